Background: an optimization exercise with open tools, aiming at small area, a short achievable clock period and few clock cycles per item. Do not read the settings as production practice.
Where RTL was checked, it was by simulation tests only, not by an equivalence proof against the original.
The runs stand in the order in which they began. Some may have run side by side, so a run need not build on the results above it, and the first need not be the original design.
Some runs may be left out. An edit can pass the tests and still lose a function that they never use.
Only the layout flow was run in runs 2 to 11, 13 to 18, 23 to 25, 29 and 31 to 36; the RTL was not checked for function there.
Power figures rest on the tool's default switching activity, not on a simulated workload.

<file path="design.v">
module sign_multOut(
input wire[31:0] op1,
input wire[31:0] op2,
output wire sign
);
assign sign = op1[31]^op2[31];
endmodule
module mult_expAdd(
input wire[31:0] op1,
input wire[31:0] op2,
output wire [9:0] expOut);
wire [9:0] sum;
wire [9:0] exp1;
wire [9:0] exp2;
assign exp1={2'b00,op1[30:23]}-'d127;
assign exp2={2'b00,op2[30:23]}-'d127;
assign sum = exp1 + exp2;
assign expOut[9:0] = (sum + 'd127);
endmodule
module mant_mult(
input wire[31:0] op1,
input wire[31:0] op2,
output wire [47:0] mantOut);
wire [23:0] op1ExtMnt;
wire [23:0] op2ExtMnt;
assign op1ExtMnt = (op1[30:23]) ? {1'b1,op1[22:0]} : {1'b0,op1[22:0]};
assign op2ExtMnt = (op2[30:23]) ? {1'b1,op2[22:0]} : {1'b0,op2[22:0]};
assign mantOut = op1ExtMnt * op2ExtMnt;
endmodule
module LZC(
input [24:0] num,
output reg [5:0] count);
always @(*)  
casex (num)  
	25'b0000000000000000000000000: count=6'd25;
	25'b0000000000000000000000001: count=6'd24;
	25'b000000000000000000000001x: count=6'd23;
	25'b00000000000000000000001xx: count=6'd22;
	25'b0000000000000000000001xxx: count=6'd21;
	25'b000000000000000000001xxxx: count=6'd20;
	25'b00000000000000000001xxxxx: count=6'd19;
	25'b0000000000000000001xxxxxx: count=6'd18;
	25'b000000000000000001xxxxxxx: count=6'd17;
	25'b00000000000000001xxxxxxxx: count=6'd16;
	25'b0000000000000001xxxxxxxxx: count=6'd15;
	25'b000000000000001xxxxxxxxxx: count=6'd14;
	25'b00000000000001xxxxxxxxxxx: count=6'd13;
	25'b0000000000001xxxxxxxxxxxx: count=6'd12;
	25'b000000000001xxxxxxxxxxxxx: count=6'd11;
	25'b00000000001xxxxxxxxxxxxxx: count=6'd10;
	25'b0000000001xxxxxxxxxxxxxxx: count=6'd9;
	25'b000000001xxxxxxxxxxxxxxxx: count=6'd8;
	25'b00000001xxxxxxxxxxxxxxxxx: count=6'd7;
	25'b0000001xxxxxxxxxxxxxxxxxx: count=6'd6;
	25'b000001xxxxxxxxxxxxxxxxxxx: count=6'd5;
	25'b00001xxxxxxxxxxxxxxxxxxxx: count=6'd4;
	25'b0001xxxxxxxxxxxxxxxxxxxxx: count=6'd3;
	25'b001xxxxxxxxxxxxxxxxxxxxxx: count=6'd2;
	25'b01xxxxxxxxxxxxxxxxxxxxxxx: count=6'd1;
default: count=6'b000000;  
endcase  
endmodule
module mantBitSelect_mult(
input [47:0] mantProduct,
input [9:0] shift,
output reg [22:0] mantResult);
always @(*)
case (shift)
	10'b0000000001: mantResult = mantProduct[46:24];
	10'b0000000000: mantResult = mantProduct[45:23];
	10'b1111111111: mantResult = mantProduct[44:22];
	10'b1111111110: mantResult = mantProduct[43:21];
	10'b1111111101: mantResult = mantProduct[42:20];
	10'b1111111100: mantResult = mantProduct[41:19];
	10'b1111111011: mantResult = mantProduct[40:18];
	10'b1111111010: mantResult = mantProduct[39:17];
	10'b1111111001: mantResult = mantProduct[38:16];
	10'b1111111000: mantResult = mantProduct[37:15];
	10'b1111110111: mantResult = mantProduct[36:14];
	10'b1111110110: mantResult = mantProduct[35:13];
	10'b1111110101: mantResult = mantProduct[34:12];
	10'b1111110100: mantResult = mantProduct[33:11];
	10'b1111110011: mantResult = mantProduct[32:10];
	10'b1111110010: mantResult = mantProduct[31:9];
	10'b1111110001: mantResult = mantProduct[30:8];
	10'b1111110000: mantResult = mantProduct[29:7];
	10'b1111101111: mantResult = mantProduct[28:6];
	10'b1111101110: mantResult = mantProduct[27:5];
	10'b1111101101: mantResult = mantProduct[26:4];
	10'b1111101100: mantResult = mantProduct[25:3];
	10'b1111101011: mantResult = mantProduct[24:2];
	10'b1111101010: mantResult = mantProduct[23:1];
	10'b1111101001: mantResult = mantProduct[22:0];
default: mantResult = 23'b0;
endcase 
endmodule
module multiplier (
input wire[31:0] op1,
input wire[31:0] op2,
output [31:0] multOut);
wire sign_out;
wire [9:0] exp_out;
wire [47:0] mant_out;
wire [5:0] count;
wire [5:0] shift;
wire [9:0] expResult;
wire [7:0] expResult_chk;
wire OF, UF;
wire [22:0] mantResult;
wire [22:0] mantResult_chk;
wire [9:0] exp_temp;
reg [9:0] expShift;
sign_multOut sign(op1,op2,sign_out);
mult_expAdd exp(op1,op2,exp_out);
mant_mult mantissa(op1,op2,mant_out);
LZC shiftAmt(mant_out[47:23],count);
assign shift = 1 - count;
assign exp_temp = exp_out + {{4{shift[5]}},shift};
assign OF = ($signed(exp_temp)>254) ? 1'b1 : 1'b0;
assign UF = ($signed(exp_temp)<0) ? 1'b1 : 1'b0;
always @(*)
case ({OF,UF})
	2'b00: expShift = {{4{shift[5]}},shift};
	2'b01: expShift = (0 - exp_out);
	default: expShift = 1;
endcase
assign expResult = (op1[30:0]&&op2[30:0])? (exp_out + expShift) : 0;
mantBitSelect_mult mantselect(mant_out,expShift,mantResult);
assign expResult_chk = (OF ? (8'b11111111):(expResult[7:0]));
assign mantResult_chk = ((OF) ? 23'b0 :((op1[30:0]&op2[30:0])? mantResult : 0));
assign multOut = {sign_out, expResult_chk , mantResult_chk};
endmodule
module mantShiftRight(
input [23:0] mantissa,
input [8:0] shift,
output reg [23:0] mantShifted);
wire [47:0] extendedMant;
assign extendedMant = {{24{1'b0}},mantissa};
always @(*)
case (shift)
	9'd0: mantShifted = extendedMant[23:0];
	9'd1: mantShifted = extendedMant[24:1];
	9'd2: mantShifted = extendedMant[25:2];
	9'd3: mantShifted = extendedMant[26:3];
	9'd4: mantShifted = extendedMant[27:4];
	9'd5: mantShifted = extendedMant[28:5];
	9'd6: mantShifted = extendedMant[29:6];
	9'd7: mantShifted = extendedMant[30:7];
	9'd8: mantShifted = extendedMant[31:8];
	9'd9: mantShifted = extendedMant[32:9];
	9'd10: mantShifted = extendedMant[33:10];
	9'd11: mantShifted = extendedMant[34:11];
	9'd12: mantShifted = extendedMant[35:12];
	9'd13: mantShifted = extendedMant[36:13];
	9'd14: mantShifted = extendedMant[37:14];
	9'd15: mantShifted = extendedMant[38:15];
	9'd16: mantShifted = extendedMant[39:16];
	9'd17: mantShifted = extendedMant[40:17];
	9'd18: mantShifted = extendedMant[41:18];
	9'd19: mantShifted = extendedMant[42:19];
	9'd20: mantShifted = extendedMant[43:20];
	9'd21: mantShifted = extendedMant[44:21];
	9'd22: mantShifted = extendedMant[45:22];
	9'd23: mantShifted = extendedMant[46:23];
default: mantShifted = 24'b0;
endcase 
endmodule
module mntAdder(
input opControl,
input [23:0] mant1,
input [23:0] mant2,
output reg [24:0] mantSum);
always @(*)
case (opControl)
	1'b0: mantSum = {1'b0,mant1} + {1'b0,mant2};
	1'b1: mantSum = ({1'b0,mant1}>{1'b0,mant2}) ? ({1'b0,mant1} - {1'b0,mant2}) : ({1'b0,mant2} - {1'b0,mant1});
endcase
endmodule
module LZCAdd(
input [24:0] num,
output reg [5:0] count);
always @(*)  
casex (num)  
	25'b0000000000000000000000001: count=6'd24;
	25'b000000000000000000000001x: count=6'd23;
	25'b00000000000000000000001xx: count=6'd22;
	25'b0000000000000000000001xxx: count=6'd21;
	25'b000000000000000000001xxxx: count=6'd20;
	25'b00000000000000000001xxxxx: count=6'd19;
	25'b0000000000000000001xxxxxx: count=6'd18;
	25'b000000000000000001xxxxxxx: count=6'd17;
	25'b00000000000000001xxxxxxxx: count=6'd16;
	25'b0000000000000001xxxxxxxxx: count=6'd15;
	25'b000000000000001xxxxxxxxxx: count=6'd14;
	25'b00000000000001xxxxxxxxxxx: count=6'd13;
	25'b0000000000001xxxxxxxxxxxx: count=6'd12;
	25'b000000000001xxxxxxxxxxxxx: count=6'd11;
	25'b00000000001xxxxxxxxxxxxxx: count=6'd10;
	25'b0000000001xxxxxxxxxxxxxxx: count=6'd9;
	25'b000000001xxxxxxxxxxxxxxxx: count=6'd8;
	25'b00000001xxxxxxxxxxxxxxxxx: count=6'd7;
	25'b0000001xxxxxxxxxxxxxxxxxx: count=6'd6;
	25'b000001xxxxxxxxxxxxxxxxxxx: count=6'd5;
	25'b00001xxxxxxxxxxxxxxxxxxxx: count=6'd4;
	25'b0001xxxxxxxxxxxxxxxxxxxxx: count=6'd3;
	25'b001xxxxxxxxxxxxxxxxxxxxxx: count=6'd2;
	25'b01xxxxxxxxxxxxxxxxxxxxxxx: count=6'd1;
default: count=6'b000000;  
endcase  
endmodule
module mantNorm(
input [24:0] mantissa,
input [8:0] shift,
output reg [23:0] mantAdjusted);
wire [46:0] extendedMant;
assign extendedMant = {mantissa,{22{1'b0}}};
always @(*)
case (shift)
	9'b000000001: mantAdjusted = extendedMant[45:23];  
	9'b000000000: mantAdjusted = extendedMant[44:22];  
	9'b111111111: mantAdjusted = extendedMant[43:21];  
	9'b111111110: mantAdjusted = extendedMant[42:20];  
	9'b111111101: mantAdjusted = extendedMant[41:19];  
	9'b111111100: mantAdjusted = extendedMant[40:18];  
	9'b111111011: mantAdjusted = extendedMant[39:17];  
	9'b111111010: mantAdjusted = extendedMant[38:16];  
	9'b111111001: mantAdjusted = extendedMant[37:15];  
	9'b111111000: mantAdjusted = extendedMant[36:14];  
	9'b111110111: mantAdjusted = extendedMant[35:13];  
	9'b111110110: mantAdjusted = extendedMant[34:12];  
	9'b111110101: mantAdjusted = extendedMant[33:11];  
	9'b111110100: mantAdjusted = extendedMant[32:10];  
	9'b111110011: mantAdjusted = extendedMant[31:9];  
	9'b111110010: mantAdjusted = extendedMant[30:8];  
	9'b111110001: mantAdjusted = extendedMant[29:7];  
	9'b111110000: mantAdjusted = extendedMant[28:6];  
	9'b111101111: mantAdjusted = extendedMant[27:5];  
	9'b111101110: mantAdjusted = extendedMant[26:4];  
	9'b111101101: mantAdjusted = extendedMant[25:3];  
	9'b111101100: mantAdjusted = extendedMant[24:2];  
	9'b111101011: mantAdjusted = extendedMant[23:1];  
	9'b111101010: mantAdjusted = extendedMant[22:0];  
default: mantAdjusted = 23'b0;
endcase 
endmodule
module adder(
input [31:0] op1,
input [31:0] op2,
output [31:0] addOut
);
wire opSign1, opSign2;
wire [7:0] opExp1;
wire [7:0] opExp2;
wire [22:0] opMnt1;
wire [22:0] opMnt2;
wire [8:0] expSmall;
wire [8:0] expLarge;
wire [8:0] expDiff;
wire [31:0] opLarge;
wire [31:0] opSmall;
wire [23:0] Mant_expSmall;
wire [23:0] Mant_expLarge;
wire [23:0] Mant_expSmall_shifted;
wire [24:0] Mantout;
wire [5:0] count;
wire [5:0] shift;
wire OF,UF;
wire [8:0] exp_temp;
reg [8:0] expShift;
wire signResult;
wire [8:0] expResult;
wire [7:0] expResult_chk;
wire [22:0] mantResult;
wire [22:0] mantResult_chk;
assign opSign1 = op1[31];
assign opExp1 = op1[30:23];
assign opMnt1 = op1[22:0];
assign opSign2 = op2[31];
assign opExp2 = op2[30:23];
assign opMnt2 = op2[22:0];
assign expLarge = (opExp1>opExp2) ? {1'b0,opExp1}:{1'b0,opExp2};
assign expSmall = (opExp1<=opExp2)?{1'b0,opExp1}:{1'b0,opExp2};
assign expDiff = expLarge - expSmall;
assign opSmall = (opExp1>opExp2) ? op2:op1;
assign opLarge = (opExp1<=opExp2) ? op2:op1;
assign Mant_expLarge = expLarge ? {1'b1,opLarge[22:0]} : {1'b0,opLarge[22:0]};
assign Mant_expSmall = expSmall ? {1'b1,opSmall[22:0]} : {1'b0,opSmall[22:0]};
mantShiftRight mntSR(Mant_expSmall, expDiff, Mant_expSmall_shifted);
assign signResult = (Mant_expLarge > Mant_expSmall_shifted) ? opLarge[31]:opSmall[31];
mntAdder mntSum(opLarge[31]^opSmall[31], Mant_expLarge, Mant_expSmall_shifted, Mantout);
LZCAdd shiftAmt(Mantout,count);
assign shift = (op1[30:0]|op2[30:0]) ? (1 - count) : 0;
assign exp_temp = expLarge + {{3{shift[5]}},shift};
assign OF = ($signed(exp_temp)>254) ? 1'b1 : 1'b0;
assign UF = ($signed(exp_temp)<0) ? 1'b1 : 1'b0;
always @(*)
case ({OF,UF})
	2'b00: expShift = {{3{shift[5]}},shift};
	2'b01: expShift = (0 - expLarge);
	default: expShift = 1;
endcase
assign expResult = ((op1[30:0]==op2[30:0]) & (opSign1^opSign2)) ? 0 : (expLarge + expShift);
mantNorm mantselect(Mantout,expShift,mantResult);
assign expResult_chk = (OF ? 8'b11111111:expResult[7:0]);
assign mantResult_chk = ((OF) ? 23'b0 : mantResult);
assign addOut = {signResult,expResult_chk,mantResult_chk};
endmodule
module exception(
input [31:0]op1,
input [31:0]op2, 
output reg [31:0]addOutException,
output reg [31:0]multoutexception,
output reg exceptionFlagADD,
output reg exceptionFlagMUL
);
always @(*)
begin
if((op1[22:0] && op1[30:23]=={8{1'b1}}) || (op2[22:0] && op2[30:23]=={8{1'b1}}))
	begin
	exceptionFlagADD=1;
	exceptionFlagMUL=1;
	addOutException={32{1'b1}};	 
	multoutexception={32{1'b1}};  
	end
else if((op1[30:23]=={8{1'b1}} && op1[22:0]=={23{1'b0}}) && (op2[30:23]=={8{1'b1}} && op2[22:0]=={23{1'b0}}) && (op1[31]^op2[31]))
	begin
	exceptionFlagADD=1;
	exceptionFlagMUL=0;
	addOutException={32{1'b1}};	 
	multoutexception={32{1'b0}};
	end
else if(((op1[30:0]==31'b0)&&(op2[30:23]=={8{1'b1}} && op2[22:0]=={23{1'b0}}))||((op2[30:0]==31'b0)&&(op1[30:23]=={8{1'b1}} && op2[22:0]=={23{1'b0}})))
	begin
	exceptionFlagADD=0;	
	exceptionFlagMUL=1;
	addOutException={32{1'b0}};
	multoutexception={32{1'b1}};	 
	end
else begin
	exceptionFlagADD=0;
	exceptionFlagMUL=0;
	addOutException={32{1'b0}};
	multoutexception={32{1'b0}};
	end
end
endmodule
module muxExcept(
input [31:0] ValidOp,
input [31:0] ExceptOp,
input exceptionFlag,
output reg[31:0] opOut
);
always @(*)
case (exceptionFlag)
	1'b0: opOut = ValidOp;
	1'b1: opOut = ExceptOp;
endcase
endmodule
module muxOP(
input [31:0] addOut,
input [31:0] multOut,
input opControl,
output reg [31:0] opOut);
always @(*)
case (opControl)
	1'b0:opOut = addOut;
	1'b1:opOut = multOut;
endcase
endmodule
module FPU(
input [31:0] Data1,
input [31:0] Data2,
input Clock,
input Reset,
input In_Data_Valid,
input Op,
output reg [31:0] Data_Out,
output reg Out_Data_Valid
);
reg [31:0] op1;
reg [31:0] op2;
reg OpReg;
reg opValid;
wire [31:0] adderOut;
wire [31:0] addOutException;
wire [31:0] multiplierOut;
wire [31:0] multOutException;
wire EFAdd,EFMult;
wire [31:0] addOut_final;
wire [31:0] multOut_final;
wire [31:0] Data_Out_Reg;
adder ADD(op1,op2,adderOut);
multiplier MULTIPLY(op1,op2,multiplierOut);
exception exceptBlock(op1,op2,addOutException,multOutException,EFAdd,EFMult);
muxExcept muxAdd(adderOut,addOutException,EFAdd,addOut_final);
muxExcept muxMult(multiplierOut,multOutException,EFMult,multOut_final);
muxOP operation(addOut_final,multOut_final,OpReg,Data_Out_Reg);
always @(posedge Clock)
begin
if(In_Data_Valid)
	OpReg <= Op;
else
	OpReg <= OpReg;
end
always @(posedge Clock)
begin
if(In_Data_Valid)
begin
	{op1,op2} <= {Data1,Data2};
end
else
	{op1,op2} <= {op1,op2};
end
always @(posedge Clock)
begin
if(Reset)
begin
	opValid <= 1'b0;
	Out_Data_Valid <= 1'b0;
end
else
begin
	opValid <= In_Data_Valid;
	Out_Data_Valid <= opValid;
end
end
always @(posedge Clock)
if(opValid)
	Data_Out <= Data_Out_Reg;
endmodule
</file>
<file path="run.sh">
#!/bin/bash
# synth_recipe.tcl (not shown) runs the flow's synth.tcl, then flattens the netlist and writes it again
# the make line also repeats each setting of config.mk as NAME=value (left out here)
make -C /OpenROAD-flow-scripts/flow DESIGN_CONFIG=/design/flow/config.mk WORK_HOME=/design/flow/orfs CLKGATE_MAP_FILE= SYNTH_SCRIPT=/design/flow/synth_recipe.tcl finish
</file>
<file path="config.mk">
export PLATFORM = sky130hd
export DESIGN_NAME = FPU
export DESIGN_NICKNAME = FPU
export VERILOG_FILES = /design/flow/design.v
export SDC_FILE = /design/flow/constraint.sdc
export NUM_CORES = 8
export LEC_CHECK = 0
export CAP_MARGIN = 20
export CORE_MARGIN = 2
export CORE_UTILIZATION = 40
export PLACE_DENSITY = 0.6
export SLEW_MARGIN = 20
</file>
<file path="constraint.sdc">
create_clock -name core_clock -period 15.0 [get_ports {Clock}]
set_input_delay 3.0000 -clock core_clock [delete_from_list [all_inputs] [get_ports {Clock}]]
set_output_delay 3.0000 -clock core_clock [all_outputs]
set_load 0.01 [all_outputs]
</file>
==> results of run 1 <==
-- path summary, 6_finish.rpt --
path	startpoint	slack, ps	to	depth (start not counted)
setup / recovery	op1[8]	480	Data_Out[4]	49
hold / removal	opValid	710	Data_Out[23]	0
setup reg to reg	op1[8]	480	Data_Out[4]	49
hold reg to reg	opValid	710	Data_Out[23]	0
-- area by class of cell --
class / instances / share of cell area [%]
antenna: 2 / 0.0110
clock buffer: 10 / 0.504
clock inverter: 6 / 0.0991
inverter: 730 / 6.03
multi-input combinational: 4145 / 74.5
sequential: 99 / 6.50
tap: 1368 / 3.77
timing repair buffer: 481 / 8.63
-- worst register-to-register path, delay by kind of cell (launching register included) --
kind                     cells  cell delay, ps
AO/OA/AOI/OAI               12            3260
AND/OR/NAND/NOR             10            2260
buffers and inverters       13            1980
adder cells (fa/ha/maj)     10            4650
multiplexers                 1             460
XOR/XNOR                     3             660
flip-flops                   1             980
-- kinds of logic (layout without fill, tap and decap cells) --
logic type      count (synthesis)  after routing
fa+ha+maj                     861            861
simple gates                 1782           1782
mux                            29             29
flops                          99             99
xor+xnor                      129            129
compound gates               1343           1344
other cells                     0              2
buf+inv                      1118           1227
-- flip-flops by register name, summed over array words and instances (netlist names) --
name,count
op1,32
Data_Out,32
opValid,1
Out_Data_Valid,1
OpReg,1
op2,32
-- stage by stage --
stage / hold WS, ps / std cells / area, um2 / utilization (%) / TNS (ps)
after floorplan: 650 / 5361 / 40700 / - / 0
after global placement: 694 / 6795 / 44600 / 44.1 / -3420
after CTS: 719 / 6811 / 44900 / 44.4 / 0
after global routing: 760 / 6839 / 45400 / 44.9 / -184
after detailed placement: 694 / 6795 / 44600 / 44.1 / -516
final: 708 / 6841 / 45500 / 44.9 / 0
-- cell usage after synthesis, types with 81 or more instances --
cell,number
o22ai_1,318
clkbuf_1,306
nor3_1,103
edfxtp_1,97
fa_1,489
nand2_1,481
a21oi_1,242
nand3_1,127
inv_1,712
ha_1,371
o21ai_0,144
nor2_1,612
a21o_1,81
xnor2_1,84
-- what timing repair did --
action | in CTS | in global routing
pin swaps | 0 | 3
setup buffers | 0 | 27
hold buffers | 0 | 0
gates resized for setup | 4 | 62
endpoints found under the setup margin | 14 | 30
gates cloned | 0 | 1
-- layer usage --
metal  share of wire [%]  vias up
met4                 6.1        4
met1                  41    21100
met2                  41     3087
met5               0.014        -
li1                    -    18800
met3                  12      696
==> run notes, run 1 <==
* CTS buffer count at 9
* DP Worst Slack at -202 ps
* Fillers at ~10000
* Initial antenna violation count at 5
* Commonest non-fill, non-tap cell in the layout: inv_1
* Synth Instances at 5361
* Min cycle time layout at ~15000 ps
* Largest family of logic cells by synthesized area: adder cells
* FF+latch area at between 2000 and 3000 um2
* Distinct cell type count after synthesis at roughly 120
* Final period utilization at a little over nine tenths
* Met2 Usage GRT at between 50% and 60%
* Met3 Use GR at 10.4%
* Min setup slack post-route at between 400 and 500 ps
* GR peak layer: met2
* Max Cap Violations at 0
* Clock sinks at 99
* Die Footprint at approximately 100000 um2
* Root Driver: clkbuf_16
* Critical path data required time at roughly 15000 ps
* Total number of yosys warnings at 13
* GR Layer Usage met1 at approximately half
* Fin. max-slew vios at 0
* Top delay family on crit path: adder cells
* Adder-cell share of the synthesized area at 35.5%
* Post-Synth Simple-Gate Area at 20.6%
* DP Wirelength at approximately 150 mm
* DR pass1 iterations at 10
* CTS tree: yes
* Via density at about 6.4
* Slew HR at about a quarter
* Max stage delay on crit path at approximately 1000 ps
* CTS Buffer Depth at 2
* Core Footprint at about 100000 um2
* # nets final at 6394
* Drt wl/cell at ~27 um
* Fmax at slightly below 0.07 GHz
* Area Overhead vs Synth at 11.7%
* Most frequent cells in the layout: inv_1, nor2_1, fa_1, nand2_1, buf_4
* FF+latch count, synth at just under 100
* First-pass GRT wire length at approximately 280 mm
* Crit path top cell by count: inv_1
* Num rows at roughly 120
* Largest net degree at the start of global routing at between 90 and 100
* HP Class: reg2reg
* DR DRC count at 0
* Final setup fails at 0
* Register area share after synthesis at around 7.3%
* Buf+Inv Stages, Crit Path at 13
* EDFF count, synth at between 90 and 100
* Post-DRT Antenna Nets at 0
* Die Width at 323 um
* Outcome: complete, no violations
* Proportion of synthesized area in mux cells at less than 1%
* Top cells by area in the synthesized netlist: fa_1, ha_1, edfxtp_1, inv_1, nor2_1
* Final wirelength at 188 mm
* Vias at about 44000
* Xor/xnor share of the synthesized area at 2.78%
* Worst setup SP type: register
* Starting DRT DRC Count at 6279
* Synthesized cell area at around 41000 um2
* H-tree levels at 3
* Global route overflow at 0
* RSZ-0062 raised after global routing: yes
* Slew @ Worst Pin at approximately 1100 ps
* Layout cells sized above 1 at 10.5%
* CP max-delay cell: edfxtp_1
* Clock Skews at ~32 ps
* Final GP Congestion at between 1 and 1.5
* Io pins at between 100 and 150
* Critical path data arrival time at about 15000 ps
* Vias in the first global route at 42500
* Die Ht at 323 um
* Area of the multi-input gates at between 30000 and 40000 um2
* Hold Violations, Final at 0
* Worst-path fanout max at 23
* Worst Setup End Kind: register
* Top FF cell, synth: edfxtp_1
* Starting density of the core at between 40% and 50%
* Top-area cell type share of the netlist area at about a quarter
* Asr flop ratio synth at 0%
* Setup Crit Path Kind: reg2reg
* CTS clk-pin slew, worst paths at around 80 ps
* Complex-gate fraction of the synthesized area at between 20% and 30%
* Global-route usage over all layers at 35.4%
* Port bufs at 100
* Syn avg cell area at between 7 and 8 um2
* Largest area contributor in the netlist: fa_1
* Worst skew pair latency at 430 ps
Testbench counts, summed over its fixed seeds: cycles 10,077, items 8,000.
Power of run 1 is not shown: default switching activity piles up to over one toggle a cycle in this logic, so the estimate is an artifact.
==> inputs of run 2 (changes only) <==
==> design.v (replaced) <==
module FPU(
input [31:0] Data1,
input [31:0] Data2,
input Clock,
input Reset,
input In_Data_Valid,
input Op,
output reg [31:0] Data_Out,
output reg Out_Data_Valid
);
reg [31:0] a0, b0;
reg op0;
reg v0, v1;
always @(posedge Clock) begin
	a0 <= Data1;
	b0 <= Data2;
	op0 <= Op;
end
always @(posedge Clock)
if (Reset) begin
	v0 <= 1'b0;
	v1 <= 1'b0;
	Out_Data_Valid <= 1'b0;
end else begin
	v0 <= In_Data_Valid;
	v1 <= v0;
	Out_Data_Valid <= v1;
end
wire s1 = a0[31];
wire s2 = b0[31];
wire [7:0] e1 = a0[30:23];
wire [7:0] e2 = b0[30:23];
wire [22:0] m1 = a0[22:0];
wire [22:0] m2 = b0[22:0];
wire [47:0] prod = {|e1, m1} * {|e2, m2};
wire [9:0] expm = {2'b00, e1} + {2'b00, e2} - 10'd127;
wire nzand = (|a0[30:0]) & (|b0[30:0]);
wire andz = ~|(a0[30:0] & b0[30:0]);
wire swap = b0[30:0] > a0[30:0];
wire [30:0] lg = swap ? b0[30:0] : a0[30:0];
wire [30:0] sm = swap ? a0[30:0] : b0[30:0];
wire sgnR = swap ? s2 : s1;
wire [7:0] eL = lg[30:23];
wire [7:0] eS = sm[30:23];
wire [23:0] ML = {|eL, lg[22:0]};
wire [23:0] MS = {|eS, sm[22:0]};
wire [7:0] d = eL - eS;
wire [23:0] MSs = MS >> d;
wire sub = s1 ^ s2;
wire [24:0] mant = sub ? ({1'b0, ML} - {1'b0, MSs}) : ({1'b0, ML} + {1'b0, MSs});
wire ff1 = &e1;
wire ff2 = &e2;
wire mz1 = ~|m1;
wire mz2 = ~|m2;
wire z1 = ~|a0[30:0];
wire z2 = ~|b0[30:0];
wire nan = (ff1 & ~mz1) | (ff2 & ~mz2);
wire inf1 = ff1 & mz1;
wire inf2 = ff2 & mz2;
wire efa = nan | (inf1 & inf2 & sub);
wire efm = nan | (z1 & inf2) | (z2 & inf1);
reg [47:0] x1;
reg [9:0] base1;
reg op1, sg1, ef1, nzand1, andz1, e254_1;
always @(posedge Clock) begin
	x1 <= op0 ? prod : {mant, 23'b0};
	base1 <= op0 ? expm : {2'b00, eL};
	op1 <= op0;
	sg1 <= op0 ? (s1 ^ s2) : sgnR;
	ef1 <= op0 ? efm : efa;
	nzand1 <= nzand;
	andz1 <= andz;
	e254_1 <= (eL == 8'd254);
end
wire [9:0] bp1 = base1 + 10'd1;
wire neg = bp1[9];
wire [24:0] lzin = x1[47:23] | ((!neg && bp1 <= 10'd24) ? (25'h1000000 >> bp1[4:0]) : 25'd0);
reg [4:0] cnt;
integer i;
always @(*) begin
	cnt = 5'd25;
	for (i = 0; i < 25; i = i + 1)
		if (lzin[i]) cnt = 5'd24 - i[4:0];
end
wire [47:0] shl = x1 << cnt;
wire zeroM = ~|x1[47:23];
wire [9:0] et = bp1 - {5'd0, cnt};
wire OFm = !et[9] && (et[8:0] >= 9'd255);
wire OFa = zeroM ? e254_1 : (et[8:0] == 9'd255);
wire OF = op1 ? OFm : OFa;
wire [22:0] mres = (OF || neg || cnt == 5'd25 || (op1 && andz1)) ? 23'd0 : shl[46:24];
wire [7:0] eres = OF ? 8'hFF :
                  (op1 ? ((nzand1 && !neg) ? et[7:0] : 8'd0)
                       : (zeroM ? 8'd0 : et[7:0]));
always @(posedge Clock)
	Data_Out <= ef1 ? 32'hFFFFFFFF : {sg1, eres, mres};
endmodule
==> run notes, run 2 <==
* Slew @ Worst Pin at 1130 ps (+19.9 ps)
* Largest net degree at the start of global routing at 77 (-21%)
* Clock Skews at 39.9 ps (+7.77 ps)
* EDFF count, synth at 0 (-100%)
* Synth Instances at 3679 (-31%)
* Worst setup SP type: register
* Worst skew pair latency at 520 ps (+90 ps)
* Most instantiated cells after synthesis: inv_1, fa_1, nand2_1
* Top cells by area in the synthesized netlist: fa_1, ha_1, dfxtp_1, inv_1, nand2_1
* Cell count of the worst hold path at 1 (+1)
* Worst reg2reg path startpoint: a0[10]
* Post-DRT Antenna Nets at 0 (unchanged)
* Port bufs at 100 (unchanged)
* Via density at 5.55 (-13%)
* Die Width at 286 um (-11%)
* Min setup slack post-route at 4680 ps (+4190 ps)
* Area Overhead vs Synth at 8.15%
* Largest area contributor in the netlist: fa_1
* First-pass GRT wire length at 157 mm (-44%)
* Complex-gate fraction of the synthesized area at 12.0% (-11 points)
* Global-route usage over all layers at 24.8% (-11 points)
* Final wirelength at 99.9 mm (-47%)
* Syn avg cell area at 8.67 um2 (+14%)
* DR DRC count at 0 (unchanged)
* Vias at 26200 (-40%)
* Proportion of synthesized area in mux cells at 6.66% (+5.9 points)
* RSZ-0062 raised after global routing: no
* Most frequent cells in the layout: inv_1, fa_1, nand2_1, ha_1, and2_1
* Max Cap Violations at 0 (unchanged)
* Max FFs per register at 48
* Starting DRT DRC Count at 2275 (-64%)
* Worst setup startpoint: a0[10]
* Final setup fails at 0 (unchanged)
* Initial antenna violation count at 4 (-1)
* Fillers at 7834 (-25%)
* CP max-delay cell: ha_2
* Fmax at 0.0969 GHz (+41%)
* Synthesized cell area at 31900 um2 (-22%)
* Min cycle time layout at 10320 ps (-4190 ps)
* Critical path data arrival time at 10700 ps (-3960 ps)
* Die Footprint at 82000 um2 (-21%)
* DR pass1 iterations at 5 (-5)
* Worst Setup End Kind: register
* CTS Buffer Depth at 2 (unchanged)
* Most common cell in the netlist: inv_1
* Register with the most flip-flops: x1
* Slew HR at 25.0% (-0.65 points)
* Distinct cell type count after synthesis at 105 (-8.7%)
* Top FF cell, synth: dfxtp_1
* Max stage delay on crit path at 1090 ps (+110 ps)
* Core Footprint at 79000 um2 (-22%)
* Hold Violations, Final at 0 (unchanged)
* Total negative slack at 0 ps (unchanged)
* HP Class: reg2reg
* FF+latch area at 3280 um2 (+11%)
* Root Driver: clkbuf_16
* Critical path data required time at 15380 ps (+240 ps)
* Drt wl/cell at 21.2 um (-23%)
* Final period utilization at 68.8% (-28 points)
* Outcome: complete, no violations
* Crit path top cell by count: o21ai_0
* DP Worst Slack at 4830 ps (+5030 ps)
* Post-CTS sizing at 0 (-4)
* Asr flop ratio synth at 0% (unchanged)
* Register area share after synthesis at 10.3% (+3.0 points)
* Num rows at 103 (-12%)
* Global route overflow at 0 (unchanged)
* Io pins at 101 (unchanged)
* Area of the multi-input gates at 25600 um2 (-24%)
* CTS tree: yes
* Layout cells sized above 1 at 5.18% (-5.3 points)
* Register-to-register setup slack at 4680 ps (+4190 ps)
* Total number of yosys warnings at 1 (-12)
* Worst-path fanout max at 46 (+100%)
* H-tree levels at 4 (+1)
* Hold EP: Out_Data_Valid
* Top-area cell type share of the netlist area at 30.4% (+6.4 points)
* Starting density of the core at 40.4% (+0.20 points)
* CTS Hold Buffers Added at 0 (unchanged)
* CTS buffer count at 17 (+8)
* Largest family of logic cells by synthesized area: adder cells
* Die Ht at 286 um (-11%)
* CTS clk-pin slew, worst paths at 80 ps (about the same)
* Worst-case reg-to-reg path depth at 39 (-20%)
* Post-CTS setup repair buffer count at 0 (unchanged)
* Diode count at 0 (-2)
* Setup Crit Path Kind: reg2reg
* Vias in the first global route at 26600 (-38%)
* FF+latch count, synth at 164 (+66%)
* Final GP Congestion at 0.985 (-3.8%)
* DP Wirelength at 78.3 mm (-46%)
* Clock sinks at 164 (+66%)
* Hold path start: v1
* Post-Synth Simple-Gate Area at 17.3% (-3.2 points)
* Fin. max-slew vios at 0 (unchanged)
* Xor/xnor share of the synthesized area at 2.82% (+0.048 points)
* Worst R2R End: x1[45]
* Commonest non-fill, non-tap cell in the layout: inv_1
* # nets final at 4493 (-30%)
* Adder-cell share of the synthesized area at 41.5% (+6.0 points)
==> run 2: metrics by stage <==
stage / hold WS [ps] / util (%) / instance area [um2] / instances
2_1_floorplan: 375 / - / 31900 / 3679
3_3_place_gp: 422 / 42.9 / 33900 / 4689
3_5_place_dp: 433 / 42.9 / 33900 / 4689
4_1_cts: 451 / 43.7 / 34500 / 4721
5_1_grt: 465 / 43.7 / 34500 / 4721
6_report: 444 / 43.7 / 34500 / 4721
==> run 2: how the worst max path moves through the flow <==
stage                  end  cells past startpoint
global route        x1[45]                     39
floorplan           x1[45]                     43
global placement    x1[45]                     39
finish              x1[45]                     39
CTS                 x1[45]                     39
detailed placement  x1[45]                     39
==> run 2: layout make-up <==
type                       count  share of cell area, %
clock buffer                  18                   1.27
clock inverter                14                  0.533
timing repair buffer         171                   4.45
tap                         1050                   3.81
multi-input combinational   2744                   74.3
sequential                   164                   9.52
inverter                     560                   6.09
==> run 2: logic make-up (layout without fill, tap and decap cells) <==
family	after synthesis	count (layout)
simple gates	1130	1130
buf+inv	771	763
fa+ha+maj	767	767
compound gates	561	561
mux	184	184
flops	164	164
xor+xnor	102	102
==> run 2: metal layers <==
| layer | up-vias | track usage, % | part of all wire (%) |
|---|---|---|---|
| met3 | 167 | 4.33 | 7.0 |
| met2 | 991 | 39.3 | 45 |
| met5 | - | 0 | 0.036 |
| met4 | 6 | 8.47 | 3.4 |
| met1 | 13100 | 34.3 | 45 |
| li1 | 11900 | - | - |
==> run 2: worst max-delay path: cells and delay by family, from the launching register on <==
| family | cells | cell delay (ps) |
|---|---|---|
| adders and majority gates | 4 | 1970 |
| xor gates and xnor gates | 2 | 320 |
| and+or+nand+nor | 12 | 3280 |
| buffers and inverters | 4 | 810 |
| muxes | 1 | 230 |
| DFF | 1 | 320 |
| AOI/OAI and AO/OA | 16 | 3230 |
Power of run 2 is left out for the same reason.
==> inputs of run 3 (changes only) <==
--- a/design.v
+++ b/design.v
@@ -9,20 +9,14 @@
 output reg Out_Data_Valid
 );
-reg [31:0] a0, b0;
-reg op0;
-reg v0, v1;
-always @(posedge Clock) begin
-	a0 <= Data1;
-	b0 <= Data2;
-	op0 <= Op;
-end
+wire [31:0] a0 = Data1;
+wire [31:0] b0 = Data2;
+wire op0 = Op;
+reg v1;
 always @(posedge Clock)
 if (Reset) begin
-	v0 <= 1'b0;
 	v1 <= 1'b0;
 	Out_Data_Valid <= 1'b0;
 end else begin
-	v0 <= In_Data_Valid;
-	v1 <= v0;
+	v1 <= In_Data_Valid;
 	Out_Data_Valid <= v1;
 end
==> run notes, run 3 <==
* Outcome: complete, no violations
* Register-to-register setup slack at 6940 ps (+2260 ps)
* Commonest non-fill, non-tap cell in the layout: inv_1
* Top FF cell, synth: dfxtp_1
* Worst Setup End Kind: register
* Final setup fails at 0 (unchanged)
* Slew HR at 23.2% (-1.8 points)
* Io pins at 101 (unchanged)
* EDFF count, synth at 0 (unchanged)
* Worst reg2reg path startpoint: base1[6]
* Critical path data arrival time at 12940 ps (+2240 ps)
* Setup Crit Path Kind: in2reg
* Vias in the first global route at 25200 (-5.3%)
* CTS tree: yes
* Largest area contributor in the netlist: fa_1
* Asr flop ratio synth at 0% (unchanged)
* Port bufs at 100 (unchanged)
* First-pass GRT wire length at 146 mm (-6.9%)
* Cell count of the worst hold path at 1 (unchanged)
* Die Footprint at 76400 um2 (-6.9%)
* Synthesized cell area at 29700 um2 (-7.0%)
* Post-CTS setup repair buffer count at 0 (unchanged)
* Register with the most flip-flops: x1
* Fin. max-slew vios at 0 (unchanged)
* Min cycle time layout at 12730 ps (+2410 ps)
* Most instantiated cells after synthesis: inv_1, fa_1, nand2_1
* Hold EP: Data_Out[31]
* Total number of yosys warnings at 1 (unchanged)
* Max stage delay on crit path at 1150 ps (+60 ps)
* Drt wl/cell at 20.6 um (-2.4%)
* FF+latch count, synth at 98 (-40%)
* Root Driver: clkbuf_16
* Die Ht at 276 um (-3.5%)
* Clock Skews at 10.7 ps (-29.2 ps)
* Worst-path fanout max at 21 (-54%)
* Total negative slack at 0 ps (unchanged)
* Clock sinks at 98 (-40%)
* CP max-delay cell: clkdlybuf4s50_1
* CTS Hold Buffers Added at 0 (unchanged)
* Top-area cell type share of the netlist area at 32.7% (+2.3 points)
* DP Wirelength at 73.8 mm (-5.8%)
* Global-route usage over all layers at 24.1% (-0.69 points)
* Worst setup SP type: primary input
* Via density at 5.54 (-0.23%)
* Final period utilization at 84.9% (+16 points)
* Top cells by area in the synthesized netlist: fa_1, ha_1, inv_1, dfxtp_1, nand2_1
* Critical path data required time at 15210 ps (-170 ps)
* Fillers at 7363 (-6.0%)
* Global route overflow at 0 (unchanged)
* Post-CTS sizing at 0 (unchanged)
* Hold Violations, Final at 0 (unchanged)
* Starting DRT DRC Count at 1765 (-22%)
* Distinct cell type count after synthesis at 86 (-18%)
* Slew @ Worst Pin at 1150 ps (+23.6 ps)
* Starting density of the core at 40.5% (+0.16 points)
* Fmax at 0.0785 GHz (-19%)
* RSZ-0062 raised after global routing: no
* H-tree levels at 3 (-1)
* Largest net degree at the start of global routing at 54 (-30%)
* Initial antenna violation count at 5 (+1)
* Final wirelength at 91.8 mm (-8.1%)
* FF+latch area at 1960 um2 (-40%)
* Most common cell in the netlist: inv_1
* Max Cap Violations at 0 (unchanged)
* Core Footprint at 73200 um2 (-7.3%)
* Max FFs per register at 48 (unchanged)
* Area of the multi-input gates at 24900 um2 (-2.9%)
* Synth Instances at 3480 (-5.4%)
* # nets final at 4317 (-3.9%)
* Die Width at 276 um (-3.5%)
* DR DRC count at 0 (unchanged)
* DR pass1 iterations at 6 (+1)
* CTS Buffer Depth at 2 (unchanged)
* Layout cells sized above 1 at 4.65% (-0.53 points)
* Num rows at 99 (-3.9%)
* HP Class: reg2reg
* Final GP Congestion at 0.981 (-0.36%)
* Syn avg cell area at 8.53 um2 (-1.6%)
* Post-DRT Antenna Nets at 0 (unchanged)
* Worst-case reg-to-reg path depth at 26 (-33%)
* CTS clk-pin slew, worst paths at 70 ps (about the same)
* Register area share after synthesis at 6.61% (-3.7 points)
* Hold path start: sg1
* Vias at 24600 (-6.0%)
* Worst R2R End: Data_Out[13]
* Area Overhead vs Synth at 7.91%
* Worst skew pair latency at 350 ps (-170 ps)
* Crit path top cell by count: o21ai_0
* CTS buffer count at 9 (-8)
* Most frequent cells in the layout: inv_1, fa_1, nand2_1, ha_1, and2_1
## run 3: changes by cell type after synthesis, sizes merged, moves of 19 or more
| cell | before | now |
|---|---|---|
| a21o | 41 | 22 |
| dfxtp | 164 | 98 |
| nand2 | 477 | 447 |
| a22oi | 21 | 1 |
| nor3 | 33 | 53 |
## run 3: worst max-delay path by stage
stage | from | end | slack, ps
2_1_floorplan | Data2[0] | x1[47] | 3900
4_1_cts | Data1[8] | x1[46] | 2340
5_1_grt | Data1[8] | x1[46] | 1400
3_3_place_gp | Data1[8] | x1[46] | 2270
6_report | Data1[8] | x1[46] | 2270
3_5_place_dp | Data1[8] | x1[46] | 1980
## run 3: routing by layer
| layer | wire, um | share of wire (%) | up-vias | GRT usage (%) |
|---|---|---|---|---|
| met5 | 0 | 0 | - | 0 |
| met2 | 43400 | 47 | 864 | 40.3 |
| met3 | 6250 | 6.8 | 116 | 3.12 |
| met4 | 2090 | 2.3 | 0 | 5.58 |
| li1 | - | - | 11300 | - |
| met1 | 40100 | 44 | 12400 | 33.2 |
## run 3: final cells by class
type / instances / area share (%)
flip-flops and latches: 98 / 6.12
repair buffers: 170 / 4.75
clock inverters: 6 / 0.184
well taps: 959 / 3.75
inverters: 569 / 6.67
clock buffers: 10 / 0.746
diodes: 2 / 0.0156
multi-input cells: 2634 / 77.8
## run 3: cell families (layout without fill, tap and decap cells)
kind of cell / after synthesis / count (layout) / synth area share [%]
DFF: 98 / 98 / 6.61
adders and majority gates: 767 / 767 / 44.6
buffers and inverters: 748 / 755 / 9.61
xor gates and xnor gates: 97 / 97 / 2.86
and+or+nand+nor: 1094 / 1094 / 17.5
other: 0 / 2 / 0
muxes: 200 / 200 / 8.10
AOI/OAI and AO/OA: 476 / 476 / 10.7
## run 3: through the flow
stage / worst slack (ps) / std cells / instance area [um2] / hold slack [ps] / utilization (%)
after floorplan: 3900 / 3480 / 29700 / 389 / -
after global placement: 2270 / 4430 / 31700 / 394 / 43.3
after detailed placement: 1980 / 4430 / 31700 / 396 / 43.3
after CTS: 2340 / 4446 / 32000 / 414 / 43.7
after global routing: 1400 / 4446 / 32000 / 440 / 43.7
final: 2270 / 4448 / 32000 / 412 / 43.8
## run 3: worst max-delay path, delay by kind of cell
family | cells | cell delay (ps)
fa+ha+maj | 4 | 1310
xor+xnor | 1 | 160
simple gates | 3 | 710
mux | 4 | 1160
compound gates | 18 | 4500
buf+inv | 4 | 2080
Power of run 3 is left out for the same reason.
==> inputs of run 4 (changes only) <==
--- a/design.v
+++ b/design.v
@@ -9,14 +9,20 @@
 output reg Out_Data_Valid
 );
-wire [31:0] a0 = Data1;
-wire [31:0] b0 = Data2;
-wire op0 = Op;
-reg v1;
+reg [31:0] a0, b0;
+reg op0;
+reg v0, v1;
+always @(posedge Clock) begin
+	a0 <= Data1;
+	b0 <= Data2;
+	op0 <= Op;
+end
 always @(posedge Clock)
 if (Reset) begin
+	v0 <= 1'b0;
 	v1 <= 1'b0;
 	Out_Data_Valid <= 1'b0;
 end else begin
-	v1 <= In_Data_Valid;
+	v0 <= In_Data_Valid;
+	v1 <= v0;
 	Out_Data_Valid <= v1;
 end
--- a/config.mk
+++ b/config.mk
@@ -6,4 +6,5 @@
 export NUM_CORES = 8
 export LEC_CHECK = 0
+export ABC_CLOCK_PERIOD_IN_PS = 4000
 export CAP_MARGIN = 20
 export CORE_MARGIN = 2
==> run notes, run 4 <==
* Worst setup SP type: register
* Final GP Congestion at 0.985 (+0.36%)
* First-pass GRT wire length at 157 mm (+7.5%)
* DR DRC count at 0 (unchanged)
* Synthesized cell area at 31900 um2 (+7.5%)
* CTS Hold Buffers Added at 0 (unchanged)
* HP Class: reg2reg
* Complex-gate fraction of the synthesized area at 12.0% (+1.3 points)
* Vias in the first global route at 26600 (+5.6%)
* Largest area contributor in the netlist: fa_1
* EDFF count, synth at 0 (unchanged)
* Critical path data required time at 15380 ps (+170 ps)
* Max Cap Violations at 0 (unchanged)
* Global route overflow at 0 (unchanged)
* Largest family of logic cells by synthesized area: adder cells
* CTS tree: yes
* Placed Instances at 4689 (+5.8%)
* Setup Crit Path Kind: reg2reg
* CTS clk-pin slew, worst paths at 80 ps (about the same)
* Clock sinks at 164 (+67%)
* Final period utilization at 68.8% (-16 points)
* Final non-filler cell total at 4721 (+6.1%)
* Post-DRT Antenna Nets at 0 (unchanged)
* Most frequent cells in the layout: inv_1, fa_1, nand2_1, ha_1, and2_1
* Starting DRT DRC Count at 2275 (+29%)
* DP Worst Slack at 4830 ps (+2850 ps)
* Slew HR at 25.0% (+1.8 points)
* Core Footprint at 79000 um2 (+7.9%)
* Top delay family on crit path: simple AND/OR/NAND/NOR gates
* Syn avg cell area at 8.67 um2 (+1.7%)
* Asr flop ratio synth at 0% (unchanged)
* Area after DPL at 33900 um2 (+6.8%)
* Design area at 34500 um2 (+7.7%)
* Global-route usage over all layers at 24.8% (+0.69 points)
* Hold Violations, Final at 0 (unchanged)
* GR peak layer: met2
* Root Driver: clkbuf_16
* Met2 Usage GRT at 39.3% (-1.0 points)
* Max FFs per register at 48 (unchanged)
* Worst skew pair latency at 520 ps (+170 ps)
* CTS buffer count at 17 (+8)
* Vias at 26200 (+6.4%)
* Most instantiated cells after synthesis: inv_1, fa_1, nand2_1
* Critical path data arrival time at 10700 ps (-2240 ps)
* Fmax at 0.0969 GHz (+23%)
* Max stage delay on crit path at 1090 ps (-60 ps)
* Total negative slack at 0 ps (unchanged)
* Starting density of the core at 40.4% (-0.16 points)
* Worst Setup End Kind: register
* Register with the most flip-flops: x1
* Post-Synth Simple-Gate Area at 17.3% (-0.22 points)
* Io pins at 101 (unchanged)
* Synth Instances at 3679 (+5.7%)
* Min setup slack post-route at 4680 ps (+2410 ps)
* Crit path top cell by count: o21ai_0
* DP Wirelength at 78.3 mm (+6.1%)
* Total number of yosys warnings at 1 (unchanged)
* Slew @ Worst Pin at 1130 ps (-23.6 ps)
* Min cycle time layout at 10320 ps (-2410 ps)
* Commonest non-fill, non-tap cell in the layout: inv_1
* Top-area cell type share of the netlist area at 30.4% (-2.3 points)
* Num rows at 103 (+4.0%)
* Adder-cell share of the synthesized area at 41.5% (-3.1 points)
* Top FF cell, synth: dfxtp_1
* DR pass1 iterations at 5 (-1)
* GR Layer Usage met1 at 34.3% (+1.0 points)
* CTS Buffer Depth at 2 (unchanged)
* Die Footprint at 82000 um2 (+7.4%)
* Distinct cell type count after synthesis at 105 (+22%)
* Post-CTS setup repair buffer count at 0 (unchanged)
* H-tree levels at 4 (+1)
* FF+latch count, synth at 164 (+67%)
* Post-CTS sizing at 0 (unchanged)
* # nets final at 4493 (+4.1%)
* Proportion of synthesized area in mux cells at 6.66% (-1.4 points)
* Largest net degree at the start of global routing at 77 (+43%)
* Worst-path fanout max at 46 (+120%)
* Met3 Use GR at 4.33% (+1.2 points)
* Register area share after synthesis at 10.3% (+3.7 points)
* Die Width at 286 um (+3.6%)
* Port bufs at 100 (unchanged)
* Xor/xnor share of the synthesized area at 2.82% (-0.038 points)
* Final setup fails at 0 (unchanged)
* Drt wl/cell at 21.2 um (+2.5%)
* Top cells by area in the synthesized netlist: fa_1, ha_1, dfxtp_1, inv_1, nand2_1
* Most common cell in the netlist: inv_1
* Initial antenna violation count at 4 (-1)
* RSZ-0062 raised after global routing: no
* Via density at 5.55 (+0.23%)
* Layout cells sized above 1 at 5.18% (+0.53 points)
* Fin. max-slew vios at 0 (unchanged)
* Clock Skews at 39.9 ps (+29.2 ps)
* CP max-delay cell: ha_2
* Diode count at 0 (-2)
* Area Overhead vs Synth at 8.15%
* Final wirelength at 99.9 mm (+8.8%)
* Buf+Inv Stages, Crit Path at 4 (unchanged)
* Die Ht at 286 um (+3.6%)
* Outcome: complete, no violations
## run 4: path summary, 6_finish.rpt
kind	from	endpoint	slack, ps	cells after the start
worst max-delay path	a0[10]	x1[45]	4680	39
worst min-delay path	v1	Out_Data_Valid	440	1
worst max register to register	a0[10]	x1[45]	4680	39
worst min register to register	v1	Out_Data_Valid	440	1
## run 4: metal layers
metal / vias up / wire, um
li1: 11900 / -
met1: 13100 / 44500
met2: 991 / 45000
met3: 167 / 6960
met4: 6 / 3380
met5: - / 36
## run 4: cell families after synthesis
kind of cell,count (synthesis)
DFF,164
and+or+nand+nor,1130
adders and majority gates,767
buffers and inverters,771
xor gates and xnor gates,102
AOI/OAI and AO/OA,561
muxes,184
## run 4: layout make-up
type,count,area [um2]
clock buffer,18,439
fill,7834,44500
multi-input combinational,2744,25600
sequential,164,3280
clock inverter,14,184
timing repair buffer,171,1530
inverter,560,2100
tap,1050,1310
## run 4: per-stage QoR
| step | utilization [%] | hold slack, ps |
|---|---|---|
| after floorplan | - | 375 |
| after global placement | 42.9 | 422 |
| after global routing | 43.7 | 465 |
| final | 43.7 | 444 |
| after CTS | 43.7 | 451 |
| after detailed placement | 42.9 | 433 |
Power of run 4 is left out for the same reason.
==> inputs of run 5 (changes only) <==
--- a/config.mk
+++ b/config.mk
@@ -6,5 +6,5 @@
 export NUM_CORES = 8
 export LEC_CHECK = 0
-export ABC_CLOCK_PERIOD_IN_PS = 4000
+export ABC_AREA = 1
 export CAP_MARGIN = 20
 export CORE_MARGIN = 2
==> run notes, run 5 <==
* Fmax at 0.107 GHz (+11%)
* H-tree levels at 4 (unchanged)
* CP max-delay cell: ha_1
* Register area share after synthesis at 10.1% (-0.18 points)
* Worst-path fanout max at 31 (-33%)
* Worst setup SP type: register
* Min setup slack post-route at 5670 ps (+989 ps)
* # nets final at 5398 (+20%)
* Max Cap Violations at 0 (unchanged)
* Top FF cell, synth: dfxtp_1
* DP Wirelength at 81.1 mm (+3.5%)
* HP Class: reg2reg
* Final wirelength at 107 mm (+6.6%)
* CTS Hold Buffers Added at 0 (unchanged)
* Global-route usage over all layers at 26.2% (+1.4 points)
* Register-to-register setup slack at 5670 ps (+990 ps)
* Critical path data arrival time at 9770 ps (-930 ps)
* Syn avg cell area at 7.03 um2 (-19%)
* Post-CTS setup repair buffer count at 0 (unchanged)
* Synthesized cell area at 32500 um2 (+1.8%)
* Slew HR at 28.9% (+3.9 points)
* First-pass GRT wire length at 168 mm (+7.2%)
* Port bufs at 100 (unchanged)
* Clock Skews at 26.3 ps (-13.6 ps)
* Top cells by area in the synthesized netlist: fa_1, nand2_1, inv_1, ha_1, dfxtp_1
* Distinct cell type count after synthesis at 52 (-50%)
* CTS clk-pin slew, worst paths at 80 ps (about the same)
* Final period utilization at 62.2% (-6.6 points)
* Drt wl/cell at 18.9 um (-11%)
* CTS Buffer Depth at 2 (unchanged)
* Min cycle time layout at 9330 ps (-989 ps)
* Final GP Congestion at 0.961 (-2.4%)
* Max stage delay on crit path at 880 ps (-210 ps)
* Commonest non-fill, non-tap cell in the layout: nand2_1
* Slew @ Worst Pin at 1060 ps (-68.9 ps)
* Die Ht at 289 um (+0.87%)
* Post-CTS sizing at 0 (unchanged)
* Setup Crit Path Kind: reg2reg
* Worst Setup End Kind: register
* EDFF count, synth at 0 (unchanged)
* Global route overflow at 0 (unchanged)
* Starting DRT DRC Count at 2976 (+31%)
* Vias at 29600 (+13%)
* CTS tree: yes
* Outcome: complete, no violations
* Util after Layout at 43.4% (-0.27 points)
* Total number of yosys warnings at 1 (unchanged)
* Top-area cell type share of the netlist area at 29.9% (-0.53 points)
* CTS buffer count at 17 (unchanged)
* Max FFs per register at 48 (unchanged)
* Die Footprint at 83500 um2 (+1.7%)
* Design area at 34900 um2 (+1.2%)
* Initial antenna violation count at 1 (-3)
* Worst skew pair latency at 510 ps (about the same)
* Diode count at 0 (unchanged)
* DP Worst Slack at 5880 ps (+1050 ps)
* Post-DRT Antenna Nets at 0 (unchanged)
* FF+latch count, synth at 164 (unchanged)
* Most instantiated cells after synthesis: nand2_1, inv_1, nand3_1
* Synth Instances at 4617 (+25%)
* Critical path data required time at 15430 ps (+50 ps)
* Area Overhead vs Synth at 7.50%
* Total negative slack at 0 ps (unchanged)
* Area after DPL at 34300 um2 (+1.2%)
* Register with the most flip-flops: x1
* Final setup fails at 0 (unchanged)
* Die Width at 289 um (+0.87%)
* Most common cell in the netlist: nand2_1
* DR DRC count at 0 (unchanged)
* Largest area contributor in the netlist: fa_1
* Asr flop ratio synth at 0% (unchanged)
* Largest net degree at the start of global routing at 95 (+23%)
* Via density at 5.25 (-5.4%)
* Num rows at 104 (+0.97%)
* Starting density of the core at 40.4% (about the same)
* Layout cells sized above 1 at 3.65% (-1.5 points)
* RSZ-0062 raised after global routing: no
* Io pins at 101 (unchanged)
* Hold Violations, Final at 0 (unchanged)
* Clock sinks at 164 (unchanged)
* Core Footprint at 80400 um2 (+1.8%)
* Root Driver: clkbuf_16
* Most frequent cells in the layout: nand2_1, inv_1, nand3_1, fa_1, ha_1
* Vias in the first global route at 29500 (+11%)
* DR pass1 iterations at 8 (+3)
* Fin. max-slew vios at 0 (unchanged)
==> run 5: changes by cell type in the layout (fill, tap and decap cells not counted), moves of 21 or more <==
cell / delta
nand2_1: +754
mux2i_1: -147
nand4_1: +32
and2_1: -243
nand3_1: +462
mux4_2: -21
nor2b_1: -29
nor2_1: -33
inv_1: +438
a21o_1: -40
xnor2_1: -36
a22oi_1: -21
==> run 5: critical path, delay by kind of cell, from the launching register on <==
kind            cells  cell delay [ps]
compound gates     13             2660
flops               1              410
buf+inv             9             2040
simple gates       20             2370
fa+ha+maj           4             1770
==> run 5: final timing paths <==
| kind | startpoint | to | cells after the start |
|---|---|---|---|
| setup / recovery | a0[23] | x1[47] | 46 |
| hold / removal | v1 | Out_Data_Valid | 2 |
| setup reg to reg | a0[23] | x1[47] | 46 |
| hold reg to reg | v1 | Out_Data_Valid | 2 |
==> run 5: final cells by class <==
| type | instances | area (um2) |
|---|---|---|
| sequential | 164 | 3280 |
| multi-input combinational | 3201 | 24400 |
| tap | 1060 | 1330 |
| clock inverter | 15 | 180 |
| timing repair buffer | 162 | 1470 |
| clock buffer | 17 | 425 |
| inverter | 1017 | 3820 |
| fill | 8435 | 45500 |
==> run 5: logic make-up after synthesis <==
kind of cell / share of synthesized area (%)
adders and majority gates: 40.8
xor gates and xnor gates: 1.63
AOI/OAI and AO/OA: 6.06
DFF: 10.1
buffers and inverters: 14.8
and+or+nand+nor: 26.6
muxes: 0.0308
==> run 5: metal layers <==
layer	routed length, um	global-route usage, %
met5	0	0
met3	8110	3.57
met1	47500	37.0
met2	47900	41.9
met4	3070	7.71
==> run 5: per-stage QoR <==
step / hold WS (ps) / std cells
floorplan: 361 / 4617
finish: 404 / 5636
detailed placement: 398 / 5604
global route: 431 / 5636
global placement: 394 / 5604
CTS: 408 / 5636
Power of run 5 is left out for the same reason.
==> inputs of run 6 (changes only) <==
==> flow/run.sh (new file) <==
#!/bin/bash
set -euo pipefail
bash standard.sh SETUP_SLACK_MARGIN=9 finish > standard.log 2>&1
==> standard.sh (new file) <==
#!/bin/bash
# synth_recipe.tcl (not shown) runs the flow's synth.tcl, then flattens the netlist and writes it again
# the make line also repeats each setting of config.mk as NAME=value (left out here)
make -C /OpenROAD-flow-scripts/flow DESIGN_CONFIG=/design/flow/config.mk WORK_HOME=/design/flow/orfs CLKGATE_MAP_FILE= SYNTH_SCRIPT=/design/flow/synth_recipe.tcl "${@:-finish}"
--- a/config.mk
+++ b/config.mk
@@ -6,5 +6,4 @@
 export NUM_CORES = 8
 export LEC_CHECK = 0
-export ABC_AREA = 1
 export CAP_MARGIN = 20
 export CORE_MARGIN = 2
removed: run.sh
==> run notes, run 6 <==
* Asr flop ratio synth at 0% (unchanged)
* Global-route usage over all layers at 28.2% (+2.0 points)
* Register with the most flip-flops: x1
* Final setup fails at 0 (unchanged)
* Hold Violations, Final at 0 (unchanged)
* Slew @ Worst Pin at 1080 ps (+26.7 ps)
* First-pass GRT wire length at 174 mm (+4.0%)
* Most common cell in the netlist: inv_1
* Outcome: complete, no violations
* Largest area contributor in the netlist: fa_1
* Starting DRT DRC Count at 2697 (-9.4%)
* Worst-path fanout max at 7 (-77%)
* Total negative slack at 0 ps (unchanged)
* Syn avg cell area at 8.67 um2 (+23%)
* Fillers at 7181 (-15%)
* GR peak layer: met2
* HP Class: reg2reg
* DR pass1 iterations at 5 (-3)
* DP Wirelength at 78.7 mm (-3.0%)
* Slew HR at 27.2% (-1.7 points)
* Min cycle time layout at 8070 ps (-1260 ps)
* EDFF count, synth at 0 (unchanged)
* Die Width at 286 um (-0.86%)
* Clock Skews at 22.0 ps (-4.31 ps)
* Synthesized cell area at 31900 um2 (-1.7%)
* Critical path data arrival time at 8450 ps (-1320 ps)
* Synth Instances at 3679 (-20%)
* Top-area cell type share of the netlist area at 30.4% (+0.53 points)
* Worst skew pair latency at 490 ps (-20 ps)
* Starting density of the core at 40.4% (about the same)
* CP max-delay cell: mux4_2
* Register area share after synthesis at 10.3% (+0.18 points)
* H-tree levels at 4 (unchanged)
* CTS buffer count at 17 (unchanged)
* Most instantiated cells after synthesis: inv_1, fa_1, nand2_1
* CTS clk-pin slew, worst paths at 90 ps (about the same)
* Top FF cell, synth: dfxtp_1
* DR DRC count at 0 (unchanged)
* Via density at 5.67 (+8.0%)
* Worst setup SP type: register
* Worst Setup End Kind: register
* Root Driver: clkbuf_16
* # nets final at 4773 (-12%)
* Max stage delay on crit path at 560 ps (-320 ps)
* Num rows at 103 (-0.96%)
* FF+latch count, synth at 164 (unchanged)
* Port bufs at 100 (unchanged)
* Met3 Use GR at 5.08% (+1.5 points)
* Area Overhead vs Synth at 26.3%
* Initial antenna violation count at 2 (+1)
* Top cells by area in the synthesized netlist: fa_1, ha_1, dfxtp_1, inv_1, nand2_1
* Post-DRT Antenna Nets at 0 (unchanged)
* CTS tree: yes
* Final GP Congestion at 0.979 (+1.9%)
* Total number of yosys warnings at 1 (unchanged)
* Top delay family on crit path: compound AO/OA/AOI/OAI gates
* Max Cap Violations at 0 (unchanged)
* Max FFs per register at 48 (unchanged)
* Commonest non-fill, non-tap cell in the layout: inv_1
* Fmax at 0.124 GHz (+16%)
* Most frequent cells in the layout: inv_1, fa_1, nand2_1, ha_1, and2_1
* CTS Buffer Depth at 2 (unchanged)
* Core Footprint at 79000 um2 (-1.8%)
* Die Footprint at 82000 um2 (-1.7%)
* Fin. max-slew vios at 0 (unchanged)
* Global route overflow at 0 (unchanged)
* RSZ-0062 raised after global routing: yes
* Setup Crit Path Kind: reg2reg
* Die Ht at 286 um (-0.86%)
* Drt wl/cell at 23.5 um (+24%)
* Final period utilization at 53.8% (-8.4 points)
* Layout cells sized above 1 at 21.3% (+18 points)
* Final wirelength at 117 mm (+10%)
* Distinct cell type count after synthesis at 105 (+100%)
* Buf+Inv Stages, Crit Path at 3 (-6)
* GR Layer Usage met1 at 37.6% (+0.66 points)
* Vias in the first global route at 28400 (-3.8%)
* Vias at 28400 (-4.1%)
* Met2 Usage GRT at 45.2% (+3.4 points)
* Io pins at 101 (unchanged)
* Largest net degree at the start of global routing at 68 (-28%)
* Clock sinks at 164 (unchanged)
* Critical path data required time at 15380 ps (-50 ps)
-- run 6: layer usage --
layer  vias up  wire [um]
met5         -          9
met4         2       5730
met3       297      10000
met2      1385      53700
met1     14200      48000
li1      12500          -
-- run 6: what timing repair did --
| item | CTS | global route |
|---|---|---|
| setup endpoints to repair | 63 | 62 |
| pin swaps | 141 | 170 |
| hold buffers | 0 | 0 |
| setup buffers | 188 | 77 |
| hold endpoints to repair | 0 | 0 |
| gates resized for setup | 365 | 199 |
| cloned | 28 | 5 |
-- run 6: cell families (layout without fill, tap and decap cells) --
logic type                 Yosys count  in the layout  synth area share, %
and+or+nand+nor                   1130           1131                 17.3
buffers and inverters              771           1040                 9.39
adders and majority gates          767            767                 41.5
AOI/OAI and AO/OA                  561            562                 12.0
muxes                              184            184                 6.66
DFF                                164            164                 10.3
xor gates and xnor gates           102            102                 2.82
other                                0              1                    0
-- run 6: worst paths after layout --
path               from            to  slack (ps)  depth (start not counted)
setup / recovery  b0[6]        x1[45]        6930                         37
hold / removal      sg1  Data_Out[31]         420                          1
setup reg to reg  b0[6]        x1[45]        6930                         37
hold reg to reg     sg1  Data_Out[31]         420                          1
-- run 6: per-stage QoR --
step | setup slack (ps) | cell area, um2 | cells | utilization (%) | hold slack (ps)
6_report | 6930 | 40300 | 5001 | 51.0 | 424
5_1_grt | 6620 | 40300 | 5000 | 51.0 | 426
4_1_cts | 7040 | 38800 | 4918 | 49.1 | 424
3_5_place_dp | 4750 | 34200 | 4671 | 43.3 | 399
3_3_place_gp | 4920 | 34200 | 4671 | 43.3 | 394
2_1_floorplan | 6900 | 32800 | 3679 | - | 375
-- run 6: area by class of cell --
class	count	area, um2	share of cell area [%]
timing repair buffer	448	4960	12.3
timing repair inverter	1	5.00	0.0124
multi-input combinational	2746	27800	68.9
sequential	164	3470	8.62
inverter	560	2130	5.29
clock inverter	13	190	0.472
tap	1050	1310	3.26
clock buffer	18	439	1.09
antenna	1	2.50	0.00621
Power of run 6 is left out for the same reason.
==> inputs of run 7 (changes only) <==
==> design.v (replaced) <==
module mul24(input [23:0] a, input [23:0] b, output [47:0] r0, output [47:0] r1);
wire [575:0] pp;
wire t1, t2;
wire t3, t4;
wire t5, t6;
wire t7, t8;
wire t9, t10;
wire t11, t12;
wire t13, t14;
wire t15, t16;
wire t17, t18;
wire t19, t20;
wire t21, t22;
wire t23, t24;
wire t25, t26;
wire t27, t28;
wire t29, t30;
wire t31, t32;
wire t33, t34;
wire t35, t36;
wire t37, t38;
wire t39, t40;
wire t41, t42;
wire t43, t44;
wire t45, t46;
wire t47, t48;
wire t49, t50;
wire t51, t52;
wire t53, t54;
wire t55, t56;
wire t57, t58;
wire t59, t60;
wire t61, t62;
wire t63, t64;
wire t65, t66;
wire t67, t68;
wire t69, t70;
wire t71, t72;
wire t73, t74;
wire t75, t76;
wire t77, t78;
wire t79, t80;
wire t81, t82;
wire t83, t84;
wire t85, t86;
wire t87, t88;
wire t89, t90;
wire t91, t92;
wire t93, t94;
wire t95, t96;
wire t97, t98;
wire t99, t100;
wire t101, t102;
wire t103, t104;
wire t105, t106;
wire t107, t108;
wire t109, t110;
wire t111, t112;
wire t113, t114;
wire t115, t116;
wire t117, t118;
wire t119, t120;
wire t121, t122;
wire t123, t124;
wire t125, t126;
wire t127, t128;
wire t129, t130;
wire t131, t132;
wire t133, t134;
wire t135, t136;
wire t137, t138;
wire t139, t140;
wire t141, t142;
wire t143, t144;
wire t145, t146;
wire t147, t148;
wire t149, t150;
wire t151, t152;
wire t153, t154;
wire t155, t156;
wire t157, t158;
wire t159, t160;
wire t161, t162;
wire t163, t164;
wire t165, t166;
wire t167, t168;
wire t169, t170;
wire t171, t172;
wire t173, t174;
wire t175, t176;
wire t177, t178;
wire t179, t180;
wire t181, t182;
wire t183, t184;
wire t185, t186;
wire t187, t188;
wire t189, t190;
wire t191, t192;
wire t193, t194;
wire t195, t196;
wire t197, t198;
wire t199, t200;
wire t201, t202;
wire t203, t204;
wire t205, t206;
wire t207, t208;
wire t209, t210;
wire t211, t212;
wire t213, t214;
wire t215, t216;
wire t217, t218;
wire t219, t220;
wire t221, t222;
wire t223, t224;
wire t225, t226;
wire t227, t228;
wire t229, t230;
wire t231, t232;
wire t233, t234;
wire t235, t236;
wire t237, t238;
wire t239, t240;
wire t241, t242;
wire t243, t244;
wire t245, t246;
wire t247, t248;
wire t249, t250;
wire t251, t252;
wire t253, t254;
wire t255, t256;
wire t257, t258;
wire t259, t260;
wire t261, t262;
wire t263, t264;
wire t265, t266;
wire t267, t268;
wire t269, t270;
wire t271, t272;
wire t273, t274;
wire t275, t276;
wire t277, t278;
wire t279, t280;
wire t281, t282;
wire t283, t284;
wire t285, t286;
wire t287, t288;
wire t289, t290;
wire t291, t292;
wire t293, t294;
wire t295, t296;
wire t297, t298;
wire t299, t300;
wire t301, t302;
wire t303, t304;
wire t305, t306;
wire t307, t308;
wire t309, t310;
wire t311, t312;
wire t313, t314;
wire t315, t316;
wire t317, t318;
wire t319, t320;
wire t321, t322;
wire t323, t324;
wire t325, t326;
wire t327, t328;
wire t329, t330;
wire t331, t332;
wire t333, t334;
wire t335, t336;
wire t337, t338;
wire t339, t340;
wire t341, t342;
wire t343, t344;
wire t345, t346;
wire t347, t348;
wire t349, t350;
wire t351, t352;
wire t353, t354;
wire t355, t356;
wire t357, t358;
wire t359, t360;
wire t361, t362;
wire t363, t364;
wire t365, t366;
wire t367, t368;
wire t369, t370;
wire t371, t372;
wire t373, t374;
wire t375, t376;
wire t377, t378;
wire t379, t380;
wire t381, t382;
wire t383, t384;
wire t385, t386;
wire t387, t388;
wire t389, t390;
wire t391, t392;
wire t393, t394;
wire t395, t396;
wire t397, t398;
wire t399, t400;
wire t401, t402;
wire t403, t404;
wire t405, t406;
wire t407, t408;
wire t409, t410;
wire t411, t412;
wire t413, t414;
wire t415, t416;
wire t417, t418;
wire t419, t420;
wire t421, t422;
wire t423, t424;
wire t425, t426;
wire t427, t428;
wire t429, t430;
wire t431, t432;
wire t433, t434;
wire t435, t436;
wire t437, t438;
wire t439, t440;
wire t441, t442;
wire t443, t444;
wire t445, t446;
wire t447, t448;
wire t449, t450;
wire t451, t452;
wire t453, t454;
wire t455, t456;
wire t457, t458;
wire t459, t460;
wire t461, t462;
wire t463, t464;
wire t465, t466;
wire t467, t468;
wire t469, t470;
wire t471, t472;
wire t473, t474;
wire t475, t476;
wire t477, t478;
wire t479, t480;
wire t481, t482;
wire t483, t484;
wire t485, t486;
wire t487, t488;
wire t489, t490;
wire t491, t492;
wire t493, t494;
wire t495, t496;
wire t497, t498;
wire t499, t500;
wire t501, t502;
wire t503, t504;
wire t505, t506;
wire t507, t508;
wire t509, t510;
wire t511, t512;
wire t513, t514;
wire t515, t516;
wire t517, t518;
wire t519, t520;
wire t521, t522;
wire t523, t524;
wire t525, t526;
wire t527, t528;
wire t529, t530;
wire t531, t532;
wire t533, t534;
wire t535, t536;
wire t537, t538;
wire t539, t540;
wire t541, t542;
wire t543, t544;
wire t545, t546;
wire t547, t548;
wire t549, t550;
wire t551, t552;
wire t553, t554;
wire t555, t556;
wire t557, t558;
wire t559, t560;
wire t561, t562;
wire t563, t564;
wire t565, t566;
wire t567, t568;
wire t569, t570;
wire t571, t572;
wire t573, t574;
wire t575, t576;
wire t577, t578;
wire t579, t580;
wire t581, t582;
wire t583, t584;
wire t585, t586;
wire t587, t588;
wire t589, t590;
wire t591, t592;
wire t593, t594;
wire t595, t596;
wire t597, t598;
wire t599, t600;
wire t601, t602;
wire t603, t604;
wire t605, t606;
wire t607, t608;
wire t609, t610;
wire t611, t612;
wire t613, t614;
wire t615, t616;
wire t617, t618;
wire t619, t620;
wire t621, t622;
wire t623, t624;
wire t625, t626;
wire t627, t628;
wire t629, t630;
wire t631, t632;
wire t633, t634;
wire t635, t636;
wire t637, t638;
wire t639, t640;
wire t641, t642;
wire t643, t644;
wire t645, t646;
wire t647, t648;
wire t649, t650;
wire t651, t652;
wire t653, t654;
wire t655, t656;
wire t657, t658;
wire t659, t660;
wire t661, t662;
wire t663, t664;
wire t665, t666;
wire t667, t668;
wire t669, t670;
wire t671, t672;
wire t673, t674;
wire t675, t676;
wire t677, t678;
wire t679, t680;
wire t681, t682;
wire t683, t684;
wire t685, t686;
wire t687, t688;
wire t689, t690;
wire t691, t692;
wire t693, t694;
wire t695, t696;
wire t697, t698;
wire t699, t700;
wire t701, t702;
wire t703, t704;
wire t705, t706;
wire t707, t708;
wire t709, t710;
wire t711, t712;
wire t713, t714;
wire t715, t716;
wire t717, t718;
wire t719, t720;
wire t721, t722;
wire t723, t724;
wire t725, t726;
wire t727, t728;
wire t729, t730;
wire t731, t732;
wire t733, t734;
wire t735, t736;
wire t737, t738;
wire t739, t740;
wire t741, t742;
wire t743, t744;
wire t745, t746;
wire t747, t748;
wire t749, t750;
wire t751, t752;
wire t753, t754;
wire t755, t756;
wire t757, t758;
wire t759, t760;
wire t761, t762;
wire t763, t764;
wire t765, t766;
wire t767, t768;
wire t769, t770;
wire t771, t772;
wire t773, t774;
wire t775, t776;
wire t777, t778;
wire t779, t780;
wire t781, t782;
wire t783, t784;
wire t785, t786;
wire t787, t788;
wire t789, t790;
wire t791, t792;
wire t793, t794;
wire t795, t796;
wire t797, t798;
wire t799, t800;
wire t801, t802;
wire t803, t804;
wire t805, t806;
wire t807, t808;
wire t809, t810;
wire t811, t812;
wire t813, t814;
wire t815, t816;
wire t817, t818;
wire t819, t820;
wire t821, t822;
wire t823, t824;
wire t825, t826;
wire t827, t828;
wire t829, t830;
wire t831, t832;
wire t833, t834;
wire t835, t836;
wire t837, t838;
wire t839, t840;
wire t841, t842;
wire t843, t844;
wire t845, t846;
wire t847, t848;
wire t849, t850;
wire t851, t852;
wire t853, t854;
wire t855, t856;
wire t857, t858;
wire t859, t860;
wire t861, t862;
wire t863, t864;
wire t865, t866;
wire t867, t868;
wire t869, t870;
wire t871, t872;
wire t873, t874;
wire t875, t876;
wire t877, t878;
wire t879, t880;
wire t881, t882;
wire t883, t884;
wire t885, t886;
wire t887, t888;
wire t889, t890;
wire t891, t892;
wire t893, t894;
wire t895, t896;
wire t897, t898;
wire t899, t900;
wire t901, t902;
wire t903, t904;
wire t905, t906;
wire t907, t908;
wire t909, t910;
wire t911, t912;
wire t913, t914;
wire t915, t916;
wire t917, t918;
wire t919, t920;
wire t921, t922;
wire t923, t924;
wire t925, t926;
wire t927, t928;
wire t929, t930;
wire t931, t932;
wire t933, t934;
wire t935, t936;
wire t937, t938;
wire t939, t940;
wire t941, t942;
wire t943, t944;
wire t945, t946;
wire t947, t948;
wire t949, t950;
wire t951, t952;
wire t953, t954;
wire t955, t956;
wire t957, t958;
wire t959, t960;
wire t961, t962;
wire t963, t964;
wire t965, t966;
wire t967, t968;
wire t969, t970;
wire t971, t972;
wire t973, t974;
wire t975, t976;
wire t977, t978;
wire t979, t980;
wire t981, t982;
wire t983, t984;
wire t985, t986;
wire t987, t988;
wire t989, t990;
wire t991, t992;
wire t993, t994;
wire t995, t996;
wire t997, t998;
wire t999, t1000;
wire t1001, t1002;
wire t1003, t1004;
wire t1005, t1006;
wire t1007, t1008;
wire t1009, t1010;
wire t1011, t1012;
genvar gi, gj;
generate for (gi = 0; gi < 24; gi = gi + 1) begin : g_i
  for (gj = 0; gj < 24; gj = gj + 1) begin : g_j
    assign pp[gi*24+gj] = a[gj] & b[gi];
  end
end endgenerate
ha2 ut1(pp[19], pp[42], t1, t2);
fa3 ut3(pp[20], pp[43], pp[66], t3, t4);
ha2 ut5(pp[89], pp[112], t5, t6);
fa3 ut7(pp[21], pp[44], pp[67], t7, t8);
fa3 ut9(pp[90], pp[113], pp[136], t9, t10);
ha2 ut11(pp[159], pp[182], t11, t12);
fa3 ut13(pp[22], pp[45], pp[68], t13, t14);
fa3 ut15(pp[91], pp[114], pp[137], t15, t16);
fa3 ut17(pp[160], pp[183], pp[206], t17, t18);
ha2 ut19(pp[229], pp[252], t19, t20);
fa3 ut21(pp[23], pp[46], pp[69], t21, t22);
fa3 ut23(pp[92], pp[115], pp[138], t23, t24);
fa3 ut25(pp[161], pp[184], pp[207], t25, t26);
fa3 ut27(pp[230], pp[253], pp[276], t27, t28);
ha2 ut29(pp[299], pp[322], t29, t30);
fa3 ut31(pp[47], pp[70], pp[93], t31, t32);
fa3 ut33(pp[116], pp[139], pp[162], t33, t34);
fa3 ut35(pp[185], pp[208], pp[231], t35, t36);
fa3 ut37(pp[254], pp[277], pp[300], t37, t38);
ha2 ut39(pp[323], pp[346], t39, t40);
fa3 ut41(pp[71], pp[94], pp[117], t41, t42);
fa3 ut43(pp[140], pp[163], pp[186], t43, t44);
fa3 ut45(pp[209], pp[232], pp[255], t45, t46);
fa3 ut47(pp[278], pp[301], pp[324], t47, t48);
fa3 ut49(pp[95], pp[118], pp[141], t49, t50);
fa3 ut51(pp[164], pp[187], pp[210], t51, t52);
fa3 ut53(pp[233], pp[256], pp[279], t53, t54);
fa3 ut55(pp[119], pp[142], pp[165], t55, t56);
fa3 ut57(pp[188], pp[211], pp[234], t57, t58);
fa3 ut59(pp[143], pp[166], pp[189], t59, t60);
ha2 ut61(pp[13], pp[36], t61, t62);
fa3 ut63(pp[14], pp[37], pp[60], t63, t64);
ha2 ut65(pp[83], pp[106], t65, t66);
fa3 ut67(pp[15], pp[38], pp[61], t67, t68);
fa3 ut69(pp[84], pp[107], pp[130], t69, t70);
ha2 ut71(pp[153], pp[176], t71, t72);
fa3 ut73(pp[16], pp[39], pp[62], t73, t74);
fa3 ut75(pp[85], pp[108], pp[131], t75, t76);
fa3 ut77(pp[154], pp[177], pp[200], t77, t78);
ha2 ut79(pp[223], pp[246], t79, t80);
fa3 ut81(pp[17], pp[40], pp[63], t81, t82);
fa3 ut83(pp[86], pp[109], pp[132], t83, t84);
fa3 ut85(pp[155], pp[178], pp[201], t85, t86);
fa3 ut87(pp[224], pp[247], pp[270], t87, t88);
ha2 ut89(pp[293], pp[316], t89, t90);
fa3 ut91(pp[18], pp[41], pp[64], t91, t92);
fa3 ut93(pp[87], pp[110], pp[133], t93, t94);
fa3 ut95(pp[156], pp[179], pp[202], t95, t96);
fa3 ut97(pp[225], pp[248], pp[271], t97, t98);
fa3 ut99(pp[294], pp[317], pp[340], t99, t100);
ha2 ut101(pp[363], pp[386], t101, t102);
fa3 ut103(t1, pp[65], pp[88], t103, t104);
fa3 ut105(pp[111], pp[134], pp[157], t105, t106);
fa3 ut107(pp[180], pp[203], pp[226], t107, t108);
fa3 ut109(pp[249], pp[272], pp[295], t109, t110);
fa3 ut111(pp[318], pp[341], pp[364], t111, t112);
fa3 ut113(pp[387], pp[410], pp[433], t113, t114);
fa3 ut115(t2, t3, t5, t115, t116);
fa3 ut117(pp[135], pp[158], pp[181], t117, t118);
fa3 ut119(pp[204], pp[227], pp[250], t119, t120);
fa3 ut121(pp[273], pp[296], pp[319], t121, t122);
fa3 ut123(pp[342], pp[365], pp[388], t123, t124);
fa3 ut125(pp[411], pp[434], pp[457], t125, t126);
fa3 ut127(t4, t6, t7, t127, t128);
fa3 ut129(t9, t11, pp[205], t129, t130);
fa3 ut131(pp[228], pp[251], pp[274], t131, t132);
fa3 ut133(pp[297], pp[320], pp[343], t133, t134);
fa3 ut135(pp[366], pp[389], pp[412], t135, t136);
fa3 ut137(pp[435], pp[458], pp[481], t137, t138);
fa3 ut139(t8, t10, t12, t139, t140);
fa3 ut141(t13, t15, t17, t141, t142);
fa3 ut143(t19, pp[275], pp[298], t143, t144);
fa3 ut145(pp[321], pp[344], pp[367], t145, t146);
fa3 ut147(pp[390], pp[413], pp[436], t147, t148);
fa3 ut149(pp[459], pp[482], pp[505], t149, t150);
fa3 ut151(t14, t16, t18, t151, t152);
fa3 ut153(t20, t21, t23, t153, t154);
fa3 ut155(t25, t27, t29, t155, t156);
fa3 ut157(pp[345], pp[368], pp[391], t157, t158);
fa3 ut159(pp[414], pp[437], pp[460], t159, t160);
fa3 ut161(pp[483], pp[506], pp[529], t161, t162);
fa3 ut163(t22, t24, t26, t163, t164);
fa3 ut165(t28, t30, t31, t165, t166);
fa3 ut167(t33, t35, t37, t167, t168);
fa3 ut169(t39, pp[369], pp[392], t169, t170);
fa3 ut171(pp[415], pp[438], pp[461], t171, t172);
fa3 ut173(pp[484], pp[507], pp[530], t173, t174);
fa3 ut175(t32, t34, t36, t175, t176);
fa3 ut177(t38, t40, t41, t177, t178);
fa3 ut179(t43, t45, t47, t179, t180);
fa3 ut181(pp[347], pp[370], pp[393], t181, t182);
fa3 ut183(pp[416], pp[439], pp[462], t183, t184);
fa3 ut185(pp[485], pp[508], pp[531], t185, t186);
fa3 ut187(t42, t44, t46, t187, t188);
fa3 ut189(t48, t49, t51, t189, t190);
fa3 ut191(t53, pp[302], pp[325], t191, t192);
fa3 ut193(pp[348], pp[371], pp[394], t193, t194);
fa3 ut195(pp[417], pp[440], pp[463], t195, t196);
fa3 ut197(pp[486], pp[509], pp[532], t197, t198);
fa3 ut199(t50, t52, t54, t199, t200);
fa3 ut201(t55, t57, pp[257], t201, t202);
fa3 ut203(pp[280], pp[303], pp[326], t203, t204);
fa3 ut205(pp[349], pp[372], pp[395], t205, t206);
fa3 ut207(pp[418], pp[441], pp[464], t207, t208);
fa3 ut209(pp[487], pp[510], pp[533], t209, t210);
fa3 ut211(t56, t58, t59, t211, t212);
fa3 ut213(pp[212], pp[235], pp[258], t213, t214);
fa3 ut215(pp[281], pp[304], pp[327], t215, t216);
fa3 ut217(pp[350], pp[373], pp[396], t217, t218);
fa3 ut219(pp[419], pp[442], pp[465], t219, t220);
fa3 ut221(pp[488], pp[511], pp[534], t221, t222);
fa3 ut223(t60, pp[167], pp[190], t223, t224);
fa3 ut225(pp[213], pp[236], pp[259], t225, t226);
fa3 ut227(pp[282], pp[305], pp[328], t227, t228);
fa3 ut229(pp[351], pp[374], pp[397], t229, t230);
fa3 ut231(pp[420], pp[443], pp[466], t231, t232);
fa3 ut233(pp[489], pp[512], pp[535], t233, t234);
fa3 ut235(pp[191], pp[214], pp[237], t235, t236);
fa3 ut237(pp[260], pp[283], pp[306], t237, t238);
fa3 ut239(pp[329], pp[352], pp[375], t239, t240);
fa3 ut241(pp[398], pp[421], pp[444], t241, t242);
fa3 ut243(pp[467], pp[490], pp[513], t243, t244);
fa3 ut245(pp[215], pp[238], pp[261], t245, t246);
fa3 ut247(pp[284], pp[307], pp[330], t247, t248);
fa3 ut249(pp[353], pp[376], pp[399], t249, t250);
fa3 ut251(pp[422], pp[445], pp[468], t251, t252);
fa3 ut253(pp[239], pp[262], pp[285], t253, t254);
fa3 ut255(pp[308], pp[331], pp[354], t255, t256);
fa3 ut257(pp[377], pp[400], pp[423], t257, t258);
fa3 ut259(pp[263], pp[286], pp[309], t259, t260);
fa3 ut261(pp[332], pp[355], pp[378], t261, t262);
fa3 ut263(pp[287], pp[310], pp[333], t263, t264);
ha2 ut265(pp[9], pp[32], t265, t266);
fa3 ut267(pp[10], pp[33], pp[56], t267, t268);
ha2 ut269(pp[79], pp[102], t269, t270);
fa3 ut271(pp[11], pp[34], pp[57], t271, t272);
fa3 ut273(pp[80], pp[103], pp[126], t273, t274);
ha2 ut275(pp[149], pp[172], t275, t276);
fa3 ut277(pp[12], pp[35], pp[58], t277, t278);
fa3 ut279(pp[81], pp[104], pp[127], t279, t280);
fa3 ut281(pp[150], pp[173], pp[196], t281, t282);
ha2 ut283(pp[219], pp[242], t283, t284);
fa3 ut285(t61, pp[59], pp[82], t285, t286);
fa3 ut287(pp[105], pp[128], pp[151], t287, t288);
fa3 ut289(pp[174], pp[197], pp[220], t289, t290);
fa3 ut291(pp[243], pp[266], pp[289], t291, t292);
fa3 ut293(t62, t63, t65, t293, t294);
fa3 ut295(pp[129], pp[152], pp[175], t295, t296);
fa3 ut297(pp[198], pp[221], pp[244], t297, t298);
fa3 ut299(pp[267], pp[290], pp[313], t299, t300);
fa3 ut301(t64, t66, t67, t301, t302);
fa3 ut303(t69, t71, pp[199], t303, t304);
fa3 ut305(pp[222], pp[245], pp[268], t305, t306);
fa3 ut307(pp[291], pp[314], pp[337], t307, t308);
fa3 ut309(t68, t70, t72, t309, t310);
fa3 ut311(t73, t75, t77, t311, t312);
fa3 ut313(t79, pp[269], pp[292], t313, t314);
fa3 ut315(pp[315], pp[338], pp[361], t315, t316);
fa3 ut317(t74, t76, t78, t317, t318);
fa3 ut319(t80, t81, t83, t319, t320);
fa3 ut321(t85, t87, t89, t321, t322);
fa3 ut323(pp[339], pp[362], pp[385], t323, t324);
fa3 ut325(t82, t84, t86, t325, t326);
fa3 ut327(t88, t90, t91, t327, t328);
fa3 ut329(t93, t95, t97, t329, t330);
fa3 ut331(t99, t101, pp[409], t331, t332);
fa3 ut333(t92, t94, t96, t333, t334);
fa3 ut335(t98, t100, t102, t335, t336);
fa3 ut337(t103, t105, t107, t337, t338);
fa3 ut339(t109, t111, t113, t339, t340);
fa3 ut341(t104, t106, t108, t341, t342);
fa3 ut343(t110, t112, t114, t343, t344);
fa3 ut345(t115, t117, t119, t345, t346);
fa3 ut347(t121, t123, t125, t347, t348);
fa3 ut349(t116, t118, t120, t349, t350);
fa3 ut351(t122, t124, t126, t351, t352);
fa3 ut353(t127, t129, t131, t353, t354);
fa3 ut355(t133, t135, t137, t355, t356);
fa3 ut357(t128, t130, t132, t357, t358);
fa3 ut359(t134, t136, t138, t359, t360);
fa3 ut361(t139, t141, t143, t361, t362);
fa3 ut363(t145, t147, t149, t363, t364);
fa3 ut365(t140, t142, t144, t365, t366);
fa3 ut367(t146, t148, t150, t367, t368);
fa3 ut369(t151, t153, t155, t369, t370);
fa3 ut371(t157, t159, t161, t371, t372);
fa3 ut373(t152, t154, t156, t373, t374);
fa3 ut375(t158, t160, t162, t375, t376);
fa3 ut377(t163, t165, t167, t377, t378);
fa3 ut379(t169, t171, t173, t379, t380);
fa3 ut381(t164, t166, t168, t381, t382);
fa3 ut383(t170, t172, t174, t383, t384);
fa3 ut385(t175, t177, t179, t385, t386);
fa3 ut387(t181, t183, t185, t387, t388);
fa3 ut389(t176, t178, t180, t389, t390);
fa3 ut391(t182, t184, t186, t391, t392);
fa3 ut393(t187, t189, t191, t393, t394);
fa3 ut395(t193, t195, t197, t395, t396);
fa3 ut397(t188, t190, t192, t397, t398);
fa3 ut399(t194, t196, t198, t399, t400);
fa3 ut401(t199, t201, t203, t401, t402);
fa3 ut403(t205, t207, t209, t403, t404);
fa3 ut405(t200, t202, t204, t405, t406);
fa3 ut407(t206, t208, t210, t407, t408);
fa3 ut409(t211, t213, t215, t409, t410);
fa3 ut411(t217, t219, t221, t411, t412);
fa3 ut413(t212, t214, t216, t413, t414);
fa3 ut415(t218, t220, t222, t415, t416);
fa3 ut417(t223, t225, t227, t417, t418);
fa3 ut419(t229, t231, t233, t419, t420);
fa3 ut421(t224, t226, t228, t421, t422);
fa3 ut423(t230, t232, t234, t423, t424);
fa3 ut425(t235, t237, t239, t425, t426);
fa3 ut427(t241, t243, pp[536], t427, t428);
fa3 ut429(t236, t238, t240, t429, t430);
fa3 ut431(t242, t244, t245, t431, t432);
fa3 ut433(t247, t249, t251, t433, t434);
fa3 ut435(pp[491], pp[514], pp[537], t435, t436);
fa3 ut437(t246, t248, t250, t437, t438);
fa3 ut439(t252, t253, t255, t439, t440);
fa3 ut441(t257, pp[446], pp[469], t441, t442);
fa3 ut443(pp[492], pp[515], pp[538], t443, t444);
fa3 ut445(t254, t256, t258, t445, t446);
fa3 ut447(t259, t261, pp[401], t447, t448);
fa3 ut449(pp[424], pp[447], pp[470], t449, t450);
fa3 ut451(pp[493], pp[516], pp[539], t451, t452);
fa3 ut453(t260, t262, t263, t453, t454);
fa3 ut455(pp[356], pp[379], pp[402], t455, t456);
fa3 ut457(pp[425], pp[448], pp[471], t457, t458);
fa3 ut459(pp[494], pp[517], pp[540], t459, t460);
fa3 ut461(t264, pp[311], pp[334], t461, t462);
fa3 ut463(pp[357], pp[380], pp[403], t463, t464);
fa3 ut465(pp[426], pp[449], pp[472], t465, t466);
fa3 ut467(pp[495], pp[518], pp[541], t467, t468);
fa3 ut469(pp[335], pp[358], pp[381], t469, t470);
fa3 ut471(pp[404], pp[427], pp[450], t471, t472);
fa3 ut473(pp[473], pp[496], pp[519], t473, t474);
fa3 ut475(pp[359], pp[382], pp[405], t475, t476);
fa3 ut477(pp[428], pp[451], pp[474], t477, t478);
fa3 ut479(pp[383], pp[406], pp[429], t479, t480);
ha2 ut481(pp[6], pp[29], t481, t482);
fa3 ut483(pp[7], pp[30], pp[53], t483, t484);
ha2 ut485(pp[76], pp[99], t485, t486);
fa3 ut487(pp[8], pp[31], pp[54], t487, t488);
fa3 ut489(pp[77], pp[100], pp[123], t489, t490);
ha2 ut491(pp[146], pp[169], t491, t492);
fa3 ut493(t265, pp[55], pp[78], t493, t494);
fa3 ut495(pp[101], pp[124], pp[147], t495, t496);
fa3 ut497(pp[170], pp[193], pp[216], t497, t498);
fa3 ut499(t266, t267, t269, t499, t500);
fa3 ut501(pp[125], pp[148], pp[171], t501, t502);
fa3 ut503(pp[194], pp[217], pp[240], t503, t504);
fa3 ut505(t268, t270, t271, t505, t506);
fa3 ut507(t273, t275, pp[195], t507, t508);
fa3 ut509(pp[218], pp[241], pp[264], t509, t510);
fa3 ut511(t272, t274, t276, t511, t512);
fa3 ut513(t277, t279, t281, t513, t514);
fa3 ut515(t283, pp[265], pp[288], t515, t516);
fa3 ut517(t278, t280, t282, t517, t518);
fa3 ut519(t284, t285, t287, t519, t520);
fa3 ut521(t289, t291, pp[312], t521, t522);
fa3 ut523(t286, t288, t290, t523, t524);
fa3 ut525(t292, t293, t295, t525, t526);
fa3 ut527(t297, t299, pp[336], t527, t528);
fa3 ut529(t294, t296, t298, t529, t530);
fa3 ut531(t300, t301, t303, t531, t532);
fa3 ut533(t305, t307, pp[360], t533, t534);
fa3 ut535(t302, t304, t306, t535, t536);
fa3 ut537(t308, t309, t311, t537, t538);
fa3 ut539(t313, t315, pp[384], t539, t540);
fa3 ut541(t310, t312, t314, t541, t542);
fa3 ut543(t316, t317, t319, t543, t544);
fa3 ut545(t321, t323, pp[408], t545, t546);
fa3 ut547(t318, t320, t322, t547, t548);
fa3 ut549(t324, t325, t327, t549, t550);
fa3 ut551(t329, t331, pp[432], t551, t552);
fa3 ut553(t326, t328, t330, t553, t554);
fa3 ut555(t332, t333, t335, t555, t556);
fa3 ut557(t337, t339, pp[456], t557, t558);
fa3 ut559(t334, t336, t338, t559, t560);
fa3 ut561(t340, t341, t343, t561, t562);
fa3 ut563(t345, t347, pp[480], t563, t564);
fa3 ut565(t342, t344, t346, t565, t566);
fa3 ut567(t348, t349, t351, t567, t568);
fa3 ut569(t353, t355, pp[504], t569, t570);
fa3 ut571(t350, t352, t354, t571, t572);
fa3 ut573(t356, t357, t359, t573, t574);
fa3 ut575(t361, t363, pp[528], t575, t576);
fa3 ut577(t358, t360, t362, t577, t578);
fa3 ut579(t364, t365, t367, t579, t580);
fa3 ut581(t369, t371, pp[552], t581, t582);
fa3 ut583(t366, t368, t370, t583, t584);
fa3 ut585(t372, t373, t375, t585, t586);
fa3 ut587(t377, t379, pp[553], t587, t588);
fa3 ut589(t374, t376, t378, t589, t590);
fa3 ut591(t380, t381, t383, t591, t592);
fa3 ut593(t385, t387, pp[554], t593, t594);
fa3 ut595(t382, t384, t386, t595, t596);
fa3 ut597(t388, t389, t391, t597, t598);
fa3 ut599(t393, t395, pp[555], t599, t600);
fa3 ut601(t390, t392, t394, t601, t602);
fa3 ut603(t396, t397, t399, t603, t604);
fa3 ut605(t401, t403, pp[556], t605, t606);
fa3 ut607(t398, t400, t402, t607, t608);
fa3 ut609(t404, t405, t407, t609, t610);
fa3 ut611(t409, t411, pp[557], t611, t612);
fa3 ut613(t406, t408, t410, t613, t614);
fa3 ut615(t412, t413, t415, t615, t616);
fa3 ut617(t417, t419, pp[558], t617, t618);
fa3 ut619(t414, t416, t418, t619, t620);
fa3 ut621(t420, t421, t423, t621, t622);
fa3 ut623(t425, t427, pp[559], t623, t624);
fa3 ut625(t422, t424, t426, t625, t626);
fa3 ut627(t428, t429, t431, t627, t628);
fa3 ut629(t433, t435, pp[560], t629, t630);
fa3 ut631(t430, t432, t434, t631, t632);
fa3 ut633(t436, t437, t439, t633, t634);
fa3 ut635(t441, t443, pp[561], t635, t636);
fa3 ut637(t438, t440, t442, t637, t638);
fa3 ut639(t444, t445, t447, t639, t640);
fa3 ut641(t449, t451, pp[562], t641, t642);
fa3 ut643(t446, t448, t450, t643, t644);
fa3 ut645(t452, t453, t455, t645, t646);
fa3 ut647(t457, t459, pp[563], t647, t648);
fa3 ut649(t454, t456, t458, t649, t650);
fa3 ut651(t460, t461, t463, t651, t652);
fa3 ut653(t465, t467, pp[564], t653, t654);
fa3 ut655(t462, t464, t466, t655, t656);
fa3 ut657(t468, t469, t471, t657, t658);
fa3 ut659(t473, pp[542], pp[565], t659, t660);
fa3 ut661(t470, t472, t474, t661, t662);
fa3 ut663(t475, t477, pp[497], t663, t664);
fa3 ut665(pp[520], pp[543], pp[566], t665, t666);
fa3 ut667(t476, t478, t479, t667, t668);
fa3 ut669(pp[452], pp[475], pp[498], t669, t670);
fa3 ut671(pp[521], pp[544], pp[567], t671, t672);
fa3 ut673(t480, pp[407], pp[430], t673, t674);
fa3 ut675(pp[453], pp[476], pp[499], t675, t676);
fa3 ut677(pp[522], pp[545], pp[568], t677, t678);
fa3 ut679(pp[431], pp[454], pp[477], t679, t680);
fa3 ut681(pp[500], pp[523], pp[546], t681, t682);
fa3 ut683(pp[455], pp[478], pp[501], t683, t684);
ha2 ut685(pp[4], pp[27], t685, t686);
fa3 ut687(pp[5], pp[28], pp[51], t687, t688);
ha2 ut689(pp[74], pp[97], t689, t690);
fa3 ut691(t481, pp[52], pp[75], t691, t692);
fa3 ut693(pp[98], pp[121], pp[144], t693, t694);
fa3 ut695(t482, t483, t485, t695, t696);
fa3 ut697(pp[122], pp[145], pp[168], t697, t698);
fa3 ut699(t484, t486, t487, t699, t700);
fa3 ut701(t489, t491, pp[192], t701, t702);
fa3 ut703(t488, t490, t492, t703, t704);
fa3 ut705(t493, t495, t497, t705, t706);
fa3 ut707(t494, t496, t498, t707, t708);
fa3 ut709(t499, t501, t503, t709, t710);
fa3 ut711(t500, t502, t504, t711, t712);
fa3 ut713(t505, t507, t509, t713, t714);
fa3 ut715(t506, t508, t510, t715, t716);
fa3 ut717(t511, t513, t515, t717, t718);
fa3 ut719(t512, t514, t516, t719, t720);
fa3 ut721(t517, t519, t521, t721, t722);
fa3 ut723(t518, t520, t522, t723, t724);
fa3 ut725(t523, t525, t527, t725, t726);
fa3 ut727(t524, t526, t528, t727, t728);
fa3 ut729(t529, t531, t533, t729, t730);
fa3 ut731(t530, t532, t534, t731, t732);
fa3 ut733(t535, t537, t539, t733, t734);
fa3 ut735(t536, t538, t540, t735, t736);
fa3 ut737(t541, t543, t545, t737, t738);
fa3 ut739(t542, t544, t546, t739, t740);
fa3 ut741(t547, t549, t551, t741, t742);
fa3 ut743(t548, t550, t552, t743, t744);
fa3 ut745(t553, t555, t557, t745, t746);
fa3 ut747(t554, t556, t558, t747, t748);
fa3 ut749(t559, t561, t563, t749, t750);
fa3 ut751(t560, t562, t564, t751, t752);
fa3 ut753(t565, t567, t569, t753, t754);
fa3 ut755(t566, t568, t570, t755, t756);
fa3 ut757(t571, t573, t575, t757, t758);
fa3 ut759(t572, t574, t576, t759, t760);
fa3 ut761(t577, t579, t581, t761, t762);
fa3 ut763(t578, t580, t582, t763, t764);
fa3 ut765(t583, t585, t587, t765, t766);
fa3 ut767(t584, t586, t588, t767, t768);
fa3 ut769(t589, t591, t593, t769, t770);
fa3 ut771(t590, t592, t594, t771, t772);
fa3 ut773(t595, t597, t599, t773, t774);
fa3 ut775(t596, t598, t600, t775, t776);
fa3 ut777(t601, t603, t605, t777, t778);
fa3 ut779(t602, t604, t606, t779, t780);
fa3 ut781(t607, t609, t611, t781, t782);
fa3 ut783(t608, t610, t612, t783, t784);
fa3 ut785(t613, t615, t617, t785, t786);
fa3 ut787(t614, t616, t618, t787, t788);
fa3 ut789(t619, t621, t623, t789, t790);
fa3 ut791(t620, t622, t624, t791, t792);
fa3 ut793(t625, t627, t629, t793, t794);
fa3 ut795(t626, t628, t630, t795, t796);
fa3 ut797(t631, t633, t635, t797, t798);
fa3 ut799(t632, t634, t636, t799, t800);
fa3 ut801(t637, t639, t641, t801, t802);
fa3 ut803(t638, t640, t642, t803, t804);
fa3 ut805(t643, t645, t647, t805, t806);
fa3 ut807(t644, t646, t648, t807, t808);
fa3 ut809(t649, t651, t653, t809, t810);
fa3 ut811(t650, t652, t654, t811, t812);
fa3 ut813(t655, t657, t659, t813, t814);
fa3 ut815(t656, t658, t660, t815, t816);
fa3 ut817(t661, t663, t665, t817, t818);
fa3 ut819(t662, t664, t666, t819, t820);
fa3 ut821(t667, t669, t671, t821, t822);
fa3 ut823(t668, t670, t672, t823, t824);
fa3 ut825(t673, t675, t677, t825, t826);
fa3 ut827(t674, t676, t678, t827, t828);
fa3 ut829(t679, t681, pp[569], t829, t830);
fa3 ut831(t680, t682, t683, t831, t832);
fa3 ut833(pp[524], pp[547], pp[570], t833, t834);
fa3 ut835(t684, pp[479], pp[502], t835, t836);
fa3 ut837(pp[525], pp[548], pp[571], t837, t838);
fa3 ut839(pp[503], pp[526], pp[549], t839, t840);
ha2 ut841(pp[3], pp[26], t841, t842);
fa3 ut843(t685, pp[50], pp[73], t843, t844);
fa3 ut845(t686, t687, t689, t845, t846);
fa3 ut847(t688, t690, t691, t847, t848);
fa3 ut849(t692, t694, t695, t849, t850);
fa3 ut851(t696, t698, t699, t851, t852);
fa3 ut853(t700, t702, t703, t853, t854);
fa3 ut855(t704, t706, t707, t855, t856);
fa3 ut857(t708, t710, t711, t857, t858);
fa3 ut859(t712, t714, t715, t859, t860);
fa3 ut861(t716, t718, t719, t861, t862);
fa3 ut863(t720, t722, t723, t863, t864);
fa3 ut865(t724, t726, t727, t865, t866);
fa3 ut867(t728, t730, t731, t867, t868);
fa3 ut869(t732, t734, t735, t869, t870);
fa3 ut871(t736, t738, t739, t871, t872);
fa3 ut873(t740, t742, t743, t873, t874);
fa3 ut875(t744, t746, t747, t875, t876);
fa3 ut877(t748, t750, t751, t877, t878);
fa3 ut879(t752, t754, t755, t879, t880);
fa3 ut881(t756, t758, t759, t881, t882);
fa3 ut883(t760, t762, t763, t883, t884);
fa3 ut885(t764, t766, t767, t885, t886);
fa3 ut887(t768, t770, t771, t887, t888);
fa3 ut889(t772, t774, t775, t889, t890);
fa3 ut891(t776, t778, t779, t891, t892);
fa3 ut893(t780, t782, t783, t893, t894);
fa3 ut895(t784, t786, t787, t895, t896);
fa3 ut897(t788, t790, t791, t897, t898);
fa3 ut899(t792, t794, t795, t899, t900);
fa3 ut901(t796, t798, t799, t901, t902);
fa3 ut903(t800, t802, t803, t903, t904);
fa3 ut905(t804, t806, t807, t905, t906);
fa3 ut907(t808, t810, t811, t907, t908);
fa3 ut909(t812, t814, t815, t909, t910);
fa3 ut911(t816, t818, t819, t911, t912);
fa3 ut913(t820, t822, t823, t913, t914);
fa3 ut915(t824, t826, t827, t915, t916);
fa3 ut917(t828, t830, t831, t917, t918);
fa3 ut919(t832, t834, t835, t919, t920);
fa3 ut921(t836, t838, t839, t921, t922);
fa3 ut923(t840, pp[527], pp[550], t923, t924);
ha2 ut925(pp[2], pp[25], t925, t926);
fa3 ut927(t841, pp[49], pp[72], t927, t928);
fa3 ut929(t842, t843, pp[96], t929, t930);
fa3 ut931(t844, t845, pp[120], t931, t932);
fa3 ut933(t846, t847, t693, t933, t934);
fa3 ut935(t848, t849, t697, t935, t936);
fa3 ut937(t850, t851, t701, t937, t938);
fa3 ut939(t852, t853, t705, t939, t940);
fa3 ut941(t854, t855, t709, t941, t942);
fa3 ut943(t856, t857, t713, t943, t944);
fa3 ut945(t858, t859, t717, t945, t946);
fa3 ut947(t860, t861, t721, t947, t948);
fa3 ut949(t862, t863, t725, t949, t950);
fa3 ut951(t864, t865, t729, t951, t952);
fa3 ut953(t866, t867, t733, t953, t954);
fa3 ut955(t868, t869, t737, t955, t956);
fa3 ut957(t870, t871, t741, t957, t958);
fa3 ut959(t872, t873, t745, t959, t960);
fa3 ut961(t874, t875, t749, t961, t962);
fa3 ut963(t876, t877, t753, t963, t964);
fa3 ut965(t878, t879, t757, t965, t966);
fa3 ut967(t880, t881, t761, t967, t968);
fa3 ut969(t882, t883, t765, t969, t970);
fa3 ut971(t884, t885, t769, t971, t972);
fa3 ut973(t886, t887, t773, t973, t974);
fa3 ut975(t888, t889, t777, t975, t976);
fa3 ut977(t890, t891, t781, t977, t978);
fa3 ut979(t892, t893, t785, t979, t980);
fa3 ut981(t894, t895, t789, t981, t982);
fa3 ut983(t896, t897, t793, t983, t984);
fa3 ut985(t898, t899, t797, t985, t986);
fa3 ut987(t900, t901, t801, t987, t988);
fa3 ut989(t902, t903, t805, t989, t990);
fa3 ut991(t904, t905, t809, t991, t992);
fa3 ut993(t906, t907, t813, t993, t994);
fa3 ut995(t908, t909, t817, t995, t996);
fa3 ut997(t910, t911, t821, t997, t998);
fa3 ut999(t912, t913, t825, t999, t1000);
fa3 ut1001(t914, t915, t829, t1001, t1002);
fa3 ut1003(t916, t917, t833, t1003, t1004);
fa3 ut1005(t918, t919, t837, t1005, t1006);
fa3 ut1007(t920, t921, pp[572], t1007, t1008);
fa3 ut1009(t922, t923, pp[573], t1009, t1010);
fa3 ut1011(t924, pp[551], pp[574], t1011, t1012);
assign r0 = {1'b0, t1012, t1010, t1008, t1006, t1004, t1002, t1000, t998, t996, t994, t992, t990, t988, t986, t984, t982, t980, t978, t976, t974, t972, t970, t968, t966, t964, t962, t960, t958, t956, t954, t952, t950, t948, t946, t944, t942, t940, t938, t936, t934, t932, t930, t928, t926, t925, pp[1], pp[0]};
assign r1 = {1'b0, pp[575], t1011, t1009, t1007, t1005, t1003, t1001, t999, t997, t995, t993, t991, t989, t987, t985, t983, t981, t979, t977, t975, t973, t971, t969, t967, t965, t963, t961, t959, t957, t955, t953, t951, t949, t947, t945, t943, t941, t939, t937, t935, t933, t931, t929, t927, pp[48], pp[24], 1'b0};
endmodule
module fa3(input a, input b, input c, output s, output co);
assign s = a ^ b ^ c;
assign co = (a & b) | (a & c) | (b & c);
endmodule
module ha2(input a, input b, output s, output co);
assign s = a ^ b;
assign co = a & b;
endmodule
module FPU(
input [31:0] Data1,
input [31:0] Data2,
input Clock,
input Reset,
input In_Data_Valid,
input Op,
output reg [31:0] Data_Out,
output reg Out_Data_Valid
);
reg [31:0] a0, b0;
reg op0;
reg [2:0] vp;
always @(posedge Clock) begin
	a0 <= Data1;
	b0 <= Data2;
	op0 <= Op;
end
always @(posedge Clock)
if (Reset) begin
	vp <= 3'd0;
	Out_Data_Valid <= 1'b0;
end else begin
	vp <= {vp[1:0], In_Data_Valid};
	Out_Data_Valid <= vp[2];
end
wire s1 = a0[31];
wire s2 = b0[31];
wire [7:0] e1 = a0[30:23];
wire [7:0] e2 = b0[30:23];
wire [23:0] MA = {|e1, a0[22:0]};
wire [23:0] MB = {|e2, b0[22:0]};
wire addm = ~op0;
wire [47:0] t0, t1;
mul24 mul(.a(MA), .b(MB & {24{op0}}), .r0(t0), .r1(t1));
wire swap = b0[30:0] > a0[30:0];
wire ge = e1 >= e2;
wire [7:0] d = ge ? (e1 - e2) : (e2 - e1);
wire [7:0] eL = ge ? e1 : e2;
wire [23:0] ML = swap ? MB : MA;
wire [23:0] MS = swap ? MA : MB;
wire sub = addm & (s1 ^ s2);
wire [23:0] MSs = (op0 || d > 8'd23) ? 24'd0 : (MS >> d[4:0]);
wire [47:0] A0 = {1'b0, ML & {24{addm}}, sub, 22'd0};
wire [47:0] A1 = {sub, MSs ^ {24{sub}}, sub, 22'd0};
wire [9:0] expm = {2'b00, e1} + {2'b00, e2} - 10'd127;
wire [9:0] base = op0 ? expm : {2'b00, eL};
wire ff1 = &e1;
wire ff2 = &e2;
wire mz1 = ~|a0[22:0];
wire mz2 = ~|b0[22:0];
wire z1 = ~|a0[30:0];
wire z2 = ~|b0[30:0];
wire nan = (ff1 & ~mz1) | (ff2 & ~mz2);
wire inf1 = ff1 & mz1;
wire inf2 = ff2 & mz2;
wire efa = nan | (inf1 & inf2 & (s1 ^ s2));
wire efm = nan | (z1 & inf2) | (z2 & inf1);
reg [47:0] row0, row1;
reg [9:0] bp1;
reg op1, sg1, ef1, nzand1, andz1, e254_1;
always @(posedge Clock) begin
	row0 <= t0 | A0;
	row1 <= t1 | A1;
	bp1 <= base + 10'd1;
	op1 <= op0;
	sg1 <= op0 ? (s1 ^ s2) : (swap ? s2 : s1);
	ef1 <= op0 ? efm : efa;
	nzand1 <= ~z1 & ~z2;
	andz1 <= ~|(a0[30:0] & b0[30:0]);
	e254_1 <= (eL == 8'd254);
end
wire [47:0] X = row0 + row1;
wire neg = bp1[9];
wire [24:0] mask = (!neg && bp1 <= 10'd24) ? (25'h1000000 >> bp1[4:0]) : 25'd0;
wire [31:0] lzin32 = {X[47:23] | mask, 7'h7f};
wire [31:0] lz_z0 = ~lzin32;
wire [15:0] lz_z1;
wire [15:0] lz_c1;
assign lz_z1[0] = lz_z0[1] & lz_z0[0];
assign lz_c1[0] = lz_z0[1];
assign lz_z1[1] = lz_z0[3] & lz_z0[2];
assign lz_c1[1] = lz_z0[3];
assign lz_z1[2] = lz_z0[5] & lz_z0[4];
assign lz_c1[2] = lz_z0[5];
assign lz_z1[3] = lz_z0[7] & lz_z0[6];
assign lz_c1[3] = lz_z0[7];
assign lz_z1[4] = lz_z0[9] & lz_z0[8];
assign lz_c1[4] = lz_z0[9];
assign lz_z1[5] = lz_z0[11] & lz_z0[10];
assign lz_c1[5] = lz_z0[11];
assign lz_z1[6] = lz_z0[13] & lz_z0[12];
assign lz_c1[6] = lz_z0[13];
assign lz_z1[7] = lz_z0[15] & lz_z0[14];
assign lz_c1[7] = lz_z0[15];
assign lz_z1[8] = lz_z0[17] & lz_z0[16];
assign lz_c1[8] = lz_z0[17];
assign lz_z1[9] = lz_z0[19] & lz_z0[18];
assign lz_c1[9] = lz_z0[19];
assign lz_z1[10] = lz_z0[21] & lz_z0[20];
assign lz_c1[10] = lz_z0[21];
assign lz_z1[11] = lz_z0[23] & lz_z0[22];
assign lz_c1[11] = lz_z0[23];
assign lz_z1[12] = lz_z0[25] & lz_z0[24];
assign lz_c1[12] = lz_z0[25];
assign lz_z1[13] = lz_z0[27] & lz_z0[26];
assign lz_c1[13] = lz_z0[27];
assign lz_z1[14] = lz_z0[29] & lz_z0[28];
assign lz_c1[14] = lz_z0[29];
assign lz_z1[15] = lz_z0[31] & lz_z0[30];
assign lz_c1[15] = lz_z0[31];
wire [7:0] lz_z2;
wire [15:0] lz_c2;
assign lz_z2[0] = lz_z1[1] & lz_z1[0];
assign lz_c2[1:0] = lz_z1[1] ? {1'b1, lz_c1[0:0]} : {1'b0, lz_c1[1:1]};
assign lz_z2[1] = lz_z1[3] & lz_z1[2];
assign lz_c2[3:2] = lz_z1[3] ? {1'b1, lz_c1[2:2]} : {1'b0, lz_c1[3:3]};
assign lz_z2[2] = lz_z1[5] & lz_z1[4];
assign lz_c2[5:4] = lz_z1[5] ? {1'b1, lz_c1[4:4]} : {1'b0, lz_c1[5:5]};
assign lz_z2[3] = lz_z1[7] & lz_z1[6];
assign lz_c2[7:6] = lz_z1[7] ? {1'b1, lz_c1[6:6]} : {1'b0, lz_c1[7:7]};
assign lz_z2[4] = lz_z1[9] & lz_z1[8];
assign lz_c2[9:8] = lz_z1[9] ? {1'b1, lz_c1[8:8]} : {1'b0, lz_c1[9:9]};
assign lz_z2[5] = lz_z1[11] & lz_z1[10];
assign lz_c2[11:10] = lz_z1[11] ? {1'b1, lz_c1[10:10]} : {1'b0, lz_c1[11:11]};
assign lz_z2[6] = lz_z1[13] & lz_z1[12];
assign lz_c2[13:12] = lz_z1[13] ? {1'b1, lz_c1[12:12]} : {1'b0, lz_c1[13:13]};
assign lz_z2[7] = lz_z1[15] & lz_z1[14];
assign lz_c2[15:14] = lz_z1[15] ? {1'b1, lz_c1[14:14]} : {1'b0, lz_c1[15:15]};
wire [3:0] lz_z3;
wire [11:0] lz_c3;
assign lz_z3[0] = lz_z2[1] & lz_z2[0];
assign lz_c3[2:0] = lz_z2[1] ? {1'b1, lz_c2[1:0]} : {1'b0, lz_c2[3:2]};
assign lz_z3[1] = lz_z2[3] & lz_z2[2];
assign lz_c3[5:3] = lz_z2[3] ? {1'b1, lz_c2[5:4]} : {1'b0, lz_c2[7:6]};
assign lz_z3[2] = lz_z2[5] & lz_z2[4];
assign lz_c3[8:6] = lz_z2[5] ? {1'b1, lz_c2[9:8]} : {1'b0, lz_c2[11:10]};
assign lz_z3[3] = lz_z2[7] & lz_z2[6];
assign lz_c3[11:9] = lz_z2[7] ? {1'b1, lz_c2[13:12]} : {1'b0, lz_c2[15:14]};
wire [1:0] lz_z4;
wire [7:0] lz_c4;
assign lz_z4[0] = lz_z3[1] & lz_z3[0];
assign lz_c4[3:0] = lz_z3[1] ? {1'b1, lz_c3[2:0]} : {1'b0, lz_c3[5:3]};
assign lz_z4[1] = lz_z3[3] & lz_z3[2];
assign lz_c4[7:4] = lz_z3[3] ? {1'b1, lz_c3[8:6]} : {1'b0, lz_c3[11:9]};
wire [0:0] lz_z5;
wire [4:0] lz_c5;
assign lz_z5[0] = lz_z4[1] & lz_z4[0];
assign lz_c5[4:0] = lz_z4[1] ? {1'b1, lz_c4[3:0]} : {1'b0, lz_c4[7:4]};
wire [4:0] cnt = lz_c5;
wire zeroM = ~|X[47:23];
reg [47:0] X2;
reg [4:0] cnt2;
reg [9:0] bp2;
reg op2, sg2, ef2, nzand2, andz2, e254_2, zeroM2;
always @(posedge Clock) begin
	X2 <= X;
	cnt2 <= cnt;
	bp2 <= bp1;
	op2 <= op1;
	sg2 <= sg1;
	ef2 <= ef1;
	nzand2 <= nzand1;
	andz2 <= andz1;
	e254_2 <= e254_1;
	zeroM2 <= zeroM;
end
wire [47:0] shl = X2 << cnt2;
wire [9:0] et = bp2 - {5'd0, cnt2};
wire negx = bp2[9];
wire OFm = !et[9] && (et[8:0] >= 9'd255);
wire OFa = zeroM2 ? e254_2 : (et[8:0] == 9'd255);
wire OF = op2 ? OFm : OFa;
wire [22:0] mres = (OF || negx || cnt2 == 5'd25 || (op2 && andz2)) ? 23'd0 : shl[46:24];
wire [7:0] eres = OF ? 8'hFF :
                  (op2 ? ((nzand2 && !negx) ? et[7:0] : 8'd0)
                       : (zeroM2 ? 8'd0 : et[7:0]));
always @(posedge Clock)
	Data_Out <= ef2 ? 32'hFFFFFFFF : {sg2, eres, mres};
endmodule
==> run.sh (new file) <==
#!/bin/bash
# synth_recipe.tcl (not shown) runs the flow's synth.tcl, then flattens the netlist and writes it again
# the make line also repeats each setting of config.mk as NAME=value (left out here)
make -C /OpenROAD-flow-scripts/flow DESIGN_CONFIG=/design/flow/config.mk WORK_HOME=/design/flow/orfs CLKGATE_MAP_FILE= SYNTH_SCRIPT=/design/flow/synth_recipe.tcl finish
--- a/config.mk
+++ b/config.mk
@@ -8,5 +8,7 @@
 export CAP_MARGIN = 20
 export CORE_MARGIN = 2
-export CORE_UTILIZATION = 40
-export PLACE_DENSITY = 0.6
+export CORE_UTILIZATION = 55
+export PLACE_DENSITY = 0.65
 export SLEW_MARGIN = 20
+export SYNTH_HIERARCHICAL = 1
+export SYNTH_MINIMUM_KEEP_SIZE = 0
removed: flow/run.sh
removed: standard.sh
==> run notes, run 7 <==
* Clock sinks at 282 (+72%)
* FF+latch area at 5650 um2 (+63%)
* Diode count at 0 (-1)
* Via density at 6.24 (+10%)
* Register area share after synthesis at 17.2% (+7.0 points)
* Worst Setup End Kind: register
* DR pass1 iterations at 6 (+1)
* Syn avg cell area at 10.2 um2 (+17%)
* Final period utilization at 40.4% (-13 points)
* Post-CTS setup repair buffer count at 0 (-100%)
* FF+latch count, synth at 282 (+72%)
* Met2 Usage GRT at 55.0% (+9.7 points)
* Largest area contributor in the netlist: fa_1
* Max Cap Violations at 0 (unchanged)
* Final wirelength at 98.7 mm (-16%)
* H-tree levels at 2 (-2)
* Worst-path fanout max at 69 (+62)
* RSZ-0062 raised after global routing: no
* CTS clk-pin slew, worst paths at 60 ps (-30 ps)
* Die Width at 248 um (-13%)
* Outcome: complete, no violations
* Vias in the first global route at 25900 (-8.6%)
* Slew HR at 21.5% (-5.7 points)
* First-pass GRT wire length at 153 mm (-12%)
* Worst skew pair latency at 570 ps (+80 ps)
* Worst setup SP type: register
* Slew @ Worst Pin at 1180 ps (+94.4 ps)
* Met3 Use GR at 5.83% (+0.75 points)
* Synth Instances at 3223 (-12%)
* Fmax at 0.165 GHz (+33%)
* Global route overflow at 0 (unchanged)
* CTS Hold Buffers Added at 0 (unchanged)
* Most frequent cells in the layout: and2_1, fa_1, dfxtp_1, nand2_1, ha_1
* Fillers at 5071 (-29%)
* Largest net degree at the start of global routing at 70 (+2.9%)
* Proportion of synthesized area in mux cells at 7.69% (+1.0 points)
* Post-Synth Simple-Gate Area at 19.8% (+2.4 points)
* Setup Crit Path Kind: reg2reg
* EDFF count, synth at 0 (unchanged)
* Vias at 24500 (-14%)
* Complex-gate fraction of the synthesized area at 10.4% (-1.6 points)
* Hold Violations, Final at 0 (unchanged)
* Root Driver: clkbuf_16
* Min cycle time layout at 6050 ps (-2020 ps)
* GR peak layer: met2
* Drt wl/cell at 25.1 um (+6.9%)
* DP Wirelength at 72.8 mm (-7.4%)
* Top cells by area in the synthesized netlist: fa_1, dfxtp_1, and2_1, ha_1, mux2i_1
* Port bufs at 100 (unchanged)
* GR Layer Usage met1 at 42.4% (+4.8 points)
* Post-CTS sizing at 0 (-100%)
* Critical path data arrival time at 6480 ps (-1970 ps)
* CTS buffer count at 36 (+19)
* Xor/xnor share of the synthesized area at 1.92% (-0.90 points)
* Most common cell in the netlist: and2_1
* HP Class: reg2reg
* Area Overhead vs Synth at 5.23%
* Starting density of the core at 55.6% (+15 points)
* Distinct cell type count after synthesis at 96 (-8.6%)
* Starting DRT DRC Count at 1959 (-27%)
* # nets final at 3840 (-20%)
* Initial antenna violation count at 2 (unchanged)
* Fin. max-slew vios at 0 (unchanged)
* Adder-cell share of the synthesized area at 35.8% (-5.7 points)
* Post-DRT Antenna Nets at 0 (unchanged)
* Layout cells sized above 1 at 6.87% (-14 points)
* Core Footprint at 58900 um2 (-25%)
* CTS tree: yes
* Critical path data required time at 15420 ps (+40 ps)
* Leakage power at about 0.015 uW
* Peak supply drop at between 0.00015 and 0.0002 V
* Area of the multi-input gates at 24800 um2 (-11%)
* Io pins at 101 (unchanged)
* Final GP Congestion at 0.924 (-5.6%)
* Commonest non-fill, non-tap cell in the layout: and2_1
* Asr flop ratio synth at 0% (unchanged)
* Placed Instances at 3863 (-17%)
* CTS Buffer Depth at 3 (+1)
* Total power at roughly 5600 uW
* Total number of yosys warnings at 7 (+6)
* Die Footprint at 61500 um2 (-25%)
* Final setup fails at 0 (unchanged)
* Num rows at 89 (-14%)
* Final non-filler cell total at 3930 (-21%)
* Die Ht at 248 um (-13%)
* Top FF cell, synth: dfxtp_1
* Top-area cell type share of the netlist area at 29.8% (-0.58 points)
* Synthesized cell area at 32700 um2 (+2.6%)
* Total negative slack at 0 ps (unchanged)
* Power per Cell Area at about 160 nW/um2
* Largest family of logic cells by synthesized area: adder cells
* Global-route usage over all layers at 32.8% (+4.6 points)
* DR DRC count at 0 (unchanged)
* Clock Skews at 20.4 ps (-1.59 ps)
* Most instantiated cells after synthesis: and2_1, fa_1, dfxtp_1
==> run 7: changes by cell type in the layout (fill, tap and decap cells not counted), moves of 51 or more <==
cell / change
buf_6: -51
buf_4: -176
inv_1: -425
ha_1: -87
nand2_1: -301
and2_1: +381
dfxtp_1: +174
==> run 7: final cells by class <==
cell class                      count  area share, %
Clock inverter                     22          0.745
Timing Repair Buffer              153           4.12
Sequential cell                   282           16.4
Tap cell                          773           2.81
Inverter                          100           1.09
Clock buffer                       44           2.85
Multi-Input combinational cell   2556           72.0
==> run 7: worst max-delay path: stages (launching register included) <==
cell,delay [ps]
dfxtp_2,310
buf_4,540
and2_1,1020
and2_1,290
fa_1,430
fa_1,580
fa_1,460
fa_1,450
fa_1,400
fa_1,570
fa_1,450
a211oi_1,250
a31oi_1,70
==> run 7: logic make-up (layout without fill, tap and decap cells) <==
family,after synthesis,count (layout)
other,1,3
multiplexers,188,188
buffers and inverters,387,319
AND/OR/NAND/NOR,1141,1141
adder cells (fa/ha/maj),644,644
AO/OA/AOI/OAI,512,512
flip-flops,282,282
XOR/XNOR,68,68
==> run 7: power breakdown <==
group	leakage (uW)	switching [uW]	internal, uW	total (uW)
combinational	0.0123	2020	1490	3520
clock	0.000613	368	541	909
sequential	0.00237	166	1010	1180
total	0.0153	2560	3040	5600
==> run 7: metal layers <==
layer | vias up | part of all wire, % | routed length (um)
met5 | - | 0.018 | 18
met4 | 2 | 3.7 | 3680
met3 | 262 | 7.5 | 7360
met2 | 1081 | 48 | 47700
met1 | 12500 | 41 | 40000
li1 | 10700 | - | -
==> run 7: final timing paths <==
kind,start,end,slack [ps],depth (start not counted)
worst min register to register,e254_1,e254_2,330,0
worst max register to register,op0,row1[29],8950,12
worst max-delay path,op0,row1[29],8950,12
worst min-delay path,e254_1,e254_2,330,0
==> run 7: metrics by stage <==
step	setup slack (ps)	utilization, %	hold WS, ps	instance area (um2)
final	8950	58.5	327	34400
after global routing	8750	58.5	341	34400
after CTS	8690	58.4	327	34400
after detailed placement	8720	56.3	314	33200
after global placement	8830	56.3	314	33200
after floorplan	9680	-	310	32700
==> run 7: per-module statistics from Yosys, one instance, submodules excluded <==
module  copies in the design  area, um2
ha2                       23       12.5
mul24                      1       5160
FPU                        1      17600
fa3                      483       20.0
==> inputs of run 8 (changes only) <==
==> flow/run.sh (new file) <==
#!/bin/bash
set -euo pipefail
bash standard.sh SETUP_SLACK_MARGIN=11 finish > standard.log 2>&1
==> standard.sh (new file) <==
#!/bin/bash
# synth_recipe.tcl (not shown) runs the flow's synth.tcl, then flattens the netlist and writes it again
# the make line also repeats each setting of config.mk as NAME=value (left out here)
make -C /OpenROAD-flow-scripts/flow DESIGN_CONFIG=/design/flow/config.mk WORK_HOME=/design/flow/orfs CLKGATE_MAP_FILE= SYNTH_SCRIPT=/design/flow/synth_recipe.tcl "${@:-finish}"
removed: run.sh
==> run notes, run 8 <==
* Clock Skews at 25.5 ps (+5.11 ps)
* Fmax at 0.205 GHz (+24%)
* RSZ-0062 raised after global routing: yes
* Final period utilization at 32.6% (-7.8 points)
* Crit path top cell by count: fa_2
* Max Cap Violations at 0 (unchanged)
* Core Footprint at 58900 um2 (unchanged)
* Max stage delay on crit path at 580 ps (-440 ps)
* Register area share after synthesis at 17.2% (unchanged)
* Total negative slack at 0 ps (unchanged)
* EDFF count, synth at 0 (unchanged)
* CTS clk-pin slew, worst paths at 60 ps (about the same)
* Layout cells sized above 1 at 25.2% (+18 points)
* Synthesized cell area at 32700 um2 (unchanged)
* Outcome: complete, no violations
* Slew HR at 25.2% (+3.7 points)
* Area Overhead vs Synth at 16.3%
* Distinct cell type count after synthesis at 96 (unchanged)
* DR DRC count at 0 (unchanged)
* First-pass GRT wire length at 166 mm (+8.3%)
* Top delay family on crit path: adder cells
* Via density at 6.38 (+2.3%)
* Post-DRT Antenna Nets at 0 (unchanged)
* Critical path data required time at 15400 ps (-20 ps)
* Die Ht at 248 um (unchanged)
* Worst setup SP type: register
* Area of the multi-input gates at 26500 um2 (+6.9%)
* Top FF cell, synth: dfxtp_1
* Global-route usage over all layers at 36.3% (+3.5 points)
* Most common cell in the netlist: and2_1
* Power per Cell Area at 158 nW/um2 (-2.7%)
* Asr flop ratio synth at 0% (unchanged)
* Worst-path cell chain: buf_12 -> buf_16 -> and2_4 -> buf_6 -> and2_4 -> fa_2 -> fa_2 -> fa_2 -> fa_2 -> fa_2 -> fa_2 -> fa_2 -> a211oi_2 -> a31oi_1
* Top cells by area in the synthesized netlist: fa_1, dfxtp_1, and2_1, ha_1, mux2i_1
* Num rows at 89 (unchanged)
* Final setup fails at 0 (unchanged)
* HP Class: reg2reg
* Vias in the first global route at 27300 (+5.1%)
* Final wirelength at 113 mm (+14%)
* Top-area cell type share of the netlist area at 29.8% (unchanged)
* CTS Hold Buffers Added at 0 (unchanged)
* Most instantiated cells after synthesis: and2_1, fa_1, dfxtp_1
* Peak supply drop at 0.000134 V (-27%)
* Largest net degree at the start of global routing at 55 (-21%)
* Most frequent cells in the layout: and2_1, fa_1, dfxtp_1, fa_2, nand2_1
* Port bufs at 100 (unchanged)
* Root Driver: clkbuf_16
* Hold Violations, Final at 0 (unchanged)
* Worst skew pair latency at 570 ps (about the same)
* Worst Setup End Kind: register
* H-tree levels at 2 (unchanged)
* DR pass1 iterations at 8 (+2)
* FF+latch area at 5720 um2 (+1.3%)
* Drt wl/cell at 27.4 um (+9.1%)
* Slew @ Worst Pin at 1120 ps (-58.7 ps)
* DP Wirelength at 72.8 mm (about the same)
* FF+latch count, synth at 282 (unchanged)
* Leakage power at 0.0163 uW (+6.5%)
* Synth Instances at 3223 (unchanged)
* CTS buffer count at 37 (+2.8%)
* Worst-path fanout max at 8 (-88%)
* Largest area contributor in the netlist: fa_1
* DP Worst Slack at 8940 ps (+216 ps)
* Syn avg cell area at 10.2 um2 (unchanged)
* Final GP Congestion at 0.931 (+0.68%)
* # nets final at 4011 (+4.5%)
* Total number of yosys warnings at 7 (unchanged)
* Die Footprint at 61500 um2 (unchanged)
* Starting DRT DRC Count at 2377 (+21%)
* Setup Crit Path Kind: reg2reg
* Commonest non-fill, non-tap cell in the layout: and2_1
* Initial antenna violation count at 8 (+6)
* Io pins at 101 (unchanged)
* Starting density of the core at 55.6% (unchanged)
* Clock sinks at 282 (unchanged)
* Fin. max-slew vios at 0 (unchanged)
* Fillers at 4734 (-6.6%)
* CTS tree: yes
* CP max-delay cell: fa_2
* Total power at 6020 uW (+7.5%)
* Buf+Inv Stages, Crit Path at 3 (+2)
* CTS Buffer Depth at 3 (unchanged)
* Die Width at 248 um (unchanged)
* Critical path data arrival time at 5290 ps (-1190 ps)
* Global route overflow at 0 (unchanged)
* Min cycle time layout at 4890 ps (-1160 ps)
* Min setup slack post-route at 10110 ps (+1160 ps)
* Vias at 26200 (+6.8%)
-- run 8: per-module statistics from Yosys, one instance, submodules excluded --
module	cells inside	copies in the design	flops+latches	cell area, um2
FPU	1948	1	282	17600
fa3	1	483	0	20.0
ha2	1	23	0	12.5
mul24	769	1	0	5160
-- run 8: cells by family (layout without fill, tap and decap cells) --
family | count (synthesis) | after routing | synth area share, %
fa+ha+maj | 644 | 644 | 35.8
other cells | 1 | 8 | 0.0115
xor+xnor | 68 | 69 | 1.92
compound gates | 512 | 513 | 10.4
buf+inv | 387 | 466 | 7.19
flops | 282 | 282 | 17.2
mux | 188 | 189 | 7.69
simple gates | 1141 | 1162 | 19.8
-- run 8: path summary, 6_finish.rpt --
kind,to,from,slack [ps],cells past startpoint
worst max-delay path,row1[29],op0,10110,14
worst min-delay path,ef2,ef1,330,0
worst max register to register,row1[29],op0,10110,14
worst min register to register,ef2,ef1,330,0
-- run 8: layout make-up --
| class | instances | share of cell area (%) |
|---|---|---|
| Multi-Input combinational cell | 2580 | 69.6 |
| Sequential cell | 282 | 15.0 |
| Timing Repair Buffer | 298 | 8.11 |
| Clock buffer | 46 | 2.74 |
| Tap cell | 773 | 2.54 |
| Inverter | 100 | 1.05 |
| Clock inverter | 21 | 0.865 |
| Antenna cell | 5 | 0.0329 |
| Timing Repair inverter | 1 | 0.0132 |
-- run 8: stage by stage --
step	cell area (um2)	cells	hold slack, ps	util, %
finish	38100	4106	326	64.6
global route	38100	4104	330	64.6
CTS	36600	4028	326	62.1
detailed placement	33500	3859	313	56.9
global placement	33500	3859	314	56.9
floorplan	33200	3225	310	-
-- run 8: report_power, final --
| part | leakage, uW | total, uW | switching [uW] | internal [uW] |
|---|---|---|---|---|
| sequential | 0.00237 | 1180 | 168 | 1010 |
| clock | 0.000654 | 986 | 368 | 618 |
| combinational | 0.0133 | 3850 | 2170 | 1680 |
-- run 8: metal layers --
layer  vias to the layer above  global-route usage, %  part of all wire, %
li1                      11000                      -                    -
met1                     13200                   45.2                   38
met2                      1466                   57.8                   46
met3                       482                   9.03                  9.6
met4                         6                   19.9                  6.8
met5                         -                      0                0.036
-- run 8: what timing repair did --
action	in CTS	in global routing
setup endpoints to repair	142	131
resized for setup	386	210
cloned	28	10
endpoints found under the hold margin	0	0
pin swaps	109	141
buffers inserted	74	63
==> inputs of run 9 (changes only) <==
--- a/design.v
+++ b/design.v
@@ -1041,4 +1041,5 @@
 );
 reg [31:0] a0, b0;
+reg [23:0] bm0;
 reg op0;
 reg [2:0] vp;
@@ -1046,4 +1047,5 @@
 	a0 <= Data1;
 	b0 <= Data2;
+	bm0 <= Op ? {|Data2[30:23], Data2[22:0]} : 24'd0;
 	op0 <= Op;
 end
@@ -1064,5 +1066,5 @@
 wire addm = ~op0;
 wire [47:0] t0, t1;
-mul24 mul(.a(MA), .b(MB & {24{op0}}), .r0(t0), .r1(t1));
+mul24 mul(.a(MA), .b(bm0), .r0(t0), .r1(t1));
 wire swap = b0[30:0] > a0[30:0];
 wire ge = e1 >= e2;
@@ -1077,4 +1079,5 @@
 wire [9:0] expm = {2'b00, e1} + {2'b00, e2} - 10'd127;
 wire [9:0] base = op0 ? expm : {2'b00, eL};
+wire [9:0] thr = base - 10'd254;
 wire ff1 = &e1;
 wire ff2 = &e2;
@@ -1090,4 +1093,6 @@
 reg [47:0] row0, row1;
 reg [9:0] bp1;
+reg [5:0] thr1;
+reg thrbig1;
 reg op1, sg1, ef1, nzand1, andz1, e254_1;
 always @(posedge Clock) begin
@@ -1095,4 +1100,6 @@
 	row1 <= t1 | A1;
 	bp1 <= base + 10'd1;
+	thr1 <= {thr[9], thr[4:0]};
+	thrbig1 <= ~thr[9] & (|thr[8:5]);
 	op1 <= op0;
 	sg1 <= op0 ? (s1 ^ s2) : (swap ? s2 : s1);
@@ -1103,7 +1110,24 @@
 end
 wire [47:0] X = row0 + row1;
-wire neg = bp1[9];
-wire [24:0] mask = (!neg && bp1 <= 10'd24) ? (25'h1000000 >> bp1[4:0]) : 25'd0;
-wire [31:0] lzin32 = {X[47:23] | mask, 7'h7f};
+reg [47:0] X2;
+reg [9:0] bp2;
+reg [5:0] thr2;
+reg thrbig2;
+reg op2, sg2, ef2, nzand2, andz2, e254_2;
+always @(posedge Clock) begin
+	X2 <= X;
+	bp2 <= bp1;
+	thr2 <= thr1;
+	thrbig2 <= thrbig1;
+	op2 <= op1;
+	sg2 <= sg1;
+	ef2 <= ef1;
+	nzand2 <= nzand1;
+	andz2 <= andz1;
+	e254_2 <= e254_1;
+end
+wire negx = bp2[9];
+wire [24:0] mask = (!negx && bp2 <= 10'd24) ? (25'h1000000 >> bp2[4:0]) : 25'd0;
+wire [31:0] lzin32 = {X2[47:23] | mask, 7'h7f};
 wire [31:0] lz_z0 = ~lzin32;
 wire [15:0] lz_z1;
@@ -1180,31 +1204,15 @@
 assign lz_c5[4:0] = lz_z4[1] ? {1'b1, lz_c4[3:0]} : {1'b0, lz_c4[7:4]};
 wire [4:0] cnt = lz_c5;
-wire zeroM = ~|X[47:23];
-reg [47:0] X2;
-reg [4:0] cnt2;
-reg [9:0] bp2;
-reg op2, sg2, ef2, nzand2, andz2, e254_2, zeroM2;
-always @(posedge Clock) begin
-	X2 <= X;
-	cnt2 <= cnt;
-	bp2 <= bp1;
-	op2 <= op1;
-	sg2 <= sg1;
-	ef2 <= ef1;
-	nzand2 <= nzand1;
-	andz2 <= andz1;
-	e254_2 <= e254_1;
-	zeroM2 <= zeroM;
-end
-wire [47:0] shl = X2 << cnt2;
-wire [9:0] et = bp2 - {5'd0, cnt2};
-wire negx = bp2[9];
-wire OFm = !et[9] && (et[8:0] >= 9'd255);
-wire OFa = zeroM2 ? e254_2 : (et[8:0] == 9'd255);
+wire zeroM = ~|X2[47:23];
+wire [47:0] shl = X2 << cnt;
+wire [7:0] et = bp2[7:0] - {3'd0, cnt};
+wire thrneg = thr2[5];
+wire OFm = thrbig2 | (~thrneg & ({1'b0, cnt} <= thr2));
+wire OFa = zeroM ? e254_2 : (~thrneg & ~thrbig2 & ({1'b0, cnt} == thr2));
 wire OF = op2 ? OFm : OFa;
-wire [22:0] mres = (OF || negx || cnt2 == 5'd25 || (op2 && andz2)) ? 23'd0 : shl[46:24];
+wire [22:0] mres = (OF || negx || cnt == 5'd25 || (op2 && andz2)) ? 23'd0 : shl[46:24];
 wire [7:0] eres = OF ? 8'hFF :
-                  (op2 ? ((nzand2 && !negx) ? et[7:0] : 8'd0)
-                       : (zeroM2 ? 8'd0 : et[7:0]));
+                  (op2 ? ((nzand2 && !negx) ? et : 8'd0)
+                       : (zeroM ? 8'd0 : et));
 always @(posedge Clock)
 	Data_Out <= ef2 ? 32'hFFFFFFFF : {sg2, eres, mres};
==> run notes, run 9 <==
* FF+latch count, synth at 315 (+12%)
* Worst Setup End Kind: register
* Io pins at 101 (unchanged)
* CTS Hold Buffers Added at 0 (unchanged)
* Slew @ Worst Pin at 1140 ps (+25.0 ps)
* H-tree levels at 2 (unchanged)
* Vias at 25200 (-3.9%)
* Fin. max-slew vios at 0 (unchanged)
* Area Overhead vs Synth at 16.9%
* First-pass GRT wire length at 167 mm (+0.62%)
* Peak supply drop at 0.000168 V (+26%)
* Outcome: complete, no violations
* Hold path start: thrbig1
* Fillers at 4650 (-1.8%)
* Final wirelength at 111 mm (-1.0%)
* Synthesized cell area at 32700 um2 (-0.20%)
* Synth Instances at 3122 (-3.1%)
* Power per Cell Area at 162 nW/um2 (+2.5%)
* CTS Buffer Depth at 3 (unchanged)
* Starting density of the core at 55.4% (-0.11 points)
* Starting DRT DRC Count at 2098 (-12%)
* Min setup slack post-route at 10130 ps (+23.3 ps)
* Clock Skews at 29.3 ps (+3.73 ps)
* Root Driver: clkbuf_16
* Worst-path cell chain: nor4_4 -> nand2_2 -> buf_12 -> and2_4 -> fa_2 -> fa_2 -> fa_2 -> fa_2 -> fa_2 -> fa_2 -> fa_2 -> nor2_1 -> mux2i_1
* Global-route usage over all layers at 36.7% (+0.49 points)
* Max stage delay on crit path at 590 ps (about the same)
* Most common cell in the netlist: and2_1
* Top-area cell type share of the netlist area at 29.9% (+0.061 points)
* Hold Violations, Final at 0 (unchanged)
* Clock sinks at 315 (+12%)
* DR DRC count at 0 (unchanged)
* Commonest non-fill, non-tap cell in the layout: and2_1
* Worst R2R End: row1[29]
* Register-to-register setup slack at 10130 ps (+20 ps)
* Syn avg cell area at 10.5 um2 (+3.0%)
* Final setup fails at 0 (unchanged)
* Worst-path fanout max at 7 (-1)
* CTS tree: yes
* Asr flop ratio synth at 0% (unchanged)
* Core Footprint at 58900 um2 (unchanged)
* Final period utilization at 32.4% (-0.16 points)
* Die Ht at 248 um (about the same)
* DP Wirelength at 73.2 mm (+0.47%)
* Die Width at 248 um (about the same)
* Most instantiated cells after synthesis: and2_1, fa_1, dfxtp_1
* Worst setup SP type: register
* Final GP Congestion at 0.969 (+4.1%)
* Largest area contributor in the netlist: fa_1
* Worst reg2reg path startpoint: a0[23]
* Fmax at 0.205 GHz (+0.48%)
* Distinct cell type count after synthesis at 92 (-4.2%)
* CTS clk-pin slew, worst paths at 60 ps (about the same)
* Min cycle time layout at 4870 ps (-23.3 ps)
* Hold EP: thrbig2
* # nets final at 3935 (-1.9%)
* Num rows at 89 (unchanged)
* Setup Crit Path Kind: reg2reg
* Top FF cell, synth: dfxtp_1
* Critical path data required time at 15460 ps (+60 ps)
* Area of the multi-input gates at 25700 um2 (-3.2%)
* Register area share after synthesis at 19.3% (+2.1 points)
* Most frequent cells in the layout: and2_1, fa_1, dfxtp_1, fa_2, ha_1
* Die Footprint at 61400 um2 (-0.20%)
* CP max-delay cell: fa_2
* Initial antenna violation count at 11 (+3)
* Slew HR at 23.6% (-1.6 points)
* RSZ-0062 raised after global routing: yes
* Worst skew pair latency at 580 ps (about the same)
* Crit path top cell by count: fa_2
* EDFF count, synth at 0 (unchanged)
* Post-DRT Antenna Nets at 0 (unchanged)
* Leakage power at 0.0167 uW (+2.6%)
* DP Worst Slack at 9710 ps (+771 ps)
* FF+latch area at 6450 um2 (+13%)
* Critical path data arrival time at 5320 ps (+30 ps)
* Max Cap Violations at 0 (unchanged)
* DR pass1 iterations at 6 (-2)
* CTS buffer count at 40 (+8.1%)
* HP Class: reg2reg
* Worst-case reg-to-reg path depth at 13 (-1)
* Top cells by area in the synthesized netlist: fa_1, dfxtp_1, and2_1, ha_1, mux2i_1
* Via density at 6.25 (-2.0%)
* Vias in the first global route at 26900 (-1.2%)
* Port bufs at 100 (unchanged)
* Drt wl/cell at 27.7 um (+0.92%)
* Largest net degree at the start of global routing at 43 (-22%)
* Layout cells sized above 1 at 24.5% (-0.70 points)
* Total number of yosys warnings at 7 (unchanged)
* Total negative slack at 0 ps (unchanged)
* Cell count of the worst hold path at 0 (unchanged)
* Global route overflow at 0 (unchanged)
## run 9: per-layer routing
layer | wire length [um] | vias up | GRT usage, %
met5 | 64 | - | 0
met4 | 7610 | 8 | 20.2
met3 | 9810 | 416 | 7.04
met2 | 50600 | 1374 | 58.7
met1 | 43300 | 12700 | 47.1
li1 | - | 10700 | -
## run 9: layout make-up
type,instances,area share (%)
multi-input cells,2457,67.2
flip-flops and latches,315,16.9
repair buffers,305,8.87
clock buffers,48,2.78
well taps,773,2.53
inverters,99,1.02
clock inverters,23,0.691
diodes,7,0.0459
## run 9: cells by family (layout without fill, tap and decap cells)
| group | count (synthesis) | in the layout | share of synthesized area, % |
|---|---|---|---|
| fa+ha+maj | 649 | 649 | 36.1 |
| flops | 315 | 315 | 19.3 |
| other cells | 1 | 10 | 0.0115 |
| xor+xnor | 70 | 70 | 1.88 |
| mux | 196 | 197 | 7.16 |
| compound gates | 482 | 483 | 9.90 |
| buf+inv | 356 | 475 | 7.04 |
| simple gates | 1053 | 1055 | 18.6 |
## run 9: per-module statistics from Yosys, one instance, submodules excluded
module	flops+latches	cell area, um2	times used
mul24	0	5160	1
ha2	0	12.5	23
FPU	315	17500	1
fa3	0	20.0	483
## run 9: worst max path at each step
stage,from,endpoint,cells after the start
5_1_grt,a0[23],row1[29],13
6_report,a0[23],row1[29],13
4_1_cts,a0[23],row1[29],13
3_5_place_dp,bp2[8],Data_Out[11],20
2_1_floorplan,a0[30],row1[25],14
3_3_place_gp,bp2[5],Data_Out[11],20
## run 9: what timing repair did
action                     in CTS  in global routing
pin swaps                     130                100
gates cloned                   22                  1
setup endpoints to repair     135                123
gates resized for setup       479                 97
setup buffers                  97                 42
## run 9: stage by stage
stage	cells	util [%]	cell area [um2]	hold WS (ps)	total power, uW
after floorplan	3124	-	33200	310	4030
after global placement	3787	57.0	33500	311	4710
after detailed placement	3787	57.0	33500	316	4730
after CTS	3977	63.6	37400	326	6020
after global routing	4023	64.8	38200	330	6560
final	4027	64.8	38200	326	6190
## run 9: worst max-delay path: cells and delay by family, from the launching register on
kind,cells,cell delay (ps)
adders and majority gates,7,3390
and+or+nand+nor,4,590
DFF,1,350
muxes,1,250
buffers and inverters,1,160
## run 9: power breakdown
part | leakage [uW] | internal [uW] | switching [uW]
clock network | 0.000634 | 579 | 402
registers | 0.00266 | 1120 | 217
logic | 0.0135 | 1790 | 2090
total | 0.0167 | 3480 | 2710
==> inputs of run 10 (changes only) <==
--- a/design.v
+++ b/design.v
@@ -1043,5 +1043,5 @@
 reg [23:0] bm0;
 reg op0;
-reg [2:0] vp;
+reg [1:0] vp;
 always @(posedge Clock) begin
 	a0 <= Data1;
@@ -1052,9 +1052,9 @@
 always @(posedge Clock)
 if (Reset) begin
-	vp <= 3'd0;
+	vp <= 2'd0;
 	Out_Data_Valid <= 1'b0;
 end else begin
-	vp <= {vp[1:0], In_Data_Valid};
-	Out_Data_Valid <= vp[2];
+	vp <= {vp[0], In_Data_Valid};
+	Out_Data_Valid <= vp[1];
 end
 wire s1 = a0[31];
@@ -1110,24 +1110,7 @@
 end
 wire [47:0] X = row0 + row1;
-reg [47:0] X2;
-reg [9:0] bp2;
-reg [5:0] thr2;
-reg thrbig2;
-reg op2, sg2, ef2, nzand2, andz2, e254_2;
-always @(posedge Clock) begin
-	X2 <= X;
-	bp2 <= bp1;
-	thr2 <= thr1;
-	thrbig2 <= thrbig1;
-	op2 <= op1;
-	sg2 <= sg1;
-	ef2 <= ef1;
-	nzand2 <= nzand1;
-	andz2 <= andz1;
-	e254_2 <= e254_1;
-end
-wire negx = bp2[9];
-wire [24:0] mask = (!negx && bp2 <= 10'd24) ? (25'h1000000 >> bp2[4:0]) : 25'd0;
-wire [31:0] lzin32 = {X2[47:23] | mask, 7'h7f};
+wire negx = bp1[9];
+wire [24:0] mask = (!negx && bp1 <= 10'd24) ? (25'h1000000 >> bp1[4:0]) : 25'd0;
+wire [31:0] lzin32 = {X[47:23] | mask, 7'h7f};
 wire [31:0] lz_z0 = ~lzin32;
 wire [15:0] lz_z1;
@@ -1204,16 +1187,16 @@
 assign lz_c5[4:0] = lz_z4[1] ? {1'b1, lz_c4[3:0]} : {1'b0, lz_c4[7:4]};
 wire [4:0] cnt = lz_c5;
-wire zeroM = ~|X2[47:23];
-wire [47:0] shl = X2 << cnt;
-wire [7:0] et = bp2[7:0] - {3'd0, cnt};
-wire thrneg = thr2[5];
-wire OFm = thrbig2 | (~thrneg & ({1'b0, cnt} <= thr2));
-wire OFa = zeroM ? e254_2 : (~thrneg & ~thrbig2 & ({1'b0, cnt} == thr2));
-wire OF = op2 ? OFm : OFa;
-wire [22:0] mres = (OF || negx || cnt == 5'd25 || (op2 && andz2)) ? 23'd0 : shl[46:24];
+wire zeroM = ~|X[47:23];
+wire [47:0] shl = X << cnt;
+wire [7:0] et = bp1[7:0] - {3'd0, cnt};
+wire thrneg = thr1[5];
+wire OFm = thrbig1 | (~thrneg & ({1'b0, cnt} <= thr1));
+wire OFa = zeroM ? e254_1 : (~thrneg & ~thrbig1 & ({1'b0, cnt} == thr1));
+wire OF = op1 ? OFm : OFa;
+wire [22:0] mres = (OF || negx || cnt == 5'd25 || (op1 && andz1)) ? 23'd0 : shl[46:24];
 wire [7:0] eres = OF ? 8'hFF :
-                  (op2 ? ((nzand2 && !negx) ? et : 8'd0)
+                  (op1 ? ((nzand1 && !negx) ? et : 8'd0)
                        : (zeroM ? 8'd0 : et));
 always @(posedge Clock)
-	Data_Out <= ef2 ? 32'hFFFFFFFF : {sg2, eres, mres};
+	Data_Out <= ef1 ? 32'hFFFFFFFF : {sg1, eres, mres};
 endmodule
==> flow/run.sh (replaced) <==
#!/bin/bash
set -euo pipefail
bash standard.sh SETUP_SLACK_MARGIN=10 finish > standard.log 2>&1
==> run notes, run 10 <==
* Io pins at 101 (unchanged)
* Distinct cell type count after synthesis at 112 (+22%)
* CTS clk-pin slew, worst paths at 70 ps (about the same)
* First-pass GRT wire length at 165 mm (-1.3%)
* Final period utilization at 37.1% (+4.7 points)
* FF+latch count, synth at 243 (-23%)
* Core Footprint at 58900 um2 (unchanged)
* RSZ-0062 raised after global routing: yes
* Final setup fails at 0 (unchanged)
* DP Worst Slack at 8250 ps (-1460 ps)
* Largest net degree at the start of global routing at 56 (+30%)
* Min cycle time layout at 5570 ps (+703 ps)
* Slew HR at 29.8% (+6.1 points)
* Commonest non-fill, non-tap cell in the layout: and2_1
* Fin. max-slew vios at 0 (unchanged)
* Drt wl/cell at 26.6 um (-4.0%)
* Total power at 7660 uW (+24%)
* Total negative slack at 0 ps (unchanged)
* Port bufs at 100 (unchanged)
* Layout cells sized above 1 at 18.2% (-6.3 points)
* Worst setup startpoint: row1[0]
* Top FF cell, synth: dfxtp_1
* Design area at 36400 um2 (-4.6%)
* Top delay family on crit path: compound AO/OA/AOI/OAI gates
* Post-DRT Antenna Nets at 0 (unchanged)
* CP max-delay cell: or4_1
* Fillers at 4867 (+4.7%)
* Critical path data required time at 15460 ps (about the same)
* EDFF count, synth at 0 (unchanged)
* Root Driver: clkbuf_16
* Most frequent cells in the layout: and2_1, fa_1, dfxtp_1, buf_4, ha_1
* Most common cell in the netlist: and2_1
* Outcome: complete, no violations
* Slew @ Worst Pin at 1050 ps (-97.8 ps)
* Worst-path fanout max at 6 (-1)
* Area after DPL at 33200 um2 (-1.0%)
* Final GP Congestion at 0.949 (-2.1%)
* Top-area cell type share of the netlist area at 29.9% (about the same)
* Hold path start: vp[1]
* DP Wirelength at 78.0 mm (+6.7%)
* Register area share after synthesis at 14.9% (-4.4 points)
* CTS Buffer Depth at 3 (unchanged)
* Global-route usage over all layers at 35.6% (-1.2 points)
* Power per Cell Area at 210 nW/um2 (+30%)
* CTS tree: yes
* Synthesized cell area at 32700 um2 (about the same)
* Via density at 6.35 (+1.5%)
* Synth Instances at 3277 (+5.0%)
* Die Footprint at 61400 um2 (about the same)
* HP Class: reg2reg
* H-tree levels at 1 (-1)
* Die Ht at 248 um (about the same)
* Fmax at 0.180 GHz (-13%)
* CTS buffer count at 29 (-28%)
* Clock Skews at 15.6 ps (-13.6 ps)
* Register-to-register setup slack at 9430 ps (-700 ps)
* Worst Setup End Kind: register
* Asr flop ratio synth at 0% (unchanged)
* Syn avg cell area at 9.97 um2 (-4.7%)
* Starting density of the core at 55.5% (about the same)
* Hold Violations, Final at 0 (unchanged)
* Critical path data arrival time at 6030 ps (+710 ps)
* Area Overhead vs Synth at 11.5%
* Worst skew pair latency at 600 ps (+20 ps)
* Final wirelength at 108 mm (-3.0%)
* DR DRC count at 0 (unchanged)
* Min setup slack post-route at 9430 ps (-703 ps)
* Peak supply drop at 0.000236 V (+40%)
* Most instantiated cells after synthesis: and2_1, fa_1, dfxtp_1
* Initial antenna violation count at 4 (-7)
* Max Cap Violations at 0 (unchanged)
* Largest area contributor in the netlist: fa_1
* Max stage delay on crit path at 490 ps (-100 ps)
* Clock sinks at 243 (-23%)
* Total number of yosys warnings at 7 (unchanged)
* Worst reg2reg path startpoint: row1[0]
* Global route overflow at 0 (unchanged)
* Top cells by area in the synthesized netlist: fa_1, dfxtp_1, and2_1, ha_1, mux2i_1
* Setup Crit Path Kind: reg2reg
* Die Width at 248 um (about the same)
* # nets final at 3991 (+1.4%)
* Starting DRT DRC Count at 1847 (-12%)
* Vias in the first global route at 27300 (+1.6%)
* Buf+Inv Stages, Crit Path at 4 (+3)
* Vias at 25800 (+2.6%)
* DR pass1 iterations at 5 (-1)
* Num rows at 89 (unchanged)
* Leakage power at 0.0158 uW (-5.8%)
* Worst setup SP type: register
==> run 10: layer usage <==
metal | global-route usage [%] | wire [um] | vias up
met5 | 0 | 0 | -
met4 | 14.6 | 5210 | 0
li1 | - | - | 11100
met1 | 45.9 | 42500 | 13100
met3 | 6.69 | 9270 | 317
met2 | 58.9 | 51100 | 1331
==> run 10: logic make-up (layout without fill, tap and decap cells) <==
family | after synthesis | in the layout | share of synthesized area [%]
AOI/OAI and AO/OA | 560 | 560 | 11.9
buffers and inverters | 388 | 402 | 7.34
DFF | 243 | 243 | 14.9
other | 1 | 6 | 0.0115
muxes | 209 | 209 | 7.68
xor gates and xnor gates | 64 | 64 | 1.74
adders and majority gates | 649 | 649 | 36.1
and+or+nand+nor | 1163 | 1164 | 20.4
==> run 10: area by class of cell <==
cell class              count  area, um2  share of cell area (%)
inverters                  97        393                    1.08
flip-flops and latches    243       4900                    13.4
repair inverters            1       8.76                  0.0240
clock buffers              32        757                    2.08
multi-input cells        2649      26700                    73.4
clock inverters            19        219                   0.601
repair buffers            253       2460                    6.74
well taps                 773        967                    2.65
diodes                      3       7.51                  0.0206
==> run 10: what timing repair did <==
item,CTS,global route
hold buffers,0,0
resized for setup,206,134
endpoints found under the setup margin,63,57
cloned,6,2
pin swaps,60,72
setup buffers,45,45
==> run 10: worst reg2reg max path: cells and delay by family (launching register included) <==
| family | cells | cell delay (ps) |
|---|---|---|
| compound gates | 14 | 2680 |
| simple gates | 9 | 1270 |
| flops | 1 | 340 |
| buf+inv | 4 | 440 |
| fa+ha+maj | 3 | 720 |
==> run 10: final timing paths <==
| kind | to | cells after the start |
|---|---|---|
| worst max-delay path | Data_Out[15] | 30 |
| worst min-delay path | Out_Data_Valid | 1 |
| worst max register to register | Data_Out[15] | 30 |
| worst min register to register | Out_Data_Valid | 1 |
==> run 10: metrics by stage <==
stage               hold WS [ps]  instances  util, %
global placement             429       3918     56.4
global route                 467       4068     61.9
floorplan                    362       3279        -
finish                       442       4070     61.9
detailed placement           432       3918     56.4
CTS                          448       4020     60.4
==> run 10: per-module statistics from Yosys (local to each module, per instance) <==
| module | cells inside | flops+latches | times used |
|---|---|---|---|
| FPU | 2002 | 243 | 1 |
| ha2 | 1 | 0 | 23 |
| mul24 | 769 | 0 | 1 |
| fa3 | 1 | 0 | 483 |
==> run 10: report_power, final <==
part | internal (uW) | leakage [uW] | switching, uW
Sequential | 832 | 0.00204 | 93.2
Clock | 420 | 0.000475 | 317
Combinational | 2490 | 0.0133 | 3510
Total | 3740 | 0.0158 | 3920
==> inputs of run 11 (changes only) <==
==> design.v (replaced) <==
module mul24(input [23:0] a, input [11:0] one, input [11:0] two, input [11:0] neg, input b23, input en, input [25:0] x0, input [25:0] x1, output [47:0] r0, output [47:0] r1);
wire [299:0] pv;
wire [25:0] ax = {1'b0, a, 1'b0};
wire [23:0] pl = a & {24{b23}};
wire [11:0] nn = ~neg & {12{en}};
wire t1, t2;
wire t3, t4;
wire t5, t6;
wire t7, t8;
wire t9, t10;
wire t11, t12;
wire t13, t14;
wire t15, t16;
wire t17, t18;
wire t19, t20;
wire t21, t22;
wire t23, t24;
wire t25, t26;
wire t27, t28;
wire t29, t30;
wire t31, t32;
wire t33, t34;
wire t35, t36;
wire t37, t38;
wire t39, t40;
wire t41, t42;
wire t43, t44;
wire t45, t46;
wire t47, t48;
wire t49, t50;
wire t51, t52;
wire t53, t54;
wire t55, t56;
wire t57, t58;
wire t59, t60;
wire t61, t62;
wire t63, t64;
wire t65, t66;
wire t67, t68;
wire t69, t70;
wire t71, t72;
wire t73, t74;
wire t75, t76;
wire t77, t78;
wire t79, t80;
wire t81, t82;
wire t83, t84;
wire t85, t86;
wire t87, t88;
wire t89, t90;
wire t91, t92;
wire t93, t94;
wire t95, t96;
wire t97, t98;
wire t99, t100;
wire t101, t102;
wire t103, t104;
wire t105, t106;
wire t107, t108;
wire t109, t110;
wire t111, t112;
wire t113, t114;
wire t115, t116;
wire t117, t118;
wire t119, t120;
wire t121, t122;
wire t123, t124;
wire t125, t126;
wire t127, t128;
wire t129, t130;
wire t131, t132;
wire t133, t134;
wire t135, t136;
wire t137, t138;
wire t139, t140;
wire t141, t142;
wire t143, t144;
wire t145, t146;
wire t147, t148;
wire t149, t150;
wire t151, t152;
wire t153, t154;
wire t155, t156;
wire t157, t158;
wire t159, t160;
wire t161, t162;
wire t163, t164;
wire t165, t166;
wire t167, t168;
wire t169, t170;
wire t171, t172;
wire t173, t174;
wire t175, t176;
wire t177, t178;
wire t179, t180;
wire t181, t182;
wire t183, t184;
wire t185, t186;
wire t187, t188;
wire t189, t190;
wire t191, t192;
wire t193, t194;
wire t195, t196;
wire t197, t198;
wire t199, t200;
wire t201, t202;
wire t203, t204;
wire t205, t206;
wire t207, t208;
wire t209, t210;
wire t211, t212;
wire t213, t214;
wire t215, t216;
wire t217, t218;
wire t219, t220;
wire t221, t222;
wire t223, t224;
wire t225, t226;
wire t227, t228;
wire t229, t230;
wire t231, t232;
wire t233, t234;
wire t235, t236;
wire t237, t238;
wire t239, t240;
wire t241, t242;
wire t243, t244;
wire t245, t246;
wire t247, t248;
wire t249, t250;
wire t251, t252;
wire t253, t254;
wire t255, t256;
wire t257, t258;
wire t259, t260;
wire t261, t262;
wire t263, t264;
wire t265, t266;
wire t267, t268;
wire t269, t270;
wire t271, t272;
wire t273, t274;
wire t275, t276;
wire t277, t278;
wire t279, t280;
wire t281, t282;
wire t283, t284;
wire t285, t286;
wire t287, t288;
wire t289, t290;
wire t291, t292;
wire t293, t294;
wire t295, t296;
wire t297, t298;
wire t299, t300;
wire t301, t302;
wire t303, t304;
wire t305, t306;
wire t307, t308;
wire t309, t310;
wire t311, t312;
wire t313, t314;
wire t315, t316;
wire t317, t318;
wire t319, t320;
wire t321, t322;
wire t323, t324;
wire t325, t326;
wire t327, t328;
wire t329, t330;
wire t331, t332;
wire t333, t334;
wire t335, t336;
wire t337, t338;
wire t339, t340;
wire t341, t342;
wire t343, t344;
wire t345, t346;
wire t347, t348;
wire t349, t350;
wire t351, t352;
wire t353, t354;
wire t355, t356;
wire t357, t358;
wire t359, t360;
wire t361, t362;
wire t363, t364;
wire t365, t366;
wire t367, t368;
wire t369, t370;
wire t371, t372;
wire t373, t374;
wire t375, t376;
wire t377, t378;
wire t379, t380;
wire t381, t382;
wire t383, t384;
wire t385, t386;
wire t387, t388;
wire t389, t390;
wire t391, t392;
wire t393, t394;
wire t395, t396;
wire t397, t398;
wire t399, t400;
wire t401, t402;
wire t403, t404;
wire t405, t406;
wire t407, t408;
wire t409, t410;
wire t411, t412;
wire t413, t414;
wire t415, t416;
wire t417, t418;
wire t419, t420;
wire t421, t422;
wire t423, t424;
wire t425, t426;
wire t427, t428;
wire t429, t430;
wire t431, t432;
wire t433, t434;
wire t435, t436;
wire t437, t438;
wire t439, t440;
wire t441, t442;
wire t443, t444;
wire t445, t446;
wire t447, t448;
wire t449, t450;
wire t451, t452;
wire t453, t454;
wire t455, t456;
wire t457, t458;
wire t459, t460;
wire t461, t462;
wire t463, t464;
wire t465, t466;
wire t467, t468;
wire t469, t470;
wire t471, t472;
wire t473, t474;
wire t475, t476;
wire t477, t478;
wire t479, t480;
wire t481, t482;
wire t483, t484;
wire t485, t486;
wire t487, t488;
wire t489, t490;
wire t491, t492;
wire t493, t494;
wire t495, t496;
wire t497, t498;
wire t499, t500;
wire t501, t502;
wire t503, t504;
wire t505, t506;
wire t507, t508;
wire t509, t510;
wire t511, t512;
wire t513, t514;
wire t515, t516;
wire t517, t518;
wire t519, t520;
wire t521, t522;
wire t523, t524;
wire t525, t526;
wire t527, t528;
wire t529, t530;
wire t531, t532;
wire t533, t534;
wire t535, t536;
wire t537, t538;
wire t539, t540;
wire t541, t542;
wire t543, t544;
wire t545, t546;
wire t547, t548;
wire t549, t550;
wire t551, t552;
wire t553, t554;
wire t555, t556;
wire t557, t558;
wire t559, t560;
wire t561, t562;
wire t563, t564;
wire t565, t566;
wire t567, t568;
wire t569, t570;
wire t571, t572;
wire t573, t574;
wire t575, t576;
wire t577, t578;
wire t579, t580;
wire t581, t582;
wire t583, t584;
wire t585, t586;
wire t587, t588;
wire t589, t590;
wire t591, t592;
genvar gi, gj;
generate for (gi = 0; gi < 12; gi = gi + 1) begin : g_pp
  for (gj = 0; gj < 25; gj = gj + 1) begin : g_j
    bpp u(one[gi], two[gi], neg[gi], ax[gj+1], ax[gj], pv[gi*25+gj]);
  end
end endgenerate
ha2 ut1(pv[16], pv[39], t1, t2);
ha2 ut3(pv[17], pv[40], t3, t4);
fa3 ut5(pv[18], pv[41], pv[64], t5, t6);
ha2 ut7(pv[87], pv[110], t7, t8);
fa3 ut9(pv[19], pv[42], pv[65], t9, t10);
ha2 ut11(pv[88], pv[111], t11, t12);
fa3 ut13(pv[20], pv[43], pv[66], t13, t14);
fa3 ut15(pv[89], pv[112], pv[135], t15, t16);
ha2 ut17(pv[158], pv[181], t17, t18);
fa3 ut19(pv[21], pv[44], pv[67], t19, t20);
fa3 ut21(pv[90], pv[113], pv[136], t21, t22);
ha2 ut23(pv[159], pv[182], t23, t24);
fa3 ut25(pv[22], pv[45], pv[68], t25, t26);
fa3 ut27(pv[91], pv[114], pv[137], t27, t28);
fa3 ut29(pv[160], pv[183], pv[206], t29, t30);
ha2 ut31(pv[229], pv[252], t31, t32);
fa3 ut33(pv[23], pv[46], pv[69], t33, t34);
fa3 ut35(pv[92], pv[115], pv[138], t35, t36);
fa3 ut37(pv[161], pv[184], pv[207], t37, t38);
ha2 ut39(pv[230], pv[253], t39, t40);
fa3 ut41(pv[24], pv[47], pv[70], t41, t42);
fa3 ut43(pv[93], pv[116], pv[139], t43, t44);
fa3 ut45(pv[162], pv[185], pv[208], t45, t46);
fa3 ut47(pv[231], pv[254], pv[277], t47, t48);
fa3 ut49(neg[0], pv[48], pv[71], t49, t50);
fa3 ut51(pv[94], pv[117], pv[140], t51, t52);
fa3 ut53(pv[163], pv[186], pv[209], t53, t54);
fa3 ut55(pv[232], pv[255], pv[278], t55, t56);
fa3 ut57(neg[0], pv[49], pv[72], t57, t58);
fa3 ut59(pv[95], pv[118], pv[141], t59, t60);
fa3 ut61(pv[164], pv[187], pv[210], t61, t62);
fa3 ut63(pv[233], pv[256], pv[279], t63, t64);
fa3 ut65(nn[0], nn[1], pv[73], t65, t66);
fa3 ut67(pv[96], pv[119], pv[142], t67, t68);
fa3 ut69(pv[165], pv[188], pv[211], t69, t70);
fa3 ut71(pv[234], pv[257], pv[280], t71, t72);
fa3 ut73(en, pv[74], pv[97], t73, t74);
fa3 ut75(pv[120], pv[143], pv[166], t75, t76);
fa3 ut77(pv[189], pv[212], pv[235], t77, t78);
ha2 ut79(pv[258], pv[281], t79, t80);
fa3 ut81(nn[2], pv[98], pv[121], t81, t82);
fa3 ut83(pv[144], pv[167], pv[190], t83, t84);
fa3 ut85(pv[213], pv[236], pv[259], t85, t86);
fa3 ut87(en, pv[99], pv[122], t87, t88);
fa3 ut89(pv[145], pv[168], pv[191], t89, t90);
ha2 ut91(pv[214], pv[237], t91, t92);
fa3 ut93(nn[3], pv[123], pv[146], t93, t94);
fa3 ut95(pv[169], pv[192], pv[215], t95, t96);
fa3 ut97(en, pv[124], pv[147], t97, t98);
ha2 ut99(pv[170], pv[193], t99, t100);
fa3 ut101(nn[4], pv[148], pv[171], t101, t102);
ha2 ut103(en, pv[149], t103, t104);
ha2 ut105(pv[10], pv[33], t105, t106);
ha2 ut107(pv[11], pv[34], t107, t108);
fa3 ut109(pv[12], pv[35], pv[58], t109, t110);
ha2 ut111(pv[81], pv[104], t111, t112);
fa3 ut113(pv[13], pv[36], pv[59], t113, t114);
ha2 ut115(pv[82], pv[105], t115, t116);
fa3 ut117(pv[14], pv[37], pv[60], t117, t118);
fa3 ut119(pv[83], pv[106], pv[129], t119, t120);
ha2 ut121(pv[152], pv[175], t121, t122);
fa3 ut123(pv[15], pv[38], pv[61], t123, t124);
fa3 ut125(pv[84], pv[107], pv[130], t125, t126);
ha2 ut127(pv[153], pv[176], t127, t128);
fa3 ut129(t1, pv[62], pv[85], t129, t130);
fa3 ut131(pv[108], pv[131], pv[154], t131, t132);
fa3 ut133(pv[177], pv[200], neg[8], t133, t134);
fa3 ut135(t2, t3, pv[63], t135, t136);
fa3 ut137(pv[86], pv[109], pv[132], t137, t138);
fa3 ut139(pv[155], pv[178], pv[201], t139, t140);
fa3 ut141(t4, t5, t7, t141, t142);
fa3 ut143(pv[133], pv[156], pv[179], t143, t144);
fa3 ut145(pv[202], pv[225], neg[9], t145, t146);
fa3 ut147(t6, t8, t9, t147, t148);
fa3 ut149(t11, pv[134], pv[157], t149, t150);
fa3 ut151(pv[180], pv[203], pv[226], t151, t152);
fa3 ut153(t10, t12, t13, t153, t154);
fa3 ut155(t15, t17, pv[204], t155, t156);
fa3 ut157(pv[227], pv[250], neg[10], t157, t158);
fa3 ut159(t14, t16, t18, t159, t160);
fa3 ut161(t19, t21, t23, t161, t162);
fa3 ut163(pv[205], pv[228], pv[251], t163, t164);
fa3 ut165(t20, t22, t24, t165, t166);
fa3 ut167(t25, t27, t29, t167, t168);
fa3 ut169(t31, pv[275], neg[11], t169, t170);
fa3 ut171(t26, t28, t30, t171, t172);
fa3 ut173(t32, t33, t35, t173, t174);
fa3 ut175(t37, t39, pv[276], t175, t176);
fa3 ut177(t34, t36, t38, t177, t178);
fa3 ut179(t40, t41, t43, t179, t180);
fa3 ut181(t45, t47, pl[0], t181, t182);
fa3 ut183(t42, t44, t46, t183, t184);
fa3 ut185(t48, t49, t51, t185, t186);
fa3 ut187(t53, t55, pl[1], t187, t188);
fa3 ut189(t50, t52, t54, t189, t190);
fa3 ut191(t56, t57, t59, t191, t192);
fa3 ut193(t61, t63, pl[2], t193, t194);
fa3 ut195(t58, t60, t62, t195, t196);
fa3 ut197(t64, t65, t67, t197, t198);
fa3 ut199(t69, t71, pl[3], t199, t200);
fa3 ut201(t66, t68, t70, t201, t202);
fa3 ut203(t72, t73, t75, t203, t204);
fa3 ut205(t77, t79, pl[4], t205, t206);
fa3 ut207(t74, t76, t78, t207, t208);
fa3 ut209(t80, t81, t83, t209, t210);
fa3 ut211(t85, pv[282], pl[5], t211, t212);
fa3 ut213(t82, t84, t86, t213, t214);
fa3 ut215(t87, t89, t91, t215, t216);
fa3 ut217(pv[260], pv[283], pl[6], t217, t218);
fa3 ut219(t88, t90, t92, t219, t220);
fa3 ut221(t93, t95, pv[238], t221, t222);
fa3 ut223(pv[261], pv[284], pl[7], t223, t224);
fa3 ut225(t94, t96, t97, t225, t226);
fa3 ut227(t99, pv[216], pv[239], t227, t228);
fa3 ut229(pv[262], pv[285], pl[8], t229, t230);
fa3 ut231(t98, t100, t101, t231, t232);
fa3 ut233(pv[194], pv[217], pv[240], t233, t234);
fa3 ut235(pv[263], pv[286], pl[9], t235, t236);
fa3 ut237(t102, t103, pv[172], t237, t238);
fa3 ut239(pv[195], pv[218], pv[241], t239, t240);
fa3 ut241(pv[264], pv[287], pl[10], t241, t242);
fa3 ut243(t104, nn[5], pv[173], t243, t244);
fa3 ut245(pv[196], pv[219], pv[242], t245, t246);
fa3 ut247(pv[265], pv[288], pl[11], t247, t248);
fa3 ut249(en, pv[174], pv[197], t249, t250);
fa3 ut251(pv[220], pv[243], pv[266], t251, t252);
ha2 ut253(pv[289], pl[12], t253, t254);
fa3 ut255(nn[6], pv[198], pv[221], t255, t256);
fa3 ut257(pv[244], pv[267], pv[290], t257, t258);
fa3 ut259(en, pv[199], pv[222], t259, t260);
ha2 ut261(pv[245], pv[268], t261, t262);
fa3 ut263(nn[7], pv[223], pv[246], t263, t264);
ha2 ut265(en, pv[224], t265, t266);
ha2 ut267(pv[6], pv[29], t267, t268);
ha2 ut269(pv[7], pv[30], t269, t270);
fa3 ut271(pv[8], pv[31], pv[54], t271, t272);
ha2 ut273(pv[77], pv[100], t273, t274);
fa3 ut275(pv[9], pv[32], pv[55], t275, t276);
ha2 ut277(pv[78], pv[101], t277, t278);
fa3 ut279(t105, pv[56], pv[79], t279, t280);
fa3 ut281(pv[102], pv[125], neg[5], t281, t282);
fa3 ut283(t106, t107, pv[57], t283, t284);
fa3 ut285(pv[80], pv[103], pv[126], t285, t286);
fa3 ut287(t108, t109, t111, t287, t288);
fa3 ut289(pv[127], pv[150], neg[6], t289, t290);
fa3 ut291(t110, t112, t113, t291, t292);
fa3 ut293(t115, pv[128], pv[151], t293, t294);
fa3 ut295(t114, t116, t117, t295, t296);
fa3 ut297(t119, t121, neg[7], t297, t298);
fa3 ut299(t118, t120, t122, t299, t300);
fa3 ut301(t123, t125, t127, t301, t302);
fa3 ut303(t124, t126, t128, t303, t304);
fa3 ut305(t129, t131, t133, t305, t306);
fa3 ut307(t130, t132, t134, t307, t308);
fa3 ut309(t135, t137, t139, t309, t310);
fa3 ut311(t136, t138, t140, t311, t312);
fa3 ut313(t141, t143, t145, t313, t314);
fa3 ut315(t142, t144, t146, t315, t316);
fa3 ut317(t147, t149, t151, t317, t318);
fa3 ut319(t148, t150, t152, t319, t320);
fa3 ut321(t153, t155, t157, t321, t322);
fa3 ut323(t154, t156, t158, t323, t324);
fa3 ut325(t159, t161, t163, t325, t326);
fa3 ut327(t160, t162, t164, t327, t328);
fa3 ut329(t165, t167, t169, t329, t330);
fa3 ut331(t166, t168, t170, t331, t332);
fa3 ut333(t171, t173, t175, t333, t334);
fa3 ut335(t172, t174, t176, t335, t336);
fa3 ut337(t177, t179, t181, t337, t338);
fa3 ut339(t178, t180, t182, t339, t340);
fa3 ut341(t183, t185, t187, t341, t342);
fa3 ut343(t184, t186, t188, t343, t344);
fa3 ut345(t189, t191, t193, t345, t346);
fa3 ut347(t190, t192, t194, t347, t348);
fa3 ut349(t195, t197, t199, t349, t350);
fa3 ut351(t196, t198, t200, t351, t352);
fa3 ut353(t201, t203, t205, t353, t354);
fa3 ut355(t202, t204, t206, t355, t356);
fa3 ut357(t207, t209, t211, t357, t358);
fa3 ut359(t208, t210, t212, t359, t360);
fa3 ut361(t213, t215, t217, t361, t362);
fa3 ut363(t214, t216, t218, t363, t364);
fa3 ut365(t219, t221, t223, t365, t366);
fa3 ut367(t220, t222, t224, t367, t368);
fa3 ut369(t225, t227, t229, t369, t370);
fa3 ut371(t226, t228, t230, t371, t372);
fa3 ut373(t231, t233, t235, t373, t374);
fa3 ut375(t232, t234, t236, t375, t376);
fa3 ut377(t237, t239, t241, t377, t378);
fa3 ut379(t238, t240, t242, t379, t380);
fa3 ut381(t243, t245, t247, t381, t382);
fa3 ut383(t244, t246, t248, t383, t384);
fa3 ut385(t249, t251, t253, t385, t386);
fa3 ut387(t250, t252, t254, t387, t388);
fa3 ut389(t255, t257, pl[13], t389, t390);
fa3 ut391(t256, t258, t259, t391, t392);
fa3 ut393(t261, pv[291], pl[14], t393, t394);
fa3 ut395(t260, t262, t263, t395, t396);
fa3 ut397(pv[269], pv[292], pl[15], t397, t398);
fa3 ut399(t264, t265, pv[247], t399, t400);
fa3 ut401(pv[270], pv[293], pl[16], t401, t402);
fa3 ut403(t266, nn[8], pv[248], t403, t404);
fa3 ut405(pv[271], pv[294], pl[17], t405, t406);
fa3 ut407(en, pv[249], pv[272], t407, t408);
ha2 ut409(pv[295], pl[18], t409, t410);
fa3 ut411(nn[9], pv[273], pv[296], t411, t412);
ha2 ut413(en, pv[274], t413, t414);
ha2 ut415(pv[4], pv[27], t415, t416);
ha2 ut417(pv[5], pv[28], t417, t418);
fa3 ut419(t267, pv[52], pv[75], t419, t420);
fa3 ut421(t268, t269, pv[53], t421, t422);
fa3 ut423(t270, t271, t273, t423, t424);
fa3 ut425(t272, t274, t275, t425, t426);
fa3 ut427(t276, t278, t279, t427, t428);
fa3 ut429(t280, t282, t283, t429, t430);
fa3 ut431(t284, t286, t287, t431, t432);
fa3 ut433(t288, t290, t291, t433, t434);
fa3 ut435(t292, t294, t295, t435, t436);
fa3 ut437(t296, t298, t299, t437, t438);
fa3 ut439(t300, t302, t303, t439, t440);
fa3 ut441(t304, t306, t307, t441, t442);
fa3 ut443(t308, t310, t311, t443, t444);
fa3 ut445(t312, t314, t315, t445, t446);
fa3 ut447(t316, t318, t319, t447, t448);
fa3 ut449(t320, t322, t323, t449, t450);
fa3 ut451(t324, t326, t327, t451, t452);
fa3 ut453(t328, t330, t331, t453, t454);
fa3 ut455(t332, t334, t335, t455, t456);
fa3 ut457(t336, t338, t339, t457, t458);
fa3 ut459(t340, t342, t343, t459, t460);
fa3 ut461(t344, t346, t347, t461, t462);
fa3 ut463(t348, t350, t351, t463, t464);
fa3 ut465(t352, t354, t355, t465, t466);
fa3 ut467(t356, t358, t359, t467, t468);
fa3 ut469(t360, t362, t363, t469, t470);
fa3 ut471(t364, t366, t367, t471, t472);
fa3 ut473(t368, t370, t371, t473, t474);
fa3 ut475(t372, t374, t375, t475, t476);
fa3 ut477(t376, t378, t379, t477, t478);
fa3 ut479(t380, t382, t383, t479, t480);
fa3 ut481(t384, t386, t387, t481, t482);
fa3 ut483(t388, t390, t391, t483, t484);
fa3 ut485(t392, t394, t395, t485, t486);
fa3 ut487(t396, t398, t399, t487, t488);
fa3 ut489(t400, t402, t403, t489, t490);
fa3 ut491(t404, t406, t407, t491, t492);
fa3 ut493(t408, t410, t411, t493, t494);
fa3 ut495(t412, t413, pv[297], t495, t496);
fa3 ut497(t414, nn[10], pv[298], t497, t498);
ha2 ut499(en, pv[299], t499, t500);
ha2 ut501(pv[2], pv[25], t501, t502);
ha2 ut503(pv[3], pv[26], t503, t504);
fa3 ut505(t415, pv[50], neg[2], t505, t506);
fa3 ut507(t416, t417, pv[51], t507, t508);
fa3 ut509(t418, t419, neg[3], t509, t510);
fa3 ut511(t420, t421, pv[76], t511, t512);
fa3 ut513(t422, t423, neg[4], t513, t514);
fa3 ut515(t424, t425, t277, t515, t516);
fa3 ut517(t426, t427, t281, t517, t518);
fa3 ut519(t428, t429, t285, t519, t520);
fa3 ut521(t430, t431, t289, t521, t522);
fa3 ut523(t432, t433, t293, t523, t524);
fa3 ut525(t434, t435, t297, t525, t526);
fa3 ut527(t436, t437, t301, t527, t528);
fa3 ut529(t438, t439, t305, t529, t530);
fa3 ut531(t440, t441, t309, t531, t532);
fa3 ut533(t442, t443, t313, t533, t534);
fa3 ut535(t444, t445, t317, t535, t536);
fa3 ut537(t446, t447, t321, t537, t538);
fa3 ut539(t448, t449, t325, t539, t540);
fa3 ut541(t450, t451, t329, t541, t542);
fa3 ut543(t452, t453, t333, t543, t544);
fa3 ut545(t454, t455, t337, t545, t546);
fa3 ut547(t456, t457, t341, t547, t548);
fa3 ut549(t458, t459, t345, t549, t550);
fa3 ut551(t460, t461, t349, t551, t552);
fa3 ut553(t462, t463, t353, t553, t554);
fa3 ut555(t464, t465, t357, t555, t556);
fa3 ut557(t466, t467, t361, t557, t558);
fa3 ut559(t468, t469, t365, t559, t560);
fa3 ut561(t470, t471, t369, t561, t562);
fa3 ut563(t472, t473, t373, t563, t564);
fa3 ut565(t474, t475, t377, t565, t566);
fa3 ut567(t476, t477, t381, t567, t568);
fa3 ut569(t478, t479, t385, t569, t570);
fa3 ut571(t480, t481, t389, t571, t572);
fa3 ut573(t482, t483, t393, t573, t574);
fa3 ut575(t484, t485, t397, t575, t576);
fa3 ut577(t486, t487, t401, t577, t578);
fa3 ut579(t488, t489, t405, t579, t580);
fa3 ut581(t490, t491, t409, t581, t582);
fa3 ut583(t492, t493, pl[19], t583, t584);
fa3 ut585(t494, t495, pl[20], t585, t586);
fa3 ut587(t496, t497, pl[21], t587, t588);
fa3 ut589(t498, t499, pl[22], t589, t590);
fa3 ut591(t500, nn[11], pl[23], t591, t592);
assign r0 = {t590, t588, t586, t584, t582, t580, t578, t576, t574, t572, t570, t568, t566, t564, t562, t560, t558, t556, t554, t552, t550, t548, t546, t544, t542, t540, t538, t536, t534, t532, t530, t528, t526, t524, t522, t520, t518, t516, t514, t512, t510, t508, t506, t504, t502, t501, pv[1], pv[0]} | {x0, 22'd0};
assign r1 = {t591, t589, t587, t585, t583, t581, t579, t577, t575, t573, t571, t569, t567, t565, t563, t561, t559, t557, t555, t553, t551, t549, t547, t545, t543, t541, t539, t537, t535, t533, t531, t529, t527, t525, t523, t521, t519, t517, t515, t513, t511, t509, t507, t505, t503, neg[1], 1'b0, neg[0]} | {x1, 22'd0};
endmodule
module fa3(input a, input b, input c, output s, output co);
assign s = a ^ b ^ c;
assign co = (a & b) | (a & c) | (b & c);
endmodule
module bpp(input one, input two, input neg, input x, input xl, output p);
assign p = ((one & x) | (two & xl)) ^ neg;
endmodule
module ha2(input a, input b, output s, output co);
assign s = a ^ b;
assign co = a & b;
endmodule
module FPU(
input [31:0] Data1,
input [31:0] Data2,
input Clock,
input Reset,
input In_Data_Valid,
input Op,
output reg [31:0] Data_Out,
output reg Out_Data_Valid
);
reg [31:0] a0, b0;
reg [11:0] one0, two0, neg0;
reg b23_0, ha0;
reg op0;
wire [25:0] be = {1'b0, |Data2[30:23], Data2[22:0], 1'b0};
integer i;
reg [1:0] vp;
always @(posedge Clock) begin
	a0 <= Data1;
	b0 <= Data2;
	op0 <= Op;
	ha0 <= |Data1[30:23];
	b23_0 <= Op & (|Data2[30:23]);
	for (i = 0; i < 12; i = i + 1) begin
		one0[i] <= Op & (be[2*i+1] ^ be[2*i]);
		two0[i] <= Op & ((be[2*i+2] & ~be[2*i+1] & ~be[2*i]) | (~be[2*i+2] & be[2*i+1] & be[2*i]));
		neg0[i] <= Op & be[2*i+2];
	end
end
always @(posedge Clock)
if (Reset) begin
	vp <= 2'd0;
	Out_Data_Valid <= 1'b0;
end else begin
	vp <= {vp[0], In_Data_Valid};
	Out_Data_Valid <= vp[1];
end
wire s1 = a0[31];
wire s2 = b0[31];
wire [7:0] e1 = a0[30:23];
wire [7:0] e2 = b0[30:23];
wire [23:0] MA = {ha0, a0[22:0]};
wire [23:0] MB = {|e2, b0[22:0]};
wire addm = ~op0;
wire swap = b0[30:0] > a0[30:0];
wire ge = e1 >= e2;
wire [7:0] d = ge ? (e1 - e2) : (e2 - e1);
wire [7:0] eL = ge ? e1 : e2;
wire [23:0] ML = swap ? MB : {|e1, a0[22:0]};
wire [23:0] MS = swap ? {|e1, a0[22:0]} : MB;
wire sub = addm & (s1 ^ s2);
wire [23:0] MSs = (op0 || d > 8'd23) ? 24'd0 : (MS >> d[4:0]);
wire [47:0] A0 = {1'b0, ML & {24{addm}}, sub, 22'd0};
wire [47:0] A1 = {sub, MSs ^ {24{sub}}, sub, 22'd0};
wire [47:0] r0, r1;
mul24 mul(.a(MA), .one(one0), .two(two0), .neg(neg0), .b23(b23_0), .en(op0),
	.x0(A0[47:22]), .x1(A1[47:22]), .r0(r0), .r1(r1));
wire [9:0] expm = {2'b00, e1} + {2'b00, e2} - 10'd127;
wire [9:0] base = op0 ? expm : {2'b00, eL};
wire [9:0] thr = base - 10'd254;
wire ff1 = &e1;
wire ff2 = &e2;
wire mz1 = ~|a0[22:0];
wire mz2 = ~|b0[22:0];
wire z1 = ~|a0[30:0];
wire z2 = ~|b0[30:0];
wire nan = (ff1 & ~mz1) | (ff2 & ~mz2);
wire inf1 = ff1 & mz1;
wire inf2 = ff2 & mz2;
wire efa = nan | (inf1 & inf2 & (s1 ^ s2));
wire efm = nan | (z1 & inf2) | (z2 & inf1);
wire [9:0] bp = base + 10'd1;
reg [47:0] row0, row1;
reg [7:0] bp1;
reg [4:0] mpos1;
reg men1, negx1;
reg [5:0] thr1;
reg thrbig1;
reg op1, sg1, ef1, nzand1, andz1, e254_1;
always @(posedge Clock) begin
	row0 <= r0;
	row1 <= r1;
	bp1 <= bp[7:0];
	mpos1 <= bp[4:0];
	men1 <= ~bp[9] & (bp <= 10'd24);
	negx1 <= bp[9];
	thr1 <= {thr[9], thr[4:0]};
	thrbig1 <= ~thr[9] & (|thr[8:5]);
	op1 <= op0;
	sg1 <= op0 ? (s1 ^ s2) : (swap ? s2 : s1);
	ef1 <= op0 ? efm : efa;
	nzand1 <= ~z1 & ~z2;
	andz1 <= ~|(a0[30:0] & b0[30:0]);
	e254_1 <= (eL == 8'd254);
end
wire [47:0] X = row0 + row1;
wire negx = negx1;
wire [24:0] mask = men1 ? (25'h1000000 >> mpos1) : 25'd0;
wire [31:0] lzin32 = {X[47:23] | mask, 7'h7f};
wire [31:0] lz_z0 = ~lzin32;
wire [15:0] lz_z1;
wire [15:0] lz_c1;
assign lz_z1[0] = lz_z0[1] & lz_z0[0];
assign lz_c1[0] = lz_z0[1];
assign lz_z1[1] = lz_z0[3] & lz_z0[2];
assign lz_c1[1] = lz_z0[3];
assign lz_z1[2] = lz_z0[5] & lz_z0[4];
assign lz_c1[2] = lz_z0[5];
assign lz_z1[3] = lz_z0[7] & lz_z0[6];
assign lz_c1[3] = lz_z0[7];
assign lz_z1[4] = lz_z0[9] & lz_z0[8];
assign lz_c1[4] = lz_z0[9];
assign lz_z1[5] = lz_z0[11] & lz_z0[10];
assign lz_c1[5] = lz_z0[11];
assign lz_z1[6] = lz_z0[13] & lz_z0[12];
assign lz_c1[6] = lz_z0[13];
assign lz_z1[7] = lz_z0[15] & lz_z0[14];
assign lz_c1[7] = lz_z0[15];
assign lz_z1[8] = lz_z0[17] & lz_z0[16];
assign lz_c1[8] = lz_z0[17];
assign lz_z1[9] = lz_z0[19] & lz_z0[18];
assign lz_c1[9] = lz_z0[19];
assign lz_z1[10] = lz_z0[21] & lz_z0[20];
assign lz_c1[10] = lz_z0[21];
assign lz_z1[11] = lz_z0[23] & lz_z0[22];
assign lz_c1[11] = lz_z0[23];
assign lz_z1[12] = lz_z0[25] & lz_z0[24];
assign lz_c1[12] = lz_z0[25];
assign lz_z1[13] = lz_z0[27] & lz_z0[26];
assign lz_c1[13] = lz_z0[27];
assign lz_z1[14] = lz_z0[29] & lz_z0[28];
assign lz_c1[14] = lz_z0[29];
assign lz_z1[15] = lz_z0[31] & lz_z0[30];
assign lz_c1[15] = lz_z0[31];
wire [7:0] lz_z2;
wire [15:0] lz_c2;
assign lz_z2[0] = lz_z1[1] & lz_z1[0];
assign lz_c2[1:0] = lz_z1[1] ? {1'b1, lz_c1[0:0]} : {1'b0, lz_c1[1:1]};
assign lz_z2[1] = lz_z1[3] & lz_z1[2];
assign lz_c2[3:2] = lz_z1[3] ? {1'b1, lz_c1[2:2]} : {1'b0, lz_c1[3:3]};
assign lz_z2[2] = lz_z1[5] & lz_z1[4];
assign lz_c2[5:4] = lz_z1[5] ? {1'b1, lz_c1[4:4]} : {1'b0, lz_c1[5:5]};
assign lz_z2[3] = lz_z1[7] & lz_z1[6];
assign lz_c2[7:6] = lz_z1[7] ? {1'b1, lz_c1[6:6]} : {1'b0, lz_c1[7:7]};
assign lz_z2[4] = lz_z1[9] & lz_z1[8];
assign lz_c2[9:8] = lz_z1[9] ? {1'b1, lz_c1[8:8]} : {1'b0, lz_c1[9:9]};
assign lz_z2[5] = lz_z1[11] & lz_z1[10];
assign lz_c2[11:10] = lz_z1[11] ? {1'b1, lz_c1[10:10]} : {1'b0, lz_c1[11:11]};
assign lz_z2[6] = lz_z1[13] & lz_z1[12];
assign lz_c2[13:12] = lz_z1[13] ? {1'b1, lz_c1[12:12]} : {1'b0, lz_c1[13:13]};
assign lz_z2[7] = lz_z1[15] & lz_z1[14];
assign lz_c2[15:14] = lz_z1[15] ? {1'b1, lz_c1[14:14]} : {1'b0, lz_c1[15:15]};
wire [3:0] lz_z3;
wire [11:0] lz_c3;
assign lz_z3[0] = lz_z2[1] & lz_z2[0];
assign lz_c3[2:0] = lz_z2[1] ? {1'b1, lz_c2[1:0]} : {1'b0, lz_c2[3:2]};
assign lz_z3[1] = lz_z2[3] & lz_z2[2];
assign lz_c3[5:3] = lz_z2[3] ? {1'b1, lz_c2[5:4]} : {1'b0, lz_c2[7:6]};
assign lz_z3[2] = lz_z2[5] & lz_z2[4];
assign lz_c3[8:6] = lz_z2[5] ? {1'b1, lz_c2[9:8]} : {1'b0, lz_c2[11:10]};
assign lz_z3[3] = lz_z2[7] & lz_z2[6];
assign lz_c3[11:9] = lz_z2[7] ? {1'b1, lz_c2[13:12]} : {1'b0, lz_c2[15:14]};
wire [1:0] lz_z4;
wire [7:0] lz_c4;
assign lz_z4[0] = lz_z3[1] & lz_z3[0];
assign lz_c4[3:0] = lz_z3[1] ? {1'b1, lz_c3[2:0]} : {1'b0, lz_c3[5:3]};
assign lz_z4[1] = lz_z3[3] & lz_z3[2];
assign lz_c4[7:4] = lz_z3[3] ? {1'b1, lz_c3[8:6]} : {1'b0, lz_c3[11:9]};
wire [0:0] lz_z5;
wire [4:0] lz_c5;
assign lz_z5[0] = lz_z4[1] & lz_z4[0];
assign lz_c5[4:0] = lz_z4[1] ? {1'b1, lz_c4[3:0]} : {1'b0, lz_c4[7:4]};
wire [4:0] cnt = lz_c5;
wire zeroM = ~|X[47:23];
wire [47:0] shl = X << cnt;
wire [7:0] et = bp1 - {3'd0, cnt};
wire thrneg = thr1[5];
wire OFm = thrbig1 | (~thrneg & ({1'b0, cnt} <= thr1));
wire OFa = zeroM ? e254_1 : (~thrneg & ~thrbig1 & ({1'b0, cnt} == thr1));
wire OF = op1 ? OFm : OFa;
wire [22:0] mres = (OF || negx || cnt == 5'd25 || (op1 && andz1)) ? 23'd0 : shl[46:24];
wire [7:0] eres = OF ? 8'hFF :
                  (op1 ? ((nzand1 && !negx) ? et : 8'd0)
                       : (zeroM ? 8'd0 : et));
always @(posedge Clock)
	Data_Out <= ef1 ? 32'hFFFFFFFF : {sg1, eres, mres};
endmodule
==> run notes, run 11 <==
* Fin Hold WS at 412 ps (-29.8 ps)
* Min cycle time layout at 5710 ps (+142 ps)
* Critical path destination: Data_Out[13]
* Register area share after synthesis at 16.6% (+1.7 points)
* Worst setup startpoint: row0[15]
* H-tree levels at 1 (unchanged)
* Worst Setup End Kind: register
* Final period utilization at 38.1% (+0.95 points)
* CTS tree: yes
* Top delay family on crit path: simple AND/OR/NAND/NOR gates
* Largest net degree at the start of global routing at 64 (+14%)
* CTS buffer count at 29 (unchanged)
* EDFF count, synth at 0 (unchanged)
* DR pass1 iterations at 6 (+1)
* Starting density of the core at 55.8% (+0.37 points)
* Commonest non-fill, non-tap cell in the layout: xnor2_1
* CP max-delay cell: or4_4
* DR DRC count at 0 (unchanged)
* Setup Crit Path Kind: reg2reg
* Via density at 6.65 (+4.7%)
* Buf+Inv Stages, Crit Path at 3 (-1)
* Layout cells sized above 1 at 25.1% (+6.9 points)
* DP Wirelength at 77.4 mm (-0.84%)
* Worst-path fanout max at 7 (+1)
* CTS Buffer Depth at 3 (unchanged)
* Util after Layout at 64.0% (+2.2 points)
* Register-to-register setup slack at 9290 ps (-140 ps)
* Root Driver: clkbuf_16
* Critical path data arrival time at 6210 ps (+180 ps)
* Clock sinks at 256 (+5.3%)
* Syn avg cell area at 9.91 um2 (-0.64%)
* Final wirelength at 107 mm (-1.1%)
* Clock Skews at 28.4 ps (+12.8 ps)
* Drt wl/cell at 26.4 um (-0.47%)
* Max Cap Violations at 0 (unchanged)
* Global route overflow at 0 (unchanged)
* Worst setup SP type: register
* Distinct cell type count after synthesis at 112 (unchanged)
* DP Worst Slack at 7720 ps (-524 ps)
* Slew HR at 24.7% (-5.0 points)
* Fin. max-slew vios at 0 (unchanged)
* Asr flop ratio synth at 0% (unchanged)
* Max stage delay on crit path at 570 ps (+80 ps)
* Die Ht at 241 um (-2.8%)
* Final GP Congestion at 0.982 (+3.5%)
* Final setup fails at 0 (unchanged)
* Most instantiated cells after synthesis: xnor2_1, a22oi_2, fa_1
* Port bufs at 100 (unchanged)
* Worst-case reg-to-reg path depth at 30 (unchanged)
* Global-route usage over all layers at 36.4% (+0.85 points)
* Vias in the first global route at 27700 (+1.4%)
* Die Footprint at 58000 um2 (-5.6%)
* Min setup slack post-route at 9290 ps (-142 ps)
* Top cells by area in the synthesized netlist: fa_1, dfxtp_1, a22oi_2, xnor2_1, ha_1
* Vias at 26900 (+4.1%)
* Post-DRT Antenna Nets at 0 (unchanged)
* First-pass GRT wire length at 162 mm (-1.6%)
* Largest area contributor in the netlist: fa_1
* FF+latch count, synth at 256 (+5.3%)
* Worst reg2reg path startpoint: row0[15]
* Slew @ Worst Pin at 1120 ps (+71.3 ps)
* Io pins at 101 (unchanged)
* Worst R2R End: Data_Out[13]
* Hold Violations, Final at 0 (unchanged)
* Fillers at 4575 (-6.0%)
* Total number of yosys warnings at 7 (unchanged)
* Top FF cell, synth: dfxtp_1
* Initial antenna violation count at 0 (-4)
* Most frequent cells in the layout: xnor2_1, a22oi_2, fa_1, dfxtp_1
* Top-area cell type share of the netlist area at 17.5% (-12 points)
* Synth Instances at 3111 (-5.1%)
* Num rows at 86 (-3.4%)
* Most common cell in the netlist: xnor2_1
* # nets final at 3783 (-5.2%)
* Critical path data required time at 15500 ps (+40 ps)
* Total negative slack at 0 ps (unchanged)
* Synthesized cell area at 30800 um2 (-5.7%)
* Core Footprint at 55200 um2 (-6.3%)
* Starting DRT DRC Count at 2558 (+38%)
* Outcome: complete, no violations
* Worst skew pair latency at 620 ps (+20 ps)
* Area Overhead vs Synth at 14.7%
* Die Width at 241 um (-2.8%)
* Diode count at 0 (-3)
* CTS clk-pin slew, worst paths at 70 ps (about the same)
* Fmax at 0.175 GHz (-2.5%)
* RSZ-0062 raised after global routing: yes
* Crit path depth at 30 (unchanged)
* HP Class: reg2reg
==> run 11: cell types whose count changed after synthesis, sizes merged, moves of 22 or more <==
cell    delta
mux2      -22
nand2     +36
buf      -156
mux2i     +22
and2     -535
or2       +60
fa       -219
a22oi    +301
xnor2    +300
o21ai     +26
o21bai    -33
xor2      +32
==> run 11: worst register-to-register path: cells and delay by family, from the launching register on <==
family	cells	cell delay, ps
adder cells (fa/ha/maj)	2	490
flip-flops	1	300
buffers and inverters	3	360
AO/OA/AOI/OAI	12	2210
AND/OR/NAND/NOR	13	2220
==> run 11: cell type report <==
class                           count  area, um2  share of cell area [%]
Inverter                          104        412                    1.16
Tap cell                          748        936                    2.65
Timing Repair Buffer              250       2300                    6.51
Sequential cell                   256       5140                    14.6
Timing Repair inverter              2       13.8                  0.0389
Multi-Input combinational cell   2632      25500                    72.3
Clock inverter                     19        214                   0.605
Clock buffer                       34        774                    2.19
==> run 11: per-stage QoR <==
| stage | cells | area, um2 |
|---|---|---|
| global route | 4045 | 35300 |
| CTS | 4025 | 34800 |
| global placement | 3917 | 32800 |
| detailed placement | 3917 | 32800 |
| floorplan | 3135 | 31100 |
| finish | 4045 | 35300 |
==> run 11: logic make-up after synthesis <==
group / count (synthesis) / share of synthesized area (%)
buffers and inverters: 247 / 3.87
AOI/OAI and AO/OA: 855 / 24.4
adders and majority gates: 440 / 24.4
xor gates and xnor gates: 396 / 11.3
and+or+nand+nor: 718 / 12.2
muxes: 197 / 7.13
DFF: 256 / 16.6
other: 2 / 0.0244
==> run 11: timing repair <==
item,CTS,global route
cloned,2,1
pin swaps,43,32
gates resized for setup,140,108
hold buffers,0,0
setup buffers,53,19
setup endpoints to repair,55,56
==> run 11: routing by layer <==
metal / global-route usage (%) / routed length, um / vias up
met5: 0 / 0 / -
li1: - / - / 11600
met3: 6.14 / 8650 / 412
met1: 46.4 / 41500 / 13400
met2: 59.1 / 50500 / 1445
met4: 19.9 / 6200 / 0
==> run 11: per-module statistics from Yosys, one instance, submodules excluded <==
| module | cells inside | copies in the design | flip-flops and latches |
|---|---|---|---|
| FPU | 2079 | 1 | 256 |
| ha2 | 1 | 32 | 0 |
| bpp | 2 | 300 | 0 |
| fa3 | 1 | 264 | 0 |
| mul24 | 136 | 1 | 0 |
==> run 11: worst min path at each step <==
stage / start / end / slack, ps / depth (start not counted)
final: sg1 / Data_Out[31] / 410 / 1
after global routing: sg1 / Data_Out[31] / 440 / 1
after CTS: sg1 / Data_Out[31] / 420 / 1
after detailed placement: sg1 / Data_Out[31] / 400 / 1
after global placement: sg1 / Data_Out[31] / 390 / 1
after floorplan: sg1 / Data_Out[31] / 390 / 1
Power of run 11 is not shown: the default activity estimate is doubtful for this run.
==> inputs of run 12 (changes only) <==
--- a/design.v
+++ b/design.v
@@ -632,5 +632,5 @@
 wire [25:0] be = {1'b0, |Data2[30:23], Data2[22:0], 1'b0};
 integer i;
-reg [1:0] vp;
+reg [2:0] vp;
 always @(posedge Clock) begin
 	a0 <= Data1;
@@ -647,9 +647,9 @@
 always @(posedge Clock)
 if (Reset) begin
-	vp <= 2'd0;
+	vp <= 3'd0;
 	Out_Data_Valid <= 1'b0;
 end else begin
-	vp <= {vp[0], In_Data_Valid};
-	Out_Data_Valid <= vp[1];
+	vp <= {vp[1:0], In_Data_Valid};
+	Out_Data_Valid <= vp[2];
 end
 wire s1 = a0[31];
@@ -712,7 +712,29 @@
 end
 wire [47:0] X = row0 + row1;
-wire negx = negx1;
-wire [24:0] mask = men1 ? (25'h1000000 >> mpos1) : 25'd0;
-wire [31:0] lzin32 = {X[47:23] | mask, 7'h7f};
+reg [47:0] X2;
+reg [7:0] bp2;
+reg [4:0] mpos2;
+reg men2, negx2;
+reg [5:0] thr2;
+reg thrbig2;
+reg op2, sg2, ef2, nzand2, andz2, e254_2;
+always @(posedge Clock) begin
+	X2 <= X;
+	bp2 <= bp1;
+	mpos2 <= mpos1;
+	men2 <= men1;
+	negx2 <= negx1;
+	thr2 <= thr1;
+	thrbig2 <= thrbig1;
+	op2 <= op1;
+	sg2 <= sg1;
+	ef2 <= ef1;
+	nzand2 <= nzand1;
+	andz2 <= andz1;
+	e254_2 <= e254_1;
+end
+wire negx = negx2;
+wire [24:0] mask = men2 ? (25'h1000000 >> mpos2) : 25'd0;
+wire [31:0] lzin32 = {X2[47:23] | mask, 7'h7f};
 wire [31:0] lz_z0 = ~lzin32;
 wire [15:0] lz_z1;
@@ -789,16 +811,16 @@
 assign lz_c5[4:0] = lz_z4[1] ? {1'b1, lz_c4[3:0]} : {1'b0, lz_c4[7:4]};
 wire [4:0] cnt = lz_c5;
-wire zeroM = ~|X[47:23];
-wire [47:0] shl = X << cnt;
-wire [7:0] et = bp1 - {3'd0, cnt};
-wire thrneg = thr1[5];
-wire OFm = thrbig1 | (~thrneg & ({1'b0, cnt} <= thr1));
-wire OFa = zeroM ? e254_1 : (~thrneg & ~thrbig1 & ({1'b0, cnt} == thr1));
-wire OF = op1 ? OFm : OFa;
-wire [22:0] mres = (OF || negx || cnt == 5'd25 || (op1 && andz1)) ? 23'd0 : shl[46:24];
+wire zeroM = ~|X2[47:23];
+wire [47:0] shl = X2 << cnt;
+wire [7:0] et = bp2 - {3'd0, cnt};
+wire thrneg = thr2[5];
+wire OFm = thrbig2 | (~thrneg & ({1'b0, cnt} <= thr2));
+wire OFa = zeroM ? e254_2 : (~thrneg & ~thrbig2 & ({1'b0, cnt} == thr2));
+wire OF = op2 ? OFm : OFa;
+wire [22:0] mres = (OF || negx || cnt == 5'd25 || (op2 && andz2)) ? 23'd0 : shl[46:24];
 wire [7:0] eres = OF ? 8'hFF :
-                  (op1 ? ((nzand1 && !negx) ? et : 8'd0)
+                  (op2 ? ((nzand2 && !negx) ? et : 8'd0)
                        : (zeroM ? 8'd0 : et));
 always @(posedge Clock)
-	Data_Out <= ef1 ? 32'hFFFFFFFF : {sg1, eres, mres};
+	Data_Out <= ef2 ? 32'hFFFFFFFF : {sg2, eres, mres};
 endmodule
==> flow/run.sh (replaced) <==
#!/bin/bash
set -euo pipefail
bash standard.sh SETUP_SLACK_MARGIN=11 finish > standard.log 2>&1
==> run notes, run 12 <==
* Sw Share at a little under half
* Leakage power at 0.0142 uW
* Hold path start: thr1[2]
* CTS tree: yes
* Worst-path cell chain: nor4_4 -> buf_4 -> nand4_4 -> a21oi_4 -> inv_4 -> a311o_1 -> or4_4 -> nand2_8 -> inv_8 -> ha_4 -> nor2b_1 -> o21ai_1 -> nand4b_1 -> o21ai_1 -> a222oi_1 -> and2_4 -> a21boi_4 -> nor2_4 -> a311oi_2 -> a21boi_2
* GR peak layer: met2
* Die Footprint at 57800 um2 (-0.20%)
* Starting density of the core at 55.7% (-0.12 points)
* Setup Crit Path Kind: reg2reg
* Peak supply drop at roughly 0.00014 V
* Register area share after synthesis at 21.3% (+4.7 points)
* Synth Instances at 2905 (-6.6%)
* Final period utilization at 27.8% (-10 points)
* Global route overflow at 0 (unchanged)
* Worst-path fanout max at 5 (-2)
* Most instantiated cells after synthesis: xnor2_1, dfxtp_1, a22oi_2
* # nets final at 3651 (-3.5%)
* Worst-case reg-to-reg path depth at 20 (-33%)
* Util after Layout at 66.9% (+2.9 points)
* DR DRC count at 0 (unchanged)
* Area of the multi-input gates at 24300 um2 (-4.9%)
* Cell internal pwr at slightly below 4000 uW
* Layout cells sized above 1 at 30.9% (+5.8 points)
* Area Overhead vs Synth at 20.1%
* RSZ-0062 raised after global routing: yes
* Max Cap Violations at 0 (unchanged)
* Crit path top cell by count: o21ai_1
* Vias in the first global route at 26900 (-3.0%)
* Slew HR at 24.6% (-0.087 points)
* Min cycle time layout at 4160 ps (-1550 ps)
* Top FF cell, synth: dfxtp_1
* Worst skew pair latency at 610 ps (about the same)
* Syn avg cell area at 10.6 um2 (+6.9%)
* Critical path data arrival time at 4670 ps (-1540 ps)
* Worst R2R End: Data_Out[13]
* Clock Skews at 41.0 ps (+12.6 ps)
* Distinct cell type count after synthesis at 92 (-18%)
* H-tree levels at 2 (+1)
* Commonest non-fill, non-tap cell in the layout: xnor2_1
* FF+latch area at 6820 um2 (+32%)
* CP max-delay cell: or4_4
* Fillers at 4229 (-7.6%)
* Cell count of the worst hold path at 0 (-1)
* Total negative slack at 0 ps (unchanged)
* Critical path data required time at 15500 ps (about the same)
* Fmax at 0.240 GHz (+37%)
* Core Footprint at 55200 um2 (unchanged)
* Largest net degree at the start of global routing at 59 (-7.8%)
* Initial antenna violation count at 5 (+5)
* Clock sinks at 328 (+28%)
* Die Width at 240 um (-0.10%)
* Worst Setup End Kind: register
* CTS clk-pin slew, worst paths at 60 ps (about the same)
* Most common cell in the netlist: xnor2_1
* Drt wl/cell at 28.3 um (+6.9%)
* Fin Hold WS at 325 ps (-87.0 ps)
* Seq pwr share at 20.0%
* Num rows at 86 (unchanged)
* Worst reg2reg path startpoint: X2[44]
* Met2 Usage GRT at 59.9% (+0.82 points)
* Via density at 6.59 (-0.85%)
* Final setup fails at 0 (unchanged)
* EDFF count, synth at 0 (unchanged)
* Max stage delay on crit path at 470 ps (-100 ps)
* DP Wirelength at 69.8 mm (-9.8%)
* Top cells by area in the synthesized netlist: dfxtp_1, fa_1, a22oi_2, xnor2_1, ha_1
* Root Driver: clkbuf_16
* HP Class: reg2reg
* First-pass GRT wire length at 164 mm (+1.5%)
* Worst setup SP type: register
* Asr flop ratio synth at 0% (unchanged)
* DR pass1 iterations at 6 (unchanged)
* Most frequent cells in the layout: xnor2_1, a22oi_2, fa_1, dfxtp_1, ha_1
* FF+latch count, synth at 328 (+28%)
* Hold Violations, Final at 0 (unchanged)
* Global-route usage over all layers at 38.2% (+1.8 points)
* Outcome: complete, no violations
* Clk pwr share at between 10% and 20%
* GR Layer Usage met1 at 46.9% (+0.57 points)
* Post-DRT Antenna Nets at 0 (unchanged)
* CTS buffer count at 40 (+38%)
* Final wirelength at 111 mm (+3.7%)
* Slew @ Worst Pin at 1120 ps (-1.49 ps)
* Power per Cell Area at roughly 200 nW/um2
* Worst setup startpoint: X2[44]
* Port bufs at 100 (unchanged)
* Met3 Use GR at 9.75% (+3.6 points)
* Register-to-register setup slack at 10840 ps (+1550 ps)
* Io pins at 101 (unchanged)
* Vias at 25900 (-3.8%)
* Synthesized cell area at 30800 um2 (-0.21%)
* Hold EP: thr2[2]
* Starting DRT DRC Count at 2630 (+2.8%)
* Fin. max-slew vios at 0 (unchanged)
* CTS Buffer Depth at 3 (unchanged)
* Die Ht at 240 um (-0.10%)
* Top-area cell type share of the netlist area at 21.3% (+3.9 points)
* Largest area contributor in the netlist: dfxtp_1
* Total number of yosys warnings at 7 (unchanged)
* Final GP Congestion at 0.966 (-1.6%)
* NetSw at 3280 uW
* Combinational Power Share at roughly two thirds
## run 12: cell types whose count changed after synthesis, sizes merged, moves of 12 or more
cell,previous run,this run
nor2,149,109
o21ai,122,90
nand4,42,14
mux2,24,44
mux2i,158,133
o22ai,21,8
buf,94,67
a21o,35,47
dfxtp,256,328
xor2,53,36
a21oi,140,107
nand2,161,147
xnor2,343,364
## run 12: layout make-up
cell class / instances / share of cell area, %
diodes: 1 / 0.00677
clock buffers: 53 / 3.06
clock inverters: 20 / 0.549
inverters: 94 / 1.01
multi-input cells: 2400 / 65.8
flip-flops and latches: 328 / 18.4
well taps: 748 / 2.53
repair buffers: 279 / 8.63
## run 12: kinds of logic after synthesis
logic type	share of synthesized area, %
AO/OA/AOI/OAI	21.4
AND/OR/NAND/NOR	10.4
adder cells (fa/ha/maj)	24.5
XOR/XNOR	11.4
flip-flops	21.3
buffers and inverters	3.26
multiplexers	7.66
other	0.0244
## run 12: worst max-delay path: cells and delay by family (launching register included)
kind	cells	cell delay, ps
compound gates	8	1790
fa+ha+maj	1	140
buf+inv	3	260
flops	1	360
simple gates	8	1490
## run 12: metrics by stage
step / instances / worst slack, ps / power (uW) / area, um2
floorplan: 2929 / 10840 / 4480 / 31100
global placement: 3709 / 9500 / 5760 / 32800
detailed placement: 3709 / 9480 / 5790 / 32800
CTS: 3869 / 10850 / 6990 / 35900
global route: 3922 / 10680 / 7640 / 37000
finish: 3923 / 10840 / 7230 / 37000
## run 12: worst max path at each step
stage / end / cells past startpoint / slack, ps
after detailed placement: row1[30] / 14 / 9480
after global placement: row1[30] / 14 / 9500
after global routing: Data_Out[13] / 20 / 10680
after floorplan: Data_Out[18] / 22 / 10840
after CTS: row1[30] / 15 / 10850
final: Data_Out[13] / 20 / 10840
## run 12: per-module statistics from Yosys, one instance, submodules excluded
module  flops+latches  cells inside  area, um2
bpp                 0             2       21.3
mul24               0           136        936
ha2                 0             1       12.5
fa3                 0             1       20.0
FPU               328          1873      17800
## run 12: power groups by stage
stage | Sequential [uW] | Clock [uW] | Combinational (uW)
after CTS | 1440 | 999 | 4550
final | 1450 | 986 | 4790
after global placement | 1460 | 0 | 4300
after floorplan | 1420 | 0 | 3060
after detailed placement | 1470 | 0 | 4320
after global routing | 1470 | 1040 | 5130
## run 12: layer usage
metal  part of all wire, %  wire, um
met5                 0.022        24
met2                    45     49600
met1                    37     41300
met3                    11     12000
met4                   7.1      7860
## run 12: what timing repair did
| action | CTS | global route |
|---|---|---|
| pin swaps | 36 | 46 |
| endpoints found under the setup margin | 121 | 109 |
| gates cloned | 8 | 5 |
| gates resized for setup | 362 | 143 |
| buffers inserted | 79 | 48 |
| hold buffers | 0 | 0 |
Testbench counts for the RTL of run 12, summed over its fixed seeds: cycles 14,231, items 8,000.
==> inputs of run 13 (changes only) <==
--- a/design.v
+++ b/design.v
@@ -692,6 +692,6 @@
 reg [4:0] mpos1;
 reg men1, negx1;
-reg [5:0] thr1;
-reg thrbig1;
+reg [4:0] thr1;
+reg thrv1, thrge1;
 reg op1, sg1, ef1, nzand1, andz1, e254_1;
 always @(posedge Clock) begin
@@ -702,6 +702,7 @@
 	men1 <= ~bp[9] & (bp <= 10'd24);
 	negx1 <= bp[9];
-	thr1 <= {thr[9], thr[4:0]};
-	thrbig1 <= ~thr[9] & (|thr[8:5]);
+	thr1 <= thr[4:0];
+	thrv1 <= ~thr[9] & (thr <= 10'd24);
+	thrge1 <= ~thr[9] & (thr >= 10'd25);
 	op1 <= op0;
 	sg1 <= op0 ? (s1 ^ s2) : (swap ? s2 : s1);
@@ -716,6 +717,6 @@
 reg [4:0] mpos2;
 reg men2, negx2;
-reg [5:0] thr2;
-reg thrbig2;
+reg [4:0] thr2;
+reg thrv2, thrge2;
 reg op2, sg2, ef2, nzand2, andz2, e254_2;
 always @(posedge Clock) begin
@@ -726,5 +727,6 @@
 	negx2 <= negx1;
 	thr2 <= thr1;
-	thrbig2 <= thrbig1;
+	thrv2 <= thrv1;
+	thrge2 <= thrge1;
 	op2 <= op1;
 	sg2 <= sg1;
@@ -812,11 +814,17 @@
 wire [4:0] cnt = lz_c5;
 wire zeroM = ~|X2[47:23];
-wire [47:0] shl = X2 << cnt;
+wire [46:0] q0 = X2[46:0];
+wire [46:0] q1 = cnt[4] ? {q0[30:0], 16'd0} : q0;
+wire [46:0] q2 = cnt[3] ? {q1[38:0], 8'd0} : q1;
+wire [46:0] q3 = cnt[2] ? {q2[42:0], 4'd0} : q2;
+wire [46:0] q4 = cnt[1] ? {q3[44:0], 2'd0} : q3;
+wire [46:0] shl = cnt[0] ? {q4[45:0], 1'd0} : q4;
 wire [7:0] et = bp2 - {3'd0, cnt};
-wire thrneg = thr2[5];
-wire OFm = thrbig2 | (~thrneg & ({1'b0, cnt} <= thr2));
-wire OFa = zeroM ? e254_2 : (~thrneg & ~thrbig2 & ({1'b0, cnt} == thr2));
+wire [24:0] therm = ~(25'h0ffffff >> thr2);
+wire OFm = thrge2 | (thrv2 & (|(X2[47:23] & therm)));
+wire OFa = zeroM ? e254_2 : (thrv2 & (((thr2 == 5'd0) & X2[47]) | ((thr2 == 5'd1) & ~X2[47] & X2[46])));
 wire OF = op2 ? OFm : OFa;
-wire [22:0] mres = (OF || negx || cnt == 5'd25 || (op2 && andz2)) ? 23'd0 : shl[46:24];
+wire zero25 = ~|lzin32[31:7];
+wire [22:0] mres = (OF || negx || zero25 || (op2 && andz2)) ? 23'd0 : shl[46:24];
 wire [7:0] eres = OF ? 8'hFF :
                   (op2 ? ((nzand2 && !negx) ? et : 8'd0)
==> flow/run.sh (replaced) <==
#!/bin/bash
set -euo pipefail
bash standard.sh SETUP_SLACK_MARGIN=11.2 finish > standard.log 2>&1
==> run notes, run 13 <==
* Post-Synth Simple-Gate Area at 10.6% (+0.16 points)
* FF+latch area at 6850 um2 (+0.55%)
* Worst Setup End Kind: register
* CTS tree: yes
* Root Driver: clkbuf_16
* Setup Crit Path Kind: reg2reg
* Fillers at 4031 (-4.7%)
* Metal2 WL at 50.0 mm (+0.68%)
* Die Footprint at 57000 um2 (-1.4%)
* First-pass GRT wire length at 170 mm (+3.5%)
* Most frequent cells in the layout: xnor2_1, a22oi_2, dfxtp_1, nand2_1, fa_1
* Synth Instances at 2908 (+0.10%)
* Post-DRT Antenna Nets at 0 (unchanged)
* Adder-cell share of the synthesized area at 24.9% (+0.43 points)
* Combinational Power Share at 64.5% (-1.8 points)
* Most common cell in the netlist: xnor2_1
* EDFF count, synth at 0 (unchanged)
* Final wirelength at 117 mm (+5.4%)
* Starting DRT DRC Count at 3008 (+14%)
* Critical path data arrival time at 4580 ps (-90 ps)
* Clock Skews at 30.7 ps (-10.2 ps)
* Port bufs at 100 (unchanged)
* Synthesized cell area at 30300 um2 (-1.5%)
* Io pins at 101 (unchanged)
* Proportion of synthesized area in mux cells at 4.70% (-3.0 points)
* Num rows at 86 (unchanged)
* Complex-gate fraction of the synthesized area at 22.9% (+1.5 points)
* # nets final at 3746 (+2.6%)
* Max Cap Violations at 0 (unchanged)
* Sw Share at 44.1% (-1.3 points)
* RSZ-0062 raised after global routing: yes
* Outcome: complete, no violations
* Commonest non-fill, non-tap cell in the layout: xnor2_1
* Cell internal pwr at 3910 uW (-1.0%)
* Fin. max-slew vios at 0 (unchanged)
* Fmax at 0.244 GHz (+1.5%)
* Most instantiated cells after synthesis: xnor2_1, dfxtp_1, a22oi_2
* DP Worst Slack at 10000 ps (+516 ps)
* Xor/xnor share of the synthesized area at 11.8% (+0.37 points)
* CTS clk-pin slew, worst paths at 60 ps (about the same)
* Routed wl met3 at 13.2 mm (+10%)
* Total number of yosys warnings at 7 (unchanged)
* Clock sinks at 328 (unchanged)
* Seq pwr share at 21.1% (+1.1 points)
* Starting density of the core at 55.3% (-0.38 points)
* Leakage power at 0.0143 uW (+0.93%)
* Largest family of logic cells by synthesized area: adder cells
* Asr flop ratio synth at 0% (unchanged)
* Worst skew pair latency at 610 ps (about the same)
* Drt wl/cell at 29.4 um (+4.0%)
* Top FF cell, synth: dfxtp_1
* Global-route usage over all layers at 40.3% (+2.1 points)
* Top cells by area in the synthesized netlist: dfxtp_1, fa_1, a22oi_2, xnor2_1, ha_1
* Initial antenna violation count at 7 (+2)
* Clk pwr share at 14.4% (+0.8 points)
* Vias at 26500 (+2.4%)
* Die Ht at 239 um (-0.72%)
* Final GP Congestion at 0.944 (-2.3%)
* DR DRC count at 0 (unchanged)
* Core Footprint at 54800 um2 (-0.78%)
* Top sig layer: met5
* Final setup fails at 0 (unchanged)
* FF+latch count, synth at 328 (unchanged)
* DP Wirelength at 68.7 mm (-1.6%)
* Area of the multi-input gates at 24300 um2 (-0.14%)
* Global route overflow at 0 (unchanged)
* Largest net degree at the start of global routing at 41 (-31%)
* Peak supply drop at 0.000135 V (-0.76%)
* Slew @ Worst Pin at 1120 ps (+8.28 ps)
* CTS Buffer Depth at 3 (unchanged)
* Layout cells sized above 1 at 35.3% (+4.3 points)
* Largest area contributor in the netlist: dfxtp_1
* Total negative slack at 0 ps (unchanged)
* Area Overhead vs Synth at 25.2%
* M1 wire length at 43.4 mm (+5.1%)
* Power per Cell Area at 184 nW/um2 (-5.9%)
* Register area share after synthesis at 21.7% (+0.32 points)
* Critical path data required time at 15480 ps (-20 ps)
* Worst setup SP type: register
* Die Width at 239 um (-0.72%)
* Syn avg cell area at 10.4 um2 (-1.6%)
* Slew HR at 24.4% (-0.20 points)
* HP Class: reg2reg
* Final period utilization at 27.3% (-0.42 points)
* Via density at 6.66 (+1.0%)
* Worst-path fanout max at 4 (-1)
* H-tree levels at 2 (unchanged)
* Distinct cell type count after synthesis at 91 (-1.1%)
* Vias in the first global route at 26800 (-0.52%)
* Top-area cell type share of the netlist area at 21.7% (+0.32 points)
* Hold Violations, Final at 0 (unchanged)
* Min cycle time layout at 4100 ps (-62.8 ps)
* DR pass1 iterations at 6 (unchanged)
* NetSw at 3080 uW (-6.0%)
* CTS buffer count at 39 (-2.5%)
* Min setup slack post-route at 10900 ps (+62.8 ps)
## run 13: cell type report
type                    count  share of cell area, %
well taps                 704                   2.32
diodes                      3                 0.0198
flip-flops and latches    328                   18.1
clock inverters            24                  0.808
multi-input cells        2406                   63.9
inverters                  79                  0.837
repair buffers            384                   11.3
clock buffers              47                   2.70
## run 13: worst paths after layout
kind | from | endpoint | slack, ps | cells after the start
worst max register to register | a0[12] | row1[38] | 10900 | 17
worst min-delay path | mpos1[0] | mpos2[0] | 320 | 0
worst min register to register | mpos1[0] | mpos2[0] | 320 | 0
worst max-delay path | a0[12] | row1[38] | 10900 | 17
## run 13: timing repair
action | 4_1_cts | 5_1_grt
hold buffers | 0 | 0
endpoints found under the setup margin | 128 | 103
gates cloned | 9 | 2
buffers inserted | 175 | 79
pin swaps | 102 | 145
gates resized for setup | 417 | 191
## run 13: power groups by stage
stage               clock (uW)  combinational (uW)  sequential (uW)
floorplan                    0                2750             1420
global placement             0                3760             1540
detailed placement           0                3810             1540
CTS                       1020                4160             1460
global route              1050                4830             1490
finish                    1010                4510             1470
## run 13: kinds of logic after synthesis
kind of cell / after synthesis
buffers and inverters: 203
flip-flops: 328
XOR/XNOR: 407
AO/OA/AOI/OAI: 781
AND/OR/NAND/NOR: 635
other: 2
multiplexers: 110
adder cells (fa/ha/maj): 442
## run 13: per-layer routing
| layer | vias to the layer above | GRT usage [%] |
|---|---|---|
| met2 | 1788 | 61.0 |
| li1 | 11100 | - |
| met4 | 4 | 28.0 |
| met1 | 13000 | 49.2 |
| met5 | - | 0.346 |
| met3 | 592 | 12.2 |
## run 13: per-module statistics from Yosys, one instance, submodules excluded
module,cells inside,flops+latches
FPU,1876,328
bpp,2,0
fa3,1,0
ha2,1,0
mul24,136,0
## run 13: critical path, stage by stage, from the launching register on
cell      delay [ps]
dfxtp_4          460
inv_1             80
ha_1             320
nand4_1          150
or4_4            570
o211ai_4         200
o22ai_4          110
buf_12           140
nor2_4           140
buf_4            140
mux4_2           560
mux2i_2          210
mux2i_1          140
buf_4            150
a22oi_2          140
nor2_1            70
xnor2_1          120
or2_4            270
## run 13: through the flow
| step | hold WS (ps) | total power, uW | cell area (um2) | util (%) | cells |
|---|---|---|---|---|---|
| 2_1_floorplan | 310 | 4170 | 30500 | - | 2932 |
| 3_3_place_gp | 311 | 5300 | 31900 | 58.2 | 3636 |
| 3_5_place_dp | 315 | 5350 | 31900 | 58.2 | 3636 |
| 4_1_cts | 328 | 6640 | 36600 | 66.7 | 3891 |
| 5_1_grt | 330 | 7380 | 37900 | 69.3 | 3972 |
| 6_report | 323 | 6990 | 38000 | 69.3 | 3975 |
==> inputs of run 14 (changes only) <==
==> flow/run.sh (replaced) <==
#!/bin/bash
set -euo pipefail
bash standard.sh SETUP_SLACK_MARGIN=10.9 'BUFFER_PORTS_ARGS=-buffer_cell sky130_fd_sc_hd__buf_1' finish > standard.log 2>&1
--- a/config.mk
+++ b/config.mk
@@ -13,2 +13,3 @@
 export SYNTH_HIERARCHICAL = 1
 export SYNTH_MINIMUM_KEEP_SIZE = 0
+export TNS_END_PERCENT = 5
==> run notes, run 14 <==
* Outcome: complete, no violations
* Design area at 35200 um2 (-7.2%)
* Combinational Power Share at 62.2% (-2.3 points)
* Fmax at 0.242 GHz (-0.96%)
* CTS buffer count at 39 (unchanged)
* Initial antenna violation count at 2 (-5)
* Largest area contributor in the netlist: dfxtp_1
* Starting density of the core at 55.3% (unchanged)
* Clk pwr share at 15.8% (+1.4 points)
* Die Width at 239 um (unchanged)
* Starting DRT DRC Count at 2523 (-16%)
* Syn avg cell area at 10.4 um2 (unchanged)
* Sw Share at 44.4% (+0.30 points)
* Total power at 6550 uW (-6.3%)
* Largest net degree at the start of global routing at 53 (+29%)
* Commonest non-fill, non-tap cell in the layout: xnor2_1
* HP Class: reg2reg
* DP Wirelength at 66.3 mm (-3.5%)
* Clock Skews at 29.1 ps (-1.65 ps)
* Most instantiated cells after synthesis: xnor2_1, dfxtp_1, a22oi_2
* Worst-path fanout max at 10 (+6)
* CTS Hold Buffers Added at 0 (unchanged)
* Global-route usage over all layers at 35.4% (-4.9 points)
* Worst skew pair latency at 590 ps (-20 ps)
* NetSw at 2910 uW (-5.6%)
* Area after DPL at 31500 um2 (-1.4%)
* Slew @ Worst Pin at 1020 ps (-104 ps)
* CTS clk-pin slew, worst paths at 60 ps (about the same)
* Slew HR at 31.4% (+6.9 points)
* Cell internal pwr at 3640 uW (-6.8%)
* Port bufs at 100 (unchanged)
* First-pass GRT wire length at 153 mm (-10%)
* Via density at 6.51 (-2.2%)
* Max stage delay on crit path at 630 ps (+60 ps)
* Worst Setup End Kind: register
* Synth Instances at 2908 (unchanged)
* Max Cap Violations at 0 (unchanged)
* Critical path data required time at 15470 ps (about the same)
* Total number of yosys warnings at 7 (unchanged)
* Post-DRT Antenna Nets at 0 (unchanged)
* Global route overflow at 0 (unchanged)
* Top cells by area in the synthesized netlist: dfxtp_1, fa_1, a22oi_2, xnor2_1, ha_1
* DR DRC count at 0 (unchanged)
* CTS tree: yes
* Worst-path cell chain: buf_12 -> inv_2 -> ha_4 -> nand4_1 -> or4_4 -> o211ai_4 -> o22ai_4 -> buf_4 -> nor2_4 -> mux2i_1 -> or2_0 -> o21ai_1 -> o21a_1 -> a22oi_1 -> xnor2_1 -> or2_2
* CP max-delay cell: or4_4
* Fin. max-slew vios at 0 (unchanged)
* Hold Violations, Final at 0 (unchanged)
* CTS Buffer Depth at 3 (unchanged)
* Diode count at 0 (-3)
* Final non-filler cell total at 3868 (-2.7%)
* # nets final at 3642 (-2.8%)
* Final GP Congestion at 0.967 (+2.5%)
* Drt wl/cell at 26.9 um (-8.6%)
* Top FF cell, synth: dfxtp_1
* Layout cells sized above 1 at 25.9% (-9.3 points)
* Vias in the first global route at 25300 (-5.6%)
* Worst setup SP type: register
* Distinct cell type count after synthesis at 91 (unchanged)
* RSZ-0062 raised after global routing: yes
* H-tree levels at 2 (unchanged)
* FF+latch count, synth at 328 (unchanged)
* Final wirelength at 104 mm (-11%)
* Num rows at 86 (unchanged)
* Register area share after synthesis at 21.7% (unchanged)
* Final period utilization at 27.6% (+0.26 points)
* Total negative slack at 0 ps (unchanged)
* EDFF count, synth at 0 (unchanged)
* Final setup fails at 0 (unchanged)
* Asr flop ratio synth at 0% (unchanged)
* Peak supply drop at 0.000112 V (-17%)
* Hold path start: ef1
* Worst-case reg-to-reg path depth at 16 (-1)
* Die Footprint at 57000 um2 (unchanged)
* Io pins at 101 (unchanged)
* Die Ht at 239 um (unchanged)
* Synthesized cell area at 30300 um2 (unchanged)
* Setup Crit Path Kind: reg2reg
* Util after Layout at 64.3% (-5.0 points)
* Worst setup startpoint: a0[13]
* Most frequent cells in the layout: xnor2_1, a22oi_2, dfxtp_1, fa_1, nand2_1
* Critical path data arrival time at 4610 ps (+30 ps)
* Power per Cell Area at 186 nW/um2 (+0.95%)
* Top-area cell type share of the netlist area at 21.7% (unchanged)
* Core Footprint at 54800 um2 (unchanged)
* Cell count of the worst hold path at 0 (unchanged)
* Root Driver: clkbuf_16
* Min cycle time layout at 4140 ps (+39.6 ps)
* Area Overhead vs Synth at 16.3%
* Vias at 25200 (-4.9%)
* Leakage power at 0.0133 uW (-7.1%)
* Clock sinks at 328 (unchanged)
* Most common cell in the netlist: xnor2_1
* DR pass1 iterations at 6 (unchanged)
* Placed Instances at 3672 (+0.99%)
* Worst reg2reg path startpoint: a0[13]
* Seq pwr share at 22.0% (+0.9 points)
==> run 14: cell counts after synthesis <==
No cell type changed its count.
==> run 14: path summary, 6_finish.rpt <==
path | slack [ps] | endpoint
worst max register to register | 10860 | row1[32]
worst min-delay path | 330 | ef2
worst min register to register | 330 | ef2
worst max-delay path | 10860 | row1[32]
==> run 14: final cells by class <==
| class | instances | area, um2 |
|---|---|---|
| Clock buffer | 44 | 1000 |
| Clock inverter | 27 | 380 |
| Fill cell | 4423 | 19500 |
| Inverter | 79 | 302 |
| Multi-Input combinational cell | 2407 | 23400 |
| Sequential cell | 328 | 6710 |
| Tap cell | 704 | 881 |
| Timing Repair Buffer | 279 | 2530 |
==> run 14: layer usage <==
metal / track usage, % / vias up / routed length (um)
met2: 55.9 / 1509 / 47300
met5: 0 / - / 12
met4: 18.6 / 2 / 5500
li1: - / 10900 / -
met3: 7.91 / 346 / 10300
met1: 45.4 / 12400 / 40700
==> run 14: per-module statistics from Yosys, one instance, submodules excluded <==
module	copies in the design	cell area (um2)	flip-flops and latches
bpp	300	21.3	0
ha2	32	12.5	0
FPU	1	17300	328
fa3	264	20.0	0
mul24	1	936	0
==> run 14: logic make-up (layout without fill, tap and decap cells) <==
kind of cell	after synthesis	in the layout	synth area share (%)
AOI/OAI and AO/OA	781	783	22.9
xor gates and xnor gates	407	407	11.8
adders and majority gates	442	442	24.9
buffers and inverters	203	429	3.41
DFF	328	328	21.7
muxes	110	110	4.70
other	2	26	0.0248
and+or+nand+nor	635	639	10.6
==> run 14: per-stage QoR <==
stage / hold slack [ps] / setup slack [ps]
floorplan: 310 / 10870
global placement: 311 / 10070
detailed placement: 316 / 10020
CTS: 327 / 10730
global route: 332 / 10770
finish: 328 / 10860
==> run 14: power by group through the flow <==
stage / logic, uW / registers, uW / clock network, uW
CTS: 3900 / 1430 / 1050
finish: 4080 / 1440 / 1030
global route: 4390 / 1460 / 1090
detailed placement: 3820 / 1460 / 0
global placement: 3760 / 1450 / 0
floorplan: 2750 / 1420 / 0
==> run 14: critical path: cells and delay by family, from the launching register on <==
family | cells | cell delay (ps)
adders and majority gates | 1 | 260
xor gates and xnor gates | 1 | 140
AOI/OAI and AO/OA | 5 | 1050
and+or+nand+nor | 5 | 1680
muxes | 1 | 170
DFF | 1 | 360
buffers and inverters | 3 | 360
==> run 14: timing repair <==
action | CTS | global route
gates cloned | 16 | 9
setup endpoints to repair | 74 | 64
pin swaps | 13 | 27
setup buffers | 40 | 60
gates resized for setup | 109 | 112
==> inputs of run 15 (changes only) <==
--- a/config.mk
+++ b/config.mk
@@ -9,4 +9,6 @@
 export CORE_MARGIN = 2
 export CORE_UTILIZATION = 55
+export CTS_BUF_LIST = sky130_fd_sc_hd__clkbuf_8
+export CTS_CLUSTER_SIZE = 24
 export PLACE_DENSITY = 0.65
 export SLEW_MARGIN = 20
==> run notes, run 15 <==
* Outcome: complete, no violations
* Max Cap Violations at 0 (unchanged)
* Synth Instances at 2908 (unchanged)
* Final wirelength at 103 mm (-0.40%)
* Critical path data required time at 12000 ps (-3470 ps)
* Global-route usage over all layers at 35.7% (+0.33 points)
* Area Overhead vs Synth at 16.2% (about the same)
* Root Driver: clkbuf_8
* Peak supply drop at 0.000103 V (-7.6%)
* Post-DRT Antenna Nets at 0 (unchanged)
* Via density at 6.45 (-0.91%)
* Cell count of the worst hold path at 0 (unchanged)
* # nets final at 3655 (+0.36%)
* Slew HR at 29.8% (-1.6 points)
* Min setup slack post-route at 10890 ps (+33.5 ps)
* DR pass1 iterations at 8 (+2)
* Layout cells sized above 1 at 27.6% (+1.6 points)
* Worst setup SP type: register
* Most common cell in the netlist: xnor2_1
* Top FF cell, synth: dfxtp_1
* Top-area cell type share of the netlist area at 21.7% (unchanged)
* Die Footprint at 57000 um2 (unchanged)
* Synthesized cell area at 30300 um2 (unchanged)
* Worst Setup End Kind: output pin
* Commonest non-fill, non-tap cell in the layout: xnor2_1
* Fmax at 0.243 GHz (+0.82%)
* Most instantiated cells after synthesis: xnor2_1, dfxtp_1, a22oi_2
* Worst-path cell chain: buf_6
* Port bufs at 100 (unchanged)
* Power per Cell Area at 183 nW/um2 (-1.6%)
* Drt wl/cell at 26.5 um (-1.3%)
* Top delay family on crit path: flip-flops
* Most frequent cells in the layout: xnor2_1, a22oi_2, dfxtp_1, fa_1, nand2_1
* DR DRC count at 0 (unchanged)
* Syn avg cell area at 10.4 um2 (unchanged)
* Register area share after synthesis at 21.7% (unchanged)
* Final period utilization at 27.4% (-0.22 points)
* Fin. max-slew vios at 0 (unchanged)
* Slew @ Worst Pin at 1050 ps (+32.1 ps)
* CP max-delay cell: dfxtp_2
* HP Class: reg2reg
* Leakage power at 0.0135 uW (+0.96%)
* Starting DRT DRC Count at 2462 (-2.4%)
* Global route overflow at 0 (unchanged)
* Initial antenna violation count at 4 (+2)
* Max stage delay on crit path at 320 ps (-310 ps)
* Clock Skews at 52.3 ps (+23.2 ps)
* Vias at 25200 (-0.012%)
* Asr flop ratio synth at 0% (unchanged)
* Largest net degree at the start of global routing at 53 (unchanged)
* Crit path depth at 1 (-15)
* Area after DPL at 31500 um2 (unchanged)
* Io pins at 101 (unchanged)
* CTS tree: yes
* DP Worst Slack at 10020 ps (unchanged)
* Top cells by area in the synthesized netlist: dfxtp_1, fa_1, a22oi_2, xnor2_1, ha_1
* Critical path data arrival time at 1110 ps (-3500 ps)
* Worst-path fanout max at 1 (-9)
* DP Wirelength at 66.3 mm (unchanged)
* Worst-case reg-to-reg path depth at 10 (-6)
* RSZ-0062 raised after global routing: yes
* Clock sinks at 328 (unchanged)
* Hold Violations, Final at 0 (unchanged)
* Setup Crit Path Kind: reg2out
* Final setup fails at 0 (unchanged)
* First-pass GRT wire length at 155 mm (+0.94%)
* Core Footprint at 54800 um2 (unchanged)
* Die Ht at 239 um (unchanged)
* EDFF count, synth at 0 (unchanged)
* Largest area contributor in the netlist: dfxtp_1
* Buf+Inv Stages, Crit Path at 1 (-2)
* Distinct cell type count after synthesis at 91 (unchanged)
* Num rows at 86 (unchanged)
* Min cycle time layout at 4110 ps (-33.5 ps)
* Design area at 35200 um2 (about the same)
* Die Width at 239 um (unchanged)
* FF+latch count, synth at 328 (unchanged)
* Worst skew pair latency at 710 ps (+120 ps)
* Starting density of the core at 55.3% (unchanged)
* Total number of yosys warnings at 7 (unchanged)
* Vias in the first global route at 25500 (+0.82%)
* CTS buffer count at 55 (+41%)
* CTS clk-pin slew, worst paths at 70 ps (about the same)
* Final GP Congestion at 0.967 (unchanged)
* H-tree levels at 2 (unchanged)
* Total negative slack at 0 ps (unchanged)
* CTS Buffer Depth at 3 (unchanged)
-- run 15: kinds of logic (layout without fill, tap and decap cells) --
kind of cell,count (synthesis),in the layout,share of synthesized area (%)
adder cells (fa/ha/maj),442,442,24.9
multiplexers,110,110,4.70
XOR/XNOR,407,407,11.8
AND/OR/NAND/NOR,635,638,10.6
buffers and inverters,203,460,3.41
AO/OA/AOI/OAI,781,783,22.9
other,2,31,0.0248
flip-flops,328,328,21.7
-- run 15: what timing repair did --
| item | in CTS | in global routing |
|---|---|---|
| pin swaps | 18 | 31 |
| cloned | 18 | 6 |
| gates resized for setup | 135 | 127 |
| buffers inserted | 49 | 49 |
| hold buffers | 0 | 0 |
| setup endpoints to repair | 107 | 90 |
-- run 15: report_power, final --
part / switching [uW] / internal [uW]
logic: 2240 / 1840
clock network: 405 / 516
registers: 244 / 1190
total: 2890 / 3550
-- run 15: modules after synthesis, one instance, submodules excluded --
module,cells,times used
mul24,136,1
ha2,1,32
FPU,1876,1
bpp,2,300
fa3,1,264
-- run 15: final timing paths --
path / end / startpoint / slack [ps]
setup / recovery: Data_Out[31] / Data_Out[31] / 10890
hold / removal: ef2 / ef1 / 320
hold reg to reg: ef2 / ef1 / 320
setup reg to reg: row1[30] / a0[21] / 10910
-- run 15: worst register-to-register path: stages, from the launching register on --
cell	delay (ps)
dfxtp_2	420
buf_12	140
buf_6	220
a22oi_2	150
xnor2_1	260
fa_1	500
fa_1	500
fa_1	440
fa_1	490
fa_1	570
or2_4	280
-- run 15: layout make-up --
cell class / count / area (um2)
Fill cell: 4422 / 19600
Clock inverter: 30 / 273
Timing Repair Buffer: 277 / 2600
Antenna cell: 5 / 12.5
Clock buffer: 74 / 1020
Inverter: 79 / 305
Sequential cell: 328 / 6710
Multi-Input combinational cell: 2406 / 23400
Tap cell: 704 / 881
-- run 15: layer usage --
layer | vias up | share of wire, % | GRT usage [%]
li1 | 10900 | - | -
met2 | 1430 | 45 | 56.0
met1 | 12500 | 40 | 45.8
met4 | 2 | 5.8 | 19.9
met5 | - | 0.012 | 0
met3 | 372 | 9.2 | 7.90
-- run 15: through the flow --
step	power [uW]	cells	utilization (%)	hold slack, ps
2_1_floorplan	4170	2932	-	310
3_3_place_gp	5220	3672	57.4	311
3_5_place_dp	5280	3672	57.4	316
4_1_cts	6290	3843	62.5	326
5_1_grt	6840	3899	64.3	330
6_report	6440	3903	64.3	323
==> inputs of run 16 (changes only) <==
--- a/design.v
+++ b/design.v
@@ -690,17 +690,13 @@
 reg [47:0] row0, row1;
 reg [7:0] bp1;
-reg [4:0] mpos1;
 reg men1, negx1;
-reg [4:0] thr1;
 reg thrv1, thrge1;
-reg op1, sg1, ef1, nzand1, andz1, e254_1;
+reg op1, sg1, ef1, nzand1, andz1;
 always @(posedge Clock) begin
 	row0 <= r0;
 	row1 <= r1;
 	bp1 <= bp[7:0];
-	mpos1 <= bp[4:0];
 	men1 <= ~bp[9] & (bp <= 10'd24);
 	negx1 <= bp[9];
-	thr1 <= thr[4:0];
 	thrv1 <= ~thr[9] & (thr <= 10'd24);
 	thrge1 <= ~thr[9] & (thr >= 10'd25);
@@ -710,21 +706,16 @@
 	nzand1 <= ~z1 & ~z2;
 	andz1 <= ~|(a0[30:0] & b0[30:0]);
-	e254_1 <= (eL == 8'd254);
 end
 wire [47:0] X = row0 + row1;
 reg [47:0] X2;
 reg [7:0] bp2;
-reg [4:0] mpos2;
 reg men2, negx2;
-reg [4:0] thr2;
 reg thrv2, thrge2;
-reg op2, sg2, ef2, nzand2, andz2, e254_2;
+reg op2, sg2, ef2, nzand2, andz2;
 always @(posedge Clock) begin
 	X2 <= X;
 	bp2 <= bp1;
-	mpos2 <= mpos1;
 	men2 <= men1;
 	negx2 <= negx1;
-	thr2 <= thr1;
 	thrv2 <= thrv1;
 	thrge2 <= thrge1;
@@ -734,8 +725,7 @@
 	nzand2 <= nzand1;
 	andz2 <= andz1;
-	e254_2 <= e254_1;
 end
 wire negx = negx2;
-wire [24:0] mask = men2 ? (25'h1000000 >> mpos2) : 25'd0;
+wire [24:0] mask = men2 ? (25'h1000000 >> bp2[4:0]) : 25'd0;
 wire [31:0] lzin32 = {X2[47:23] | mask, 7'h7f};
 wire [31:0] lz_z0 = ~lzin32;
@@ -821,7 +811,9 @@
 wire [46:0] shl = cnt[0] ? {q4[45:0], 1'd0} : q4;
 wire [7:0] et = bp2 - {3'd0, cnt};
-wire [24:0] therm = ~(25'h0ffffff >> thr2);
+wire [4:0] thr5 = bp2[4:0] + 5'd1;
+wire [24:0] therm = ~(25'h0ffffff >> thr5);
 wire OFm = thrge2 | (thrv2 & (|(X2[47:23] & therm)));
-wire OFa = zeroM ? e254_2 : (thrv2 & (((thr2 == 5'd0) & X2[47]) | ((thr2 == 5'd1) & ~X2[47] & X2[46])));
+wire bp255 = (bp2 == 8'd255);
+wire OFa = zeroM ? bp255 : ((bp255 & X2[47]) | ((bp2 == 8'd0) & ~X2[47] & X2[46]));
 wire OF = op2 ? OFm : OFa;
 wire zero25 = ~|lzin32[31:7];
--- a/config.mk
+++ b/config.mk
@@ -9,6 +9,4 @@
 export CORE_MARGIN = 2
 export CORE_UTILIZATION = 55
-export CTS_BUF_LIST = sky130_fd_sc_hd__clkbuf_8
-export CTS_CLUSTER_SIZE = 24
 export PLACE_DENSITY = 0.65
 export SLEW_MARGIN = 20
==> run notes, run 16 <==
* Final period utilization at 27.2% (-0.15 points)
* Fmax at 0.245 GHz (+0.55%)
* Complex-gate fraction of the synthesized area at 22.3% (-0.62 points)
* EDFF count, synth at 0 (unchanged)
* Initial antenna violation count at 8 (+4)
* Vias at 25500 (+1.4%)
* Xor/xnor share of the synthesized area at 12.1% (+0.29 points)
* Leakage power at 0.0137 uW (+1.8%)
* Final wirelength at 106 mm (+2.7%)
* Fin Hold WS at 324 ps (+1.26 ps)
* HP Class: reg2reg
* Post-Synth Simple-Gate Area at 10.1% (-0.52 points)
* Placed Instances at 3645 (-0.74%)
* Critical path data arrival time at 4540 ps (+3430 ps)
* Top cells by area in the synthesized netlist: dfxtp_1, fa_1, a22oi_2, xnor2_1, ha_1
* Slew HR at 28.2% (-1.6 points)
* Top-area cell type share of the netlist area at 21.0% (-0.67 points)
* Worst-path fanout max at 11 (+10)
* Starting density of the core at 55.8% (+0.45 points)
* Worst setup SP type: register
* Vias in the first global route at 25300 (-0.79%)
* Top sig layer: met5
* Final setup fails at 0 (unchanged)
* Max Cap Violations at 0 (unchanged)
* Register area share after synthesis at 21.0% (-0.67 points)
* Fillers at 4195 (-5.1%)
* CTS tree: yes
* Slew @ Worst Pin at 1070 ps (+15.1 ps)
* Die Width at 238 um (-0.28%)
* Starting DRT DRC Count at 2808 (+14%)
* Port bufs at 100 (unchanged)
* Global route overflow at 0 (unchanged)
* Area Overhead vs Synth at 19.3%
* Top FF cell, synth: dfxtp_1
* Clock sinks at 316 (-3.7%)
* M1 wire length at 41.5 mm (+0.83%)
* Worst Setup End Kind: register
* Outcome: complete, no violations
* Final non-filler cell total at 3921 (+0.46%)
* Power per Cell Area at 184 nW/um2 (+0.60%)
* Syn avg cell area at 10.5 um2 (+0.65%)
* CTS clk-pin slew, worst paths at 60 ps (about the same)
* Asr flop ratio synth at 0% (unchanged)
* Drt wl/cell at 27.1 um (+2.2%)
* Synth Instances at 2873 (-1.2%)
* Root Driver: clkbuf_16
* Proportion of synthesized area in mux cells at 5.95% (+1.3 points)
* Final GP Congestion at 0.993 (+2.6%)
* Largest net degree at the start of global routing at 56 (+5.7%)
* Register-to-register setup slack at 10920 ps (about the same)
* Total number of yosys warnings at 7 (unchanged)
* DP Wirelength at 69.7 mm (+5.1%)
* Metal2 WL at 47.9 mm (+2.4%)
* # nets final at 3706 (+1.4%)
* Most frequent cells in the layout: xnor2_1, a22oi_2, fa_1, dfxtp_1, buf_4
* Die Footprint at 56700 um2 (-0.55%)
* Setup Crit Path Kind: reg2reg
* Clock Skews at 36.7 ps (-15.5 ps)
* Total power at 6610 uW (+2.7%)
* Total negative slack at 0 ps (unchanged)
* DR pass1 iterations at 5 (-3)
* CTS Buffer Depth at 3 (unchanged)
* Commonest non-fill, non-tap cell in the layout: xnor2_1
* Area after DPL at 31400 um2 (-0.15%)
* Worst skew pair latency at 590 ps (-120 ps)
* Critical path data required time at 15460 ps (+3460 ps)
* RSZ-0062 raised after global routing: yes
* H-tree levels at 2 (unchanged)
* FF+latch count, synth at 316 (-3.7%)
* CTS Hold Buffers Added at 0 (unchanged)
* Most instantiated cells after synthesis: xnor2_1, dfxtp_1, a22oi_2
* CTS buffer count at 37 (-33%)
* DR DRC count at 0 (unchanged)
* Post-DRT Antenna Nets at 0 (unchanged)
* Fin. max-slew vios at 0 (unchanged)
* Routed wl met3 at 10.5 mm (+9.6%)
* Distinct cell type count after synthesis at 84 (-7.7%)
* Adder-cell share of the synthesized area at 25.2% (+0.28 points)
* Num rows at 85 (-1.2%)
* Peak supply drop at 0.000146 V (+42%)
* Layout cells sized above 1 at 28.5% (+0.94 points)
* Hold Violations, Final at 0 (unchanged)
* Largest area contributor in the netlist: dfxtp_1
* Min cycle time layout at 4080 ps (-22.3 ps)
* FF+latch area at 6480 um2 (-3.3%)
* Via density at 6.51 (+0.93%)
* Largest family of logic cells by synthesized area: adder cells
* Most common cell in the netlist: xnor2_1
* First-pass GRT wire length at 153 mm (-0.91%)
* Synthesized cell area at 30100 um2 (-0.56%)
* Io pins at 101 (unchanged)
* Area of the multi-input gates at 23700 um2 (+1.3%)
* Design area at 36000 um2 (+2.1%)
* Die Ht at 238 um (-0.28%)
* Core Footprint at 54000 um2 (-1.4%)
* Global-route usage over all layers at 35.5% (-0.17 points)
## run 16: cell count changes in the layout (fill, tap and decap cells not counted), moves of 27 or more
| cell | change |
|---|---|
| clkbuf_8 | -70 |
| mux2i_1 | +34 |
| buf_4 | +80 |
| a21oi_1 | -30 |
| buf_1 | +27 |
| nand2_1 | -70 |
| clkbuf_16 | +47 |
## run 16: what timing repair did
action,in CTS,in global routing
pin swaps,15,29
gates cloned,6,13
endpoints found under the setup margin,80,62
setup buffers,30,156
gates resized for setup,133,170
## run 16: final cells by class
class	count	share of cell area, %
multi-input cells	2374	66.0
repair inverters	1	0.0139
flip-flops and latches	316	18.0
well taps	696	2.42
repair buffers	366	8.80
diodes	3	0.0209
clock inverters	23	0.870
inverters	97	1.06
clock buffers	45	2.80
## run 16: path summary, 6_finish.rpt
kind,from,to,cells after the start
max,a0[4],row1[29],17
min,bp1[6],bp2[6],0
max reg2reg,a0[4],row1[29],17
min reg2reg,bp1[6],bp2[6],0
## run 16: logic make-up after synthesis
kind of cell,count (synthesis)
flops,316
compound gates,748
buf+inv,209
xor+xnor,414
fa+ha+maj,445
mux,151
other cells,2
simple gates,588
## run 16: Yosys stat by module, one instance, submodules excluded
| module | flops+latches | cells inside |
|---|---|---|
| mul24 | 0 | 136 |
| ha2 | 0 | 1 |
| bpp | 0 | 2 |
| FPU | 316 | 1841 |
| fa3 | 0 | 1 |
## run 16: where the power goes
group / switching, uW / internal (uW) / total [uW]
clock: 396 / 589 / 984
combinational: 2320 / 1890 / 4220
sequential: 262 / 1150 / 1410
## run 16: layer usage
layer,GRT usage [%],vias up
met5,0,-
met4,15.7,8
met3,8.42,412
met2,57.4,1576
met1,45.5,12500
li1,-,11000
## run 16: per-stage QoR
stage          setup WS [ps]  utilization [%]
2_1_floorplan          10880                -
3_3_place_gp            9930             58.1
3_5_place_dp            9790             58.1
4_1_cts                10880             62.3
5_1_grt                10780             66.5
6_report               10920             66.5
## run 16: critical path, stage by stage (launching register included)
cell	delay (ps)
dfxtp_4	400
buf_12	160
inv_1	50
ha_1	300
a21oi_1	180
o21a_1	160
o2111ai_1	140
a211oi_2	320
o21a_1	200
buf_6	120
buf_12	140
mux2i_4	90
mux4_2	550
mux2_4	300
and2_1	150
nor4_2	290
xnor2_1	100
or2_2	300
==> inputs of run 17 (changes only) <==
--- a/design.v
+++ b/design.v
@@ -1,5 +1,6 @@
-module mul24(input [23:0] a, input [11:0] one, input [11:0] two, input [11:0] neg, input b23, input en, input [25:0] x0, input [25:0] x1, output [47:0] r0, output [47:0] r1);
+module mul24(input [23:0] a, input [23:0] a2, input [11:0] one, input [11:0] two, input [11:0] neg, input b23, input en, input [25:0] x0, input [25:0] x1, output [47:0] r0, output [47:0] r1);
 wire [299:0] pv;
 wire [25:0] ax = {1'b0, a, 1'b0};
+wire [25:0] ax2 = {1'b0, a2, 1'b0};
 wire [23:0] pl = a & {24{b23}};
 wire [11:0] nn = ~neg & {12{en}};
@@ -301,5 +302,10 @@
 wire t591, t592;
 genvar gi, gj;
-generate for (gi = 0; gi < 12; gi = gi + 1) begin : g_pp
+generate for (gi = 0; gi < 6; gi = gi + 1) begin : g_pp
+  for (gj = 0; gj < 25; gj = gj + 1) begin : g_j
+    bpp u(one[gi], two[gi], neg[gi], ax2[gj+1], ax2[gj], pv[gi*25+gj]);
+  end
+end endgenerate
+generate for (gi = 6; gi < 12; gi = gi + 1) begin : g_pq
   for (gj = 0; gj < 25; gj = gj + 1) begin : g_j
     bpp u(one[gi], two[gi], neg[gi], ax[gj+1], ax[gj], pv[gi*25+gj]);
@@ -627,4 +633,5 @@
 );
 reg [31:0] a0, b0;
+reg [23:0] am0;
 reg [11:0] one0, two0, neg0;
 reg b23_0, ha0;
@@ -638,4 +645,5 @@
 	op0 <= Op;
 	ha0 <= |Data1[30:23];
+	am0 <= Op ? {|Data1[30:23], Data1[22:0]} : 24'd0;
 	b23_0 <= Op & (|Data2[30:23]);
 	for (i = 0; i < 12; i = i + 1) begin
@@ -671,5 +679,5 @@
 wire [47:0] A1 = {sub, MSs ^ {24{sub}}, sub, 22'd0};
 wire [47:0] r0, r1;
-mul24 mul(.a(MA), .one(one0), .two(two0), .neg(neg0), .b23(b23_0), .en(op0),
+mul24 mul(.a(MA), .a2(am0), .one(one0), .two(two0), .neg(neg0), .b23(b23_0), .en(op0),
 	.x0(A0[47:22]), .x1(A1[47:22]), .r0(r0), .r1(r1));
 wire [9:0] expm = {2'b00, e1} + {2'b00, e2} - 10'd127;
==> run notes, run 17 <==
* CTS buffer count at 40 (+8.1%)
* Top FF cell, synth: dfxtp_1
* GR Layer Usage met1 at 44.4% (-1.2 points)
* Worst-path fanout max at 10 (-1)
* Area Overhead vs Synth at 13.3%
* CTS tree: yes
* Post-DRT Antenna Nets at 0 (unchanged)
* Largest area contributor in the netlist: dfxtp_1
* Outcome: complete, no violations
* Peak supply drop at 0.000133 V (-9.3%)
* Critical path data required time at 15430 ps (-30 ps)
* Util after Layout at 63.3% (-3.2 points)
* Synthesized cell area at 31000 um2 (+2.7%)
* Most instantiated cells after synthesis: xnor2_1, dfxtp_1, a22oi_2
* Largest net degree at the start of global routing at 56 (unchanged)
* Critical path data arrival time at 4570 ps (+30 ps)
* Top cells by area in the synthesized netlist: dfxtp_1, fa_1, a22oi_2, xnor2_1, ha_1
* Final GP Congestion at 0.957 (-3.6%)
* DR DRC count at 0 (unchanged)
* Core Footprint at 55400 um2 (+2.6%)
* RSZ-0062 raised after global routing: yes
* Global-route usage over all layers at 33.8% (-1.8 points)
* Slew @ Worst Pin at 973 ps (-94.7 ps)
* CP max-delay cell: or4b_4
* Root Driver: clkbuf_16
* Total negative slack at 0 ps (unchanged)
* EDFF count, synth at 0 (unchanged)
* Area after DPL at 32100 um2 (+2.1%)
* Worst skew pair latency at 580 ps (about the same)
* Setup Crit Path Kind: reg2reg
* CTS clk-pin slew, worst paths at 60 ps (about the same)
* Max stage delay on crit path at 550 ps (about the same)
* Fillers at 4606 (+9.8%)
* Global route overflow at 0 (unchanged)
* H-tree levels at 2 (unchanged)
* Fin. max-slew vios at 0 (unchanged)
* Clock sinks at 340 (+7.6%)
* GR peak layer: met2
* Leakage power at 0.0134 uW (-2.2%)
* Total power at 6370 uW (-3.7%)
* CTS Buffer Depth at 3 (unchanged)
* Slew HR at 35.1% (+6.9 points)
* Final non-filler cell total at 3946 (+0.64%)
* Clock Skews at 17.1 ps (-19.6 ps)
* Starting density of the core at 55.9% (+0.065 points)
* FF+latch area at 6900 um2 (+6.4%)
* Total number of yosys warnings at 7 (unchanged)
* Final period utilization at 27.6% (+0.32 points)
* Vias at 24600 (-3.4%)
* Most common cell in the netlist: xnor2_1
* Asr flop ratio synth at 0% (unchanged)
* DR pass1 iterations at 6 (+1)
* Die Width at 241 um (+1.3%)
* CTS Hold Buffers Added at 0 (unchanged)
* Starting DRT DRC Count at 2317 (-17%)
* Die Ht at 241 um (+1.3%)
* HP Class: reg2reg
* Hold Violations, Final at 0 (unchanged)
* Min cycle time layout at 4130 ps (+48.4 ps)
* Met2 Usage GRT at 55.9% (-1.5 points)
* Layout cells sized above 1 at 24.0% (-4.5 points)
* # nets final at 3678 (-0.76%)
* First-pass GRT wire length at 150 mm (-1.9%)
* Synth Instances at 2964 (+3.2%)
* Most frequent cells in the layout: xnor2_1, dfxtp_1, a22oi_2, fa_1, nand2_1
* Vias in the first global route at 25600 (+1.2%)
* DP Wirelength at 69.7 mm (about the same)
* Worst Setup End Kind: register
* Final wirelength at 97.2 mm (-8.6%)
* Placed Instances at 3775 (+3.6%)
* Met3 Use GR at 5.73% (-2.7 points)
* Die Footprint at 58200 um2 (+2.6%)
* Distinct cell type count after synthesis at 100 (+19%)
* Design area at 35100 um2 (-2.4%)
* Area of the multi-input gates at 23500 um2 (-0.72%)
* Fmax at 0.242 GHz (-1.2%)
* Port bufs at 100 (unchanged)
* Power per Cell Area at 182 nW/um2 (-1.3%)
* Io pins at 101 (unchanged)
* Final setup fails at 0 (unchanged)
* Initial antenna violation count at 0 (-8)
* FF+latch count, synth at 340 (+7.6%)
* Top-area cell type share of the netlist area at 22.0% (+1.0 points)
* Commonest non-fill, non-tap cell in the layout: xnor2_1
* Max Cap Violations at 0 (unchanged)
* Num rows at 86 (+1.2%)
* Drt wl/cell at 24.6 um (-9.1%)
* Via density at 6.25 (-4.0%)
* Worst-path cell chain: inv_2 -> ha_4 -> or2_0 -> a311o_1 -> or4b_4 -> nor4_4 -> buf_4 -> buf_4 -> a41o_4 -> inv_4 -> ha_1 -> nor2b_1 -> o21ai_1 -> nand2b_1 -> a21o_1 -> a21o_1 -> nor3_2 -> xnor2_1 -> o21ai_0
* Worst setup SP type: register
* Syn avg cell area at 10.4 um2 (-0.46%)
* Register area share after synthesis at 22.0% (+1.0 points)
-- run 17: changes by cell type in the layout (fill, tap and decap cells not counted), moves of 16 or more --
cell     previous run  this run
xnor2_1           374       358
and2_1             48        71
dfxtp_4            34        17
a221o_1            27         8
mux2i_1           101        78
buf_4             197       122
dfxtp_1           259       302
xor2_1             33        50
a21oi_1           115       136
nand2_1           150       195
-- run 17: routing by layer --
layer	vias up	share of wire, %
li1	11000	-
met1	12300	42
met2	1156	47
met3	230	7.7
met4	0	3.7
met5	-	0
-- run 17: layout make-up --
| type | count | area share, % |
|---|---|---|
| clock buffer | 50 | 3.22 |
| sequential | 340 | 19.7 |
| multi-input combinational | 2440 | 67.1 |
| timing repair buffer | 251 | 5.33 |
| inverter | 92 | 1.03 |
| antenna | 1 | 0.00713 |
| tap | 748 | 2.67 |
| clock inverter | 24 | 0.966 |
-- run 17: worst max-delay path: cells and delay by family, from the launching register on --
kind | cells | cell delay, ps
adders and majority gates | 2 | 440
DFF | 1 | 380
AOI/OAI and AO/OA | 6 | 1140
xor gates and xnor gates | 1 | 130
and+or+nand+nor | 6 | 1440
buffers and inverters | 4 | 430
-- run 17: logic make-up (layout without fill, tap and decap cells) --
| group | Yosys count | in the layout | synth area share [%] |
|---|---|---|---|
| fa+ha+maj | 445 | 445 | 24.5 |
| mux | 129 | 129 | 5.22 |
| other cells | 2 | 27 | 0.0243 |
| simple gates | 654 | 655 | 11.0 |
| flops | 340 | 340 | 22.0 |
| buf+inv | 211 | 417 | 3.58 |
| compound gates | 773 | 775 | 22.1 |
| xor+xnor | 410 | 410 | 11.6 |
-- run 17: Yosys stat by module (local to each module, per instance) --
module	cells inside	times used
ha2	1	32
bpp	2	300
FPU	1932	1
mul24	136	1
fa3	1	264
-- run 17: power breakdown --
part           leakage, uW  switching, uW  total [uW]  internal, uW
sequential         0.00286            284        1500          1220
clock             0.000722            417        1060           648
combinational      0.00982           2100        3810          1710
-- run 17: metrics by stage --
stage	hold slack, ps	setup slack, ps
6_report	325	10870
5_1_grt	329	10700
4_1_cts	327	10850
3_5_place_dp	312	9660
3_3_place_gp	310	9750
2_1_floorplan	310	10880
-- run 17: timing repair --
item,in CTS,in global routing
pin swaps,20,16
endpoints found under the hold margin,0,0
setup buffers,34,55
gates resized for setup,121,67
endpoints found under the setup margin,87,71
gates cloned,6,1
-- run 17: worst paths after layout --
path                            startpoint            to  slack (ps)  cells after the start
worst max-delay path                bp2[0]  Data_Out[30]       10870                     19
worst min register to register      bp1[3]        bp2[3]         320                      0
worst min-delay path                bp1[3]        bp2[3]         320                      0
worst max register to register      bp2[0]  Data_Out[30]       10870                     19
==> inputs of run 18 (changes only) <==
--- a/config.mk
+++ b/config.mk
@@ -9,4 +9,6 @@
 export CORE_MARGIN = 2
 export CORE_UTILIZATION = 55
+export CTS_CLUSTER_DIAMETER = 120
+export CTS_CLUSTER_SIZE = 28
 export PLACE_DENSITY = 0.65
 export SLEW_MARGIN = 20
==> run notes, run 18 <==
* Top FF cell, synth: dfxtp_1
* Leakage power at 0.0128 uW (-4.2%)
* DP Wirelength at 69.7 mm (unchanged)
* Distinct cell type count after synthesis at 100 (unchanged)
* Largest area contributor in the netlist: dfxtp_1
* Clock Skews at 26.3 ps (+9.19 ps)
* Most common cell in the netlist: xnor2_1
* CTS clk-pin slew, worst paths at 110 ps (+50 ps)
* Peak supply drop at 0.000140 V (+5.6%)
* Routed wl met3 at 6.88 mm (-7.5%)
* Top-area cell type share of the netlist area at 22.0% (unchanged)
* Final setup fails at 0 (unchanged)
* Layout cells sized above 1 at 21.7% (-2.2 points)
* Final wirelength at 95.7 mm (-1.5%)
* Worst setup SP type: register
* Most instantiated cells after synthesis: xnor2_1, dfxtp_1, a22oi_2
* First-pass GRT wire length at 149 mm (-1.0%)
* Die Ht at 241 um (unchanged)
* Total number of yosys warnings at 7 (unchanged)
* Placed Instances at 3775 (unchanged)
* Total negative slack at 0 ps (unchanged)
* Final non-filler cell total at 3869 (-2.0%)
* Final period utilization at 28.0% (+0.42 points)
* Via density at 6.28 (+0.62%)
* Asr flop ratio synth at 0% (unchanged)
* Root Driver: clkbuf_16
* Syn avg cell area at 10.4 um2 (unchanged)
* Fmax at 0.238 GHz (-1.5%)
* Setup Crit Path Kind: reg2reg
* Synth Instances at 2964 (unchanged)
* Register area share after synthesis at 22.0% (unchanged)
* CTS Buffer Depth at 3 (unchanged)
* HP Class: reg2reg
* Starting density of the core at 55.9% (unchanged)
* Fillers at 4738 (+2.9%)
* Critical path data required time at 15460 ps (+30 ps)
* Port bufs at 100 (unchanged)
* Util after Layout at 61.1% (-2.2 points)
* Largest net degree at the start of global routing at 56 (unchanged)
* Total power at 5890 uW (-7.6%)
* Worst Setup End Kind: register
* Die Footprint at 58200 um2 (unchanged)
* Worst skew pair latency at 570 ps (about the same)
* Power per Cell Area at 174 nW/um2 (-4.3%)
* M1 wire length at 40.3 mm (-0.22%)
* Slew @ Worst Pin at 973 ps (+0.841 ps)
* Final GP Congestion at 0.957 (unchanged)
* Num rows at 86 (unchanged)
* Vias in the first global route at 25300 (-1.2%)
* CTS tree: yes
* Design area at 33900 um2 (-3.4%)
* Core Footprint at 55400 um2 (unchanged)
* Vias at 24300 (-1.3%)
* H-tree levels at 1 (-1)
* Outcome: complete, no violations
* Slew HR at 35.0% (-0.056 points)
* DR pass1 iterations at 5 (-1)
* Top cells by area in the synthesized netlist: dfxtp_1, fa_1, a22oi_2, xnor2_1, ha_1
* Clock sinks at 340 (unchanged)
* DR DRC count at 0 (unchanged)
* Hold Violations, Final at 0 (unchanged)
* Starting DRT DRC Count at 2220 (-4.2%)
* Area after DPL at 32100 um2 (unchanged)
* Fin. max-slew vios at 0 (unchanged)
* # nets final at 3626 (-1.4%)
* Max Cap Violations at 0 (unchanged)
* Worst-path fanout max at 11 (+1)
* Synthesized cell area at 31000 um2 (unchanged)
* Top sig layer: met5
* Min cycle time layout at 4200 ps (+63.6 ps)
* RSZ-0062 raised after global routing: yes
* Io pins at 101 (unchanged)
* Area Overhead vs Synth at 9.46%
* Global route overflow at 0 (unchanged)
* Initial antenna violation count at 1 (+1)
* EDFF count, synth at 0 (unchanged)
* Most frequent cells in the layout: xnor2_1, dfxtp_1, a22oi_2, fa_1, nand2_1
* Critical path data arrival time at 4650 ps (+80 ps)
* FF+latch count, synth at 340 (unchanged)
* Metal2 WL at 44.7 mm (-2.2%)
* Commonest non-fill, non-tap cell in the layout: xnor2_1
* Post-DRT Antenna Nets at 0 (unchanged)
* CTS buffer count at 18 (-55%)
* Global-route usage over all layers at 33.3% (-0.47 points)
* Drt wl/cell at 24.7 um (+0.42%)
* Die Width at 241 um (unchanged)
## run 18: cell count changes in the layout (fill, tap and decap cells not counted), moves of 4 or more
cell	change
mux2i_1	+7
inv_2	-4
clkbuf_16	-21
buf_6	-4
buf_4	-25
buf_8	+4
bufinv_16	-5
mux2i_2	-6
clkinv_2	-7
clkbuf_8	-6
buf_12	-4
## run 18: critical path: stages, from the launching register on
cell       delay (ps)
dfxtp_1           440
inv_1              70
ha_2              370
a21oi_1           260
o31ai_4           130
a221oi_4          400
o2111a_2          310
a211o_4           170
bufbuf_16         290
mux4_2            350
mux2i_1           250
mux2i_1           170
a32o_1            250
a21oi_1           210
xnor2_1            90
or2_2             310
## run 18: metrics by stage
| step | hold slack, ps | setup WS (ps) |
|---|---|---|
| 4_1_cts | 333 | 10850 |
| 3_3_place_gp | 310 | 9750 |
| 5_1_grt | 341 | 10670 |
| 2_1_floorplan | 310 | 10880 |
| 3_5_place_dp | 312 | 9660 |
| 6_report | 332 | 10800 |
## run 18: final timing paths
kind	from	end	slack, ps	cells after the start
worst min-delay path	bp1[2]	bp2[2]	330	0
worst min register to register	bp1[2]	bp2[2]	330	0
worst max-delay path	a0[26]	row1[29]	10800	15
worst max register to register	a0[26]	row1[29]	10800	15
## run 18: cell type report
type	instances	area [um2]	share of cell area [%]
Antenna cell	1	2.50	0.00739
Inverter	92	364	1.07
Clock inverter	8	139	0.410
Tap cell	748	936	2.76
Sequential cell	340	6890	20.3
Clock buffer	19	464	1.37
Timing Repair Buffer	222	1610	4.75
Multi-Input combinational cell	2439	23500	69.3
## run 18: logic make-up after synthesis
kind of cell    count (synthesis)  synth area share, %
simple gates                  654                 11.0
flops                         340                 22.0
compound gates                773                 22.1
other cells                     2               0.0243
fa+ha+maj                     445                 24.5
buf+inv                       211                 3.58
mux                           129                 5.22
xor+xnor                      410                 11.6
## run 18: Yosys stat by module (local to each module, per instance)
module,flops+latches,cells,cell area (um2)
mul24,0,136,936
bpp,0,2,21.3
fa3,0,1,20.0
FPU,340,1932,17900
ha2,0,1,12.5
## run 18: power by group
group / internal (uW) / switching [uW]
clock network: 256 / 337
registers: 1210 / 285
logic: 1700 / 2100
## run 18: layer usage
metal  track usage, %  vias up
li1                 -    10800
met5                0        -
met4             11.7        2
met1             44.1    12200
met2             55.2     1061
met3             5.66      234
## run 18: timing repair
| action | CTS | global route |
|---|---|---|
| setup endpoints to repair | 86 | 75 |
| pin swaps | 20 | 16 |
| buffers inserted | 30 | 30 |
| resized for setup | 118 | 49 |
| gates cloned | 5 | 1 |
| hold buffers | 0 | 0 |
==> inputs of run 19 (changes only) <==
--- a/design.v
+++ b/design.v
@@ -632,6 +632,8 @@
 output reg Out_Data_Valid
 );
-reg [31:0] a0, b0;
-reg [23:0] am0;
+reg [31:0] a0;
+reg [31:23] b0;
+reg [23:0] ab0;
+reg mz2_0, andz0;
 reg [11:0] one0, two0, neg0;
 reg b23_0, ha0;
@@ -642,8 +644,10 @@
 always @(posedge Clock) begin
 	a0 <= Data1;
-	b0 <= Data2;
+	b0 <= Data2[31:23];
 	op0 <= Op;
 	ha0 <= |Data1[30:23];
-	am0 <= Op ? {|Data1[30:23], Data1[22:0]} : 24'd0;
+	ab0 <= Op ? {|Data1[30:23], Data1[22:0]} : {|Data2[30:23], Data2[22:0]};
+	mz2_0 <= ~|Data2[22:0];
+	andz0 <= ~|(Data1[30:0] & Data2[30:0]);
 	b23_0 <= Op & (|Data2[30:23]);
 	for (i = 0; i < 12; i = i + 1) begin
@@ -666,7 +670,7 @@
 wire [7:0] e2 = b0[30:23];
 wire [23:0] MA = {ha0, a0[22:0]};
-wire [23:0] MB = {|e2, b0[22:0]};
+wire [23:0] MB = ab0;    
 wire addm = ~op0;
-wire swap = b0[30:0] > a0[30:0];
+wire swap = {e2, ab0[22:0]} > a0[30:0];
 wire ge = e1 >= e2;
 wire [7:0] d = ge ? (e1 - e2) : (e2 - e1);
@@ -679,5 +683,5 @@
 wire [47:0] A1 = {sub, MSs ^ {24{sub}}, sub, 22'd0};
 wire [47:0] r0, r1;
-mul24 mul(.a(MA), .a2(am0), .one(one0), .two(two0), .neg(neg0), .b23(b23_0), .en(op0),
+mul24 mul(.a(MA), .a2(ab0), .one(one0), .two(two0), .neg(neg0), .b23(b23_0), .en(op0),
 	.x0(A0[47:22]), .x1(A1[47:22]), .r0(r0), .r1(r1));
 wire [9:0] expm = {2'b00, e1} + {2'b00, e2} - 10'd127;
@@ -687,7 +691,7 @@
 wire ff2 = &e2;
 wire mz1 = ~|a0[22:0];
-wire mz2 = ~|b0[22:0];
+wire mz2 = mz2_0;
 wire z1 = ~|a0[30:0];
-wire z2 = ~|b0[30:0];
+wire z2 = ~|e2 & mz2_0;
 wire nan = (ff1 & ~mz1) | (ff2 & ~mz2);
 wire inf1 = ff1 & mz1;
@@ -713,5 +717,5 @@
 	ef1 <= op0 ? efm : efa;
 	nzand1 <= ~z1 & ~z2;
-	andz1 <= ~|(a0[30:0] & b0[30:0]);
+	andz1 <= andz0;
 end
 wire [47:0] X = row0 + row1;
==> flow/run.sh (replaced) <==
#!/bin/bash
set -euo pipefail
bash standard.sh SETUP_SLACK_MARGIN=10.9 REMOVE_ABC_BUFFERS=1 'BUFFER_PORTS_ARGS=-buffer_cell sky130_fd_sc_hd__buf_1' finish > standard.log 2>&1
==> run notes, run 19 <==
* Outcome: complete, no violations
* Complex-gate fraction of the synthesized area at 23.6% (+1.4 points)
* CP max-delay cell: fa_1
* FF+latch count, synth at 319 (-6.2%)
* Min cycle time layout at 4200 ps (+4.00 ps)
* Asr flop ratio synth at 0% (unchanged)
* Starting density of the core at 55.5% (-0.34 points)
* Global-route usage over all layers at 36.2% (+2.8 points)
* Worst Setup End Kind: register
* Most instantiated cells after synthesis: xnor2_1, dfxtp_1, a22oi_2
* Final setup fails at 0 (unchanged)
* Vias at 25200 (+3.5%)
* Die Ht at 240 um (-0.68%)
* Layout cells sized above 1 at 22.5% (+0.76 points)
* Vias in the first global route at 25500 (+0.78%)
* Num rows at 86 (unchanged)
* DR pass1 iterations at 5 (unchanged)
* Total number of yosys warnings at 7 (unchanged)
* Setup Crit Path Kind: reg2reg
* Port bufs at 100 (unchanged)
* Die Footprint at 57400 um2 (-1.4%)
* Fin. max-slew vios at 0 (unchanged)
* Largest area contributor in the netlist: dfxtp_1
* Fmax at 0.238 GHz (about the same)
* Power per Cell Area at 192 nW/um2 (+11%)
* Top cells by area in the synthesized netlist: dfxtp_1, fa_1, a22oi_2, xnor2_1, ha_1
* Total negative slack at 0 ps (unchanged)
* CTS Hold Buffers Added at 0 (unchanged)
* Final period utilization at 28.0% (about the same)
* Peak supply drop at 0.000136 V (-2.9%)
* Largest family of logic cells by synthesized area: adder cells
* Fillers at 4719 (-0.40%)
* Starting DRT DRC Count at 2312 (+4.1%)
* Hold Violations, Final at 0 (unchanged)
* Via density at 6.52 (+3.8%)
* Register area share after synthesis at 20.9% (-1.1 points)
* Syn avg cell area at 10.3 um2 (-1.4%)
* HP Class: reg2reg
* Die Width at 240 um (-0.68%)
* Post-DRT Antenna Nets at 0 (unchanged)
* Core Footprint at 55000 um2 (-0.78%)
* Top FF cell, synth: dfxtp_1
* Fin Hold WS at 331 ps (-0.850 ps)
* Commonest non-fill, non-tap cell in the layout: xnor2_1
* Root Driver: clkbuf_16
* Critical path data required time at 15460 ps (about the same)
* Final wirelength at 104 mm (+9.1%)
* CTS clk-pin slew, worst paths at 110 ps (about the same)
* Top-area cell type share of the netlist area at 20.9% (-1.1 points)
* Critical path data arrival time at 4660 ps (about the same)
* First-pass GRT wire length at 157 mm (+5.4%)
* Post-Synth Simple-Gate Area at 10.6% (-0.38 points)
* Slew @ Worst Pin at 1120 ps (+151 ps)
* Distinct cell type count after synthesis at 91 (-9.0%)
* Max Cap Violations at 0 (unchanged)
* Crit path top cell by count: fa_1
* Area Overhead vs Synth at 9.52% (about the same)
* Most common cell in the netlist: xnor2_1
* Largest net degree at the start of global routing at 52 (-7.1%)
* Initial antenna violation count at 6 (+5)
* RSZ-0062 raised after global routing: yes
* Util after Layout at 60.8% (-0.33 points)
* Worst-path cell chain: buf_4 -> a22oi_2 -> xnor2_1 -> fa_1 -> fa_1 -> fa_1 -> fa_1 -> fa_1 -> or2_2
* Top delay family on crit path: adder cells
* EDFF count, synth at 0 (unchanged)
* Final non-filler cell total at 3858 (-0.28%)
* Worst setup SP type: register
* Most frequent cells in the layout: xnor2_1, a22oi_2, dfxtp_1, fa_1
* CTS buffer count at 17 (-1)
* Slew HR at 23.6% (-11 points)
* CTS tree: yes
* # nets final at 3591 (-0.97%)
* Placed Instances at 3793 (+0.48%)
* Adder-cell share of the synthesized area at 23.8% (-0.68 points)
* Synthesized cell area at 30500 um2 (-1.4%)
* Clock Skews at 21.1 ps (-5.22 ps)
* CTS Buffer Depth at 3 (unchanged)
* Max stage delay on crit path at 650 ps (+210 ps)
* DR DRC count at 0 (unchanged)
* Proportion of synthesized area in mux cells at 5.79% (+0.57 points)
* Synth Instances at 2965 (+0.034%)
* Leakage power at 0.0124 uW (-3.2%)
* Global route overflow at 0 (unchanged)
* Worst-path fanout max at 25 (+14)
* DP Wirelength at 76.3 mm (+9.4%)
* Xor/xnor share of the synthesized area at 11.8% (+0.24 points)
* Io pins at 101 (unchanged)
* Final GP Congestion at 0.949 (-0.79%)
* Clock sinks at 319 (-6.2%)
* Drt wl/cell at 27.0 um (+9.4%)
* Worst skew pair latency at 560 ps (about the same)
* H-tree levels at 1 (unchanged)
* Buf+Inv Stages, Crit Path at 1 (-1)
-- run 19: changes by cell type in the layout (fill, tap and decap cells not counted), moves of 20 or more --
cell / change
mux2_2: +26
mux4_2: -21
o21ai_1: -20
and2_1: -35
nand2_1: -61
xnor2_1: +21
ha_1: -26
nor3_1: +24
mux2i_1: +30
-- run 19: what timing repair did --
action | 4_1_cts | 5_1_grt
cloned | 4 | 0
setup buffers | 21 | 14
gates resized for setup | 76 | 73
pin swaps | 9 | 13
endpoints found under the setup margin | 76 | 84
-- run 19: through the flow --
stage	cell area [um2]	power (uW)	worst slack, ps
final	33400	6430	10800
after global routing	33400	6800	10680
after CTS	33000	6280	10730
after detailed placement	31900	5690	9670
after global placement	31900	5620	9720
after floorplan	29900	3990	8440
-- run 19: layer usage --
metal | GRT usage (%) | wire [um] | vias up
met5 | 0 | 23 | -
met4 | 15.6 | 5270 | 4
met3 | 6.22 | 8570 | 289
met2 | 59.0 | 48200 | 1296
met1 | 47.3 | 42300 | 12600
li1 | - | - | 11000
-- run 19: per-module statistics from Yosys (local to each module, per instance) --
module / cell area [um2] / times used / cells inside
fa3: 20.0 / 264 / 1
ha2: 12.5 / 32 / 1
mul24: 936 / 1 / 136
FPU: 17500 / 1 / 1933
bpp: 21.3 / 300 / 2
-- run 19: final cells by class --
type	instances	area [um2]	share of cell area, %
Antenna cell	2	5.00	0.0150
Multi-Input combinational cell	2452	23700	71.0
Clock buffer	17	425	1.27
Inverter	90	338	1.01
Tap cell	748	936	2.80
Timing Repair Buffer	223	1460	4.36
Clock inverter	7	95.1	0.284
Sequential cell	319	6430	19.2
-- run 19: worst paths after layout --
check          start        to  slack, ps  cells after the start
max          two0[9]  row1[27]      10800                      9
min           bp1[3]    bp2[3]        330                      0
max reg2reg  two0[9]  row1[27]      10800                      9
min reg2reg   bp1[3]    bp2[3]        330                      0
-- run 19: cells by family after synthesis --
| logic type | count (synthesis) |
|---|---|
| adder cells (fa/ha/maj) | 420 |
| XOR/XNOR | 412 |
| AO/OA/AOI/OAI | 818 |
| flip-flops | 319 |
| other | 2 |
| buffers and inverters | 220 |
| AND/OR/NAND/NOR | 607 |
| multiplexers | 167 |
-- run 19: report_power, final --
group          internal, uW  total [uW]  leakage (uW)  switching (uW)
clock network           221         535      0.000256             314
registers              1160        1380       0.00268             221
logic                  1910        4510       0.00949            2610
total                  3290        6430        0.0124            3140
Testbench counts for the RTL of run 19, summed over its fixed seeds: cycles 14,231, items 8,000.
==> inputs of run 20 (changes only) <==
==> flow/run.sh (replaced) <==
#!/bin/bash
set -euo pipefail
bash standard.sh SETUP_SLACK_MARGIN=10.9 'BUFFER_PORTS_ARGS=-buffer_cell sky130_fd_sc_hd__buf_1' finish > standard.log 2>&1
==> run notes, run 20 <==
* Outcome: complete, no violations
* Fin. max-slew vios at 0 (unchanged)
* Slew HR at 23.2% (-0.36 points)
* Power per Cell Area at 190 nW/um2 (-1.4%)
* EDFF count, synth at 0 (unchanged)
* Design area at 33600 um2 (+0.58%)
* DR pass1 iterations at 7 (+2)
* CTS clk-pin slew, worst paths at 110 ps (about the same)
* Largest net degree at the start of global routing at 71 (+37%)
* Largest area contributor in the netlist: dfxtp_1
* Syn avg cell area at 10.3 um2 (unchanged)
* Top-area cell type share of the netlist area at 20.9% (unchanged)
* Asr flop ratio synth at 0% (unchanged)
* Most common cell in the netlist: xnor2_1
* Register-to-register setup slack at 10810 ps (about the same)
* First-pass GRT wire length at 154 mm (-1.8%)
* Critical path data required time at 15430 ps (-30 ps)
* Vias in the first global route at 25100 (-1.5%)
* Total number of yosys warnings at 7 (unchanged)
* RSZ-0062 raised after global routing: yes
* Top FF cell, synth: dfxtp_1
* FF+latch count, synth at 319 (unchanged)
* Peak supply drop at 0.000230 V (+69%)
* Global-route usage over all layers at 35.1% (-1.0 points)
* Min cycle time layout at 4190 ps (-9.60 ps)
* Worst-path fanout max at 16 (-36%)
* Die Width at 240 um (unchanged)
* CTS tree: yes
* Slew @ Worst Pin at 1130 ps (+5.26 ps)
* Min setup slack post-route at 10810 ps (+9.60 ps)
* Final non-filler cell total at 3860 (+0.052%)
* Io pins at 101 (unchanged)
* Met2 Usage GRT at 58.5% (-0.43 points)
* CTS buffer count at 15 (-2)
* Crit path top cell by count: fa_1
* Die Footprint at 57400 um2 (unchanged)
* Total power at 6380 uW (-0.83%)
* Synthesized cell area at 30500 um2 (unchanged)
* Initial antenna violation count at 5 (-1)
* Worst setup SP type: register
* GR peak layer: met2
* Clock Skews at 32.0 ps (+10.9 ps)
* Post-DRT Antenna Nets at 0 (unchanged)
* Leakage power at 0.0125 uW (+0.37%)
* Fmax at 0.239 GHz (+0.23%)
* Global route overflow at 0 (unchanged)
* H-tree levels at 1 (unchanged)
* Worst-path cell chain: buf_4 -> a22oi_2 -> xnor2_1 -> fa_1 -> fa_1 -> fa_1 -> fa_1 -> fa_1 -> or2_2
* Commonest non-fill, non-tap cell in the layout: xnor2_1
* Die Ht at 240 um (unchanged)
* Port bufs at 100 (unchanged)
* Max stage delay on crit path at 600 ps (-50 ps)
* Total negative slack at 0 ps (unchanged)
* Num rows at 86 (unchanged)
* Register area share after synthesis at 20.9% (unchanged)
* Drt wl/cell at 26.5 um (-2.0%)
* Via density at 6.43 (-1.3%)
* DP Worst Slack at 9500 ps (-168 ps)
* Met3 Use GR at 5.16% (-1.1 points)
* Critical path data arrival time at 4620 ps (-40 ps)
* Most instantiated cells after synthesis: xnor2_1, dfxtp_1, a22oi_2
* Max Cap Violations at 0 (unchanged)
* Core Footprint at 55000 um2 (unchanged)
* Setup Crit Path Kind: reg2reg
* HP Class: reg2reg
* Distinct cell type count after synthesis at 91 (unchanged)
* GR Layer Usage met1 at 45.4% (-1.9 points)
* Root Driver: clkbuf_16
* Placed Instances at 3780 (-0.34%)
* Final wirelength at 102 mm (-2.0%)
* Starting DRT DRC Count at 2018 (-13%)
* Vias at 24800 (-1.3%)
* Starting density of the core at 55.5% (unchanged)
* Worst skew pair latency at 550 ps (about the same)
* Final period utilization at 27.9% (-0.064 points)
* Worst Setup End Kind: register
* Final GP Congestion at 0.977 (+2.9%)
* Most frequent cells in the layout: xnor2_1, a22oi_2, dfxtp_1, fa_1
* DP Wirelength at 75.3 mm (-1.3%)
* CP max-delay cell: fa_1
* Hold Violations, Final at 0 (unchanged)
* CTS Hold Buffers Added at 0 (unchanged)
* # nets final at 3598 (+0.19%)
* Synth Instances at 2965 (unchanged)
* Area after DPL at 31800 um2 (-0.25%)
* DR DRC count at 0 (unchanged)
* Clock sinks at 319 (unchanged)
* Area Overhead vs Synth at 10.2%
* CTS Buffer Depth at 3 (unchanged)
* Layout cells sized above 1 at 23.6% (+1.1 points)
* Final setup fails at 0 (unchanged)
* Top cells by area in the synthesized netlist: dfxtp_1, fa_1, a22oi_2, xnor2_1, ha_1
## run 20: where the power goes
| group | switching, uW | total [uW] | internal, uW |
|---|---|---|---|
| clock network | 286 | 471 | 186 |
| logic | 2580 | 4500 | 1930 |
| registers | 242 | 1400 | 1160 |
## run 20: final timing paths
check	start	end	cells past startpoint
setup reg to reg	ab0[23]	row1[31]	9
hold reg to reg	nzand1	nzand2	0
setup / recovery	ab0[23]	row1[31]	9
hold / removal	nzand1	nzand2	0
## run 20: layout make-up
type,count,area (um2)
Sequential cell,319,6500
Antenna cell,1,2.50
Fill cell,4706,21400
Tap cell,748,936
Timing Repair Buffer,232,1650
Multi-Input combinational cell,2452,23800
Clock inverter,2,21.3
Inverter,90,347
Clock buffer,16,379
## run 20: what timing repair did
action / in CTS / in global routing
pin swaps: 13 / 22
buffers inserted: 29 / 23
resized for setup: 96 / 105
setup endpoints to repair: 82 / 71
cloned: 5 / 4
## run 20: kinds of logic after synthesis
logic type      after synthesis  synth area share [%]
compound gates              818                  23.6
simple gates                607                  10.6
fa+ha+maj                   420                  23.8
mux                         167                  5.79
buf+inv                     220                  3.46
other cells                   2                0.0246
flops                       319                  20.9
xor+xnor                    412                  11.8
## run 20: worst max-delay path, delay by kind of cell (launching register included)
family          cells  cell delay [ps]
simple gates        1              310
fa+ha+maj           5             2620
xor+xnor            1              340
compound gates      1              100
buf+inv             1              380
flops               1              320
## run 20: metal layers
metal	vias up	routed length, um
met3	260	7260
li1	11000	-
met2	1155	48600
met5	-	26
met4	4	5120
met1	12400	41400
## run 20: through the flow
step	hold slack (ps)	util, %
global route	330	61.2
finish	328	61.2
detailed placement	313	57.9
CTS	330	59.9
floorplan	310	-
global placement	311	57.9
## run 20: per-module statistics from Yosys (local to each module, per instance)
module | cell area, um2 | copies in the design | cells | flip-flops and latches
mul24 | 936 | 1 | 136 | 0
fa3 | 20.0 | 264 | 1 | 0
bpp | 21.3 | 300 | 2 | 0
FPU | 17500 | 1 | 1933 | 319
ha2 | 12.5 | 32 | 1 | 0
==> inputs of run 21 (changes only) <==
==> flow/run.sh (replaced) <==
#!/bin/bash
set -euo pipefail
bash standard.sh SETUP_SLACK_MARGIN=10.6 'BUFFER_PORTS_ARGS=-buffer_cell sky130_fd_sc_hd__buf_1' finish > standard.log 2>&1
==> run notes, run 21 <==
* Final setup fails at 0 (unchanged)
* Post-DRT Antenna Nets at 0 (unchanged)
* DP Wirelength at 75.1 mm (-0.29%)
* Top-area cell type share of the netlist area at 20.9% (unchanged)
* Leakage power at 0.0123 uW (-1.3%)
* Vias at 24500 (-1.2%)
* Initial antenna violation count at 5 (unchanged)
* CTS Buffer Depth at 3 (unchanged)
* CTS clk-pin slew, worst paths at 120 ps (about the same)
* Vias in the first global route at 25000 (-0.25%)
* Worst setup SP type: register
* CP max-delay cell: buf_4
* Fin Hold WS at 322 ps (-5.95 ps)
* Die Ht at 240 um (unchanged)
* Most frequent cells in the layout: xnor2_1, a22oi_2, dfxtp_1, fa_1, ha_1
* Port bufs at 100 (unchanged)
* Final period utilization at 29.8% (+1.8 points)
* Worst skew pair latency at 550 ps (about the same)
* Root Driver: clkbuf_16
* Final GP Congestion at 0.963 (-1.4%)
* Io pins at 101 (unchanged)
* Area after DPL at 31900 um2 (+0.14%)
* Largest net degree at the start of global routing at 71 (unchanged)
* Syn avg cell area at 10.3 um2 (unchanged)
* Slew HR at 32.1% (+8.9 points)
* Area Overhead vs Synth at 7.95%
* Num rows at 86 (unchanged)
* Clock sinks at 319 (unchanged)
* Fmax at 0.224 GHz (-6.2%)
* Top cells by area in the synthesized netlist: dfxtp_1, fa_1, a22oi_2, xnor2_1, ha_1
* H-tree levels at 1 (unchanged)
* DR pass1 iterations at 6 (-1)
* Crit path top cell by count: fa_1
* Power per Cell Area at 192 nW/um2 (+1.0%)
* Core Footprint at 55000 um2 (unchanged)
* Final wirelength at 99.6 mm (-2.7%)
* Min cycle time layout at 4470 ps (+276 ps)
* Via density at 6.38 (-0.89%)
* Total number of yosys warnings at 7 (unchanged)
* Slew @ Worst Pin at 1020 ps (-112 ps)
* Synthesized cell area at 30500 um2 (unchanged)
* Max stage delay on crit path at 720 ps (+120 ps)
* First-pass GRT wire length at 153 mm (-0.84%)
* Peak supply drop at 0.000158 V (-31%)
* Global-route usage over all layers at 34.7% (-0.40 points)
* DP Worst Slack at 9590 ps (+92.4 ps)
* FF+latch count, synth at 319 (unchanged)
* Distinct cell type count after synthesis at 91 (unchanged)
* Die Footprint at 57400 um2 (unchanged)
* CTS Hold Buffers Added at 0 (unchanged)
* Fillers at 4813 (+2.3%)
* Worst-path cell chain: buf_4 -> nor2b_1 -> fa_1 -> fa_1 -> fa_1 -> fa_1 -> fa_1 -> or2_2
* Commonest non-fill, non-tap cell in the layout: xnor2_1
* Synth Instances at 2965 (unchanged)
* Die Width at 240 um (unchanged)
* Asr flop ratio synth at 0% (unchanged)
* Critical path data arrival time at 4890 ps (+270 ps)
* Most common cell in the netlist: xnor2_1
* Layout cells sized above 1 at 20.7% (-2.9 points)
* Design area at 33000 um2 (-2.0%)
* CTS tree: yes
* Clock Skews at 25.9 ps (-6.18 ps)
* Max Cap Violations at 0 (unchanged)
* RSZ-0062 raised after global routing: yes
* DR DRC count at 0 (unchanged)
* EDFF count, synth at 0 (unchanged)
* Global route overflow at 0 (unchanged)
* CTS buffer count at 16 (+1)
* Fin. max-slew vios at 0 (unchanged)
* Register area share after synthesis at 20.9% (unchanged)
* Critical path data required time at 15430 ps (about the same)
* Drt wl/cell at 25.9 um (-2.4%)
* Top FF cell, synth: dfxtp_1
* Total negative slack at 0 ps (unchanged)
* Starting density of the core at 55.5% (unchanged)
* Largest area contributor in the netlist: dfxtp_1
* Hold Violations, Final at 0 (unchanged)
* Worst-path fanout max at 70 (+54)
* Setup Crit Path Kind: reg2reg
* Most instantiated cells after synthesis: xnor2_1, dfxtp_1, a22oi_2
* HP Class: reg2reg
* Starting DRT DRC Count at 2280 (+13%)
* # nets final at 3579 (-0.53%)
* Min setup slack post-route at 10530 ps (-276 ps)
* Worst Setup End Kind: register
* Outcome: complete, no violations
run 21: cell count changes in the layout (fill, tap and decap cells not counted), sizes merged:
cell      delta
diode        +2
clkinv       -1
a21oi        +1
inv          +3
clkbuf       +2
bufbuf       -2
clkinvlp     -1
buf         -17
run 21: kinds of logic after synthesis:
family	Yosys count	share of synthesized area, %
AO/OA/AOI/OAI	818	23.6
flip-flops	319	20.9
AND/OR/NAND/NOR	607	10.6
adder cells (fa/ha/maj)	420	23.8
multiplexers	167	5.79
other	2	0.0246
XOR/XNOR	412	11.8
buffers and inverters	220	3.46
run 21: path summary, 6_finish.rpt:
path                            slack (ps)  depth (start not counted)        to  start
worst max register to register       10530                          8  row1[32]    op0
worst min-delay path                   320                          0       op2    op1
worst min register to register         320                          0       op2    op1
worst max-delay path                 10530                          8  row1[32]    op0
run 21: per-layer routing:
layer	track usage [%]	part of all wire, %	up-vias
met5	0	0	-
met4	14.9	4.9	0
met3	4.52	7.0	255
met2	57.5	47	1168
met1	45.6	41	12200
li1	-	-	11000
run 21: power breakdown:
group          internal (uW)  switching, uW
Clock                    220            298
Combinational           1870           2550
Sequential              1160            216
Total                   3250           3060
run 21: worst max-delay path, delay by kind of cell (launching register included):
kind	cells	cell delay [ps]
DFF	1	330
buffers and inverters	1	720
adders and majority gates	5	2550
and+or+nand+nor	2	700
run 21: stage by stage:
| stage | utilization (%) | power (uW) | instances |
|---|---|---|---|
| after floorplan | - | 4220 | 2989 |
| after global placement | 58.0 | 5630 | 3788 |
| after detailed placement | 58.0 | 5680 | 3788 |
| after CTS | 59.5 | 6220 | 3834 |
| after global routing | 59.9 | 6700 | 3844 |
| final | 59.9 | 6310 | 3847 |
run 21: Yosys stat by module (local to each module, per instance):
module  cells  flops+latches
ha2         1              0
fa3         1              0
bpp         2              0
FPU      1933            319
mul24     136              0
run 21: what timing repair did:
action                                  4_1_cts  5_1_grt
gates cloned                                  3        2
endpoints found under the setup margin       47       52
endpoints found under the hold margin         0        0
buffers inserted                             20        8
resized for setup                            36       32
pin swaps                                     9        4
run 21: cell type report:
cell class | count | area [um2] | share of cell area, %
diodes | 3 | 7.51 | 0.0228
clock buffers | 20 | 447 | 1.36
clock inverters | 3 | 48.8 | 0.148
inverters | 90 | 338 | 1.03
multi-input cells | 2453 | 23400 | 71.1
flip-flops and latches | 319 | 6420 | 19.5
well taps | 748 | 936 | 2.84
repair buffers | 211 | 1330 | 4.02
==> inputs of run 22 (changes only) <==
==> flow/run.sh (replaced) <==
#!/bin/bash
set -euo pipefail
bash standard.sh SETUP_SLACK_MARGIN=11.05 'BUFFER_PORTS_ARGS=-buffer_cell sky130_fd_sc_hd__buf_1' finish > standard.log 2>&1
==> run notes, run 22 <==
* EDFF count, synth at 0 (unchanged)
* Slew HR at 32.2% (+0.14 points)
* Max Cap Violations at 0 (unchanged)
* FF+latch count, synth at 319 (unchanged)
* DR DRC count at 0 (unchanged)
* Util after Layout at 62.8% (+2.8 points)
* Outcome: complete, no violations
* Area Overhead vs Synth at 13.1%
* Top cells by area in the synthesized netlist: dfxtp_1, fa_1, a22oi_2, xnor2_1, ha_1
* # nets final at 3629 (+1.4%)
* Num rows at 86 (unchanged)
* CTS Hold Buffers Added at 0 (unchanged)
* H-tree levels at 1 (unchanged)
* RSZ-0062 raised after global routing: yes
* Die Ht at 240 um (unchanged)
* Global route overflow at 0 (unchanged)
* Largest area contributor in the netlist: dfxtp_1
* Starting density of the core at 55.5% (unchanged)
* Syn avg cell area at 10.3 um2 (unchanged)
* Critical path data required time at 15460 ps (+30 ps)
* Worst-case reg-to-reg path depth at 17 (+9)
* Top FF cell, synth: dfxtp_1
* Io pins at 101 (unchanged)
* Final period utilization at 27.2% (-2.6 points)
* Register-to-register setup slack at 10920 ps (+390 ps)
* Total negative slack at 0 ps (unchanged)
* DP Wirelength at 74.8 mm (-0.36%)
* Vias in the first global route at 25800 (+3.1%)
* Root Driver: clkbuf_16
* First-pass GRT wire length at 159 mm (+3.9%)
* Top-area cell type share of the netlist area at 20.9% (unchanged)
* Die Width at 240 um (unchanged)
* Die Footprint at 57400 um2 (unchanged)
* Largest net degree at the start of global routing at 62 (-13%)
* Final wirelength at 105 mm (+5.9%)
* Worst reg2reg path startpoint: a0[23]
* Fin. max-slew vios at 0 (unchanged)
* CTS tree: yes
* Most frequent cells in the layout: xnor2_1, a22oi_2, fa_1, dfxtp_1, a21oi_1
* Slew @ Worst Pin at 1000 ps (-13.5 ps)
* Total number of yosys warnings at 7 (unchanged)
* Worst setup SP type: register
* Via density at 6.48 (+1.7%)
* DR pass1 iterations at 6 (unchanged)
* Placed Instances at 3764 (-0.63%)
* Register area share after synthesis at 20.9% (unchanged)
* Vias at 25300 (+3.0%)
* Post-DRT Antenna Nets at 0 (unchanged)
* Global-route usage over all layers at 36.5% (+1.8 points)
* Most common cell in the netlist: xnor2_1
* CTS Buffer Depth at 3 (unchanged)
* Fmax at 0.245 GHz (+9.6%)
* Power per Cell Area at 188 nW/um2 (-2.0%)
* Final setup fails at 0 (unchanged)
* Setup Crit Path Kind: reg2reg
* Worst-path fanout max at 5 (-93%)
* Leakage power at 0.0128 uW (+3.8%)
* Min cycle time layout at 4080 ps (-392 ps)
* Clock sinks at 319 (unchanged)
* Port bufs at 100 (unchanged)
* Peak supply drop at 0.000169 V (+6.5%)
* Clock Skews at 31.1 ps (+5.28 ps)
* Worst setup startpoint: a0[23]
* Asr flop ratio synth at 0% (unchanged)
* Core Footprint at 55000 um2 (unchanged)
* Layout cells sized above 1 at 26.2% (+5.5 points)
* Worst R2R End: row1[27]
* Commonest non-fill, non-tap cell in the layout: xnor2_1
* CTS clk-pin slew, worst paths at 110 ps (about the same)
* Synthesized cell area at 30500 um2 (unchanged)
* Drt wl/cell at 27.1 um (+4.6%)
* Synth Instances at 2965 (unchanged)
* Critical path data arrival time at 4530 ps (-360 ps)
* Hold Violations, Final at 0 (unchanged)
* Cell count of the worst hold path at 0 (unchanged)
* Final GP Congestion at 0.963 (about the same)
* Hold path start: bp1[2]
* Final non-filler cell total at 3896 (+1.3%)
* Distinct cell type count after synthesis at 91 (unchanged)
* Worst skew pair latency at 570 ps (+20 ps)
* Initial antenna violation count at 4 (-1)
* Starting DRT DRC Count at 2274 (-0.26%)
* CTS buffer count at 17 (+1)
* Hold EP: bp2[2]
* Most instantiated cells after synthesis: xnor2_1, dfxtp_1, a22oi_2
* HP Class: reg2reg
* Worst Setup End Kind: register
## run 22: worst max path at each step
stage / end / slack [ps] / cells after the start
floorplan: row1[27] / 11040 / 13
global placement: row1[27] / 9860 / 13
detailed placement: row1[27] / 9770 / 14
CTS: Data_Out[3] / 10920 / 1
global route: row1[37] / 10780 / 14
finish: row1[27] / 10920 / 17
## run 22: logic make-up (layout without fill, tap and decap cells)
logic type      count (synthesis)  in the layout  share of synthesized area (%)
mux                           167            167                           5.79
xor+xnor                      412            412                           11.8
flops                         319            319                           20.9
fa+ha+maj                     420            420                           23.8
buf+inv                       220            377                           3.46
compound gates                818            819                           23.6
simple gates                  607            607                           10.6
other cells                     2             27                         0.0246
## run 22: area by class of cell
cell class              count  area [um2]
inverters                  90         360
clock buffers              18         439
well taps                 748         936
fillers                  4617       20500
repair buffers            262        2130
diodes                      1        2.50
clock inverters             7        88.8
multi-input cells        2451       24000
flip-flops and latches    319        6580
## run 22: metal layers
layer	wire, um	vias up	track usage [%]
li1	-	11100	-
met1	41300	12400	45.8
met2	47800	1365	58.9
met3	9500	406	8.03
met4	6850	2	19.4
met5	9	-	0
## run 22: timing repair
item / CTS / global route
setup endpoints to repair: 117 / 106
gates cloned: 4 / 1
buffers inserted: 72 / 29
pin swaps: 19 / 32
gates resized for setup: 169 / 114
endpoints found under the hold margin: 0 / 0
## run 22: worst max-delay path, cell delays in order (launching register included)
cell       delay [ps]
dfxtp_2           370
inv_4              60
ha_4              250
buf_12            120
nand4b_1          170
buf_6             150
nor4_4            380
a21bo_4           290
a41o_4            270
a21oi_4           250
buf_6             150
mux2i_4            90
mux2_4            280
mux2_4            290
a21o_1            190
a2111oi_4         310
xnor2_1           110
or2_4             230
## run 22: per-stage QoR
step	setup slack, ps	power [uW]	instance area, um2	hold WS (ps)
finish	10920	6480	34500	330
global route	10780	6870	34500	335
CTS	10920	6280	33700	332
detailed placement	9770	5640	31700	312
global placement	9860	5600	31700	313
floorplan	11040	4220	30700	310
## run 22: modules after synthesis, one instance, submodules excluded
module / times used / cell area [um2]
fa3: 264 / 20.0
mul24: 1 / 936
ha2: 32 / 12.5
bpp: 300 / 21.3
FPU: 1 / 17500
## run 22: power by group
group / internal (uW) / total, uW / leakage (uW) / switching, uW
Sequential: 1160 / 1420 / 0.00270 / 258
Clock: 225 / 539 / 0.000258 / 314
Combinational: 1970 / 4520 / 0.00981 / 2560
Total: 3350 / 6480 / 0.0128 / 3130
==> inputs of run 23 (changes only) <==
--- a/design.v
+++ b/design.v
@@ -4,4 +4,5 @@
 wire [25:0] ax2 = {1'b0, a2, 1'b0};
 wire [23:0] pl = a & {24{b23}};
+wire [11:0] zero = ~(one | two);
 wire [11:0] nn = ~neg & {12{en}};
 wire t1, t2;
@@ -303,11 +304,23 @@
 genvar gi, gj;
 generate for (gi = 0; gi < 6; gi = gi + 1) begin : g_pp
+  wire [25:0] ny;
+  assign ny[0] = ~neg[gi];
+  assign ny[25] = ~neg[gi];
+  for (gj = 0; gj < 24; gj = gj + 1) begin : g_x
+    bxo ux(ax2[gj+1], neg[gi], ny[gj+1]);
+  end
   for (gj = 0; gj < 25; gj = gj + 1) begin : g_j
-    bpp u(one[gi], two[gi], neg[gi], ax2[gj+1], ax2[gj], pv[gi*25+gj]);
+    bsel3 u(one[gi], two[gi], zero[gi], ny[25], ny[gj+1], ny[gj], pv[gi*25+gj]);
   end
 end endgenerate
 generate for (gi = 6; gi < 12; gi = gi + 1) begin : g_pq
+  wire [25:0] ny;
+  assign ny[0] = ~neg[gi];
+  assign ny[25] = ~neg[gi];
+  for (gj = 0; gj < 24; gj = gj + 1) begin : g_x
+    bxo ux(ax[gj+1], neg[gi], ny[gj+1]);
+  end
   for (gj = 0; gj < 25; gj = gj + 1) begin : g_j
-    bpp u(one[gi], two[gi], neg[gi], ax[gj+1], ax[gj], pv[gi*25+gj]);
+    bsel3 u(one[gi], two[gi], zero[gi], ny[25] , ny[gj+1], ny[gj], pv[gi*25+gj]);
   end
 end endgenerate
@@ -615,6 +628,9 @@
 assign co = (a & b) | (a & c) | (b & c);
 endmodule
-module bpp(input one, input two, input neg, input x, input xl, output p);
-assign p = ((one & x) | (two & xl)) ^ neg;
+module bxo(input a, input n, output y);
+assign y = ~(a ^ n);
+endmodule
+module bsel3(input one, input two, input zero, input nneg, input y, input yl, output p);
+assign p = ~((one & y) | (two & yl) | (zero & nneg));
 endmodule
 module ha2(input a, input b, output s, output co);
==> flow/run.sh (replaced) <==
#!/bin/bash
set -euo pipefail
bash standard.sh SETUP_SLACK_MARGIN=10.9 'BUFFER_PORTS_ARGS=-buffer_cell sky130_fd_sc_hd__buf_1' finish > standard.log 2>&1
==> run notes, run 23 <==
* Worst-case reg-to-reg path depth at 8 (-9)
* Setup Crit Path Kind: in2reg
* Adder-cell share of the synthesized area at 24.3% (+0.47 points)
* Peak supply drop at 0.000138 V (-18%)
* Sw Share at 47.9% (-0.41 points)
* Clk pwr share at 8.4% (about the same)
* Vias at 27500 (+8.9%)
* Core Footprint at 53800 um2 (-2.1%)
* Register-to-register setup slack at 10690 ps (-230 ps)
* Layout cells sized above 1 at 18.3% (-7.9 points)
* Min cycle time layout at 4360 ps (+287 ps)
* Global route overflow at 0 (unchanged)
* CTS Buffer Depth at 3 (unchanged)
* Port bufs at 100 (unchanged)
* Clock sinks at 319 (unchanged)
* HP Class: reg2reg
* Fmax at 0.229 GHz (-6.6%)
* Synthesized cell area at 30000 um2 (-1.8%)
* Largest net degree at the start of global routing at 62 (unchanged)
* RSZ-0062 raised after global routing: yes
* Proportion of synthesized area in mux cells at 6.88% (+1.1 points)
* Die Width at 238 um (-0.87%)
* Starting DRT DRC Count at 5034 (+120%)
* Root Driver: clkbuf_16
* Largest area contributor in the netlist: dfxtp_1
* Combinational Power Share at 70.3% (+0.5 points)
* Worst skew pair latency at 590 ps (+20 ps)
* Hold path start: bp1[5]
* Cell count of the worst hold path at 0 (unchanged)
* Fillers at 4416 (-4.4%)
* Asr flop ratio synth at 0% (unchanged)
* Seq pwr share at 21.4% (-0.5 points)
* Die Ht at 238 um (-0.87%)
* Fin. max-slew vios at 0 (unchanged)
* First-pass GRT wire length at 168 mm (+5.9%)
* EDFF count, synth at 0 (unchanged)
* Worst-path fanout max at 9 (+4)
* Register area share after synthesis at 21.3% (+0.38 points)
* Top FF cell, synth: dfxtp_1
* Initial antenna violation count at 5 (+1)
* Synth Instances at 2957 (-0.27%)
* Final GP Congestion at 0.989 (+2.7%)
* # nets final at 3641 (+0.33%)
* Max Cap Violations at 0 (unchanged)
* CTS clk-pin slew, worst paths at 100 ps (about the same)
* Xor/xnor share of the synthesized area at 11.6% (-0.25 points)
* Worst setup SP type: primary input
* Hold EP: bp2[5]
* Critical path data arrival time at 4740 ps (+210 ps)
* Total negative slack at 0 ps (unchanged)
* Top cells by area in the synthesized netlist: dfxtp_1, fa_1, xnor2_1, a222oi_1, ha_1
* DP Wirelength at 79.1 mm (+5.8%)
* Worst Setup End Kind: register
* Slew @ Worst Pin at 805 ps (-199 ps)
* Post-DRT Antenna Nets at 0 (unchanged)
* Complex-gate fraction of the synthesized area at 21.1% (-2.5 points)
* Critical path data required time at 15380 ps (-80 ps)
* Area Overhead vs Synth at 13.6%
* Die Footprint at 56400 um2 (-1.7%)
* Post-Synth Simple-Gate Area at 11.0% (+0.43 points)
* Num rows at 85 (-1.2%)
* Most frequent cells in the layout: xnor2_1, a222oi_1, dfxtp_1, fa_1, ha_1
* Most common cell in the netlist: xnor2_1
* CTS buffer count at 17 (unchanged)
* Leakage power at 0.0129 uW (+0.90%)
* Clock Skews at 38.8 ps (+7.60 ps)
* Final setup fails at 0 (unchanged)
* DR pass1 iterations at 15 (+9)
* CTS tree: yes
* Commonest non-fill, non-tap cell in the layout: xnor2_1
* CP max-delay cell: a21boi_0
* FF+latch count, synth at 319 (unchanged)
* Max stage delay on crit path at 660 ps (+280 ps)
* Starting density of the core at 55.7% (+0.21 points)
* Syn avg cell area at 10.1 um2 (-1.5%)
* Total number of yosys warnings at 7 (unchanged)
* Distinct cell type count after synthesis at 96 (+5.5%)
* Largest family of logic cells by synthesized area: adder cells
* Most instantiated cells after synthesis: xnor2_1, dfxtp_1, a222oi_1
* Slew HR at 46.0% (+14 points)
* Drt wl/cell at 29.3 um (+8.3%)
* Power per Cell Area at 195 nW/um2 (+4.1%)
* Top-area cell type share of the netlist area at 21.3% (+0.38 points)
* Outcome: complete, no violations
* Final period utilization at 29.1% (+1.9 points)
* Fin Hold WS at 336 ps (+6.00 ps)
* NetSw at 3190 uW (+1.8%)
* Global-route usage over all layers at 39.2% (+2.7 points)
* Via density at 7.13 (+10%)
* Final wirelength at 113 mm (+7.2%)
* Worst reg2reg path startpoint: two0[4]
* DR DRC count at 0 (unchanged)
* Worst-path cell chain: buf_1 -> or3b_2 -> a21boi_0
* Hold Violations, Final at 0 (unchanged)
* Io pins at 101 (unchanged)
* Worst R2R End: row1[33]
* Vias in the first global route at 27200 (+5.6%)
* H-tree levels at 1 (unchanged)
* Cell internal pwr at 3470 uW (+3.5%)
run 23: through the flow:
step,instances,total power [uW],utilization (%),cell area [um2],setup WS (ps)
finish,3857,6650,63.3,34100,10640
detailed placement,3677,5800,57.7,31100,9160
global placement,3677,5750,57.7,31100,9160
floorplan,2957,4430,-,30100,10880
global route,3857,7050,63.3,34100,10620
CTS,3822,6500,62.2,33500,10820
run 23: per-module statistics from Yosys (local to each module, per instance):
module / cell area, um2 / copies in the design
FPU: 17800 / 1
bsel3: 10.0 / 300
bxo: 8.76 / 288
fa3: 20.0 / 264
ha2: 12.5 / 32
mul24: 1030 / 1
run 23: worst max-delay path: cells and delay by family:
kind	cells	cell delay [ps]
buffers and inverters	1	570
AO/OA/AOI/OAI	1	660
AND/OR/NAND/NOR	1	510
run 23: layout make-up:
cell class / instances / area (um2) / share of cell area [%]
Sequential cell: 319 / 6570 / 19.3
Timing Repair inverter: 9 / 55.1 / 0.162
Clock inverter: 7 / 124 / 0.364
Multi-Input combinational cell: 2404 / 23100 / 67.7
Inverter: 105 / 454 / 1.33
Tap cell: 696 / 871 / 2.56
Antenna cell: 2 / 5.00 / 0.0147
Clock buffer: 19 / 433 / 1.27
Timing Repair Buffer: 296 / 2480 / 7.27
run 23: cell families after synthesis:
| logic type | after synthesis |
|---|---|
| xor+xnor | 397 |
| fa+ha+maj | 421 |
| simple gates | 619 |
| buf+inv | 241 |
| flops | 319 |
| other cells | 2 |
| compound gates | 792 |
| mux | 166 |
run 23: routing by layer:
metal | wire (um) | vias to the layer above | part of all wire [%] | global-route usage [%]
li1 | - | 11700 | - | -
met1 | 42300 | 13300 | 37 | 50.1
met2 | 49400 | 2060 | 44 | 61.1
met3 | 13600 | 475 | 12 | 9.63
met4 | 7700 | 8 | 6.8 | 21.7
met5 | 71 | - | 0.063 | 0
run 23: worst max-delay path by stage:
stage,startpoint,slack [ps],cells past startpoint,to
CTS,one0[8],10820,9,row1[32]
floorplan,bp2[1],10880,21,Data_Out[30]
detailed placement,bp2[1],9160,21,Data_Out[30]
global placement,bp2[1],9160,21,Data_Out[30]
global route,bp2[0],10620,21,Data_Out[30]
finish,Data2[5],10640,3,two0[2]
run 23: what timing repair did:
item / in CTS / in global routing
buffers inserted: 99 / 30
pin swaps: 25 / 42
cloned: 20 / 3
hold buffers: 0 / 0
setup endpoints to repair: 96 / 82
resized for setup: 144 / 93
run 23: power groups by stage:
| stage | registers (uW) | clock network, uW | logic (uW) |
|---|---|---|---|
| final | 1420 | 556 | 4680 |
| after global routing | 1440 | 596 | 5010 |
| after CTS | 1420 | 568 | 4510 |
| after detailed placement | 1450 | 0 | 4340 |
| after global placement | 1450 | 0 | 4300 |
| after floorplan | 1370 | 0 | 3060 |
==> inputs of run 24 (changes only) <==
--- a/design.v
+++ b/design.v
@@ -4,5 +4,4 @@
 wire [25:0] ax2 = {1'b0, a2, 1'b0};
 wire [23:0] pl = a & {24{b23}};
-wire [11:0] zero = ~(one | two);
 wire [11:0] nn = ~neg & {12{en}};
 wire t1, t2;
@@ -304,23 +303,11 @@
 genvar gi, gj;
 generate for (gi = 0; gi < 6; gi = gi + 1) begin : g_pp
-  wire [25:0] ny;
-  assign ny[0] = ~neg[gi];
-  assign ny[25] = ~neg[gi];
-  for (gj = 0; gj < 24; gj = gj + 1) begin : g_x
-    bxo ux(ax2[gj+1], neg[gi], ny[gj+1]);
-  end
   for (gj = 0; gj < 25; gj = gj + 1) begin : g_j
-    bsel3 u(one[gi], two[gi], zero[gi], ny[25], ny[gj+1], ny[gj], pv[gi*25+gj]);
+    bpp u(one[gi], two[gi], neg[gi], ax2[gj+1], ax2[gj], pv[gi*25+gj]);
   end
 end endgenerate
 generate for (gi = 6; gi < 12; gi = gi + 1) begin : g_pq
-  wire [25:0] ny;
-  assign ny[0] = ~neg[gi];
-  assign ny[25] = ~neg[gi];
-  for (gj = 0; gj < 24; gj = gj + 1) begin : g_x
-    bxo ux(ax[gj+1], neg[gi], ny[gj+1]);
-  end
   for (gj = 0; gj < 25; gj = gj + 1) begin : g_j
-    bsel3 u(one[gi], two[gi], zero[gi], ny[25] , ny[gj+1], ny[gj], pv[gi*25+gj]);
+    bpp u(one[gi], two[gi], neg[gi], ax[gj+1], ax[gj], pv[gi*25+gj]);
   end
 end endgenerate
@@ -628,9 +615,6 @@
 assign co = (a & b) | (a & c) | (b & c);
 endmodule
-module bxo(input a, input n, output y);
-assign y = ~(a ^ n);
-endmodule
-module bsel3(input one, input two, input zero, input nneg, input y, input yl, output p);
-assign p = ~((one & y) | (two & yl) | (zero & nneg));
+module bpp(input one, input two, input neg, input x, input xl, output p);
+assign p = ((one & x) | (two & xl)) ^ neg;
 endmodule
 module ha2(input a, input b, output s, output co);
@@ -693,7 +677,8 @@
 wire [7:0] eL = ge ? e1 : e2;
 wire [23:0] ML = swap ? MB : {|e1, a0[22:0]};
-wire [23:0] MS = swap ? {|e1, a0[22:0]} : MB;
+wire [23:0] MSe = ge ? MB : {|e1, a0[22:0]};
+wire [23:0] MS0 = swap ? {|e1, a0[22:0]} : MB;
 wire sub = addm & (s1 ^ s2);
-wire [23:0] MSs = (op0 || d > 8'd23) ? 24'd0 : (MS >> d[4:0]);
+wire [23:0] MSs = (op0 || d > 8'd23) ? 24'd0 : ((d == 8'd0) ? MS0 : (MSe >> d[4:0]));
 wire [47:0] A0 = {1'b0, ML & {24{addm}}, sub, 22'd0};
 wire [47:0] A1 = {sub, MSs ^ {24{sub}}, sub, 22'd0};
==> run notes, run 24 <==
* Synthesized cell area at 31500 um2 (+4.9%)
* CTS Hold Buffers Added at 0 (unchanged)
* Synth Instances at 3018 (+2.1%)
* Largest area contributor in the netlist: dfxtp_1
* Total negative slack at 0 ps (unchanged)
* Final setup fails at 0 (unchanged)
* Top-area cell type share of the netlist area at 20.3% (-1.0 points)
* EDFF count, synth at 0 (unchanged)
* Fillers at 4762 (+7.8%)
* Final wirelength at 114 mm (+1.3%)
* Total number of yosys warnings at 7 (unchanged)
* Clock Skews at 21.3 ps (-17.4 ps)
* DP Wirelength at 80.5 mm (+1.7%)
* Critical path data required time at 15450 ps (+70 ps)
* Slew @ Worst Pin at 1030 ps (+224 ps)
* Syn avg cell area at 10.4 um2 (+2.8%)
* CTS clk-pin slew, worst paths at 100 ps (about the same)
* Clock sinks at 319 (unchanged)
* Global route overflow at 0 (unchanged)
* Top delay family on crit path: adder cells
* Worst skew pair latency at 560 ps (-30 ps)
* Clk pwr share at 8.4% (about the same)
* Layout cells sized above 1 at 22.9% (+4.5 points)
* Power per Cell Area at 188 nW/um2 (-4.0%)
* DR pass1 iterations at 6 (-9)
* Critical path destination: row1[30]
* Min cycle time layout at 4230 ps (-133 ps)
* Register area share after synthesis at 20.3% (-1.0 points)
* Worst reg2reg path startpoint: one0[8]
* Most instantiated cells after synthesis: xnor2_1, dfxtp_1, a22oi_2
* Distinct cell type count after synthesis at 103 (+7.3%)
* Final period utilization at 28.2% (-0.88 points)
* Leakage power at 0.0126 uW (-2.3%)
* Placed Instances at 3832 (+4.2%)
* Worst Setup End Kind: register
* Via density at 6.73 (-5.6%)
* H-tree levels at 1 (unchanged)
* Max stage delay on crit path at 610 ps (-50 ps)
* Top FF cell, synth: dfxtp_1
* CTS buffer count at 17 (unchanged)
* DR DRC count at 0 (unchanged)
* Final GP Congestion at 0.959 (-3.1%)
* Cell internal pwr at 3300 uW (-4.9%)
* Post-DRT Antenna Nets at 0 (unchanged)
* Hold Violations, Final at 0 (unchanged)
* Outcome: complete, no violations
* Vias at 26200 (-4.8%)
* FF+latch count, synth at 319 (unchanged)
* NetSw at 3100 uW (-2.8%)
* Global-route usage over all layers at 37.9% (-1.4 points)
* Num rows at 87 (+2.4%)
* Fmax at 0.236 GHz (+3.1%)
* Worst-path fanout max at 25 (+16)
* Worst setup startpoint: one0[8]
* Port bufs at 100 (unchanged)
* Critical path data arrival time at 4680 ps (-60 ps)
* Die Width at 243 um (+2.4%)
* Largest net degree at the start of global routing at 62 (unchanged)
* Core Footprint at 56500 um2 (+5.0%)
* Worst R2R End: row1[30]
* Worst-case reg-to-reg path depth at 9 (+1)
* Asr flop ratio synth at 0% (unchanged)
* Starting density of the core at 55.7% (about the same)
* Die Ht at 243 um (+2.4%)
* Sw Share at 48.4% (+0.55 points)
* Die Footprint at 59100 um2 (+4.9%)
* Crit path depth at 9 (+6)
* Max Cap Violations at 0 (unchanged)
* Final non-filler cell total at 3893 (+0.93%)
* RSZ-0062 raised after global routing: yes
* Crit path top cell by count: fa_1
* CTS tree: yes
* Drt wl/cell at 29.4 um (+0.33%)
* CP max-delay cell: fa_1
* Setup Crit Path Kind: reg2reg
* Starting DRT DRC Count at 2576 (-49%)
* Register-to-register setup slack at 10770 ps (+80 ps)
* Root Driver: clkbuf_16
* Slew HR at 31.4% (-15 points)
* Buf+Inv Stages, Crit Path at 1 (unchanged)
* Top cells by area in the synthesized netlist: dfxtp_1, fa_1, a22oi_2, xnor2_1, ha_1
* Area Overhead vs Synth at 8.33%
* Fin. max-slew vios at 0 (unchanged)
* Io pins at 101 (unchanged)
* Commonest non-fill, non-tap cell in the layout: xnor2_1
* Most common cell in the netlist: xnor2_1
* HP Class: reg2reg
* Worst-path cell chain: buf_4 -> a22oi_2 -> xnor2_1 -> fa_1 -> fa_1 -> fa_1 -> fa_1 -> fa_1 -> or2_2
* # nets final at 3621 (-0.55%)
* CTS Buffer Depth at 3 (unchanged)
* First-pass GRT wire length at 170 mm (+1.0%)
* Vias in the first global route at 27300 (+0.18%)
* Combinational Power Share at 69.3% (-1.0 points)
* Worst setup SP type: register
* Initial antenna violation count at 5 (unchanged)
* Seq pwr share at 22.4% (+1.0 points)
* Peak supply drop at 0.000232 V (+68%)
* Most frequent cells in the layout: xnor2_1, a22oi_2, dfxtp_1, fa_1, ha_1
-- run 24: cell types whose count changed after synthesis, sizes merged, moves of 10 or more --
cell	before	now
nand4	17	28
nor2	132	121
a21o	43	57
a21oi	136	148
a22oi	11	310
nand2	137	79
a222oi	301	1
buf	84	105
nor3	23	42
o21ai	95	106
a221o	7	21
inv	104	94
-- run 24: power groups by stage --
stage | registers [uW] | clock network [uW] | logic [uW]
after floorplan | 1400 | 0 | 2910
after global placement | 1440 | 0 | 4130
after detailed placement | 1440 | 0 | 4180
after CTS | 1430 | 545 | 4240
after global routing | 1450 | 569 | 4770
final | 1430 | 535 | 4430
-- run 24: area by class of cell --
type	count	area, um2	share of cell area, %
multi-input combinational	2482	24300	71.4
sequential	319	6450	18.9
timing repair buffer	218	1470	4.31
tap	756	946	2.77
clock buffer	17	425	1.25
inverter	95	360	1.06
clock inverter	5	100	0.294
antenna	1	2.50	0.00734
-- run 24: worst min path at each step --
stage,to,start,depth (start not counted),slack (ps)
floorplan,andz1,andz0,0,310
global placement,sg2,sg1,0,310
detailed placement,thrge2,thrge1,0,310
CTS,thrge2,thrge1,0,320
global route,thrge2,thrge1,0,330
finish,thrge2,thrge1,0,330
-- run 24: timing repair --
| item | CTS | global route |
|---|---|---|
| setup endpoints to repair | 78 | 73 |
| pin swaps | 7 | 6 |
| gates resized for setup | 48 | 85 |
| gates cloned | 3 | 1 |
| setup buffers | 15 | 19 |
-- run 24: metrics by stage --
step	instance area (um2)	hold WS [ps]	setup slack, ps	utilization [%]	power [uW]
2_1_floorplan	31600	310	10880	-	4310
5_1_grt	34100	328	10730	60.3	6780
4_1_cts	33500	325	10690	59.3	6210
3_3_place_gp	32600	311	9490	57.8	5570
6_report	34100	327	10770	60.3	6390
3_5_place_dp	32600	313	9500	57.8	5620
-- run 24: Yosys stat by module (local to each module, per instance) --
module / area (um2) / copies in the design / cells
FPU: 18500 / 1 / 1986
mul24: 936 / 1 / 136
bpp: 21.3 / 300 / 2
fa3: 20.0 / 264 / 1
ha2: 12.5 / 32 / 1
-- run 24: routing by layer --
metal  part of all wire [%]  global-route usage, %  vias to the layer above
met5                  0.057                      0                        -
met4                    7.4                   21.6                        4
met3                    9.7                   8.96                      511
met2                     45                   61.2                     1649
met1                     38                   46.3                    12800
li1                       -                      -                    11200
-- run 24: worst reg2reg max path, delay by kind of cell (launching register included) --
family	cells	cell delay, ps
buf+inv	1	470
compound gates	1	200
flops	1	320
simple gates	1	330
xor+xnor	1	170
fa+ha+maj	5	2640
-- run 24: cell families (layout without fill, tap and decap cells) --
group           count (synthesis)  count (layout)  synth area share [%]
compound gates                881             882                  24.7
xor+xnor                      398             398                  11.1
fa+ha+maj                     420             420                  23.1
buf+inv                       243             335                  3.96
flops                         319             319                  20.3
mux                           175             175                  6.63
other cells                     2              27                0.0239
simple gates                  580             581                  10.2
==> inputs of run 25 (changes only) <==
--- a/config.mk
+++ b/config.mk
@@ -8,8 +8,8 @@
 export CAP_MARGIN = 20
 export CORE_MARGIN = 2
-export CORE_UTILIZATION = 55
+export CORE_UTILIZATION = 62
 export CTS_CLUSTER_DIAMETER = 120
 export CTS_CLUSTER_SIZE = 28
-export PLACE_DENSITY = 0.65
+export PLACE_DENSITY = 0.7
 export SLEW_MARGIN = 20
 export SYNTH_HIERARCHICAL = 1
==> run notes, run 25 <==
* Commonest non-fill, non-tap cell in the layout: xnor2_1
* CTS Buffer Depth at 3 (unchanged)
* Worst setup SP type: register
* Fin. max-slew vios at 0 (unchanged)
* FF+latch count, synth at 319 (unchanged)
* Die Ht at 229 um (-5.7%)
* Slew HR at 29.2% (-2.2 points)
* Global route overflow at 0 (unchanged)
* H-tree levels at 1 (unchanged)
* Via density at 7.00 (+4.1%)
* Layout cells sized above 1 at 23.2% (+0.29 points)
* Port bufs at 100 (unchanged)
* Final GP Congestion at 0.998 (+4.1%)
* Most instantiated cells after synthesis: xnor2_1, dfxtp_1, a22oi_2
* Total negative slack at 0 ps (unchanged)
* Area after DPL at 32600 um2 (-0.27%)
* Final setup fails at 0 (unchanged)
* # nets final at 3633 (+0.33%)
* Max Cap Violations at 0 (unchanged)
* Io pins at 101 (unchanged)
* Drt wl/cell at 29.1 um (-1.0%)
* First-pass GRT wire length at 167 mm (-1.9%)
* Most frequent cells in the layout: xnor2_1, a22oi_2, dfxtp_1, fa_1, ha_1
* Outcome: complete, no violations
* Starting DRT DRC Count at 3113 (+21%)
* Worst skew pair latency at 550 ps (about the same)
* Clock Skews at 29.1 ps (+7.80 ps)
* Vias at 26800 (+2.2%)
* Post-DRT Antenna Nets at 0 (unchanged)
* Largest area contributor in the netlist: dfxtp_1
* Slew @ Worst Pin at 1060 ps (+32.0 ps)
* Power per Cell Area at 187 nW/um2 (-0.42%)
* Fmax at 0.238 GHz (+0.75%)
* Final period utilization at 28.0% (-0.21 points)
* Fillers at 3824 (-20%)
* Hold Violations, Final at 0 (unchanged)
* Leakage power at 0.0127 uW (+0.52%)
* CTS buffer count at 16 (-1)
* Top cells by area in the synthesized netlist: dfxtp_1, fa_1, a22oi_2, xnor2_1, ha_1
* Synthesized cell area at 31500 um2 (unchanged)
* Vias in the first global route at 27700 (+1.5%)
* Die Width at 229 um (-5.7%)
* Total number of yosys warnings at 7 (unchanged)
* Root Driver: clkbuf_16
* Die Footprint at 52600 um2 (-11%)
* Worst-path fanout max at 25 (unchanged)
* RSZ-0062 raised after global routing: yes
* Setup Crit Path Kind: reg2reg
* HP Class: reg2reg
* Largest net degree at the start of global routing at 62 (unchanged)
* Top FF cell, synth: dfxtp_1
* Worst Setup End Kind: register
* Asr flop ratio synth at 0% (unchanged)
* CTS tree: yes
* DR DRC count at 0 (unchanged)
* Core Footprint at 50200 um2 (-11%)
* DP Wirelength at 78.8 mm (-2.1%)
* Initial antenna violation count at 3 (-2)
* CTS Hold Buffers Added at 0 (unchanged)
* EDFF count, synth at 0 (unchanged)
* Top-area cell type share of the netlist area at 20.3% (unchanged)
* Synth Instances at 3018 (unchanged)
* Most common cell in the netlist: xnor2_1
* Global-route usage over all layers at 41.5% (+3.6 points)
* Design area at 34100 um2 (about the same)
* Final wirelength at 111 mm (-2.9%)
* CTS clk-pin slew, worst paths at 110 ps (about the same)
* Critical path data arrival time at 4630 ps (-50 ps)
* Num rows at 82 (-5.7%)
* DR pass1 iterations at 8 (+2)
* Min cycle time layout at 4200 ps (-31.5 ps)
* Clock sinks at 319 (unchanged)
* Critical path data required time at 15430 ps (-20 ps)
* Peak supply drop at 0.000216 V (-6.8%)
* Area Overhead vs Synth at 8.33% (about the same)
* Starting density of the core at 62.7% (+7.0 points)
* Syn avg cell area at 10.4 um2 (unchanged)
* Register area share after synthesis at 20.3% (unchanged)
* Distinct cell type count after synthesis at 103 (unchanged)
-- run 25: worst paths after layout --
| kind | startpoint | endpoint | slack (ps) | cells past startpoint |
|---|---|---|---|---|
| min | bp1[2] | bp2[2] | 330 | 0 |
| max reg2reg | one0[2] | row1[23] | 10800 | 9 |
| max | one0[2] | row1[23] | 10800 | 9 |
| min reg2reg | bp1[2] | bp2[2] | 330 | 0 |
-- run 25: timing repair --
action / in CTS / in global routing
setup buffers: 18 / 28
setup endpoints to repair: 75 / 62
resized for setup: 65 / 71
pin swaps: 8 / 13
gates cloned: 2 / 1
hold endpoints to repair: 0 / 0
-- run 25: modules after synthesis (local to each module, per instance) --
module  cells  times used  flops+latches  area, um2
mul24     136           1              0        936
ha2         1          32              0       12.5
FPU      1986           1            319      18500
fa3         1         264              0       20.0
bpp         2         300              0       21.3
-- run 25: power breakdown --
| group | switching [uW] | total [uW] | internal, uW |
|---|---|---|---|
| clock network | 294 | 508 | 214 |
| registers | 262 | 1430 | 1160 |
| logic | 2510 | 4430 | 1920 |
-- run 25: metal layers --
layer	wire length, um	share of wire (%)	vias up	GRT usage [%]
met5	10	0.0090	-	0
met1	38900	35	12800	48.7
li1	-	-	11200	-
met4	8810	7.9	2	26.9
met2	50100	45	2077	66.2
met3	13400	12	662	12.4
-- run 25: kinds of logic after synthesis --
group                      count (synthesis)  synth area share (%)
other                                      2                0.0239
xor gates and xnor gates                 398                  11.1
DFF                                      319                  20.3
muxes                                    175                  6.63
buffers and inverters                    243                  3.96
and+or+nand+nor                          580                  10.2
AOI/OAI and AO/OA                        881                  24.7
adders and majority gates                420                  23.1
-- run 25: through the flow --
stage	hold WS, ps	std cells	setup slack (ps)	power [uW]	util, %
after CTS	323	3791	10760	6130	66.7
after detailed placement	313	3750	9540	5570	64.9
after global placement	311	3750	9550	5490	64.9
after floorplan	310	3042	10880	4310	-
final	326	3821	10800	6370	68.0
after global routing	340	3820	10790	6740	67.9
-- run 25: area by class of cell --
type,instances,area (um2),share of cell area (%)
diodes,1,2.50,0.00734
repair buffers,232,1630,4.77
multi-input cells,2481,24300,71.4
flip-flops and latches,319,6450,18.9
well taps,672,841,2.47
clock inverters,4,53.8,0.158
inverters,95,364,1.07
clock buffers,17,425,1.25
-- run 25: critical path: stages, from the launching register on --
cell	delay (ps)
dfxtp_1	340
buf_4	470
a22oi_2	170
xnor2_1	270
fa_1	500
fa_1	510
fa_1	420
fa_1	590
fa_1	490
or2_2	300
==> inputs of run 26 (changes only) <==
--- a/design.v
+++ b/design.v
@@ -677,8 +677,7 @@
 wire [7:0] eL = ge ? e1 : e2;
 wire [23:0] ML = swap ? MB : {|e1, a0[22:0]};
-wire [23:0] MSe = ge ? MB : {|e1, a0[22:0]};
-wire [23:0] MS0 = swap ? {|e1, a0[22:0]} : MB;
+wire [23:0] MS = swap ? {|e1, a0[22:0]} : MB;
 wire sub = addm & (s1 ^ s2);
-wire [23:0] MSs = (op0 || d > 8'd23) ? 24'd0 : ((d == 8'd0) ? MS0 : (MSe >> d[4:0]));
+wire [23:0] MSs = (op0 || d > 8'd23) ? 24'd0 : (MS >> d[4:0]);
 wire [47:0] A0 = {1'b0, ML & {24{addm}}, sub, 22'd0};
 wire [47:0] A1 = {sub, MSs ^ {24{sub}}, sub, 22'd0};
--- a/config.mk
+++ b/config.mk
@@ -15,3 +15,3 @@
 export SYNTH_HIERARCHICAL = 1
 export SYNTH_MINIMUM_KEEP_SIZE = 0
-export TNS_END_PERCENT = 5
+export TNS_END_PERCENT = 20
==> run notes, run 26 <==
* Outcome: complete, no violations
* Global-route usage over all layers at 39.2% (-2.3 points)
* DP Wirelength at 73.6 mm (-6.5%)
* Total negative slack at 0 ps (unchanged)
* Register area share after synthesis at 20.9% (+0.63 points)
* DR DRC count at 0 (unchanged)
* Fin. max-slew vios at 0 (unchanged)
* Fmax at 0.239 GHz (+0.43%)
* Starting DRT DRC Count at 2405 (-23%)
* Min cycle time layout at 4180 ps (-18.0 ps)
* Complex-gate fraction of the synthesized area at 23.6% (-1.1 points)
* Area Overhead vs Synth at 11.1%
* Top cells by area in the synthesized netlist: dfxtp_1, fa_1, a22oi_2, xnor2_1, ha_1
* CTS Buffer Depth at 3 (unchanged)
* Die Footprint at 51000 um2 (-2.9%)
* Worst Setup End Kind: register
* CTS buffer count at 15 (-1)
* Worst skew pair latency at 560 ps (about the same)
* Fillers at 3730 (-2.5%)
* H-tree levels at 1 (unchanged)
* Final period utilization at 27.9% (-0.12 points)
* Io pins at 101 (unchanged)
* Adder-cell share of the synthesized area at 23.8% (+0.71 points)
* Starting density of the core at 62.6% (-0.10 points)
* Synth Instances at 2965 (-1.8%)
* Total number of yosys warnings at 7 (unchanged)
* Slew @ Worst Pin at 1030 ps (-33.2 ps)
* Distinct cell type count after synthesis at 91 (-12%)
* Max Cap Violations at 0 (unchanged)
* Most instantiated cells after synthesis: xnor2_1, dfxtp_1, a22oi_2
* Vias at 25700 (-4.0%)
* Synthesized cell area at 30500 um2 (-3.0%)
* Top-area cell type share of the netlist area at 20.9% (+0.63 points)
* RSZ-0062 raised after global routing: yes
* Area after DPL at 31800 um2 (-2.5%)
* Asr flop ratio synth at 0% (unchanged)
* Die Width at 226 um (-1.5%)
* Die Ht at 226 um (-1.5%)
* Initial antenna violation count at 10 (+7)
* Post-Synth Simple-Gate Area at 10.6% (+0.35 points)
* HP Class: reg2reg
* CTS tree: yes
* Setup Crit Path Kind: reg2reg
* Final wirelength at 102 mm (-7.9%)
* Commonest non-fill, non-tap cell in the layout: xnor2_1
* Final GP Congestion at 1.04 (+4.2%)
* Worst setup SP type: register
* EDFF count, synth at 0 (unchanged)
* Final setup fails at 0 (unchanged)
* Root Driver: clkbuf_16
* Worst-path fanout max at 6 (-76%)
* Top FF cell, synth: dfxtp_1
* Clock sinks at 319 (unchanged)
* Critical path data required time at 15430 ps (about the same)
* Syn avg cell area at 10.3 um2 (-1.3%)
* Largest family of logic cells by synthesized area: adder cells
* Num rows at 81 (-1.2%)
* Post-DRT Antenna Nets at 0 (unchanged)
* Layout cells sized above 1 at 24.1% (+0.90 points)
* Port bufs at 100 (unchanged)
* Via density at 6.77 (-3.3%)
* Vias in the first global route at 26100 (-5.7%)
* Peak supply drop at 0.000128 V (-41%)
* Hold Violations, Final at 0 (unchanged)
* Core Footprint at 48700 um2 (-2.8%)
* First-pass GRT wire length at 153 mm (-8.4%)
* DR pass1 iterations at 7 (-1)
* # nets final at 3612 (-0.58%)
* Most frequent cells in the layout: xnor2_1, a22oi_2, dfxtp_1, fa_1, ha_1
* Slew HR at 31.5% (+2.3 points)
* Proportion of synthesized area in mux cells at 5.79% (-0.84 points)
* Xor/xnor share of the synthesized area at 11.8% (+0.74 points)
* Global route overflow at 0 (unchanged)
* Largest net degree at the start of global routing at 62 (unchanged)
* CTS clk-pin slew, worst paths at 110 ps (about the same)
* Largest area contributor in the netlist: dfxtp_1
* Most common cell in the netlist: xnor2_1
* Leakage power at 0.0126 uW (-0.26%)
* Power per Cell Area at 185 nW/um2 (-0.84%)
* Design area at 33900 um2 (-0.55%)
* FF+latch count, synth at 319 (unchanged)
* Drt wl/cell at 27.0 um (-7.2%)
* Critical path data arrival time at 4610 ps (-20 ps)
* Clock Skews at 31.9 ps (+2.74 ps)
-- run 26: cell count changes after synthesis, sizes merged, moves of 13 or more --
cell    delta
xnor2     +18
a31oi     +13
mux4      -19
nand2     +59
mux2i     +19
buf       -34
o21ai     -13
nor2      -15
clkbuf    +16
-- run 26: where the power goes --
part / switching (uW) / internal (uW) / leakage, uW
Sequential: 226 / 1160 / 0.00269
Combinational: 2510 / 1910 / 0.00972
Clock: 280 / 196 / 0.000211
Total: 3020 / 3260 / 0.0126
-- run 26: cell families (layout without fill, tap and decap cells) --
logic type,count (synthesis),in the layout
buf+inv,220,355
other cells,2,28
simple gates,607,607
mux,167,167
flops,319,319
compound gates,818,820
xor+xnor,412,412
fa+ha+maj,420,420
-- run 26: stage by stage --
| stage | hold slack [ps] | std cells | setup WS [ps] | power [uW] | util, % |
|---|---|---|---|---|---|
| finish | 322 | 3792 | 10820 | 6280 | 69.6 |
| floorplan | 310 | 2989 | 10900 | 4220 | - |
| global placement | 312 | 3701 | 9840 | 5460 | 65.1 |
| detailed placement | 312 | 3701 | 9730 | 5540 | 65.1 |
| global route | 333 | 3790 | 10750 | 6640 | 69.5 |
| CTS | 328 | 3752 | 10850 | 6070 | 67.4 |
-- run 26: final timing paths --
check	slack [ps]	endpoint	startpoint	cells after the start
max	10820	row1[27]	b0[23]	17
min	320	sg2	sg1	0
max reg2reg	10820	row1[27]	b0[23]	17
min reg2reg	320	sg2	sg1	0
-- run 26: critical path: stages (launching register included) --
cell	delay, ps
dfxtp_4	400
inv_4	40
ha_4	240
buf_12	120
nand4b_1	170
buf_6	140
nor4_4	390
a21bo_4	300
a41o_4	270
a21oi_4	230
buf_6	140
mux2_4	290
mux4_2	500
buf_6	150
o31ai_4	240
a2111oi_4	50
xnor2_1	150
or2_4	230
-- run 26: what timing repair did --
item | 4_1_cts | 5_1_grt
gates cloned | 4 | 1
resized for setup | 97 | 146
buffers inserted | 28 | 36
pin swaps | 14 | 22
hold buffers | 0 | 0
endpoints found under the setup margin | 73 | 62
-- run 26: final cells by class --
type	instances	area (um2)	share of cell area, %
well taps	664	831	2.45
multi-input cells	2452	23900	70.4
clock buffers	17	403	1.19
flip-flops and latches	319	6480	19.1
diodes	2	5.00	0.0148
repair buffers	246	1940	5.71
inverters	90	345	1.02
clock inverters	2	25.0	0.0738
-- run 26: Yosys stat by module (local to each module, per instance) --
module  cells  flip-flops and latches
bpp         2                       0
FPU      1933                     319
ha2         1                       0
fa3         1                       0
mul24     136                       0
-- run 26: routing by layer --
metal	vias to the layer above	track usage, %	routed length, um
met5	-	0	80
met4	12	23.9	6860
met3	443	9.06	10400
met2	1630	62.4	47000
met1	12600	48.3	38200
li1	11000	-	-
Testbench counts for the RTL of run 26, summed over its fixed seeds: cycles 14,231, items 8,000.
==> inputs of run 27 (changes only) <==
==> flow/run.sh (replaced) <==
#!/bin/bash
set -euo pipefail
bash standard.sh SETUP_SLACK_MARGIN=11.0 'BUFFER_PORTS_ARGS=-buffer_cell sky130_fd_sc_hd__buf_1' finish > standard.log 2>&1
--- a/config.mk
+++ b/config.mk
@@ -15,3 +15,3 @@
 export SYNTH_HIERARCHICAL = 1
 export SYNTH_MINIMUM_KEEP_SIZE = 0
-export TNS_END_PERCENT = 20
+export TNS_END_PERCENT = 5
==> run notes, run 27 <==
* Register area share after synthesis at 20.9% (unchanged)
* DR pass1 iterations at 6 (-1)
* Placed Instances at 3674 (-0.73%)
* Root Driver: clkbuf_16
* Top FF cell, synth: dfxtp_1
* Asr flop ratio synth at 0% (unchanged)
* Port bufs at 100 (unchanged)
* Die Width at 226 um (unchanged)
* Final period utilization at 27.6% (-0.30 points)
* Synthesized cell area at 30500 um2 (unchanged)
* DR DRC count at 0 (unchanged)
* Area Overhead vs Synth at 11.2% (about the same)
* Slew HR at 22.6% (-8.9 points)
* Worst skew pair latency at 580 ps (+20 ps)
* Total number of yosys warnings at 7 (unchanged)
* Starting density of the core at 62.6% (unchanged)
* Die Ht at 226 um (unchanged)
* Distinct cell type count after synthesis at 91 (unchanged)
* Synth Instances at 2965 (unchanged)
* Fin. max-slew vios at 0 (unchanged)
* Largest net degree at the start of global routing at 63 (+1.6%)
* Worst reg2reg path startpoint: a0[23]
* Post-DRT Antenna Nets at 0 (unchanged)
* Critical path destination: row1[27]
* FF+latch count, synth at 319 (unchanged)
* Most instantiated cells after synthesis: xnor2_1, dfxtp_1, a22oi_2
* Hold Violations, Final at 0 (unchanged)
* Max stage delay on crit path at 540 ps (+40 ps)
* CTS Hold Buffers Added at 0 (unchanged)
* Core Footprint at 48700 um2 (unchanged)
* Global route overflow at 0 (unchanged)
* CTS clk-pin slew, worst paths at 100 ps (about the same)
* Vias in the first global route at 25800 (-1.1%)
* Die Footprint at 51000 um2 (unchanged)
* Slew @ Worst Pin at 1140 ps (+111 ps)
* Worst setup startpoint: a0[23]
* CTS tree: yes
* Syn avg cell area at 10.3 um2 (unchanged)
* # nets final at 3608 (-0.11%)
* Fillers at 3760 (+0.80%)
* Initial antenna violation count at 10 (unchanged)
* Final non-filler cell total at 3789 (-0.079%)
* Global-route usage over all layers at 39.5% (+0.30 points)
* Total negative slack at 0 ps (unchanged)
* CP max-delay cell: mux4_2
* Vias at 25400 (-1.0%)
* Worst Setup End Kind: register
* Total power at 6420 uW (+2.3%)
* Layout cells sized above 1 at 24.8% (+0.73 points)
* HP Class: reg2reg
* First-pass GRT wire length at 153 mm (+0.48%)
* Via density at 6.71 (-0.95%)
* Worst setup SP type: register
* Clock sinks at 319 (unchanged)
* Drt wl/cell at 26.8 um (-0.94%)
* Max Cap Violations at 0 (unchanged)
* Critical path data required time at 15460 ps (+30 ps)
* Top-area cell type share of the netlist area at 20.9% (unchanged)
* Critical path data arrival time at 4590 ps (-20 ps)
* Final setup fails at 0 (unchanged)
* Final wirelength at 101 mm (-1.0%)
* FF+latch area at 6590 um2 (+1.6%)
* Register-to-register setup slack at 10860 ps (+50 ps)
* EDFF count, synth at 0 (unchanged)
* CTS buffer count at 16 (+1)
* Crit path top cell by count: buf_6
* Starting DRT DRC Count at 2491 (+3.6%)
* Most common cell in the netlist: xnor2_1
* RSZ-0062 raised after global routing: yes
* Area of the multi-input gates at 23800 um2 (-0.21%)
* Leakage power at 0.0126 uW (about the same)
* Final GP Congestion at 1.02 (-1.6%)
* Power per Cell Area at 189 nW/um2 (+2.2%)
* Util after Layout at 69.6% (about the same)
* CTS Buffer Depth at 3 (unchanged)
* Worst-case reg-to-reg path depth at 16 (-1)
* Num rows at 81 (unchanged)
* Min cycle time layout at 4140 ps (-45.1 ps)
* Clock Skews at 49.6 ps (+17.7 ps)
* DP Wirelength at 72.6 mm (-1.4%)
* Top cells by area in the synthesized netlist: dfxtp_1, fa_1, a22oi_2, xnor2_1, ha_1
* Worst-path cell chain: inv_4 -> ha_4 -> buf_12 -> nand4b_1 -> buf_6 -> nor4_4 -> a21bo_4 -> a41o_4 -> a21oi_4 -> buf_6 -> mux2_4 -> mux4_2 -> o31ai_4 -> a2111oi_4 -> xnor2_1 -> or2_4
* Most frequent cells in the layout: xnor2_1, a22oi_2, fa_1, dfxtp_1
* Commonest non-fill, non-tap cell in the layout: xnor2_1
* Io pins at 101 (unchanged)
* Worst R2R End: row1[27]
* Setup Crit Path Kind: reg2reg
* Fmax at 0.242 GHz (+1.1%)
* Largest area contributor in the netlist: dfxtp_1
* Outcome: complete, no violations
* H-tree levels at 1 (unchanged)
* Peak supply drop at 0.000219 V (+70%)
* Worst-path fanout max at 5 (-1)
## run 27: cell type report
cell class | count | area share, %
Antenna cell | 2 | 0.0147
Clock buffer | 17 | 1.25
Clock inverter | 4 | 0.155
Inverter | 90 | 1.04
Multi-Input combinational cell | 2452 | 70.2
Sequential cell | 319 | 19.4
Tap cell | 664 | 2.45
Timing Repair Buffer | 241 | 5.47
## run 27: cells by family after synthesis
family,Yosys count,synth area share [%]
compound gates,818,23.6
simple gates,607,10.6
fa+ha+maj,420,23.8
xor+xnor,412,11.8
flops,319,20.9
buf+inv,220,3.46
mux,167,5.79
other cells,2,0.0246
## run 27: how the worst min path moves through the flow
| stage | startpoint | to | slack [ps] | depth (start not counted) |
|---|---|---|---|---|
| finish | bp1[3] | bp2[3] | 330 | 0 |
| global route | bp1[4] | bp2[4] | 330 | 0 |
| CTS | bp1[2] | bp2[2] | 330 | 0 |
| detailed placement | bp1[0] | bp2[0] | 310 | 0 |
| global placement | bp1[0] | bp2[0] | 310 | 0 |
| floorplan | andz0 | andz1 | 310 | 0 |
## run 27: repair_timing
| item | 4_1_cts | 5_1_grt |
|---|---|---|
| pin swaps | 17 | 23 |
| gates cloned | 6 | 0 |
| buffers inserted | 67 | 18 |
| endpoints found under the setup margin | 103 | 102 |
| resized for setup | 171 | 68 |
## run 27: routing by layer
metal  vias up  share of wire (%)  wire, um  global-route usage (%)
met3       440                9.5      9620                    9.15
met4         8                7.1      7240                    23.7
li1      11000                  -         -                       -
met2      1500                 46     46300                    63.4
met1     12500                 38     38200                    48.4
met5         -              0.048        49                       0
## run 27: where the power goes
group / total (uW) / switching [uW] / internal, uW
logic: 4490 / 2540 / 1950
clock network: 506 / 294 / 212
registers: 1430 / 268 / 1160
## run 27: critical path: cells and delay by family, from the launching register on
family,cells,cell delay (ps)
mux,2,830
simple gates,3,780
flops,1,370
compound gates,5,1160
buf+inv,4,470
fa+ha+maj,1,250
xor+xnor,1,180
## run 27: per-stage QoR
step                cell area (um2)  hold WS [ps]  setup slack (ps)
floorplan                     30700           310             10990
global placement              31600           312              9760
detailed placement            31600           312              9690
CTS                           33500           331             10920
global route                  33900           335             10770
finish                        33900           329             10860
## run 27: per-module statistics from Yosys (local to each module, per instance)
| module | cells | times used |
|---|---|---|
| fa3 | 1 | 264 |
| FPU | 1933 | 1 |
| bpp | 2 | 300 |
| ha2 | 1 | 32 |
| mul24 | 136 | 1 |
==> inputs of run 28 (changes only) <==
==> flow/run.sh (replaced) <==
#!/bin/bash
set -euo pipefail
bash standard.sh SETUP_SLACK_MARGIN=10.9 'BUFFER_PORTS_ARGS=-buffer_cell sky130_fd_sc_hd__buf_1' finish > standard.log 2>&1
--- a/config.mk
+++ b/config.mk
@@ -11,5 +11,5 @@
 export CTS_CLUSTER_DIAMETER = 120
 export CTS_CLUSTER_SIZE = 28
-export PLACE_DENSITY = 0.7
+export PLACE_DENSITY = 0.75
 export SLEW_MARGIN = 20
 export SYNTH_HIERARCHICAL = 1
==> run notes, run 28 <==
* Outcome: complete, no violations
* Io pins at 101 (unchanged)
* Leakage power at 0.0127 uW (+0.18%)
* Top cells by area in the synthesized netlist: dfxtp_1, fa_1, a22oi_2, xnor2_1, ha_1
* Peak supply drop at 0.000204 V (-6.7%)
* Critical path data arrival time at 4660 ps (+70 ps)
* Final period utilization at 28.2% (+0.65 points)
* Die Footprint at 51000 um2 (unchanged)
* Commonest non-fill, non-tap cell in the layout: xnor2_1
* GR Layer Usage met1 at 49.7% (+1.3 points)
* Largest family of logic cells by synthesized area: adder cells
* Vias at 25500 (+0.20%)
* Initial antenna violation count at 6 (-4)
* Starting density of the core at 62.6% (unchanged)
* Fin. max-slew vios at 0 (unchanged)
* Hold Violations, Final at 0 (unchanged)
* Syn avg cell area at 10.3 um2 (unchanged)
* Worst setup SP type: register
* Die Ht at 226 um (unchanged)
* H-tree levels at 1 (unchanged)
* CTS Hold Buffers Added at 0 (unchanged)
* Num rows at 81 (unchanged)
* Worst Setup End Kind: register
* Die Width at 226 um (unchanged)
* DR pass1 iterations at 6 (unchanged)
* Post-DRT Antenna Nets at 0 (unchanged)
* Top FF cell, synth: dfxtp_1
* HP Class: reg2reg
* GR peak layer: met2
* Final wirelength at 101 mm (-0.75%)
* Critical path data required time at 15430 ps (-30 ps)
* Worst-path fanout max at 5 (unchanged)
* Clock Skews at 39.3 ps (-10.3 ps)
* DP Wirelength at 73.8 mm (+1.6%)
* Worst reg2reg path startpoint: b0[23]
* Final setup fails at 0 (unchanged)
* Min setup slack post-route at 10770 ps (-97.1 ps)
* Diode count at 0 (-2)
* Total number of yosys warnings at 7 (unchanged)
* Hold path start: thrv1
* CTS buffer count at 16 (unchanged)
* Vias in the first global route at 25200 (-2.3%)
* Met2 Usage GRT at 62.9% (-0.48 points)
* Complex-gate fraction of the synthesized area at 23.6% (unchanged)
* FF+latch count, synth at 319 (unchanged)
* Setup Crit Path Kind: reg2reg
* Total power at 6440 uW (+0.27%)
* CTS Buffer Depth at 3 (unchanged)
* Top-area cell type share of the netlist area at 20.9% (unchanged)
* Fmax at 0.236 GHz (-2.3%)
* Register-to-register setup slack at 10770 ps (-100 ps)
* Asr flop ratio synth at 0% (unchanged)
* Total negative slack at 0 ps (unchanged)
* Largest area contributor in the netlist: dfxtp_1
* Most frequent cells in the layout: xnor2_1, a22oi_2, dfxtp_1, fa_1, ha_1
* Largest net degree at the start of global routing at 63 (unchanged)
* Root Driver: clkbuf_16
* Via density at 6.72 (+0.17%)
* Register area share after synthesis at 20.9% (unchanged)
* Adder-cell share of the synthesized area at 23.8% (unchanged)
* Final GP Congestion at 1.04 (+1.4%)
* First-pass GRT wire length at 150 mm (-1.9%)
* Slew @ Worst Pin at 1060 ps (-82.4 ps)
* Proportion of synthesized area in mux cells at 5.79% (unchanged)
* EDFF count, synth at 0 (unchanged)
* Drt wl/cell at 26.6 um (-0.77%)
* Clock sinks at 319 (unchanged)
* Port bufs at 100 (unchanged)
* Min cycle time layout at 4230 ps (+97.1 ps)
* Distinct cell type count after synthesis at 91 (unchanged)
* CTS tree: yes
* Starting DRT DRC Count at 2933 (+18%)
* Slew HR at 28.7% (+6.1 points)
* Xor/xnor share of the synthesized area at 11.8% (unchanged)
* Design area at 33900 um2 (-0.12%)
* Power per Cell Area at 190 nW/um2 (+0.39%)
* Fin Hold WS at 321 ps (-8.42 ps)
* Worst setup startpoint: b0[23]
* Core Footprint at 48700 um2 (unchanged)
* Post-Synth Simple-Gate Area at 10.6% (unchanged)
* Worst skew pair latency at 570 ps (about the same)
* DR DRC count at 0 (unchanged)
* RSZ-0062 raised after global routing: yes
* Met3 Use GR at 6.15% (-3.0 points)
* Fillers at 3713 (-1.3%)
* Area Overhead vs Synth at 11.0%
* Area after DPL at 31700 um2 (+0.46%)
* Max Cap Violations at 0 (unchanged)
* Synth Instances at 2965 (unchanged)
* CTS clk-pin slew, worst paths at 100 ps (about the same)
* Global route overflow at 0 (unchanged)
* Synthesized cell area at 30500 um2 (unchanged)
* DP Worst Slack at 9610 ps (-78.8 ps)
* Most instantiated cells after synthesis: xnor2_1, dfxtp_1, a22oi_2
* # nets final at 3609 (+0.028%)
* Most common cell in the netlist: xnor2_1
* Layout cells sized above 1 at 23.9% (-0.89 points)
* Global-route usage over all layers at 38.5% (-0.98 points)
-- run 28: final cells by class --
cell class,instances,area [um2],share of cell area (%)
Inverter,90,347,1.02
Multi-Input combinational cell,2452,23800,70.3
Timing Repair Buffer,242,1850,5.45
Clock inverter,5,104,0.306
Clock buffer,18,439,1.30
Sequential cell,319,6490,19.1
Tap cell,664,831,2.45
-- run 28: final timing paths --
path         cells past startpoint  endpoint
max                             18  row1[27]
min                              0     thrv2
max reg2reg                     18  row1[27]
min reg2reg                      0     thrv2
-- run 28: repair_timing --
action / CTS / global route
endpoints found under the setup margin: 80 / 66
resized for setup: 110 / 110
buffers inserted: 28 / 32
cloned: 4 / 3
pin swaps: 13 / 24
-- run 28: power breakdown --
part / total (uW) / internal, uW / switching [uW]
clock: 546 / 252 / 294
combinational: 4500 / 1930 / 2570
sequential: 1390 / 1160 / 234
total: 6440 / 3340 / 3100
-- run 28: routing by layer --
layer | up-vias | wire length, um
met5 | - | 35
met2 | 1462 | 46500
met1 | 12600 | 39000
met3 | 411 | 8880
met4 | 6 | 6260
li1 | 11000 | -
-- run 28: kinds of logic (layout without fill, tap and decap cells) --
| logic type | count (synthesis) | after routing |
|---|---|---|
| DFF | 319 | 319 |
| xor gates and xnor gates | 412 | 412 |
| and+or+nand+nor | 607 | 607 |
| buffers and inverters | 220 | 355 |
| muxes | 167 | 167 |
| AOI/OAI and AO/OA | 818 | 820 |
| adders and majority gates | 420 | 420 |
| other | 2 | 26 |
-- run 28: through the flow --
stage | cells | utilization, %
detailed placement | 3700 | 65.1
finish | 3790 | 69.5
CTS | 3755 | 67.7
floorplan | 2989 | -
global placement | 3700 | 65.1
global route | 3790 | 69.5
-- run 28: critical path: stages (launching register included) --
cell        delay [ps]
dfxtp_4            400
inv_4               50
ha_4               240
buf_12             120
nand4b_1           190
buf_6              160
nor4_4             380
buf_4              180
and3_4             240
clkinvlp_4         150
o21ai_4            150
buf_8              170
mux2_4             300
mux4_2             520
buf_6              150
o31ai_4            250
a2111oi_4           60
xnor2_1            150
or2_4              220
-- run 28: per-module statistics from Yosys, one instance, submodules excluded --
module | flip-flops and latches | cell area, um2 | times used | cells
fa3 | 0 | 20.0 | 264 | 1
FPU | 319 | 17500 | 1 | 1933
bpp | 0 | 21.3 | 300 | 2
mul24 | 0 | 936 | 1 | 136
ha2 | 0 | 12.5 | 32 | 1
==> inputs of run 29 (changes only) <==
--- a/design.v
+++ b/design.v
@@ -677,7 +677,8 @@
 wire [7:0] eL = ge ? e1 : e2;
 wire [23:0] ML = swap ? MB : {|e1, a0[22:0]};
-wire [23:0] MS = swap ? {|e1, a0[22:0]} : MB;
+wire [23:0] MSe = ge ? MB : {|e1, a0[22:0]};
+wire [23:0] MS0 = swap ? {|e1, a0[22:0]} : MB;
 wire sub = addm & (s1 ^ s2);
-wire [23:0] MSs = (op0 || d > 8'd23) ? 24'd0 : (MS >> d[4:0]);
+wire [23:0] MSs = (op0 || d > 8'd23) ? 24'd0 : ((d == 8'd0) ? MS0 : (MSe >> d[4:0]));
 wire [47:0] A0 = {1'b0, ML & {24{addm}}, sub, 22'd0};
 wire [47:0] A1 = {sub, MSs ^ {24{sub}}, sub, 22'd0};
==> run notes, run 29 <==
* Outcome: complete, no violations
* CTS clk-pin slew, worst paths at 110 ps (about the same)
* Design area at 34100 um2 (+0.52%)
* Num rows at 82 (+1.2%)
* Setup Crit Path Kind: reg2reg
* Final wirelength at 117 mm (+16%)
* Area Overhead vs Synth at 8.26%
* CTS tree: yes
* Area after DPL at 32600 um2 (+2.7%)
* Starting density of the core at 62.7% (+0.10 points)
* Final GP Congestion at 1.02 (-2.1%)
* First-pass GRT wire length at 173 mm (+15%)
* RSZ-0062 raised after global routing: yes
* Die Footprint at 52600 um2 (+3.0%)
* Via density at 7.10 (+5.6%)
* Util after Layout at 67.9% (-1.6 points)
* CTS Buffer Depth at 3 (unchanged)
* Drt wl/cell at 30.8 um (+16%)
* Final setup fails at 0 (unchanged)
* Commonest non-fill, non-tap cell in the layout: xnor2_1
* Fin Hold WS at 338 ps (+16.6 ps)
* DR pass1 iterations at 8 (+2)
* Layout cells sized above 1 at 22.7% (-1.2 points)
* Peak supply drop at 0.000130 V (-36%)
* DR DRC count at 0 (unchanged)
* Fin. max-slew vios at 0 (unchanged)
* Slew @ Worst Pin at 1040 ps (-18.8 ps)
* Worst Setup End Kind: register
* Top FF cell, synth: dfxtp_1
* Port bufs at 100 (unchanged)
* Worst setup SP type: register
* Leakage power at 0.0126 uW (-0.25%)
* Starting DRT DRC Count at 2843 (-3.1%)
* DP Wirelength at 79.5 mm (+7.7%)
* Most common cell in the netlist: xnor2_1
* Largest area contributor in the netlist: dfxtp_1
* Synthesized cell area at 31500 um2 (+3.1%)
* Worst-path fanout max at 40 (+35)
* FF+latch count, synth at 319 (unchanged)
* Asr flop ratio synth at 0% (unchanged)
* Critical path data required time at 15450 ps (+20 ps)
* Fmax at 0.243 GHz (+3.0%)
* Die Width at 229 um (+1.5%)
* Core Footprint at 50200 um2 (+2.9%)
* Vias in the first global route at 27700 (+10%)
* Clk pwr share at 8.6% (about the same)
* Register-to-register setup slack at 10890 ps (+120 ps)
* Post-DRT Antenna Nets at 0 (unchanged)
* Register area share after synthesis at 20.3% (-0.63 points)
* HP Class: reg2reg
* Distinct cell type count after synthesis at 103 (+13%)
* Total number of yosys warnings at 7 (unchanged)
* EDFF count, synth at 0 (unchanged)
* Min cycle time layout at 4110 ps (-122 ps)
* Root Driver: clkbuf_16
* Most instantiated cells after synthesis: xnor2_1, dfxtp_1, a22oi_2
* Most frequent cells in the layout: xnor2_1, a22oi_2, dfxtp_1, fa_1, ha_1
* CTS buffer count at 17 (+1)
* CTS Hold Buffers Added at 0 (unchanged)
* Synth Instances at 3018 (+1.8%)
* Seq pwr share at 23.6% (+2.0 points)
* Syn avg cell area at 10.4 um2 (+1.3%)
* # nets final at 3618 (+0.25%)
* Top-area cell type share of the netlist area at 20.3% (-0.63 points)
* Fillers at 3846 (+3.6%)
* NetSw at 2960 uW (-4.3%)
* Final period utilization at 27.4% (-0.81 points)
* Largest net degree at the start of global routing at 62 (-1.6%)
* Sw Share at 47.7% (-0.36 points)
* Max Cap Violations at 0 (unchanged)
* Initial antenna violation count at 4 (-2)
* Global-route usage over all layers at 43.8% (+5.3 points)
* Hold Violations, Final at 0 (unchanged)
* Total power at 6210 uW (-3.6%)
* Slew HR at 30.8% (+2.1 points)
* Top cells by area in the synthesized netlist: dfxtp_1, fa_1, a22oi_2, xnor2_1, ha_1
* Critical path data arrival time at 4560 ps (-100 ps)
* Io pins at 101 (unchanged)
* Cell internal pwr at 3240 uW (-2.9%)
* Clock Skews at 31.6 ps (-7.73 ps)
* Power per Cell Area at 182 nW/um2 (-4.1%)
* Global route overflow at 0 (unchanged)
* Vias at 27100 (+6.2%)
* Die Ht at 229 um (+1.5%)
* H-tree levels at 1 (unchanged)
* Combinational Power Share at 67.8% (-2.1 points)
* Total negative slack at 0 ps (unchanged)
* Worst skew pair latency at 570 ps (about the same)
* Clock sinks at 319 (unchanged)
-- run 29: timing repair --
action | CTS | global route
gates cloned | 3 | 1
setup endpoints to repair | 79 | 69
pin swaps | 8 | 9
hold endpoints to repair | 0 | 0
gates resized for setup | 70 | 80
setup buffers | 13 | 14
-- run 29: per-module statistics from Yosys (local to each module, per instance) --
| module | flops+latches | cells inside | times used | cell area (um2) |
|---|---|---|---|---|
| FPU | 319 | 1986 | 1 | 18500 |
| mul24 | 0 | 136 | 1 | 936 |
| bpp | 0 | 2 | 300 | 21.3 |
| fa3 | 0 | 1 | 264 | 20.0 |
| ha2 | 0 | 1 | 32 | 12.5 |
-- run 29: cells by family after synthesis --
group	after synthesis	synth area share [%]
other	2	0.0239
flip-flops	319	20.3
multiplexers	175	6.63
AND/OR/NAND/NOR	580	10.2
buffers and inverters	243	3.96
adder cells (fa/ha/maj)	420	23.1
XOR/XNOR	398	11.1
AO/OA/AOI/OAI	881	24.7
-- run 29: path summary, 6_finish.rpt --
path         start  endpoint  cells after the start
min reg2reg  negx1     negx2                      0
max            op0  row1[31]                      9
max reg2reg    op0  row1[31]                      9
min          negx1     negx2                      0
-- run 29: power by group through the flow --
stage | clock (uW) | sequential, uW | combinational (uW)
floorplan | 0 | 1400 | 2910
CTS | 540 | 1450 | 4000
global placement | 0 | 1460 | 3850
global route | 561 | 1470 | 4510
finish | 536 | 1460 | 4210
detailed placement | 0 | 1470 | 3940
-- run 29: per-layer routing --
layer	routed length, um	vias to the layer above	share of wire, %	global-route usage [%]
met4	10000	4	8.6	30.1
met3	14100	627	12	12.1
li1	-	11200	-	-
met2	52000	1981	44	69.5
met1	41100	13200	35	51.7
met5	26	-	0.022	0
-- run 29: stage by stage --
| step | worst slack, ps | std cells |
|---|---|---|
| floorplan | 10880 | 3042 |
| global placement | 9790 | 3752 |
| detailed placement | 9730 | 3752 |
| CTS | 10760 | 3793 |
| global route | 10810 | 3808 |
| finish | 10890 | 3811 |
-- run 29: layout make-up --
class                           count  area [um2]  share of cell area (%)
Clock buffer                       18         429                    1.26
Antenna cell                        3        7.51                  0.0220
Inverter                           95         357                    1.05
Sequential cell                   319        6450                    18.9
Timing Repair Buffer              215        1530                    4.48
Multi-Input combinational cell   2482       24400                    71.5
Tap cell                          672         841                    2.47
Clock inverter                      7        92.6                   0.272
-- run 29: critical path, stage by stage, from the launching register on --
cell,delay (ps)
dfxtp_2,330
buf_6,290
buf_16,280
nor2b_1,230
fa_1,460
fa_1,460
fa_1,460
fa_1,610
fa_1,530
or2_2,310
==> inputs of run 30 (changes only) <==
--- a/design.v
+++ b/design.v
@@ -677,8 +677,7 @@
 wire [7:0] eL = ge ? e1 : e2;
 wire [23:0] ML = swap ? MB : {|e1, a0[22:0]};
-wire [23:0] MSe = ge ? MB : {|e1, a0[22:0]};
-wire [23:0] MS0 = swap ? {|e1, a0[22:0]} : MB;
+wire [23:0] MS = swap ? {|e1, a0[22:0]} : MB;
 wire sub = addm & (s1 ^ s2);
-wire [23:0] MSs = (op0 || d > 8'd23) ? 24'd0 : ((d == 8'd0) ? MS0 : (MSe >> d[4:0]));
+wire [23:0] MSs = (op0 || d > 8'd23) ? 24'd0 : (MS >> d[4:0]);
 wire [47:0] A0 = {1'b0, ML & {24{addm}}, sub, 22'd0};
 wire [47:0] A1 = {sub, MSs ^ {24{sub}}, sub, 22'd0};
--- a/config.mk
+++ b/config.mk
@@ -11,5 +11,5 @@
 export CTS_CLUSTER_DIAMETER = 120
 export CTS_CLUSTER_SIZE = 28
-export PLACE_DENSITY = 0.75
+export PLACE_DENSITY = 0.7
 export SLEW_MARGIN = 20
 export SYNTH_HIERARCHICAL = 1
==> run notes, run 30 <==
* Leakage power at 0.0123 uW (-2.4%)
* Min cycle time layout at 4230 ps (+117 ps)
* Die Width at 226 um (-1.5%)
* Commonest non-fill, non-tap cell in the layout: xnor2_1
* Die Footprint at 51000 um2 (-2.9%)
* Register area share after synthesis at 20.9% (+0.63 points)
* Die Ht at 226 um (-1.5%)
* Slew @ Worst Pin at 1100 ps (+66.9 ps)
* DR pass1 iterations at 5 (-3)
* Layout cells sized above 1 at 22.3% (-0.46 points)
* CTS buffer count at 16 (-1)
* Most frequent cells in the layout: xnor2_1, a22oi_2, dfxtp_1, fa_1
* Area of the multi-input gates at 23600 um2 (-3.0%)
* Io pins at 101 (unchanged)
* Starting density of the core at 62.6% (-0.10 points)
* DP Worst Slack at 9700 ps (-27.9 ps)
* H-tree levels at 1 (unchanged)
* Distinct cell type count after synthesis at 91 (-12%)
* Worst setup SP type: register
* Fin. max-slew vios at 0 (unchanged)
* EDFF count, synth at 0 (unchanged)
* Crit path depth at 17 (+8)
* Outcome: complete, no violations
* Most common cell in the netlist: xnor2_1
* First-pass GRT wire length at 150 mm (-13%)
* Worst Setup End Kind: register
* Area Overhead vs Synth at 8.46%
* Setup Crit Path Kind: reg2reg
* Num rows at 81 (-1.2%)
* CTS Hold Buffers Added at 0 (unchanged)
* Synth Instances at 2965 (-1.8%)
* Critical path data required time at 15460 ps (about the same)
* Critical path data arrival time at 4680 ps (+120 ps)
* Drt wl/cell at 26.1 um (-15%)
* CTS clk-pin slew, worst paths at 100 ps (about the same)
* # nets final at 3577 (-1.1%)
* CP max-delay cell: mux4_2
* Global route overflow at 0 (unchanged)
* Slew HR at 26.4% (-4.5 points)
* Vias at 25100 (-7.1%)
* Min setup slack post-route at 10770 ps (-117 ps)
* Top-area cell type share of the netlist area at 20.9% (+0.63 points)
* Core Footprint at 48700 um2 (-2.8%)
* CTS tree: yes
* Power per Cell Area at 188 nW/um2 (+3.4%)
* FF+latch area at 6480 um2 (+0.47%)
* Total negative slack at 0 ps (unchanged)
* Final non-filler cell total at 3757 (-1.4%)
* Post-DRT Antenna Nets at 0 (unchanged)
* Synthesized cell area at 30500 um2 (-3.0%)
* Largest net degree at the start of global routing at 71 (+15%)
* Port bufs at 100 (unchanged)
* Max stage delay on crit path at 510 ps (-100 ps)
* FF+latch count, synth at 319 (unchanged)
* RSZ-0062 raised after global routing: yes
* Worst-path fanout max at 5 (-88%)
* CTS Buffer Depth at 3 (unchanged)
* Fillers at 3937 (+2.4%)
* Peak supply drop at 0.000188 V (+44%)
* Syn avg cell area at 10.3 um2 (-1.3%)
* Starting DRT DRC Count at 2594 (-8.8%)
* Top cells by area in the synthesized netlist: dfxtp_1, fa_1, a22oi_2, xnor2_1, ha_1
* Asr flop ratio synth at 0% (unchanged)
* Worst-path cell chain: inv_4 -> ha_4 -> buf_12 -> nand4b_1 -> buf_6 -> nor4_4 -> a21bo_4 -> a41o_4 -> a21oi_4 -> buf_12 -> mux2_2 -> mux4_2 -> buf_6 -> o31ai_4 -> a2111oi_4 -> xnor2_1 -> or2_4
* Diode count at 0 (-3)
* Clock sinks at 319 (unchanged)
* Vias in the first global route at 25600 (-7.8%)
* Largest area contributor in the netlist: dfxtp_1
* Top delay family on crit path: compound AO/OA/AOI/OAI gates
* Most instantiated cells after synthesis: xnor2_1, dfxtp_1, a22oi_2
* Final wirelength at 98.1 mm (-16%)
* Initial antenna violation count at 4 (unchanged)
* Total number of yosys warnings at 7 (unchanged)
* Worst skew pair latency at 570 ps (about the same)
* Global-route usage over all layers at 38.3% (-5.5 points)
* Buf+Inv Stages, Crit Path at 5 (+3)
* Final GP Congestion at 0.991 (-2.3%)
* Fmax at 0.237 GHz (-2.8%)
* Top FF cell, synth: dfxtp_1
* DP Wirelength at 73.2 mm (-7.9%)
* Via density at 6.69 (-5.8%)
* Max Cap Violations at 0 (unchanged)
* Cell count of the worst hold path at 0 (unchanged)
* Final period utilization at 28.2% (+0.78 points)
* Placed Instances at 3698 (-1.4%)
* Final setup fails at 0 (unchanged)
* Clock Skews at 45.2 ps (+13.6 ps)
* HP Class: reg2reg
* Root Driver: clkbuf_16
* DR DRC count at 0 (unchanged)
* Worst-case reg-to-reg path depth at 17 (+8)
* Hold Violations, Final at 0 (unchanged)
## run 30: final timing paths
kind | from | end | slack, ps
max | b0[23] | row1[27] | 10770
min | bp1[0] | bp2[0] | 330
max reg2reg | b0[23] | row1[27] | 10770
min reg2reg | bp1[0] | bp2[0] | 330
## run 30: worst reg2reg max path, delay by kind of cell, from the launching register on
kind            cells  cell delay (ps)
buf+inv             5              610
xor+xnor            1              170
fa+ha+maj           1              250
simple gates        3              820
mux                 2              830
flops               1              390
compound gates      5             1070
## run 30: cell families after synthesis
| family | share of synthesized area (%) |
|---|---|
| AO/OA/AOI/OAI | 23.6 |
| AND/OR/NAND/NOR | 10.6 |
| adder cells (fa/ha/maj) | 23.8 |
| XOR/XNOR | 11.8 |
| flip-flops | 20.9 |
| buffers and inverters | 3.46 |
| multiplexers | 5.79 |
| other | 0.0246 |
## run 30: report_power, final
part	internal, uW	leakage (uW)	switching, uW
Combinational	1860	0.00940	2490
Sequential	1160	0.00268	232
Clock	213	0.000236	289
## run 30: repair_timing
item                       in CTS  in global routing
pin swaps                      11                 12
gates resized for setup        87                 59
gates cloned                    3                  1
setup buffers                  19                 14
setup endpoints to repair      73                 60
## run 30: Yosys stat by module, one instance, submodules excluded
module | cell area, um2 | flops+latches
mul24 | 936 | 0
ha2 | 12.5 | 0
FPU | 17500 | 319
bpp | 21.3 | 0
fa3 | 20.0 | 0
## run 30: per-stage QoR
stage          hold slack, ps  power, uW  instance area (um2)  util, %
6_report                  331       6240                33100     67.9
5_1_grt                   342       6610                33100     67.9
4_1_cts                   333       6110                32700     67.1
3_5_place_dp              312       5580                31700     65.1
3_3_place_gp              310       5490                31700     65.1
2_1_floorplan             310       4220                30600        -
## run 30: final cells by class
cell class | count | share of cell area (%)
well taps | 664 | 2.51
flip-flops and latches | 319 | 19.6
clock buffers | 18 | 1.30
repair buffers | 210 | 4.05
clock inverters | 4 | 0.163
inverters | 90 | 1.05
multi-input cells | 2452 | 71.4
## run 30: routing by layer
| metal | GRT usage, % | up-vias | part of all wire (%) |
|---|---|---|---|
| met1 | 48.2 | 12400 | 39 |
| met2 | 62.2 | 1395 | 46 |
| li1 | - | 10900 | - |
| met3 | 6.75 | 406 | 8.4 |
| met4 | 21.8 | 2 | 6.6 |
| met5 | 0 | - | 0.018 |
Testbench counts for the RTL of run 30, summed over its fixed seeds: cycles 14,231, items 8,000.
==> inputs of run 31 (changes only) <==
--- a/design.v
+++ b/design.v
@@ -677,7 +677,8 @@
 wire [7:0] eL = ge ? e1 : e2;
 wire [23:0] ML = swap ? MB : {|e1, a0[22:0]};
-wire [23:0] MS = swap ? {|e1, a0[22:0]} : MB;
+wire [23:0] MSe = ge ? MB : {|e1, a0[22:0]};
+wire [23:0] MS0 = swap ? {|e1, a0[22:0]} : MB;
 wire sub = addm & (s1 ^ s2);
-wire [23:0] MSs = (op0 || d > 8'd23) ? 24'd0 : (MS >> d[4:0]);
+wire [23:0] MSs = (op0 || d > 8'd23) ? 24'd0 : ((d == 8'd0) ? MS0 : (MSe >> d[4:0]));
 wire [47:0] A0 = {1'b0, ML & {24{addm}}, sub, 22'd0};
 wire [47:0] A1 = {sub, MSs ^ {24{sub}}, sub, 22'd0};
==> flow/run.sh (replaced) <==
#!/bin/bash
set -euo pipefail
bash standard.sh SETUP_SLACK_MARGIN=11.0 'BUFFER_PORTS_ARGS=-buffer_cell sky130_fd_sc_hd__buf_1' finish > standard.log 2>&1
--- a/config.mk
+++ b/config.mk
@@ -15,3 +15,3 @@
 export SYNTH_HIERARCHICAL = 1
 export SYNTH_MINIMUM_KEEP_SIZE = 0
-export TNS_END_PERCENT = 5
+export TNS_END_PERCENT = 20
==> run notes, run 31 <==
* H-tree levels at 1 (unchanged)
* CTS clk-pin slew, worst paths at 110 ps (about the same)
* Fmax at 0.242 GHz (+2.3%)
* Slew @ Worst Pin at 1200 ps (+98.9 ps)
* Most frequent cells in the layout: xnor2_1, a22oi_2, dfxtp_1, fa_1, ha_1
* Top-area cell type share of the netlist area at 20.3% (-0.63 points)
* Clock Skews at 33.4 ps (-11.7 ps)
* Global-route usage over all layers at 42.6% (+4.3 points)
* CTS Buffer Depth at 3 (unchanged)
* Distinct cell type count after synthesis at 103 (+13%)
* Final period utilization at 27.6% (-0.62 points)
* Met3 Use GR at 13.0% (+6.3 points)
* Worst Setup End Kind: register
* Synth Instances at 3018 (+1.8%)
* Commonest non-fill, non-tap cell in the layout: xnor2_1
* Layout cells sized above 1 at 26.4% (+4.1 points)
* Top cells by area in the synthesized netlist: dfxtp_1, fa_1, a22oi_2, xnor2_1, ha_1
* DR pass1 iterations at 9 (+4)
* CP max-delay cell: fa_1
* First-pass GRT wire length at 170 mm (+13%)
* Total negative slack at 0 ps (unchanged)
* Crit path top cell by count: fa_1
* Worst skew pair latency at 550 ps (-20 ps)
* Die Ht at 229 um (+1.5%)
* Top delay family on crit path: adder cells
* Worst-path cell chain: buf_6 -> a22oi_2 -> xnor2_1 -> fa_1 -> fa_1 -> fa_1 -> fa_1 -> fa_1 -> or2_2
* Proportion of synthesized area in mux cells at 6.63% (+0.84 points)
* Critical path data required time at 15440 ps (-20 ps)
* HP Class: reg2reg
* Final GP Congestion at 0.984 (-0.72%)
* Io pins at 101 (unchanged)
* RSZ-0062 raised after global routing: yes
* Syn avg cell area at 10.4 um2 (+1.3%)
* FF+latch count, synth at 319 (unchanged)
* Vias at 28000 (+11%)
* Area Overhead vs Synth at 12.7%
* DR DRC count at 0 (unchanged)
* DP Wirelength at 80.0 mm (+9.3%)
* Setup Crit Path Kind: reg2reg
* Total number of yosys warnings at 7 (unchanged)
* Starting density of the core at 62.7% (+0.10 points)
* Largest family of logic cells by synthesized area: compound AO/OA/AOI/OAI gates
* Worst setup SP type: register
* Adder-cell share of the synthesized area at 23.1% (-0.71 points)
* Most instantiated cells after synthesis: xnor2_1, dfxtp_1, a22oi_2
* Design area at 35500 um2 (+7.1%)
* Placed Instances at 3726 (+0.76%)
* # nets final at 3664 (+2.4%)
* Outcome: complete, no violations
* Critical path data arrival time at 4580 ps (-100 ps)
* Util after Layout at 70.7% (+2.8 points)
* Top FF cell, synth: dfxtp_1
* Most common cell in the netlist: xnor2_1
* GR Layer Usage met1 at 48.4% (+0.22 points)
* Starting DRT DRC Count at 3589 (+38%)
* Die Width at 229 um (+1.5%)
* Fillers at 3456 (-12%)
* Post-DRT Antenna Nets at 0 (unchanged)
* Final non-filler cell total at 3853 (+2.6%)
* Die Footprint at 52600 um2 (+3.0%)
* Largest area contributor in the netlist: dfxtp_1
* Register area share after synthesis at 20.3% (-0.63 points)
* Peak supply drop at 0.000259 V (+38%)
* Final wirelength at 123 mm (+25%)
* CTS buffer count at 16 (unchanged)
* Post-Synth Simple-Gate Area at 10.2% (-0.35 points)
* CTS tree: yes
* Asr flop ratio synth at 0% (unchanged)
* Buf+Inv Stages, Crit Path at 1 (-4)
* Port bufs at 100 (unchanged)
* Global route overflow at 0 (unchanged)
* Core Footprint at 50200 um2 (+2.9%)
* Slew HR at 19.7% (-6.7 points)
* Largest net degree at the start of global routing at 62 (-13%)
* Fin. max-slew vios at 0 (unchanged)
* GR peak layer: met2
* Power per Cell Area at 185 nW/um2 (-1.8%)
* Area after DPL at 32400 um2 (+2.2%)
* Via density at 7.27 (+8.7%)
* Worst-path fanout max at 18 (+13)
* Min cycle time layout at 4130 ps (-93.7 ps)
* CTS Hold Buffers Added at 0 (unchanged)
* Complex-gate fraction of the synthesized area at 24.7% (+1.1 points)
* Met2 Usage GRT at 68.9% (+6.6 points)
* EDFF count, synth at 0 (unchanged)
* Initial antenna violation count at 7 (+3)
* Final setup fails at 0 (unchanged)
* Xor/xnor share of the synthesized area at 11.1% (-0.74 points)
* Max stage delay on crit path at 730 ps (+220 ps)
* Synthesized cell area at 31500 um2 (+3.1%)
* Clock sinks at 319 (unchanged)
* Hold Violations, Final at 0 (unchanged)
* Leakage power at 0.0131 uW (+6.0%)
* Drt wl/cell at 31.8 um (+22%)
* Num rows at 82 (+1.2%)
* Vias in the first global route at 27900 (+9.1%)
* Root Driver: clkbuf_16
* Max Cap Violations at 0 (unchanged)
run 31: cell types whose count changed after synthesis, sizes merged, moves of 10 or more:
cell	previous run	this run
a22oi	320	310
xnor2	381	363
a211oi	18	29
nand2	138	79
a21o	45	57
nor2	106	121
mux4	3	22
o211ai	9	19
a31oi	37	24
clkbuf	59	43
mux2i	124	105
o21ai	93	106
o21a	10	20
buf	71	105
run 31: stage by stage:
step	hold slack (ps)	total power, uW	worst slack (ps)
after global routing	332	6880	10840
final	327	6560	10870
after global placement	311	5500	9600
after floorplan	310	4310	11000
after detailed placement	312	5590	9610
after CTS	322	6210	10910
run 31: area by class of cell:
class	count	area, um2	area share, %
Antenna cell	2	5.00	0.0141
Clock buffer	18	439	1.24
Clock inverter	3	55.1	0.155
Inverter	95	360	1.02
Multi-Input combinational cell	2487	24800	70.0
Sequential cell	319	6540	18.4
Tap cell	672	841	2.37
Timing Repair Buffer	257	2410	6.80
run 31: metal layers:
layer  wire, um  share of wire (%)
met3      15700                 13
met4      12200                 10
met5        115              0.094
met2      53600                 44
met1      41000                 33
run 31: worst paths after layout:
path,startpoint,depth (start not counted),slack [ps],to
min reg2reg,bp1[7],0,330,bp2[7]
max,a0[15],9,10870,row1[29]
max reg2reg,a0[15],9,10870,row1[29]
min,bp1[7],0,330,bp2[7]
run 31: logic make-up (layout without fill, tap and decap cells):
| logic type | after synthesis | after routing |
|---|---|---|
| xor gates and xnor gates | 398 | 398 |
| and+or+nand+nor | 580 | 583 |
| adders and majority gates | 420 | 420 |
| AOI/OAI and AO/OA | 881 | 885 |
| DFF | 319 | 319 |
| other | 2 | 28 |
| buffers and inverters | 243 | 373 |
| muxes | 175 | 175 |
run 31: modules after synthesis, one instance, submodules excluded:
module	cells	area (um2)	copies in the design	flops+latches
FPU	1986	18500	1	319
bpp	2	21.3	300	0
fa3	1	20.0	264	0
ha2	1	12.5	32	0
mul24	136	936	1	0
run 31: timing repair:
item                       4_1_cts  5_1_grt
setup endpoints to repair      117       93
resized for setup              143      133
setup buffers                   30       62
cloned                           5        7
pin swaps                       13       21
hold endpoints to repair         0        0
run 31: power by group:
part	leakage (uW)	total, uW	internal, uW	switching (uW)
Sequential	0.00270	1460	1160	296
Clock	0.000240	520	218	301
Combinational	0.0101	4580	2000	2590
Total	0.0131	6560	3380	3180
run 31: worst reg2reg max path, delay by kind of cell, from the launching register on:
kind | cells | cell delay [ps]
adders and majority gates | 5 | 2710
xor gates and xnor gates | 1 | 170
DFF | 1 | 370
AOI/OAI and AO/OA | 1 | 180
buffers and inverters | 1 | 280
and+or+nand+nor | 1 | 330
==> inputs of run 32 (changes only) <==
--- a/design.v
+++ b/design.v
@@ -723,5 +723,6 @@
 reg [47:0] X2;
 reg [7:0] bp2;
-reg men2, negx2;
+reg [24:0] mask2;
+reg negx2;
 reg thrv2, thrge2;
 reg op2, sg2, ef2, nzand2, andz2;
@@ -729,5 +730,5 @@
 	X2 <= X;
 	bp2 <= bp1;
-	men2 <= men1;
+	mask2 <= men1 ? (25'h1000000 >> bp1[4:0]) : 25'd0;
 	negx2 <= negx1;
 	thrv2 <= thrv1;
@@ -740,5 +741,5 @@
 end
 wire negx = negx2;
-wire [24:0] mask = men2 ? (25'h1000000 >> bp2[4:0]) : 25'd0;
+wire [24:0] mask = mask2;
 wire [31:0] lzin32 = {X2[47:23] | mask, 7'h7f};
 wire [31:0] lz_z0 = ~lzin32;
--- a/config.mk
+++ b/config.mk
@@ -15,3 +15,3 @@
 export SYNTH_HIERARCHICAL = 1
 export SYNTH_MINIMUM_KEEP_SIZE = 0
-export TNS_END_PERCENT = 20
+export TNS_END_PERCENT = 5
==> run notes, run 32 <==
* Clk pwr share at 9.1% (+1.2 points)
* Worst Setup End Kind: register
* Worst setup SP type: register
* Worst-path fanout max at 27 (+9)
* Synthesized cell area at 31400 um2 (-0.19%)
* Post-DRT Antenna Nets at 0 (unchanged)
* Starting density of the core at 62.7% (about the same)
* Cell internal pwr at 3290 uW (-2.5%)
* Most frequent cells in the layout: xnor2_1, a22oi_2, dfxtp_1, fa_1, mux2i_1
* Layout cells sized above 1 at 22.5% (-4.0 points)
* Synth Instances at 3026 (+0.27%)
* DP Wirelength at 73.4 mm (-8.3%)
* Syn avg cell area at 10.4 um2 (-0.45%)
* Starting DRT DRC Count at 2627 (-27%)
* DR DRC count at 0 (unchanged)
* CTS Hold Buffers Added at 0 (unchanged)
* Global route overflow at 0 (unchanged)
* Die Ht at 229 um (about the same)
* Critical path data arrival time at 4520 ps (-60 ps)
* Max stage delay on crit path at 640 ps (-90 ps)
* Top delay family on crit path: adder cells
* Total number of yosys warnings at 7 (unchanged)
* Global-route usage over all layers at 39.0% (-3.6 points)
* Hold Violations, Final at 0 (unchanged)
* NetSw at 2970 uW (-6.6%)
* Fillers at 3899 (+13%)
* Slew @ Worst Pin at 1000 ps (-203 ps)
* Leakage power at 0.0129 uW (-1.4%)
* Fmax at 0.246 GHz (+1.8%)
* Root Driver: clkbuf_16
* EDFF count, synth at 0 (unchanged)
* CTS clk-pin slew, worst paths at 100 ps (about the same)
* Initial antenna violation count at 8 (+1)
* Core Footprint at 50100 um2 (-0.20%)
* Drt wl/cell at 27.9 um (-12%)
* Worst-path cell chain: buf_4 -> xnor2_1 -> fa_1 -> fa_1 -> fa_1 -> fa_1 -> fa_1 -> or2_2
* Fin. max-slew vios at 0 (unchanged)
* Outcome: complete, no violations
* Clock Skews at 44.8 ps (+11.3 ps)
* Top-area cell type share of the netlist area at 21.9% (+1.6 points)
* Min cycle time layout at 4060 ps (-71.5 ps)
* Largest area contributor in the netlist: dfxtp_1
* Asr flop ratio synth at 0% (unchanged)
* Final setup fails at 0 (unchanged)
* Crit path top cell by count: fa_1
* Port bufs at 100 (unchanged)
* Die Width at 229 um (about the same)
* Final wirelength at 107 mm (-13%)
* Design area at 34400 um2 (-3.0%)
* Setup Crit Path Kind: reg2reg
* Via density at 6.82 (-6.2%)
* Max Cap Violations at 0 (unchanged)
* DR pass1 iterations at 6 (-3)
* Die Footprint at 52500 um2 (-0.19%)
* Most instantiated cells after synthesis: xnor2_1, dfxtp_1, a22oi_2
* Slew HR at 33.3% (+14 points)
* Distinct cell type count after synthesis at 86 (-17%)
* Final GP Congestion at 1.02 (+3.4%)
* CTS Buffer Depth at 3 (unchanged)
* Sw Share at 47.5% (-1.1 points)
* H-tree levels at 1 (unchanged)
* Peak supply drop at 0.000171 V (-34%)
* Area after DPL at 32600 um2 (+0.42%)
* Combinational Power Share at 67.2% (-2.6 points)
* RSZ-0062 raised after global routing: yes
* Commonest non-fill, non-tap cell in the layout: xnor2_1
* Seq pwr share at 23.7% (+1.5 points)
* Io pins at 101 (unchanged)
* Top cells by area in the synthesized netlist: dfxtp_1, fa_1, a22oi_2, xnor2_1, ha_1
* # nets final at 3642 (-0.60%)
* Power per Cell Area at 182 nW/um2 (-1.5%)
* Top FF cell, synth: dfxtp_1
* Num rows at 82 (unchanged)
* Vias in the first global route at 26700 (-4.3%)
* Vias at 26100 (-6.6%)
* Most common cell in the netlist: xnor2_1
* Clock sinks at 343 (+7.5%)
* First-pass GRT wire length at 158 mm (-7.0%)
* FF+latch count, synth at 343 (+7.5%)
* Critical path data required time at 15460 ps (+20 ps)
* Worst skew pair latency at 570 ps (+20 ps)
* Register area share after synthesis at 21.9% (+1.6 points)
* CP max-delay cell: fa_1
* Area Overhead vs Synth at 9.55%
* Total negative slack at 0 ps (unchanged)
* Largest net degree at the start of global routing at 62 (unchanged)
* Buf+Inv Stages, Crit Path at 1 (unchanged)
* Final period utilization at 27.1% (-0.48 points)
* CTS buffer count at 18 (+2)
* HP Class: reg2reg
* CTS tree: yes
-- run 32: changes by cell type after synthesis, moves of 12 or more --
| cell | change |
|---|---|
| nand2_1 | +52 |
| mux2i_1 | +46 |
| a21oi_1 | -37 |
| a21o_1 | -29 |
| o21ai_0 | +27 |
| dfxtp_1 | +24 |
| mux2_2 | -21 |
| nor2_1 | +21 |
| a221o_1 | -20 |
| nor4_1 | +16 |
| a22oi_1 | +12 |
-- run 32: final timing paths --
check,from,to,slack [ps],cells past startpoint
hold / removal,bp1[5],bp2[5],340,0
hold reg to reg,bp1[5],bp2[5],340,0
setup / recovery,neg0[9],row1[28],10940,8
setup reg to reg,neg0[9],row1[28],10940,8
-- run 32: logic make-up after synthesis --
group | count (synthesis) | synth area share, %
other cells | 2 | 0.0239
mux | 202 | 7.50
xor+xnor | 402 | 11.2
flops | 343 | 21.9
compound gates | 776 | 21.8
simple gates | 666 | 11.1
fa+ha+maj | 418 | 23.1
buf+inv | 217 | 3.38
-- run 32: modules after synthesis, one instance, submodules excluded --
module	cell area, um2	flip-flops and latches	cells inside
FPU	18400	343	1994
bpp	21.3	0	2
fa3	20.0	0	1
mul24	936	0	136
ha2	12.5	0	1
-- run 32: power by group through the flow --
stage | combinational, uW | clock, uW | sequential [uW]
2_1_floorplan | 2810 | 0 | 1460
3_3_place_gp | 3930 | 0 | 1510
3_5_place_dp | 4020 | 0 | 1520
4_1_cts | 4060 | 577 | 1490
5_1_grt | 4530 | 606 | 1500
6_report | 4210 | 569 | 1480
-- run 32: metrics by stage --
step | setup WS [ps] | hold slack (ps) | instances | utilization [%] | total power [uW]
global placement | 9760 | 311 | 3757 | 65.0 | 5450
finish | 10940 | 337 | 3834 | 68.7 | 6270
CTS | 10920 | 339 | 3800 | 67.2 | 6130
detailed placement | 9660 | 313 | 3757 | 65.0 | 5540
global route | 10900 | 346 | 3832 | 68.7 | 6640
floorplan | 11000 | 310 | 3050 | - | 4270
-- run 32: final cells by class --
| type | instances | area, um2 | share of cell area [%] |
|---|---|---|---|
| Inverter | 85 | 324 | 0.942 |
| Tap cell | 672 | 841 | 2.44 |
| Sequential cell | 343 | 7010 | 20.4 |
| Clock buffer | 18 | 450 | 1.31 |
| Antenna cell | 2 | 5.00 | 0.0145 |
| Multi-Input combinational cell | 2492 | 24000 | 69.6 |
| Timing Repair Buffer | 216 | 1700 | 4.94 |
| Clock inverter | 6 | 116 | 0.338 |
-- run 32: worst register-to-register path, delay by kind of cell (launching register included) --
kind          cells  cell delay, ps
fa+ha+maj         5            2630
buf+inv           1             450
simple gates      1             330
flops             1             320
xor+xnor          1             260
-- run 32: what timing repair did --
item	in CTS	in global routing
resized for setup	91	78
setup buffers	15	31
cloned	4	1
pin swaps	8	14
endpoints found under the setup margin	120	81
-- run 32: metal layers --
metal	wire length (um)	vias up	share of wire [%]	track usage [%]
met5	63	-	0.059	0
li1	-	11100	-	-
met1	40000	12900	37	49.0
met3	12500	463	12	8.93
met2	47200	1677	44	62.1
met4	7110	10	6.6	22.3
==> inputs of run 33 (changes only) <==
==> flow/run.sh (replaced) <==
#!/bin/bash
set -euo pipefail
bash standard.sh SETUP_SLACK_MARGIN=10.9 'BUFFER_PORTS_ARGS=-buffer_cell sky130_fd_sc_hd__buf_1' finish > standard.log 2>&1
==> run notes, run 33 <==
* Outcome: complete, no violations
* Fin. max-slew vios at 0 (unchanged)
* Top-area cell type share of the netlist area at 21.9% (unchanged)
* EDFF count, synth at 0 (unchanged)
* Setup Crit Path Kind: reg2reg
* Final non-filler cell total at 3824 (-0.26%)
* Clock Skews at 25.9 ps (-18.9 ps)
* Max Cap Violations at 0 (unchanged)
* Port bufs at 100 (unchanged)
* Worst skew pair latency at 560 ps (about the same)
* H-tree levels at 1 (unchanged)
* Layout cells sized above 1 at 20.7% (-1.7 points)
* Critical path data arrival time at 4630 ps (+110 ps)
* Cell internal pwr at 3270 uW (-0.77%)
* Area after DPL at 32700 um2 (+0.32%)
* Top FF cell, synth: dfxtp_1
* Util after Layout at 67.5% (-1.2 points)
* Leakage power at 0.0126 uW (-1.9%)
* Seq pwr share at 23.4% (-0.3 points)
* Area Overhead vs Synth at 7.57%
* Vias in the first global route at 26600 (-0.52%)
* Worst setup SP type: register
* RSZ-0062 raised after global routing: yes
* Synthesized cell area at 31400 um2 (unchanged)
* NetSw at 2980 uW (+0.11%)
* Global-route usage over all layers at 39.9% (+0.86 points)
* First-pass GRT wire length at 161 mm (+1.7%)
* DR DRC count at 0 (unchanged)
* Drt wl/cell at 27.9 um (about the same)
* Die Width at 229 um (unchanged)
* Die Footprint at 52500 um2 (unchanged)
* Most instantiated cells after synthesis: xnor2_1, dfxtp_1, a22oi_2
* Most common cell in the netlist: xnor2_1
* Combinational Power Share at 67.6% (+0.4 points)
* Worst-case reg-to-reg path depth at 9 (+1)
* Final period utilization at 27.8% (+0.74 points)
* Top cells by area in the synthesized netlist: dfxtp_1, fa_1, a22oi_2, xnor2_1, ha_1
* Fmax at 0.240 GHz (-2.7%)
* Vias at 25900 (-1.0%)
* Min cycle time layout at 4170 ps (+111 ps)
* Largest area contributor in the netlist: dfxtp_1
* HP Class: reg2reg
* Register area share after synthesis at 21.9% (unchanged)
* Clock sinks at 343 (unchanged)
* Largest net degree at the start of global routing at 62 (unchanged)
* FF+latch count, synth at 343 (unchanged)
* Clk pwr share at 9.0% (about the same)
* Post-DRT Antenna Nets at 0 (unchanged)
* Cell count of the worst hold path at 0 (unchanged)
* Io pins at 101 (unchanged)
* Final setup fails at 0 (unchanged)
* DP Wirelength at 74.4 mm (+1.4%)
* CTS tree: yes
* Starting DRT DRC Count at 2769 (+5.4%)
* Worst setup startpoint: one0[11]
* Slew @ Worst Pin at 1050 ps (+51.3 ps)
* Slew HR at 29.9% (-3.4 points)
* Final GP Congestion at 0.965 (-5.2%)
* Placed Instances at 3774 (+0.45%)
* Root Driver: clkbuf_16
* # nets final at 3629 (-0.36%)
* Critical path data required time at 15460 ps (about the same)
* Design area at 33800 um2 (-1.8%)
* Hold Violations, Final at 0 (unchanged)
* Total negative slack at 0 ps (unchanged)
* Core Footprint at 50100 um2 (unchanged)
* Worst Setup End Kind: register
* Initial antenna violation count at 7 (-1)
* Worst reg2reg path startpoint: one0[11]
* Hold path start: sg1
* Synth Instances at 3026 (unchanged)
* Num rows at 82 (unchanged)
* Starting density of the core at 62.7% (unchanged)
* Sw Share at 47.7% (+0.22 points)
* DR pass1 iterations at 8 (+2)
* Fin Hold WS at 338 ps (+0.759 ps)
* Global route overflow at 0 (unchanged)
* CTS clk-pin slew, worst paths at 100 ps (about the same)
* Via density at 6.77 (-0.76%)
* Distinct cell type count after synthesis at 86 (unchanged)
* Final wirelength at 107 mm (-0.34%)
* CTS Buffer Depth at 3 (unchanged)
* Asr flop ratio synth at 0% (unchanged)
* CTS Hold Buffers Added at 0 (unchanged)
* Total number of yosys warnings at 7 (unchanged)
* Power per Cell Area at 185 nW/um2 (+1.5%)
* Commonest non-fill, non-tap cell in the layout: xnor2_1
* Worst-path fanout max at 25 (-7.4%)
* Peak supply drop at 0.000133 V (-22%)
* Die Ht at 229 um (unchanged)
* CTS buffer count at 18 (unchanged)
* Most frequent cells in the layout: xnor2_1, dfxtp_1, a22oi_2, fa_1, mux2i_1
* Syn avg cell area at 10.4 um2 (unchanged)
-- run 33: layer usage --
layer  vias to the layer above  track usage, %  share of wire [%]
li1                      11100               -                  -
met2                      1648            63.4                 45
met4                        10            22.7                6.7
met5                         -               0              0.058
met3                       466            9.64                 10
met1                     12700            49.8                 38
-- run 33: cell families after synthesis --
| group | Yosys count | synth area share, % |
|---|---|---|
| AOI/OAI and AO/OA | 776 | 21.8 |
| muxes | 202 | 7.50 |
| adders and majority gates | 418 | 23.1 |
| DFF | 343 | 21.9 |
| xor gates and xnor gates | 402 | 11.2 |
| and+or+nand+nor | 666 | 11.1 |
| buffers and inverters | 217 | 3.38 |
| other | 2 | 0.0239 |
-- run 33: timing repair --
action | 4_1_cts | 5_1_grt
buffers inserted | 8 | 9
gates cloned | 2 | 2
gates resized for setup | 42 | 51
setup endpoints to repair | 85 | 56
pin swaps | 6 | 7
-- run 33: power by group through the flow --
stage	sequential [uW]	clock (uW)	combinational, uW
finish	1460	564	4220
floorplan	1460	0	2810
CTS	1460	574	4090
global placement	1480	0	3970
detailed placement	1480	0	4060
global route	1480	607	4520
-- run 33: Yosys stat by module, one instance, submodules excluded --
module  copies in the design  cell area [um2]  flip-flops and latches  cells
bpp                      300             21.3                       0      2
mul24                      1              936                       0    136
fa3                      264             20.0                       0      1
FPU                        1            18400                     343   1994
ha2                       32             12.5                       0      1
-- run 33: final timing paths --
path	end	slack (ps)
setup / recovery	row1[26]	10830
hold / removal	sg2	340
setup reg to reg	row1[26]	10830
hold reg to reg	sg2	340
-- run 33: area by class of cell --
type / instances / area [um2]
diodes: 3 / 7.51
clock buffers: 19 / 454
clock inverters: 7 / 111
fillers: 4075 / 16300
inverters: 85 / 324
multi-input cells: 2491 / 23900
flip-flops and latches: 343 / 6930
well taps: 672 / 841
repair buffers: 204 / 1260
-- run 33: worst max-delay path, stage by stage, from the launching register on --
cell     delay (ps)
dfxtp_1         330
buf_4           480
a22oi_2         180
xnor2_1         230
fa_1            480
fa_1            500
fa_1            410
fa_1            510
fa_1            590
or2_2           320
-- run 33: per-stage QoR --
step | worst slack, ps | total power, uW
5_1_grt | 10790 | 6610
3_3_place_gp | 9730 | 5450
6_report | 10830 | 6250
3_5_place_dp | 9630 | 5540
2_1_floorplan | 10880 | 4270
4_1_cts | 10740 | 6120
## Run 34: large edit since run 33, in outline
design.v: 840 -> 840 lines; modules unchanged: 4
  mul24: edited, 612 -> 612 lines
==> module mul24 as of run 34 <==
module mul24(input [23:0] a, input [23:0] a2, input [11:0] one, input [11:0] two, input [11:0] neg, input b23, input en, input [25:0] x0, input [25:0] x1, output [47:0] r0, output [47:0] r1);
wire [299:0] pv;
wire [25:0] ax = {1'b0, a, 1'b0};
wire [25:0] ax2 = {1'b0, a2, 1'b0};
wire [23:0] pl = a & {24{b23}};
wire [11:0] nn = ~neg & {12{en}};
wire t1, t2;
wire t3, t4;
wire t5, t6;
wire t7, t8;
wire t9, t10;
wire t11, t12;
wire t13, t14;
wire t15, t16;
wire t17, t18;
wire t19, t20;
wire t21, t22;
wire t23, t24;
wire t25, t26;
wire t27, t28;
wire t29, t30;
wire t31, t32;
wire t33, t34;
wire t35, t36;
wire t37, t38;
wire t39, t40;
wire t41, t42;
wire t43, t44;
wire t45, t46;
wire t47, t48;
wire t49, t50;
wire t51, t52;
wire t53, t54;
wire t55, t56;
wire t57, t58;
wire t59, t60;
wire t61, t62;
wire t63, t64;
wire t65, t66;
wire t67, t68;
wire t69, t70;
wire t71, t72;
wire t73, t74;
wire t75, t76;
wire t77, t78;
wire t79, t80;
wire t81, t82;
wire t83, t84;
wire t85, t86;
wire t87, t88;
wire t89, t90;
wire t91, t92;
wire t93, t94;
wire t95, t96;
wire t97, t98;
wire t99, t100;
wire t101, t102;
wire t103, t104;
wire t105, t106;
wire t107, t108;
wire t109, t110;
wire t111, t112;
wire t113, t114;
wire t115, t116;
wire t117, t118;
wire t119, t120;
wire t121, t122;
wire t123, t124;
wire t125, t126;
wire t127, t128;
wire t129, t130;
wire t131, t132;
wire t133, t134;
wire t135, t136;
wire t137, t138;
wire t139, t140;
wire t141, t142;
wire t143, t144;
wire t145, t146;
wire t147, t148;
wire t149, t150;
wire t151, t152;
wire t153, t154;
wire t155, t156;
wire t157, t158;
wire t159, t160;
wire t161, t162;
wire t163, t164;
wire t165, t166;
wire t167, t168;
wire t169, t170;
wire t171, t172;
wire t173, t174;
wire t175, t176;
wire t177, t178;
wire t179, t180;
wire t181, t182;
wire t183, t184;
wire t185, t186;
wire t187, t188;
wire t189, t190;
wire t191, t192;
wire t193, t194;
wire t195, t196;
wire t197, t198;
wire t199, t200;
wire t201, t202;
wire t203, t204;
wire t205, t206;
wire t207, t208;
wire t209, t210;
wire t211, t212;
wire t213, t214;
wire t215, t216;
wire t217, t218;
wire t219, t220;
wire t221, t222;
wire t223, t224;
wire t225, t226;
wire t227, t228;
wire t229, t230;
wire t231, t232;
wire t233, t234;
wire t235, t236;
wire t237, t238;
wire t239, t240;
wire t241, t242;
wire t243, t244;
wire t245, t246;
wire t247, t248;
wire t249, t250;
wire t251, t252;
wire t253, t254;
wire t255, t256;
wire t257, t258;
wire t259, t260;
wire t261, t262;
wire t263, t264;
wire t265, t266;
wire t267, t268;
wire t269, t270;
wire t271, t272;
wire t273, t274;
wire t275, t276;
wire t277, t278;
wire t279, t280;
wire t281, t282;
wire t283, t284;
wire t285, t286;
wire t287, t288;
wire t289, t290;
wire t291, t292;
wire t293, t294;
wire t295, t296;
wire t297, t298;
wire t299, t300;
wire t301, t302;
wire t303, t304;
wire t305, t306;
wire t307, t308;
wire t309, t310;
wire t311, t312;
wire t313, t314;
wire t315, t316;
wire t317, t318;
wire t319, t320;
wire t321, t322;
wire t323, t324;
wire t325, t326;
wire t327, t328;
wire t329, t330;
wire t331, t332;
wire t333, t334;
wire t335, t336;
wire t337, t338;
wire t339, t340;
wire t341, t342;
wire t343, t344;
wire t345, t346;
wire t347, t348;
wire t349, t350;
wire t351, t352;
wire t353, t354;
wire t355, t356;
wire t357, t358;
wire t359, t360;
wire t361, t362;
wire t363, t364;
wire t365, t366;
wire t367, t368;
wire t369, t370;
wire t371, t372;
wire t373, t374;
wire t375, t376;
wire t377, t378;
wire t379, t380;
wire t381, t382;
wire t383, t384;
wire t385, t386;
wire t387, t388;
wire t389, t390;
wire t391, t392;
wire t393, t394;
wire t395, t396;
wire t397, t398;
wire t399, t400;
wire t401, t402;
wire t403, t404;
wire t405, t406;
wire t407, t408;
wire t409, t410;
wire t411, t412;
wire t413, t414;
wire t415, t416;
wire t417, t418;
wire t419, t420;
wire t421, t422;
wire t423, t424;
wire t425, t426;
wire t427, t428;
wire t429, t430;
wire t431, t432;
wire t433, t434;
wire t435, t436;
wire t437, t438;
wire t439, t440;
wire t441, t442;
wire t443, t444;
wire t445, t446;
wire t447, t448;
wire t449, t450;
wire t451, t452;
wire t453, t454;
wire t455, t456;
wire t457, t458;
wire t459, t460;
wire t461, t462;
wire t463, t464;
wire t465, t466;
wire t467, t468;
wire t469, t470;
wire t471, t472;
wire t473, t474;
wire t475, t476;
wire t477, t478;
wire t479, t480;
wire t481, t482;
wire t483, t484;
wire t485, t486;
wire t487, t488;
wire t489, t490;
wire t491, t492;
wire t493, t494;
wire t495, t496;
wire t497, t498;
wire t499, t500;
wire t501, t502;
wire t503, t504;
wire t505, t506;
wire t507, t508;
wire t509, t510;
wire t511, t512;
wire t513, t514;
wire t515, t516;
wire t517, t518;
wire t519, t520;
wire t521, t522;
wire t523, t524;
wire t525, t526;
wire t527, t528;
wire t529, t530;
wire t531, t532;
wire t533, t534;
wire t535, t536;
wire t537, t538;
wire t539, t540;
wire t541, t542;
wire t543, t544;
wire t545, t546;
wire t547, t548;
wire t549, t550;
wire t551, t552;
wire t553, t554;
wire t555, t556;
wire t557, t558;
wire t559, t560;
wire t561, t562;
wire t563, t564;
wire t565, t566;
wire t567, t568;
wire t569, t570;
wire t571, t572;
wire t573, t574;
wire t575, t576;
wire t577, t578;
wire t579, t580;
wire t581, t582;
wire t583, t584;
wire t585, t586;
wire t587, t588;
wire t589, t590;
wire t591, t592;
genvar gi, gj;
generate for (gi = 0; gi < 6; gi = gi + 1) begin : g_pp
  for (gj = 0; gj < 25; gj = gj + 1) begin : g_j
    bpp u(one[gi], two[gi], neg[gi], ax2[gj+1], ax2[gj], pv[gi*25+gj]);
  end
end endgenerate
generate for (gi = 6; gi < 12; gi = gi + 1) begin : g_pq
  for (gj = 0; gj < 25; gj = gj + 1) begin : g_j
    bpp u(one[gi], two[gi], neg[gi], ax[gj+1], ax[gj], pv[gi*25+gj]);
  end
end endgenerate
ha2 ut1(neg[8], pv[16], t1, t2);
ha2 ut3(pv[17], pv[40], t3, t4);
fa3 ut5(neg[9], pv[18], pv[41], t5, t6);
ha2 ut7(pv[64], pv[87], t7, t8);
fa3 ut9(pv[19], pv[42], pv[65], t9, t10);
ha2 ut11(pv[88], pv[111], t11, t12);
fa3 ut13(neg[10], pv[20], pv[43], t13, t14);
fa3 ut15(pv[66], pv[89], pv[112], t15, t16);
ha2 ut17(pv[135], pv[158], t17, t18);
fa3 ut19(pv[21], pv[44], pv[67], t19, t20);
fa3 ut21(pv[90], pv[113], pv[136], t21, t22);
ha2 ut23(pv[159], pv[182], t23, t24);
fa3 ut25(neg[11], pv[22], pv[45], t25, t26);
fa3 ut27(pv[68], pv[91], pv[114], t27, t28);
fa3 ut29(pv[137], pv[160], pv[183], t29, t30);
ha2 ut31(pv[206], pv[229], t31, t32);
fa3 ut33(pv[23], pv[46], pv[69], t33, t34);
fa3 ut35(pv[92], pv[115], pv[138], t35, t36);
fa3 ut37(pv[161], pv[184], pv[207], t37, t38);
ha2 ut39(pv[230], pv[253], t39, t40);
fa3 ut41(pl[0], pv[24], pv[47], t41, t42);
fa3 ut43(pv[70], pv[93], pv[116], t43, t44);
fa3 ut45(pv[139], pv[162], pv[185], t45, t46);
fa3 ut47(pv[208], pv[231], pv[254], t47, t48);
fa3 ut49(pl[1], neg[0], pv[48], t49, t50);
fa3 ut51(pv[71], pv[94], pv[117], t51, t52);
fa3 ut53(pv[140], pv[163], pv[186], t53, t54);
fa3 ut55(pv[209], pv[232], pv[255], t55, t56);
fa3 ut57(pl[2], neg[0], pv[49], t57, t58);
fa3 ut59(pv[72], pv[95], pv[118], t59, t60);
fa3 ut61(pv[141], pv[164], pv[187], t61, t62);
fa3 ut63(pv[210], pv[233], pv[256], t63, t64);
fa3 ut65(pl[3], nn[0], nn[1], t65, t66);
fa3 ut67(pv[73], pv[96], pv[119], t67, t68);
fa3 ut69(pv[142], pv[165], pv[188], t69, t70);
fa3 ut71(pv[211], pv[234], pv[257], t71, t72);
fa3 ut73(en, pl[4], pv[74], t73, t74);
fa3 ut75(pv[97], pv[120], pv[143], t75, t76);
fa3 ut77(pv[166], pv[189], pv[212], t77, t78);
ha2 ut79(pv[235], pv[258], t79, t80);
fa3 ut81(pl[5], nn[2], pv[98], t81, t82);
fa3 ut83(pv[121], pv[144], pv[167], t83, t84);
fa3 ut85(pv[190], pv[213], pv[236], t85, t86);
fa3 ut87(en, pl[6], pv[99], t87, t88);
fa3 ut89(pv[122], pv[145], pv[168], t89, t90);
ha2 ut91(pv[191], pv[214], t91, t92);
fa3 ut93(pl[7], nn[3], pv[123], t93, t94);
fa3 ut95(pv[146], pv[169], pv[192], t95, t96);
fa3 ut97(en, pl[8], pv[124], t97, t98);
ha2 ut99(pv[147], pv[170], t99, t100);
fa3 ut101(pl[9], nn[4], pv[148], t101, t102);
ha2 ut103(en, pl[10], t103, t104);
ha2 ut105(neg[5], pv[10], t105, t106);
ha2 ut107(pv[11], pv[34], t107, t108);
fa3 ut109(neg[6], pv[12], pv[35], t109, t110);
ha2 ut111(pv[58], pv[81], t111, t112);
fa3 ut113(pv[13], pv[36], pv[59], t113, t114);
ha2 ut115(pv[82], pv[105], t115, t116);
fa3 ut117(neg[7], pv[14], pv[37], t117, t118);
fa3 ut119(pv[60], pv[83], pv[106], t119, t120);
ha2 ut121(pv[129], pv[152], t121, t122);
fa3 ut123(pv[15], pv[38], pv[61], t123, t124);
fa3 ut125(pv[84], pv[107], pv[130], t125, t126);
ha2 ut127(pv[153], pv[176], t127, t128);
fa3 ut129(pv[39], pv[62], pv[85], t129, t130);
fa3 ut131(pv[108], pv[131], pv[154], t131, t132);
fa3 ut133(pv[177], pv[200], t1, t133, t134);
fa3 ut135(pv[63], pv[86], pv[109], t135, t136);
fa3 ut137(pv[132], pv[155], pv[178], t137, t138);
fa3 ut139(pv[201], t2, t3, t139, t140);
fa3 ut141(pv[110], pv[133], pv[156], t141, t142);
fa3 ut143(pv[179], pv[202], pv[225], t143, t144);
fa3 ut145(t4, t7, t5, t145, t146);
fa3 ut147(pv[134], pv[157], pv[180], t147, t148);
fa3 ut149(pv[203], pv[226], t8, t149, t150);
fa3 ut151(t11, t6, t9, t151, t152);
fa3 ut153(pv[181], pv[204], pv[227], t153, t154);
fa3 ut155(pv[250], t12, t17, t155, t156);
fa3 ut157(t10, t13, t15, t157, t158);
fa3 ut159(pv[205], pv[228], pv[251], t159, t160);
fa3 ut161(t18, t23, t14, t161, t162);
fa3 ut163(t16, t19, t21, t163, t164);
fa3 ut165(pv[252], pv[275], t24, t165, t166);
fa3 ut167(t31, t20, t22, t167, t168);
fa3 ut169(t25, t27, t29, t169, t170);
fa3 ut171(pv[276], t32, t39, t171, t172);
fa3 ut173(t26, t28, t30, t173, t174);
fa3 ut175(t33, t35, t37, t175, t176);
fa3 ut177(pv[277], t40, t34, t177, t178);
fa3 ut179(t36, t38, t41, t179, t180);
fa3 ut181(t43, t45, t47, t181, t182);
fa3 ut183(pv[278], t42, t44, t183, t184);
fa3 ut185(t46, t48, t49, t185, t186);
fa3 ut187(t51, t53, t55, t187, t188);
fa3 ut189(pv[279], t50, t52, t189, t190);
fa3 ut191(t54, t56, t57, t191, t192);
fa3 ut193(t59, t61, t63, t193, t194);
fa3 ut195(pv[280], t58, t60, t195, t196);
fa3 ut197(t62, t64, t65, t197, t198);
fa3 ut199(t67, t69, t71, t199, t200);
fa3 ut201(pv[281], t79, t66, t201, t202);
fa3 ut203(t68, t70, t72, t203, t204);
fa3 ut205(t73, t75, t77, t205, t206);
fa3 ut207(pv[259], pv[282], t80, t207, t208);
fa3 ut209(t74, t76, t78, t209, t210);
fa3 ut211(t81, t83, t85, t211, t212);
fa3 ut213(pv[237], pv[260], pv[283], t213, t214);
fa3 ut215(t91, t82, t84, t215, t216);
fa3 ut217(t86, t87, t89, t217, t218);
fa3 ut219(pv[215], pv[238], pv[261], t219, t220);
fa3 ut221(pv[284], t92, t88, t221, t222);
fa3 ut223(t90, t93, t95, t223, t224);
fa3 ut225(pv[193], pv[216], pv[239], t225, t226);
fa3 ut227(pv[262], pv[285], t99, t227, t228);
fa3 ut229(t94, t96, t97, t229, t230);
fa3 ut231(pv[171], pv[194], pv[217], t231, t232);
fa3 ut233(pv[240], pv[263], pv[286], t233, t234);
fa3 ut235(t100, t98, t101, t235, t236);
fa3 ut237(pv[149], pv[172], pv[195], t237, t238);
fa3 ut239(pv[218], pv[241], pv[264], t239, t240);
fa3 ut241(pv[287], t103, t102, t241, t242);
fa3 ut243(pl[11], nn[5], pv[173], t243, t244);
fa3 ut245(pv[196], pv[219], pv[242], t245, t246);
fa3 ut247(pv[265], pv[288], t104, t247, t248);
fa3 ut249(en, pl[12], pv[174], t249, t250);
fa3 ut251(pv[197], pv[220], pv[243], t251, t252);
ha2 ut253(pv[266], pv[289], t253, t254);
fa3 ut255(pl[13], nn[6], pv[198], t255, t256);
fa3 ut257(pv[221], pv[244], pv[267], t257, t258);
fa3 ut259(en, pl[14], pv[199], t259, t260);
ha2 ut261(pv[222], pv[245], t261, t262);
fa3 ut263(pl[15], nn[7], pv[223], t263, t264);
ha2 ut265(en, pl[16], t265, t266);
ha2 ut267(neg[3], pv[6], t267, t268);
ha2 ut269(pv[7], pv[30], t269, t270);
fa3 ut271(neg[4], pv[8], pv[31], t271, t272);
ha2 ut273(pv[54], pv[77], t273, t274);
fa3 ut275(pv[9], pv[32], pv[55], t275, t276);
ha2 ut277(pv[78], pv[101], t277, t278);
fa3 ut279(pv[33], pv[56], pv[79], t279, t280);
fa3 ut281(pv[102], pv[125], t105, t281, t282);
fa3 ut283(pv[57], pv[80], pv[103], t283, t284);
fa3 ut285(pv[126], t106, t107, t285, t286);
fa3 ut287(pv[104], pv[127], pv[150], t287, t288);
fa3 ut289(t108, t111, t109, t289, t290);
fa3 ut291(pv[128], pv[151], t112, t291, t292);
fa3 ut293(t115, t110, t113, t293, t294);
fa3 ut295(pv[175], t116, t121, t295, t296);
fa3 ut297(t114, t117, t119, t297, t298);
fa3 ut299(t122, t127, t118, t299, t300);
fa3 ut301(t120, t123, t125, t301, t302);
fa3 ut303(t128, t124, t126, t303, t304);
fa3 ut305(t129, t131, t133, t305, t306);
fa3 ut307(t130, t132, t135, t307, t308);
fa3 ut309(t137, t134, t139, t309, t310);
fa3 ut311(t136, t138, t141, t311, t312);
fa3 ut313(t143, t140, t145, t313, t314);
fa3 ut315(t142, t144, t147, t315, t316);
fa3 ut317(t149, t146, t151, t317, t318);
fa3 ut319(t148, t153, t150, t319, t320);
fa3 ut321(t155, t152, t157, t321, t322);
fa3 ut323(t154, t159, t156, t323, t324);
fa3 ut325(t161, t158, t163, t325, t326);
fa3 ut327(t160, t165, t162, t327, t328);
fa3 ut329(t167, t164, t169, t329, t330);
fa3 ut331(t166, t171, t168, t331, t332);
fa3 ut333(t170, t173, t175, t333, t334);
fa3 ut335(t172, t174, t177, t335, t336);
fa3 ut337(t176, t179, t181, t337, t338);
fa3 ut339(t178, t180, t183, t339, t340);
fa3 ut341(t182, t185, t187, t341, t342);
fa3 ut343(t184, t186, t189, t343, t344);
fa3 ut345(t188, t191, t193, t345, t346);
fa3 ut347(t190, t192, t195, t347, t348);
fa3 ut349(t194, t197, t199, t349, t350);
fa3 ut351(t196, t198, t201, t351, t352);
fa3 ut353(t200, t203, t205, t353, t354);
fa3 ut355(t207, t202, t204, t355, t356);
fa3 ut357(t209, t206, t211, t357, t358);
fa3 ut359(t213, t208, t210, t359, t360);
fa3 ut361(t215, t212, t217, t361, t362);
fa3 ut363(t214, t219, t216, t363, t364);
fa3 ut365(t221, t218, t223, t365, t366);
fa3 ut367(t220, t225, t222, t367, t368);
fa3 ut369(t227, t224, t229, t369, t370);
fa3 ut371(t226, t231, t233, t371, t372);
fa3 ut373(t228, t230, t235, t373, t374);
fa3 ut375(t232, t234, t237, t375, t376);
fa3 ut377(t239, t236, t241, t377, t378);
fa3 ut379(t238, t240, t243, t379, t380);
fa3 ut381(t245, t247, t242, t381, t382);
fa3 ut383(t253, t244, t246, t383, t384);
fa3 ut385(t248, t249, t251, t385, t386);
fa3 ut387(pv[290], t254, t250, t387, t388);
fa3 ut389(t252, t255, t257, t389, t390);
fa3 ut391(pv[268], pv[291], t261, t391, t392);
fa3 ut393(t256, t258, t259, t393, t394);
fa3 ut395(pv[246], pv[269], pv[292], t395, t396);
fa3 ut397(t262, t260, t263, t397, t398);
fa3 ut399(pv[224], pv[247], pv[270], t399, t400);
fa3 ut401(pv[293], t265, t264, t401, t402);
fa3 ut403(pl[17], nn[8], pv[248], t403, t404);
fa3 ut405(pv[271], pv[294], t266, t405, t406);
fa3 ut407(en, pl[18], pv[249], t407, t408);
ha2 ut409(pv[272], pv[295], t409, t410);
fa3 ut411(pl[19], nn[9], pv[273], t411, t412);
ha2 ut413(en, pl[20], t413, t414);
ha2 ut415(neg[2], pv[4], t415, t416);
ha2 ut417(pv[5], pv[28], t417, t418);
fa3 ut419(pv[29], pv[52], pv[75], t419, t420);
fa3 ut421(pv[53], pv[76], t268, t421, t422);
fa3 ut423(pv[100], t270, t273, t423, t424);
fa3 ut425(t274, t277, t272, t425, t426);
fa3 ut427(t278, t276, t279, t427, t428);
fa3 ut429(t280, t283, t282, t429, t430);
fa3 ut431(t284, t287, t286, t431, t432);
fa3 ut433(t288, t291, t290, t433, t434);
fa3 ut435(t292, t295, t294, t435, t436);
fa3 ut437(t296, t299, t298, t437, t438);
fa3 ut439(t300, t303, t302, t439, t440);
fa3 ut441(t304, t307, t306, t441, t442);
fa3 ut443(t308, t311, t310, t443, t444);
fa3 ut445(t312, t315, t314, t445, t446);
fa3 ut447(t316, t319, t318, t447, t448);
fa3 ut449(t320, t323, t322, t449, t450);
fa3 ut451(t324, t327, t326, t451, t452);
fa3 ut453(t328, t331, t330, t453, t454);
fa3 ut455(t332, t335, t334, t455, t456);
fa3 ut457(t336, t339, t338, t457, t458);
fa3 ut459(t340, t343, t342, t459, t460);
fa3 ut461(t344, t347, t346, t461, t462);
fa3 ut463(t348, t351, t350, t463, t464);
fa3 ut465(t352, t355, t354, t465, t466);
fa3 ut467(t356, t359, t358, t467, t468);
fa3 ut469(t360, t363, t362, t469, t470);
fa3 ut471(t364, t367, t366, t471, t472);
fa3 ut473(t371, t368, t370, t473, t474);
fa3 ut475(t372, t375, t374, t475, t476);
fa3 ut477(t376, t379, t381, t477, t478);
fa3 ut479(t380, t383, t385, t479, t480);
fa3 ut481(t384, t387, t386, t481, t482);
fa3 ut483(t388, t391, t390, t483, t484);
fa3 ut485(t395, t392, t394, t485, t486);
fa3 ut487(t396, t399, t398, t487, t488);
fa3 ut489(t400, t403, t405, t489, t490);
fa3 ut491(t409, t404, t406, t491, t492);
fa3 ut493(pv[296], t410, t408, t493, t494);
fa3 ut495(pv[274], pv[297], t413, t495, t496);
fa3 ut497(pl[21], nn[10], pv[298], t497, t498);
ha2 ut499(en, pl[22], t499, t500);
ha2 ut501(neg[1], pv[2], t501, t502);
ha2 ut503(pv[3], pv[26], t503, t504);
fa3 ut505(pv[27], pv[50], t415, t505, t506);
fa3 ut507(pv[51], t416, t417, t507, t508);
fa3 ut509(t418, t267, t419, t509, t510);
fa3 ut511(t269, t420, t421, t511, t512);
fa3 ut513(t271, t422, t423, t513, t514);
fa3 ut515(t275, t424, t425, t515, t516);
fa3 ut517(t426, t281, t427, t517, t518);
fa3 ut519(t285, t428, t429, t519, t520);
fa3 ut521(t289, t430, t431, t521, t522);
fa3 ut523(t293, t432, t433, t523, t524);
fa3 ut525(t297, t434, t435, t525, t526);
fa3 ut527(t301, t436, t437, t527, t528);
fa3 ut529(t305, t438, t439, t529, t530);
fa3 ut531(t309, t440, t441, t531, t532);
fa3 ut533(t313, t442, t443, t533, t534);
fa3 ut535(t317, t444, t445, t535, t536);
fa3 ut537(t321, t446, t447, t537, t538);
fa3 ut539(t325, t448, t449, t539, t540);
fa3 ut541(t329, t450, t451, t541, t542);
fa3 ut543(t333, t452, t453, t543, t544);
fa3 ut545(t337, t454, t455, t545, t546);
fa3 ut547(t341, t456, t457, t547, t548);
fa3 ut549(t345, t458, t459, t549, t550);
fa3 ut551(t349, t460, t461, t551, t552);
fa3 ut553(t353, t462, t463, t553, t554);
fa3 ut555(t357, t464, t465, t555, t556);
fa3 ut557(t361, t466, t467, t557, t558);
fa3 ut559(t365, t468, t469, t559, t560);
fa3 ut561(t369, t470, t471, t561, t562);
fa3 ut563(t373, t472, t473, t563, t564);
fa3 ut565(t377, t474, t475, t565, t566);
fa3 ut567(t378, t476, t477, t567, t568);
fa3 ut569(t382, t479, t478, t569, t570);
fa3 ut571(t389, t480, t481, t571, t572);
fa3 ut573(t393, t482, t483, t573, t574);
fa3 ut575(t397, t484, t485, t575, t576);
fa3 ut577(t401, t486, t487, t577, t578);
fa3 ut579(t402, t489, t488, t579, t580);
fa3 ut581(t407, t490, t491, t581, t582);
fa3 ut583(t411, t492, t493, t583, t584);
fa3 ut585(t412, t495, t494, t585, t586);
fa3 ut587(t414, t497, t496, t587, t588);
fa3 ut589(pv[299], t499, t498, t589, t590);
fa3 ut591(pl[23], nn[11], t500, t591, t592);
assign r0 = {t590, t588, t586, t584, t582, t580, t578, t576, t574, t572, t570, t568, t566, t564, t562, t560, t558, t556, t554, t552, t550, t548, t546, t544, t542, t540, t538, t536, t534, t532, t530, t528, t526, t524, t522, t520, t518, t516, t514, t512, t510, t508, t506, t504, t502, t501, pv[1], neg[0]} | {x0, 22'd0};
assign r1 = {t591, t589, t587, t585, t583, t581, t579, t577, t575, t573, t571, t569, t567, t565, t563, t561, t559, t557, t555, t553, t551, t549, t547, t545, t543, t541, t539, t537, t535, t533, t531, t529, t527, t525, t523, t521, t519, t517, t515, t513, t511, t509, t507, t505, t503, pv[25], 1'b0, pv[0]} | {x1, 22'd0};
endmodule
==> flow/run.sh (replaced) <==
#!/bin/bash
set -euo pipefail
bash standard.sh SETUP_SLACK_MARGIN=11.0 'BUFFER_PORTS_ARGS=-buffer_cell sky130_fd_sc_hd__buf_1' finish > standard.log 2>&1
==> run notes, run 34 <==
* CTS clk-pin slew, worst paths at 110 ps (about the same)
* Synthesized cell area at 31400 um2 (unchanged)
* CTS Hold Buffers Added at 0 (unchanged)
* Post-DRT Antenna Nets at 0 (unchanged)
* Vias at 26200 (+1.2%)
* HP Class: reg2reg
* CTS tree: yes
* Global route overflow at 0 (unchanged)
* Worst skew pair latency at 560 ps (about the same)
* Asr flop ratio synth at 0% (unchanged)
* FF+latch count, synth at 343 (unchanged)
* Num rows at 82 (unchanged)
* Final setup fails at 0 (unchanged)
* Fin. max-slew vios at 0 (unchanged)
* Max Cap Violations at 0 (unchanged)
* Slew HR at 36.0% (+6.2 points)
* CTS buffer count at 17 (-1)
* Combinational Power Share at 67.4% (-0.2 points)
* Slew @ Worst Pin at 951 ps (-101 ps)
* Fmax at 0.241 GHz (+0.37%)
* Global-route usage over all layers at 40.1% (+0.18 points)
* Initial antenna violation count at 5 (-2)
* Routed wl met3 at 11.9 mm (+7.3%)
* Outcome: complete, no violations
* Starting DRT DRC Count at 2837 (+2.5%)
* Critical path data arrival time at 4600 ps (-30 ps)
* Setup Crit Path Kind: reg2reg
* Clk pwr share at 9.0% (about the same)
* Clock Skews at 25.2 ps (-0.653 ps)
* Io pins at 101 (unchanged)
* M1 wire length at 40.0 mm (-0.47%)
* FF+latch area at 6950 um2 (+0.25%)
* H-tree levels at 1 (unchanged)
* EDFF count, synth at 0 (unchanged)
* Final GP Congestion at 1.00 (+4.1%)
* Commonest non-fill, non-tap cell in the layout: xnor2_1
* DR pass1 iterations at 6 (-2)
* Die Ht at 229 um (unchanged)
* Root Driver: clkbuf_16
* Clock sinks at 343 (unchanged)
* Core Footprint at 50100 um2 (unchanged)
* Final period utilization at 27.7% (-0.10 points)
* Vias in the first global route at 26700 (+0.67%)
* Worst setup SP type: register
* Register-to-register setup slack at 10840 ps (+20 ps)
* Most common cell in the netlist: xnor2_1
* Most frequent cells in the layout: xnor2_1, dfxtp_1, a22oi_2, fa_1, mux2i_1
* Min setup slack post-route at 10840 ps (+15.6 ps)
* DP Wirelength at 74.8 mm (+0.63%)
* Layout cells sized above 1 at 22.5% (+1.8 points)
* Fillers at 3991 (-2.1%)
* Metal2 WL at 48.5 mm (+1.0%)
* Sw Share at 47.5% (-0.18 points)
* Distinct cell type count after synthesis at 86 (unchanged)
* Critical path data required time at 15450 ps (about the same)
* RSZ-0062 raised after global routing: yes
* Die Footprint at 52500 um2 (unchanged)
* Total negative slack at 0 ps (unchanged)
* Drt wl/cell at 27.9 um (+0.31%)
* Leakage power at 0.0128 uW (+1.5%)
* Hold EP: bp2[7]
* Register area share after synthesis at 21.9% (unchanged)
* Worst-path fanout max at 25 (unchanged)
* Synth Instances at 3026 (unchanged)
* Cell count of the worst hold path at 0 (unchanged)
* Hold path start: bp1[7]
* Worst R2R End: row1[30]
* DR DRC count at 0 (unchanged)
* Via density at 6.82 (+0.81%)
* DP Worst Slack at 9660 ps (+32.1 ps)
* Die Width at 229 um (unchanged)
* Power per Cell Area at 183 nW/um2 (-1.2%)
* Peak supply drop at 0.000157 V (+18%)
* Final wirelength at 107 mm (+0.71%)
* # nets final at 3642 (+0.36%)
* Area after DPL at 32700 um2 (about the same)
* Fin Hold WS at 325 ps (-12.7 ps)
* Seq pwr share at 23.6% (+0.2 points)
* Worst-case reg-to-reg path depth at 9 (unchanged)
* NetSw at 2960 uW (-0.67%)
* Design area at 34100 um2 (+0.88%)
* Starting density of the core at 62.7% (unchanged)
* Top sig layer: met5
* First-pass GRT wire length at 161 mm (+0.33%)
* Largest net degree at the start of global routing at 62 (unchanged)
* Worst Setup End Kind: register
* Min cycle time layout at 4160 ps (-15.6 ps)
* Total power at 6230 uW (-0.29%)
* Area Overhead vs Synth at 8.52%
* Top FF cell, synth: dfxtp_1
* Top cells by area in the synthesized netlist: dfxtp_1, fa_1, a22oi_2, xnor2_1, ha_1
* Port bufs at 100 (unchanged)
* Cell internal pwr at 3270 uW (about the same)
* Worst reg2reg path startpoint: two0[7]
* CTS Buffer Depth at 3 (unchanged)
* Hold Violations, Final at 0 (unchanged)
* Area of the multi-input gates at 24000 um2 (+0.53%)
* Top-area cell type share of the netlist area at 21.9% (unchanged)
* Most instantiated cells after synthesis: xnor2_1, dfxtp_1, a22oi_2
* Largest area contributor in the netlist: dfxtp_1
* Syn avg cell area at 10.4 um2 (unchanged)
* Total number of yosys warnings at 7 (unchanged)
[run 34: through the flow]
step	cells	utilization [%]
after floorplan	3050	-
after global placement	3774	65.2
after detailed placement	3774	65.2
after CTS	3821	67.3
after global routing	3834	68.1
final	3839	68.1
[run 34: repair_timing]
action                                  in CTS  in global routing
resized for setup                          105                 54
cloned                                       5                  1
setup buffers                               17                 12
pin swaps                                   11                  8
endpoints found under the setup margin     121                 81
[run 34: kinds of logic (layout without fill, tap and decap cells)]
group,after synthesis,in the layout,share of synthesized area [%]
adders and majority gates,418,418,23.1
buffers and inverters,217,326,3.38
and+or+nand+nor,666,668,11.1
AOI/OAI and AO/OA,776,777,21.8
xor gates and xnor gates,402,402,11.2
other,2,31,0.0239
muxes,202,202,7.50
DFF,343,343,21.9
[run 34: modules after synthesis (local to each module, per instance)]
module	times used	flops+latches	cells inside
FPU	1	343	1994
mul24	1	0	136
ha2	32	0	1
fa3	264	0	1
bpp	300	0	2
[run 34: routing by layer]
metal  GRT usage (%)  vias to the layer above
met5               0                        -
met4            21.9                        4
met3            9.18                      490
met2            63.8                     1814
met1            50.6                    12800
li1                -                    11100
[run 34: cell type report]
cell class / count / share of cell area, %
flip-flops and latches: 343 / 20.4
diodes: 5 / 0.0367
multi-input cells: 2493 / 70.4
clock buffers: 19 / 1.30
repair buffers: 216 / 4.25
inverters: 85 / 0.958
well taps: 672 / 2.47
clock inverters: 6 / 0.257
[run 34: worst max-delay path: stages (launching register included)]
cell and delay (ps):
dfxtp_1 320, buf_4 430, a22oi_2 110, xnor2_1 170, fa_1 610, fa_1 490
fa_1 440, fa_1 560, fa_1 560, or2_2 320
[run 34: power groups by stage]
stage / combinational [uW] / sequential [uW] / clock (uW)
5_1_grt: 4470 / 1490 / 595
6_report: 4200 / 1470 / 559
4_1_cts: 4040 / 1470 / 567
3_3_place_gp: 3900 / 1490 / 0
2_1_floorplan: 2770 / 1460 / 0
3_5_place_dp: 3990 / 1490 / 0
[run 34: worst max path at each step]
stage,from,end,slack [ps],cells after the start
after floorplan,one0[9],row1[26],10960,8
after global placement,b0[23],row1[30],9760,15
after detailed placement,b0[23],row1[30],9660,15
after CTS,Data_Out[23],Data_Out[23],10960,1
after global routing,two0[5],row1[30],10840,9
final,two0[7],row1[30],10840,9
==> inputs of run 35 (changes only) <==
==> flow/run.sh (replaced) <==
#!/bin/bash
set -euo pipefail
bash standard.sh SETUP_SLACK_MARGIN=10.9 'BUFFER_PORTS_ARGS=-buffer_cell sky130_fd_sc_hd__buf_1' finish > standard.log 2>&1
==> run notes, run 35 <==
* Top-area cell type share of the netlist area at 21.9% (unchanged)
* Die Ht at 229 um (unchanged)
* HP Class: reg2reg
* Crit path depth at 9 (unchanged)
* Worst-case reg-to-reg path depth at 9 (unchanged)
* Seq pwr share at 23.6% (about the same)
* Fin. max-slew vios at 0 (unchanged)
* FF+latch count, synth at 343 (unchanged)
* Via density at 6.75 (-1.1%)
* Worst skew pair latency at 560 ps (about the same)
* CTS clk-pin slew, worst paths at 110 ps (about the same)
* Die Footprint at 52500 um2 (unchanged)
* Worst-path cell chain: buf_4 -> a22oi_2 -> xnor2_1 -> fa_1 -> fa_1 -> fa_1 -> fa_1 -> fa_1 -> or2_2
* Combinational Power Share at 67.7% (+0.3 points)
* Peak supply drop at 0.000141 V (-9.7%)
* Most common cell in the netlist: xnor2_1
* NetSw at 2890 uW (-2.2%)
* Clock Skews at 31.4 ps (+6.21 ps)
* Largest net degree at the start of global routing at 52 (-16%)
* Num rows at 82 (unchanged)
* CTS Buffer Depth at 3 (unchanged)
* Fin Hold WS at 336 ps (+10.6 ps)
* Util after Layout at 67.6% (-0.52 points)
* Starting DRT DRC Count at 2980 (+5.0%)
* Setup Crit Path Kind: reg2reg
* DP Wirelength at 73.7 mm (-1.5%)
* DR DRC count at 0 (unchanged)
* Worst-path fanout max at 25 (unchanged)
* Register area share after synthesis at 21.9% (unchanged)
* Global-route usage over all layers at 39.3% (-0.74 points)
* Die Width at 229 um (unchanged)
* Synth Instances at 3026 (unchanged)
* Worst setup SP type: register
* Vias at 25900 (-1.2%)
* Area Overhead vs Synth at 7.70%
* Most frequent cells in the layout: xnor2_1, dfxtp_1, a22oi_2, fa_1, mux2i_1
* Port bufs at 100 (unchanged)
* Top delay family on crit path: adder cells
* Core Footprint at 50100 um2 (unchanged)
* Crit path top cell by count: fa_1
* Power per Cell Area at 181 nW/um2 (-1.1%)
* Final period utilization at 27.5% (-0.22 points)
* CP max-delay cell: fa_1
* Min cycle time layout at 4120 ps (-33.6 ps)
* Final GP Congestion at 1.01 (+0.74%)
* Top cells by area in the synthesized netlist: dfxtp_1, fa_1, a22oi_2, xnor2_1, ha_1
* Leakage power at 0.0127 uW (-1.2%)
* Fmax at 0.242 GHz (+0.81%)
* Vias in the first global route at 26100 (-2.4%)
* Total negative slack at 0 ps (unchanged)
* Total number of yosys warnings at 7 (unchanged)
* Clock sinks at 343 (unchanged)
* Sw Share at 47.3% (-0.19 points)
* Final wirelength at 105 mm (-1.8%)
* Starting density of the core at 62.7% (unchanged)
* Post-DRT Antenna Nets at 0 (unchanged)
* DR pass1 iterations at 7 (+1)
* Critical path data required time at 15440 ps (about the same)
* Fillers at 3994 (+0.075%)
* Io pins at 101 (unchanged)
* Initial antenna violation count at 3 (-2)
* Most instantiated cells after synthesis: xnor2_1, dfxtp_1, a22oi_2
* CTS buffer count at 17 (unchanged)
* Buf+Inv Stages, Crit Path at 1 (unchanged)
* Synthesized cell area at 31400 um2 (unchanged)
* Worst Setup End Kind: register
* Cell internal pwr at 3220 uW (-1.5%)
* Layout cells sized above 1 at 20.8% (-1.8 points)
* Global route overflow at 0 (unchanged)
* Outcome: complete, no violations
* Root Driver: clkbuf_16
* First-pass GRT wire length at 159 mm (-1.5%)
* Slew @ Worst Pin at 1010 ps (+60.8 ps)
* H-tree levels at 1 (unchanged)
* Final setup fails at 0 (unchanged)
* Cell count of the worst hold path at 0 (unchanged)
* Commonest non-fill, non-tap cell in the layout: xnor2_1
* Drt wl/cell at 27.5 um (-1.7%)
* CTS tree: yes
* Critical path data arrival time at 4570 ps (-30 ps)
* Syn avg cell area at 10.4 um2 (unchanged)
* Asr flop ratio synth at 0% (unchanged)
* Hold Violations, Final at 0 (unchanged)
* Largest area contributor in the netlist: dfxtp_1
* Clk pwr share at 8.7% (-0.3 points)
* Distinct cell type count after synthesis at 86 (unchanged)
* RSZ-0062 raised after global routing: yes
* EDFF count, synth at 0 (unchanged)
* Top FF cell, synth: dfxtp_1
* Slew HR at 32.5% (-3.6 points)
* Max Cap Violations at 0 (unchanged)
* # nets final at 3642 (unchanged)
* Max stage delay on crit path at 550 ps (-60 ps)
## run 35: final cells by class
type / count / area, um2 / share of cell area, %
Clock inverter: 5 / 70.1 / 0.207
Inverter: 85 / 324 / 0.958
Timing Repair Buffer: 216 / 1340 / 3.96
Sequential cell: 343 / 6890 / 20.4
Antenna cell: 4 / 10.0 / 0.0296
Clock buffer: 17 / 425 / 1.26
Tap cell: 672 / 841 / 2.49
Multi-Input combinational cell: 2493 / 23900 / 70.7
## run 35: cells by family after synthesis
logic type,Yosys count,synth area share [%]
other cells,2,0.0239
simple gates,666,11.1
xor+xnor,402,11.2
buf+inv,217,3.38
fa+ha+maj,418,23.1
flops,343,21.9
compound gates,776,21.8
mux,202,7.50
## run 35: routing by layer
metal / routed length (um) / track usage, % / vias to the layer above
li1: - / - / 11100
met1: 40300 / 50.3 / 12600
met3: 11400 / 8.63 / 433
met4: 6340 / 21.7 / 4
met2: 47200 / 62.1 / 1728
met5: 29 / 0 / -
## run 35: final timing paths
path	start	slack, ps	end
worst max-delay path	one0[10]	10880	row1[28]
worst min-delay path	andz1	340	andz2
worst max register to register	one0[10]	10880	row1[28]
worst min register to register	andz1	340	andz2
## run 35: power by group through the flow
stage	clock, uW	sequential (uW)	combinational, uW
3_5_place_dp	0	1460	3990
5_1_grt	573	1460	4440
4_1_cts	537	1440	4020
3_3_place_gp	0	1460	3930
6_report	532	1440	4140
2_1_floorplan	0	1460	2780
## run 35: Yosys stat by module (local to each module, per instance)
module | cells | flip-flops and latches
fa3 | 1 | 0
bpp | 2 | 0
mul24 | 136 | 0
ha2 | 1 | 0
FPU | 1994 | 343
## run 35: repair_timing
| item | CTS | global route |
|---|---|---|
| buffers inserted | 6 | 11 |
| cloned | 2 | 4 |
| gates resized for setup | 35 | 55 |
| pin swaps | 5 | 11 |
| hold buffers | 0 | 0 |
| setup endpoints to repair | 85 | 64 |
## run 35: worst reg2reg max path, stage by stage (launching register included)
cell,delay (ps)
dfxtp_1,330
buf_4,470
a22oi_2,230
xnor2_1,220
fa_1,460
fa_1,480
fa_1,410
fa_1,550
fa_1,550
or2_2,320
## run 35: metrics by stage
step           total power, uW  instance area, um2  std cells  setup WS (ps)
6_report                  6110               33800       3835          10880
5_1_grt                   6480               33800       3831          10750
4_1_cts                   6000               33400       3816          10800
3_5_place_dp              5450               32700       3786           9670
3_3_place_gp              5390               32700       3786           9710
2_1_floorplan             4230               31500       3050          10890
==> inputs of run 36 (changes only) <==
--- a/config.mk
+++ b/config.mk
@@ -8,8 +8,8 @@
 export CAP_MARGIN = 20
 export CORE_MARGIN = 2
-export CORE_UTILIZATION = 62
-export CTS_CLUSTER_DIAMETER = 120
-export CTS_CLUSTER_SIZE = 28
-export PLACE_DENSITY = 0.7
+export CORE_UTILIZATION = 60
+export CTS_CLUSTER_DIAMETER = 110
+export CTS_CLUSTER_SIZE = 30
+export PLACE_DENSITY = 0.68
 export SLEW_MARGIN = 20
 export SYNTH_HIERARCHICAL = 1
==> run notes, run 36 <==
* Num rows at 83 (+1.2%)
* Critical path destination: row1[27]
* Power per Cell Area at 182 nW/um2 (+0.83%)
* Top cells by area in the synthesized netlist: dfxtp_1, fa_1, a22oi_2, xnor2_1, ha_1
* Critical path data required time at 15450 ps (about the same)
* Worst-case reg-to-reg path depth at 9 (unchanged)
* DP Wirelength at 75.6 mm (+2.6%)
* Core Footprint at 51500 um2 (+2.9%)
* Synth Instances at 3026 (unchanged)
* Worst R2R End: row1[27]
* Worst skew pair latency at 560 ps (about the same)
* Crit path top cell by count: fa_1
* Design area at 33800 um2 (about the same)
* Most frequent cells in the layout: xnor2_1, dfxtp_1, a22oi_2, fa_1, mux2i_1
* First-pass GRT wire length at 161 mm (+1.4%)
* Xor/xnor share of the synthesized area at 11.2% (unchanged)
* Commonest non-fill, non-tap cell in the layout: xnor2_1
* Worst reg2reg path startpoint: a0[8]
* Max Cap Violations at 0 (unchanged)
* Die Footprint at 54200 um2 (+3.3%)
* Io pins at 101 (unchanged)
* Slew HR at 37.9% (+5.4 points)
* Fmax at 0.241 GHz (-0.71%)
* Area Overhead vs Synth at 7.72% (about the same)
* Peak supply drop at 0.000174 V (+23%)
* NetSw at 2930 uW (+1.4%)
* Asr flop ratio synth at 0% (unchanged)
* Starting DRT DRC Count at 2565 (-14%)
* Synthesized cell area at 31400 um2 (unchanged)
* Total negative slack at 0 ps (unchanged)
* Top delay family on crit path: adder cells
* Distinct cell type count after synthesis at 86 (unchanged)
* H-tree levels at 1 (unchanged)
* CP max-delay cell: fa_1
* Top FF cell, synth: dfxtp_1
* Outcome: complete, no violations
* Top-area cell type share of the netlist area at 21.9% (unchanged)
* Area after DPL at 32700 um2 (about the same)
* Die Width at 233 um (+1.6%)
* Worst setup startpoint: a0[8]
* Largest area contributor in the netlist: dfxtp_1
* Sw Share at 47.5% (+0.24 points)
* Buf+Inv Stages, Crit Path at 1 (unchanged)
* Post-Synth Simple-Gate Area at 11.1% (unchanged)
* Slew @ Worst Pin at 923 ps (-88.2 ps)
* Largest net degree at the start of global routing at 62 (+19%)
* Via density at 6.76 (about the same)
* Critical path data arrival time at 4600 ps (+30 ps)
* EDFF count, synth at 0 (unchanged)
* Vias at 26000 (+0.31%)
* Clk pwr share at 9.0% (+0.3 points)
* Fin Hold WS at 330 ps (-5.09 ps)
* Fillers at 4170 (+4.4%)
* Initial antenna violation count at 6 (+3)
* CTS tree: yes
* # nets final at 3639 (-0.082%)
* Root Driver: clkbuf_16
* Cell internal pwr at 3230 uW (+0.40%)
* FF+latch count, synth at 343 (unchanged)
* Setup Crit Path Kind: reg2reg
* Worst Setup End Kind: register
* DR pass1 iterations at 5 (-2)
* CTS Hold Buffers Added at 0 (unchanged)
* CTS clk-pin slew, worst paths at 110 ps (about the same)
* Leakage power at 0.0127 uW (about the same)
* Worst-path fanout max at 19 (-24%)
* Hold Violations, Final at 0 (unchanged)
* Drt wl/cell at 27.7 um (+0.88%)
* Register area share after synthesis at 21.9% (unchanged)
* Global route overflow at 0 (unchanged)
* Clock Skews at 14.9 ps (-16.5 ps)
* CTS buffer count at 17 (unchanged)
* Final non-filler cell total at 3843 (+0.21%)
* CTS Buffer Depth at 3 (unchanged)
* Min cycle time layout at 4150 ps (+29.4 ps)
* Complex-gate fraction of the synthesized area at 21.8% (unchanged)
* Total number of yosys warnings at 7 (unchanged)
* Seq pwr share at 23.5% (about the same)
* Final wirelength at 106 mm (+1.1%)
* Global-route usage over all layers at 39.1% (-0.19 points)
* Port bufs at 100 (unchanged)
* Proportion of synthesized area in mux cells at 7.50% (unchanged)
* Max stage delay on crit path at 620 ps (+70 ps)
* Crit path depth at 9 (unchanged)
* Clock sinks at 343 (unchanged)
* Starting density of the core at 61.0% (-1.8 points)
* Final GP Congestion at 1.00 (-0.81%)
* Die Ht at 233 um (+1.6%)
* Most common cell in the netlist: xnor2_1
* DR DRC count at 0 (unchanged)
* HP Class: reg2reg
* Final setup fails at 0 (unchanged)
* Worst setup SP type: register
* Adder-cell share of the synthesized area at 23.1% (unchanged)
* Fin. max-slew vios at 0 (unchanged)
* Register-to-register setup slack at 10850 ps (-30 ps)
* Layout cells sized above 1 at 20.9% (+0.13 points)
* RSZ-0062 raised after global routing: yes
* Largest family of logic cells by synthesized area: adder cells
* Final period utilization at 27.7% (+0.20 points)
* Placed Instances at 3792 (+0.16%)
* Post-DRT Antenna Nets at 0 (unchanged)
* Most instantiated cells after synthesis: xnor2_1, dfxtp_1, a22oi_2
* Combinational Power Share at 67.6% (about the same)
* Vias in the first global route at 26800 (+2.6%)
* Worst-path cell chain: buf_4 -> a22oi_2 -> xnor2_1 -> fa_1 -> fa_1 -> fa_1 -> fa_1 -> fa_1 -> or2_2
* Syn avg cell area at 10.4 um2 (unchanged)
run 36: cells by family after synthesis:
group | Yosys count
AO/OA/AOI/OAI | 776
XOR/XNOR | 402
adder cells (fa/ha/maj) | 418
buffers and inverters | 217
flip-flops | 343
multiplexers | 202
other | 2
AND/OR/NAND/NOR | 666
run 36: worst min-delay path by stage:
| stage | from | end | cells after the start |
|---|---|---|---|
| after floorplan | andz0 | andz1 | 0 |
| after global placement | sg1 | sg2 | 0 |
| after detailed placement | negx1 | negx2 | 0 |
| after CTS | negx1 | negx2 | 0 |
| after global routing | bp1[6] | bp2[6] | 0 |
| final | negx1 | negx2 | 0 |
run 36: area by class of cell:
type	count	area [um2]	area share, %
inverter	85	324	0.958
timing repair buffer	214	1320	3.91
tap	680	851	2.51
antenna	4	10.0	0.0296
sequential	343	6910	20.4
clock inverter	7	96.3	0.285
multi-input combinational	2492	23900	70.6
clock buffer	18	429	1.27
run 36: power groups by stage:
stage / clock [uW] / combinational (uW) / sequential [uW]
global placement: 0 / 3930 / 1460
global route: 599 / 4470 / 1470
detailed placement: 0 / 4010 / 1460
CTS: 565 / 4040 / 1440
finish: 555 / 4160 / 1450
floorplan: 0 / 2780 / 1460
run 36: repair_timing:
action,CTS,global route
buffers inserted,6,12
setup endpoints to repair,65,65
cloned,2,2
gates resized for setup,42,54
pin swaps,4,8
run 36: through the flow:
stage | util [%] | setup WS (ps) | power (uW)
after floorplan | - | 10890 | 4230
after global placement | 63.5 | 9630 | 5390
after detailed placement | 63.5 | 9540 | 5470
after CTS | 65.0 | 10830 | 6050
after global routing | 65.7 | 10780 | 6530
final | 65.7 | 10850 | 6170
run 36: worst register-to-register path, cell delays in order (launching register included):
cell and delay, ps:
dfxtp_1 330, buf_4 460, a22oi_2 190, xnor2_1 190
fa_1 510, fa_1 460, fa_1 510, fa_1 440
fa_1 620, or2_2 340
run 36: metal layers:
metal  track usage [%]  wire length [um]  vias to the layer above
met4              22.7              6950                       10
met5                 0                62                        -
li1                  -                 -                    11100
met3              9.80             10900                      465
met1              49.5             41300                    12800
met2              60.8             47300                     1569
run 36: modules after synthesis, one instance, submodules excluded:
module | cells inside | flops+latches
mul24 | 136 | 0
ha2 | 1 | 0
fa3 | 1 | 0
bpp | 2 | 0
FPU | 1994 | 343
==> inputs of run 37 (changes only) <==
==> design.v: back to that of run 19 <==
==> run notes, run 37 <==
* Outcome: complete, no violations
* Min cycle time layout at 4250 ps (+98.2 ps)
* Slew @ Worst Pin at 1070 ps (+150 ps)
* Global-route usage over all layers at 37.2% (-2.0 points)
* CTS Buffer Depth at 3 (unchanged)
* Starting density of the core at 60.8% (-0.13 points)
* Most common cell in the netlist: xnor2_1
* Most instantiated cells after synthesis: xnor2_1, dfxtp_1, a22oi_2
* Root Driver: clkbuf_16
* Vias in the first global route at 25300 (-5.4%)
* # nets final at 3581 (-1.6%)
* Distinct cell type count after synthesis at 91 (+5.8%)
* Final GP Congestion at 1.01 (+0.42%)
* Fin. max-slew vios at 0 (unchanged)
* Total power at 6330 uW (+2.7%)
* Num rows at 82 (-1.2%)
* DP Wirelength at 73.9 mm (-2.3%)
* CTS clk-pin slew, worst paths at 110 ps (about the same)
* Syn avg cell area at 10.3 um2 (-0.81%)
* Critical path data required time at 15430 ps (-20 ps)
* Final period utilization at 28.3% (+0.65 points)
* Die Width at 230 um (-1.4%)
* Worst setup SP type: register
* FF+latch area at 6480 um2 (-6.1%)
* Fillers at 4079 (-2.2%)
* Power per Cell Area at 190 nW/um2 (+4.5%)
* Sw Share at 48.7% (+1.1 points)
* Top cells by area in the synthesized netlist: dfxtp_1, fa_1, a22oi_2, xnor2_1, ha_1
* Global route overflow at 0 (unchanged)
* Drt wl/cell at 26.4 um (-4.8%)
* Peak supply drop at 0.000206 V (+19%)
* Fmax at 0.235 GHz (-2.3%)
* Area Overhead vs Synth at 8.94%
* Synthesized cell area at 30500 um2 (-2.8%)
* H-tree levels at 1 (unchanged)
* Total negative slack at 0 ps (unchanged)
* CTS Hold Buffers Added at 0 (unchanged)
* Die Ht at 230 um (-1.4%)
* Clk pwr share at 7.9% (-1.1 points)
* Final wirelength at 99.5 mm (-6.5%)
* Total number of yosys warnings at 7 (unchanged)
* Post-DRT Antenna Nets at 0 (unchanged)
* Cell internal pwr at 3250 uW (+0.43%)
* Top-area cell type share of the netlist area at 20.9% (-0.94 points)
* Layout cells sized above 1 at 22.7% (+1.8 points)
* Leakage power at 0.0124 uW (-2.4%)
* Core Footprint at 50200 um2 (-2.6%)
* Area of the multi-input gates at 23700 um2 (-0.72%)
* EDFF count, synth at 0 (unchanged)
* Largest net degree at the start of global routing at 63 (+1.6%)
* Asr flop ratio synth at 0% (unchanged)
* CTS buffer count at 15 (-2)
* Clock sinks at 319 (-7.0%)
* Commonest non-fill, non-tap cell in the layout: xnor2_1
* Worst-path fanout max at 17 (-2)
* Hold Violations, Final at 0 (unchanged)
* Starting DRT DRC Count at 2678 (+4.4%)
* Combinational Power Share at 70.0% (+2.4 points)
* Port bufs at 100 (unchanged)
* Io pins at 101 (unchanged)
* Top FF cell, synth: dfxtp_1
* Worst Setup End Kind: register
* Final setup fails at 0 (unchanged)
* Max Cap Violations at 0 (unchanged)
* Seq pwr share at 22.1% (-1.4 points)
* RSZ-0062 raised after global routing: yes
* Most frequent cells in the layout: xnor2_1, a22oi_2, dfxtp_1, fa_1, a21oi_1
* NetSw at 3080 uW (+5.2%)
* Synth Instances at 2965 (-2.0%)
* Register area share after synthesis at 20.9% (-0.94 points)
* Critical path data arrival time at 4680 ps (+80 ps)
* Clock Skews at 29.0 ps (+14.1 ps)
* CTS tree: yes
* DR DRC count at 0 (unchanged)
* DR pass1 iterations at 7 (+2)
* First-pass GRT wire length at 152 mm (-5.7%)
* Setup Crit Path Kind: reg2reg
* Worst skew pair latency at 560 ps (about the same)
* HP Class: reg2reg
* Vias at 25100 (-3.4%)
* Largest area contributor in the netlist: dfxtp_1
* Die Footprint at 52700 um2 (-2.8%)
* FF+latch count, synth at 319 (-7.0%)
* Initial antenna violation count at 10 (+4)
* Via density at 6.65 (-1.5%)
* Slew HR at 27.0% (-11 points)
==> run 37: final timing paths <==
path	endpoint	slack, ps	startpoint	depth (start not counted)
worst max-delay path	row1[28]	10750	a0[21]	18
worst min-delay path	andz2	330	andz1	0
worst max register to register	row1[28]	10750	a0[21]	18
worst min register to register	andz2	330	andz1	0
==> run 37: timing repair <==
item                                    in CTS  in global routing
buffers inserted                            26                 15
endpoints found under the setup margin      75                 62
cloned                                       3                  2
pin swaps                                   10                 18
resized for setup                           87                 89
==> run 37: cell type report <==
type	count	share of cell area, %
Inverter	90	1.03
Clock inverter	6	0.256
Sequential cell	319	19.5
Tap cell	672	2.53
Multi-Input combinational cell	2453	71.3
Antenna cell	3	0.0226
Timing Repair Buffer	214	4.22
Clock buffer	15	1.13
==> run 37: power groups by stage <==
stage	Sequential [uW]	Clock [uW]	Combinational, uW
after CTS	1400	512	4280
final	1400	500	4430
after global placement	1410	0	4160
after global routing	1420	536	4740
after floorplan	1380	0	2830
after detailed placement	1420	0	4240
==> run 37: logic make-up (layout without fill, tap and decap cells) <==
group | Yosys count | in the layout | share of synthesized area, %
AO/OA/AOI/OAI | 818 | 820 | 23.6
AND/OR/NAND/NOR | 607 | 607 | 10.6
adder cells (fa/ha/maj) | 420 | 420 | 23.8
XOR/XNOR | 412 | 412 | 11.8
flip-flops | 319 | 319 | 20.9
buffers and inverters | 220 | 325 | 3.46
multiplexers | 167 | 168 | 5.79
other | 2 | 29 | 0.0246
==> run 37: layer usage <==
metal  part of all wire [%]  global-route usage (%)
met1                     39                    47.7
met4                    5.6                    18.1
met2                     47                    60.8
met5                  0.071                       0
met3                    8.6                    6.50
==> run 37: metrics by stage <==
step,instances,hold slack (ps),area [um2],setup slack (ps),util [%]
floorplan,2989,310,30600,10880,-
global placement,3702,313,31700,9740,63.2
detailed placement,3702,312,31700,9680,63.2
CTS,3752,331,32700,10740,65.2
global route,3769,336,33200,10610,66.3
finish,3772,327,33300,10750,66.3
==> run 37: per-module statistics from Yosys, one instance, submodules excluded <==
module	copies in the design	flip-flops and latches	cell area (um2)
FPU	1	319	17500
bpp	300	0	21.3
fa3	264	0	20.0
ha2	32	0	12.5
mul24	1	0	936
==> run 37: worst max-delay path: stages, from the launching register on <==
cell	delay, ps
dfxtp_1	350
buf_8	220
inv_1	120
ha_1	300
nand2_1	140
o21ai_0	190
a22oi_2	180
buf_4	170
and2_2	310
a21oi_4	140
buf_4	180
o211ai_1	490
buf_4	240
nor2_1	40
nor2_1	240
o32ai_2	150
nor3_1	220
xnor2_1	90
or2_2	320
Testbench counts for the RTL of run 37, summed over its fixed seeds: cycles 14,231, items 8,000.
==> inputs of run 38 (changes only) <==
==> flow/run.sh (replaced) <==
#!/bin/bash
set -euo pipefail
bash standard.sh SETUP_SLACK_MARGIN=10.95 'BUFFER_PORTS_ARGS=-buffer_cell sky130_fd_sc_hd__buf_1' finish > standard.log 2>&1
--- a/config.mk
+++ b/config.mk
@@ -8,8 +8,8 @@
 export CAP_MARGIN = 20
 export CORE_MARGIN = 2
-export CORE_UTILIZATION = 60
-export CTS_CLUSTER_DIAMETER = 110
-export CTS_CLUSTER_SIZE = 30
-export PLACE_DENSITY = 0.68
+export CORE_UTILIZATION = 62
+export CTS_CLUSTER_DIAMETER = 120
+export CTS_CLUSTER_SIZE = 28
+export PLACE_DENSITY = 0.7
 export SLEW_MARGIN = 20
 export SYNTH_HIERARCHICAL = 1
==> run notes, run 38 <==
* Peak supply drop at 0.000171 V (-17%)
* Die Width at 226 um (-1.6%)
* CTS Buffer Depth at 3 (unchanged)
* CTS tree: yes
* EDFF count, synth at 0 (unchanged)
* CTS clk-pin slew, worst paths at 110 ps (about the same)
* Register area share after synthesis at 20.9% (unchanged)
* Outcome: complete, no violations
* Largest area contributor in the netlist: dfxtp_1
* Power per Cell Area at 188 nW/um2 (-1.3%)
* Clock sinks at 319 (unchanged)
* DR DRC count at 0 (unchanged)
* Critical path data required time at 15440 ps (about the same)
* CTS buffer count at 16 (+1)
* Clock Skews at 24.2 ps (-4.85 ps)
* Max Cap Violations at 0 (unchanged)
* Vias in the first global route at 25200 (-0.38%)
* Num rows at 81 (-1.2%)
* Final GP Congestion at 1.01 (+0.50%)
* DP Wirelength at 72.6 mm (-1.8%)
* Area Overhead vs Synth at 10.9%
* Top-area cell type share of the netlist area at 20.9% (unchanged)
* First-pass GRT wire length at 149 mm (-1.7%)
* Fin. max-slew vios at 0 (unchanged)
* Placed Instances at 3683 (-0.51%)
* CTS Hold Buffers Added at 0 (unchanged)
* Top cells by area in the synthesized netlist: dfxtp_1, fa_1, a22oi_2, xnor2_1, ha_1
* Syn avg cell area at 10.3 um2 (unchanged)
* Worst reg2reg path startpoint: a0[23]
* Drt wl/cell at 26.1 um (-1.1%)
* Worst Setup End Kind: register
* Hold path start: bp1[0]
* Worst setup startpoint: a0[23]
* Worst setup SP type: register
* Min cycle time layout at 4120 ps (-128 ps)
* Layout cells sized above 1 at 24.8% (+2.1 points)
* FF+latch count, synth at 319 (unchanged)
* Initial antenna violation count at 6 (-4)
* Final period utilization at 27.5% (-0.86 points)
* Final wirelength at 99.0 mm (-0.55%)
* # nets final at 3609 (+0.78%)
* Hold Violations, Final at 0 (unchanged)
* Via density at 6.65 (about the same)
* Vias at 25200 (+0.61%)
* Worst skew pair latency at 550 ps (about the same)
* Most common cell in the netlist: xnor2_1
* Starting density of the core at 62.6% (+1.8 points)
* Port bufs at 100 (unchanged)
* Cell count of the worst hold path at 0 (unchanged)
* Total number of yosys warnings at 7 (unchanged)
* RSZ-0062 raised after global routing: yes
* Asr flop ratio synth at 0% (unchanged)
* Distinct cell type count after synthesis at 91 (unchanged)
* Slew HR at 26.8% (-0.23 points)
* Leakage power at 0.0126 uW (+1.8%)
* HP Class: reg2reg
* Worst-path fanout max at 6 (-11)
* Most frequent cells in the layout: xnor2_1, a22oi_2, fa_1, dfxtp_1
* Global route overflow at 0 (unchanged)
* DR pass1 iterations at 6 (-1)
* Starting DRT DRC Count at 2552 (-4.7%)
* Top FF cell, synth: dfxtp_1
* Total negative slack at 0 ps (unchanged)
* Commonest non-fill, non-tap cell in the layout: xnor2_1
* Setup Crit Path Kind: reg2reg
* Die Footprint at 51000 um2 (-3.2%)
* Post-DRT Antenna Nets at 0 (unchanged)
* Most instantiated cells after synthesis: xnor2_1, dfxtp_1, a22oi_2
* Die Ht at 226 um (-1.6%)
* Slew @ Worst Pin at 1080 ps (+3.33 ps)
* Synthesized cell area at 30500 um2 (unchanged)
* H-tree levels at 1 (unchanged)
* Critical path data arrival time at 4560 ps (-120 ps)
* Io pins at 101 (unchanged)
* Synth Instances at 2965 (unchanged)
* Final setup fails at 0 (unchanged)
* Root Driver: clkbuf_16
* Global-route usage over all layers at 38.2% (+1.1 points)
* Worst-case reg-to-reg path depth at 18 (unchanged)
* Final non-filler cell total at 3793 (+0.56%)
* Fmax at 0.243 GHz (+3.1%)
* Largest net degree at the start of global routing at 62 (-1.6%)
* Core Footprint at 48700 um2 (-2.8%)
[run 38: cell counts after synthesis]
Identical to the previous run, type by type.
[run 38: cell type report]
type                            count  area, um2
Antenna cell                        2       5.00
Inverter                           90        353
Clock inverter                      7       86.3
Timing Repair Buffer              242       1690
Sequential cell                   319       6550
Fill cell                        3747      14900
Tap cell                          664        831
Clock buffer                       17        425
Multi-Input combinational cell   2452      23900
[run 38: Yosys stat by module, one instance, submodules excluded]
| module | flip-flops and latches | cells | area [um2] |
|---|---|---|---|
| ha2 | 0 | 1 | 12.5 |
| bpp | 0 | 2 | 21.3 |
| fa3 | 0 | 1 | 20.0 |
| FPU | 319 | 1933 | 17500 |
| mul24 | 0 | 136 | 936 |
[run 38: critical path, stage by stage, from the launching register on]
cell,delay [ps]
dfxtp_4,390
inv_6,50
ha_4,220
buf_12,120
nand4b_1,200
buf_4,180
nor4_4,350
a21bo_4,290
a41oi_4,220
buf_6,160
buf_8,120
mux2i_1,190
nand4_1,250
mux2i_2,380
mux2i_4,160
a2bb2oi_1,180
o32ai_2,150
xnor2_1,90
or2_2,290
[run 38: power breakdown]
part,internal [uW],switching [uW]
logic,1920,2510
clock network,229,294
registers,1160,256
[run 38: metrics by stage]
step | hold slack (ps) | power, uW | area [um2] | setup WS [ps] | util [%]
after floorplan | 310 | 4220 | 30600 | 10930 | -
after global placement | 313 | 5500 | 31600 | 9810 | 64.9
after detailed placement | 312 | 5580 | 31600 | 9680 | 64.9
after CTS | 337 | 6150 | 32900 | 10810 | 67.5
after global routing | 340 | 6740 | 33900 | 10760 | 69.5
final | 332 | 6360 | 33900 | 10880 | 69.5
[run 38: repair_timing]
item / CTS / global route
pin swaps: 12 / 32
gates resized for setup: 122 / 116
buffers inserted: 32 / 45
endpoints found under the setup margin: 81 / 84
cloned: 4 / 3
[run 38: cells by family (layout without fill, tap and decap cells)]
family / after synthesis / count (layout) / share of synthesized area (%)
compound gates: 818 / 819 / 23.6
xor+xnor: 412 / 412 / 11.8
fa+ha+maj: 420 / 420 / 23.8
buf+inv: 220 / 356 / 3.46
flops: 319 / 319 / 20.9
mux: 167 / 168 / 5.79
other cells: 2 / 28 / 0.0246
simple gates: 607 / 607 / 10.6
[run 38: layer usage]
layer,GRT usage [%],wire length [um],vias up
met4,20.1,5740,4
met5,0,23,-
met1,48.5,38200,12500
met2,62.3,46200,1399
met3,6.87,8780,343
li1,-,-,11000
[run 38: final timing paths]
path | end | slack, ps
setup reg to reg | row1[30] | 10880
hold reg to reg | bp2[0] | 330
setup / recovery | row1[30] | 10880
hold / removal | bp2[0] | 330
==> inputs of run 39 (changes only) <==
==> flow/run.sh (replaced) <==
#!/bin/bash
set -euo pipefail
bash standard.sh SETUP_SLACK_MARGIN=10.85 'BUFFER_PORTS_ARGS=-buffer_cell sky130_fd_sc_hd__buf_1' finish > standard.log 2>&1
==> run notes, run 39 <==
* Outcome: complete, no violations
* Worst skew pair latency at 550 ps (about the same)
* Global-route usage over all layers at 38.2% (-0.042 points)
* Top cells by area in the synthesized netlist: dfxtp_1, fa_1, a22oi_2, xnor2_1, ha_1
* NetSw at 2980 uW (-2.4%)
* CTS Hold Buffers Added at 0 (unchanged)
* Most instantiated cells after synthesis: xnor2_1, dfxtp_1, a22oi_2
* Area Overhead vs Synth at 8.70%
* Fmax at 0.241 GHz (-0.78%)
* Layout cells sized above 1 at 22.3% (-2.5 points)
* Clock sinks at 319 (unchanged)
* Fillers at 3849 (+2.7%)
* Syn avg cell area at 10.3 um2 (unchanged)
* Most common cell in the netlist: xnor2_1
* M1 wire length at 38.7 mm (+1.2%)
* FF+latch area at 6470 um2 (-1.2%)
* Num rows at 81 (unchanged)
* Power per Cell Area at 187 nW/um2 (-0.67%)
* CTS Buffer Depth at 3 (unchanged)
* Total negative slack at 0 ps (unchanged)
* Register-to-register setup slack at 10840 ps (-30 ps)
* Top sig layer: met5
* Peak supply drop at 0.000168 V (-1.4%)
* Drt wl/cell at 26.0 um (-0.50%)
* Die Footprint at 51000 um2 (unchanged)
* Final setup fails at 0 (unchanged)
* Final period utilization at 27.7% (+0.22 points)
* Fin Hold WS at 330 ps (-1.99 ps)
* FF+latch count, synth at 319 (unchanged)
* Final GP Congestion at 1.02 (+1.0%)
* Worst-path fanout max at 15 (+9)
* Synth Instances at 2965 (unchanged)
* Critical path data required time at 15430 ps (about the same)
* Largest area contributor in the netlist: dfxtp_1
* Diode count at 0 (-2)
* Leakage power at 0.0124 uW (-1.5%)
* Worst Setup End Kind: register
* HP Class: reg2reg
* Io pins at 101 (unchanged)
* Area of the multi-input gates at 23600 um2 (-1.2%)
* Core Footprint at 48700 um2 (unchanged)
* Total number of yosys warnings at 7 (unchanged)
* Fin. max-slew vios at 0 (unchanged)
* Via density at 6.61 (-0.74%)
* Register area share after synthesis at 20.9% (unchanged)
* Clock Skews at 27.1 ps (+2.96 ps)
* EDFF count, synth at 0 (unchanged)
* Starting DRT DRC Count at 2520 (-1.3%)
* CTS tree: yes
* Initial antenna violation count at 5 (-1)
* Post-DRT Antenna Nets at 0 (unchanged)
* Area after DPL at 31700 um2 (+0.35%)
* Min cycle time layout at 4160 ps (+32.3 ps)
* Hold Violations, Final at 0 (unchanged)
* Vias at 24900 (-1.3%)
* Final non-filler cell total at 3770 (-0.61%)
* RSZ-0062 raised after global routing: yes
* Setup Crit Path Kind: reg2reg
* Starting density of the core at 62.6% (unchanged)
* Critical path data arrival time at 4580 ps (+20 ps)
* Port bufs at 100 (unchanged)
* Most frequent cells in the layout: xnor2_1, a22oi_2, dfxtp_1, fa_1, ha_1
* Die Width at 226 um (unchanged)
* Global route overflow at 0 (unchanged)
* Design area at 33200 um2 (-2.0%)
* H-tree levels at 1 (unchanged)
* Worst setup SP type: register
* CTS buffer count at 15 (-1)
* Seq pwr share at 22.2% (about the same)
* Metal2 WL at 44.9 mm (-2.7%)
* Placed Instances at 3701 (+0.49%)
* Vias in the first global route at 25400 (+0.68%)
* Max Cap Violations at 0 (unchanged)
* Slew @ Worst Pin at 1090 ps (+9.70 ps)
* Top-area cell type share of the netlist area at 20.9% (unchanged)
* Largest net degree at the start of global routing at 71 (+15%)
* Combinational Power Share at 70.4% (+0.8 points)
* DR DRC count at 0 (unchanged)
* Final wirelength at 97.9 mm (-1.1%)
* Slew HR at 27.0% (+0.25 points)
* Top FF cell, synth: dfxtp_1
* DR pass1 iterations at 6 (unchanged)
* # nets final at 3594 (-0.42%)
* Commonest non-fill, non-tap cell in the layout: xnor2_1
* Root Driver: clkbuf_16
* Die Ht at 226 um (unchanged)
* Synthesized cell area at 30500 um2 (unchanged)
* Clk pwr share at 7.4% (-0.8 points)
* Routed wl met3 at 8.11 mm (-7.7%)
* Distinct cell type count after synthesis at 91 (unchanged)
* Asr flop ratio synth at 0% (unchanged)
* Sw Share at 48.2% (+0.12 points)
* Cell internal pwr at 3210 uW (-2.9%)
* First-pass GRT wire length at 149 mm (-0.20%)
* DP Wirelength at 72.4 mm (-0.27%)
* Util after Layout at 68.1% (-1.4 points)
* CTS clk-pin slew, worst paths at 110 ps (about the same)
==> run 39: cell counts after synthesis <==
Identical to the previous run, type by type.
==> run 39: path summary, 6_finish.rpt <==
path | start | to | cells past startpoint
max | b0[23] | row1[29] | 16
min | ef1 | ef2 | 0
max reg2reg | b0[23] | row1[29] | 16
min reg2reg | ef1 | ef2 | 0
==> run 39: modules after synthesis, one instance, submodules excluded <==
module,flip-flops and latches,cell area [um2]
mul24,0,936
FPU,319,17500
ha2,0,12.5
bpp,0,21.3
fa3,0,20.0
==> run 39: metrics by stage <==
step / worst slack (ps) / power (uW)
finish: 10840 / 6190
global route: 10670 / 6570
CTS: 10810 / 6060
detailed placement: 9740 / 5550
global placement: 9820 / 5480
floorplan: 10830 / 4220
==> run 39: power by group through the flow <==
stage	Sequential [uW]	Combinational [uW]	Clock (uW)
floorplan	1380	2830	0
global placement	1380	4100	0
detailed placement	1390	4170	0
CTS	1370	4230	468
global route	1390	4680	494
finish	1370	4360	457
==> run 39: layout make-up <==
| cell class | instances | share of cell area, % |
|---|---|---|
| multi-input combinational | 2453 | 71.2 |
| inverter | 90 | 1.03 |
| sequential | 319 | 19.5 |
| timing repair buffer | 227 | 4.56 |
| tap | 664 | 2.50 |
| clock buffer | 15 | 1.13 |
| clock inverter | 2 | 0.0716 |
==> run 39: timing repair <==
action,CTS,global route
endpoints found under the hold margin,0,0
setup endpoints to repair,71,60
setup buffers,22,23
gates resized for setup,80,72
pin swaps,13,17
gates cloned,5,2
==> run 39: critical path: stages, from the launching register on <==
cell and delay (ps):
dfxtp_4 380, inv_2 60, ha_4 250, buf_12 150
nand4b_1 300, nor4_4 380, a21bo_2 300, a41o_4 280
a21oi_4 210, buf_6 140, mux2_2 320, mux4_2 520
nor2_1 160, nor3_2 60, a211oi_2 180, xnor2_1 80
or2_2 300
==> run 39: kinds of logic (layout without fill, tap and decap cells) <==
kind of cell               count (synthesis)  in the layout  synth area share, %
AOI/OAI and AO/OA                        818            820                 23.6
DFF                                      319            319                 20.9
muxes                                    167            168                 5.79
other                                      2             26               0.0246
and+or+nand+nor                          607            607                 10.6
adders and majority gates                420            420                 23.8
xor gates and xnor gates                 412            412                 11.8
buffers and inverters                    220            334                 3.46
==> run 39: metal layers <==
layer / GRT usage (%) / up-vias
met1: 48.7 / 12300
met4: 20.5 / 8
met5: 0 / -
li1: - / 11000
met2: 61.8 / 1329
met3: 6.78 / 348
==> inputs of run 40 (changes only) <==
==> flow/run.sh (replaced) <==
#!/bin/bash
set -euo pipefail
bash standard.sh SETUP_SLACK_MARGIN=10.8 'BUFFER_PORTS_ARGS=-buffer_cell sky130_fd_sc_hd__buf_1' finish > standard.log 2>&1
==> run notes, run 40 <==
* Top cells by area in the synthesized netlist: dfxtp_1, fa_1, a22oi_2, xnor2_1, ha_1
* Most frequent cells in the layout: xnor2_1, a22oi_2, dfxtp_1, fa_1, ha_1
* Worst Setup End Kind: register
* CTS buffer count at 16 (+1)
* Setup Crit Path Kind: reg2reg
* Max Cap Violations at 0 (unchanged)
* Cell internal pwr at 3230 uW (+0.76%)
* Clock Skews at 22.1 ps (-5.06 ps)
* Worst R2R End: row1[27]
* Outcome: complete, no violations
* Register area share after synthesis at 20.9% (unchanged)
* DR DRC count at 0 (unchanged)
* Combinational Power Share at 69.9% (-0.5 points)
* Initial antenna violation count at 9 (+4)
* Post-DRT Antenna Nets at 0 (unchanged)
* Min cycle time layout at 4270 ps (+113 ps)
* Starting DRT DRC Count at 2560 (+1.6%)
* EDFF count, synth at 0 (unchanged)
* Util after Layout at 67.7% (-0.39 points)
* Hold Violations, Final at 0 (unchanged)
* Worst reg2reg path startpoint: b0[23]
* Syn avg cell area at 10.3 um2 (unchanged)
* M1 wire length at 37.7 mm (-2.6%)
* Max stage delay on crit path at 420 ps (-100 ps)
* Power per Cell Area at 188 nW/um2 (+0.96%)
* NetSw at 2980 uW (about the same)
* Global route overflow at 0 (unchanged)
* # nets final at 3584 (-0.28%)
* Core Footprint at 48700 um2 (unchanged)
* Final GP Congestion at 1.02 (-0.46%)
* Worst setup startpoint: b0[23]
* Critical path data required time at 15440 ps (about the same)
* Worst setup SP type: register
* Die Footprint at 51000 um2 (unchanged)
* CTS clk-pin slew, worst paths at 110 ps (about the same)
* Vias in the first global route at 25400 (-0.18%)
* Port bufs at 100 (unchanged)
* Largest area contributor in the netlist: dfxtp_1
* Final wirelength at 97.1 mm (-0.75%)
* Final setup fails at 0 (unchanged)
* Slew HR at 32.4% (+5.4 points)
* Starting density of the core at 62.6% (unchanged)
* CTS tree: yes
* RSZ-0062 raised after global routing: yes
* H-tree levels at 1 (unchanged)
* Via density at 6.62 (+0.25%)
* First-pass GRT wire length at 149 mm (about the same)
* Worst-path fanout max at 30 (+15)
* Area of the multi-input gates at 23500 um2 (-0.45%)
* Routed wl met3 at 8.66 mm (+6.8%)
* Top-area cell type share of the netlist area at 20.9% (unchanged)
* Metal2 WL at 45.0 mm (+0.20%)
* Layout cells sized above 1 at 21.7% (-0.60 points)
* Top sig layer: met5
* Clock sinks at 319 (unchanged)
* CTS Hold Buffers Added at 0 (unchanged)
* Final period utilization at 28.5% (+0.75 points)
* CP max-delay cell: nor4_4
* Critical path data arrival time at 4710 ps (+130 ps)
* Global-route usage over all layers at 37.9% (-0.30 points)
* Leakage power at 0.0123 uW (-0.29%)
* DP Wirelength at 72.4 mm (about the same)
* FF+latch count, synth at 319 (unchanged)
* Num rows at 81 (unchanged)
* Die Ht at 226 um (unchanged)
* Min setup slack post-route at 10730 ps (-113 ps)
* Fmax at 0.234 GHz (-2.6%)
* Most instantiated cells after synthesis: xnor2_1, dfxtp_1, a22oi_2
* Seq pwr share at 22.0% (-0.2 points)
* Total negative slack at 0 ps (unchanged)
* Slew @ Worst Pin at 994 ps (-92.4 ps)
* FF+latch area at 6440 um2 (-0.48%)
* Sw Share at 48.0% (-0.19 points)
* Root Driver: clkbuf_16
* Critical path destination: row1[27]
* Worst-case reg-to-reg path depth at 15 (-1)
* Die Width at 226 um (unchanged)
* Most common cell in the netlist: xnor2_1
* Synth Instances at 2965 (unchanged)
* DP Worst Slack at 9730 ps (-3.30 ps)
* Asr flop ratio synth at 0% (unchanged)
* Worst skew pair latency at 550 ps (about the same)
* Drt wl/cell at 25.8 um (-0.62%)
* Io pins at 101 (unchanged)
* Commonest non-fill, non-tap cell in the layout: xnor2_1
* HP Class: reg2reg
* Fin. max-slew vios at 0 (unchanged)
* Register-to-register setup slack at 10730 ps (-110 ps)
* Top FF cell, synth: dfxtp_1
* Fillers at 3881 (+0.83%)
* CTS Buffer Depth at 3 (unchanged)
* Distinct cell type count after synthesis at 91 (unchanged)
* Peak supply drop at 0.000207 V (+23%)
* Synthesized cell area at 30500 um2 (unchanged)
* Largest net degree at the start of global routing at 62 (-13%)
* Worst-path cell chain: inv_2 -> ha_4 -> buf_12 -> nand4b_1 -> nor4_4 -> a21bo_4 -> a41o_4 -> a21oi_4 -> mux2i_2 -> mux2_2 -> mux2_4 -> a21o_1 -> a2111oi_4 -> xnor2_1 -> or2_2
* Clk pwr share at 8.1% (+0.7 points)
* Area Overhead vs Synth at 8.08%
* Vias at 24900 (+0.12%)
* Total number of yosys warnings at 7 (unchanged)
* DR pass1 iterations at 7 (+1)
## run 40: worst max-delay path: cells and delay by family (launching register included)
family	cells	cell delay, ps
AO/OA/AOI/OAI	5	1420
adder cells (fa/ha/maj)	1	210
AND/OR/NAND/NOR	3	1040
XOR/XNOR	1	100
multiplexers	3	740
buffers and inverters	2	250
flip-flops	1	380
## run 40: worst min path at each step
stage,from,endpoint,slack (ps),cells after the start
2_1_floorplan,andz0,andz1,310,0
3_3_place_gp,bp1[2],bp2[2],310,0
3_5_place_dp,op1,op2,310,0
4_1_cts,thrv1,thrv2,330,0
5_1_grt,bp1[3],bp2[3],340,0
6_report,negx1,negx2,330,0
## run 40: routing by layer
metal  up-vias  GRT usage (%)
li1      10900              -
met4         4           18.9
met5         -              0
met3       324           6.58
met1     12300           48.5
met2      1395           61.9
## run 40: through the flow
stage	hold WS, ps	power, uW	std cells	instance area (um2)
CTS	332	6110	3754	32700
floorplan	310	4220	2989	30600
global route	340	6620	3765	33000
global placement	313	5490	3707	31800
finish	333	6220	3765	33000
detailed placement	313	5570	3707	31800
## run 40: logic make-up (layout without fill, tap and decap cells)
| family | Yosys count | after routing | synth area share, % |
|---|---|---|---|
| AOI/OAI and AO/OA | 818 | 819 | 23.6 |
| and+or+nand+nor | 607 | 607 | 10.6 |
| adders and majority gates | 420 | 420 | 23.8 |
| xor gates and xnor gates | 412 | 412 | 11.8 |
| DFF | 319 | 319 | 20.9 |
| buffers and inverters | 220 | 329 | 3.46 |
| muxes | 167 | 168 | 5.79 |
| other | 2 | 27 | 0.0246 |
## run 40: per-module statistics from Yosys (local to each module, per instance)
module | flops+latches | cells inside | times used | area (um2)
ha2 | 0 | 1 | 32 | 12.5
mul24 | 0 | 136 | 1 | 936
FPU | 319 | 1933 | 1 | 17500
fa3 | 0 | 1 | 264 | 20.0
bpp | 0 | 2 | 300 | 21.3
## run 40: cell type report
type | instances | area share [%]
Antenna cell | 1 | 0.00758
Clock buffer | 18 | 1.33
Clock inverter | 4 | 0.163
Inverter | 90 | 1.04
Multi-Input combinational cell | 2452 | 71.3
Sequential cell | 319 | 19.5
Tap cell | 664 | 2.52
Timing Repair Buffer | 217 | 4.13
## run 40: power groups by stage
stage,registers [uW],clock network [uW],logic [uW]
3_5_place_dp,1380,0,4190
2_1_floorplan,1380,0,2830
6_report,1370,506,4340
3_3_place_gp,1380,0,4120
5_1_grt,1390,542,4690
4_1_cts,1360,516,4240
## run 40: repair_timing
action                                 CTS  global route
setup endpoints to repair               47            56
pin swaps                               10             7
gates resized for setup                 61            51
gates cloned                             3             1
endpoints found under the hold margin    0             0
buffers inserted                        22             9

==> static timing again, ports no longer ideal <==
No port has a modelled driver above. Below, the same layouts with a new extraction and two added sets of constraints. Step 1 (the two cells are an assumption about what drives the block):
set clk [get_ports {Clock}]
set_driving_cell -lib_cell sky130_fd_sc_hd__clkbuf_16 $clk
set_driving_cell -lib_cell sky130_fd_sc_hd__buf_2 [delete_from_list [all_inputs] $clk]
Step 2 also shifts input and output timing later by t, the mid clock arrival at the registers, as if the neighbouring blocks saw the same clock. a / b / c = no drivers / after step 1 / after step 2; a / b = the first two.
run	shift t [ns]	setup slack, ns	worst setup path at the end	cell pins on the clock port's net
run 1	0.470	0.483 / 0.483 / 0.483	register to register	1
run 2	0.569	4.676 / 4.676 / 4.676	register to register	1
run 3	0.396	2.268 / 2.280 / 1.885	input to register	1
run 4	0.569	4.676 / 4.676 / 4.676	register to register	1
run 5	0.556	5.665 / 5.665 / 5.665	register to register	1
run 6	0.549	6.930 / 6.930 / 6.930	register to register	1
run 7	0.613	8.947 / 8.947 / 8.947	register to register	1
run 8	0.613	10.110 / 10.110 / 10.110	register to register	1
run 9	0.627	10.134 / 10.134 / 10.134	register to register	1
run 10	0.653	9.430 / 9.430 / 9.430	register to register	1
run 11	0.671	9.288 / 9.288 / 9.288	register to register	1
run 12	0.656	10.836 / 10.836 / 10.686	input to register	1
run 13	0.653	10.899 / 10.899 / 10.657	input to register	1
run 14	0.641	10.859 / 10.859 / 10.498	input to register	1
run 15	0.742	10.893 / 10.836 / 10.479	input to register	1
run 16	0.635	10.915 / 10.898 / 10.405	input to register	1
run 17	0.637	10.867 / 10.835 / 10.826	input to register	1
run 18	0.621	10.803 / 10.803 / 10.803	register to register	1
run 19	0.620	10.799 / 10.799 / 10.475	input to register	1
run 20	0.601	10.809 / 10.809 / 10.532	input to register	1
run 21	0.600	10.532 / 10.532 / 10.532	register to register	1
run 22	0.615	10.924 / 10.894 / 10.597	input to register	1
run 23	0.635	10.638 / 10.674 / 10.038	input to register	1
run 24	0.615	10.770 / 10.770 / 10.643	input to register	1
run 25	0.599	10.802 / 10.802 / 10.663	input to register	1
run 26	0.604	10.820 / 10.820 / 10.338	input to register	1
run 27	0.617	10.865 / 10.865 / 10.550	input to register	1
run 28	0.608	10.768 / 10.768 / 10.585	input to register	1
run 29	0.615	10.890 / 10.859 / 10.633	input to register	1
run 30	0.607	10.773 / 10.773 / 10.507	input to register	1
run 31	0.599	10.866 / 10.860 / 10.540	input to register	1
run 32	0.611	10.938 / 10.889 / 10.595	input to register	1
run 33	0.614	10.827 / 10.827 / 10.640	input to register	1
run 34	0.613	10.843 / 10.843 / 10.747	input to register	1
run 35	0.611	10.876 / 10.866 / 10.722	input to register	1
run 36	0.619	10.847 / 10.835 / 10.735	input to register	1
run 37	0.608	10.749 / 10.749 / 10.580	input to register	1
run 38	0.597	10.877 / 10.877 / 10.551	input to register	1
run 39	0.595	10.845 / 10.845 / 10.654	input to register	1
run 40	0.603	10.732 / 10.732 / 10.488	input to register	1
After both steps every run listed still meets setup and hold. For run 23, which loses most, drivers alone change the setup slack by +0.036 ns; drivers and shift together by -0.600 ns.
